This design comes from an exercise in tuning for small area and a short achievable clock period on the open sky130 flow, not from production work.
At most, simulation tests tie the RTL to the original design; equivalence was not proved.
Runs are listed by start time; runs that overlapped did not see each other's results, and the first one shown may already differ from the original design.
Not every run is shown, and edits may drop behaviour that the tests do not exercise.
Function not checked in run 6: the RTL went through the layout flow alone.
No activity file was given, so power comes from the tool's default toggle rates.

<file path="design/flow/config.mk">
export PLATFORM = sky130hd
export DESIGN_NAME = afvip
export DESIGN_NICKNAME = afvip
export VERILOG_FILES = /design/flow/design.v
export SDC_FILE = /design/flow/constraint.sdc
export NUM_CORES = 8
export LEC_CHECK = 0
export CAP_MARGIN = 20
export CORE_MARGIN = 2
export CORE_UTILIZATION = 30
export PLACE_DENSITY = 0.4
export SLEW_MARGIN = 20
</file>
<file path="design/flow/constraint.sdc">
create_clock -name core_clock -period 13.0 [get_ports {clk}]
set_input_delay 2.6000 -clock core_clock [delete_from_list [all_inputs] [get_ports {clk}]]
set_output_delay 2.6000 -clock core_clock [all_outputs]
set_load 0.01 [all_outputs]
</file>
<file path="design/flow/design.v">
`timescale 1ns/1ps
module rw_field #(
  parameter TP        = 1              ,  
  parameter DWIDTH    = 32             ,  
  parameter RST_VALUE = {DWIDTH{1'd0}}    
)(
  input                   clk   ,  
  input                   rst_n ,  
  input                   en    ,  
  input      [DWIDTH-1:0] d     ,  
  output reg [DWIDTH-1:0] q        
);
always_ff @(posedge clk or negedge rst_n)
if (~rst_n) q <= RST_VALUE; else  
if (en)     q <= d        ;       
endmodule
`timescale 1ns/1ps
module rwa_field #(
  parameter TP        = 1              ,  
  parameter DWIDTH    = 32             ,  
  parameter RST_VALUE = {DWIDTH{1'd0}}    
)(
  input                   clk   ,  
  input                   rst_n ,  
  input                   en    ,  
  input      [DWIDTH-1:0] d     ,  
  output reg [DWIDTH-1:0] q        
);
always_ff @(posedge clk or negedge rst_n)
if (~rst_n)         q <= RST_VALUE; else  
if (en)             q <= d        ; else  
if (q != RST_VALUE) q <= RST_VALUE;       
endmodule
`timescale 1ns/1ps
module rws_field #(
  parameter TP        = 1              ,  
  parameter DWIDTH    = 32             ,  
  parameter RST_VALUE = {DWIDTH{1'd0}}    
)(
  input                   clk   ,  
  input                   rst_n ,  
  input                   a_en  ,  
  input                   b_en  ,  
  input      [DWIDTH-1:0] a_d   ,  
  input      [DWIDTH-1:0] b_d   ,  
  output reg [DWIDTH-1:0]   q      
);
always_ff @(posedge clk or negedge rst_n)
if (~rst_n) q <= RST_VALUE; else  
if (a_en)   q <= a_d      ; else  
if (b_en)   q <= b_d      ;       
endmodule
`timescale 1ns/1ps
module afvip_hw_registers #(
  parameter TP             = 1                 ,  
  parameter APB_ADDR_WIDTH = 16                ,  
  parameter BASE_ADDR      = 16'h8000             
)(
  input                       clk                            ,  
  input                       rst_n                          ,  
  output [               2:0] cfg_instr_op_code              ,  
  output [               4:0] cfg_instr_reg_rs0              ,  
  output [               4:0] cfg_instr_reg_rs1              ,  
  output [               4:0] cfg_instr_reg_dst              ,  
  output [               7:0] cfg_instr_imm                  ,  
  output [               0:0] ev_intr_clr_err                ,  
  output [               0:0] ev_intr_clr_finish             ,  
  output [               0:0] ev_ctrl_start                  ,  
  output [              31:0] work_reg00                     ,  
  input  [              31:0] ip_wdata_work_reg00            ,  
  input  [               0:0] ip_we_work_reg00              ,  
  output [              31:0] work_reg01                     ,  
  input  [              31:0] ip_wdata_work_reg01            ,  
  input  [               0:0] ip_we_work_reg01              ,  
  output [              31:0] work_reg02                     ,  
  input  [              31:0] ip_wdata_work_reg02            ,  
  input  [               0:0] ip_we_work_reg02              ,  
  output [              31:0] work_reg03                     ,  
  input  [              31:0] ip_wdata_work_reg03            ,  
  input  [               0:0] ip_we_work_reg03              ,  
  output [              31:0] work_reg04                     ,  
  input  [              31:0] ip_wdata_work_reg04            ,  
  input  [               0:0] ip_we_work_reg04              ,  
  output [              31:0] work_reg05                     ,  
  input  [              31:0] ip_wdata_work_reg05            ,  
  input  [               0:0] ip_we_work_reg05              ,  
  output [              31:0] work_reg06                     ,  
  input  [              31:0] ip_wdata_work_reg06            ,  
  input  [               0:0] ip_we_work_reg06              ,  
  output [              31:0] work_reg07                     ,  
  input  [              31:0] ip_wdata_work_reg07            ,  
  input  [               0:0] ip_we_work_reg07              ,  
  output [              31:0] work_reg08                     ,  
  input  [              31:0] ip_wdata_work_reg08            ,  
  input  [               0:0] ip_we_work_reg08              ,  
  output [              31:0] work_reg09                     ,  
  input  [              31:0] ip_wdata_work_reg09            ,  
  input  [               0:0] ip_we_work_reg09              ,  
  output [              31:0] work_reg0A                     ,  
  input  [              31:0] ip_wdata_work_reg0A            ,  
  input  [               0:0] ip_we_work_reg0A              ,  
  output [              31:0] work_reg0B                     ,  
  input  [              31:0] ip_wdata_work_reg0B            ,  
  input  [               0:0] ip_we_work_reg0B              ,  
  output [              31:0] work_reg0C                     ,  
  input  [              31:0] ip_wdata_work_reg0C            ,  
  input  [               0:0] ip_we_work_reg0C              ,  
  output [              31:0] work_reg0D                     ,  
  input  [              31:0] ip_wdata_work_reg0D            ,  
  input  [               0:0] ip_we_work_reg0D              ,  
  output [              31:0] work_reg0E                     ,  
  input  [              31:0] ip_wdata_work_reg0E            ,  
  input  [               0:0] ip_we_work_reg0E              ,  
  output [              31:0] work_reg0F                     ,  
  input  [              31:0] ip_wdata_work_reg0F            ,  
  input  [               0:0] ip_we_work_reg0F              ,  
  output [              31:0] work_reg10                     ,  
  input  [              31:0] ip_wdata_work_reg10            ,  
  input  [               0:0] ip_we_work_reg10              ,  
  output [              31:0] work_reg11                     ,  
  input  [              31:0] ip_wdata_work_reg11            ,  
  input  [               0:0] ip_we_work_reg11              ,  
  output [              31:0] work_reg12                     ,  
  input  [              31:0] ip_wdata_work_reg12            ,  
  input  [               0:0] ip_we_work_reg12              ,  
  output [              31:0] work_reg13                     ,  
  input  [              31:0] ip_wdata_work_reg13            ,  
  input  [               0:0] ip_we_work_reg13              ,  
  output [              31:0] work_reg14                     ,  
  input  [              31:0] ip_wdata_work_reg14            ,  
  input  [               0:0] ip_we_work_reg14              ,  
  output [              31:0] work_reg15                     ,  
  input  [              31:0] ip_wdata_work_reg15            ,  
  input  [               0:0] ip_we_work_reg15              ,  
  output [              31:0] work_reg16                     ,  
  input  [              31:0] ip_wdata_work_reg16            ,  
  input  [               0:0] ip_we_work_reg16              ,  
  output [              31:0] work_reg17                     ,  
  input  [              31:0] ip_wdata_work_reg17            ,  
  input  [               0:0] ip_we_work_reg17              ,  
  output [              31:0] work_reg18                     ,  
  input  [              31:0] ip_wdata_work_reg18            ,  
  input  [               0:0] ip_we_work_reg18              ,  
  output [              31:0] work_reg19                     ,  
  input  [              31:0] ip_wdata_work_reg19            ,  
  input  [               0:0] ip_we_work_reg19              ,  
  output [              31:0] work_reg1A                     ,  
  input  [              31:0] ip_wdata_work_reg1A            ,  
  input  [               0:0] ip_we_work_reg1A              ,  
  output [              31:0] work_reg1B                     ,  
  input  [              31:0] ip_wdata_work_reg1B            ,  
  input  [               0:0] ip_we_work_reg1B              ,  
  output [              31:0] work_reg1C                     ,  
  input  [              31:0] ip_wdata_work_reg1C            ,  
  input  [               0:0] ip_we_work_reg1C              ,  
  output [              31:0] work_reg1D                     ,  
  input  [              31:0] ip_wdata_work_reg1D            ,  
  input  [               0:0] ip_we_work_reg1D              ,  
  output [              31:0] work_reg1E                     ,  
  input  [              31:0] ip_wdata_work_reg1E            ,  
  input  [               0:0] ip_we_work_reg1E              ,  
  output [              31:0] work_reg1F                     ,  
  input  [              31:0] ip_wdata_work_reg1F            ,  
  input  [               0:0] ip_we_work_reg1F              ,  
  input  [               0:0] sts_intr_error_cfg             ,  
  input  [               0:0] sts_intr_finish_op             ,  
  input                       psel                           ,  
  input                       penable                        ,  
  input  [APB_ADDR_WIDTH-1:0] paddr                          ,  
  input                       pwrite                         ,  
  input                [31:0] pwdata                         ,  
  output                      pready                         ,  
  output reg           [31:0] prdata                         ,  
  output reg                  pslverr                           
);
localparam APB_ADDR_CFG_INSTR                           = BASE_ADDR + 16'h80  ;
localparam APB_ADDR_STS_INTR                            = BASE_ADDR + 16'h84  ;
localparam APB_ADDR_EV_INTR_CLR                         = BASE_ADDR + 16'h88  ;
localparam APB_ADDR_EV_CTRL                             = BASE_ADDR + 16'h8c  ;
localparam APB_ADDR_WORK_REG00                          = BASE_ADDR + 16'h0   ;
localparam APB_ADDR_WORK_REG01                          = BASE_ADDR + 16'h4   ;
localparam APB_ADDR_WORK_REG02                          = BASE_ADDR + 16'h8   ;
localparam APB_ADDR_WORK_REG03                          = BASE_ADDR + 16'hc   ;
localparam APB_ADDR_WORK_REG04                          = BASE_ADDR + 16'h10  ;
localparam APB_ADDR_WORK_REG05                          = BASE_ADDR + 16'h14  ;
localparam APB_ADDR_WORK_REG06                          = BASE_ADDR + 16'h18  ;
localparam APB_ADDR_WORK_REG07                          = BASE_ADDR + 16'h1c  ;
localparam APB_ADDR_WORK_REG08                          = BASE_ADDR + 16'h20  ;
localparam APB_ADDR_WORK_REG09                          = BASE_ADDR + 16'h24  ;
localparam APB_ADDR_WORK_REG0A                          = BASE_ADDR + 16'h28  ;
localparam APB_ADDR_WORK_REG0B                          = BASE_ADDR + 16'h2c  ;
localparam APB_ADDR_WORK_REG0C                          = BASE_ADDR + 16'h30  ;
localparam APB_ADDR_WORK_REG0D                          = BASE_ADDR + 16'h34  ;
localparam APB_ADDR_WORK_REG0E                          = BASE_ADDR + 16'h38  ;
localparam APB_ADDR_WORK_REG0F                          = BASE_ADDR + 16'h3c  ;
localparam APB_ADDR_WORK_REG10                          = BASE_ADDR + 16'h40  ;
localparam APB_ADDR_WORK_REG11                          = BASE_ADDR + 16'h44  ;
localparam APB_ADDR_WORK_REG12                          = BASE_ADDR + 16'h48  ;
localparam APB_ADDR_WORK_REG13                          = BASE_ADDR + 16'h4c  ;
localparam APB_ADDR_WORK_REG14                          = BASE_ADDR + 16'h50  ;
localparam APB_ADDR_WORK_REG15                          = BASE_ADDR + 16'h54  ;
localparam APB_ADDR_WORK_REG16                          = BASE_ADDR + 16'h58  ;
localparam APB_ADDR_WORK_REG17                          = BASE_ADDR + 16'h5c  ;
localparam APB_ADDR_WORK_REG18                          = BASE_ADDR + 16'h60  ;
localparam APB_ADDR_WORK_REG19                          = BASE_ADDR + 16'h64  ;
localparam APB_ADDR_WORK_REG1A                          = BASE_ADDR + 16'h68  ;
localparam APB_ADDR_WORK_REG1B                          = BASE_ADDR + 16'h6c  ;
localparam APB_ADDR_WORK_REG1C                          = BASE_ADDR + 16'h70  ;
localparam APB_ADDR_WORK_REG1D                          = BASE_ADDR + 16'h74  ;
localparam APB_ADDR_WORK_REG1E                          = BASE_ADDR + 16'h78  ;
localparam APB_ADDR_WORK_REG1F                          = BASE_ADDR + 16'h7c  ;
localparam RST_VAL_CFG_INSTR_OP_CODE                    = 3'h0    ;
localparam RST_VAL_CFG_INSTR_REG_RS0                    = 5'h0    ;
localparam RST_VAL_CFG_INSTR_REG_RS1                    = 5'h0    ;
localparam RST_VAL_CFG_INSTR_REG_DST                    = 5'h0    ;
localparam RST_VAL_CFG_INSTR_IMM                        = 8'h0    ;
localparam RST_VAL_EV_INTR_CLR_ERR                      = 1'h0    ;
localparam RST_VAL_EV_INTR_CLR_FINISH                   = 1'h0    ;
localparam RST_VAL_EV_CTRL_START                        = 1'h0    ;
localparam RST_VAL_WORK_REG00                           = 32'h0   ;
localparam RST_VAL_WORK_REG01                           = 32'h0   ;
localparam RST_VAL_WORK_REG02                           = 32'h0   ;
localparam RST_VAL_WORK_REG03                           = 32'h0   ;
localparam RST_VAL_WORK_REG04                           = 32'h0   ;
localparam RST_VAL_WORK_REG05                           = 32'h0   ;
localparam RST_VAL_WORK_REG06                           = 32'h0   ;
localparam RST_VAL_WORK_REG07                           = 32'h0   ;
localparam RST_VAL_WORK_REG08                           = 32'h0   ;
localparam RST_VAL_WORK_REG09                           = 32'h0   ;
localparam RST_VAL_WORK_REG0A                           = 32'h0   ;
localparam RST_VAL_WORK_REG0B                           = 32'h0   ;
localparam RST_VAL_WORK_REG0C                           = 32'h0   ;
localparam RST_VAL_WORK_REG0D                           = 32'h0   ;
localparam RST_VAL_WORK_REG0E                           = 32'h0   ;
localparam RST_VAL_WORK_REG0F                           = 32'h0   ;
localparam RST_VAL_WORK_REG10                           = 32'h0   ;
localparam RST_VAL_WORK_REG11                           = 32'h0   ;
localparam RST_VAL_WORK_REG12                           = 32'h0   ;
localparam RST_VAL_WORK_REG13                           = 32'h0   ;
localparam RST_VAL_WORK_REG14                           = 32'h0   ;
localparam RST_VAL_WORK_REG15                           = 32'h0   ;
localparam RST_VAL_WORK_REG16                           = 32'h0   ;
localparam RST_VAL_WORK_REG17                           = 32'h0   ;
localparam RST_VAL_WORK_REG18                           = 32'h0   ;
localparam RST_VAL_WORK_REG19                           = 32'h0   ;
localparam RST_VAL_WORK_REG1A                           = 32'h0   ;
localparam RST_VAL_WORK_REG1B                           = 32'h0   ;
localparam RST_VAL_WORK_REG1C                           = 32'h0   ;
localparam RST_VAL_WORK_REG1D                           = 32'h0   ;
localparam RST_VAL_WORK_REG1E                           = 32'h0   ;
localparam RST_VAL_WORK_REG1F                           = 32'h0   ;
wire         write_access                           ;  
wire [31:0]  read_data                              ;  
wire         set_error                              ;  
wire         try_write_access                       ;  
wire         try_read_access                        ;  
wire         try_misaligned_access                  ;  
wire         read_addr_decoded                      ;  
wire         write_addr_decoded                     ;  
wire         am_cfg_instr                           ;  
wire         am_sts_intr                            ;  
wire         am_ev_intr_clr                         ;  
wire         am_ev_ctrl                             ;  
wire         am_work_reg00                          ;  
wire         am_work_reg01                          ;  
wire         am_work_reg02                          ;  
wire         am_work_reg03                          ;  
wire         am_work_reg04                          ;  
wire         am_work_reg05                          ;  
wire         am_work_reg06                          ;  
wire         am_work_reg07                          ;  
wire         am_work_reg08                          ;  
wire         am_work_reg09                          ;  
wire         am_work_reg0A                          ;  
wire         am_work_reg0B                          ;  
wire         am_work_reg0C                          ;  
wire         am_work_reg0D                          ;  
wire         am_work_reg0E                          ;  
wire         am_work_reg0F                          ;  
wire         am_work_reg10                          ;  
wire         am_work_reg11                          ;  
wire         am_work_reg12                          ;  
wire         am_work_reg13                          ;  
wire         am_work_reg14                          ;  
wire         am_work_reg15                          ;  
wire         am_work_reg16                          ;  
wire         am_work_reg17                          ;  
wire         am_work_reg18                          ;  
wire         am_work_reg19                          ;  
wire         am_work_reg1A                          ;  
wire         am_work_reg1B                          ;  
wire         am_work_reg1C                          ;  
wire         am_work_reg1D                          ;  
wire         am_work_reg1E                          ;  
wire         am_work_reg1F                          ;  
wire         we_cfg_instr                           ;  
wire         we_ev_intr_clr                         ;  
wire         we_ev_ctrl                             ;  
wire         we_work_reg00                          ;  
wire         we_work_reg01                          ;  
wire         we_work_reg02                          ;  
wire         we_work_reg03                          ;  
wire         we_work_reg04                          ;  
wire         we_work_reg05                          ;  
wire         we_work_reg06                          ;  
wire         we_work_reg07                          ;  
wire         we_work_reg08                          ;  
wire         we_work_reg09                          ;  
wire         we_work_reg0A                          ;  
wire         we_work_reg0B                          ;  
wire         we_work_reg0C                          ;  
wire         we_work_reg0D                          ;  
wire         we_work_reg0E                          ;  
wire         we_work_reg0F                          ;  
wire         we_work_reg10                          ;  
wire         we_work_reg11                          ;  
wire         we_work_reg12                          ;  
wire         we_work_reg13                          ;  
wire         we_work_reg14                          ;  
wire         we_work_reg15                          ;  
wire         we_work_reg16                          ;  
wire         we_work_reg17                          ;  
wire         we_work_reg18                          ;  
wire         we_work_reg19                          ;  
wire         we_work_reg1A                          ;  
wire         we_work_reg1B                          ;  
wire         we_work_reg1C                          ;  
wire         we_work_reg1D                          ;  
wire         we_work_reg1E                          ;  
wire         we_work_reg1F                          ;  
wire  [ 2:0] wdata_cfg_instr_op_code                ;  
wire  [ 4:0] wdata_cfg_instr_reg_rs0                ;  
wire  [ 4:0] wdata_cfg_instr_reg_rs1                ;  
wire  [ 4:0] wdata_cfg_instr_reg_dst                ;  
wire  [ 7:0] wdata_cfg_instr_imm                    ;  
wire  [ 0:0] wdata_ev_intr_clr_err                  ;  
wire  [ 0:0] wdata_ev_intr_clr_finish               ;  
wire  [ 0:0] wdata_ev_ctrl_start                    ;  
wire  [31:0] wdata_work_reg00                       ;  
wire  [31:0] wdata_work_reg01                       ;  
wire  [31:0] wdata_work_reg02                       ;  
wire  [31:0] wdata_work_reg03                       ;  
wire  [31:0] wdata_work_reg04                       ;  
wire  [31:0] wdata_work_reg05                       ;  
wire  [31:0] wdata_work_reg06                       ;  
wire  [31:0] wdata_work_reg07                       ;  
wire  [31:0] wdata_work_reg08                       ;  
wire  [31:0] wdata_work_reg09                       ;  
wire  [31:0] wdata_work_reg0A                       ;  
wire  [31:0] wdata_work_reg0B                       ;  
wire  [31:0] wdata_work_reg0C                       ;  
wire  [31:0] wdata_work_reg0D                       ;  
wire  [31:0] wdata_work_reg0E                       ;  
wire  [31:0] wdata_work_reg0F                       ;  
wire  [31:0] wdata_work_reg10                       ;  
wire  [31:0] wdata_work_reg11                       ;  
wire  [31:0] wdata_work_reg12                       ;  
wire  [31:0] wdata_work_reg13                       ;  
wire  [31:0] wdata_work_reg14                       ;  
wire  [31:0] wdata_work_reg15                       ;  
wire  [31:0] wdata_work_reg16                       ;  
wire  [31:0] wdata_work_reg17                       ;  
wire  [31:0] wdata_work_reg18                       ;  
wire  [31:0] wdata_work_reg19                       ;  
wire  [31:0] wdata_work_reg1A                       ;  
wire  [31:0] wdata_work_reg1B                       ;  
wire  [31:0] wdata_work_reg1C                       ;  
wire  [31:0] wdata_work_reg1D                       ;  
wire  [31:0] wdata_work_reg1E                       ;  
wire  [31:0] wdata_work_reg1F                       ;  
assign pready                     = 1'b1 ;
assign write_access               = psel & penable & pwrite ;
assign read_addr_decoded  = (1'd0|am_cfg_instr|am_sts_intr|am_ev_intr_clr|am_ev_ctrl|am_work_reg00|am_work_reg01|am_work_reg02|am_work_reg03|am_work_reg04|am_work_reg05|am_work_reg06|am_work_reg07|am_work_reg08|am_work_reg09|am_work_reg0A|am_work_reg0B|am_work_reg0C|am_work_reg0D|am_work_reg0E|am_work_reg0F|am_work_reg10|am_work_reg11|am_work_reg12|am_work_reg13|am_work_reg14|am_work_reg15|am_work_reg16|am_work_reg17|am_work_reg18|am_work_reg19|am_work_reg1A|am_work_reg1B|am_work_reg1C|am_work_reg1D|am_work_reg1E|am_work_reg1F);
assign write_addr_decoded = (1'd0|am_cfg_instr|am_ev_intr_clr|am_ev_ctrl|am_work_reg00|am_work_reg01|am_work_reg02|am_work_reg03|am_work_reg04|am_work_reg05|am_work_reg06|am_work_reg07|am_work_reg08|am_work_reg09|am_work_reg0A|am_work_reg0B|am_work_reg0C|am_work_reg0D|am_work_reg0E|am_work_reg0F|am_work_reg10|am_work_reg11|am_work_reg12|am_work_reg13|am_work_reg14|am_work_reg15|am_work_reg16|am_work_reg17|am_work_reg18|am_work_reg19|am_work_reg1A|am_work_reg1B|am_work_reg1C|am_work_reg1D|am_work_reg1E|am_work_reg1F);
assign am_cfg_instr               = (paddr == APB_ADDR_CFG_INSTR           );  
assign am_sts_intr                = (paddr == APB_ADDR_STS_INTR            );  
assign am_ev_intr_clr             = (paddr == APB_ADDR_EV_INTR_CLR         );  
assign am_ev_ctrl                 = (paddr == APB_ADDR_EV_CTRL             );  
assign am_work_reg00              = (paddr == APB_ADDR_WORK_REG00          );  
assign am_work_reg01              = (paddr == APB_ADDR_WORK_REG01          );  
assign am_work_reg02              = (paddr == APB_ADDR_WORK_REG02          );  
assign am_work_reg03              = (paddr == APB_ADDR_WORK_REG03          );  
assign am_work_reg04              = (paddr == APB_ADDR_WORK_REG04          );  
assign am_work_reg05              = (paddr == APB_ADDR_WORK_REG05          );  
assign am_work_reg06              = (paddr == APB_ADDR_WORK_REG06          );  
assign am_work_reg07              = (paddr == APB_ADDR_WORK_REG07          );  
assign am_work_reg08              = (paddr == APB_ADDR_WORK_REG08          );  
assign am_work_reg09              = (paddr == APB_ADDR_WORK_REG09          );  
assign am_work_reg0A              = (paddr == APB_ADDR_WORK_REG0A          );  
assign am_work_reg0B              = (paddr == APB_ADDR_WORK_REG0B          );  
assign am_work_reg0C              = (paddr == APB_ADDR_WORK_REG0C          );  
assign am_work_reg0D              = (paddr == APB_ADDR_WORK_REG0D          );  
assign am_work_reg0E              = (paddr == APB_ADDR_WORK_REG0E          );  
assign am_work_reg0F              = (paddr == APB_ADDR_WORK_REG0F          );  
assign am_work_reg10              = (paddr == APB_ADDR_WORK_REG10          );  
assign am_work_reg11              = (paddr == APB_ADDR_WORK_REG11          );  
assign am_work_reg12              = (paddr == APB_ADDR_WORK_REG12          );  
assign am_work_reg13              = (paddr == APB_ADDR_WORK_REG13          );  
assign am_work_reg14              = (paddr == APB_ADDR_WORK_REG14          );  
assign am_work_reg15              = (paddr == APB_ADDR_WORK_REG15          );  
assign am_work_reg16              = (paddr == APB_ADDR_WORK_REG16          );  
assign am_work_reg17              = (paddr == APB_ADDR_WORK_REG17          );  
assign am_work_reg18              = (paddr == APB_ADDR_WORK_REG18          );  
assign am_work_reg19              = (paddr == APB_ADDR_WORK_REG19          );  
assign am_work_reg1A              = (paddr == APB_ADDR_WORK_REG1A          );  
assign am_work_reg1B              = (paddr == APB_ADDR_WORK_REG1B          );  
assign am_work_reg1C              = (paddr == APB_ADDR_WORK_REG1C          );  
assign am_work_reg1D              = (paddr == APB_ADDR_WORK_REG1D          );  
assign am_work_reg1E              = (paddr == APB_ADDR_WORK_REG1E          );  
assign am_work_reg1F              = (paddr == APB_ADDR_WORK_REG1F          );  
assign we_cfg_instr               = write_access & am_cfg_instr              ;  
assign we_ev_intr_clr             = write_access & am_ev_intr_clr            ;  
assign we_ev_ctrl                 = write_access & am_ev_ctrl                ;  
assign we_work_reg00              = write_access & am_work_reg00             ;  
assign we_work_reg01              = write_access & am_work_reg01             ;  
assign we_work_reg02              = write_access & am_work_reg02             ;  
assign we_work_reg03              = write_access & am_work_reg03             ;  
assign we_work_reg04              = write_access & am_work_reg04             ;  
assign we_work_reg05              = write_access & am_work_reg05             ;  
assign we_work_reg06              = write_access & am_work_reg06             ;  
assign we_work_reg07              = write_access & am_work_reg07             ;  
assign we_work_reg08              = write_access & am_work_reg08             ;  
assign we_work_reg09              = write_access & am_work_reg09             ;  
assign we_work_reg0A              = write_access & am_work_reg0A             ;  
assign we_work_reg0B              = write_access & am_work_reg0B             ;  
assign we_work_reg0C              = write_access & am_work_reg0C             ;  
assign we_work_reg0D              = write_access & am_work_reg0D             ;  
assign we_work_reg0E              = write_access & am_work_reg0E             ;  
assign we_work_reg0F              = write_access & am_work_reg0F             ;  
assign we_work_reg10              = write_access & am_work_reg10             ;  
assign we_work_reg11              = write_access & am_work_reg11             ;  
assign we_work_reg12              = write_access & am_work_reg12             ;  
assign we_work_reg13              = write_access & am_work_reg13             ;  
assign we_work_reg14              = write_access & am_work_reg14             ;  
assign we_work_reg15              = write_access & am_work_reg15             ;  
assign we_work_reg16              = write_access & am_work_reg16             ;  
assign we_work_reg17              = write_access & am_work_reg17             ;  
assign we_work_reg18              = write_access & am_work_reg18             ;  
assign we_work_reg19              = write_access & am_work_reg19             ;  
assign we_work_reg1A              = write_access & am_work_reg1A             ;  
assign we_work_reg1B              = write_access & am_work_reg1B             ;  
assign we_work_reg1C              = write_access & am_work_reg1C             ;  
assign we_work_reg1D              = write_access & am_work_reg1D             ;  
assign we_work_reg1E              = write_access & am_work_reg1E             ;  
assign we_work_reg1F              = write_access & am_work_reg1F             ;  
assign wdata_cfg_instr_op_code    = pwdata[ 2: 0];  
assign wdata_cfg_instr_reg_rs0    = pwdata[ 7: 3];  
assign wdata_cfg_instr_reg_rs1    = pwdata[12: 8];  
assign wdata_cfg_instr_reg_dst    = pwdata[20:16];  
assign wdata_cfg_instr_imm        = pwdata[31:24];  
assign wdata_ev_intr_clr_err      = pwdata[ 0: 0];  
assign wdata_ev_intr_clr_finish   = pwdata[ 1: 1];  
assign wdata_ev_ctrl_start        = pwdata[ 0: 0];  
assign wdata_work_reg00           = pwdata[31: 0];  
assign wdata_work_reg01           = pwdata[31: 0];  
assign wdata_work_reg02           = pwdata[31: 0];  
assign wdata_work_reg03           = pwdata[31: 0];  
assign wdata_work_reg04           = pwdata[31: 0];  
assign wdata_work_reg05           = pwdata[31: 0];  
assign wdata_work_reg06           = pwdata[31: 0];  
assign wdata_work_reg07           = pwdata[31: 0];  
assign wdata_work_reg08           = pwdata[31: 0];  
assign wdata_work_reg09           = pwdata[31: 0];  
assign wdata_work_reg0A           = pwdata[31: 0];  
assign wdata_work_reg0B           = pwdata[31: 0];  
assign wdata_work_reg0C           = pwdata[31: 0];  
assign wdata_work_reg0D           = pwdata[31: 0];  
assign wdata_work_reg0E           = pwdata[31: 0];  
assign wdata_work_reg0F           = pwdata[31: 0];  
assign wdata_work_reg10           = pwdata[31: 0];  
assign wdata_work_reg11           = pwdata[31: 0];  
assign wdata_work_reg12           = pwdata[31: 0];  
assign wdata_work_reg13           = pwdata[31: 0];  
assign wdata_work_reg14           = pwdata[31: 0];  
assign wdata_work_reg15           = pwdata[31: 0];  
assign wdata_work_reg16           = pwdata[31: 0];  
assign wdata_work_reg17           = pwdata[31: 0];  
assign wdata_work_reg18           = pwdata[31: 0];  
assign wdata_work_reg19           = pwdata[31: 0];  
assign wdata_work_reg1A           = pwdata[31: 0];  
assign wdata_work_reg1B           = pwdata[31: 0];  
assign wdata_work_reg1C           = pwdata[31: 0];  
assign wdata_work_reg1D           = pwdata[31: 0];  
assign wdata_work_reg1E           = pwdata[31: 0];  
assign wdata_work_reg1F           = pwdata[31: 0];  
assign read_data = (32'd0
                 | ({32{am_cfg_instr              }} & {cfg_instr_imm, 3'b0, cfg_instr_reg_dst, 3'b0, cfg_instr_reg_rs1, cfg_instr_reg_rs0, cfg_instr_op_code})
                 | ({32{am_sts_intr               }} & {30'b0, sts_intr_finish_op, sts_intr_error_cfg})
                 | ({32{am_ev_intr_clr            }} & {30'b0, ev_intr_clr_finish, ev_intr_clr_err})
                 | ({32{am_ev_ctrl                }} & {31'b0, ev_ctrl_start})
                 | ({32{am_work_reg00             }} & {work_reg00})
                 | ({32{am_work_reg01             }} & {work_reg01})
                 | ({32{am_work_reg02             }} & {work_reg02})
                 | ({32{am_work_reg03             }} & {work_reg03})
                 | ({32{am_work_reg04             }} & {work_reg04})
                 | ({32{am_work_reg05             }} & {work_reg05})
                 | ({32{am_work_reg06             }} & {work_reg06})
                 | ({32{am_work_reg07             }} & {work_reg07})
                 | ({32{am_work_reg08             }} & {work_reg08})
                 | ({32{am_work_reg09             }} & {work_reg09})
                 | ({32{am_work_reg0A             }} & {work_reg0A})
                 | ({32{am_work_reg0B             }} & {work_reg0B})
                 | ({32{am_work_reg0C             }} & {work_reg0C})
                 | ({32{am_work_reg0D             }} & {work_reg0D})
                 | ({32{am_work_reg0E             }} & {work_reg0E})
                 | ({32{am_work_reg0F             }} & {work_reg0F})
                 | ({32{am_work_reg10             }} & {work_reg10})
                 | ({32{am_work_reg11             }} & {work_reg11})
                 | ({32{am_work_reg12             }} & {work_reg12})
                 | ({32{am_work_reg13             }} & {work_reg13})
                 | ({32{am_work_reg14             }} & {work_reg14})
                 | ({32{am_work_reg15             }} & {work_reg15})
                 | ({32{am_work_reg16             }} & {work_reg16})
                 | ({32{am_work_reg17             }} & {work_reg17})
                 | ({32{am_work_reg18             }} & {work_reg18})
                 | ({32{am_work_reg19             }} & {work_reg19})
                 | ({32{am_work_reg1A             }} & {work_reg1A})
                 | ({32{am_work_reg1B             }} & {work_reg1B})
                 | ({32{am_work_reg1C             }} & {work_reg1C})
                 | ({32{am_work_reg1D             }} & {work_reg1D})
                 | ({32{am_work_reg1E             }} & {work_reg1E})
                 | ({32{am_work_reg1F             }} & {work_reg1F})
);
always @(posedge clk or negedge rst_n)
if(~rst_n)                        prdata <= 32'd0    ; else  
if(psel & (!penable) & (!pwrite)) prdata <= read_data;       
assign try_write_access        = psel & (~penable) &   pwrite     ;
assign try_read_access         = psel & (~penable) & (~pwrite)    ;
assign try_misaligned_access   = psel & (~penable) & (|paddr[1:0]);
assign set_error = (try_write_access & (~write_addr_decoded))|
                   (try_read_access  & (~read_addr_decoded ))|
                    try_misaligned_access                    ;
always @(posedge clk or negedge rst_n)
if(~rst_n)    pslverr <= 1'd0; else  
if(set_error) pslverr <= 1'd1; else  
if(pslverr)   pslverr <= 1'd0;       
rw_field #(
  .TP         (TP                                          ),  
  .DWIDTH     (3                                           ),  
  .RST_VALUE  (RST_VAL_CFG_INSTR_OP_CODE                   )   
)rw_field_cfg_instr_op_code                     (
  .clk        (clk                                         ),  
  .rst_n      (rst_n                                       ),  
  .en         (we_cfg_instr                                ),  
  .d          (wdata_cfg_instr_op_code                     ),  
  .q          (cfg_instr_op_code                           )   
);
rw_field #(
  .TP         (TP                                          ),  
  .DWIDTH     (5                                           ),  
  .RST_VALUE  (RST_VAL_CFG_INSTR_REG_RS0                   )   
)rw_field_cfg_instr_reg_rs0                     (
  .clk        (clk                                         ),  
  .rst_n      (rst_n                                       ),  
  .en         (we_cfg_instr                                ),  
  .d          (wdata_cfg_instr_reg_rs0                     ),  
  .q          (cfg_instr_reg_rs0                           )   
);
rw_field #(
  .TP         (TP                                          ),  
  .DWIDTH     (5                                           ),  
  .RST_VALUE  (RST_VAL_CFG_INSTR_REG_RS1                   )   
)rw_field_cfg_instr_reg_rs1                     (
  .clk        (clk                                         ),  
  .rst_n      (rst_n                                       ),  
  .en         (we_cfg_instr                                ),  
  .d          (wdata_cfg_instr_reg_rs1                     ),  
  .q          (cfg_instr_reg_rs1                           )   
);
rw_field #(
  .TP         (TP                                          ),  
  .DWIDTH     (5                                           ),  
  .RST_VALUE  (RST_VAL_CFG_INSTR_REG_DST                   )   
)rw_field_cfg_instr_reg_dst                     (
  .clk        (clk                                         ),  
  .rst_n      (rst_n                                       ),  
  .en         (we_cfg_instr                                ),  
  .d          (wdata_cfg_instr_reg_dst                     ),  
  .q          (cfg_instr_reg_dst                           )   
);
rw_field #(
  .TP         (TP                                          ),  
  .DWIDTH     (8                                           ),  
  .RST_VALUE  (RST_VAL_CFG_INSTR_IMM                       )   
)rw_field_cfg_instr_imm                         (
  .clk        (clk                                         ),  
  .rst_n      (rst_n                                       ),  
  .en         (we_cfg_instr                                ),  
  .d          (wdata_cfg_instr_imm                         ),  
  .q          (cfg_instr_imm                               )   
);
rwa_field #(
  .TP         (TP                                          ),  
  .DWIDTH     (1                                           ),  
  .RST_VALUE  (RST_VAL_EV_INTR_CLR_ERR                     )   
)rwa_field_ev_intr_clr_err                       (
  .clk        (clk                                         ),  
  .rst_n      (rst_n                                       ),  
  .en         (we_ev_intr_clr                              ),  
  .d          (wdata_ev_intr_clr_err                       ),  
  .q          (ev_intr_clr_err                             )   
);
rwa_field #(
  .TP         (TP                                          ),  
  .DWIDTH     (1                                           ),  
  .RST_VALUE  (RST_VAL_EV_INTR_CLR_FINISH                  )   
)rwa_field_ev_intr_clr_finish                    (
  .clk        (clk                                         ),  
  .rst_n      (rst_n                                       ),  
  .en         (we_ev_intr_clr                              ),  
  .d          (wdata_ev_intr_clr_finish                    ),  
  .q          (ev_intr_clr_finish                          )   
);
rwa_field #(
  .TP         (TP                                          ),  
  .DWIDTH     (1                                           ),  
  .RST_VALUE  (RST_VAL_EV_CTRL_START                       )   
)rwa_field_ev_ctrl_start                         (
  .clk        (clk                                         ),  
  .rst_n      (rst_n                                       ),  
  .en         (we_ev_ctrl                                  ),  
  .d          (wdata_ev_ctrl_start                         ),  
  .q          (ev_ctrl_start                               )   
);
rws_field #(
  .TP         (TP                                             ),  
  .DWIDTH     (32                                             ),  
  .RST_VALUE  (RST_VAL_WORK_REG00                             )   
)rws_field_work_reg00                            (
  .clk        (clk                                            ),  
  .rst_n      (rst_n                                          ),  
  .a_en       (we_work_reg00                                  ),  
  .b_en       (ip_we_work_reg00                               ),  
  .a_d        (wdata_work_reg00                               ),  
  .b_d        (ip_wdata_work_reg00                            ),  
  .q          (work_reg00                                     )   
);
rws_field #(
  .TP         (TP                                             ),  
  .DWIDTH     (32                                             ),  
  .RST_VALUE  (RST_VAL_WORK_REG01                             )   
)rws_field_work_reg01                            (
  .clk        (clk                                            ),  
  .rst_n      (rst_n                                          ),  
  .a_en       (we_work_reg01                                  ),  
  .b_en       (ip_we_work_reg01                               ),  
  .a_d        (wdata_work_reg01                               ),  
  .b_d        (ip_wdata_work_reg01                            ),  
  .q          (work_reg01                                     )   
);
rws_field #(
  .TP         (TP                                             ),  
  .DWIDTH     (32                                             ),  
  .RST_VALUE  (RST_VAL_WORK_REG02                             )   
)rws_field_work_reg02                            (
  .clk        (clk                                            ),  
  .rst_n      (rst_n                                          ),  
  .a_en       (we_work_reg02                                  ),  
  .b_en       (ip_we_work_reg02                               ),  
  .a_d        (wdata_work_reg02                               ),  
  .b_d        (ip_wdata_work_reg02                            ),  
  .q          (work_reg02                                     )   
);
rws_field #(
  .TP         (TP                                             ),  
  .DWIDTH     (32                                             ),  
  .RST_VALUE  (RST_VAL_WORK_REG03                             )   
)rws_field_work_reg03                            (
  .clk        (clk                                            ),  
  .rst_n      (rst_n                                          ),  
  .a_en       (we_work_reg03                                  ),  
  .b_en       (ip_we_work_reg03                               ),  
  .a_d        (wdata_work_reg03                               ),  
  .b_d        (ip_wdata_work_reg03                            ),  
  .q          (work_reg03                                     )   
);
rws_field #(
  .TP         (TP                                             ),  
  .DWIDTH     (32                                             ),  
  .RST_VALUE  (RST_VAL_WORK_REG04                             )   
)rws_field_work_reg04                            (
  .clk        (clk                                            ),  
  .rst_n      (rst_n                                          ),  
  .a_en       (we_work_reg04                                  ),  
  .b_en       (ip_we_work_reg04                               ),  
  .a_d        (wdata_work_reg04                               ),  
  .b_d        (ip_wdata_work_reg04                            ),  
  .q          (work_reg04                                     )   
);
rws_field #(
  .TP         (TP                                             ),  
  .DWIDTH     (32                                             ),  
  .RST_VALUE  (RST_VAL_WORK_REG05                             )   
)rws_field_work_reg05                            (
  .clk        (clk                                            ),  
  .rst_n      (rst_n                                          ),  
  .a_en       (we_work_reg05                                  ),  
  .b_en       (ip_we_work_reg05                               ),  
  .a_d        (wdata_work_reg05                               ),  
  .b_d        (ip_wdata_work_reg05                            ),  
  .q          (work_reg05                                     )   
);
rws_field #(
  .TP         (TP                                             ),  
  .DWIDTH     (32                                             ),  
  .RST_VALUE  (RST_VAL_WORK_REG06                             )   
)rws_field_work_reg06                            (
  .clk        (clk                                            ),  
  .rst_n      (rst_n                                          ),  
  .a_en       (we_work_reg06                                  ),  
  .b_en       (ip_we_work_reg06                               ),  
  .a_d        (wdata_work_reg06                               ),  
  .b_d        (ip_wdata_work_reg06                            ),  
  .q          (work_reg06                                     )   
);
rws_field #(
  .TP         (TP                                             ),  
  .DWIDTH     (32                                             ),  
  .RST_VALUE  (RST_VAL_WORK_REG07                             )   
)rws_field_work_reg07                            (
  .clk        (clk                                            ),  
  .rst_n      (rst_n                                          ),  
  .a_en       (we_work_reg07                                  ),  
  .b_en       (ip_we_work_reg07                               ),  
  .a_d        (wdata_work_reg07                               ),  
  .b_d        (ip_wdata_work_reg07                            ),  
  .q          (work_reg07                                     )   
);
rws_field #(
  .TP         (TP                                             ),  
  .DWIDTH     (32                                             ),  
  .RST_VALUE  (RST_VAL_WORK_REG08                             )   
)rws_field_work_reg08                            (
  .clk        (clk                                            ),  
  .rst_n      (rst_n                                          ),  
  .a_en       (we_work_reg08                                  ),  
  .b_en       (ip_we_work_reg08                               ),  
  .a_d        (wdata_work_reg08                               ),  
  .b_d        (ip_wdata_work_reg08                            ),  
  .q          (work_reg08                                     )   
);
rws_field #(
  .TP         (TP                                             ),  
  .DWIDTH     (32                                             ),  
  .RST_VALUE  (RST_VAL_WORK_REG09                             )   
)rws_field_work_reg09                            (
  .clk        (clk                                            ),  
  .rst_n      (rst_n                                          ),  
  .a_en       (we_work_reg09                                  ),  
  .b_en       (ip_we_work_reg09                               ),  
  .a_d        (wdata_work_reg09                               ),  
  .b_d        (ip_wdata_work_reg09                            ),  
  .q          (work_reg09                                     )   
);
rws_field #(
  .TP         (TP                                             ),  
  .DWIDTH     (32                                             ),  
  .RST_VALUE  (RST_VAL_WORK_REG0A                             )   
)rws_field_work_reg0A                            (
  .clk        (clk                                            ),  
  .rst_n      (rst_n                                          ),  
  .a_en       (we_work_reg0A                                  ),  
  .b_en       (ip_we_work_reg0A                               ),  
  .a_d        (wdata_work_reg0A                               ),  
  .b_d        (ip_wdata_work_reg0A                            ),  
  .q          (work_reg0A                                     )   
);
rws_field #(
  .TP         (TP                                             ),  
  .DWIDTH     (32                                             ),  
  .RST_VALUE  (RST_VAL_WORK_REG0B                             )   
)rws_field_work_reg0B                            (
  .clk        (clk                                            ),  
  .rst_n      (rst_n                                          ),  
  .a_en       (we_work_reg0B                                  ),  
  .b_en       (ip_we_work_reg0B                               ),  
  .a_d        (wdata_work_reg0B                               ),  
  .b_d        (ip_wdata_work_reg0B                            ),  
  .q          (work_reg0B                                     )   
);
rws_field #(
  .TP         (TP                                             ),  
  .DWIDTH     (32                                             ),  
  .RST_VALUE  (RST_VAL_WORK_REG0C                             )   
)rws_field_work_reg0C                            (
  .clk        (clk                                            ),  
  .rst_n      (rst_n                                          ),  
  .a_en       (we_work_reg0C                                  ),  
  .b_en       (ip_we_work_reg0C                               ),  
  .a_d        (wdata_work_reg0C                               ),  
  .b_d        (ip_wdata_work_reg0C                            ),  
  .q          (work_reg0C                                     )   
);
rws_field #(
  .TP         (TP                                             ),  
  .DWIDTH     (32                                             ),  
  .RST_VALUE  (RST_VAL_WORK_REG0D                             )   
)rws_field_work_reg0D                            (
  .clk        (clk                                            ),  
  .rst_n      (rst_n                                          ),  
  .a_en       (we_work_reg0D                                  ),  
  .b_en       (ip_we_work_reg0D                               ),  
  .a_d        (wdata_work_reg0D                               ),  
  .b_d        (ip_wdata_work_reg0D                            ),  
  .q          (work_reg0D                                     )   
);
rws_field #(
  .TP         (TP                                             ),  
  .DWIDTH     (32                                             ),  
  .RST_VALUE  (RST_VAL_WORK_REG0E                             )   
)rws_field_work_reg0E                            (
  .clk        (clk                                            ),  
  .rst_n      (rst_n                                          ),  
  .a_en       (we_work_reg0E                                  ),  
  .b_en       (ip_we_work_reg0E                               ),  
  .a_d        (wdata_work_reg0E                               ),  
  .b_d        (ip_wdata_work_reg0E                            ),  
  .q          (work_reg0E                                     )   
);
rws_field #(
  .TP         (TP                                             ),  
  .DWIDTH     (32                                             ),  
  .RST_VALUE  (RST_VAL_WORK_REG0F                             )   
)rws_field_work_reg0F                            (
  .clk        (clk                                            ),  
  .rst_n      (rst_n                                          ),  
  .a_en       (we_work_reg0F                                  ),  
  .b_en       (ip_we_work_reg0F                               ),  
  .a_d        (wdata_work_reg0F                               ),  
  .b_d        (ip_wdata_work_reg0F                            ),  
  .q          (work_reg0F                                     )   
);
rws_field #(
  .TP         (TP                                             ),  
  .DWIDTH     (32                                             ),  
  .RST_VALUE  (RST_VAL_WORK_REG10                             )   
)rws_field_work_reg10                            (
  .clk        (clk                                            ),  
  .rst_n      (rst_n                                          ),  
  .a_en       (we_work_reg10                                  ),  
  .b_en       (ip_we_work_reg10                               ),  
  .a_d        (wdata_work_reg10                               ),  
  .b_d        (ip_wdata_work_reg10                            ),  
  .q          (work_reg10                                     )   
);
rws_field #(
  .TP         (TP                                             ),  
  .DWIDTH     (32                                             ),  
  .RST_VALUE  (RST_VAL_WORK_REG11                             )   
)rws_field_work_reg11                            (
  .clk        (clk                                            ),  
  .rst_n      (rst_n                                          ),  
  .a_en       (we_work_reg11                                  ),  
  .b_en       (ip_we_work_reg11                               ),  
  .a_d        (wdata_work_reg11                               ),  
  .b_d        (ip_wdata_work_reg11                            ),  
  .q          (work_reg11                                     )   
);
rws_field #(
  .TP         (TP                                             ),  
  .DWIDTH     (32                                             ),  
  .RST_VALUE  (RST_VAL_WORK_REG12                             )   
)rws_field_work_reg12                            (
  .clk        (clk                                            ),  
  .rst_n      (rst_n                                          ),  
  .a_en       (we_work_reg12                                  ),  
  .b_en       (ip_we_work_reg12                               ),  
  .a_d        (wdata_work_reg12                               ),  
  .b_d        (ip_wdata_work_reg12                            ),  
  .q          (work_reg12                                     )   
);
rws_field #(
  .TP         (TP                                             ),  
  .DWIDTH     (32                                             ),  
  .RST_VALUE  (RST_VAL_WORK_REG13                             )   
)rws_field_work_reg13                            (
  .clk        (clk                                            ),  
  .rst_n      (rst_n                                          ),  
  .a_en       (we_work_reg13                                  ),  
  .b_en       (ip_we_work_reg13                               ),  
  .a_d        (wdata_work_reg13                               ),  
  .b_d        (ip_wdata_work_reg13                            ),  
  .q          (work_reg13                                     )   
);
rws_field #(
  .TP         (TP                                             ),  
  .DWIDTH     (32                                             ),  
  .RST_VALUE  (RST_VAL_WORK_REG14                             )   
)rws_field_work_reg14                            (
  .clk        (clk                                            ),  
  .rst_n      (rst_n                                          ),  
  .a_en       (we_work_reg14                                  ),  
  .b_en       (ip_we_work_reg14                               ),  
  .a_d        (wdata_work_reg14                               ),  
  .b_d        (ip_wdata_work_reg14                            ),  
  .q          (work_reg14                                     )   
);
rws_field #(
  .TP         (TP                                             ),  
  .DWIDTH     (32                                             ),  
  .RST_VALUE  (RST_VAL_WORK_REG15                             )   
)rws_field_work_reg15                            (
  .clk        (clk                                            ),  
  .rst_n      (rst_n                                          ),  
  .a_en       (we_work_reg15                                  ),  
  .b_en       (ip_we_work_reg15                               ),  
  .a_d        (wdata_work_reg15                               ),  
  .b_d        (ip_wdata_work_reg15                            ),  
  .q          (work_reg15                                     )   
);
rws_field #(
  .TP         (TP                                             ),  
  .DWIDTH     (32                                             ),  
  .RST_VALUE  (RST_VAL_WORK_REG16                             )   
)rws_field_work_reg16                            (
  .clk        (clk                                            ),  
  .rst_n      (rst_n                                          ),  
  .a_en       (we_work_reg16                                  ),  
  .b_en       (ip_we_work_reg16                               ),  
  .a_d        (wdata_work_reg16                               ),  
  .b_d        (ip_wdata_work_reg16                            ),  
  .q          (work_reg16                                     )   
);
rws_field #(
  .TP         (TP                                             ),  
  .DWIDTH     (32                                             ),  
  .RST_VALUE  (RST_VAL_WORK_REG17                             )   
)rws_field_work_reg17                            (
  .clk        (clk                                            ),  
  .rst_n      (rst_n                                          ),  
  .a_en       (we_work_reg17                                  ),  
  .b_en       (ip_we_work_reg17                               ),  
  .a_d        (wdata_work_reg17                               ),  
  .b_d        (ip_wdata_work_reg17                            ),  
  .q          (work_reg17                                     )   
);
rws_field #(
  .TP         (TP                                             ),  
  .DWIDTH     (32                                             ),  
  .RST_VALUE  (RST_VAL_WORK_REG18                             )   
)rws_field_work_reg18                            (
  .clk        (clk                                            ),  
  .rst_n      (rst_n                                          ),  
  .a_en       (we_work_reg18                                  ),  
  .b_en       (ip_we_work_reg18                               ),  
  .a_d        (wdata_work_reg18                               ),  
  .b_d        (ip_wdata_work_reg18                            ),  
  .q          (work_reg18                                     )   
);
rws_field #(
  .TP         (TP                                             ),  
  .DWIDTH     (32                                             ),  
  .RST_VALUE  (RST_VAL_WORK_REG19                             )   
)rws_field_work_reg19                            (
  .clk        (clk                                            ),  
  .rst_n      (rst_n                                          ),  
  .a_en       (we_work_reg19                                  ),  
  .b_en       (ip_we_work_reg19                               ),  
  .a_d        (wdata_work_reg19                               ),  
  .b_d        (ip_wdata_work_reg19                            ),  
  .q          (work_reg19                                     )   
);
rws_field #(
  .TP         (TP                                             ),  
  .DWIDTH     (32                                             ),  
  .RST_VALUE  (RST_VAL_WORK_REG1A                             )   
)rws_field_work_reg1A                            (
  .clk        (clk                                            ),  
  .rst_n      (rst_n                                          ),  
  .a_en       (we_work_reg1A                                  ),  
  .b_en       (ip_we_work_reg1A                               ),  
  .a_d        (wdata_work_reg1A                               ),  
  .b_d        (ip_wdata_work_reg1A                            ),  
  .q          (work_reg1A                                     )   
);
rws_field #(
  .TP         (TP                                             ),  
  .DWIDTH     (32                                             ),  
  .RST_VALUE  (RST_VAL_WORK_REG1B                             )   
)rws_field_work_reg1B                            (
  .clk        (clk                                            ),  
  .rst_n      (rst_n                                          ),  
  .a_en       (we_work_reg1B                                  ),  
  .b_en       (ip_we_work_reg1B                               ),  
  .a_d        (wdata_work_reg1B                               ),  
  .b_d        (ip_wdata_work_reg1B                            ),  
  .q          (work_reg1B                                     )   
);
rws_field #(
  .TP         (TP                                             ),  
  .DWIDTH     (32                                             ),  
  .RST_VALUE  (RST_VAL_WORK_REG1C                             )   
)rws_field_work_reg1C                            (
  .clk        (clk                                            ),  
  .rst_n      (rst_n                                          ),  
  .a_en       (we_work_reg1C                                  ),  
  .b_en       (ip_we_work_reg1C                               ),  
  .a_d        (wdata_work_reg1C                               ),  
  .b_d        (ip_wdata_work_reg1C                            ),  
  .q          (work_reg1C                                     )   
);
rws_field #(
  .TP         (TP                                             ),  
  .DWIDTH     (32                                             ),  
  .RST_VALUE  (RST_VAL_WORK_REG1D                             )   
)rws_field_work_reg1D                            (
  .clk        (clk                                            ),  
  .rst_n      (rst_n                                          ),  
  .a_en       (we_work_reg1D                                  ),  
  .b_en       (ip_we_work_reg1D                               ),  
  .a_d        (wdata_work_reg1D                               ),  
  .b_d        (ip_wdata_work_reg1D                            ),  
  .q          (work_reg1D                                     )   
);
rws_field #(
  .TP         (TP                                             ),  
  .DWIDTH     (32                                             ),  
  .RST_VALUE  (RST_VAL_WORK_REG1E                             )   
)rws_field_work_reg1E                            (
  .clk        (clk                                            ),  
  .rst_n      (rst_n                                          ),  
  .a_en       (we_work_reg1E                                  ),  
  .b_en       (ip_we_work_reg1E                               ),  
  .a_d        (wdata_work_reg1E                               ),  
  .b_d        (ip_wdata_work_reg1E                            ),  
  .q          (work_reg1E                                     )   
);
rws_field #(
  .TP         (TP                                             ),  
  .DWIDTH     (32                                             ),  
  .RST_VALUE  (RST_VAL_WORK_REG1F                             )   
)rws_field_work_reg1F                            (
  .clk        (clk                                            ),  
  .rst_n      (rst_n                                          ),  
  .a_en       (we_work_reg1F                                  ),  
  .b_en       (ip_we_work_reg1F                               ),  
  .a_d        (wdata_work_reg1F                               ),  
  .b_d        (ip_wdata_work_reg1F                            ),  
  .q          (work_reg1F                                     )   
);
endmodule
`timescale 1ns/1ps
module afvip_au#(
  parameter TP = 1    
)(
  input             clk                            ,  
  input             rst_n                          ,  
  output            afvip_intr                     ,  
  input      [31:0] work_reg00                     ,  
  input      [31:0] work_reg01                     ,  
  input      [31:0] work_reg02                     ,  
  input      [31:0] work_reg03                     ,  
  input      [31:0] work_reg04                     ,  
  input      [31:0] work_reg05                     ,  
  input      [31:0] work_reg06                     ,  
  input      [31:0] work_reg07                     ,  
  input      [31:0] work_reg08                     ,  
  input      [31:0] work_reg09                     ,  
  input      [31:0] work_reg0A                     ,  
  input      [31:0] work_reg0B                     ,  
  input      [31:0] work_reg0C                     ,  
  input      [31:0] work_reg0D                     ,  
  input      [31:0] work_reg0E                     ,  
  input      [31:0] work_reg0F                     ,  
  input      [31:0] work_reg10                     ,  
  input      [31:0] work_reg11                     ,  
  input      [31:0] work_reg12                     ,  
  input      [31:0] work_reg13                     ,  
  input      [31:0] work_reg14                     ,  
  input      [31:0] work_reg15                     ,  
  input      [31:0] work_reg16                     ,  
  input      [31:0] work_reg17                     ,  
  input      [31:0] work_reg18                     ,  
  input      [31:0] work_reg19                     ,  
  input      [31:0] work_reg1A                     ,  
  input      [31:0] work_reg1B                     ,  
  input      [31:0] work_reg1C                     ,  
  input      [31:0] work_reg1D                     ,  
  input      [31:0] work_reg1E                     ,  
  input      [31:0] work_reg1F                     ,  
  output     [ 0:0] ip_we_work_reg00               ,  
  output     [ 0:0] ip_we_work_reg01               ,  
  output     [ 0:0] ip_we_work_reg02               ,  
  output     [ 0:0] ip_we_work_reg03               ,  
  output     [ 0:0] ip_we_work_reg04               ,  
  output     [ 0:0] ip_we_work_reg05               ,  
  output     [ 0:0] ip_we_work_reg06               ,  
  output     [ 0:0] ip_we_work_reg07               ,  
  output     [ 0:0] ip_we_work_reg08               ,  
  output     [ 0:0] ip_we_work_reg09               ,  
  output     [ 0:0] ip_we_work_reg0A               ,  
  output     [ 0:0] ip_we_work_reg0B               ,  
  output     [ 0:0] ip_we_work_reg0C               ,  
  output     [ 0:0] ip_we_work_reg0D               ,  
  output     [ 0:0] ip_we_work_reg0E               ,  
  output     [ 0:0] ip_we_work_reg0F               ,  
  output     [ 0:0] ip_we_work_reg10               ,  
  output     [ 0:0] ip_we_work_reg11               ,  
  output     [ 0:0] ip_we_work_reg12               ,  
  output     [ 0:0] ip_we_work_reg13               ,  
  output     [ 0:0] ip_we_work_reg14               ,  
  output     [ 0:0] ip_we_work_reg15               ,  
  output     [ 0:0] ip_we_work_reg16               ,  
  output     [ 0:0] ip_we_work_reg17               ,  
  output     [ 0:0] ip_we_work_reg18               ,  
  output     [ 0:0] ip_we_work_reg19               ,  
  output     [ 0:0] ip_we_work_reg1A               ,  
  output     [ 0:0] ip_we_work_reg1B               ,  
  output     [ 0:0] ip_we_work_reg1C               ,  
  output     [ 0:0] ip_we_work_reg1D               ,  
  output     [ 0:0] ip_we_work_reg1E               ,  
  output     [ 0:0] ip_we_work_reg1F               ,  
  output     [31:0] ip_wdata_work_reg00            ,  
  output     [31:0] ip_wdata_work_reg01            ,  
  output     [31:0] ip_wdata_work_reg02            ,  
  output     [31:0] ip_wdata_work_reg03            ,  
  output     [31:0] ip_wdata_work_reg04            ,  
  output     [31:0] ip_wdata_work_reg05            ,  
  output     [31:0] ip_wdata_work_reg06            ,  
  output     [31:0] ip_wdata_work_reg07            ,  
  output     [31:0] ip_wdata_work_reg08            ,  
  output     [31:0] ip_wdata_work_reg09            ,  
  output     [31:0] ip_wdata_work_reg0A            ,  
  output     [31:0] ip_wdata_work_reg0B            ,  
  output     [31:0] ip_wdata_work_reg0C            ,  
  output     [31:0] ip_wdata_work_reg0D            ,  
  output     [31:0] ip_wdata_work_reg0E            ,  
  output     [31:0] ip_wdata_work_reg0F            ,  
  output     [31:0] ip_wdata_work_reg10            ,  
  output     [31:0] ip_wdata_work_reg11            ,  
  output     [31:0] ip_wdata_work_reg12            ,  
  output     [31:0] ip_wdata_work_reg13            ,  
  output     [31:0] ip_wdata_work_reg14            ,  
  output     [31:0] ip_wdata_work_reg15            ,  
  output     [31:0] ip_wdata_work_reg16            ,  
  output     [31:0] ip_wdata_work_reg17            ,  
  output     [31:0] ip_wdata_work_reg18            ,  
  output     [31:0] ip_wdata_work_reg19            ,  
  output     [31:0] ip_wdata_work_reg1A            ,  
  output     [31:0] ip_wdata_work_reg1B            ,  
  output     [31:0] ip_wdata_work_reg1C            ,  
  output     [31:0] ip_wdata_work_reg1D            ,  
  output     [31:0] ip_wdata_work_reg1E            ,  
  output     [31:0] ip_wdata_work_reg1F            ,  
  input      [ 2:0] cfg_instr_op_code              ,  
  input      [ 4:0] cfg_instr_reg_rs0              ,  
  input      [ 4:0] cfg_instr_reg_rs1              ,  
  input      [ 4:0] cfg_instr_reg_dst              ,  
  input      [ 7:0] cfg_instr_imm                  ,  
  input      [ 0:0] ev_intr_clr_err                ,  
  input      [ 0:0] ev_intr_clr_finish             ,  
  input      [ 0:0] ev_ctrl_start                  ,  
  output reg [ 0:0] sts_intr_error_cfg             ,  
  output reg [ 0:0] sts_intr_finish_op                
);
wire        valid_instruction ;  
wire        instr_0           ;  
wire        instr_1           ;  
wire        instr_2           ;  
wire        instr_3           ;  
wire        instr_4           ;  
wire [31:0] lut [31:0]        ;  
wire [31:0] rs0_val           ;  
wire [31:0] rs1_val           ;  
reg         lut_we            ;  
reg   [4:0] lut_addr          ;  
reg  [31:0] lut_wdata         ;  
assign valid_instruction = (cfg_instr_op_code < 5);  
assign instr_0           = (cfg_instr_op_code == 3'd0)      ;  
assign instr_1           = (cfg_instr_op_code == 3'd1)      ;  
assign instr_2           = (cfg_instr_op_code == 3'd2)      ;  
assign instr_3           = (cfg_instr_op_code == 3'd3)      ;  
assign instr_4           = (cfg_instr_op_code == 3'd4)      ;  
assign lut[0]   = work_reg00;  
assign lut[1]   = work_reg01;  
assign lut[2]   = work_reg02;  
assign lut[3]   = work_reg03;  
assign lut[4]   = work_reg04;  
assign lut[5]   = work_reg05;  
assign lut[6]   = work_reg06;  
assign lut[7]   = work_reg07;  
assign lut[8]   = work_reg08;  
assign lut[9]   = work_reg09;  
assign lut[10]  = work_reg0A;  
assign lut[11]  = work_reg0B;  
assign lut[12]  = work_reg0C;  
assign lut[13]  = work_reg0D;  
assign lut[14]  = work_reg0E;  
assign lut[15]  = work_reg0F;  
assign lut[16]  = work_reg10;  
assign lut[17]  = work_reg11;  
assign lut[18]  = work_reg12;  
assign lut[19]  = work_reg13;  
assign lut[20]  = work_reg14;  
assign lut[21]  = work_reg15;  
assign lut[22]  = work_reg16;  
assign lut[23]  = work_reg17;  
assign lut[24]  = work_reg18;  
assign lut[25]  = work_reg19;  
assign lut[26]  = work_reg1A;  
assign lut[27]  = work_reg1B;  
assign lut[28]  = work_reg1C;  
assign lut[29]  = work_reg1D;  
assign lut[30]  = work_reg1E;  
assign lut[31]  = work_reg1F;  
assign rs0_val = lut[cfg_instr_reg_rs0]           ;  
assign rs1_val = lut[cfg_instr_reg_rs1]           ;  
always @(posedge clk or negedge rst_n)
if(~rst_n)                                            lut_we <= 1'd0; else  
if(ev_ctrl_start & valid_instruction) lut_we <= 1'd1; else  
if(lut_we)                                            lut_we <= 1'd0;       
always @(posedge clk or negedge rst_n)
if(~rst_n)                            lut_addr <= 5'd0                        ; else  
if(ev_ctrl_start & valid_instruction) lut_addr <= cfg_instr_reg_dst;       
always @(posedge clk or negedge rst_n)
if(~rst_n)                  lut_wdata <= 32'd0                            ; else  
if(ev_ctrl_start & instr_0) lut_wdata <= rs0_val + cfg_instr_imm          ; else  
if(ev_ctrl_start & instr_1) lut_wdata <= rs0_val * cfg_instr_imm          ; else  
if(ev_ctrl_start & instr_2) lut_wdata <= rs0_val + rs1_val                ; else  
if(ev_ctrl_start & instr_3) lut_wdata <= rs0_val * rs1_val                ; else  
if(ev_ctrl_start & instr_4) lut_wdata <= rs0_val * rs1_val + cfg_instr_imm;       
assign ip_wdata_work_reg00 = lut_wdata;
assign ip_wdata_work_reg01 = lut_wdata;
assign ip_wdata_work_reg02 = lut_wdata;
assign ip_wdata_work_reg03 = lut_wdata;
assign ip_wdata_work_reg04 = lut_wdata;
assign ip_wdata_work_reg05 = lut_wdata;
assign ip_wdata_work_reg06 = lut_wdata;
assign ip_wdata_work_reg07 = lut_wdata;
assign ip_wdata_work_reg08 = lut_wdata;
assign ip_wdata_work_reg09 = lut_wdata;
assign ip_wdata_work_reg0A = lut_wdata;
assign ip_wdata_work_reg0B = lut_wdata;
assign ip_wdata_work_reg0C = lut_wdata;
assign ip_wdata_work_reg0D = lut_wdata;
assign ip_wdata_work_reg0E = lut_wdata;
assign ip_wdata_work_reg0F = lut_wdata;
assign ip_wdata_work_reg10 = lut_wdata;
assign ip_wdata_work_reg11 = lut_wdata;
assign ip_wdata_work_reg12 = lut_wdata;
assign ip_wdata_work_reg13 = lut_wdata;
assign ip_wdata_work_reg14 = lut_wdata;
assign ip_wdata_work_reg15 = lut_wdata;
assign ip_wdata_work_reg16 = lut_wdata;
assign ip_wdata_work_reg17 = lut_wdata;
assign ip_wdata_work_reg18 = lut_wdata;
assign ip_wdata_work_reg19 = lut_wdata;
assign ip_wdata_work_reg1A = lut_wdata;
assign ip_wdata_work_reg1B = lut_wdata;
assign ip_wdata_work_reg1C = lut_wdata;
assign ip_wdata_work_reg1D = lut_wdata;
assign ip_wdata_work_reg1E = lut_wdata;
assign ip_wdata_work_reg1F = lut_wdata;
assign ip_we_work_reg00 = lut_we & (lut_addr == 5'h00);
assign ip_we_work_reg01 = lut_we & (lut_addr == 5'h01);
assign ip_we_work_reg02 = lut_we & (lut_addr == 5'h02);
assign ip_we_work_reg03 = lut_we & (lut_addr == 5'h03);
assign ip_we_work_reg04 = lut_we & (lut_addr == 5'h04);
assign ip_we_work_reg05 = lut_we & (lut_addr == 5'h05);
assign ip_we_work_reg06 = lut_we & (lut_addr == 5'h06);
assign ip_we_work_reg07 = lut_we & (lut_addr == 5'h07);
assign ip_we_work_reg08 = lut_we & (lut_addr == 5'h08);
assign ip_we_work_reg09 = lut_we & (lut_addr == 5'h09);
assign ip_we_work_reg0A = lut_we & (lut_addr == 5'h0A);
assign ip_we_work_reg0B = lut_we & (lut_addr == 5'h0B);
assign ip_we_work_reg0C = lut_we & (lut_addr == 5'h0C);
assign ip_we_work_reg0D = lut_we & (lut_addr == 5'h0D);
assign ip_we_work_reg0E = lut_we & (lut_addr == 5'h0E);
assign ip_we_work_reg0F = lut_we & (lut_addr == 5'h0F);
assign ip_we_work_reg10 = lut_we & (lut_addr == 5'h10);
assign ip_we_work_reg11 = lut_we & (lut_addr == 5'h11);
assign ip_we_work_reg12 = lut_we & (lut_addr == 5'h12);
assign ip_we_work_reg13 = lut_we & (lut_addr == 5'h13);
assign ip_we_work_reg14 = lut_we & (lut_addr == 5'h14);
assign ip_we_work_reg15 = lut_we & (lut_addr == 5'h15);
assign ip_we_work_reg16 = lut_we & (lut_addr == 5'h16);
assign ip_we_work_reg17 = lut_we & (lut_addr == 5'h17);
assign ip_we_work_reg18 = lut_we & (lut_addr == 5'h18);
assign ip_we_work_reg19 = lut_we & (lut_addr == 5'h19);
assign ip_we_work_reg1A = lut_we & (lut_addr == 5'h1A);
assign ip_we_work_reg1B = lut_we & (lut_addr == 5'h1B);
assign ip_we_work_reg1C = lut_we & (lut_addr == 5'h1C);
assign ip_we_work_reg1D = lut_we & (lut_addr == 5'h1D);
assign ip_we_work_reg1E = lut_we & (lut_addr == 5'h1E);
assign ip_we_work_reg1F = lut_we & (lut_addr == 5'h1F);
always @(posedge clk or negedge rst_n)
if(~rst_n)                               sts_intr_error_cfg <= 1'd0     ; else  
if(ev_ctrl_start & (~valid_instruction)) sts_intr_error_cfg <= 1'd1     ; else  
if(ev_intr_clr_err)                      sts_intr_error_cfg <= 1'd0     ;       
always @(posedge clk or negedge rst_n)
if(~rst_n)                               sts_intr_finish_op <= 1'd0     ; else  
if(ev_ctrl_start &   valid_instruction ) sts_intr_finish_op <= 1'd1     ; else  
if(ev_intr_clr_finish)                   sts_intr_finish_op <= 1'd0     ;       
assign afvip_intr = sts_intr_error_cfg | sts_intr_finish_op;
endmodule
`timescale 1ns/1ps
module afvip #(
    parameter TP = 0   
)(
    input            clk        ,  
    input            rst_n      ,  
    output           afvip_intr ,  
    input            psel       ,  
    input            penable    ,  
    input     [15:0] paddr      ,  
    input            pwrite     ,  
    input     [31:0] pwdata     ,  
    output           pready     ,  
    output    [31:0] prdata     ,  
    output           pslverr       
);
wire [31:0] work_reg00                     ;  
wire [31:0] ip_wdata_work_reg00            ;  
wire [ 0:0] ip_we_work_reg00              ;  
wire [31:0] work_reg01                     ;  
wire [31:0] ip_wdata_work_reg01            ;  
wire [ 0:0] ip_we_work_reg01              ;  
wire [31:0] work_reg02                     ;  
wire [31:0] ip_wdata_work_reg02            ;  
wire [ 0:0] ip_we_work_reg02              ;  
wire [31:0] work_reg03                     ;  
wire [31:0] ip_wdata_work_reg03            ;  
wire [ 0:0] ip_we_work_reg03              ;  
wire [31:0] work_reg04                     ;  
wire [31:0] ip_wdata_work_reg04            ;  
wire [ 0:0] ip_we_work_reg04              ;  
wire [31:0] work_reg05                     ;  
wire [31:0] ip_wdata_work_reg05            ;  
wire [ 0:0] ip_we_work_reg05              ;  
wire [31:0] work_reg06                     ;  
wire [31:0] ip_wdata_work_reg06            ;  
wire [ 0:0] ip_we_work_reg06              ;  
wire [31:0] work_reg07                     ;  
wire [31:0] ip_wdata_work_reg07            ;  
wire [ 0:0] ip_we_work_reg07              ;  
wire [31:0] work_reg08                     ;  
wire [31:0] ip_wdata_work_reg08            ;  
wire [ 0:0] ip_we_work_reg08              ;  
wire [31:0] work_reg09                     ;  
wire [31:0] ip_wdata_work_reg09            ;  
wire [ 0:0] ip_we_work_reg09              ;  
wire [31:0] work_reg0A                     ;  
wire [31:0] ip_wdata_work_reg0A            ;  
wire [ 0:0] ip_we_work_reg0A              ;  
wire [31:0] work_reg0B                     ;  
wire [31:0] ip_wdata_work_reg0B            ;  
wire [ 0:0] ip_we_work_reg0B              ;  
wire [31:0] work_reg0C                     ;  
wire [31:0] ip_wdata_work_reg0C            ;  
wire [ 0:0] ip_we_work_reg0C              ;  
wire [31:0] work_reg0D                     ;  
wire [31:0] ip_wdata_work_reg0D            ;  
wire [ 0:0] ip_we_work_reg0D              ;  
wire [31:0] work_reg0E                     ;  
wire [31:0] ip_wdata_work_reg0E            ;  
wire [ 0:0] ip_we_work_reg0E              ;  
wire [31:0] work_reg0F                     ;  
wire [31:0] ip_wdata_work_reg0F            ;  
wire [ 0:0] ip_we_work_reg0F              ;  
wire [31:0] work_reg10                     ;  
wire [31:0] ip_wdata_work_reg10            ;  
wire [ 0:0] ip_we_work_reg10              ;  
wire [31:0] work_reg11                     ;  
wire [31:0] ip_wdata_work_reg11            ;  
wire [ 0:0] ip_we_work_reg11              ;  
wire [31:0] work_reg12                     ;  
wire [31:0] ip_wdata_work_reg12            ;  
wire [ 0:0] ip_we_work_reg12              ;  
wire [31:0] work_reg13                     ;  
wire [31:0] ip_wdata_work_reg13            ;  
wire [ 0:0] ip_we_work_reg13              ;  
wire [31:0] work_reg14                     ;  
wire [31:0] ip_wdata_work_reg14            ;  
wire [ 0:0] ip_we_work_reg14              ;  
wire [31:0] work_reg15                     ;  
wire [31:0] ip_wdata_work_reg15            ;  
wire [ 0:0] ip_we_work_reg15              ;  
wire [31:0] work_reg16                     ;  
wire [31:0] ip_wdata_work_reg16            ;  
wire [ 0:0] ip_we_work_reg16              ;  
wire [31:0] work_reg17                     ;  
wire [31:0] ip_wdata_work_reg17            ;  
wire [ 0:0] ip_we_work_reg17              ;  
wire [31:0] work_reg18                     ;  
wire [31:0] ip_wdata_work_reg18            ;  
wire [ 0:0] ip_we_work_reg18              ;  
wire [31:0] work_reg19                     ;  
wire [31:0] ip_wdata_work_reg19            ;  
wire [ 0:0] ip_we_work_reg19              ;  
wire [31:0] work_reg1A                     ;  
wire [31:0] ip_wdata_work_reg1A            ;  
wire [ 0:0] ip_we_work_reg1A              ;  
wire [31:0] work_reg1B                     ;  
wire [31:0] ip_wdata_work_reg1B            ;  
wire [ 0:0] ip_we_work_reg1B              ;  
wire [31:0] work_reg1C                     ;  
wire [31:0] ip_wdata_work_reg1C            ;  
wire [ 0:0] ip_we_work_reg1C              ;  
wire [31:0] work_reg1D                     ;  
wire [31:0] ip_wdata_work_reg1D            ;  
wire [ 0:0] ip_we_work_reg1D              ;  
wire [31:0] work_reg1E                     ;  
wire [31:0] ip_wdata_work_reg1E            ;  
wire [ 0:0] ip_we_work_reg1E              ;  
wire [31:0] work_reg1F                     ;  
wire [31:0] ip_wdata_work_reg1F            ;  
wire [ 0:0] ip_we_work_reg1F              ;  
wire [ 2:0] cfg_instr_op_code              ;  
wire [ 4:0] cfg_instr_reg_rs0              ;  
wire [ 4:0] cfg_instr_reg_rs1              ;  
wire [ 4:0] cfg_instr_reg_dst              ;  
wire [ 7:0] cfg_instr_imm                  ;  
wire [ 0:0] ev_intr_clr_err                ;  
wire [ 0:0] ev_intr_clr_finish             ;  
wire [ 0:0] ev_ctrl_start                  ;  
wire [ 0:0] sts_intr_error_cfg             ;  
wire [ 0:0] sts_intr_finish_op             ;  
wire        lut_we                         ;  
wire  [4:0] lut_addr                       ;  
wire [31:0] lut_wdata                      ;  
afvip_hw_registers #(
  .TP                             (TP                   ),  
  .APB_ADDR_WIDTH                 (16                   ),  
  .BASE_ADDR                      (16'h0000             )   
)afvip_hw_registers_i(
  .clk                            (clk                  ),  
  .rst_n                          (rst_n                ),  
  .work_reg00                     (work_reg00           ),  
  .work_reg01                     (work_reg01           ),  
  .work_reg02                     (work_reg02           ),  
  .work_reg03                     (work_reg03           ),  
  .work_reg04                     (work_reg04           ),  
  .work_reg05                     (work_reg05           ),  
  .work_reg06                     (work_reg06           ),  
  .work_reg07                     (work_reg07           ),  
  .work_reg08                     (work_reg08           ),  
  .work_reg09                     (work_reg09           ),  
  .work_reg0A                     (work_reg0A           ),  
  .work_reg0B                     (work_reg0B           ),  
  .work_reg0C                     (work_reg0C           ),  
  .work_reg0D                     (work_reg0D           ),  
  .work_reg0E                     (work_reg0E           ),  
  .work_reg0F                     (work_reg0F           ),  
  .work_reg10                     (work_reg10           ),  
  .work_reg11                     (work_reg11           ),  
  .work_reg12                     (work_reg12           ),  
  .work_reg13                     (work_reg13           ),  
  .work_reg14                     (work_reg14           ),  
  .work_reg15                     (work_reg15           ),  
  .work_reg16                     (work_reg16           ),  
  .work_reg17                     (work_reg17           ),  
  .work_reg18                     (work_reg18           ),  
  .work_reg19                     (work_reg19           ),  
  .work_reg1A                     (work_reg1A           ),  
  .work_reg1B                     (work_reg1B           ),  
  .work_reg1C                     (work_reg1C           ),  
  .work_reg1D                     (work_reg1D           ),  
  .work_reg1E                     (work_reg1E           ),  
  .work_reg1F                     (work_reg1F           ),  
  .ip_we_work_reg00               (ip_we_work_reg00     ),  
  .ip_we_work_reg01               (ip_we_work_reg01     ),  
  .ip_we_work_reg02               (ip_we_work_reg02     ),  
  .ip_we_work_reg03               (ip_we_work_reg03     ),  
  .ip_we_work_reg04               (ip_we_work_reg04     ),  
  .ip_we_work_reg05               (ip_we_work_reg05     ),  
  .ip_we_work_reg06               (ip_we_work_reg06     ),  
  .ip_we_work_reg07               (ip_we_work_reg07     ),  
  .ip_we_work_reg08               (ip_we_work_reg08     ),  
  .ip_we_work_reg09               (ip_we_work_reg09     ),  
  .ip_we_work_reg0A               (ip_we_work_reg0A     ),  
  .ip_we_work_reg0B               (ip_we_work_reg0B     ),  
  .ip_we_work_reg0C               (ip_we_work_reg0C     ),  
  .ip_we_work_reg0D               (ip_we_work_reg0D     ),  
  .ip_we_work_reg0E               (ip_we_work_reg0E     ),  
  .ip_we_work_reg0F               (ip_we_work_reg0F     ),  
  .ip_we_work_reg10               (ip_we_work_reg10     ),  
  .ip_we_work_reg11               (ip_we_work_reg11     ),  
  .ip_we_work_reg12               (ip_we_work_reg12     ),  
  .ip_we_work_reg13               (ip_we_work_reg13     ),  
  .ip_we_work_reg14               (ip_we_work_reg14     ),  
  .ip_we_work_reg15               (ip_we_work_reg15     ),  
  .ip_we_work_reg16               (ip_we_work_reg16     ),  
  .ip_we_work_reg17               (ip_we_work_reg17     ),  
  .ip_we_work_reg18               (ip_we_work_reg18     ),  
  .ip_we_work_reg19               (ip_we_work_reg19     ),  
  .ip_we_work_reg1A               (ip_we_work_reg1A     ),  
  .ip_we_work_reg1B               (ip_we_work_reg1B     ),  
  .ip_we_work_reg1C               (ip_we_work_reg1C     ),  
  .ip_we_work_reg1D               (ip_we_work_reg1D     ),  
  .ip_we_work_reg1E               (ip_we_work_reg1E     ),  
  .ip_we_work_reg1F               (ip_we_work_reg1F     ),  
  .ip_wdata_work_reg00            (ip_wdata_work_reg00  ),  
  .ip_wdata_work_reg01            (ip_wdata_work_reg01  ),  
  .ip_wdata_work_reg02            (ip_wdata_work_reg02  ),  
  .ip_wdata_work_reg03            (ip_wdata_work_reg03  ),  
  .ip_wdata_work_reg04            (ip_wdata_work_reg04  ),  
  .ip_wdata_work_reg05            (ip_wdata_work_reg05  ),  
  .ip_wdata_work_reg06            (ip_wdata_work_reg06  ),  
  .ip_wdata_work_reg07            (ip_wdata_work_reg07  ),  
  .ip_wdata_work_reg08            (ip_wdata_work_reg08  ),  
  .ip_wdata_work_reg09            (ip_wdata_work_reg09  ),  
  .ip_wdata_work_reg0A            (ip_wdata_work_reg0A  ),  
  .ip_wdata_work_reg0B            (ip_wdata_work_reg0B  ),  
  .ip_wdata_work_reg0C            (ip_wdata_work_reg0C  ),  
  .ip_wdata_work_reg0D            (ip_wdata_work_reg0D  ),  
  .ip_wdata_work_reg0E            (ip_wdata_work_reg0E  ),  
  .ip_wdata_work_reg0F            (ip_wdata_work_reg0F  ),  
  .ip_wdata_work_reg10            (ip_wdata_work_reg10  ),  
  .ip_wdata_work_reg11            (ip_wdata_work_reg11  ),  
  .ip_wdata_work_reg12            (ip_wdata_work_reg12  ),  
  .ip_wdata_work_reg13            (ip_wdata_work_reg13  ),  
  .ip_wdata_work_reg14            (ip_wdata_work_reg14  ),  
  .ip_wdata_work_reg15            (ip_wdata_work_reg15  ),  
  .ip_wdata_work_reg16            (ip_wdata_work_reg16  ),  
  .ip_wdata_work_reg17            (ip_wdata_work_reg17  ),  
  .ip_wdata_work_reg18            (ip_wdata_work_reg18  ),  
  .ip_wdata_work_reg19            (ip_wdata_work_reg19  ),  
  .ip_wdata_work_reg1A            (ip_wdata_work_reg1A  ),  
  .ip_wdata_work_reg1B            (ip_wdata_work_reg1B  ),  
  .ip_wdata_work_reg1C            (ip_wdata_work_reg1C  ),  
  .ip_wdata_work_reg1D            (ip_wdata_work_reg1D  ),  
  .ip_wdata_work_reg1E            (ip_wdata_work_reg1E  ),  
  .ip_wdata_work_reg1F            (ip_wdata_work_reg1F  ),  
  .cfg_instr_op_code              (cfg_instr_op_code    ),  
  .cfg_instr_reg_rs0              (cfg_instr_reg_rs0    ),  
  .cfg_instr_reg_rs1              (cfg_instr_reg_rs1    ),  
  .cfg_instr_reg_dst              (cfg_instr_reg_dst    ),  
  .cfg_instr_imm                  (cfg_instr_imm        ),  
  .ev_intr_clr_err                (ev_intr_clr_err      ),  
  .ev_intr_clr_finish             (ev_intr_clr_finish   ),  
  .ev_ctrl_start                  (ev_ctrl_start        ),  
  .sts_intr_error_cfg             (sts_intr_error_cfg   ),  
  .sts_intr_finish_op             (sts_intr_finish_op   ),  
  .psel                           (psel                 ),  
  .penable                        (penable              ),  
  .paddr                          (paddr                ),  
  .pwrite                         (pwrite               ),  
  .pwdata                         (pwdata               ),  
  .pready                         (pready               ),  
  .prdata                         (prdata               ),  
  .pslverr                        (pslverr              )   
);
afvip_au #(
  .TP                             (TP                    )   
)afvip_au_i(
  .clk                            (clk                   ),  
  .rst_n                          (rst_n                 ),  
  .afvip_intr                     (afvip_intr            ),  
  .work_reg00                     (work_reg00            ),  
  .work_reg01                     (work_reg01            ),  
  .work_reg02                     (work_reg02            ),  
  .work_reg03                     (work_reg03            ),  
  .work_reg04                     (work_reg04            ),  
  .work_reg05                     (work_reg05            ),  
  .work_reg06                     (work_reg06            ),  
  .work_reg07                     (work_reg07            ),  
  .work_reg08                     (work_reg08            ),  
  .work_reg09                     (work_reg09            ),  
  .work_reg0A                     (work_reg0A            ),  
  .work_reg0B                     (work_reg0B            ),  
  .work_reg0C                     (work_reg0C            ),  
  .work_reg0D                     (work_reg0D            ),  
  .work_reg0E                     (work_reg0E            ),  
  .work_reg0F                     (work_reg0F            ),  
  .work_reg10                     (work_reg10            ),  
  .work_reg11                     (work_reg11            ),  
  .work_reg12                     (work_reg12            ),  
  .work_reg13                     (work_reg13            ),  
  .work_reg14                     (work_reg14            ),  
  .work_reg15                     (work_reg15            ),  
  .work_reg16                     (work_reg16            ),  
  .work_reg17                     (work_reg17            ),  
  .work_reg18                     (work_reg18            ),  
  .work_reg19                     (work_reg19            ),  
  .work_reg1A                     (work_reg1A            ),  
  .work_reg1B                     (work_reg1B            ),  
  .work_reg1C                     (work_reg1C            ),  
  .work_reg1D                     (work_reg1D            ),  
  .work_reg1E                     (work_reg1E            ),  
  .work_reg1F                     (work_reg1F            ),  
  .ip_we_work_reg00               (ip_we_work_reg00      ),  
  .ip_we_work_reg01               (ip_we_work_reg01      ),  
  .ip_we_work_reg02               (ip_we_work_reg02      ),  
  .ip_we_work_reg03               (ip_we_work_reg03      ),  
  .ip_we_work_reg04               (ip_we_work_reg04      ),  
  .ip_we_work_reg05               (ip_we_work_reg05      ),  
  .ip_we_work_reg06               (ip_we_work_reg06      ),  
  .ip_we_work_reg07               (ip_we_work_reg07      ),  
  .ip_we_work_reg08               (ip_we_work_reg08      ),  
  .ip_we_work_reg09               (ip_we_work_reg09      ),  
  .ip_we_work_reg0A               (ip_we_work_reg0A      ),  
  .ip_we_work_reg0B               (ip_we_work_reg0B      ),  
  .ip_we_work_reg0C               (ip_we_work_reg0C      ),  
  .ip_we_work_reg0D               (ip_we_work_reg0D      ),  
  .ip_we_work_reg0E               (ip_we_work_reg0E      ),  
  .ip_we_work_reg0F               (ip_we_work_reg0F      ),  
  .ip_we_work_reg10               (ip_we_work_reg10      ),  
  .ip_we_work_reg11               (ip_we_work_reg11      ),  
  .ip_we_work_reg12               (ip_we_work_reg12      ),  
  .ip_we_work_reg13               (ip_we_work_reg13      ),  
  .ip_we_work_reg14               (ip_we_work_reg14      ),  
  .ip_we_work_reg15               (ip_we_work_reg15      ),  
  .ip_we_work_reg16               (ip_we_work_reg16      ),  
  .ip_we_work_reg17               (ip_we_work_reg17      ),  
  .ip_we_work_reg18               (ip_we_work_reg18      ),  
  .ip_we_work_reg19               (ip_we_work_reg19      ),  
  .ip_we_work_reg1A               (ip_we_work_reg1A      ),  
  .ip_we_work_reg1B               (ip_we_work_reg1B      ),  
  .ip_we_work_reg1C               (ip_we_work_reg1C      ),  
  .ip_we_work_reg1D               (ip_we_work_reg1D      ),  
  .ip_we_work_reg1E               (ip_we_work_reg1E      ),  
  .ip_we_work_reg1F               (ip_we_work_reg1F      ),  
  .ip_wdata_work_reg00            (ip_wdata_work_reg00   ),  
  .ip_wdata_work_reg01            (ip_wdata_work_reg01   ),  
  .ip_wdata_work_reg02            (ip_wdata_work_reg02   ),  
  .ip_wdata_work_reg03            (ip_wdata_work_reg03   ),  
  .ip_wdata_work_reg04            (ip_wdata_work_reg04   ),  
  .ip_wdata_work_reg05            (ip_wdata_work_reg05   ),  
  .ip_wdata_work_reg06            (ip_wdata_work_reg06   ),  
  .ip_wdata_work_reg07            (ip_wdata_work_reg07   ),  
  .ip_wdata_work_reg08            (ip_wdata_work_reg08   ),  
  .ip_wdata_work_reg09            (ip_wdata_work_reg09   ),  
  .ip_wdata_work_reg0A            (ip_wdata_work_reg0A   ),  
  .ip_wdata_work_reg0B            (ip_wdata_work_reg0B   ),  
  .ip_wdata_work_reg0C            (ip_wdata_work_reg0C   ),  
  .ip_wdata_work_reg0D            (ip_wdata_work_reg0D   ),  
  .ip_wdata_work_reg0E            (ip_wdata_work_reg0E   ),  
  .ip_wdata_work_reg0F            (ip_wdata_work_reg0F   ),  
  .ip_wdata_work_reg10            (ip_wdata_work_reg10   ),  
  .ip_wdata_work_reg11            (ip_wdata_work_reg11   ),  
  .ip_wdata_work_reg12            (ip_wdata_work_reg12   ),  
  .ip_wdata_work_reg13            (ip_wdata_work_reg13   ),  
  .ip_wdata_work_reg14            (ip_wdata_work_reg14   ),  
  .ip_wdata_work_reg15            (ip_wdata_work_reg15   ),  
  .ip_wdata_work_reg16            (ip_wdata_work_reg16   ),  
  .ip_wdata_work_reg17            (ip_wdata_work_reg17   ),  
  .ip_wdata_work_reg18            (ip_wdata_work_reg18   ),  
  .ip_wdata_work_reg19            (ip_wdata_work_reg19   ),  
  .ip_wdata_work_reg1A            (ip_wdata_work_reg1A   ),  
  .ip_wdata_work_reg1B            (ip_wdata_work_reg1B   ),  
  .ip_wdata_work_reg1C            (ip_wdata_work_reg1C   ),  
  .ip_wdata_work_reg1D            (ip_wdata_work_reg1D   ),  
  .ip_wdata_work_reg1E            (ip_wdata_work_reg1E   ),  
  .ip_wdata_work_reg1F            (ip_wdata_work_reg1F   ),  
  .cfg_instr_op_code              (cfg_instr_op_code     ),  
  .cfg_instr_reg_rs0              (cfg_instr_reg_rs0     ),  
  .cfg_instr_reg_rs1              (cfg_instr_reg_rs1     ),  
  .cfg_instr_reg_dst              (cfg_instr_reg_dst     ),  
  .cfg_instr_imm                  (cfg_instr_imm         ),  
  .ev_intr_clr_err                (ev_intr_clr_err       ),  
  .ev_intr_clr_finish             (ev_intr_clr_finish    ),  
  .ev_ctrl_start                  (ev_ctrl_start         ),  
  .sts_intr_error_cfg             (sts_intr_error_cfg    ),  
  .sts_intr_finish_op             (sts_intr_finish_op    )   
);
endmodule 
</file>
<file path="design/flow/run.sh">
#!/bin/bash
# synth_recipe.tcl (not shown) runs the flow's synth.tcl, then flattens the netlist and writes it again
# the make line also repeats each setting of config.mk as NAME=value (left out here)
make -C /OpenROAD-flow-scripts/flow DESIGN_CONFIG=/design/flow/config.mk WORK_HOME=/design/flow/orfs CLKGATE_MAP_FILE= SYNTH_SCRIPT=/design/flow/synth_recipe.tcl finish
</file>
==> results.json, run 1 <==
{
  "grt_pass1_wl_um": 965000,
  "cts.htree.levels": 4,
  "postLayoutCoreUtil_pct": 34.4,
  "final.period_utilization_pct": 92.3,
  "post_cts_hold_buffer_count": 0,
  "final_period_minus_worst_setup_slack_ns": 12.00,
  "number_of_enable_flip_flop_cells_after_synthesis": 0,
  "cts_root_buf": "sky130_fd_sc_hd__clkbuf_16",
  "cts.sinks": 1126,
  "path_clk_slew_ns": 0.08,
  "floorplan.io_pins": 88,
  "timing_limited_maximum_frequency_mhz": 83.3,
  "power.leakage_nw": 46.7,
  "postCtsResizedCells": 0,
  "overall_die_width_um": 574,
  "worst_setup_path_start_kind": "flop",
  "ys_seq_elements": 1126,
  "met2_wirelength_um": 284000,
  "synth_cell_types": 103,
  "cts.path.max_buffers": 4,
  "slew_headroom_pct": 5.34,
  "p_int_w": 0.00651,
  "power.ir.vdd_worst_mv": 0.109,
  "max_incr_delay_on_cp_ns": 0.99,
  "dp.cells": 15300,
  "tritoncts": "done",
  "multi_input_area_sq_mm": 0.0641,
  "worst_skew_pair.late_latency_ns": 0.95,
  "power_density_mw_per_mm2": 84.0,
  "min-delay-path-class": "flop to flop",
  "via_count_of_the_first_global_routing_pass": 98000,
  "synth.avg_cell_area_sq_um": 8.55,
  "clockPowerShare_pct": 47.9,
  "num-nets-final": 11900,
  "synthesis.area_sq_mm": 0.0974,
  "setup.worst_path.end_class": "flop",
  "routed_via_count": 108000,
  "seq_power_share_pct": 38.1,
  "via_per_inst": 6.88,
  "postSynthCellCount": 11400,
  "cts.repair_timing.setup_buffer_count": 0,
  "totalWireLength_um": 738000,
  "critPathTopFamily": "simple AND/OR/NAND/NOR gates",
  "post_route_met1_wirelength_um": 286000,
  "wl_met3_um": 101000,
  "critical_path_buf_inv_count": 7,
  "total_power_w": 0.00934,
  "tritoncts.num_buffers": 156,
  "final_setup_viols": 0,
  "postSynth.asyncResetShare_pct": 100,
  "seq_area_frac_synth_pct": 28.9,
  "sequential_cell_area_in_the_final_layout_sq_mm": 0.0282,
  "switchingPower_w": 0.00283,
  "critical-path-slowest-cell": "sky130_fd_sc_hd__nor2_4",
  "port_buffer_count": 86,
  "synth_flop_cell": "sky130_fd_sc_hd__dfrtp_1",
  "routed.top_layer": "met5",
  "dieArea_sq_mm": 0.329,
  "rd_place_congestion": 1.04,
  "max_cap_violations": 0,
  "critical_path_required_ns": 13.80,
  "setup_tns_ns": 0,
  "instances_no_fill": 15700,
  "slew_violations": 0,
  "rsz_0062_raised_after_global_routing": "false",
  "placeableCoreArea_sq_mm": 0.323,
  "grt_antenna_before_repair": 89,
  "detail_route.first_pass.iterations": 14,
  "sw_frac_of_total_pct": 30.3,
  "final-hold-violation-count": 0,
  "post_route_cells_drive_above_1_share_pct": 10.3,
  "fillers": 33300,
  "grt-ovfl-total": 0,
  "pre_cts_slack_ns": 1.28,
  "dp.final_hpwl_um": 476000,
  "grt_start_max_net_pins": 149,
  "run_status": "no timing/DRC/antenna violations",
  "postLayoutSetupSlackWorst_ns": 0.997,
  "wire_per_inst_um": 47.1,
  "drcViolationCount": 0,
  "globalRouteTotalUtil_pct": 43.4,
  "row_count": 209,
  "worst-slew-pin-transition_ns": 1.42,
  "criticalPathCategory": "flop to flop",
  "synth_nets": 12200,
  "power_frac_comb_pct": 14.1,
  "worst-endpoint-arrival_ns": 12.80,
  "die_h_um": 574,
  "synthToLayoutAreaGrowth_pct": 14.2,
  "initial_standard_cell_utilization_of_the_core_pct": 30.1,
  "drt_first_iter_violations": 20600,
  "final_worst_clock_skew_ns": 0.0668,
  "synth-warning-count": 7,
  "ant_nets": 0,
  "critical_path.max_fanout": 22
}
-- routing by layer --
| metal | vias to the layer above | GRT usage (%) |
|---|---|---|
| met5 | - | 0.348 |
| met4 | 18 | 30.9 |
| met3 | 3324 | 18.0 |
| met2 | 10500 | 58.0 |
| met1 | 53900 | 55.6 |
| li1 | 39900 | - |
-- layout make-up --
class | count | area share, %
antenna | 128 | 0.288
clock buffer | 218 | 4.01
clock inverter | 48 | 0.437
inverter | 679 | 2.30
multi-input combinational | 8465 | 57.7
sequential | 1126 | 25.4
tap | 4325 | 4.87
timing repair buffer | 665 | 5.04
-- cells in the mapped netlist, types with 246 or more instances --
| master | n | share of area [%] |
|---|---|---|
| sky130_fd_sc_hd__a21oi_1 | 907 | 4.7 |
| sky130_fd_sc_hd__a22oi_1 | 658 | 5.1 |
| sky130_fd_sc_hd__and3_1 | 288 | 1.9 |
| sky130_fd_sc_hd__clkbuf_1 | 803 | 3.1 |
| sky130_fd_sc_hd__dfrtp_1 | 1126 | 29 |
| sky130_fd_sc_hd__fa_1 | 567 | 12 |
| sky130_fd_sc_hd__inv_1 | 664 | 2.6 |
| sky130_fd_sc_hd__mux2i_1 | 1071 | 11 |
| sky130_fd_sc_hd__nand2_1 | 943 | 3.6 |
| sky130_fd_sc_hd__nand3_1 | 432 | 2.2 |
| sky130_fd_sc_hd__nand4_1 | 246 | 1.6 |
| sky130_fd_sc_hd__nor2_1 | 1211 | 4.7 |
| sky130_fd_sc_hd__o21ai_0 | 382 | 2.0 |
-- kinds of logic after synthesis --
kind of cell               count (synthesis)  share of synthesized area, %
other                                      1                       0.00385
DFF                                     1126                          28.9
and+or+nand+nor                         3693                          17.8
AOI/OAI and AO/OA                       2687                          18.4
buffers and inverters                   1792                          7.18
adders and majority gates                777                          14.4
muxes                                   1111                          11.5
xor gates and xnor gates                 196                          1.81
-- per-stage QoR --
step | cell area (sq um) | hold WS [ns]
detailed placement | 106000 | 0.459
global placement | 106000 | 0.441
global route | 111000 | 0.503
CTS | 111000 | 0.476
floorplan | 97400 | 0.424
finish | 111000 | 0.471
-- placed cells by master, fill, tap and decap left out, types with 430 or more instances in the layout --
cell type / netlist / layout
sky130_fd_sc_hd__mux2i_1: 1071 / 1071
sky130_fd_sc_hd__nand2_1: 943 / 906
sky130_fd_sc_hd__dfrtp_1: 1126 / 1110
sky130_fd_sc_hd__fa_1: 567 / 567
sky130_fd_sc_hd__a22oi_1: 658 / 658
sky130_fd_sc_hd__nand3_1: 432 / 430
sky130_fd_sc_hd__nor2_1: 1211 / 1114
sky130_fd_sc_hd__a21oi_1: 907 / 904
sky130_fd_sc_hd__buf_4: 11 / 548
sky130_fd_sc_hd__inv_1: 664 / 664
-- power groups by stage --
stage               clock (W)  combinational [W]  sequential, W
floorplan                   0           0.000623        0.00360
global placement            0            0.00130        0.00362
detailed placement          0            0.00129        0.00362
CTS                   0.00444            0.00130        0.00355
global route          0.00458            0.00139        0.00355
finish                0.00447            0.00131        0.00355
-- path summary, 6_finish.rpt --
path                       start                                              end  slack (ns)  cells past startpoint
min in group asynchronous  rst_n  afvip_hw_registers_i.rws_field_work_reg13.q[18]        1.62                      1
max in group asynchronous  rst_n   afvip_hw_registers_i.rws_field_work_reg10.q[5]        9.22                      3
min reg2reg                 flop                    afvip_au_i.sts_intr_finish_op        0.47                      1
max reg2reg                 flop                         afvip_au_i.lut_wdata[29]         1.0                     35
min                         flop                    afvip_au_i.sts_intr_finish_op        0.47                      1
max                         flop                         afvip_au_i.lut_wdata[29]         1.0                     35
==> run 2, diff against run 1 <==
==> design/flow/design.v (replaced) <==
`timescale 1ns/1ps
module rw_field #(
  parameter TP        = 1              ,  
  parameter DWIDTH    = 32             ,  
  parameter RST_VALUE = {DWIDTH{1'd0}}    
)(
  input                   clk   ,  
  input                   rst_n ,  
  input                   en    ,  
  input      [DWIDTH-1:0] d     ,  
  output reg [DWIDTH-1:0] q        
);
always_ff @(posedge clk or negedge rst_n)
if (~rst_n) q <= RST_VALUE; else  
if (en)     q <= d        ;       
endmodule
`timescale 1ns/1ps
module rwa_field #(
  parameter TP        = 1              ,  
  parameter DWIDTH    = 32             ,  
  parameter RST_VALUE = {DWIDTH{1'd0}}    
)(
  input                   clk   ,  
  input                   rst_n ,  
  input                   en    ,  
  input      [DWIDTH-1:0] d     ,  
  output reg [DWIDTH-1:0] q        
);
always_ff @(posedge clk or negedge rst_n)
if (~rst_n)         q <= RST_VALUE; else  
if (en)             q <= d        ; else  
if (q != RST_VALUE) q <= RST_VALUE;       
endmodule
`timescale 1ns/1ps
module rws_field #(
  parameter TP        = 1              ,  
  parameter DWIDTH    = 32             ,  
  parameter RST_VALUE = {DWIDTH{1'd0}}    
)(
  input                   clk   ,  
  input                   rst_n ,  
  input                   a_en  ,  
  input                   b_en  ,  
  input      [DWIDTH-1:0] a_d   ,  
  input      [DWIDTH-1:0] b_d   ,  
  output reg [DWIDTH-1:0]   q      
);
always_ff @(posedge clk or negedge rst_n)
if (~rst_n) q <= RST_VALUE; else  
if (a_en)   q <= a_d      ; else  
if (b_en)   q <= b_d      ;       
endmodule
module afvip_au (
  input  [31:0] a,
  input  [31:0] m,
  input  [31:0] c,
  output [31:0] s,
  output [31:0] cy
);
  wire t0 = (a[0] & m[27]) ^ (a[1] & m[26]) ^ (a[2] & m[25]);
  wire t1 = ((a[0] & m[27]) & (a[1] & m[26])) | ((a[0] & m[27]) & (a[2] & m[25])) | ((a[1] & m[26]) & (a[2] & m[25]));
  wire t2 = (a[0] & m[28]) ^ (a[1] & m[27]) ^ (a[2] & m[26]);
  wire t3 = ((a[0] & m[28]) & (a[1] & m[27])) | ((a[0] & m[28]) & (a[2] & m[26])) | ((a[1] & m[27]) & (a[2] & m[26]));
  wire t4 = (a[3] & m[25]) ^ (a[4] & m[24]) ^ (a[5] & m[23]);
  wire t5 = ((a[3] & m[25]) & (a[4] & m[24])) | ((a[3] & m[25]) & (a[5] & m[23])) | ((a[4] & m[24]) & (a[5] & m[23]));
  wire t6 = (a[0] & m[29]) ^ (a[1] & m[28]) ^ (a[2] & m[27]);
  wire t7 = ((a[0] & m[29]) & (a[1] & m[28])) | ((a[0] & m[29]) & (a[2] & m[27])) | ((a[1] & m[28]) & (a[2] & m[27]));
  wire t8 = (a[3] & m[26]) ^ (a[4] & m[25]) ^ (a[5] & m[24]);
  wire t9 = ((a[3] & m[26]) & (a[4] & m[25])) | ((a[3] & m[26]) & (a[5] & m[24])) | ((a[4] & m[25]) & (a[5] & m[24]));
  wire t10 = (a[6] & m[23]) ^ (a[7] & m[22]) ^ (a[8] & m[21]);
  wire t11 = ((a[6] & m[23]) & (a[7] & m[22])) | ((a[6] & m[23]) & (a[8] & m[21])) | ((a[7] & m[22]) & (a[8] & m[21]));
  wire t12 = (a[0] & m[30]) ^ (a[1] & m[29]) ^ (a[2] & m[28]);
  wire t13 = ((a[0] & m[30]) & (a[1] & m[29])) | ((a[0] & m[30]) & (a[2] & m[28])) | ((a[1] & m[29]) & (a[2] & m[28]));
  wire t14 = (a[3] & m[27]) ^ (a[4] & m[26]) ^ (a[5] & m[25]);
  wire t15 = ((a[3] & m[27]) & (a[4] & m[26])) | ((a[3] & m[27]) & (a[5] & m[25])) | ((a[4] & m[26]) & (a[5] & m[25]));
  wire t16 = (a[6] & m[24]) ^ (a[7] & m[23]) ^ (a[8] & m[22]);
  wire t17 = ((a[6] & m[24]) & (a[7] & m[23])) | ((a[6] & m[24]) & (a[8] & m[22])) | ((a[7] & m[23]) & (a[8] & m[22]));
  wire t18 = (a[9] & m[21]) ^ (a[10] & m[20]) ^ (a[11] & m[19]);
  wire t19 = ((a[9] & m[21]) & (a[10] & m[20])) | ((a[9] & m[21]) & (a[11] & m[19])) | ((a[10] & m[20]) & (a[11] & m[19]));
  wire t20 = (a[0] & m[31]) ^ (a[1] & m[30]) ^ (a[2] & m[29]);
  wire t21 = (a[3] & m[28]) ^ (a[4] & m[27]) ^ (a[5] & m[26]);
  wire t22 = (a[6] & m[25]) ^ (a[7] & m[24]) ^ (a[8] & m[23]);
  wire t23 = (a[9] & m[22]) ^ (a[10] & m[21]) ^ (a[11] & m[20]);
  wire t24 = (a[12] & m[19]) ^ (a[13] & m[18]) ^ (a[14] & m[17]);
  wire t25 = (a[0] & m[18]) ^ (a[1] & m[17]) ^ (a[2] & m[16]);
  wire t26 = ((a[0] & m[18]) & (a[1] & m[17])) | ((a[0] & m[18]) & (a[2] & m[16])) | ((a[1] & m[17]) & (a[2] & m[16]));
  wire t27 = (a[0] & m[19]) ^ (a[1] & m[18]) ^ (a[2] & m[17]);
  wire t28 = ((a[0] & m[19]) & (a[1] & m[18])) | ((a[0] & m[19]) & (a[2] & m[17])) | ((a[1] & m[18]) & (a[2] & m[17]));
  wire t29 = (a[3] & m[16]) ^ (a[4] & m[15]) ^ (a[5] & m[14]);
  wire t30 = ((a[3] & m[16]) & (a[4] & m[15])) | ((a[3] & m[16]) & (a[5] & m[14])) | ((a[4] & m[15]) & (a[5] & m[14]));
  wire t31 = (a[0] & m[20]) ^ (a[1] & m[19]) ^ (a[2] & m[18]);
  wire t32 = ((a[0] & m[20]) & (a[1] & m[19])) | ((a[0] & m[20]) & (a[2] & m[18])) | ((a[1] & m[19]) & (a[2] & m[18]));
  wire t33 = (a[3] & m[17]) ^ (a[4] & m[16]) ^ (a[5] & m[15]);
  wire t34 = ((a[3] & m[17]) & (a[4] & m[16])) | ((a[3] & m[17]) & (a[5] & m[15])) | ((a[4] & m[16]) & (a[5] & m[15]));
  wire t35 = (a[6] & m[14]) ^ (a[7] & m[13]) ^ (a[8] & m[12]);
  wire t36 = ((a[6] & m[14]) & (a[7] & m[13])) | ((a[6] & m[14]) & (a[8] & m[12])) | ((a[7] & m[13]) & (a[8] & m[12]));
  wire t37 = (a[0] & m[21]) ^ (a[1] & m[20]) ^ (a[2] & m[19]);
  wire t38 = ((a[0] & m[21]) & (a[1] & m[20])) | ((a[0] & m[21]) & (a[2] & m[19])) | ((a[1] & m[20]) & (a[2] & m[19]));
  wire t39 = (a[3] & m[18]) ^ (a[4] & m[17]) ^ (a[5] & m[16]);
  wire t40 = ((a[3] & m[18]) & (a[4] & m[17])) | ((a[3] & m[18]) & (a[5] & m[16])) | ((a[4] & m[17]) & (a[5] & m[16]));
  wire t41 = (a[6] & m[15]) ^ (a[7] & m[14]) ^ (a[8] & m[13]);
  wire t42 = ((a[6] & m[15]) & (a[7] & m[14])) | ((a[6] & m[15]) & (a[8] & m[13])) | ((a[7] & m[14]) & (a[8] & m[13]));
  wire t43 = (a[9] & m[12]) ^ (a[10] & m[11]) ^ (a[11] & m[10]);
  wire t44 = ((a[9] & m[12]) & (a[10] & m[11])) | ((a[9] & m[12]) & (a[11] & m[10])) | ((a[10] & m[11]) & (a[11] & m[10]));
  wire t45 = (a[0] & m[22]) ^ (a[1] & m[21]) ^ (a[2] & m[20]);
  wire t46 = ((a[0] & m[22]) & (a[1] & m[21])) | ((a[0] & m[22]) & (a[2] & m[20])) | ((a[1] & m[21]) & (a[2] & m[20]));
  wire t47 = (a[3] & m[19]) ^ (a[4] & m[18]) ^ (a[5] & m[17]);
  wire t48 = ((a[3] & m[19]) & (a[4] & m[18])) | ((a[3] & m[19]) & (a[5] & m[17])) | ((a[4] & m[18]) & (a[5] & m[17]));
  wire t49 = (a[6] & m[16]) ^ (a[7] & m[15]) ^ (a[8] & m[14]);
  wire t50 = ((a[6] & m[16]) & (a[7] & m[15])) | ((a[6] & m[16]) & (a[8] & m[14])) | ((a[7] & m[15]) & (a[8] & m[14]));
  wire t51 = (a[9] & m[13]) ^ (a[10] & m[12]) ^ (a[11] & m[11]);
  wire t52 = ((a[9] & m[13]) & (a[10] & m[12])) | ((a[9] & m[13]) & (a[11] & m[11])) | ((a[10] & m[12]) & (a[11] & m[11]));
  wire t53 = (a[12] & m[10]) ^ (a[13] & m[9]) ^ (a[14] & m[8]);
  wire t54 = ((a[12] & m[10]) & (a[13] & m[9])) | ((a[12] & m[10]) & (a[14] & m[8])) | ((a[13] & m[9]) & (a[14] & m[8]));
  wire t55 = (a[0] & m[23]) ^ (a[1] & m[22]) ^ (a[2] & m[21]);
  wire t56 = ((a[0] & m[23]) & (a[1] & m[22])) | ((a[0] & m[23]) & (a[2] & m[21])) | ((a[1] & m[22]) & (a[2] & m[21]));
  wire t57 = (a[3] & m[20]) ^ (a[4] & m[19]) ^ (a[5] & m[18]);
  wire t58 = ((a[3] & m[20]) & (a[4] & m[19])) | ((a[3] & m[20]) & (a[5] & m[18])) | ((a[4] & m[19]) & (a[5] & m[18]));
  wire t59 = (a[6] & m[17]) ^ (a[7] & m[16]) ^ (a[8] & m[15]);
  wire t60 = ((a[6] & m[17]) & (a[7] & m[16])) | ((a[6] & m[17]) & (a[8] & m[15])) | ((a[7] & m[16]) & (a[8] & m[15]));
  wire t61 = (a[9] & m[14]) ^ (a[10] & m[13]) ^ (a[11] & m[12]);
  wire t62 = ((a[9] & m[14]) & (a[10] & m[13])) | ((a[9] & m[14]) & (a[11] & m[12])) | ((a[10] & m[13]) & (a[11] & m[12]));
  wire t63 = (a[12] & m[11]) ^ (a[13] & m[10]) ^ (a[14] & m[9]);
  wire t64 = ((a[12] & m[11]) & (a[13] & m[10])) | ((a[12] & m[11]) & (a[14] & m[9])) | ((a[13] & m[10]) & (a[14] & m[9]));
  wire t65 = (a[15] & m[8]) ^ (a[16] & m[7]) ^ (a[17] & m[6]);
  wire t66 = ((a[15] & m[8]) & (a[16] & m[7])) | ((a[15] & m[8]) & (a[17] & m[6])) | ((a[16] & m[7]) & (a[17] & m[6]));
  wire t67 = (a[0] & m[24]) ^ (a[1] & m[23]) ^ (a[2] & m[22]);
  wire t68 = ((a[0] & m[24]) & (a[1] & m[23])) | ((a[0] & m[24]) & (a[2] & m[22])) | ((a[1] & m[23]) & (a[2] & m[22]));
  wire t69 = (a[3] & m[21]) ^ (a[4] & m[20]) ^ (a[5] & m[19]);
  wire t70 = ((a[3] & m[21]) & (a[4] & m[20])) | ((a[3] & m[21]) & (a[5] & m[19])) | ((a[4] & m[20]) & (a[5] & m[19]));
  wire t71 = (a[6] & m[18]) ^ (a[7] & m[17]) ^ (a[8] & m[16]);
  wire t72 = ((a[6] & m[18]) & (a[7] & m[17])) | ((a[6] & m[18]) & (a[8] & m[16])) | ((a[7] & m[17]) & (a[8] & m[16]));
  wire t73 = (a[9] & m[15]) ^ (a[10] & m[14]) ^ (a[11] & m[13]);
  wire t74 = ((a[9] & m[15]) & (a[10] & m[14])) | ((a[9] & m[15]) & (a[11] & m[13])) | ((a[10] & m[14]) & (a[11] & m[13]));
  wire t75 = (a[12] & m[12]) ^ (a[13] & m[11]) ^ (a[14] & m[10]);
  wire t76 = ((a[12] & m[12]) & (a[13] & m[11])) | ((a[12] & m[12]) & (a[14] & m[10])) | ((a[13] & m[11]) & (a[14] & m[10]));
  wire t77 = (a[15] & m[9]) ^ (a[16] & m[8]) ^ (a[17] & m[7]);
  wire t78 = ((a[15] & m[9]) & (a[16] & m[8])) | ((a[15] & m[9]) & (a[17] & m[7])) | ((a[16] & m[8]) & (a[17] & m[7]));
  wire t79 = (a[18] & m[6]) ^ (a[19] & m[5]) ^ (a[20] & m[4]);
  wire t80 = ((a[18] & m[6]) & (a[19] & m[5])) | ((a[18] & m[6]) & (a[20] & m[4])) | ((a[19] & m[5]) & (a[20] & m[4]));
  wire t81 = (a[0] & m[25]) ^ (a[1] & m[24]) ^ (a[2] & m[23]);
  wire t82 = ((a[0] & m[25]) & (a[1] & m[24])) | ((a[0] & m[25]) & (a[2] & m[23])) | ((a[1] & m[24]) & (a[2] & m[23]));
  wire t83 = (a[3] & m[22]) ^ (a[4] & m[21]) ^ (a[5] & m[20]);
  wire t84 = ((a[3] & m[22]) & (a[4] & m[21])) | ((a[3] & m[22]) & (a[5] & m[20])) | ((a[4] & m[21]) & (a[5] & m[20]));
  wire t85 = (a[6] & m[19]) ^ (a[7] & m[18]) ^ (a[8] & m[17]);
  wire t86 = ((a[6] & m[19]) & (a[7] & m[18])) | ((a[6] & m[19]) & (a[8] & m[17])) | ((a[7] & m[18]) & (a[8] & m[17]));
  wire t87 = (a[9] & m[16]) ^ (a[10] & m[15]) ^ (a[11] & m[14]);
  wire t88 = ((a[9] & m[16]) & (a[10] & m[15])) | ((a[9] & m[16]) & (a[11] & m[14])) | ((a[10] & m[15]) & (a[11] & m[14]));
  wire t89 = (a[12] & m[13]) ^ (a[13] & m[12]) ^ (a[14] & m[11]);
  wire t90 = ((a[12] & m[13]) & (a[13] & m[12])) | ((a[12] & m[13]) & (a[14] & m[11])) | ((a[13] & m[12]) & (a[14] & m[11]));
  wire t91 = (a[15] & m[10]) ^ (a[16] & m[9]) ^ (a[17] & m[8]);
  wire t92 = ((a[15] & m[10]) & (a[16] & m[9])) | ((a[15] & m[10]) & (a[17] & m[8])) | ((a[16] & m[9]) & (a[17] & m[8]));
  wire t93 = (a[18] & m[7]) ^ (a[19] & m[6]) ^ (a[20] & m[5]);
  wire t94 = ((a[18] & m[7]) & (a[19] & m[6])) | ((a[18] & m[7]) & (a[20] & m[5])) | ((a[19] & m[6]) & (a[20] & m[5]));
  wire t95 = (a[21] & m[4]) ^ (a[22] & m[3]) ^ (a[23] & m[2]);
  wire t96 = ((a[21] & m[4]) & (a[22] & m[3])) | ((a[21] & m[4]) & (a[23] & m[2])) | ((a[22] & m[3]) & (a[23] & m[2]));
  wire t97 = (a[0] & m[26]) ^ (a[1] & m[25]) ^ (a[2] & m[24]);
  wire t98 = ((a[0] & m[26]) & (a[1] & m[25])) | ((a[0] & m[26]) & (a[2] & m[24])) | ((a[1] & m[25]) & (a[2] & m[24]));
  wire t99 = (a[3] & m[23]) ^ (a[4] & m[22]) ^ (a[5] & m[21]);
  wire t100 = ((a[3] & m[23]) & (a[4] & m[22])) | ((a[3] & m[23]) & (a[5] & m[21])) | ((a[4] & m[22]) & (a[5] & m[21]));
  wire t101 = (a[6] & m[20]) ^ (a[7] & m[19]) ^ (a[8] & m[18]);
  wire t102 = ((a[6] & m[20]) & (a[7] & m[19])) | ((a[6] & m[20]) & (a[8] & m[18])) | ((a[7] & m[19]) & (a[8] & m[18]));
  wire t103 = (a[9] & m[17]) ^ (a[10] & m[16]) ^ (a[11] & m[15]);
  wire t104 = ((a[9] & m[17]) & (a[10] & m[16])) | ((a[9] & m[17]) & (a[11] & m[15])) | ((a[10] & m[16]) & (a[11] & m[15]));
  wire t105 = (a[12] & m[14]) ^ (a[13] & m[13]) ^ (a[14] & m[12]);
  wire t106 = ((a[12] & m[14]) & (a[13] & m[13])) | ((a[12] & m[14]) & (a[14] & m[12])) | ((a[13] & m[13]) & (a[14] & m[12]));
  wire t107 = (a[15] & m[11]) ^ (a[16] & m[10]) ^ (a[17] & m[9]);
  wire t108 = ((a[15] & m[11]) & (a[16] & m[10])) | ((a[15] & m[11]) & (a[17] & m[9])) | ((a[16] & m[10]) & (a[17] & m[9]));
  wire t109 = (a[18] & m[8]) ^ (a[19] & m[7]) ^ (a[20] & m[6]);
  wire t110 = ((a[18] & m[8]) & (a[19] & m[7])) | ((a[18] & m[8]) & (a[20] & m[6])) | ((a[19] & m[7]) & (a[20] & m[6]));
  wire t111 = (a[21] & m[5]) ^ (a[22] & m[4]) ^ (a[23] & m[3]);
  wire t112 = ((a[21] & m[5]) & (a[22] & m[4])) | ((a[21] & m[5]) & (a[23] & m[3])) | ((a[22] & m[4]) & (a[23] & m[3]));
  wire t113 = (a[24] & m[2]) ^ (a[25] & m[1]) ^ (a[26] & m[0]);
  wire t114 = ((a[24] & m[2]) & (a[25] & m[1])) | ((a[24] & m[2]) & (a[26] & m[0])) | ((a[25] & m[1]) & (a[26] & m[0]));
  wire t115 = t0 ^ (a[3] & m[24]) ^ (a[4] & m[23]);
  wire t116 = (t0 & (a[3] & m[24])) | (t0 & (a[4] & m[23])) | ((a[3] & m[24]) & (a[4] & m[23]));
  wire t117 = (a[5] & m[22]) ^ (a[6] & m[21]) ^ (a[7] & m[20]);
  wire t118 = ((a[5] & m[22]) & (a[6] & m[21])) | ((a[5] & m[22]) & (a[7] & m[20])) | ((a[6] & m[21]) & (a[7] & m[20]));
  wire t119 = (a[8] & m[19]) ^ (a[9] & m[18]) ^ (a[10] & m[17]);
  wire t120 = ((a[8] & m[19]) & (a[9] & m[18])) | ((a[8] & m[19]) & (a[10] & m[17])) | ((a[9] & m[18]) & (a[10] & m[17]));
  wire t121 = (a[11] & m[16]) ^ (a[12] & m[15]) ^ (a[13] & m[14]);
  wire t122 = ((a[11] & m[16]) & (a[12] & m[15])) | ((a[11] & m[16]) & (a[13] & m[14])) | ((a[12] & m[15]) & (a[13] & m[14]));
  wire t123 = (a[14] & m[13]) ^ (a[15] & m[12]) ^ (a[16] & m[11]);
  wire t124 = ((a[14] & m[13]) & (a[15] & m[12])) | ((a[14] & m[13]) & (a[16] & m[11])) | ((a[15] & m[12]) & (a[16] & m[11]));
  wire t125 = (a[17] & m[10]) ^ (a[18] & m[9]) ^ (a[19] & m[8]);
  wire t126 = ((a[17] & m[10]) & (a[18] & m[9])) | ((a[17] & m[10]) & (a[19] & m[8])) | ((a[18] & m[9]) & (a[19] & m[8]));
  wire t127 = (a[20] & m[7]) ^ (a[21] & m[6]) ^ (a[22] & m[5]);
  wire t128 = ((a[20] & m[7]) & (a[21] & m[6])) | ((a[20] & m[7]) & (a[22] & m[5])) | ((a[21] & m[6]) & (a[22] & m[5]));
  wire t129 = (a[23] & m[4]) ^ (a[24] & m[3]) ^ (a[25] & m[2]);
  wire t130 = ((a[23] & m[4]) & (a[24] & m[3])) | ((a[23] & m[4]) & (a[25] & m[2])) | ((a[24] & m[3]) & (a[25] & m[2]));
  wire t131 = (a[26] & m[1]) ^ (a[27] & m[0]) ^ c[27];
  wire t132 = ((a[26] & m[1]) & (a[27] & m[0])) | ((a[26] & m[1]) & c[27]) | ((a[27] & m[0]) & c[27]);
  wire t133 = t1 ^ t2 ^ t4;
  wire t134 = (t1 & t2) | (t1 & t4) | (t2 & t4);
  wire t135 = (a[6] & m[22]) ^ (a[7] & m[21]) ^ (a[8] & m[20]);
  wire t136 = ((a[6] & m[22]) & (a[7] & m[21])) | ((a[6] & m[22]) & (a[8] & m[20])) | ((a[7] & m[21]) & (a[8] & m[20]));
  wire t137 = (a[9] & m[19]) ^ (a[10] & m[18]) ^ (a[11] & m[17]);
  wire t138 = ((a[9] & m[19]) & (a[10] & m[18])) | ((a[9] & m[19]) & (a[11] & m[17])) | ((a[10] & m[18]) & (a[11] & m[17]));
  wire t139 = (a[12] & m[16]) ^ (a[13] & m[15]) ^ (a[14] & m[14]);
  wire t140 = ((a[12] & m[16]) & (a[13] & m[15])) | ((a[12] & m[16]) & (a[14] & m[14])) | ((a[13] & m[15]) & (a[14] & m[14]));
  wire t141 = (a[15] & m[13]) ^ (a[16] & m[12]) ^ (a[17] & m[11]);
  wire t142 = ((a[15] & m[13]) & (a[16] & m[12])) | ((a[15] & m[13]) & (a[17] & m[11])) | ((a[16] & m[12]) & (a[17] & m[11]));
  wire t143 = (a[18] & m[10]) ^ (a[19] & m[9]) ^ (a[20] & m[8]);
  wire t144 = ((a[18] & m[10]) & (a[19] & m[9])) | ((a[18] & m[10]) & (a[20] & m[8])) | ((a[19] & m[9]) & (a[20] & m[8]));
  wire t145 = (a[21] & m[7]) ^ (a[22] & m[6]) ^ (a[23] & m[5]);
  wire t146 = ((a[21] & m[7]) & (a[22] & m[6])) | ((a[21] & m[7]) & (a[23] & m[5])) | ((a[22] & m[6]) & (a[23] & m[5]));
  wire t147 = (a[24] & m[4]) ^ (a[25] & m[3]) ^ (a[26] & m[2]);
  wire t148 = ((a[24] & m[4]) & (a[25] & m[3])) | ((a[24] & m[4]) & (a[26] & m[2])) | ((a[25] & m[3]) & (a[26] & m[2]));
  wire t149 = (a[27] & m[1]) ^ (a[28] & m[0]) ^ c[28];
  wire t150 = ((a[27] & m[1]) & (a[28] & m[0])) | ((a[27] & m[1]) & c[28]) | ((a[28] & m[0]) & c[28]);
  wire t151 = t3 ^ t5 ^ t6;
  wire t152 = (t3 & t5) | (t3 & t6) | (t5 & t6);
  wire t153 = t8 ^ t10 ^ (a[9] & m[20]);
  wire t154 = (t8 & t10) | (t8 & (a[9] & m[20])) | (t10 & (a[9] & m[20]));
  wire t155 = (a[10] & m[19]) ^ (a[11] & m[18]) ^ (a[12] & m[17]);
  wire t156 = ((a[10] & m[19]) & (a[11] & m[18])) | ((a[10] & m[19]) & (a[12] & m[17])) | ((a[11] & m[18]) & (a[12] & m[17]));
  wire t157 = (a[13] & m[16]) ^ (a[14] & m[15]) ^ (a[15] & m[14]);
  wire t158 = ((a[13] & m[16]) & (a[14] & m[15])) | ((a[13] & m[16]) & (a[15] & m[14])) | ((a[14] & m[15]) & (a[15] & m[14]));
  wire t159 = (a[16] & m[13]) ^ (a[17] & m[12]) ^ (a[18] & m[11]);
  wire t160 = ((a[16] & m[13]) & (a[17] & m[12])) | ((a[16] & m[13]) & (a[18] & m[11])) | ((a[17] & m[12]) & (a[18] & m[11]));
  wire t161 = (a[19] & m[10]) ^ (a[20] & m[9]) ^ (a[21] & m[8]);
  wire t162 = ((a[19] & m[10]) & (a[20] & m[9])) | ((a[19] & m[10]) & (a[21] & m[8])) | ((a[20] & m[9]) & (a[21] & m[8]));
  wire t163 = (a[22] & m[7]) ^ (a[23] & m[6]) ^ (a[24] & m[5]);
  wire t164 = ((a[22] & m[7]) & (a[23] & m[6])) | ((a[22] & m[7]) & (a[24] & m[5])) | ((a[23] & m[6]) & (a[24] & m[5]));
  wire t165 = (a[25] & m[4]) ^ (a[26] & m[3]) ^ (a[27] & m[2]);
  wire t166 = ((a[25] & m[4]) & (a[26] & m[3])) | ((a[25] & m[4]) & (a[27] & m[2])) | ((a[26] & m[3]) & (a[27] & m[2]));
  wire t167 = (a[28] & m[1]) ^ (a[29] & m[0]) ^ c[29];
  wire t168 = ((a[28] & m[1]) & (a[29] & m[0])) | ((a[28] & m[1]) & c[29]) | ((a[29] & m[0]) & c[29]);
  wire t169 = t7 ^ t9 ^ t11;
  wire t170 = (t7 & t9) | (t7 & t11) | (t9 & t11);
  wire t171 = t12 ^ t14 ^ t16;
  wire t172 = (t12 & t14) | (t12 & t16) | (t14 & t16);
  wire t173 = t18 ^ (a[12] & m[18]) ^ (a[13] & m[17]);
  wire t174 = (t18 & (a[12] & m[18])) | (t18 & (a[13] & m[17])) | ((a[12] & m[18]) & (a[13] & m[17]));
  wire t175 = (a[14] & m[16]) ^ (a[15] & m[15]) ^ (a[16] & m[14]);
  wire t176 = ((a[14] & m[16]) & (a[15] & m[15])) | ((a[14] & m[16]) & (a[16] & m[14])) | ((a[15] & m[15]) & (a[16] & m[14]));
  wire t177 = (a[17] & m[13]) ^ (a[18] & m[12]) ^ (a[19] & m[11]);
  wire t178 = ((a[17] & m[13]) & (a[18] & m[12])) | ((a[17] & m[13]) & (a[19] & m[11])) | ((a[18] & m[12]) & (a[19] & m[11]));
  wire t179 = (a[20] & m[10]) ^ (a[21] & m[9]) ^ (a[22] & m[8]);
  wire t180 = ((a[20] & m[10]) & (a[21] & m[9])) | ((a[20] & m[10]) & (a[22] & m[8])) | ((a[21] & m[9]) & (a[22] & m[8]));
  wire t181 = (a[23] & m[7]) ^ (a[24] & m[6]) ^ (a[25] & m[5]);
  wire t182 = ((a[23] & m[7]) & (a[24] & m[6])) | ((a[23] & m[7]) & (a[25] & m[5])) | ((a[24] & m[6]) & (a[25] & m[5]));
  wire t183 = (a[26] & m[4]) ^ (a[27] & m[3]) ^ (a[28] & m[2]);
  wire t184 = ((a[26] & m[4]) & (a[27] & m[3])) | ((a[26] & m[4]) & (a[28] & m[2])) | ((a[27] & m[3]) & (a[28] & m[2]));
  wire t185 = (a[29] & m[1]) ^ (a[30] & m[0]) ^ c[30];
  wire t186 = ((a[29] & m[1]) & (a[30] & m[0])) | ((a[29] & m[1]) & c[30]) | ((a[30] & m[0]) & c[30]);
  wire t187 = t13 ^ t15 ^ t17;
  wire t188 = t19 ^ t20 ^ t21;
  wire t189 = t22 ^ t23 ^ t24;
  wire t190 = (a[15] & m[16]) ^ (a[16] & m[15]) ^ (a[17] & m[14]);
  wire t191 = (a[18] & m[13]) ^ (a[19] & m[12]) ^ (a[20] & m[11]);
  wire t192 = (a[21] & m[10]) ^ (a[22] & m[9]) ^ (a[23] & m[8]);
  wire t193 = (a[24] & m[7]) ^ (a[25] & m[6]) ^ (a[26] & m[5]);
  wire t194 = (a[27] & m[4]) ^ (a[28] & m[3]) ^ (a[29] & m[2]);
  wire t195 = (a[30] & m[1]) ^ (a[31] & m[0]) ^ c[31];
  wire t196 = (a[0] & m[12]) ^ (a[1] & m[11]) ^ (a[2] & m[10]);
  wire t197 = ((a[0] & m[12]) & (a[1] & m[11])) | ((a[0] & m[12]) & (a[2] & m[10])) | ((a[1] & m[11]) & (a[2] & m[10]));
  wire t198 = (a[0] & m[13]) ^ (a[1] & m[12]) ^ (a[2] & m[11]);
  wire t199 = ((a[0] & m[13]) & (a[1] & m[12])) | ((a[0] & m[13]) & (a[2] & m[11])) | ((a[1] & m[12]) & (a[2] & m[11]));
  wire t200 = (a[3] & m[10]) ^ (a[4] & m[9]) ^ (a[5] & m[8]);
  wire t201 = ((a[3] & m[10]) & (a[4] & m[9])) | ((a[3] & m[10]) & (a[5] & m[8])) | ((a[4] & m[9]) & (a[5] & m[8]));
  wire t202 = (a[0] & m[14]) ^ (a[1] & m[13]) ^ (a[2] & m[12]);
  wire t203 = ((a[0] & m[14]) & (a[1] & m[13])) | ((a[0] & m[14]) & (a[2] & m[12])) | ((a[1] & m[13]) & (a[2] & m[12]));
  wire t204 = (a[3] & m[11]) ^ (a[4] & m[10]) ^ (a[5] & m[9]);
  wire t205 = ((a[3] & m[11]) & (a[4] & m[10])) | ((a[3] & m[11]) & (a[5] & m[9])) | ((a[4] & m[10]) & (a[5] & m[9]));
  wire t206 = (a[6] & m[8]) ^ (a[7] & m[7]) ^ (a[8] & m[6]);
  wire t207 = ((a[6] & m[8]) & (a[7] & m[7])) | ((a[6] & m[8]) & (a[8] & m[6])) | ((a[7] & m[7]) & (a[8] & m[6]));
  wire t208 = (a[0] & m[15]) ^ (a[1] & m[14]) ^ (a[2] & m[13]);
  wire t209 = ((a[0] & m[15]) & (a[1] & m[14])) | ((a[0] & m[15]) & (a[2] & m[13])) | ((a[1] & m[14]) & (a[2] & m[13]));
  wire t210 = (a[3] & m[12]) ^ (a[4] & m[11]) ^ (a[5] & m[10]);
  wire t211 = ((a[3] & m[12]) & (a[4] & m[11])) | ((a[3] & m[12]) & (a[5] & m[10])) | ((a[4] & m[11]) & (a[5] & m[10]));
  wire t212 = (a[6] & m[9]) ^ (a[7] & m[8]) ^ (a[8] & m[7]);
  wire t213 = ((a[6] & m[9]) & (a[7] & m[8])) | ((a[6] & m[9]) & (a[8] & m[7])) | ((a[7] & m[8]) & (a[8] & m[7]));
  wire t214 = (a[9] & m[6]) ^ (a[10] & m[5]) ^ (a[11] & m[4]);
  wire t215 = ((a[9] & m[6]) & (a[10] & m[5])) | ((a[9] & m[6]) & (a[11] & m[4])) | ((a[10] & m[5]) & (a[11] & m[4]));
  wire t216 = (a[0] & m[16]) ^ (a[1] & m[15]) ^ (a[2] & m[14]);
  wire t217 = ((a[0] & m[16]) & (a[1] & m[15])) | ((a[0] & m[16]) & (a[2] & m[14])) | ((a[1] & m[15]) & (a[2] & m[14]));
  wire t218 = (a[3] & m[13]) ^ (a[4] & m[12]) ^ (a[5] & m[11]);
  wire t219 = ((a[3] & m[13]) & (a[4] & m[12])) | ((a[3] & m[13]) & (a[5] & m[11])) | ((a[4] & m[12]) & (a[5] & m[11]));
  wire t220 = (a[6] & m[10]) ^ (a[7] & m[9]) ^ (a[8] & m[8]);
  wire t221 = ((a[6] & m[10]) & (a[7] & m[9])) | ((a[6] & m[10]) & (a[8] & m[8])) | ((a[7] & m[9]) & (a[8] & m[8]));
  wire t222 = (a[9] & m[7]) ^ (a[10] & m[6]) ^ (a[11] & m[5]);
  wire t223 = ((a[9] & m[7]) & (a[10] & m[6])) | ((a[9] & m[7]) & (a[11] & m[5])) | ((a[10] & m[6]) & (a[11] & m[5]));
  wire t224 = (a[12] & m[4]) ^ (a[13] & m[3]) ^ (a[14] & m[2]);
  wire t225 = ((a[12] & m[4]) & (a[13] & m[3])) | ((a[12] & m[4]) & (a[14] & m[2])) | ((a[13] & m[3]) & (a[14] & m[2]));
  wire t226 = (a[0] & m[17]) ^ (a[1] & m[16]) ^ (a[2] & m[15]);
  wire t227 = ((a[0] & m[17]) & (a[1] & m[16])) | ((a[0] & m[17]) & (a[2] & m[15])) | ((a[1] & m[16]) & (a[2] & m[15]));
  wire t228 = (a[3] & m[14]) ^ (a[4] & m[13]) ^ (a[5] & m[12]);
  wire t229 = ((a[3] & m[14]) & (a[4] & m[13])) | ((a[3] & m[14]) & (a[5] & m[12])) | ((a[4] & m[13]) & (a[5] & m[12]));
  wire t230 = (a[6] & m[11]) ^ (a[7] & m[10]) ^ (a[8] & m[9]);
  wire t231 = ((a[6] & m[11]) & (a[7] & m[10])) | ((a[6] & m[11]) & (a[8] & m[9])) | ((a[7] & m[10]) & (a[8] & m[9]));
  wire t232 = (a[9] & m[8]) ^ (a[10] & m[7]) ^ (a[11] & m[6]);
  wire t233 = ((a[9] & m[8]) & (a[10] & m[7])) | ((a[9] & m[8]) & (a[11] & m[6])) | ((a[10] & m[7]) & (a[11] & m[6]));
  wire t234 = (a[12] & m[5]) ^ (a[13] & m[4]) ^ (a[14] & m[3]);
  wire t235 = ((a[12] & m[5]) & (a[13] & m[4])) | ((a[12] & m[5]) & (a[14] & m[3])) | ((a[13] & m[4]) & (a[14] & m[3]));
  wire t236 = (a[15] & m[2]) ^ (a[16] & m[1]) ^ (a[17] & m[0]);
  wire t237 = ((a[15] & m[2]) & (a[16] & m[1])) | ((a[15] & m[2]) & (a[17] & m[0])) | ((a[16] & m[1]) & (a[17] & m[0]));
  wire t238 = t25 ^ (a[3] & m[15]) ^ (a[4] & m[14]);
  wire t239 = (t25 & (a[3] & m[15])) | (t25 & (a[4] & m[14])) | ((a[3] & m[15]) & (a[4] & m[14]));
  wire t240 = (a[5] & m[13]) ^ (a[6] & m[12]) ^ (a[7] & m[11]);
  wire t241 = ((a[5] & m[13]) & (a[6] & m[12])) | ((a[5] & m[13]) & (a[7] & m[11])) | ((a[6] & m[12]) & (a[7] & m[11]));
  wire t242 = (a[8] & m[10]) ^ (a[9] & m[9]) ^ (a[10] & m[8]);
  wire t243 = ((a[8] & m[10]) & (a[9] & m[9])) | ((a[8] & m[10]) & (a[10] & m[8])) | ((a[9] & m[9]) & (a[10] & m[8]));
  wire t244 = (a[11] & m[7]) ^ (a[12] & m[6]) ^ (a[13] & m[5]);
  wire t245 = ((a[11] & m[7]) & (a[12] & m[6])) | ((a[11] & m[7]) & (a[13] & m[5])) | ((a[12] & m[6]) & (a[13] & m[5]));
  wire t246 = (a[14] & m[4]) ^ (a[15] & m[3]) ^ (a[16] & m[2]);
  wire t247 = ((a[14] & m[4]) & (a[15] & m[3])) | ((a[14] & m[4]) & (a[16] & m[2])) | ((a[15] & m[3]) & (a[16] & m[2]));
  wire t248 = (a[17] & m[1]) ^ (a[18] & m[0]) ^ c[18];
  wire t249 = ((a[17] & m[1]) & (a[18] & m[0])) | ((a[17] & m[1]) & c[18]) | ((a[18] & m[0]) & c[18]);
  wire t250 = t26 ^ t27 ^ t29;
  wire t251 = (t26 & t27) | (t26 & t29) | (t27 & t29);
  wire t252 = (a[6] & m[13]) ^ (a[7] & m[12]) ^ (a[8] & m[11]);
  wire t253 = ((a[6] & m[13]) & (a[7] & m[12])) | ((a[6] & m[13]) & (a[8] & m[11])) | ((a[7] & m[12]) & (a[8] & m[11]));
  wire t254 = (a[9] & m[10]) ^ (a[10] & m[9]) ^ (a[11] & m[8]);
  wire t255 = ((a[9] & m[10]) & (a[10] & m[9])) | ((a[9] & m[10]) & (a[11] & m[8])) | ((a[10] & m[9]) & (a[11] & m[8]));
  wire t256 = (a[12] & m[7]) ^ (a[13] & m[6]) ^ (a[14] & m[5]);
  wire t257 = ((a[12] & m[7]) & (a[13] & m[6])) | ((a[12] & m[7]) & (a[14] & m[5])) | ((a[13] & m[6]) & (a[14] & m[5]));
  wire t258 = (a[15] & m[4]) ^ (a[16] & m[3]) ^ (a[17] & m[2]);
  wire t259 = ((a[15] & m[4]) & (a[16] & m[3])) | ((a[15] & m[4]) & (a[17] & m[2])) | ((a[16] & m[3]) & (a[17] & m[2]));
  wire t260 = (a[18] & m[1]) ^ (a[19] & m[0]) ^ c[19];
  wire t261 = ((a[18] & m[1]) & (a[19] & m[0])) | ((a[18] & m[1]) & c[19]) | ((a[19] & m[0]) & c[19]);
  wire t262 = t28 ^ t30 ^ t31;
  wire t263 = (t28 & t30) | (t28 & t31) | (t30 & t31);
  wire t264 = t33 ^ t35 ^ (a[9] & m[11]);
  wire t265 = (t33 & t35) | (t33 & (a[9] & m[11])) | (t35 & (a[9] & m[11]));
  wire t266 = (a[10] & m[10]) ^ (a[11] & m[9]) ^ (a[12] & m[8]);
  wire t267 = ((a[10] & m[10]) & (a[11] & m[9])) | ((a[10] & m[10]) & (a[12] & m[8])) | ((a[11] & m[9]) & (a[12] & m[8]));
  wire t268 = (a[13] & m[7]) ^ (a[14] & m[6]) ^ (a[15] & m[5]);
  wire t269 = ((a[13] & m[7]) & (a[14] & m[6])) | ((a[13] & m[7]) & (a[15] & m[5])) | ((a[14] & m[6]) & (a[15] & m[5]));
  wire t270 = (a[16] & m[4]) ^ (a[17] & m[3]) ^ (a[18] & m[2]);
  wire t271 = ((a[16] & m[4]) & (a[17] & m[3])) | ((a[16] & m[4]) & (a[18] & m[2])) | ((a[17] & m[3]) & (a[18] & m[2]));
  wire t272 = (a[19] & m[1]) ^ (a[20] & m[0]) ^ c[20];
  wire t273 = ((a[19] & m[1]) & (a[20] & m[0])) | ((a[19] & m[1]) & c[20]) | ((a[20] & m[0]) & c[20]);
  wire t274 = t32 ^ t34 ^ t36;
  wire t275 = (t32 & t34) | (t32 & t36) | (t34 & t36);
  wire t276 = t37 ^ t39 ^ t41;
  wire t277 = (t37 & t39) | (t37 & t41) | (t39 & t41);
  wire t278 = t43 ^ (a[12] & m[9]) ^ (a[13] & m[8]);
  wire t279 = (t43 & (a[12] & m[9])) | (t43 & (a[13] & m[8])) | ((a[12] & m[9]) & (a[13] & m[8]));
  wire t280 = (a[14] & m[7]) ^ (a[15] & m[6]) ^ (a[16] & m[5]);
  wire t281 = ((a[14] & m[7]) & (a[15] & m[6])) | ((a[14] & m[7]) & (a[16] & m[5])) | ((a[15] & m[6]) & (a[16] & m[5]));
  wire t282 = (a[17] & m[4]) ^ (a[18] & m[3]) ^ (a[19] & m[2]);
  wire t283 = ((a[17] & m[4]) & (a[18] & m[3])) | ((a[17] & m[4]) & (a[19] & m[2])) | ((a[18] & m[3]) & (a[19] & m[2]));
  wire t284 = (a[20] & m[1]) ^ (a[21] & m[0]) ^ c[21];
  wire t285 = ((a[20] & m[1]) & (a[21] & m[0])) | ((a[20] & m[1]) & c[21]) | ((a[21] & m[0]) & c[21]);
  wire t286 = t38 ^ t40 ^ t42;
  wire t287 = (t38 & t40) | (t38 & t42) | (t40 & t42);
  wire t288 = t44 ^ t45 ^ t47;
  wire t289 = (t44 & t45) | (t44 & t47) | (t45 & t47);
  wire t290 = t49 ^ t51 ^ t53;
  wire t291 = (t49 & t51) | (t49 & t53) | (t51 & t53);
  wire t292 = (a[15] & m[7]) ^ (a[16] & m[6]) ^ (a[17] & m[5]);
  wire t293 = ((a[15] & m[7]) & (a[16] & m[6])) | ((a[15] & m[7]) & (a[17] & m[5])) | ((a[16] & m[6]) & (a[17] & m[5]));
  wire t294 = (a[18] & m[4]) ^ (a[19] & m[3]) ^ (a[20] & m[2]);
  wire t295 = ((a[18] & m[4]) & (a[19] & m[3])) | ((a[18] & m[4]) & (a[20] & m[2])) | ((a[19] & m[3]) & (a[20] & m[2]));
  wire t296 = (a[21] & m[1]) ^ (a[22] & m[0]) ^ c[22];
  wire t297 = ((a[21] & m[1]) & (a[22] & m[0])) | ((a[21] & m[1]) & c[22]) | ((a[22] & m[0]) & c[22]);
  wire t298 = t46 ^ t48 ^ t50;
  wire t299 = (t46 & t48) | (t46 & t50) | (t48 & t50);
  wire t300 = t52 ^ t54 ^ t55;
  wire t301 = (t52 & t54) | (t52 & t55) | (t54 & t55);
  wire t302 = t57 ^ t59 ^ t61;
  wire t303 = (t57 & t59) | (t57 & t61) | (t59 & t61);
  wire t304 = t63 ^ t65 ^ (a[18] & m[5]);
  wire t305 = (t63 & t65) | (t63 & (a[18] & m[5])) | (t65 & (a[18] & m[5]));
  wire t306 = (a[19] & m[4]) ^ (a[20] & m[3]) ^ (a[21] & m[2]);
  wire t307 = ((a[19] & m[4]) & (a[20] & m[3])) | ((a[19] & m[4]) & (a[21] & m[2])) | ((a[20] & m[3]) & (a[21] & m[2]));
  wire t308 = (a[22] & m[1]) ^ (a[23] & m[0]) ^ c[23];
  wire t309 = ((a[22] & m[1]) & (a[23] & m[0])) | ((a[22] & m[1]) & c[23]) | ((a[23] & m[0]) & c[23]);
  wire t310 = t56 ^ t58 ^ t60;
  wire t311 = (t56 & t58) | (t56 & t60) | (t58 & t60);
  wire t312 = t62 ^ t64 ^ t66;
  wire t313 = (t62 & t64) | (t62 & t66) | (t64 & t66);
  wire t314 = t67 ^ t69 ^ t71;
  wire t315 = (t67 & t69) | (t67 & t71) | (t69 & t71);
  wire t316 = t73 ^ t75 ^ t77;
  wire t317 = (t73 & t75) | (t73 & t77) | (t75 & t77);
  wire t318 = t79 ^ (a[21] & m[3]) ^ (a[22] & m[2]);
  wire t319 = (t79 & (a[21] & m[3])) | (t79 & (a[22] & m[2])) | ((a[21] & m[3]) & (a[22] & m[2]));
  wire t320 = (a[23] & m[1]) ^ (a[24] & m[0]) ^ c[24];
  wire t321 = ((a[23] & m[1]) & (a[24] & m[0])) | ((a[23] & m[1]) & c[24]) | ((a[24] & m[0]) & c[24]);
  wire t322 = t68 ^ t70 ^ t72;
  wire t323 = (t68 & t70) | (t68 & t72) | (t70 & t72);
  wire t324 = t74 ^ t76 ^ t78;
  wire t325 = (t74 & t76) | (t74 & t78) | (t76 & t78);
  wire t326 = t80 ^ t81 ^ t83;
  wire t327 = (t80 & t81) | (t80 & t83) | (t81 & t83);
  wire t328 = t85 ^ t87 ^ t89;
  wire t329 = (t85 & t87) | (t85 & t89) | (t87 & t89);
  wire t330 = t91 ^ t93 ^ t95;
  wire t331 = (t91 & t93) | (t91 & t95) | (t93 & t95);
  wire t332 = (a[24] & m[1]) ^ (a[25] & m[0]) ^ c[25];
  wire t333 = ((a[24] & m[1]) & (a[25] & m[0])) | ((a[24] & m[1]) & c[25]) | ((a[25] & m[0]) & c[25]);
  wire t334 = t82 ^ t84 ^ t86;
  wire t335 = (t82 & t84) | (t82 & t86) | (t84 & t86);
  wire t336 = t88 ^ t90 ^ t92;
  wire t337 = (t88 & t90) | (t88 & t92) | (t90 & t92);
  wire t338 = t94 ^ t96 ^ t97;
  wire t339 = (t94 & t96) | (t94 & t97) | (t96 & t97);
  wire t340 = t99 ^ t101 ^ t103;
  wire t341 = (t99 & t101) | (t99 & t103) | (t101 & t103);
  wire t342 = t105 ^ t107 ^ t109;
  wire t343 = (t105 & t107) | (t105 & t109) | (t107 & t109);
  wire t344 = t111 ^ t113 ^ c[26];
  wire t345 = (t111 & t113) | (t111 & c[26]) | (t113 & c[26]);
  wire t346 = t98 ^ t100 ^ t102;
  wire t347 = (t98 & t100) | (t98 & t102) | (t100 & t102);
  wire t348 = t104 ^ t106 ^ t108;
  wire t349 = (t104 & t106) | (t104 & t108) | (t106 & t108);
  wire t350 = t110 ^ t112 ^ t114;
  wire t351 = (t110 & t112) | (t110 & t114) | (t112 & t114);
  wire t352 = t115 ^ t117 ^ t119;
  wire t353 = (t115 & t117) | (t115 & t119) | (t117 & t119);
  wire t354 = t121 ^ t123 ^ t125;
  wire t355 = (t121 & t123) | (t121 & t125) | (t123 & t125);
  wire t356 = t127 ^ t129 ^ t131;
  wire t357 = (t127 & t129) | (t127 & t131) | (t129 & t131);
  wire t358 = t116 ^ t118 ^ t120;
  wire t359 = (t116 & t118) | (t116 & t120) | (t118 & t120);
  wire t360 = t122 ^ t124 ^ t126;
  wire t361 = (t122 & t124) | (t122 & t126) | (t124 & t126);
  wire t362 = t128 ^ t130 ^ t132;
  wire t363 = (t128 & t130) | (t128 & t132) | (t130 & t132);
  wire t364 = t133 ^ t135 ^ t137;
  wire t365 = (t133 & t135) | (t133 & t137) | (t135 & t137);
  wire t366 = t139 ^ t141 ^ t143;
  wire t367 = (t139 & t141) | (t139 & t143) | (t141 & t143);
  wire t368 = t145 ^ t147 ^ t149;
  wire t369 = (t145 & t147) | (t145 & t149) | (t147 & t149);
  wire t370 = t134 ^ t136 ^ t138;
  wire t371 = (t134 & t136) | (t134 & t138) | (t136 & t138);
  wire t372 = t140 ^ t142 ^ t144;
  wire t373 = (t140 & t142) | (t140 & t144) | (t142 & t144);
  wire t374 = t146 ^ t148 ^ t150;
  wire t375 = (t146 & t148) | (t146 & t150) | (t148 & t150);
  wire t376 = t151 ^ t153 ^ t155;
  wire t377 = (t151 & t153) | (t151 & t155) | (t153 & t155);
  wire t378 = t157 ^ t159 ^ t161;
  wire t379 = (t157 & t159) | (t157 & t161) | (t159 & t161);
  wire t380 = t163 ^ t165 ^ t167;
  wire t381 = (t163 & t165) | (t163 & t167) | (t165 & t167);
  wire t382 = t152 ^ t154 ^ t156;
  wire t383 = (t152 & t154) | (t152 & t156) | (t154 & t156);
  wire t384 = t158 ^ t160 ^ t162;
  wire t385 = (t158 & t160) | (t158 & t162) | (t160 & t162);
  wire t386 = t164 ^ t166 ^ t168;
  wire t387 = (t164 & t166) | (t164 & t168) | (t166 & t168);
  wire t388 = t169 ^ t171 ^ t173;
  wire t389 = (t169 & t171) | (t169 & t173) | (t171 & t173);
  wire t390 = t175 ^ t177 ^ t179;
  wire t391 = (t175 & t177) | (t175 & t179) | (t177 & t179);
  wire t392 = t181 ^ t183 ^ t185;
  wire t393 = (t181 & t183) | (t181 & t185) | (t183 & t185);
  wire t394 = t170 ^ t172 ^ t174;
  wire t395 = t176 ^ t178 ^ t180;
  wire t396 = t182 ^ t184 ^ t186;
  wire t397 = t187 ^ t188 ^ t189;
  wire t398 = t190 ^ t191 ^ t192;
  wire t399 = t193 ^ t194 ^ t195;
  wire t400 = (a[0] & m[8]) ^ (a[1] & m[7]) ^ (a[2] & m[6]);
  wire t401 = ((a[0] & m[8]) & (a[1] & m[7])) | ((a[0] & m[8]) & (a[2] & m[6])) | ((a[1] & m[7]) & (a[2] & m[6]));
  wire t402 = (a[0] & m[9]) ^ (a[1] & m[8]) ^ (a[2] & m[7]);
  wire t403 = ((a[0] & m[9]) & (a[1] & m[8])) | ((a[0] & m[9]) & (a[2] & m[7])) | ((a[1] & m[8]) & (a[2] & m[7]));
  wire t404 = (a[3] & m[6]) ^ (a[4] & m[5]) ^ (a[5] & m[4]);
  wire t405 = ((a[3] & m[6]) & (a[4] & m[5])) | ((a[3] & m[6]) & (a[5] & m[4])) | ((a[4] & m[5]) & (a[5] & m[4]));
  wire t406 = (a[0] & m[10]) ^ (a[1] & m[9]) ^ (a[2] & m[8]);
  wire t407 = ((a[0] & m[10]) & (a[1] & m[9])) | ((a[0] & m[10]) & (a[2] & m[8])) | ((a[1] & m[9]) & (a[2] & m[8]));
  wire t408 = (a[3] & m[7]) ^ (a[4] & m[6]) ^ (a[5] & m[5]);
  wire t409 = ((a[3] & m[7]) & (a[4] & m[6])) | ((a[3] & m[7]) & (a[5] & m[5])) | ((a[4] & m[6]) & (a[5] & m[5]));
  wire t410 = (a[6] & m[4]) ^ (a[7] & m[3]) ^ (a[8] & m[2]);
  wire t411 = ((a[6] & m[4]) & (a[7] & m[3])) | ((a[6] & m[4]) & (a[8] & m[2])) | ((a[7] & m[3]) & (a[8] & m[2]));
  wire t412 = (a[0] & m[11]) ^ (a[1] & m[10]) ^ (a[2] & m[9]);
  wire t413 = ((a[0] & m[11]) & (a[1] & m[10])) | ((a[0] & m[11]) & (a[2] & m[9])) | ((a[1] & m[10]) & (a[2] & m[9]));
  wire t414 = (a[3] & m[8]) ^ (a[4] & m[7]) ^ (a[5] & m[6]);
  wire t415 = ((a[3] & m[8]) & (a[4] & m[7])) | ((a[3] & m[8]) & (a[5] & m[6])) | ((a[4] & m[7]) & (a[5] & m[6]));
  wire t416 = (a[6] & m[5]) ^ (a[7] & m[4]) ^ (a[8] & m[3]);
  wire t417 = ((a[6] & m[5]) & (a[7] & m[4])) | ((a[6] & m[5]) & (a[8] & m[3])) | ((a[7] & m[4]) & (a[8] & m[3]));
  wire t418 = (a[9] & m[2]) ^ (a[10] & m[1]) ^ (a[11] & m[0]);
  wire t419 = ((a[9] & m[2]) & (a[10] & m[1])) | ((a[9] & m[2]) & (a[11] & m[0])) | ((a[10] & m[1]) & (a[11] & m[0]));
  wire t420 = t196 ^ (a[3] & m[9]) ^ (a[4] & m[8]);
  wire t421 = (t196 & (a[3] & m[9])) | (t196 & (a[4] & m[8])) | ((a[3] & m[9]) & (a[4] & m[8]));
  wire t422 = (a[5] & m[7]) ^ (a[6] & m[6]) ^ (a[7] & m[5]);
  wire t423 = ((a[5] & m[7]) & (a[6] & m[6])) | ((a[5] & m[7]) & (a[7] & m[5])) | ((a[6] & m[6]) & (a[7] & m[5]));
  wire t424 = (a[8] & m[4]) ^ (a[9] & m[3]) ^ (a[10] & m[2]);
  wire t425 = ((a[8] & m[4]) & (a[9] & m[3])) | ((a[8] & m[4]) & (a[10] & m[2])) | ((a[9] & m[3]) & (a[10] & m[2]));
  wire t426 = (a[11] & m[1]) ^ (a[12] & m[0]) ^ c[12];
  wire t427 = ((a[11] & m[1]) & (a[12] & m[0])) | ((a[11] & m[1]) & c[12]) | ((a[12] & m[0]) & c[12]);
  wire t428 = t197 ^ t198 ^ t200;
  wire t429 = (t197 & t198) | (t197 & t200) | (t198 & t200);
  wire t430 = (a[6] & m[7]) ^ (a[7] & m[6]) ^ (a[8] & m[5]);
  wire t431 = ((a[6] & m[7]) & (a[7] & m[6])) | ((a[6] & m[7]) & (a[8] & m[5])) | ((a[7] & m[6]) & (a[8] & m[5]));
  wire t432 = (a[9] & m[4]) ^ (a[10] & m[3]) ^ (a[11] & m[2]);
  wire t433 = ((a[9] & m[4]) & (a[10] & m[3])) | ((a[9] & m[4]) & (a[11] & m[2])) | ((a[10] & m[3]) & (a[11] & m[2]));
  wire t434 = (a[12] & m[1]) ^ (a[13] & m[0]) ^ c[13];
  wire t435 = ((a[12] & m[1]) & (a[13] & m[0])) | ((a[12] & m[1]) & c[13]) | ((a[13] & m[0]) & c[13]);
  wire t436 = t199 ^ t201 ^ t202;
  wire t437 = (t199 & t201) | (t199 & t202) | (t201 & t202);
  wire t438 = t204 ^ t206 ^ (a[9] & m[5]);
  wire t439 = (t204 & t206) | (t204 & (a[9] & m[5])) | (t206 & (a[9] & m[5]));
  wire t440 = (a[10] & m[4]) ^ (a[11] & m[3]) ^ (a[12] & m[2]);
  wire t441 = ((a[10] & m[4]) & (a[11] & m[3])) | ((a[10] & m[4]) & (a[12] & m[2])) | ((a[11] & m[3]) & (a[12] & m[2]));
  wire t442 = (a[13] & m[1]) ^ (a[14] & m[0]) ^ c[14];
  wire t443 = ((a[13] & m[1]) & (a[14] & m[0])) | ((a[13] & m[1]) & c[14]) | ((a[14] & m[0]) & c[14]);
  wire t444 = t203 ^ t205 ^ t207;
  wire t445 = (t203 & t205) | (t203 & t207) | (t205 & t207);
  wire t446 = t208 ^ t210 ^ t212;
  wire t447 = (t208 & t210) | (t208 & t212) | (t210 & t212);
  wire t448 = t214 ^ (a[12] & m[3]) ^ (a[13] & m[2]);
  wire t449 = (t214 & (a[12] & m[3])) | (t214 & (a[13] & m[2])) | ((a[12] & m[3]) & (a[13] & m[2]));
  wire t450 = (a[14] & m[1]) ^ (a[15] & m[0]) ^ c[15];
  wire t451 = ((a[14] & m[1]) & (a[15] & m[0])) | ((a[14] & m[1]) & c[15]) | ((a[15] & m[0]) & c[15]);
  wire t452 = t209 ^ t211 ^ t213;
  wire t453 = (t209 & t211) | (t209 & t213) | (t211 & t213);
  wire t454 = t215 ^ t216 ^ t218;
  wire t455 = (t215 & t216) | (t215 & t218) | (t216 & t218);
  wire t456 = t220 ^ t222 ^ t224;
  wire t457 = (t220 & t222) | (t220 & t224) | (t222 & t224);
  wire t458 = (a[15] & m[1]) ^ (a[16] & m[0]) ^ c[16];
  wire t459 = ((a[15] & m[1]) & (a[16] & m[0])) | ((a[15] & m[1]) & c[16]) | ((a[16] & m[0]) & c[16]);
  wire t460 = t217 ^ t219 ^ t221;
  wire t461 = (t217 & t219) | (t217 & t221) | (t219 & t221);
  wire t462 = t223 ^ t225 ^ t226;
  wire t463 = (t223 & t225) | (t223 & t226) | (t225 & t226);
  wire t464 = t228 ^ t230 ^ t232;
  wire t465 = (t228 & t230) | (t228 & t232) | (t230 & t232);
  wire t466 = t234 ^ t236 ^ c[17];
  wire t467 = (t234 & t236) | (t234 & c[17]) | (t236 & c[17]);
  wire t468 = t227 ^ t229 ^ t231;
  wire t469 = (t227 & t229) | (t227 & t231) | (t229 & t231);
  wire t470 = t233 ^ t235 ^ t237;
  wire t471 = (t233 & t235) | (t233 & t237) | (t235 & t237);
  wire t472 = t238 ^ t240 ^ t242;
  wire t473 = (t238 & t240) | (t238 & t242) | (t240 & t242);
  wire t474 = t244 ^ t246 ^ t248;
  wire t475 = (t244 & t246) | (t244 & t248) | (t246 & t248);
  wire t476 = t239 ^ t241 ^ t243;
  wire t477 = (t239 & t241) | (t239 & t243) | (t241 & t243);
  wire t478 = t245 ^ t247 ^ t249;
  wire t479 = (t245 & t247) | (t245 & t249) | (t247 & t249);
  wire t480 = t250 ^ t252 ^ t254;
  wire t481 = (t250 & t252) | (t250 & t254) | (t252 & t254);
  wire t482 = t256 ^ t258 ^ t260;
  wire t483 = (t256 & t258) | (t256 & t260) | (t258 & t260);
  wire t484 = t251 ^ t253 ^ t255;
  wire t485 = (t251 & t253) | (t251 & t255) | (t253 & t255);
  wire t486 = t257 ^ t259 ^ t261;
  wire t487 = (t257 & t259) | (t257 & t261) | (t259 & t261);
  wire t488 = t262 ^ t264 ^ t266;
  wire t489 = (t262 & t264) | (t262 & t266) | (t264 & t266);
  wire t490 = t268 ^ t270 ^ t272;
  wire t491 = (t268 & t270) | (t268 & t272) | (t270 & t272);
  wire t492 = t263 ^ t265 ^ t267;
  wire t493 = (t263 & t265) | (t263 & t267) | (t265 & t267);
  wire t494 = t269 ^ t271 ^ t273;
  wire t495 = (t269 & t271) | (t269 & t273) | (t271 & t273);
  wire t496 = t274 ^ t276 ^ t278;
  wire t497 = (t274 & t276) | (t274 & t278) | (t276 & t278);
  wire t498 = t280 ^ t282 ^ t284;
  wire t499 = (t280 & t282) | (t280 & t284) | (t282 & t284);
  wire t500 = t275 ^ t277 ^ t279;
  wire t501 = (t275 & t277) | (t275 & t279) | (t277 & t279);
  wire t502 = t281 ^ t283 ^ t285;
  wire t503 = (t281 & t283) | (t281 & t285) | (t283 & t285);
  wire t504 = t286 ^ t288 ^ t290;
  wire t505 = (t286 & t288) | (t286 & t290) | (t288 & t290);
  wire t506 = t292 ^ t294 ^ t296;
  wire t507 = (t292 & t294) | (t292 & t296) | (t294 & t296);
  wire t508 = t287 ^ t289 ^ t291;
  wire t509 = (t287 & t289) | (t287 & t291) | (t289 & t291);
  wire t510 = t293 ^ t295 ^ t297;
  wire t511 = (t293 & t295) | (t293 & t297) | (t295 & t297);
  wire t512 = t298 ^ t300 ^ t302;
  wire t513 = (t298 & t300) | (t298 & t302) | (t300 & t302);
  wire t514 = t304 ^ t306 ^ t308;
  wire t515 = (t304 & t306) | (t304 & t308) | (t306 & t308);
  wire t516 = t299 ^ t301 ^ t303;
  wire t517 = (t299 & t301) | (t299 & t303) | (t301 & t303);
  wire t518 = t305 ^ t307 ^ t309;
  wire t519 = (t305 & t307) | (t305 & t309) | (t307 & t309);
  wire t520 = t310 ^ t312 ^ t314;
  wire t521 = (t310 & t312) | (t310 & t314) | (t312 & t314);
  wire t522 = t316 ^ t318 ^ t320;
  wire t523 = (t316 & t318) | (t316 & t320) | (t318 & t320);
  wire t524 = t311 ^ t313 ^ t315;
  wire t525 = (t311 & t313) | (t311 & t315) | (t313 & t315);
  wire t526 = t317 ^ t319 ^ t321;
  wire t527 = (t317 & t319) | (t317 & t321) | (t319 & t321);
  wire t528 = t322 ^ t324 ^ t326;
  wire t529 = (t322 & t324) | (t322 & t326) | (t324 & t326);
  wire t530 = t328 ^ t330 ^ t332;
  wire t531 = (t328 & t330) | (t328 & t332) | (t330 & t332);
  wire t532 = t323 ^ t325 ^ t327;
  wire t533 = (t323 & t325) | (t323 & t327) | (t325 & t327);
  wire t534 = t329 ^ t331 ^ t333;
  wire t535 = (t329 & t331) | (t329 & t333) | (t331 & t333);
  wire t536 = t334 ^ t336 ^ t338;
  wire t537 = (t334 & t336) | (t334 & t338) | (t336 & t338);
  wire t538 = t340 ^ t342 ^ t344;
  wire t539 = (t340 & t342) | (t340 & t344) | (t342 & t344);
  wire t540 = t335 ^ t337 ^ t339;
  wire t541 = (t335 & t337) | (t335 & t339) | (t337 & t339);
  wire t542 = t341 ^ t343 ^ t345;
  wire t543 = (t341 & t343) | (t341 & t345) | (t343 & t345);
  wire t544 = t346 ^ t348 ^ t350;
  wire t545 = (t346 & t348) | (t346 & t350) | (t348 & t350);
  wire t546 = t352 ^ t354 ^ t356;
  wire t547 = (t352 & t354) | (t352 & t356) | (t354 & t356);
  wire t548 = t347 ^ t349 ^ t351;
  wire t549 = (t347 & t349) | (t347 & t351) | (t349 & t351);
  wire t550 = t353 ^ t355 ^ t357;
  wire t551 = (t353 & t355) | (t353 & t357) | (t355 & t357);
  wire t552 = t358 ^ t360 ^ t362;
  wire t553 = (t358 & t360) | (t358 & t362) | (t360 & t362);
  wire t554 = t364 ^ t366 ^ t368;
  wire t555 = (t364 & t366) | (t364 & t368) | (t366 & t368);
  wire t556 = t359 ^ t361 ^ t363;
  wire t557 = (t359 & t361) | (t359 & t363) | (t361 & t363);
  wire t558 = t365 ^ t367 ^ t369;
  wire t559 = (t365 & t367) | (t365 & t369) | (t367 & t369);
  wire t560 = t370 ^ t372 ^ t374;
  wire t561 = (t370 & t372) | (t370 & t374) | (t372 & t374);
  wire t562 = t376 ^ t378 ^ t380;
  wire t563 = (t376 & t378) | (t376 & t380) | (t378 & t380);
  wire t564 = t371 ^ t373 ^ t375;
  wire t565 = (t371 & t373) | (t371 & t375) | (t373 & t375);
  wire t566 = t377 ^ t379 ^ t381;
  wire t567 = (t377 & t379) | (t377 & t381) | (t379 & t381);
  wire t568 = t382 ^ t384 ^ t386;
  wire t569 = (t382 & t384) | (t382 & t386) | (t384 & t386);
  wire t570 = t388 ^ t390 ^ t392;
  wire t571 = (t388 & t390) | (t388 & t392) | (t390 & t392);
  wire t572 = t383 ^ t385 ^ t387;
  wire t573 = t389 ^ t391 ^ t393;
  wire t574 = t394 ^ t395 ^ t396;
  wire t575 = t397 ^ t398 ^ t399;
  wire t576 = (a[0] & m[5]) ^ (a[1] & m[4]) ^ (a[2] & m[3]);
  wire t577 = ((a[0] & m[5]) & (a[1] & m[4])) | ((a[0] & m[5]) & (a[2] & m[3])) | ((a[1] & m[4]) & (a[2] & m[3]));
  wire t578 = (a[0] & m[6]) ^ (a[1] & m[5]) ^ (a[2] & m[4]);
  wire t579 = ((a[0] & m[6]) & (a[1] & m[5])) | ((a[0] & m[6]) & (a[2] & m[4])) | ((a[1] & m[5]) & (a[2] & m[4]));
  wire t580 = (a[3] & m[3]) ^ (a[4] & m[2]) ^ (a[5] & m[1]);
  wire t581 = ((a[3] & m[3]) & (a[4] & m[2])) | ((a[3] & m[3]) & (a[5] & m[1])) | ((a[4] & m[2]) & (a[5] & m[1]));
  wire t582 = (a[0] & m[7]) ^ (a[1] & m[6]) ^ (a[2] & m[5]);
  wire t583 = ((a[0] & m[7]) & (a[1] & m[6])) | ((a[0] & m[7]) & (a[2] & m[5])) | ((a[1] & m[6]) & (a[2] & m[5]));
  wire t584 = (a[3] & m[4]) ^ (a[4] & m[3]) ^ (a[5] & m[2]);
  wire t585 = ((a[3] & m[4]) & (a[4] & m[3])) | ((a[3] & m[4]) & (a[5] & m[2])) | ((a[4] & m[3]) & (a[5] & m[2]));
  wire t586 = (a[6] & m[1]) ^ (a[7] & m[0]) ^ c[7];
  wire t587 = ((a[6] & m[1]) & (a[7] & m[0])) | ((a[6] & m[1]) & c[7]) | ((a[7] & m[0]) & c[7]);
  wire t588 = t400 ^ (a[3] & m[5]) ^ (a[4] & m[4]);
  wire t589 = (t400 & (a[3] & m[5])) | (t400 & (a[4] & m[4])) | ((a[3] & m[5]) & (a[4] & m[4]));
  wire t590 = (a[5] & m[3]) ^ (a[6] & m[2]) ^ (a[7] & m[1]);
  wire t591 = ((a[5] & m[3]) & (a[6] & m[2])) | ((a[5] & m[3]) & (a[7] & m[1])) | ((a[6] & m[2]) & (a[7] & m[1]));
  wire t592 = (a[8] & m[0]) ^ c[8];
  wire t593 = (a[8] & m[0]) & c[8];
  wire t594 = t401 ^ t402 ^ t404;
  wire t595 = (t401 & t402) | (t401 & t404) | (t402 & t404);
  wire t596 = (a[6] & m[3]) ^ (a[7] & m[2]) ^ (a[8] & m[1]);
  wire t597 = ((a[6] & m[3]) & (a[7] & m[2])) | ((a[6] & m[3]) & (a[8] & m[1])) | ((a[7] & m[2]) & (a[8] & m[1]));
  wire t598 = (a[9] & m[0]) ^ c[9];
  wire t599 = (a[9] & m[0]) & c[9];
  wire t600 = t403 ^ t405 ^ t406;
  wire t601 = (t403 & t405) | (t403 & t406) | (t405 & t406);
  wire t602 = t408 ^ t410 ^ (a[9] & m[1]);
  wire t603 = (t408 & t410) | (t408 & (a[9] & m[1])) | (t410 & (a[9] & m[1]));
  wire t604 = (a[10] & m[0]) ^ c[10];
  wire t605 = (a[10] & m[0]) & c[10];
  wire t606 = t407 ^ t409 ^ t411;
  wire t607 = (t407 & t409) | (t407 & t411) | (t409 & t411);
  wire t608 = t412 ^ t414 ^ t416;
  wire t609 = (t412 & t414) | (t412 & t416) | (t414 & t416);
  wire t610 = t418 ^ c[11];
  wire t611 = t418 & c[11];
  wire t612 = t413 ^ t415 ^ t417;
  wire t613 = (t413 & t415) | (t413 & t417) | (t415 & t417);
  wire t614 = t419 ^ t420 ^ t422;
  wire t615 = (t419 & t420) | (t419 & t422) | (t420 & t422);
  wire t616 = t424 ^ t426;
  wire t617 = t424 & t426;
  wire t618 = t421 ^ t423 ^ t425;
  wire t619 = (t421 & t423) | (t421 & t425) | (t423 & t425);
  wire t620 = t427 ^ t428 ^ t430;
  wire t621 = (t427 & t428) | (t427 & t430) | (t428 & t430);
  wire t622 = t432 ^ t434;
  wire t623 = t432 & t434;
  wire t624 = t429 ^ t431 ^ t433;
  wire t625 = (t429 & t431) | (t429 & t433) | (t431 & t433);
  wire t626 = t435 ^ t436 ^ t438;
  wire t627 = (t435 & t436) | (t435 & t438) | (t436 & t438);
  wire t628 = t440 ^ t442;
  wire t629 = t440 & t442;
  wire t630 = t437 ^ t439 ^ t441;
  wire t631 = (t437 & t439) | (t437 & t441) | (t439 & t441);
  wire t632 = t443 ^ t444 ^ t446;
  wire t633 = (t443 & t444) | (t443 & t446) | (t444 & t446);
  wire t634 = t448 ^ t450;
  wire t635 = t448 & t450;
  wire t636 = t445 ^ t447 ^ t449;
  wire t637 = (t445 & t447) | (t445 & t449) | (t447 & t449);
  wire t638 = t451 ^ t452 ^ t454;
  wire t639 = (t451 & t452) | (t451 & t454) | (t452 & t454);
  wire t640 = t456 ^ t458;
  wire t641 = t456 & t458;
  wire t642 = t453 ^ t455 ^ t457;
  wire t643 = (t453 & t455) | (t453 & t457) | (t455 & t457);
  wire t644 = t459 ^ t460 ^ t462;
  wire t645 = (t459 & t460) | (t459 & t462) | (t460 & t462);
  wire t646 = t464 ^ t466;
  wire t647 = t464 & t466;
  wire t648 = t461 ^ t463 ^ t465;
  wire t649 = (t461 & t463) | (t461 & t465) | (t463 & t465);
  wire t650 = t467 ^ t468 ^ t470;
  wire t651 = (t467 & t468) | (t467 & t470) | (t468 & t470);
  wire t652 = t472 ^ t474;
  wire t653 = t472 & t474;
  wire t654 = t469 ^ t471 ^ t473;
  wire t655 = (t469 & t471) | (t469 & t473) | (t471 & t473);
  wire t656 = t475 ^ t476 ^ t478;
  wire t657 = (t475 & t476) | (t475 & t478) | (t476 & t478);
  wire t658 = t480 ^ t482;
  wire t659 = t480 & t482;
  wire t660 = t477 ^ t479 ^ t481;
  wire t661 = (t477 & t479) | (t477 & t481) | (t479 & t481);
  wire t662 = t483 ^ t484 ^ t486;
  wire t663 = (t483 & t484) | (t483 & t486) | (t484 & t486);
  wire t664 = t488 ^ t490;
  wire t665 = t488 & t490;
  wire t666 = t485 ^ t487 ^ t489;
  wire t667 = (t485 & t487) | (t485 & t489) | (t487 & t489);
  wire t668 = t491 ^ t492 ^ t494;
  wire t669 = (t491 & t492) | (t491 & t494) | (t492 & t494);
  wire t670 = t496 ^ t498;
  wire t671 = t496 & t498;
  wire t672 = t493 ^ t495 ^ t497;
  wire t673 = (t493 & t495) | (t493 & t497) | (t495 & t497);
  wire t674 = t499 ^ t500 ^ t502;
  wire t675 = (t499 & t500) | (t499 & t502) | (t500 & t502);
  wire t676 = t504 ^ t506;
  wire t677 = t504 & t506;
  wire t678 = t501 ^ t503 ^ t505;
  wire t679 = (t501 & t503) | (t501 & t505) | (t503 & t505);
  wire t680 = t507 ^ t508 ^ t510;
  wire t681 = (t507 & t508) | (t507 & t510) | (t508 & t510);
  wire t682 = t512 ^ t514;
  wire t683 = t512 & t514;
  wire t684 = t509 ^ t511 ^ t513;
  wire t685 = (t509 & t511) | (t509 & t513) | (t511 & t513);
  wire t686 = t515 ^ t516 ^ t518;
  wire t687 = (t515 & t516) | (t515 & t518) | (t516 & t518);
  wire t688 = t520 ^ t522;
  wire t689 = t520 & t522;
  wire t690 = t517 ^ t519 ^ t521;
  wire t691 = (t517 & t519) | (t517 & t521) | (t519 & t521);
  wire t692 = t523 ^ t524 ^ t526;
  wire t693 = (t523 & t524) | (t523 & t526) | (t524 & t526);
  wire t694 = t528 ^ t530;
  wire t695 = t528 & t530;
  wire t696 = t525 ^ t527 ^ t529;
  wire t697 = (t525 & t527) | (t525 & t529) | (t527 & t529);
  wire t698 = t531 ^ t532 ^ t534;
  wire t699 = (t531 & t532) | (t531 & t534) | (t532 & t534);
  wire t700 = t536 ^ t538;
  wire t701 = t536 & t538;
  wire t702 = t533 ^ t535 ^ t537;
  wire t703 = (t533 & t535) | (t533 & t537) | (t535 & t537);
  wire t704 = t539 ^ t540 ^ t542;
  wire t705 = (t539 & t540) | (t539 & t542) | (t540 & t542);
  wire t706 = t544 ^ t546;
  wire t707 = t544 & t546;
  wire t708 = t541 ^ t543 ^ t545;
  wire t709 = (t541 & t543) | (t541 & t545) | (t543 & t545);
  wire t710 = t547 ^ t548 ^ t550;
  wire t711 = (t547 & t548) | (t547 & t550) | (t548 & t550);
  wire t712 = t552 ^ t554;
  wire t713 = t552 & t554;
  wire t714 = t549 ^ t551 ^ t553;
  wire t715 = (t549 & t551) | (t549 & t553) | (t551 & t553);
  wire t716 = t555 ^ t556 ^ t558;
  wire t717 = (t555 & t556) | (t555 & t558) | (t556 & t558);
  wire t718 = t560 ^ t562;
  wire t719 = t560 & t562;
  wire t720 = t557 ^ t559 ^ t561;
  wire t721 = (t557 & t559) | (t557 & t561) | (t559 & t561);
  wire t722 = t563 ^ t564 ^ t566;
  wire t723 = (t563 & t564) | (t563 & t566) | (t564 & t566);
  wire t724 = t568 ^ t570;
  wire t725 = t568 & t570;
  wire t726 = t565 ^ t567 ^ t569;
  wire t727 = t571 ^ t572 ^ t573;
  wire t728 = t574 ^ t575;
  wire t729 = (a[0] & m[3]) ^ (a[1] & m[2]) ^ (a[2] & m[1]);
  wire t730 = ((a[0] & m[3]) & (a[1] & m[2])) | ((a[0] & m[3]) & (a[2] & m[1])) | ((a[1] & m[2]) & (a[2] & m[1]));
  wire t731 = (a[0] & m[4]) ^ (a[1] & m[3]) ^ (a[2] & m[2]);
  wire t732 = ((a[0] & m[4]) & (a[1] & m[3])) | ((a[0] & m[4]) & (a[2] & m[2])) | ((a[1] & m[3]) & (a[2] & m[2]));
  wire t733 = (a[3] & m[1]) ^ (a[4] & m[0]) ^ c[4];
  wire t734 = ((a[3] & m[1]) & (a[4] & m[0])) | ((a[3] & m[1]) & c[4]) | ((a[4] & m[0]) & c[4]);
  wire t735 = t576 ^ (a[3] & m[2]) ^ (a[4] & m[1]);
  wire t736 = (t576 & (a[3] & m[2])) | (t576 & (a[4] & m[1])) | ((a[3] & m[2]) & (a[4] & m[1]));
  wire t737 = (a[5] & m[0]) ^ c[5];
  wire t738 = (a[5] & m[0]) & c[5];
  wire t739 = t577 ^ t578 ^ t580;
  wire t740 = (t577 & t578) | (t577 & t580) | (t578 & t580);
  wire t741 = (a[6] & m[0]) ^ c[6];
  wire t742 = (a[6] & m[0]) & c[6];
  wire t743 = t579 ^ t581 ^ t582;
  wire t744 = (t579 & t581) | (t579 & t582) | (t581 & t582);
  wire t745 = t584 ^ t586;
  wire t746 = t584 & t586;
  wire t747 = t583 ^ t585 ^ t587;
  wire t748 = (t583 & t585) | (t583 & t587) | (t585 & t587);
  wire t749 = t588 ^ t590 ^ t592;
  wire t750 = (t588 & t590) | (t588 & t592) | (t590 & t592);
  wire t751 = t589 ^ t591 ^ t593;
  wire t752 = (t589 & t591) | (t589 & t593) | (t591 & t593);
  wire t753 = t594 ^ t596 ^ t598;
  wire t754 = (t594 & t596) | (t594 & t598) | (t596 & t598);
  wire t755 = t595 ^ t597 ^ t599;
  wire t756 = (t595 & t597) | (t595 & t599) | (t597 & t599);
  wire t757 = t600 ^ t602 ^ t604;
  wire t758 = (t600 & t602) | (t600 & t604) | (t602 & t604);
  wire t759 = t601 ^ t603 ^ t605;
  wire t760 = (t601 & t603) | (t601 & t605) | (t603 & t605);
  wire t761 = t606 ^ t608 ^ t610;
  wire t762 = (t606 & t608) | (t606 & t610) | (t608 & t610);
  wire t763 = t607 ^ t609 ^ t611;
  wire t764 = (t607 & t609) | (t607 & t611) | (t609 & t611);
  wire t765 = t612 ^ t614 ^ t616;
  wire t766 = (t612 & t614) | (t612 & t616) | (t614 & t616);
  wire t767 = t613 ^ t615 ^ t617;
  wire t768 = (t613 & t615) | (t613 & t617) | (t615 & t617);
  wire t769 = t618 ^ t620 ^ t622;
  wire t770 = (t618 & t620) | (t618 & t622) | (t620 & t622);
  wire t771 = t619 ^ t621 ^ t623;
  wire t772 = (t619 & t621) | (t619 & t623) | (t621 & t623);
  wire t773 = t624 ^ t626 ^ t628;
  wire t774 = (t624 & t626) | (t624 & t628) | (t626 & t628);
  wire t775 = t625 ^ t627 ^ t629;
  wire t776 = (t625 & t627) | (t625 & t629) | (t627 & t629);
  wire t777 = t630 ^ t632 ^ t634;
  wire t778 = (t630 & t632) | (t630 & t634) | (t632 & t634);
  wire t779 = t631 ^ t633 ^ t635;
  wire t780 = (t631 & t633) | (t631 & t635) | (t633 & t635);
  wire t781 = t636 ^ t638 ^ t640;
  wire t782 = (t636 & t638) | (t636 & t640) | (t638 & t640);
  wire t783 = t637 ^ t639 ^ t641;
  wire t784 = (t637 & t639) | (t637 & t641) | (t639 & t641);
  wire t785 = t642 ^ t644 ^ t646;
  wire t786 = (t642 & t644) | (t642 & t646) | (t644 & t646);
  wire t787 = t643 ^ t645 ^ t647;
  wire t788 = (t643 & t645) | (t643 & t647) | (t645 & t647);
  wire t789 = t648 ^ t650 ^ t652;
  wire t790 = (t648 & t650) | (t648 & t652) | (t650 & t652);
  wire t791 = t649 ^ t651 ^ t653;
  wire t792 = (t649 & t651) | (t649 & t653) | (t651 & t653);
  wire t793 = t654 ^ t656 ^ t658;
  wire t794 = (t654 & t656) | (t654 & t658) | (t656 & t658);
  wire t795 = t655 ^ t657 ^ t659;
  wire t796 = (t655 & t657) | (t655 & t659) | (t657 & t659);
  wire t797 = t660 ^ t662 ^ t664;
  wire t798 = (t660 & t662) | (t660 & t664) | (t662 & t664);
  wire t799 = t661 ^ t663 ^ t665;
  wire t800 = (t661 & t663) | (t661 & t665) | (t663 & t665);
  wire t801 = t666 ^ t668 ^ t670;
  wire t802 = (t666 & t668) | (t666 & t670) | (t668 & t670);
  wire t803 = t667 ^ t669 ^ t671;
  wire t804 = (t667 & t669) | (t667 & t671) | (t669 & t671);
  wire t805 = t672 ^ t674 ^ t676;
  wire t806 = (t672 & t674) | (t672 & t676) | (t674 & t676);
  wire t807 = t673 ^ t675 ^ t677;
  wire t808 = (t673 & t675) | (t673 & t677) | (t675 & t677);
  wire t809 = t678 ^ t680 ^ t682;
  wire t810 = (t678 & t680) | (t678 & t682) | (t680 & t682);
  wire t811 = t679 ^ t681 ^ t683;
  wire t812 = (t679 & t681) | (t679 & t683) | (t681 & t683);
  wire t813 = t684 ^ t686 ^ t688;
  wire t814 = (t684 & t686) | (t684 & t688) | (t686 & t688);
  wire t815 = t685 ^ t687 ^ t689;
  wire t816 = (t685 & t687) | (t685 & t689) | (t687 & t689);
  wire t817 = t690 ^ t692 ^ t694;
  wire t818 = (t690 & t692) | (t690 & t694) | (t692 & t694);
  wire t819 = t691 ^ t693 ^ t695;
  wire t820 = (t691 & t693) | (t691 & t695) | (t693 & t695);
  wire t821 = t696 ^ t698 ^ t700;
  wire t822 = (t696 & t698) | (t696 & t700) | (t698 & t700);
  wire t823 = t697 ^ t699 ^ t701;
  wire t824 = (t697 & t699) | (t697 & t701) | (t699 & t701);
  wire t825 = t702 ^ t704 ^ t706;
  wire t826 = (t702 & t704) | (t702 & t706) | (t704 & t706);
  wire t827 = t703 ^ t705 ^ t707;
  wire t828 = (t703 & t705) | (t703 & t707) | (t705 & t707);
  wire t829 = t708 ^ t710 ^ t712;
  wire t830 = (t708 & t710) | (t708 & t712) | (t710 & t712);
  wire t831 = t709 ^ t711 ^ t713;
  wire t832 = (t709 & t711) | (t709 & t713) | (t711 & t713);
  wire t833 = t714 ^ t716 ^ t718;
  wire t834 = (t714 & t716) | (t714 & t718) | (t716 & t718);
  wire t835 = t715 ^ t717 ^ t719;
  wire t836 = (t715 & t717) | (t715 & t719) | (t717 & t719);
  wire t837 = t720 ^ t722 ^ t724;
  wire t838 = (t720 & t722) | (t720 & t724) | (t722 & t724);
  wire t839 = t721 ^ t723 ^ t725;
  wire t840 = t726 ^ t727 ^ t728;
  wire t841 = (a[0] & m[2]) ^ (a[1] & m[1]) ^ (a[2] & m[0]);
  wire t842 = ((a[0] & m[2]) & (a[1] & m[1])) | ((a[0] & m[2]) & (a[2] & m[0])) | ((a[1] & m[1]) & (a[2] & m[0]));
  wire t843 = t729 ^ (a[3] & m[0]) ^ c[3];
  wire t844 = (t729 & (a[3] & m[0])) | (t729 & c[3]) | ((a[3] & m[0]) & c[3]);
  wire t845 = t730 ^ t731 ^ t733;
  wire t846 = (t730 & t731) | (t730 & t733) | (t731 & t733);
  wire t847 = t732 ^ t734 ^ t735;
  wire t848 = (t732 & t734) | (t732 & t735) | (t734 & t735);
  wire t849 = t736 ^ t738 ^ t739;
  wire t850 = (t736 & t738) | (t736 & t739) | (t738 & t739);
  wire t851 = t740 ^ t742 ^ t743;
  wire t852 = (t740 & t742) | (t740 & t743) | (t742 & t743);
  wire t853 = t744 ^ t746 ^ t747;
  wire t854 = (t744 & t746) | (t744 & t747) | (t746 & t747);
  wire t855 = t748 ^ t750 ^ t751;
  wire t856 = (t748 & t750) | (t748 & t751) | (t750 & t751);
  wire t857 = t752 ^ t754 ^ t755;
  wire t858 = (t752 & t754) | (t752 & t755) | (t754 & t755);
  wire t859 = t756 ^ t758 ^ t759;
  wire t860 = (t756 & t758) | (t756 & t759) | (t758 & t759);
  wire t861 = t760 ^ t762 ^ t763;
  wire t862 = (t760 & t762) | (t760 & t763) | (t762 & t763);
  wire t863 = t764 ^ t766 ^ t767;
  wire t864 = (t764 & t766) | (t764 & t767) | (t766 & t767);
  wire t865 = t768 ^ t770 ^ t771;
  wire t866 = (t768 & t770) | (t768 & t771) | (t770 & t771);
  wire t867 = t772 ^ t774 ^ t775;
  wire t868 = (t772 & t774) | (t772 & t775) | (t774 & t775);
  wire t869 = t776 ^ t778 ^ t779;
  wire t870 = (t776 & t778) | (t776 & t779) | (t778 & t779);
  wire t871 = t780 ^ t782 ^ t783;
  wire t872 = (t780 & t782) | (t780 & t783) | (t782 & t783);
  wire t873 = t784 ^ t786 ^ t787;
  wire t874 = (t784 & t786) | (t784 & t787) | (t786 & t787);
  wire t875 = t788 ^ t790 ^ t791;
  wire t876 = (t788 & t790) | (t788 & t791) | (t790 & t791);
  wire t877 = t792 ^ t794 ^ t795;
  wire t878 = (t792 & t794) | (t792 & t795) | (t794 & t795);
  wire t879 = t796 ^ t798 ^ t799;
  wire t880 = (t796 & t798) | (t796 & t799) | (t798 & t799);
  wire t881 = t800 ^ t802 ^ t803;
  wire t882 = (t800 & t802) | (t800 & t803) | (t802 & t803);
  wire t883 = t804 ^ t806 ^ t807;
  wire t884 = (t804 & t806) | (t804 & t807) | (t806 & t807);
  wire t885 = t808 ^ t810 ^ t811;
  wire t886 = (t808 & t810) | (t808 & t811) | (t810 & t811);
  wire t887 = t812 ^ t814 ^ t815;
  wire t888 = (t812 & t814) | (t812 & t815) | (t814 & t815);
  wire t889 = t816 ^ t818 ^ t819;
  wire t890 = (t816 & t818) | (t816 & t819) | (t818 & t819);
  wire t891 = t820 ^ t822 ^ t823;
  wire t892 = (t820 & t822) | (t820 & t823) | (t822 & t823);
  wire t893 = t824 ^ t826 ^ t827;
  wire t894 = (t824 & t826) | (t824 & t827) | (t826 & t827);
  wire t895 = t828 ^ t830 ^ t831;
  wire t896 = (t828 & t830) | (t828 & t831) | (t830 & t831);
  wire t897 = t832 ^ t834 ^ t835;
  wire t898 = (t832 & t834) | (t832 & t835) | (t834 & t835);
  wire t899 = t836 ^ t838 ^ t839;
  wire t900 = (a[0] & m[1]) ^ (a[1] & m[0]) ^ c[1];
  wire t901 = ((a[0] & m[1]) & (a[1] & m[0])) | ((a[0] & m[1]) & c[1]) | ((a[1] & m[0]) & c[1]);
  wire t902 = t841 ^ c[2];
  wire t903 = t841 & c[2];
  wire t904 = t842 ^ t843;
  wire t905 = t842 & t843;
  wire t906 = t844 ^ t845;
  wire t907 = t844 & t845;
  wire t908 = t846 ^ t847 ^ t737;
  wire t909 = (t846 & t847) | (t846 & t737) | (t847 & t737);
  wire t910 = t848 ^ t849 ^ t741;
  wire t911 = (t848 & t849) | (t848 & t741) | (t849 & t741);
  wire t912 = t850 ^ t851 ^ t745;
  wire t913 = (t850 & t851) | (t850 & t745) | (t851 & t745);
  wire t914 = t852 ^ t853 ^ t749;
  wire t915 = (t852 & t853) | (t852 & t749) | (t853 & t749);
  wire t916 = t854 ^ t855 ^ t753;
  wire t917 = (t854 & t855) | (t854 & t753) | (t855 & t753);
  wire t918 = t856 ^ t857 ^ t757;
  wire t919 = (t856 & t857) | (t856 & t757) | (t857 & t757);
  wire t920 = t858 ^ t859 ^ t761;
  wire t921 = (t858 & t859) | (t858 & t761) | (t859 & t761);
  wire t922 = t860 ^ t861 ^ t765;
  wire t923 = (t860 & t861) | (t860 & t765) | (t861 & t765);
  wire t924 = t862 ^ t863 ^ t769;
  wire t925 = (t862 & t863) | (t862 & t769) | (t863 & t769);
  wire t926 = t864 ^ t865 ^ t773;
  wire t927 = (t864 & t865) | (t864 & t773) | (t865 & t773);
  wire t928 = t866 ^ t867 ^ t777;
  wire t929 = (t866 & t867) | (t866 & t777) | (t867 & t777);
  wire t930 = t868 ^ t869 ^ t781;
  wire t931 = (t868 & t869) | (t868 & t781) | (t869 & t781);
  wire t932 = t870 ^ t871 ^ t785;
  wire t933 = (t870 & t871) | (t870 & t785) | (t871 & t785);
  wire t934 = t872 ^ t873 ^ t789;
  wire t935 = (t872 & t873) | (t872 & t789) | (t873 & t789);
  wire t936 = t874 ^ t875 ^ t793;
  wire t937 = (t874 & t875) | (t874 & t793) | (t875 & t793);
  wire t938 = t876 ^ t877 ^ t797;
  wire t939 = (t876 & t877) | (t876 & t797) | (t877 & t797);
  wire t940 = t878 ^ t879 ^ t801;
  wire t941 = (t878 & t879) | (t878 & t801) | (t879 & t801);
  wire t942 = t880 ^ t881 ^ t805;
  wire t943 = (t880 & t881) | (t880 & t805) | (t881 & t805);
  wire t944 = t882 ^ t883 ^ t809;
  wire t945 = (t882 & t883) | (t882 & t809) | (t883 & t809);
  wire t946 = t884 ^ t885 ^ t813;
  wire t947 = (t884 & t885) | (t884 & t813) | (t885 & t813);
  wire t948 = t886 ^ t887 ^ t817;
  wire t949 = (t886 & t887) | (t886 & t817) | (t887 & t817);
  wire t950 = t888 ^ t889 ^ t821;
  wire t951 = (t888 & t889) | (t888 & t821) | (t889 & t821);
  wire t952 = t890 ^ t891 ^ t825;
  wire t953 = (t890 & t891) | (t890 & t825) | (t891 & t825);
  wire t954 = t892 ^ t893 ^ t829;
  wire t955 = (t892 & t893) | (t892 & t829) | (t893 & t829);
  wire t956 = t894 ^ t895 ^ t833;
  wire t957 = (t894 & t895) | (t894 & t833) | (t895 & t833);
  wire t958 = t896 ^ t897 ^ t837;
  wire t959 = (t896 & t897) | (t896 & t837) | (t897 & t837);
  wire t960 = t898 ^ t899 ^ t840;
  assign s[0] = (a[0] & m[0]);
  assign cy[0] = c[0];
  assign s[1] = t900;
  assign cy[1] = 1'b0;
  assign s[2] = t901;
  assign cy[2] = t902;
  assign s[3] = t903;
  assign cy[3] = t904;
  assign s[4] = t905;
  assign cy[4] = t906;
  assign s[5] = t907;
  assign cy[5] = t908;
  assign s[6] = t909;
  assign cy[6] = t910;
  assign s[7] = t911;
  assign cy[7] = t912;
  assign s[8] = t913;
  assign cy[8] = t914;
  assign s[9] = t915;
  assign cy[9] = t916;
  assign s[10] = t917;
  assign cy[10] = t918;
  assign s[11] = t919;
  assign cy[11] = t920;
  assign s[12] = t921;
  assign cy[12] = t922;
  assign s[13] = t923;
  assign cy[13] = t924;
  assign s[14] = t925;
  assign cy[14] = t926;
  assign s[15] = t927;
  assign cy[15] = t928;
  assign s[16] = t929;
  assign cy[16] = t930;
  assign s[17] = t931;
  assign cy[17] = t932;
  assign s[18] = t933;
  assign cy[18] = t934;
  assign s[19] = t935;
  assign cy[19] = t936;
  assign s[20] = t937;
  assign cy[20] = t938;
  assign s[21] = t939;
  assign cy[21] = t940;
  assign s[22] = t941;
  assign cy[22] = t942;
  assign s[23] = t943;
  assign cy[23] = t944;
  assign s[24] = t945;
  assign cy[24] = t946;
  assign s[25] = t947;
  assign cy[25] = t948;
  assign s[26] = t949;
  assign cy[26] = t950;
  assign s[27] = t951;
  assign cy[27] = t952;
  assign s[28] = t953;
  assign cy[28] = t954;
  assign s[29] = t955;
  assign cy[29] = t956;
  assign s[30] = t957;
  assign cy[30] = t958;
  assign s[31] = t959;
  assign cy[31] = t960;
endmodule
`timescale 1ns/1ps
module afvip #(
    parameter TP = 0
)(
    input            clk        ,
    input            rst_n      ,
    output           afvip_intr ,
    input            psel       ,
    input            penable    ,
    input     [15:0] paddr      ,
    input            pwrite     ,
    input     [31:0] pwdata     ,
    output           pready     ,
    output    [31:0] prdata     ,
    output           pslverr
);
wire        a_low    = ~|paddr[15:8];
wire        a_work   = a_low & ~paddr[7] & ~|paddr[1:0];
wire        a_cfg    = a_low & (paddr[7:0] == 8'h80);
wire        a_sts    = a_low & (paddr[7:0] == 8'h84);
wire        a_clr    = a_low & (paddr[7:0] == 8'h88);
wire        a_ctl    = a_low & (paddr[7:0] == 8'h8C);
wire [4:0]  a_idx    = paddr[6:2];
wire        wr_acc   = psel & penable & pwrite;
wire        rd_setup = psel & ~penable & ~pwrite;
wire        we_work  = wr_acc & a_work;
wire        we_cfg   = wr_acc & a_cfg;
wire        we_clr   = wr_acc & a_clr;
wire        we_ctl   = wr_acc & a_ctl;
reg  [2:0]  op;
reg  [4:0]  rs0, rs1, dst;
reg  [7:0]  imm;
always @(posedge clk or negedge rst_n)
if (~rst_n) begin
  op <= 3'd0; rs0 <= 5'd0; rs1 <= 5'd0; dst <= 5'd0; imm <= 8'd0;
end else if (we_cfg) begin
  op <= pwdata[2:0]; rs0 <= pwdata[7:3]; rs1 <= pwdata[12:8]; dst <= pwdata[20:16]; imm <= pwdata[31:24];
end
reg         clr_err, clr_fin, start;
always @(posedge clk or negedge rst_n)
if (~rst_n) begin
  clr_err <= 1'b0; clr_fin <= 1'b0; start <= 1'b0;
end else begin
  clr_err <= we_clr & pwdata[0];
  clr_fin <= we_clr & pwdata[1];
  start   <= we_ctl & pwdata[0];
end
wire        op_ok = (op < 3'd5);
reg         err, fin;
always @(posedge clk or negedge rst_n)
if (~rst_n)                err <= 1'b0; else
if (start & ~op_ok)        err <= 1'b1; else
if (clr_err)               err <= 1'b0;
always @(posedge clk or negedge rst_n)
if (~rst_n)                fin <= 1'b0; else
if (start &  op_ok)        fin <= 1'b1; else
if (clr_fin)               fin <= 1'b0;
assign afvip_intr = err | fin;
reg         pend1;    
reg         pend2;    
wire [31:0] res;
wire        au_commit = (pend1 & ~we_work) | pend2;
always @(posedge clk or negedge rst_n)
if (~rst_n) begin
  pend1 <= 1'b0; pend2 <= 1'b0;
end else begin
  pend1 <= start & op_ok;
  pend2 <= pend1 & we_work & (a_idx != dst);
end
wire        wr_any = we_work | au_commit;
wire [4:0]  widx   = we_work ? a_idx  : dst;
wire [31:0] wbus   = we_work ? pwdata : res;
reg  [1023:0] wreg;
reg  [31:0]   vld;
wire [31:0]   wsel = {32{wr_any}} & (32'd1 << widx);
integer i;
always @(posedge clk)
  for (i = 0; i < 32; i = i + 1)
    if (wsel[i]) wreg[i*32 +: 32] <= wbus;
always @(posedge clk or negedge rst_n)
if (~rst_n) vld <= 32'd0;
else        vld <= vld | wsel;
reg         a_ok, b_ok;
wire [4:0]  rsel = rd_setup ? a_idx : (a_ok ? rs1 : rs0);
wire [31:0] rhot = vld & (32'd1 << rsel);
reg  [31:0] rval;
always @* begin
  rval = 32'd0;
  for (i = 0; i < 32; i = i + 1)
    rval = rval | (wreg[i*32 +: 32] & {32{rhot[i]}});
end
reg  [31:0] opa, opb;
wire        fill  = ~rd_setup;
wire        snp_a = wr_any & (widx == rs0);
wire        snp_b = wr_any & (widx == rs1);
always @(posedge clk) begin
  if (snp_a)                opa <= wbus; else
  if (fill & ~a_ok)         opa <= rval;
  if (snp_b)                opb <= wbus; else
  if (fill & a_ok & ~b_ok)  opb <= rval;
end
always @(posedge clk or negedge rst_n)
if (~rst_n) begin
  a_ok <= 1'b0; b_ok <= 1'b0;
end else if (we_cfg) begin
  a_ok <= 1'b0; b_ok <= 1'b0;
end else begin
  a_ok <= a_ok | fill | snp_a;
  b_ok <= b_ok | (fill & a_ok) | snp_b;
end
wire        m_b   = (op == 3'd3) | (op == 3'd4);
wire        m_imm = (op == 3'd1);
wire        c_b   = (op == 3'd2);
wire        c_imm = (op == 3'd0) | (op == 3'd4);
wire [31:0] mval  = ({32{m_b}} & opb) | {24'd0, {8{m_imm}} & imm} | {31'd0, ~m_b & ~m_imm};
wire [31:0] cval  = ({32{c_b}} & opb) | {24'd0, {8{c_imm}} & imm};
wire [31:0] cs_s, cs_c;
reg  [31:0] st_s, st_c;
afvip_au afvip_au_i (.a(opa), .m(mval), .c(cval), .s(cs_s), .cy(cs_c));
always @(posedge clk) begin
  st_s <= cs_s;
  st_c <= cs_c;
end
assign res = st_s + st_c;
wire [31:0] work_val = (pend2 & (a_idx == dst)) ? res : rval;
wire [31:0] rdata    = ({32{a_work}} & work_val)
                     | ({32{a_cfg }} & {imm, 3'd0, dst, 3'd0, rs1, rs0, op})
                     | ({32{a_sts }} & {30'd0, fin, err})
                     | ({32{a_clr }} & {30'd0, clr_fin, clr_err})
                     | ({32{a_ctl }} & {31'd0, start});
wire        dec_ok   = a_work | a_cfg | a_clr | a_ctl | (a_sts & ~pwrite);
reg  [31:0] prdata_r;
reg         pslverr_r;
always @(posedge clk) begin
  prdata_r  <= rdata;
  pslverr_r <= ~dec_ok;
end
assign prdata  = prdata_r;
assign pslverr = pslverr_r;
assign pready  = 1'b1;
endmodule
==> results.json, run 2 <==
{
  "tritoncts": "done",
  "initial_standard_cell_utilization_of_the_core_pct": 30.1,
  "grt_antenna_before_repair": 14,
  "ant_nets": 0,
  "sequential_cell_area_in_the_final_layout_sq_mm": 0.0363,
  "yosys.area_share.adder_pct": 15.0,
  "floorplan.io_pins": 88,
  "synthToLayoutAreaGrowth_pct": 15.9,
  "timing.reg2reg.setup_slack_ns": 5.30,
  "regToRegEndpoint": "st_c[31]",
  "yosysTopAreaCellShare_pct": 51.9,
  "via_count_of_the_first_global_routing_pass": 42500,
  "row_count": 168,
  "most-common-layout-cells": "1088 x sky130_fd_sc_hd__edfxtp_1, 514 x sky130_fd_sc_hd__inv_1, 436 x sky130_fd_sc_hd__fa_1",
  "postSynthCellCount": 4660,
  "cts.sinks": 1251,
  "multi_input_area_sq_mm": 0.0243,
  "die_h_um": 462,
  "worst-slew-pin-transition_ns": 1.20,
  "min_path_cells": 1,
  "post_cts_hold_buffer_count": 0,
  "routed_via_count": 41800,
  "synth_nets": 5209,
  "setup.worst_path.end_class": "flop",
  "synth_top_family_by_area": "adder cells",
  "drcViolationCount": 0,
  "detail_route.first_pass.iterations": 6,
  "num-nets-final": 5370,
  "setup_tns_ns": 0,
  "wire_per_inst_um": 34.9,
  "cts_root_buf": "sky130_fd_sc_hd__clkbuf_16",
  "synth_cell_types": 88,
  "synth_most_common_cell": "sky130_fd_sc_hd__edfxtp_1",
  "final.period_utilization_pct": 59.2,
  "port_buffer_count": 86,
  "critical_path.max_fanout": 134,
  "final_setup_viols": 0,
  "grt-ovfl-total": 0,
  "synth-simple-area-share_pct": 9.35,
  "post_route_cells_drive_above_1_share_pct": 11.9,
  "ff2ff_path_depth": 22,
  "post_synth_mux_area_share_pct": 1.73,
  "worst_setup_path_start_kind": "flop",
  "synthesis.area_sq_mm": 0.0630,
  "min-delay-path-class": "flop to flop",
  "run_status": "no timing/DRC/antenna violations",
  "critical_path_required_ns": 13.73,
  "netlist.top_cell.by_area": "sky130_fd_sc_hd__edfxtp_1",
  "dp.cells": 7480,
  "layout.cells.most_common": "sky130_fd_sc_hd__edfxtp_1",
  "via_per_inst": 5.41,
  "postSynth.asyncResetShare_pct": 5.36,
  "timing_limited_maximum_frequency_mhz": 130,
  "postCtsResizedCells": 0,
  "synth.avg_cell_area_sq_um": 13.5,
  "worst-endpoint-arrival_ns": 8.43,
  "totalWireLength_um": 270000,
  "synthTopCellsByArea": "sky130_fd_sc_hd__edfxtp_1 52%, sky130_fd_sc_hd__fa_1 14%, sky130_fd_sc_hd__a22oi_1 3.5%, sky130_fd_sc_hd__inv_1 3.1%, sky130_fd_sc_hd__dfxtp_1 3.1%",
  "final_period_minus_worst_setup_slack_ns": 7.70,
  "synth_flop_cell": "sky130_fd_sc_hd__edfxtp_1",
  "final-hold-violation-count": 0,
  "r2r_start": "op[1]",
  "max_cap_violations": 0,
  "synth_compound_gate_area_share_pct": 9.83,
  "ys_top_cells_by_count": "1088 x sky130_fd_sc_hd__edfxtp_1, 520 x sky130_fd_sc_hd__inv_1, 436 x sky130_fd_sc_hd__fa_1",
  "largest_register_ff_count": 1024,
  "grt_start_max_net_pins": 135,
  "tritoncts.num_buffers": 141,
  "timing.hold.worst.start": "vld[13]",
  "placeableCoreArea_sq_mm": 0.209,
  "biggest_register": "wreg",
  "drt_first_iter_violations": 4914,
  "seq_area_frac_synth_pct": 57.6,
  "synth-warning-count": 1,
  "dp.final_hpwl_um": 168000,
  "worst_hold_path.endpoint": "vld[13]",
  "slew_headroom_pct": 19.8,
  "rsz_0062_raised_after_global_routing": "false",
  "postLayoutCoreUtil_pct": 34.9,
  "ys_seq_elements": 1251,
  "grt_pass1_wl_um": 367000,
  "final_worst_clock_skew_ns": 0.0683,
  "post_synthesis_xor_xnor_area_fraction_pct": 1.43,
  "dieArea_sq_mm": 0.214,
  "globalRouteTotalUtil_pct": 25.2,
  "cts.htree.levels": 4,
  "path_clk_slew_ns": 0.08,
  "criticalPathCategory": "flop to flop",
  "number_of_enable_flip_flop_cells_after_synthesis": 1088,
  "fillers": 20500,
  "instances_no_fill": 7735,
  "cts.repair_timing.setup_buffer_count": 0,
  "rd_place_congestion": 0.862,
  "cts.path.max_buffers": 3,
  "slew_violations": 0,
  "overall_die_width_um": 462,
  "worst_skew_pair.late_latency_ns": 0.80
}
run 2: critical path, cell delays in order (launching register included):
cell,delay (ns)
sky130_fd_sc_hd__dfrtp_1,0.64
sky130_fd_sc_hd__nor3b_2,0.64
sky130_fd_sc_hd__nand2b_4,0.25
sky130_fd_sc_hd__buf_6,0.57
sky130_fd_sc_hd__buf_4,0.81
sky130_fd_sc_hd__and3_1,0.28
sky130_fd_sc_hd__fa_1,0.45
sky130_fd_sc_hd__fa_1,0.56
sky130_fd_sc_hd__inv_1,0.06
sky130_fd_sc_hd__fa_1,0.49
sky130_fd_sc_hd__fa_1,0.56
sky130_fd_sc_hd__inv_1,0.05
sky130_fd_sc_hd__ha_1,0.27
sky130_fd_sc_hd__inv_1,0.05
sky130_fd_sc_hd__fa_1,0.38
sky130_fd_sc_hd__fa_1,0.41
sky130_fd_sc_hd__xnor2_1,0.21
sky130_fd_sc_hd__xnor2_1,0.16
sky130_fd_sc_hd__xnor2_1,0.16
sky130_fd_sc_hd__xnor2_1,0.16
sky130_fd_sc_hd__xnor2_1,0.16
sky130_fd_sc_hd__xnor2_1,0.16
sky130_fd_sc_hd__xnor2_1,0.14
run 2: kinds of logic after synthesis:
family / count (synthesis)
DFF: 1251
and+or+nand+nor: 1106
AOI/OAI and AO/OA: 813
buffers and inverters: 788
adders and majority gates: 496
xor gates and xnor gates: 103
muxes: 102
other: 1
run 2: worst max path at each step:
| stage | startpoint | end | slack (ns) | cells after the start |
|---|---|---|---|---|
| 2_1_floorplan | op[0] | st_c[31] | 6.29 | 24 |
| 3_3_place_gp | op[1] | st_c[31] | 5.11 | 22 |
| 3_5_place_dp | op[1] | st_c[31] | 5.06 | 22 |
| 4_1_cts | op[1] | st_c[31] | 5.08 | 22 |
| 5_1_grt | op[1] | st_c[31] | 4.80 | 22 |
| 6_report | op[1] | st_c[31] | 5.30 | 22 |
run 2: cell type report:
cell class | count | area share, %
Inverter | 520 | 2.67
Sequential cell | 1251 | 49.7
Clock buffer | 178 | 5.05
Tap cell | 2805 | 4.81
Multi-Input combinational cell | 2621 | 33.2
Clock inverter | 71 | 1.26
Antenna cell | 3 | 0.0103
Timing Repair Buffer | 286 | 3.33
run 2: stage by stage:
step | worst slack (ns) | hold slack, ns | instance area, sq um
final | 5.30 | 0.462 | 73000
after global routing | 4.80 | 0.494 | 73000
after CTS | 5.08 | 0.463 | 72900
after detailed placement | 5.06 | 0.451 | 68300
after global placement | 5.11 | 0.449 | 68300
after floorplan | 6.29 | 0.428 | 63000
run 2: layer usage:
| layer | routed length, um | GRT usage, % |
|---|---|---|
| met1 | 113000 | 33.2 |
| met2 | 131000 | 42.3 |
| met3 | 17200 | 3.90 |
| met4 | 9610 | 8.14 |
| met5 | 7 | 0 |
Power of run 2 is not shown: the default activity estimate is doubtful for this run.
==> run 3: too many edits to list; what changed since run 2 <==
design/flow/design.v: 1226 -> 1003 lines; modules unchanged: 3
  afvip_au: edited, 1033 -> 801 lines, shown in part
  afvip: edited, 140 -> 149 lines
==> module afvip_au as of run 3, first 37 of 801 lines <==
module afvip_au (
  input  [31:0] a,
  input  [31:0] y,
  input  [7:0]  c,
  output [95:0] r
);
  wire [32:0] yx = {y, 1'b0};
  wire [15:0] one, two, neg;
  genvar g;
  for (g = 0; g < 16; g = g + 1) begin : g_booth
    assign one[g] = yx[2*g+1] ^ yx[2*g];
    assign two[g] = (yx[2*g+2] & ~yx[2*g+1] & ~yx[2*g]) | (~yx[2*g+2] & yx[2*g+1] & yx[2*g]);
    assign neg[g] = yx[2*g+2];
  end
  wire t0 = ((one[0] & a[0]) ^ neg[0]);
  wire t1 = (((one[0] & a[1]) | (two[0] & a[0])) ^ neg[0]);
  wire t2 = (((one[0] & a[2]) | (two[0] & a[1])) ^ neg[0]);
  wire t3 = (((one[0] & a[3]) | (two[0] & a[2])) ^ neg[0]);
  wire t4 = (((one[0] & a[4]) | (two[0] & a[3])) ^ neg[0]);
  wire t5 = (((one[0] & a[5]) | (two[0] & a[4])) ^ neg[0]);
  wire t6 = (((one[0] & a[6]) | (two[0] & a[5])) ^ neg[0]);
  wire t7 = (((one[0] & a[7]) | (two[0] & a[6])) ^ neg[0]);
  wire t8 = (((one[0] & a[8]) | (two[0] & a[7])) ^ neg[0]);
  wire t9 = (((one[0] & a[9]) | (two[0] & a[8])) ^ neg[0]);
  wire t10 = (((one[0] & a[10]) | (two[0] & a[9])) ^ neg[0]);
  wire t11 = (((one[0] & a[11]) | (two[0] & a[10])) ^ neg[0]);
  wire t12 = (((one[0] & a[12]) | (two[0] & a[11])) ^ neg[0]);
  wire t13 = (((one[0] & a[13]) | (two[0] & a[12])) ^ neg[0]);
  wire t14 = (((one[0] & a[14]) | (two[0] & a[13])) ^ neg[0]);
  wire t15 = (((one[0] & a[15]) | (two[0] & a[14])) ^ neg[0]);
  wire t16 = (((one[0] & a[16]) | (two[0] & a[15])) ^ neg[0]);
  wire t17 = (((one[0] & a[17]) | (two[0] & a[16])) ^ neg[0]);
  wire t18 = (((one[0] & a[18]) | (two[0] & a[17])) ^ neg[0]);
  wire t19 = (((one[0] & a[19]) | (two[0] & a[18])) ^ neg[0]);
  wire t20 = (((one[0] & a[20]) | (two[0] & a[19])) ^ neg[0]);
  wire t21 = (((one[0] & a[21]) | (two[0] & a[20])) ^ neg[0]);
  wire t22 = (((one[0] & a[22]) | (two[0] & a[21])) ^ neg[0]);
==> module afvip as of run 3 <==
module afvip #(
    parameter TP = 0
)(
    input            clk        ,
    input            rst_n      ,
    output           afvip_intr ,
    input            psel       ,
    input            penable    ,
    input     [15:0] paddr      ,
    input            pwrite     ,
    input     [31:0] pwdata     ,
    output           pready     ,
    output    [31:0] prdata     ,
    output           pslverr
);
integer i;
wire        a_low    = ~|paddr[15:8];
wire        a_work   = a_low & ~paddr[7] & ~|paddr[1:0];
wire        a_cfg    = a_low & (paddr[7:0] == 8'h80);
wire        a_sts    = a_low & (paddr[7:0] == 8'h84);
wire        a_clr    = a_low & (paddr[7:0] == 8'h88);
wire        a_ctl    = a_low & (paddr[7:0] == 8'h8C);
wire [4:0]  a_idx    = paddr[6:2];
wire        wr_acc   = psel & penable & pwrite;
wire        rd_setup = psel & ~penable & ~pwrite;
wire        we_work  = wr_acc & a_work;
wire        we_cfg   = wr_acc & a_cfg;
wire        we_clr   = wr_acc & a_clr;
wire        we_ctl   = wr_acc & a_ctl;
reg  [2:0]  op;
reg  [4:0]  rs0, rs1, dst;
reg  [7:0]  imm;
reg         mul, y_imm, c_b, c_imm, op_ok;
wire [2:0]  wop = pwdata[2:0];
always @(posedge clk or negedge rst_n)
if (~rst_n) begin
  op <= 3'd0; rs0 <= 5'd0; rs1 <= 5'd0; dst <= 5'd0; imm <= 8'd0;
  mul <= 1'b0; y_imm <= 1'b0; c_b <= 1'b0; c_imm <= 1'b0; op_ok <= 1'b1;
end else if (we_cfg) begin
  op <= wop; rs0 <= pwdata[7:3]; rs1 <= pwdata[12:8]; dst <= pwdata[20:16]; imm <= pwdata[31:24];
  mul   <= (wop == 3'd1) | (wop == 3'd3) | (wop == 3'd4);
  y_imm <= (wop == 3'd1);
  c_b   <= (wop == 3'd2);
  c_imm <= (wop == 3'd4);
  op_ok <= (wop < 3'd5);
end
reg         clr_err, clr_fin, start;
always @(posedge clk or negedge rst_n)
if (~rst_n) begin
  clr_err <= 1'b0; clr_fin <= 1'b0; start <= 1'b0;
end else begin
  clr_err <= we_clr & pwdata[0];
  clr_fin <= we_clr & pwdata[1];
  start   <= we_ctl & pwdata[0];
end
reg         err, fin;
always @(posedge clk or negedge rst_n)
if (~rst_n)                err <= 1'b0; else
if (start & ~op_ok)        err <= 1'b1; else
if (clr_err)               err <= 1'b0;
always @(posedge clk or negedge rst_n)
if (~rst_n)                fin <= 1'b0; else
if (start &  op_ok)        fin <= 1'b1; else
if (clr_fin)               fin <= 1'b0;
assign afvip_intr = err | fin;
reg         pend1;    
reg         pend2;    
wire [31:0] res;
wire        au_now = (pend1 | pend2) & ~we_work;
always @(posedge clk or negedge rst_n)
if (~rst_n) begin
  pend1 <= 1'b0; pend2 <= 1'b0;
end else begin
  pend1 <= start & op_ok;
  pend2 <= pend1 & we_work & (a_idx != dst);
end
wire [31:0] wbus  = we_work ? pwdata : res;
wire [31:0] a_hot = 32'd1 << a_idx;
wire [31:0] d_hot = 32'd1 << dst;
reg  [1023:0] wreg;
reg  [31:0]   vld;
wire [31:0]   wsel = ({32{we_work}} & a_hot) | ({32{au_now}} & d_hot);
always @(posedge clk)
  for (i = 0; i < 32; i = i + 1)
    if (wsel[i]) wreg[i*32 +: 32] <= wbus;
always @(posedge clk or negedge rst_n)
if (~rst_n) vld <= 32'd0;
else        vld <= vld | wsel;
reg         a_ok, b_ok;
wire [31:0] f_hot = vld & (32'd1 << (a_ok ? rs1 : rs0));
wire [31:0] r_hot = vld & a_hot & {32{a_work}} & ~({32{pend2}} & d_hot);
wire [31:0] rhot  = rd_setup ? r_hot : f_hot;
reg  [31:0] rval;
always @* begin
  rval = 32'd0;
  for (i = 0; i < 32; i = i + 1)
    rval = rval | (wreg[i*32 +: 32] & {32{rhot[i]}});
end
reg  [31:0] opa, opb;
wire        fill    = ~rd_setup;
wire        snp_a   = (we_work & (a_idx == rs0)) | (au_now & (dst == rs0));
wire        snp_b   = (we_work & (a_idx == rs1)) | (au_now & (dst == rs1));
wire        fill_a  = fill & ~a_ok;
wire        fill_b  = fill & a_ok & ~b_ok;
wire        ld_imm  = we_cfg & (wop == 3'd1);
wire        b_snp   = ~we_cfg & ~y_imm & snp_b;
wire        b_fill  = ~we_cfg & ~y_imm & ~snp_b & fill_b;
always @(posedge clk) begin
  if (snp_a)                opa <= wbus; else
  if (fill_a)               opa <= rval;
  if (ld_imm | b_snp | b_fill)
    opb <= ({32{ld_imm}} & {24'd0, pwdata[31:24]}) | ({32{b_snp}} & wbus) | ({32{b_fill}} & rval);
end
always @(posedge clk or negedge rst_n)
if (~rst_n) begin
  a_ok <= 1'b0; b_ok <= 1'b0;
end else if (we_cfg) begin
  a_ok <= 1'b0; b_ok <= ld_imm;
end else begin
  a_ok <= a_ok | fill | snp_a;
  b_ok <= b_ok | (fill & a_ok) | snp_b;
end
wire [95:0] cs;
reg  [95:0] st;
afvip_au afvip_au_i (.a(opa), .y(opb), .c(imm & {8{c_imm}}), .r(cs));
always @(posedge clk)
  st <= mul ? cs : {32'd0, (c_b ? opb : {24'd0, imm}), opa};
wire [31:0] r0 = st[31:0], r1 = st[63:32], r2 = st[95:64];
wire [31:0] cs_s = r0 ^ r1 ^ r2;
wire [31:0] cs_c = (r0 & r1) | (r0 & r2) | (r1 & r2);
assign res = cs_s + {cs_c[30:0], 1'b0};
wire        fwd      = a_work & pend2 & (a_idx == dst);
wire [31:0] rdata    = rval
                     | ({32{fwd   }} & res)
                     | ({32{a_cfg }} & {imm, 3'd0, dst, 3'd0, rs1, rs0, op})
                     | ({32{a_sts }} & {30'd0, fin, err})
                     | ({32{a_clr }} & {30'd0, clr_fin, clr_err})
                     | ({32{a_ctl }} & {31'd0, start});
wire        dec_ok   = a_work | a_cfg | a_clr | a_ctl | (a_sts & ~pwrite);
reg  [31:0] prdata_r;
reg         pslverr_r;
always @(posedge clk) begin
  prdata_r  <= rdata;
  pslverr_r <= ~dec_ok;
end
assign prdata  = prdata_r;
assign pslverr = pslverr_r;
assign pready  = 1'b1;
endmodule
removed: design/flow/run.sh
==> design/flow/flow/run.sh (new file) <==
#!/bin/bash
set -euo pipefail
export SETUP_SLACK_MARGIN=8.5
bash standard.sh finish > standard.log 2>&1
==> design/flow/standard.sh (new file) <==
#!/bin/bash
# synth_recipe.tcl (not shown) runs the flow's synth.tcl, then flattens the netlist and writes it again
# the make line also repeats each setting of config.mk as NAME=value (left out here)
make -C /OpenROAD-flow-scripts/flow DESIGN_CONFIG=/design/flow/config.mk WORK_HOME=/design/flow/orfs CLKGATE_MAP_FILE= SYNTH_SCRIPT=/design/flow/synth_recipe.tcl "${@:-finish}"
--- a/design/flow/config.mk
+++ b/design/flow/config.mk
@@ -7,6 +7,7 @@
 export LEC_CHECK = 0
+export ABC_AREA = 1
 export CAP_MARGIN = 20
 export CORE_MARGIN = 2
-export CORE_UTILIZATION = 30
-export PLACE_DENSITY = 0.4
+export CORE_UTILIZATION = 60
+export PLACE_DENSITY = 0.7
 export SLEW_MARGIN = 20
==> results.json, run 3 <==
{
  "detail_route.first_pass.iterations": 10,
  "cts.path.max_buffers": 3,
  "tritoncts.num_buffers": 134,
  "biggest_register": "wreg",
  "synth_flop_cell": "sky130_fd_sc_hd__edfxtp_1",
  "cts.htree.levels": 4,
  "dpl_cell_area_sq_mm": 0.0679,
  "slew_violations": 0,
  "routed.top_layer": "met5",
  "seq_area_frac_synth_pct": 56.8,
  "ys_seq_elements": 1283,
  "max_incr_delay_on_cp_ns": 0.71,
  "grt_start_max_net_pins": 102,
  "final-hold-violation-count": 0,
  "globalRouteTotalUtil_pct": 52.7,
  "drt_first_iter_violations": 12600,
  "sw_frac_of_total_pct": 24.2,
  "final_setup_viols": 0,
  "ant_nets": 0,
  "power_frac_comb_pct": 6.6,
  "met2_wirelength_um": 123000,
  "layout.cells.most_common": "sky130_fd_sc_hd__nand2_1",
  "timing.critical_path.cells": "clkinvlp_4, buf_4, o22ai_2, xor2_1, fa_1, fa_1, inv_1, fa_1, fa_1, fa_1, nand2_1, o21ai_0",
  "max_cap_violations": 0,
  "placeableCoreArea_sq_mm": 0.107,
  "dieArea_sq_mm": 0.111,
  "postSynthCellCount": 6459,
  "grt_antenna_before_repair": 24,
  "postLayoutCoreUtil_pct": 73.4,
  "worst-endpoint-arrival_ns": 5.20,
  "worst_setup_path_start_kind": "flop",
  "r2r_start": "opa[17]",
  "final_worst_clock_skew_ns": 0.0647,
  "synth_most_common_cell": "sky130_fd_sc_hd__nand2_1",
  "timing.critical_path.mode_cell": "sky130_fd_sc_hd__fa_1",
  "postSynth.asyncResetShare_pct": 5.61,
  "post-route-cell-area_sq_mm": 0.0788,
  "wl_met3_um": 58300,
  "critical-path-slowest-cell": "sky130_fd_sc_hd__edfxtp_1",
  "post_cts_hold_buffer_count": 0,
  "crit_path_from": "opa[17]",
  "seq_power_share_pct": 49.7,
  "most-common-layout-cells": "1380 x sky130_fd_sc_hd__nand2_1, 1103 x sky130_fd_sc_hd__nand3_1, 1088 x sky130_fd_sc_hd__edfxtp_1",
  "totalWireLength_um": 309000,
  "port_buffer_count": 86,
  "timing_limited_maximum_frequency_mhz": 217,
  "cts_root_buf": "sky130_fd_sc_hd__clkbuf_16",
  "die_h_um": 333,
  "post_route_met1_wirelength_um": 92200,
  "number_of_enable_flip_flop_cells_after_synthesis": 1088,
  "criticalPathCategory": "flop to flop",
  "setup_tns_ns": 0,
  "floorplan.io_pins": 88,
  "synthesis.area_sq_mm": 0.0651,
  "initial_standard_cell_utilization_of_the_core_pct": 60.6,
  "worst_skew_pair.late_latency_ns": 0.81,
  "routed_via_count": 58800,
  "run_status": "no timing/DRC/antenna violations",
  "drcViolationCount": 0,
  "critical_path_required_ns": 13.60,
  "critical_path.max_fanout": 8,
  "timing.hold.worst.start": "clr_err",
  "reg.largest.list": "wreg x1024, st x90",
  "min-delay-path-class": "flop to flop",
  "netlist.top_cell.by_area": "sky130_fd_sc_hd__edfxtp_1",
  "grt-ovfl-total": 0,
  "switchingPower_w": 0.00215,
  "tritoncts": "done",
  "final_period_minus_worst_setup_slack_ns": 4.61,
  "dp.final_hpwl_um": 159000,
  "power.leakage_nw": 31.9,
  "p_int_w": 0.00674,
  "yosysTopAreaCellShare_pct": 50.2,
  "via_per_inst": 7.12,
  "worst-slew-pin-transition_ns": 1.22,
  "power_density_mw_per_mm2": 113,
  "clockPowerShare_pct": 43.7,
  "row_count": 120,
  "num-nets-final": 7035,
  "via_count_of_the_first_global_routing_pass": 53300,
  "synthToLayoutAreaGrowth_pct": 21.0,
  "largest_register_ff_count": 1024,
  "ys_top_cells_by_count": "1489 x sky130_fd_sc_hd__nand2_1, 1132 x sky130_fd_sc_hd__nand3_1, 1088 x sky130_fd_sc_hd__edfxtp_1",
  "synth_cell_types": 55,
  "grt_pass1_wl_um": 404000,
  "rd_place_congestion": 1.03,
  "setup.worst_path.end_class": "flop",
  "power.ir.vdd_worst_mv": 0.151,
  "final.period_utilization_pct": 35.4,
  "slew_headroom_pct": 18.8,
  "synth_nets": 6768,
  "synth-warning-count": 1,
  "rsz_0062_raised_after_global_routing": "true",
  "wire_per_inst_um": 37.4,
  "synthTopCellsByArea": "sky130_fd_sc_hd__edfxtp_1 50%, sky130_fd_sc_hd__nand3_1 8.7%, sky130_fd_sc_hd__nand2_1 8.6%, sky130_fd_sc_hd__fa_1 6.1%, sky130_fd_sc_hd__dfxtp_1 3.8%",
  "overall_die_width_um": 333,
  "synth.avg_cell_area_sq_um": 10.1,
  "cts.sinks": 1283,
  "post_route_cells_drive_above_1_share_pct": 16.5,
  "path_clk_slew_ns": 0.06
}
[run 3: cell types whose count changed after synthesis, sizes merged, moves of 239 or more]
cell / before / now
nand2: 280 / 1515
a22oi: 293 / 5
o22ai: 16 / 262
nand3: 86 / 1134
fa: 436 / 197
nor2: 123 / 510
xor2: 27 / 274
[run 3: area by class of cell]
class / count / area [sq um]
fillers: 7359 / 28600
clock inverters: 75 / 782
diodes: 26 / 65.1
inverters: 386 / 1640
well taps: 1403 / 1760
repair buffers: 504 / 6550
clock buffers: 167 / 3620
multi-input cells: 4412 / 27400
repair inverters: 5 / 40.0
flip-flops and latches: 1283 / 37000
[run 3: cell families after synthesis]
family / after synthesis / share of synthesized area, %
flops: 1283 / 56.8
buf+inv: 772 / 5.09
other cells: 1 / 0.00576
xor+xnor: 299 / 4.02
simple gates: 3319 / 22.2
compound gates: 529 / 4.73
fa+ha+maj: 256 / 7.19
[run 3: final timing paths]
kind,depth (start not counted),endpoint,slack (ns)
max in group asynchronous,2,mul,10.10
max,12,st[59],8.39
max reg2reg,12,st[59],8.39
min in group asynchronous,1,vld[25],1.73
min reg2reg,1,err,0.46
min,1,err,0.46
[run 3: critical path: cells and delay by family, from the launching register on]
kind	cells	cell delay [ns]
xor+xnor	1	0.24
buf+inv	3	0.70
simple gates	1	0.09
compound gates	2	0.25
flops	1	0.71
fa+ha+maj	5	2.42
[run 3: what timing repair did]
item / 4_1_cts / 5_1_grt
cloned: 44 / 31
endpoints found under the hold margin: 0 / 0
resized for setup: 560 / 218
pin swaps: 83 / 126
buffers inserted: 121 / 70
setup endpoints to repair: 2281 / 546
[run 3: metal layers]
metal | track usage [%] | vias to the layer above
li1 | - | 22800
met4 | 41.9 | 24
met3 | 23.6 | 2080
met5 | 1.87 | -
met2 | 74.0 | 6745
met1 | 62.8 | 27200
[run 3: stage by stage]
stage	power, W	worst slack [ns]	std cells	hold WS, ns
6_report	0.00890	8.39	8261	0.462
2_1_floorplan	0.00469	8.02	6459	0.434
5_1_grt	0.00900	8.34	8240	0.472
4_1_cts	0.00875	8.48	8134	0.463
3_5_place_dp	0.00491	5.57	7727	0.458
3_3_place_gp	0.00491	5.20	7726	0.447
[run 3: power groups by stage]
stage                     registers [W]  logic, W  clock network [W]
after floorplan                 0.00452  0.000169                  0
final                           0.00442  0.000587            0.00389
after global routing            0.00442  0.000572            0.00400
after global placement          0.00451  0.000394                  0
after CTS                       0.00443  0.000483            0.00384
after detailed placement        0.00451  0.000396                  0
==> run 4, diff against run 3 <==
--- a/design/flow/design.v
+++ b/design/flow/design.v
@@ -56,3 +56,3 @@
   input  [7:0]  c,
-  output [95:0] r
+  output [127:0] r
 );
@@ -697,61 +697,2 @@
   wire t630 = t522 ^ t523 ^ t524;
-  wire t631 = t2 ^ t32 ^ neg[1];
-  wire t632 = (t2 & t32) | (t2 & neg[1]) | (t32 & neg[1]);
-  wire t633 = t3 ^ t33 ^ c[3];
-  wire t634 = (t3 & t33) | (t3 & c[3]) | (t33 & c[3]);
-  wire t635 = t525 ^ neg[2] ^ c[4];
-  wire t636 = (t525 & neg[2]) | (t525 & c[4]) | (neg[2] & c[4]);
-  wire t637 = t526 ^ t527 ^ c[5];
-  wire t638 = (t526 & t527) | (t526 & c[5]) | (t527 & c[5]);
-  wire t639 = t528 ^ t529 ^ t531;
-  wire t640 = (t528 & t529) | (t528 & t531) | (t529 & t531);
-  wire t641 = t530 ^ t532 ^ t533;
-  wire t642 = (t530 & t532) | (t530 & t533) | (t532 & t533);
-  wire t643 = t534 ^ t536 ^ t537;
-  wire t644 = (t534 & t536) | (t534 & t537) | (t536 & t537);
-  wire t645 = t538 ^ t540 ^ t541;
-  wire t646 = (t538 & t540) | (t538 & t541) | (t540 & t541);
-  wire t647 = t542 ^ t544 ^ t545;
-  wire t648 = (t542 & t544) | (t542 & t545) | (t544 & t545);
-  wire t649 = t546 ^ t548 ^ t549;
-  wire t650 = (t546 & t548) | (t546 & t549) | (t548 & t549);
-  wire t651 = t550 ^ t552 ^ t553;
-  wire t652 = (t550 & t552) | (t550 & t553) | (t552 & t553);
-  wire t653 = t554 ^ t556 ^ t557;
-  wire t654 = (t554 & t556) | (t554 & t557) | (t556 & t557);
-  wire t655 = t558 ^ t560 ^ t561;
-  wire t656 = (t558 & t560) | (t558 & t561) | (t560 & t561);
-  wire t657 = t562 ^ t564 ^ t565;
-  wire t658 = (t562 & t564) | (t562 & t565) | (t564 & t565);
-  wire t659 = t566 ^ t568 ^ t569;
-  wire t660 = (t566 & t568) | (t566 & t569) | (t568 & t569);
-  wire t661 = t570 ^ t572 ^ t573;
-  wire t662 = (t570 & t572) | (t570 & t573) | (t572 & t573);
-  wire t663 = t574 ^ t576 ^ t577;
-  wire t664 = (t574 & t576) | (t574 & t577) | (t576 & t577);
-  wire t665 = t578 ^ t580 ^ t581;
-  wire t666 = (t578 & t580) | (t578 & t581) | (t580 & t581);
-  wire t667 = t582 ^ t584 ^ t585;
-  wire t668 = (t582 & t584) | (t582 & t585) | (t584 & t585);
-  wire t669 = t586 ^ t588 ^ t589;
-  wire t670 = (t586 & t588) | (t586 & t589) | (t588 & t589);
-  wire t671 = t590 ^ t592 ^ t593;
-  wire t672 = (t590 & t592) | (t590 & t593) | (t592 & t593);
-  wire t673 = t594 ^ t596 ^ t597;
-  wire t674 = (t594 & t596) | (t594 & t597) | (t596 & t597);
-  wire t675 = t598 ^ t600 ^ t601;
-  wire t676 = (t598 & t600) | (t598 & t601) | (t600 & t601);
-  wire t677 = t602 ^ t604 ^ t605;
-  wire t678 = (t602 & t604) | (t602 & t605) | (t604 & t605);
-  wire t679 = t606 ^ t608 ^ t609;
-  wire t680 = (t606 & t608) | (t606 & t609) | (t608 & t609);
-  wire t681 = t610 ^ t612 ^ t613;
-  wire t682 = (t610 & t612) | (t610 & t613) | (t612 & t613);
-  wire t683 = t614 ^ t616 ^ t617;
-  wire t684 = (t614 & t616) | (t614 & t617) | (t616 & t617);
-  wire t685 = t618 ^ t620 ^ t621;
-  wire t686 = (t618 & t620) | (t618 & t621) | (t620 & t621);
-  wire t687 = t622 ^ t624 ^ t625;
-  wire t688 = (t622 & t624) | (t622 & t625) | (t624 & t625);
-  wire t689 = t626 ^ t628 ^ t629;
   assign r[0] = t0;
@@ -759,2 +700,3 @@
   assign r[64] = c[0];
+  assign r[96] = 1'b0;
   assign r[1] = t1;
@@ -762,92 +704,123 @@
   assign r[65] = 1'b0;
-  assign r[2] = t631;
-  assign r[34] = c[2];
-  assign r[66] = 1'b0;
-  assign r[3] = t632;
-  assign r[35] = t633;
-  assign r[67] = 1'b0;
-  assign r[4] = t634;
-  assign r[36] = t635;
-  assign r[68] = 1'b0;
-  assign r[5] = t636;
-  assign r[37] = t637;
-  assign r[69] = 1'b0;
-  assign r[6] = t638;
-  assign r[38] = t639;
-  assign r[70] = 1'b0;
-  assign r[7] = t640;
-  assign r[39] = t641;
-  assign r[71] = t535;
-  assign r[8] = t642;
-  assign r[40] = t643;
-  assign r[72] = t539;
-  assign r[9] = t644;
-  assign r[41] = t645;
-  assign r[73] = t543;
-  assign r[10] = t646;
-  assign r[42] = t647;
-  assign r[74] = t547;
-  assign r[11] = t648;
-  assign r[43] = t649;
-  assign r[75] = t551;
-  assign r[12] = t650;
-  assign r[44] = t651;
-  assign r[76] = t555;
-  assign r[13] = t652;
-  assign r[45] = t653;
-  assign r[77] = t559;
-  assign r[14] = t654;
-  assign r[46] = t655;
-  assign r[78] = t563;
-  assign r[15] = t656;
-  assign r[47] = t657;
-  assign r[79] = t567;
-  assign r[16] = t658;
-  assign r[48] = t659;
-  assign r[80] = t571;
-  assign r[17] = t660;
-  assign r[49] = t661;
-  assign r[81] = t575;
-  assign r[18] = t662;
-  assign r[50] = t663;
-  assign r[82] = t579;
-  assign r[19] = t664;
-  assign r[51] = t665;
-  assign r[83] = t583;
-  assign r[20] = t666;
-  assign r[52] = t667;
-  assign r[84] = t587;
-  assign r[21] = t668;
-  assign r[53] = t669;
-  assign r[85] = t591;
-  assign r[22] = t670;
-  assign r[54] = t671;
-  assign r[86] = t595;
-  assign r[23] = t672;
-  assign r[55] = t673;
-  assign r[87] = t599;
-  assign r[24] = t674;
-  assign r[56] = t675;
-  assign r[88] = t603;
-  assign r[25] = t676;
-  assign r[57] = t677;
-  assign r[89] = t607;
-  assign r[26] = t678;
-  assign r[58] = t679;
-  assign r[90] = t611;
-  assign r[27] = t680;
-  assign r[59] = t681;
-  assign r[91] = t615;
-  assign r[28] = t682;
-  assign r[60] = t683;
-  assign r[92] = t619;
-  assign r[29] = t684;
-  assign r[61] = t685;
-  assign r[93] = t623;
-  assign r[30] = t686;
-  assign r[62] = t687;
-  assign r[94] = t627;
-  assign r[31] = t688;
-  assign r[63] = t689;
-  assign r[95] = t630;
+  assign r[97] = 1'b0;
+  assign r[2] = t2;
+  assign r[34] = t32;
+  assign r[66] = neg[1];
+  assign r[98] = c[2];
+  assign r[3] = t3;
+  assign r[35] = t33;
+  assign r[67] = c[3];
+  assign r[99] = 1'b0;
+  assign r[4] = t525;
+  assign r[36] = neg[2];
+  assign r[68] = c[4];
+  assign r[100] = 1'b0;
+  assign r[5] = t526;
+  assign r[37] = t527;
+  assign r[69] = c[5];
+  assign r[101] = 1'b0;
+  assign r[6] = t528;
+  assign r[38] = t529;
+  assign r[70] = t531;
+  assign r[102] = 1'b0;
+  assign r[7] = t530;
+  assign r[39] = t532;
+  assign r[71] = t533;
+  assign r[103] = t535;
+  assign r[8] = t534;
+  assign r[40] = t536;
+  assign r[72] = t537;
+  assign r[104] = t539;
+  assign r[9] = t538;
+  assign r[41] = t540;
+  assign r[73] = t541;
+  assign r[105] = t543;
+  assign r[10] = t542;
+  assign r[42] = t544;
+  assign r[74] = t545;
+  assign r[106] = t547;
+  assign r[11] = t546;
+  assign r[43] = t548;
+  assign r[75] = t549;
+  assign r[107] = t551;
+  assign r[12] = t550;
+  assign r[44] = t552;
+  assign r[76] = t553;
+  assign r[108] = t555;
+  assign r[13] = t554;
+  assign r[45] = t556;
+  assign r[77] = t557;
+  assign r[109] = t559;
+  assign r[14] = t558;
+  assign r[46] = t560;
+  assign r[78] = t561;
+  assign r[110] = t563;
+  assign r[15] = t562;
+  assign r[47] = t564;
+  assign r[79] = t565;
+  assign r[111] = t567;
+  assign r[16] = t566;
+  assign r[48] = t568;
+  assign r[80] = t569;
+  assign r[112] = t571;
+  assign r[17] = t570;
+  assign r[49] = t572;
+  assign r[81] = t573;
+  assign r[113] = t575;
+  assign r[18] = t574;
+  assign r[50] = t576;
+  assign r[82] = t577;
+  assign r[114] = t579;
+  assign r[19] = t578;
+  assign r[51] = t580;
+  assign r[83] = t581;
+  assign r[115] = t583;
+  assign r[20] = t582;
+  assign r[52] = t584;
+  assign r[84] = t585;
+  assign r[116] = t587;
+  assign r[21] = t586;
+  assign r[53] = t588;
+  assign r[85] = t589;
+  assign r[117] = t591;
+  assign r[22] = t590;
+  assign r[54] = t592;
+  assign r[86] = t593;
+  assign r[118] = t595;
+  assign r[23] = t594;
+  assign r[55] = t596;
+  assign r[87] = t597;
+  assign r[119] = t599;
+  assign r[24] = t598;
+  assign r[56] = t600;
+  assign r[88] = t601;
+  assign r[120] = t603;
+  assign r[25] = t602;
+  assign r[57] = t604;
+  assign r[89] = t605;
+  assign r[121] = t607;
+  assign r[26] = t606;
+  assign r[58] = t608;
+  assign r[90] = t609;
+  assign r[122] = t611;
+  assign r[27] = t610;
+  assign r[59] = t612;
+  assign r[91] = t613;
+  assign r[123] = t615;
+  assign r[28] = t614;
+  assign r[60] = t616;
+  assign r[92] = t617;
+  assign r[124] = t619;
+  assign r[29] = t618;
+  assign r[61] = t620;
+  assign r[93] = t621;
+  assign r[125] = t623;
+  assign r[30] = t622;
+  assign r[62] = t624;
+  assign r[94] = t625;
+  assign r[126] = t627;
+  assign r[31] = t626;
+  assign r[63] = t628;
+  assign r[95] = t629;
+  assign r[127] = t630;
 endmodule
@@ -919,19 +892,24 @@
 assign afvip_intr = err | fin;
-reg         pend1;    
-reg         pend2;    
+reg         pend;     
 wire [31:0] res;
-wire        au_now = (pend1 | pend2) & ~we_work;
+reg         wb_v;
+reg  [4:0]  wb_idx;
+reg  [31:0] wb_dat;
 always @(posedge clk or negedge rst_n)
 if (~rst_n) begin
-  pend1 <= 1'b0; pend2 <= 1'b0;
+  pend <= 1'b0; wb_v <= 1'b0;
 end else begin
-  pend1 <= start & op_ok;
-  pend2 <= pend1 & we_work & (a_idx != dst);
+  pend <= start & op_ok;
+  wb_v <= we_work;
 end
-wire [31:0] wbus  = we_work ? pwdata : res;
-wire [31:0] a_hot = 32'd1 << a_idx;
+always @(posedge clk) begin
+  wb_idx <= a_idx;
+  wb_dat <= pwdata;
+end
+wire [31:0] wbus  = wb_v ? wb_dat : res;
 wire [31:0] d_hot = 32'd1 << dst;
+wire [31:0] w_hot = 32'd1 << wb_idx;
 reg  [1023:0] wreg;
 reg  [31:0]   vld;
-wire [31:0]   wsel = ({32{we_work}} & a_hot) | ({32{au_now}} & d_hot);
+wire [31:0]   wsel = ({32{wb_v}} & w_hot) | ({32{pend}} & d_hot);
 always @(posedge clk)
@@ -943,8 +921,11 @@
 reg         a_ok, b_ok;
-wire [31:0] f_hot = vld & (32'd1 << (a_ok ? rs1 : rs0));
-wire [31:0] r_hot = vld & a_hot & {32{a_work}} & ~({32{pend2}} & d_hot);
+wire [4:0]  f_idx = a_ok ? rs1 : rs0;
+wire [31:0] r_vld = vld & ~({32{wb_v}} & w_hot);           
+wire [31:0] f_hot = r_vld & (32'd1 << f_idx);
+wire [31:0] r_hot = r_vld & (32'd1 << a_idx) & {32{a_work}};
 wire [31:0] rhot  = rd_setup ? r_hot : f_hot;
+wire        r_fwd = wb_v & (rd_setup ? (a_work & (a_idx == wb_idx)) : (f_idx == wb_idx));
 reg  [31:0] rval;
 always @* begin
-  rval = 32'd0;
+  rval = {32{r_fwd}} & wb_dat;
   for (i = 0; i < 32; i = i + 1)
@@ -954,14 +935,11 @@
 wire        fill    = ~rd_setup;
-wire        snp_a   = (we_work & (a_idx == rs0)) | (au_now & (dst == rs0));
-wire        snp_b   = (we_work & (a_idx == rs1)) | (au_now & (dst == rs1));
+wire        au_a    = pend & (dst == rs0);
+wire        au_b    = pend & (dst == rs1);
 wire        fill_a  = fill & ~a_ok;
 wire        fill_b  = fill & a_ok & ~b_ok;
-wire        ld_imm  = we_cfg & (wop == 3'd1);
-wire        b_snp   = ~we_cfg & ~y_imm & snp_b;
-wire        b_fill  = ~we_cfg & ~y_imm & ~snp_b & fill_b;
 always @(posedge clk) begin
-  if (snp_a)                opa <= wbus; else
+  if (au_a)                 opa <= res; else
   if (fill_a)               opa <= rval;
-  if (ld_imm | b_snp | b_fill)
-    opb <= ({32{ld_imm}} & {24'd0, pwdata[31:24]}) | ({32{b_snp}} & wbus) | ({32{b_fill}} & rval);
+  if (au_b & ~y_imm)        opb <= res; else
+  if (fill_b)               opb <= y_imm ? {24'd0, imm} : rval;
 end
@@ -971,19 +949,19 @@
 end else if (we_cfg) begin
-  a_ok <= 1'b0; b_ok <= ld_imm;
+  a_ok <= 1'b0; b_ok <= 1'b0;
 end else begin
-  a_ok <= a_ok | fill | snp_a;
-  b_ok <= b_ok | (fill & a_ok) | snp_b;
+  a_ok <= (a_ok | fill | au_a) & ~(we_work & (a_idx == rs0));
+  b_ok <= (b_ok | (fill & a_ok) | au_b) & ~(we_work & (a_idx == rs1) & ~y_imm);
 end
-wire [95:0] cs;
-reg  [95:0] st;
+wire [127:0] cs;
+reg  [127:0] st;
 afvip_au afvip_au_i (.a(opa), .y(opb), .c(imm & {8{c_imm}}), .r(cs));
 always @(posedge clk)
-  st <= mul ? cs : {32'd0, (c_b ? opb : {24'd0, imm}), opa};
-wire [31:0] r0 = st[31:0], r1 = st[63:32], r2 = st[95:64];
-wire [31:0] cs_s = r0 ^ r1 ^ r2;
-wire [31:0] cs_c = (r0 & r1) | (r0 & r2) | (r1 & r2);
-assign res = cs_s + {cs_c[30:0], 1'b0};
-wire        fwd      = a_work & pend2 & (a_idx == dst);
+  st <= mul ? cs : {64'd0, (c_b ? opb : {24'd0, imm}), opa};
+wire [31:0] r0 = st[31:0], r1 = st[63:32], r2 = st[95:64], r3 = st[127:96];
+wire [31:0] s1 = r0 ^ r1 ^ r2;
+wire [31:0] c1 = {(r0[30:0] & r1[30:0]) | (r0[30:0] & r2[30:0]) | (r1[30:0] & r2[30:0]), 1'b0};
+wire [31:0] s2 = s1 ^ c1 ^ r3;
+wire [31:0] c2 = {(s1[30:0] & c1[30:0]) | (s1[30:0] & r3[30:0]) | (c1[30:0] & r3[30:0]), 1'b0};
+assign res = s2 + c2;
 wire [31:0] rdata    = rval
-                     | ({32{fwd   }} & res)
                      | ({32{a_cfg }} & {imm, 3'd0, dst, 3'd0, rs1, rs0, op})
--- a/design/flow/config.mk
+++ b/design/flow/config.mk
@@ -10,4 +10,4 @@
 export CORE_MARGIN = 2
-export CORE_UTILIZATION = 60
-export PLACE_DENSITY = 0.7
+export CORE_UTILIZATION = 55
+export PLACE_DENSITY = 0.65
 export SLEW_MARGIN = 20
==> results.json, run 4 <==
{
  "most-common-layout-cells": "1453 x sky130_fd_sc_hd__nand2_1, 1088 x sky130_fd_sc_hd__edfxtp_1, 892 x sky130_fd_sc_hd__nand3_1",
  "post_cts_hold_buffer_count": 0,
  "final-hold-violation-count": 0,
  "critical_path_required_ns": 13.52,
  "setup_tns_ns": 0,
  "synth_cell_types": 55,
  "tritoncts": "done",
  "drt_first_iter_violations": 8188,
  "grt-ovfl-total": 0,
  "die_h_um": 351,
  "seq_area_frac_synth_pct": 58.0,
  "synth-warning-count": 1,
  "via_count_of_the_first_global_routing_pass": 50900,
  "ys_seq_elements": 1351,
  "path_clk_slew_ns": 0.06,
  "cts_root_buf": "sky130_fd_sc_hd__clkbuf_16",
  "initial_standard_cell_utilization_of_the_core_pct": 55.3,
  "synthTopCellsByArea": "sky130_fd_sc_hd__edfxtp_1 49%, sky130_fd_sc_hd__nand2_1 8.8%, sky130_fd_sc_hd__nand3_1 7.0%, sky130_fd_sc_hd__fa_1 6.0%, sky130_fd_sc_hd__dfxtp_1 5.8%",
  "synth_compound_gate_area_share_pct": 4.85,
  "postSynth.asyncResetShare_pct": 5.33,
  "cts.htree.levels": 4,
  "via_per_inst": 6.35,
  "worst-slew-pin-transition_ns": 1.17,
  "number_of_enable_flip_flop_cells_after_synthesis": 1088,
  "final_period_minus_worst_setup_slack_ns": 4.56,
  "synth-simple-area-share_pct": 20.9,
  "setup.worst_path.end_class": "flop",
  "wire_per_inst_um": 33.2,
  "synth_nets": 6850,
  "post_synth_mux_area_share_pct": 0,
  "worst_setup_path_start_kind": "flop",
  "power.ir.vdd_worst_mv": 0.140,
  "cts.path.max_buffers": 3,
  "grt_start_max_net_pins": 72,
  "netlist.top_cell.by_area": "sky130_fd_sc_hd__edfxtp_1",
  "dieArea_sq_mm": 0.123,
  "run_status": "no timing/DRC/antenna violations",
  "post_synthesis_xor_xnor_area_fraction_pct": 3.75,
  "final.period_utilization_pct": 35.1,
  "synth_top_family_by_area": "simple AND/OR/NAND/NOR gates",
  "min-delay-path-class": "flop to flop",
  "worst_skew_pair.late_latency_ns": 0.82,
  "yosys.area_share.adder_pct": 7.13,
  "rd_place_congestion": 1.05,
  "fillers": 9510,
  "overall_die_width_um": 351,
  "placeableCoreArea_sq_mm": 0.119,
  "largest_register_ff_count": 1024,
  "row_count": 127,
  "grt_pass1_wl_um": 386000,
  "cts.sinks": 1351,
  "power.leakage_nw": 32.0,
  "power_density_mw_per_mm2": 116,
  "layout.cells.most_common": "sky130_fd_sc_hd__nand2_1",
  "drcViolationCount": 0,
  "multi_input_area_sq_mm": 0.0263,
  "reg.largest.list": "wreg x1024, st x121",
  "synth_most_common_cell": "sky130_fd_sc_hd__nand2_1",
  "num-nets-final": 7099,
  "postSynthCellCount": 6540,
  "sequential_cell_area_in_the_final_layout_sq_mm": 0.0383,
  "rsz_0062_raised_after_global_routing": "true",
  "tritoncts.num_buffers": 144,
  "routed_via_count": 54100,
  "post_route_cells_drive_above_1_share_pct": 14.4,
  "synthesis.area_sq_mm": 0.0661,
  "final_worst_clock_skew_ns": 0.0400,
  "synth_flop_cell": "sky130_fd_sc_hd__edfxtp_1",
  "critical_path.max_fanout": 32,
  "post-route-cell-area_sq_mm": 0.0780,
  "floorplan.io_pins": 88,
  "synth.avg_cell_area_sq_um": 10.1,
  "totalWireLength_um": 283000,
  "dp.final_hpwl_um": 180000,
  "port_buffer_count": 86,
  "slew_headroom_pct": 21.6,
  "final_setup_viols": 0,
  "max_cap_violations": 0,
  "criticalPathCategory": "flop to flop",
  "synthToLayoutAreaGrowth_pct": 18.0,
  "timing_limited_maximum_frequency_mhz": 219,
  "detail_route.first_pass.iterations": 9,
  "worst_hold_slack_ns": 0.465,
  "slew_violations": 0,
  "total_power_w": 0.00904,
  "grt_antenna_before_repair": 11,
  "dpl_cell_area_sq_mm": 0.0692,
  "ant_nets": 0,
  "biggest_register": "wreg",
  "globalRouteTotalUtil_pct": 45.5,
  "ys_top_cells_by_count": "1545 x sky130_fd_sc_hd__nand2_1, 1088 x sky130_fd_sc_hd__edfxtp_1, 921 x sky130_fd_sc_hd__nand3_1",
  "yosysTopAreaCellShare_pct": 49.5,
  "worst-endpoint-arrival_ns": 5.08
}
==> run 4: power breakdown <==
part           switching [W]  internal [W]  total [W]
clock network        0.00178       0.00230    0.00408
logic               0.000207      0.000101   0.000308
registers          0.0000237       0.00463    0.00466
==> run 4: repair_timing <==
action / in CTS / in global routing
setup buffers: 78 / 56
gates resized for setup: 462 / 211
pin swaps: 54 / 68
setup endpoints to repair: 375 / 486
gates cloned: 21 / 10
==> run 4: cell families (layout without fill, tap and decap cells) <==
logic type	Yosys count	in the layout
buf+inv	882	1248
xor+xnor	283	283
flops	1351	1351
fa+ha+maj	257	257
simple gates	3232	3234
other cells	1	4
compound gates	534	537
==> run 4: worst max-delay path, stage by stage, from the launching register on <==
cell and delay [ns]:
sky130_fd_sc_hd__dfxtp_1 0.32, sky130_fd_sc_hd__fa_1 0.57, sky130_fd_sc_hd__fa_1 0.45, sky130_fd_sc_hd__ha_1 0.44, sky130_fd_sc_hd__a21oi_1 0.39, sky130_fd_sc_hd__o21ai_0 0.20
sky130_fd_sc_hd__a21oi_2 0.35, sky130_fd_sc_hd__nand3_1 0.37, sky130_fd_sc_hd__nand2_1 0.25, sky130_fd_sc_hd__nand3_1 0.29, sky130_fd_sc_hd__nand2_1 0.18, sky130_fd_sc_hd__buf_6 0.40
==> run 4: area by class of cell <==
type | count | share of cell area, %
timing repair buffer | 411 | 5.68
clock inverter | 74 | 0.827
sequential | 1351 | 49.1
multi-input combinational | 4312 | 33.7
antenna | 3 | 0.00963
clock buffer | 194 | 5.10
timing repair inverter | 4 | 0.0369
inverter | 565 | 2.88
tap | 1612 | 2.59
==> run 4: metal layers <==
| metal | up-vias | share of wire, % | GRT usage [%] |
|---|---|---|---|
| met4 | 4 | 9.3 | 35.2 |
| met1 | 26100 | 34 | 54.6 |
| li1 | 22700 | - | - |
| met5 | - | 0.035 | 0.510 |
| met2 | 4305 | 44 | 68.2 |
| met3 | 1062 | 13 | 14.4 |
==> run 4: worst paths after layout <==
path	startpoint	end	slack (ns)	cells past startpoint
setup reg to reg	st[21]	wreg[214]	8.44	11
hold / removal	vld[7]	vld[7]	0.47	1
setup / recovery	st[21]	wreg[214]	8.44	11
min in group asynchronous	rst_n	vld[22]	1.80	1
hold reg to reg	vld[7]	vld[7]	0.47	1
max in group asynchronous	rst_n	wb_v	10.02	2
==> run 4: stage by stage <==
stage | util [%] | cells | worst slack (ns)
after floorplan | - | 6540 | 8.16
after global placement | 57.9 | 8090 | 5.67
after detailed placement | 57.9 | 8090 | 5.62
after CTS | 64.0 | 8457 | 8.41
after global routing | 65.2 | 8524 | 8.46
final | 65.2 | 8526 | 8.44
==> run 5, diff against run 4 <==
--- a/design/flow/design.v
+++ b/design/flow/design.v
@@ -338,489 +338,551 @@
   wire t271 = (((one[15] & a[1]) | (two[15] & a[0])) ^ neg[15]);
-  wire t272 = t24 ^ t54 ^ t82;
-  wire t273 = (t24 & t54) | (t24 & t82) | (t54 & t82);
-  wire t274 = t25 ^ t55 ^ t83;
-  wire t275 = (t25 & t55) | (t25 & t83) | (t55 & t83);
-  wire t276 = t26 ^ t56 ^ t84;
-  wire t277 = (t26 & t56) | (t26 & t84) | (t56 & t84);
-  wire t278 = t110 ^ t134 ^ t156;
-  wire t279 = (t110 & t134) | (t110 & t156) | (t134 & t156);
-  wire t280 = t27 ^ t57 ^ t85;
-  wire t281 = (t27 & t57) | (t27 & t85) | (t57 & t85);
-  wire t282 = t111 ^ t135 ^ t157;
-  wire t283 = (t111 & t135) | (t111 & t157) | (t135 & t157);
-  wire t284 = t28 ^ t58 ^ t86;
-  wire t285 = (t28 & t58) | (t28 & t86) | (t58 & t86);
-  wire t286 = t112 ^ t136 ^ t158;
-  wire t287 = (t112 & t136) | (t112 & t158) | (t136 & t158);
-  wire t288 = t178 ^ t196 ^ t212;
-  wire t289 = (t178 & t196) | (t178 & t212) | (t196 & t212);
-  wire t290 = t29 ^ t59 ^ t87;
-  wire t291 = (t29 & t59) | (t29 & t87) | (t59 & t87);
-  wire t292 = t113 ^ t137 ^ t159;
-  wire t293 = (t113 & t137) | (t113 & t159) | (t137 & t159);
-  wire t294 = t179 ^ t197 ^ t213;
-  wire t295 = (t179 & t197) | (t179 & t213) | (t197 & t213);
-  wire t296 = t30 ^ t60 ^ t88;
-  wire t297 = (t30 & t60) | (t30 & t88) | (t60 & t88);
-  wire t298 = t114 ^ t138 ^ t160;
-  wire t299 = (t114 & t138) | (t114 & t160) | (t138 & t160);
-  wire t300 = t180 ^ t198 ^ t214;
-  wire t301 = (t180 & t198) | (t180 & t214) | (t198 & t214);
-  wire t302 = t228 ^ t240 ^ t250;
-  wire t303 = (t228 & t240) | (t228 & t250) | (t240 & t250);
-  wire t304 = t31 ^ t61 ^ t89;
-  wire t305 = t115 ^ t139 ^ t161;
-  wire t306 = t181 ^ t199 ^ t215;
-  wire t307 = t229 ^ t241 ^ t251;
-  wire t308 = t16 ^ t46 ^ t74;
-  wire t309 = (t16 & t46) | (t16 & t74) | (t46 & t74);
-  wire t310 = t17 ^ t47 ^ t75;
-  wire t311 = (t17 & t47) | (t17 & t75) | (t47 & t75);
-  wire t312 = t18 ^ t48 ^ t76;
-  wire t313 = (t18 & t48) | (t18 & t76) | (t48 & t76);
-  wire t314 = t102 ^ t126 ^ t148;
-  wire t315 = (t102 & t126) | (t102 & t148) | (t126 & t148);
-  wire t316 = t19 ^ t49 ^ t77;
-  wire t317 = (t19 & t49) | (t19 & t77) | (t49 & t77);
-  wire t318 = t103 ^ t127 ^ t149;
-  wire t319 = (t103 & t127) | (t103 & t149) | (t127 & t149);
-  wire t320 = t20 ^ t50 ^ t78;
-  wire t321 = (t20 & t50) | (t20 & t78) | (t50 & t78);
-  wire t322 = t104 ^ t128 ^ t150;
-  wire t323 = (t104 & t128) | (t104 & t150) | (t128 & t150);
-  wire t324 = t170 ^ t188 ^ t204;
-  wire t325 = (t170 & t188) | (t170 & t204) | (t188 & t204);
-  wire t326 = t21 ^ t51 ^ t79;
-  wire t327 = (t21 & t51) | (t21 & t79) | (t51 & t79);
-  wire t328 = t105 ^ t129 ^ t151;
-  wire t329 = (t105 & t129) | (t105 & t151) | (t129 & t151);
-  wire t330 = t171 ^ t189 ^ t205;
-  wire t331 = (t171 & t189) | (t171 & t205) | (t189 & t205);
-  wire t332 = t22 ^ t52 ^ t80;
-  wire t333 = (t22 & t52) | (t22 & t80) | (t52 & t80);
-  wire t334 = t106 ^ t130 ^ t152;
-  wire t335 = (t106 & t130) | (t106 & t152) | (t130 & t152);
-  wire t336 = t172 ^ t190 ^ t206;
-  wire t337 = (t172 & t190) | (t172 & t206) | (t190 & t206);
-  wire t338 = t220 ^ t232 ^ t242;
-  wire t339 = (t220 & t232) | (t220 & t242) | (t232 & t242);
-  wire t340 = t23 ^ t53 ^ t81;
-  wire t341 = (t23 & t53) | (t23 & t81) | (t53 & t81);
-  wire t342 = t107 ^ t131 ^ t153;
-  wire t343 = (t107 & t131) | (t107 & t153) | (t131 & t153);
-  wire t344 = t173 ^ t191 ^ t207;
-  wire t345 = (t173 & t191) | (t173 & t207) | (t191 & t207);
-  wire t346 = t221 ^ t233 ^ t243;
-  wire t347 = (t221 & t233) | (t221 & t243) | (t233 & t243);
-  wire t348 = t272 ^ t108 ^ t132;
-  wire t349 = (t272 & t108) | (t272 & t132) | (t108 & t132);
-  wire t350 = t154 ^ t174 ^ t192;
-  wire t351 = (t154 & t174) | (t154 & t192) | (t174 & t192);
-  wire t352 = t208 ^ t222 ^ t234;
-  wire t353 = (t208 & t222) | (t208 & t234) | (t222 & t234);
-  wire t354 = t244 ^ t252 ^ neg[12];
-  wire t355 = (t244 & t252) | (t244 & neg[12]) | (t252 & neg[12]);
-  wire t356 = t273 ^ t274 ^ t109;
-  wire t357 = (t273 & t274) | (t273 & t109) | (t274 & t109);
-  wire t358 = t133 ^ t155 ^ t175;
-  wire t359 = (t133 & t155) | (t133 & t175) | (t155 & t175);
-  wire t360 = t193 ^ t209 ^ t223;
-  wire t361 = (t193 & t209) | (t193 & t223) | (t209 & t223);
-  wire t362 = t235 ^ t245 ^ t253;
-  wire t363 = (t235 & t245) | (t235 & t253) | (t245 & t253);
-  wire t364 = t275 ^ t276 ^ t278;
-  wire t365 = (t275 & t276) | (t275 & t278) | (t276 & t278);
-  wire t366 = t176 ^ t194 ^ t210;
-  wire t367 = (t176 & t194) | (t176 & t210) | (t194 & t210);
-  wire t368 = t224 ^ t236 ^ t246;
-  wire t369 = (t224 & t236) | (t224 & t246) | (t236 & t246);
-  wire t370 = t254 ^ t260 ^ neg[13];
-  wire t371 = (t254 & t260) | (t254 & neg[13]) | (t260 & neg[13]);
-  wire t372 = t277 ^ t279 ^ t280;
-  wire t373 = (t277 & t279) | (t277 & t280) | (t279 & t280);
-  wire t374 = t282 ^ t177 ^ t195;
-  wire t375 = (t282 & t177) | (t282 & t195) | (t177 & t195);
-  wire t376 = t211 ^ t225 ^ t237;
-  wire t377 = (t211 & t225) | (t211 & t237) | (t225 & t237);
-  wire t378 = t247 ^ t255 ^ t261;
-  wire t379 = (t247 & t255) | (t247 & t261) | (t255 & t261);
-  wire t380 = t281 ^ t283 ^ t284;
-  wire t381 = (t281 & t283) | (t281 & t284) | (t283 & t284);
-  wire t382 = t286 ^ t288 ^ t226;
-  wire t383 = (t286 & t288) | (t286 & t226) | (t288 & t226);
-  wire t384 = t238 ^ t248 ^ t256;
-  wire t385 = (t238 & t248) | (t238 & t256) | (t248 & t256);
-  wire t386 = t262 ^ t266 ^ neg[14];
-  wire t387 = (t262 & t266) | (t262 & neg[14]) | (t266 & neg[14]);
-  wire t388 = t285 ^ t287 ^ t289;
-  wire t389 = (t285 & t287) | (t285 & t289) | (t287 & t289);
-  wire t390 = t290 ^ t292 ^ t294;
-  wire t391 = (t290 & t292) | (t290 & t294) | (t292 & t294);
-  wire t392 = t227 ^ t239 ^ t249;
-  wire t393 = (t227 & t239) | (t227 & t249) | (t239 & t249);
-  wire t394 = t257 ^ t263 ^ t267;
-  wire t395 = (t257 & t263) | (t257 & t267) | (t263 & t267);
-  wire t396 = t291 ^ t293 ^ t295;
-  wire t397 = (t291 & t293) | (t291 & t295) | (t293 & t295);
-  wire t398 = t296 ^ t298 ^ t300;
-  wire t399 = (t296 & t298) | (t296 & t300) | (t298 & t300);
-  wire t400 = t302 ^ t258 ^ t264;
-  wire t401 = (t302 & t258) | (t302 & t264) | (t258 & t264);
-  wire t402 = t268 ^ t270 ^ neg[15];
-  wire t403 = (t268 & t270) | (t268 & neg[15]) | (t270 & neg[15]);
-  wire t404 = t297 ^ t299 ^ t301;
-  wire t405 = t303 ^ t304 ^ t305;
-  wire t406 = t306 ^ t307 ^ t259;
-  wire t407 = t265 ^ t269 ^ t271;
-  wire t408 = t10 ^ t40 ^ t68;
-  wire t409 = (t10 & t40) | (t10 & t68) | (t40 & t68);
-  wire t410 = t11 ^ t41 ^ t69;
-  wire t411 = (t11 & t41) | (t11 & t69) | (t41 & t69);
-  wire t412 = t12 ^ t42 ^ t70;
-  wire t413 = (t12 & t42) | (t12 & t70) | (t42 & t70);
-  wire t414 = t96 ^ t120 ^ t142;
-  wire t415 = (t96 & t120) | (t96 & t142) | (t120 & t142);
-  wire t416 = t13 ^ t43 ^ t71;
-  wire t417 = (t13 & t43) | (t13 & t71) | (t43 & t71);
-  wire t418 = t97 ^ t121 ^ t143;
-  wire t419 = (t97 & t121) | (t97 & t143) | (t121 & t143);
-  wire t420 = t14 ^ t44 ^ t72;
-  wire t421 = (t14 & t44) | (t14 & t72) | (t44 & t72);
-  wire t422 = t98 ^ t122 ^ t144;
-  wire t423 = (t98 & t122) | (t98 & t144) | (t122 & t144);
-  wire t424 = t164 ^ t182 ^ neg[7];
-  wire t425 = (t164 & t182) | (t164 & neg[7]) | (t182 & neg[7]);
-  wire t426 = t15 ^ t45 ^ t73;
-  wire t427 = (t15 & t45) | (t15 & t73) | (t45 & t73);
-  wire t428 = t99 ^ t123 ^ t145;
-  wire t429 = (t99 & t123) | (t99 & t145) | (t123 & t145);
-  wire t430 = t165 ^ t183;
-  wire t431 = t165 & t183;
-  wire t432 = t308 ^ t100 ^ t124;
-  wire t433 = (t308 & t100) | (t308 & t124) | (t100 & t124);
-  wire t434 = t146 ^ t166 ^ t184;
-  wire t435 = (t146 & t166) | (t146 & t184) | (t166 & t184);
-  wire t436 = t200 ^ neg[8];
-  wire t437 = t200 & neg[8];
-  wire t438 = t309 ^ t310 ^ t101;
-  wire t439 = (t309 & t310) | (t309 & t101) | (t310 & t101);
-  wire t440 = t125 ^ t147 ^ t167;
-  wire t441 = (t125 & t147) | (t125 & t167) | (t147 & t167);
-  wire t442 = t185 ^ t201;
-  wire t443 = t185 & t201;
-  wire t444 = t311 ^ t312 ^ t314;
-  wire t445 = (t311 & t312) | (t311 & t314) | (t312 & t314);
-  wire t446 = t168 ^ t186 ^ t202;
-  wire t447 = (t168 & t186) | (t168 & t202) | (t186 & t202);
-  wire t448 = t216 ^ neg[9];
-  wire t449 = t216 & neg[9];
-  wire t450 = t313 ^ t315 ^ t316;
-  wire t451 = (t313 & t315) | (t313 & t316) | (t315 & t316);
-  wire t452 = t318 ^ t169 ^ t187;
-  wire t453 = (t318 & t169) | (t318 & t187) | (t169 & t187);
-  wire t454 = t203 ^ t217;
-  wire t455 = t203 & t217;
-  wire t456 = t317 ^ t319 ^ t320;
-  wire t457 = (t317 & t319) | (t317 & t320) | (t319 & t320);
-  wire t458 = t322 ^ t324 ^ t218;
-  wire t459 = (t322 & t324) | (t322 & t218) | (t324 & t218);
-  wire t460 = t230 ^ neg[10];
-  wire t461 = t230 & neg[10];
-  wire t462 = t321 ^ t323 ^ t325;
-  wire t463 = (t321 & t323) | (t321 & t325) | (t323 & t325);
-  wire t464 = t326 ^ t328 ^ t330;
-  wire t465 = (t326 & t328) | (t326 & t330) | (t328 & t330);
-  wire t466 = t219 ^ t231;
-  wire t467 = t219 & t231;
-  wire t468 = t327 ^ t329 ^ t331;
-  wire t469 = (t327 & t329) | (t327 & t331) | (t329 & t331);
-  wire t470 = t332 ^ t334 ^ t336;
-  wire t471 = (t332 & t334) | (t332 & t336) | (t334 & t336);
-  wire t472 = t338 ^ neg[11];
-  wire t473 = t338 & neg[11];
-  wire t474 = t333 ^ t335 ^ t337;
-  wire t475 = (t333 & t335) | (t333 & t337) | (t335 & t337);
-  wire t476 = t339 ^ t340 ^ t342;
-  wire t477 = (t339 & t340) | (t339 & t342) | (t340 & t342);
-  wire t478 = t344 ^ t346;
-  wire t479 = t344 & t346;
-  wire t480 = t341 ^ t343 ^ t345;
-  wire t481 = (t341 & t343) | (t341 & t345) | (t343 & t345);
-  wire t482 = t347 ^ t348 ^ t350;
-  wire t483 = (t347 & t348) | (t347 & t350) | (t348 & t350);
-  wire t484 = t352 ^ t354;
-  wire t485 = t352 & t354;
-  wire t486 = t349 ^ t351 ^ t353;
-  wire t487 = (t349 & t351) | (t349 & t353) | (t351 & t353);
-  wire t488 = t355 ^ t356 ^ t358;
-  wire t489 = (t355 & t356) | (t355 & t358) | (t356 & t358);
-  wire t490 = t360 ^ t362;
-  wire t491 = t360 & t362;
-  wire t492 = t357 ^ t359 ^ t361;
-  wire t493 = (t357 & t359) | (t357 & t361) | (t359 & t361);
-  wire t494 = t363 ^ t364 ^ t366;
-  wire t495 = (t363 & t364) | (t363 & t366) | (t364 & t366);
-  wire t496 = t368 ^ t370;
-  wire t497 = t368 & t370;
-  wire t498 = t365 ^ t367 ^ t369;
-  wire t499 = (t365 & t367) | (t365 & t369) | (t367 & t369);
-  wire t500 = t371 ^ t372 ^ t374;
-  wire t501 = (t371 & t372) | (t371 & t374) | (t372 & t374);
-  wire t502 = t376 ^ t378;
-  wire t503 = t376 & t378;
-  wire t504 = t373 ^ t375 ^ t377;
-  wire t505 = (t373 & t375) | (t373 & t377) | (t375 & t377);
-  wire t506 = t379 ^ t380 ^ t382;
-  wire t507 = (t379 & t380) | (t379 & t382) | (t380 & t382);
-  wire t508 = t384 ^ t386;
-  wire t509 = t384 & t386;
-  wire t510 = t381 ^ t383 ^ t385;
-  wire t511 = (t381 & t383) | (t381 & t385) | (t383 & t385);
-  wire t512 = t387 ^ t388 ^ t390;
-  wire t513 = (t387 & t388) | (t387 & t390) | (t388 & t390);
-  wire t514 = t392 ^ t394;
-  wire t515 = t392 & t394;
-  wire t516 = t389 ^ t391 ^ t393;
-  wire t517 = (t389 & t391) | (t389 & t393) | (t391 & t393);
-  wire t518 = t395 ^ t396 ^ t398;
-  wire t519 = (t395 & t396) | (t395 & t398) | (t396 & t398);
-  wire t520 = t400 ^ t402;
-  wire t521 = t400 & t402;
-  wire t522 = t397 ^ t399 ^ t401;
-  wire t523 = t403 ^ t404 ^ t405;
-  wire t524 = t406 ^ t407;
-  wire t525 = t4 ^ t34 ^ t62;
-  wire t526 = (t4 & t34) | (t4 & t62) | (t34 & t62);
-  wire t527 = t5 ^ t35 ^ t63;
-  wire t528 = (t5 & t35) | (t5 & t63) | (t35 & t63);
-  wire t529 = t6 ^ t36 ^ t64;
-  wire t530 = (t6 & t36) | (t6 & t64) | (t36 & t64);
-  wire t531 = t90 ^ neg[3] ^ c[6];
-  wire t532 = (t90 & neg[3]) | (t90 & c[6]) | (neg[3] & c[6]);
-  wire t533 = t7 ^ t37 ^ t65;
-  wire t534 = (t7 & t37) | (t7 & t65) | (t37 & t65);
-  wire t535 = t91 ^ c[7];
-  wire t536 = t91 & c[7];
-  wire t537 = t8 ^ t38 ^ t66;
-  wire t538 = (t8 & t38) | (t8 & t66) | (t38 & t66);
-  wire t539 = t92 ^ t116 ^ neg[4];
-  wire t540 = (t92 & t116) | (t92 & neg[4]) | (t116 & neg[4]);
-  wire t541 = t9 ^ t39 ^ t67;
-  wire t542 = (t9 & t39) | (t9 & t67) | (t39 & t67);
-  wire t543 = t93 ^ t117;
-  wire t544 = t93 & t117;
-  wire t545 = t408 ^ t94 ^ t118;
-  wire t546 = (t408 & t94) | (t408 & t118) | (t94 & t118);
-  wire t547 = t140 ^ neg[5];
-  wire t548 = t140 & neg[5];
-  wire t549 = t409 ^ t410 ^ t95;
-  wire t550 = (t409 & t410) | (t409 & t95) | (t410 & t95);
-  wire t551 = t119 ^ t141;
-  wire t552 = t119 & t141;
-  wire t553 = t411 ^ t412 ^ t414;
-  wire t554 = (t411 & t412) | (t411 & t414) | (t412 & t414);
-  wire t555 = t162 ^ neg[6];
-  wire t556 = t162 & neg[6];
-  wire t557 = t413 ^ t415 ^ t416;
-  wire t558 = (t413 & t415) | (t413 & t416) | (t415 & t416);
-  wire t559 = t418 ^ t163;
-  wire t560 = t418 & t163;
-  wire t561 = t417 ^ t419 ^ t420;
-  wire t562 = (t417 & t419) | (t417 & t420) | (t419 & t420);
-  wire t563 = t422 ^ t424;
-  wire t564 = t422 & t424;
-  wire t565 = t421 ^ t423 ^ t425;
-  wire t566 = (t421 & t423) | (t421 & t425) | (t423 & t425);
-  wire t567 = t426 ^ t428 ^ t430;
-  wire t568 = (t426 & t428) | (t426 & t430) | (t428 & t430);
-  wire t569 = t427 ^ t429 ^ t431;
-  wire t570 = (t427 & t429) | (t427 & t431) | (t429 & t431);
-  wire t571 = t432 ^ t434 ^ t436;
-  wire t572 = (t432 & t434) | (t432 & t436) | (t434 & t436);
-  wire t573 = t433 ^ t435 ^ t437;
-  wire t574 = (t433 & t435) | (t433 & t437) | (t435 & t437);
-  wire t575 = t438 ^ t440 ^ t442;
-  wire t576 = (t438 & t440) | (t438 & t442) | (t440 & t442);
-  wire t577 = t439 ^ t441 ^ t443;
-  wire t578 = (t439 & t441) | (t439 & t443) | (t441 & t443);
-  wire t579 = t444 ^ t446 ^ t448;
-  wire t580 = (t444 & t446) | (t444 & t448) | (t446 & t448);
-  wire t581 = t445 ^ t447 ^ t449;
-  wire t582 = (t445 & t447) | (t445 & t449) | (t447 & t449);
-  wire t583 = t450 ^ t452 ^ t454;
-  wire t584 = (t450 & t452) | (t450 & t454) | (t452 & t454);
-  wire t585 = t451 ^ t453 ^ t455;
-  wire t586 = (t451 & t453) | (t451 & t455) | (t453 & t455);
-  wire t587 = t456 ^ t458 ^ t460;
-  wire t588 = (t456 & t458) | (t456 & t460) | (t458 & t460);
-  wire t589 = t457 ^ t459 ^ t461;
-  wire t590 = (t457 & t459) | (t457 & t461) | (t459 & t461);
-  wire t591 = t462 ^ t464 ^ t466;
-  wire t592 = (t462 & t464) | (t462 & t466) | (t464 & t466);
-  wire t593 = t463 ^ t465 ^ t467;
-  wire t594 = (t463 & t465) | (t463 & t467) | (t465 & t467);
-  wire t595 = t468 ^ t470 ^ t472;
-  wire t596 = (t468 & t470) | (t468 & t472) | (t470 & t472);
-  wire t597 = t469 ^ t471 ^ t473;
-  wire t598 = (t469 & t471) | (t469 & t473) | (t471 & t473);
-  wire t599 = t474 ^ t476 ^ t478;
-  wire t600 = (t474 & t476) | (t474 & t478) | (t476 & t478);
-  wire t601 = t475 ^ t477 ^ t479;
-  wire t602 = (t475 & t477) | (t475 & t479) | (t477 & t479);
-  wire t603 = t480 ^ t482 ^ t484;
-  wire t604 = (t480 & t482) | (t480 & t484) | (t482 & t484);
-  wire t605 = t481 ^ t483 ^ t485;
-  wire t606 = (t481 & t483) | (t481 & t485) | (t483 & t485);
-  wire t607 = t486 ^ t488 ^ t490;
-  wire t608 = (t486 & t488) | (t486 & t490) | (t488 & t490);
-  wire t609 = t487 ^ t489 ^ t491;
-  wire t610 = (t487 & t489) | (t487 & t491) | (t489 & t491);
-  wire t611 = t492 ^ t494 ^ t496;
-  wire t612 = (t492 & t494) | (t492 & t496) | (t494 & t496);
-  wire t613 = t493 ^ t495 ^ t497;
-  wire t614 = (t493 & t495) | (t493 & t497) | (t495 & t497);
-  wire t615 = t498 ^ t500 ^ t502;
-  wire t616 = (t498 & t500) | (t498 & t502) | (t500 & t502);
-  wire t617 = t499 ^ t501 ^ t503;
-  wire t618 = (t499 & t501) | (t499 & t503) | (t501 & t503);
-  wire t619 = t504 ^ t506 ^ t508;
-  wire t620 = (t504 & t506) | (t504 & t508) | (t506 & t508);
-  wire t621 = t505 ^ t507 ^ t509;
-  wire t622 = (t505 & t507) | (t505 & t509) | (t507 & t509);
-  wire t623 = t510 ^ t512 ^ t514;
-  wire t624 = (t510 & t512) | (t510 & t514) | (t512 & t514);
-  wire t625 = t511 ^ t513 ^ t515;
-  wire t626 = (t511 & t513) | (t511 & t515) | (t513 & t515);
-  wire t627 = t516 ^ t518 ^ t520;
-  wire t628 = (t516 & t518) | (t516 & t520) | (t518 & t520);
-  wire t629 = t517 ^ t519 ^ t521;
-  wire t630 = t522 ^ t523 ^ t524;
-  assign r[0] = t0;
-  assign r[32] = neg[0];
-  assign r[64] = c[0];
+  wire t272 = t0 ^ neg[0] ^ c[0];
+  wire t273 = (t0 & neg[0]) | (t0 & c[0]) | (neg[0] & c[0]);
+  wire t274 = t2 ^ t32 ^ neg[1];
+  wire t275 = (t2 & t32) | (t2 & neg[1]) | (t32 & neg[1]);
+  wire t276 = t3 ^ t33 ^ c[3];
+  wire t277 = (t3 & t33) | (t3 & c[3]) | (t33 & c[3]);
+  wire t278 = t4 ^ t34 ^ t62;
+  wire t279 = (t4 & t34) | (t4 & t62) | (t34 & t62);
+  wire t280 = t5 ^ t35 ^ t63;
+  wire t281 = (t5 & t35) | (t5 & t63) | (t35 & t63);
+  wire t282 = t6 ^ t36 ^ t64;
+  wire t283 = (t6 & t36) | (t6 & t64) | (t36 & t64);
+  wire t284 = t90 ^ neg[3] ^ c[6];
+  wire t285 = (t90 & neg[3]) | (t90 & c[6]) | (neg[3] & c[6]);
+  wire t286 = t7 ^ t37 ^ t65;
+  wire t287 = (t7 & t37) | (t7 & t65) | (t37 & t65);
+  wire t288 = t8 ^ t38 ^ t66;
+  wire t289 = (t8 & t38) | (t8 & t66) | (t38 & t66);
+  wire t290 = t92 ^ t116 ^ neg[4];
+  wire t291 = (t92 & t116) | (t92 & neg[4]) | (t116 & neg[4]);
+  wire t292 = t9 ^ t39 ^ t67;
+  wire t293 = (t9 & t39) | (t9 & t67) | (t39 & t67);
+  wire t294 = t10 ^ t40 ^ t68;
+  wire t295 = (t10 & t40) | (t10 & t68) | (t40 & t68);
+  wire t296 = t94 ^ t118 ^ t140;
+  wire t297 = (t94 & t118) | (t94 & t140) | (t118 & t140);
+  wire t298 = t11 ^ t41 ^ t69;
+  wire t299 = (t11 & t41) | (t11 & t69) | (t41 & t69);
+  wire t300 = t95 ^ t119 ^ t141;
+  wire t301 = (t95 & t119) | (t95 & t141) | (t119 & t141);
+  wire t302 = t12 ^ t42 ^ t70;
+  wire t303 = (t12 & t42) | (t12 & t70) | (t42 & t70);
+  wire t304 = t96 ^ t120 ^ t142;
+  wire t305 = (t96 & t120) | (t96 & t142) | (t120 & t142);
+  wire t306 = t13 ^ t43 ^ t71;
+  wire t307 = (t13 & t43) | (t13 & t71) | (t43 & t71);
+  wire t308 = t97 ^ t121 ^ t143;
+  wire t309 = (t97 & t121) | (t97 & t143) | (t121 & t143);
+  wire t310 = t14 ^ t44 ^ t72;
+  wire t311 = (t14 & t44) | (t14 & t72) | (t44 & t72);
+  wire t312 = t98 ^ t122 ^ t144;
+  wire t313 = (t98 & t122) | (t98 & t144) | (t122 & t144);
+  wire t314 = t164 ^ t182 ^ neg[7];
+  wire t315 = (t164 & t182) | (t164 & neg[7]) | (t182 & neg[7]);
+  wire t316 = t15 ^ t45 ^ t73;
+  wire t317 = (t15 & t45) | (t15 & t73) | (t45 & t73);
+  wire t318 = t99 ^ t123 ^ t145;
+  wire t319 = (t99 & t123) | (t99 & t145) | (t123 & t145);
+  wire t320 = t16 ^ t46 ^ t74;
+  wire t321 = (t16 & t46) | (t16 & t74) | (t46 & t74);
+  wire t322 = t100 ^ t124 ^ t146;
+  wire t323 = (t100 & t124) | (t100 & t146) | (t124 & t146);
+  wire t324 = t166 ^ t184 ^ t200;
+  wire t325 = (t166 & t184) | (t166 & t200) | (t184 & t200);
+  wire t326 = t17 ^ t47 ^ t75;
+  wire t327 = (t17 & t47) | (t17 & t75) | (t47 & t75);
+  wire t328 = t101 ^ t125 ^ t147;
+  wire t329 = (t101 & t125) | (t101 & t147) | (t125 & t147);
+  wire t330 = t167 ^ t185 ^ t201;
+  wire t331 = (t167 & t185) | (t167 & t201) | (t185 & t201);
+  wire t332 = t18 ^ t48 ^ t76;
+  wire t333 = (t18 & t48) | (t18 & t76) | (t48 & t76);
+  wire t334 = t102 ^ t126 ^ t148;
+  wire t335 = (t102 & t126) | (t102 & t148) | (t126 & t148);
+  wire t336 = t168 ^ t186 ^ t202;
+  wire t337 = (t168 & t186) | (t168 & t202) | (t186 & t202);
+  wire t338 = t19 ^ t49 ^ t77;
+  wire t339 = (t19 & t49) | (t19 & t77) | (t49 & t77);
+  wire t340 = t103 ^ t127 ^ t149;
+  wire t341 = (t103 & t127) | (t103 & t149) | (t127 & t149);
+  wire t342 = t169 ^ t187 ^ t203;
+  wire t343 = (t169 & t187) | (t169 & t203) | (t187 & t203);
+  wire t344 = t20 ^ t50 ^ t78;
+  wire t345 = (t20 & t50) | (t20 & t78) | (t50 & t78);
+  wire t346 = t104 ^ t128 ^ t150;
+  wire t347 = (t104 & t128) | (t104 & t150) | (t128 & t150);
+  wire t348 = t170 ^ t188 ^ t204;
+  wire t349 = (t170 & t188) | (t170 & t204) | (t188 & t204);
+  wire t350 = t218 ^ t230 ^ neg[10];
+  wire t351 = (t218 & t230) | (t218 & neg[10]) | (t230 & neg[10]);
+  wire t352 = t21 ^ t51 ^ t79;
+  wire t353 = (t21 & t51) | (t21 & t79) | (t51 & t79);
+  wire t354 = t105 ^ t129 ^ t151;
+  wire t355 = (t105 & t129) | (t105 & t151) | (t129 & t151);
+  wire t356 = t171 ^ t189 ^ t205;
+  wire t357 = (t171 & t189) | (t171 & t205) | (t189 & t205);
+  wire t358 = t22 ^ t52 ^ t80;
+  wire t359 = (t22 & t52) | (t22 & t80) | (t52 & t80);
+  wire t360 = t106 ^ t130 ^ t152;
+  wire t361 = (t106 & t130) | (t106 & t152) | (t130 & t152);
+  wire t362 = t172 ^ t190 ^ t206;
+  wire t363 = (t172 & t190) | (t172 & t206) | (t190 & t206);
+  wire t364 = t220 ^ t232 ^ t242;
+  wire t365 = (t220 & t232) | (t220 & t242) | (t232 & t242);
+  wire t366 = t23 ^ t53 ^ t81;
+  wire t367 = (t23 & t53) | (t23 & t81) | (t53 & t81);
+  wire t368 = t107 ^ t131 ^ t153;
+  wire t369 = (t107 & t131) | (t107 & t153) | (t131 & t153);
+  wire t370 = t173 ^ t191 ^ t207;
+  wire t371 = (t173 & t191) | (t173 & t207) | (t191 & t207);
+  wire t372 = t221 ^ t233 ^ t243;
+  wire t373 = (t221 & t233) | (t221 & t243) | (t233 & t243);
+  wire t374 = t24 ^ t54 ^ t82;
+  wire t375 = (t24 & t54) | (t24 & t82) | (t54 & t82);
+  wire t376 = t108 ^ t132 ^ t154;
+  wire t377 = (t108 & t132) | (t108 & t154) | (t132 & t154);
+  wire t378 = t174 ^ t192 ^ t208;
+  wire t379 = (t174 & t192) | (t174 & t208) | (t192 & t208);
+  wire t380 = t222 ^ t234 ^ t244;
+  wire t381 = (t222 & t234) | (t222 & t244) | (t234 & t244);
+  wire t382 = t25 ^ t55 ^ t83;
+  wire t383 = (t25 & t55) | (t25 & t83) | (t55 & t83);
+  wire t384 = t109 ^ t133 ^ t155;
+  wire t385 = (t109 & t133) | (t109 & t155) | (t133 & t155);
+  wire t386 = t175 ^ t193 ^ t209;
+  wire t387 = (t175 & t193) | (t175 & t209) | (t193 & t209);
+  wire t388 = t223 ^ t235 ^ t245;
+  wire t389 = (t223 & t235) | (t223 & t245) | (t235 & t245);
+  wire t390 = t26 ^ t56 ^ t84;
+  wire t391 = (t26 & t56) | (t26 & t84) | (t56 & t84);
+  wire t392 = t110 ^ t134 ^ t156;
+  wire t393 = (t110 & t134) | (t110 & t156) | (t134 & t156);
+  wire t394 = t176 ^ t194 ^ t210;
+  wire t395 = (t176 & t194) | (t176 & t210) | (t194 & t210);
+  wire t396 = t224 ^ t236 ^ t246;
+  wire t397 = (t224 & t236) | (t224 & t246) | (t236 & t246);
+  wire t398 = t254 ^ t260 ^ neg[13];
+  wire t399 = (t254 & t260) | (t254 & neg[13]) | (t260 & neg[13]);
+  wire t400 = t27 ^ t57 ^ t85;
+  wire t401 = (t27 & t57) | (t27 & t85) | (t57 & t85);
+  wire t402 = t111 ^ t135 ^ t157;
+  wire t403 = (t111 & t135) | (t111 & t157) | (t135 & t157);
+  wire t404 = t177 ^ t195 ^ t211;
+  wire t405 = (t177 & t195) | (t177 & t211) | (t195 & t211);
+  wire t406 = t225 ^ t237 ^ t247;
+  wire t407 = (t225 & t237) | (t225 & t247) | (t237 & t247);
+  wire t408 = t28 ^ t58 ^ t86;
+  wire t409 = (t28 & t58) | (t28 & t86) | (t58 & t86);
+  wire t410 = t112 ^ t136 ^ t158;
+  wire t411 = (t112 & t136) | (t112 & t158) | (t136 & t158);
+  wire t412 = t178 ^ t196 ^ t212;
+  wire t413 = (t178 & t196) | (t178 & t212) | (t196 & t212);
+  wire t414 = t226 ^ t238 ^ t248;
+  wire t415 = (t226 & t238) | (t226 & t248) | (t238 & t248);
+  wire t416 = t256 ^ t262 ^ t266;
+  wire t417 = (t256 & t262) | (t256 & t266) | (t262 & t266);
+  wire t418 = t29 ^ t59 ^ t87;
+  wire t419 = (t29 & t59) | (t29 & t87) | (t59 & t87);
+  wire t420 = t113 ^ t137 ^ t159;
+  wire t421 = (t113 & t137) | (t113 & t159) | (t137 & t159);
+  wire t422 = t179 ^ t197 ^ t213;
+  wire t423 = (t179 & t197) | (t179 & t213) | (t197 & t213);
+  wire t424 = t227 ^ t239 ^ t249;
+  wire t425 = (t227 & t239) | (t227 & t249) | (t239 & t249);
+  wire t426 = t257 ^ t263 ^ t267;
+  wire t427 = (t257 & t263) | (t257 & t267) | (t263 & t267);
+  wire t428 = t30 ^ t60 ^ t88;
+  wire t429 = (t30 & t60) | (t30 & t88) | (t60 & t88);
+  wire t430 = t114 ^ t138 ^ t160;
+  wire t431 = (t114 & t138) | (t114 & t160) | (t138 & t160);
+  wire t432 = t180 ^ t198 ^ t214;
+  wire t433 = (t180 & t198) | (t180 & t214) | (t198 & t214);
+  wire t434 = t228 ^ t240 ^ t250;
+  wire t435 = (t228 & t240) | (t228 & t250) | (t240 & t250);
+  wire t436 = t258 ^ t264 ^ t268;
+  wire t437 = (t258 & t264) | (t258 & t268) | (t264 & t268);
+  wire t438 = t31 ^ t61 ^ t89;
+  wire t439 = t115 ^ t139 ^ t161;
+  wire t440 = t181 ^ t199 ^ t215;
+  wire t441 = t229 ^ t241 ^ t251;
+  wire t442 = t259 ^ t265 ^ t269;
+  wire t443 = t273 ^ t1 ^ c[1];
+  wire t444 = (t273 & t1) | (t273 & c[1]) | (t1 & c[1]);
+  wire t445 = t277 ^ t278 ^ neg[2];
+  wire t446 = (t277 & t278) | (t277 & neg[2]) | (t278 & neg[2]);
+  wire t447 = t279 ^ t280 ^ c[5];
+  wire t448 = (t279 & t280) | (t279 & c[5]) | (t280 & c[5]);
+  wire t449 = t281 ^ t282 ^ t284;
+  wire t450 = (t281 & t282) | (t281 & t284) | (t282 & t284);
+  wire t451 = t283 ^ t285 ^ t286;
+  wire t452 = (t283 & t285) | (t283 & t286) | (t285 & t286);
+  wire t453 = t287 ^ t288 ^ t290;
+  wire t454 = (t287 & t288) | (t287 & t290) | (t288 & t290);
+  wire t455 = t289 ^ t291 ^ t292;
+  wire t456 = (t289 & t291) | (t289 & t292) | (t291 & t292);
+  wire t457 = t293 ^ t294 ^ t296;
+  wire t458 = (t293 & t294) | (t293 & t296) | (t294 & t296);
+  wire t459 = t295 ^ t297 ^ t298;
+  wire t460 = (t295 & t297) | (t295 & t298) | (t297 & t298);
+  wire t461 = t299 ^ t301 ^ t302;
+  wire t462 = (t299 & t301) | (t299 & t302) | (t301 & t302);
+  wire t463 = t304 ^ t162 ^ neg[6];
+  wire t464 = (t304 & t162) | (t304 & neg[6]) | (t162 & neg[6]);
+  wire t465 = t303 ^ t305 ^ t306;
+  wire t466 = (t303 & t305) | (t303 & t306) | (t305 & t306);
+  wire t467 = t307 ^ t309 ^ t310;
+  wire t468 = (t307 & t309) | (t307 & t310) | (t309 & t310);
+  wire t469 = t311 ^ t313 ^ t315;
+  wire t470 = (t311 & t313) | (t311 & t315) | (t313 & t315);
+  wire t471 = t316 ^ t318 ^ t165;
+  wire t472 = (t316 & t318) | (t316 & t165) | (t318 & t165);
+  wire t473 = t317 ^ t319 ^ t320;
+  wire t474 = (t317 & t319) | (t317 & t320) | (t319 & t320);
+  wire t475 = t322 ^ t324 ^ neg[8];
+  wire t476 = (t322 & t324) | (t322 & neg[8]) | (t324 & neg[8]);
+  wire t477 = t321 ^ t323 ^ t325;
+  wire t478 = (t321 & t323) | (t321 & t325) | (t323 & t325);
+  wire t479 = t326 ^ t328 ^ t330;
+  wire t480 = (t326 & t328) | (t326 & t330) | (t328 & t330);
+  wire t481 = t327 ^ t329 ^ t331;
+  wire t482 = (t327 & t329) | (t327 & t331) | (t329 & t331);
+  wire t483 = t332 ^ t334 ^ t336;
+  wire t484 = (t332 & t334) | (t332 & t336) | (t334 & t336);
+  wire t485 = t333 ^ t335 ^ t337;
+  wire t486 = (t333 & t335) | (t333 & t337) | (t335 & t337);
+  wire t487 = t338 ^ t340 ^ t342;
+  wire t488 = (t338 & t340) | (t338 & t342) | (t340 & t342);
+  wire t489 = t339 ^ t341 ^ t343;
+  wire t490 = (t339 & t341) | (t339 & t343) | (t341 & t343);
+  wire t491 = t344 ^ t346 ^ t348;
+  wire t492 = (t344 & t346) | (t344 & t348) | (t346 & t348);
+  wire t493 = t345 ^ t347 ^ t349;
+  wire t494 = (t345 & t347) | (t345 & t349) | (t347 & t349);
+  wire t495 = t351 ^ t352 ^ t354;
+  wire t496 = (t351 & t352) | (t351 & t354) | (t352 & t354);
+  wire t497 = t356 ^ t219 ^ t231;
+  wire t498 = (t356 & t219) | (t356 & t231) | (t219 & t231);
+  wire t499 = t353 ^ t355 ^ t357;
+  wire t500 = (t353 & t355) | (t353 & t357) | (t355 & t357);
+  wire t501 = t358 ^ t360 ^ t362;
+  wire t502 = (t358 & t360) | (t358 & t362) | (t360 & t362);
+  wire t503 = t359 ^ t361 ^ t363;
+  wire t504 = (t359 & t361) | (t359 & t363) | (t361 & t363);
+  wire t505 = t365 ^ t366 ^ t368;
+  wire t506 = (t365 & t366) | (t365 & t368) | (t366 & t368);
+  wire t507 = t367 ^ t369 ^ t371;
+  wire t508 = (t367 & t369) | (t367 & t371) | (t369 & t371);
+  wire t509 = t373 ^ t374 ^ t376;
+  wire t510 = (t373 & t374) | (t373 & t376) | (t374 & t376);
+  wire t511 = t378 ^ t380 ^ t252;
+  wire t512 = (t378 & t380) | (t378 & t252) | (t380 & t252);
+  wire t513 = t375 ^ t377 ^ t379;
+  wire t514 = (t375 & t377) | (t375 & t379) | (t377 & t379);
+  wire t515 = t381 ^ t382 ^ t384;
+  wire t516 = (t381 & t382) | (t381 & t384) | (t382 & t384);
+  wire t517 = t386 ^ t388 ^ t253;
+  wire t518 = (t386 & t388) | (t386 & t253) | (t388 & t253);
+  wire t519 = t383 ^ t385 ^ t387;
+  wire t520 = (t383 & t385) | (t383 & t387) | (t385 & t387);
+  wire t521 = t389 ^ t390 ^ t392;
+  wire t522 = (t389 & t390) | (t389 & t392) | (t390 & t392);
+  wire t523 = t394 ^ t396 ^ t398;
+  wire t524 = (t394 & t396) | (t394 & t398) | (t396 & t398);
+  wire t525 = t391 ^ t393 ^ t395;
+  wire t526 = (t391 & t393) | (t391 & t395) | (t393 & t395);
+  wire t527 = t397 ^ t399 ^ t400;
+  wire t528 = (t397 & t399) | (t397 & t400) | (t399 & t400);
+  wire t529 = t402 ^ t404 ^ t406;
+  wire t530 = (t402 & t404) | (t402 & t406) | (t404 & t406);
+  wire t531 = t401 ^ t403 ^ t405;
+  wire t532 = (t401 & t403) | (t401 & t405) | (t403 & t405);
+  wire t533 = t407 ^ t408 ^ t410;
+  wire t534 = (t407 & t408) | (t407 & t410) | (t408 & t410);
+  wire t535 = t412 ^ t414 ^ t416;
+  wire t536 = (t412 & t414) | (t412 & t416) | (t414 & t416);
+  wire t537 = t409 ^ t411 ^ t413;
+  wire t538 = (t409 & t411) | (t409 & t413) | (t411 & t413);
+  wire t539 = t415 ^ t417 ^ t418;
+  wire t540 = (t415 & t417) | (t415 & t418) | (t417 & t418);
+  wire t541 = t420 ^ t422 ^ t424;
+  wire t542 = (t420 & t422) | (t420 & t424) | (t422 & t424);
+  wire t543 = t419 ^ t421 ^ t423;
+  wire t544 = (t419 & t421) | (t419 & t423) | (t421 & t423);
+  wire t545 = t425 ^ t427 ^ t428;
+  wire t546 = (t425 & t427) | (t425 & t428) | (t427 & t428);
+  wire t547 = t430 ^ t432 ^ t434;
+  wire t548 = (t430 & t432) | (t430 & t434) | (t432 & t434);
+  wire t549 = t436 ^ t270 ^ neg[15];
+  wire t550 = (t436 & t270) | (t436 & neg[15]) | (t270 & neg[15]);
+  wire t551 = t429 ^ t431 ^ t433;
+  wire t552 = t435 ^ t437 ^ t438;
+  wire t553 = t439 ^ t440 ^ t441;
+  wire t554 = t444 ^ t274 ^ c[2];
+  wire t555 = (t444 & t274) | (t444 & c[2]) | (t274 & c[2]);
+  wire t556 = t450 ^ t451 ^ t91;
+  wire t557 = (t450 & t451) | (t450 & t91) | (t451 & t91);
+  wire t558 = t454 ^ t455 ^ t93;
+  wire t559 = (t454 & t455) | (t454 & t93) | (t455 & t93);
+  wire t560 = t456 ^ t457 ^ neg[5];
+  wire t561 = (t456 & t457) | (t456 & neg[5]) | (t457 & neg[5]);
+  wire t562 = t458 ^ t459 ^ t300;
+  wire t563 = (t458 & t459) | (t458 & t300) | (t459 & t300);
+  wire t564 = t460 ^ t461 ^ t463;
+  wire t565 = (t460 & t461) | (t460 & t463) | (t461 & t463);
+  wire t566 = t462 ^ t464 ^ t465;
+  wire t567 = (t462 & t464) | (t462 & t465) | (t464 & t465);
+  wire t568 = t466 ^ t467 ^ t312;
+  wire t569 = (t466 & t467) | (t466 & t312) | (t467 & t312);
+  wire t570 = t468 ^ t469 ^ t471;
+  wire t571 = (t468 & t469) | (t468 & t471) | (t469 & t471);
+  wire t572 = t470 ^ t472 ^ t473;
+  wire t573 = (t470 & t472) | (t470 & t473) | (t472 & t473);
+  wire t574 = t474 ^ t476 ^ t477;
+  wire t575 = (t474 & t476) | (t474 & t477) | (t476 & t477);
+  wire t576 = t478 ^ t480 ^ t481;
+  wire t577 = (t478 & t480) | (t478 & t481) | (t480 & t481);
+  wire t578 = t483 ^ t216 ^ neg[9];
+  wire t579 = (t483 & t216) | (t483 & neg[9]) | (t216 & neg[9]);
+  wire t580 = t482 ^ t484 ^ t485;
+  wire t581 = (t482 & t484) | (t482 & t485) | (t484 & t485);
+  wire t582 = t486 ^ t488 ^ t489;
+  wire t583 = (t486 & t488) | (t486 & t489) | (t488 & t489);
+  wire t584 = t490 ^ t492 ^ t493;
+  wire t585 = (t490 & t492) | (t490 & t493) | (t492 & t493);
+  wire t586 = t494 ^ t496 ^ t498;
+  wire t587 = (t494 & t496) | (t494 & t498) | (t496 & t498);
+  wire t588 = t499 ^ t501 ^ t364;
+  wire t589 = (t499 & t501) | (t499 & t364) | (t501 & t364);
+  wire t590 = t500 ^ t502 ^ t503;
+  wire t591 = (t500 & t502) | (t500 & t503) | (t502 & t503);
+  wire t592 = t505 ^ t370 ^ t372;
+  wire t593 = (t505 & t370) | (t505 & t372) | (t370 & t372);
+  wire t594 = t504 ^ t506 ^ t507;
+  wire t595 = (t504 & t506) | (t504 & t507) | (t506 & t507);
+  wire t596 = t509 ^ t511 ^ neg[12];
+  wire t597 = (t509 & t511) | (t509 & neg[12]) | (t511 & neg[12]);
+  wire t598 = t508 ^ t510 ^ t512;
+  wire t599 = (t508 & t510) | (t508 & t512) | (t510 & t512);
+  wire t600 = t513 ^ t515 ^ t517;
+  wire t601 = (t513 & t515) | (t513 & t517) | (t515 & t517);
+  wire t602 = t514 ^ t516 ^ t518;
+  wire t603 = (t514 & t516) | (t514 & t518) | (t516 & t518);
+  wire t604 = t519 ^ t521 ^ t523;
+  wire t605 = (t519 & t521) | (t519 & t523) | (t521 & t523);
+  wire t606 = t520 ^ t522 ^ t524;
+  wire t607 = (t520 & t522) | (t520 & t524) | (t522 & t524);
+  wire t608 = t525 ^ t527 ^ t529;
+  wire t609 = (t525 & t527) | (t525 & t529) | (t527 & t529);
+  wire t610 = t526 ^ t528 ^ t530;
+  wire t611 = (t526 & t528) | (t526 & t530) | (t528 & t530);
+  wire t612 = t531 ^ t533 ^ t535;
+  wire t613 = (t531 & t533) | (t531 & t535) | (t533 & t535);
+  wire t614 = t532 ^ t534 ^ t536;
+  wire t615 = (t532 & t534) | (t532 & t536) | (t534 & t536);
+  wire t616 = t537 ^ t539 ^ t541;
+  wire t617 = (t537 & t539) | (t537 & t541) | (t539 & t541);
+  wire t618 = t538 ^ t540 ^ t542;
+  wire t619 = (t538 & t540) | (t538 & t542) | (t540 & t542);
+  wire t620 = t543 ^ t545 ^ t547;
+  wire t621 = (t543 & t545) | (t543 & t547) | (t545 & t547);
+  wire t622 = t544 ^ t546 ^ t548;
+  wire t623 = t550 ^ t551 ^ t552;
+  wire t624 = t553 ^ t442 ^ t271;
+  wire t625 = t555 ^ t275 ^ t276;
+  wire t626 = (t555 & t275) | (t555 & t276) | (t275 & t276);
+  wire t627 = t445 ^ c[4];
+  wire t628 = t445 & c[4];
+  wire t629 = t446 ^ t447;
+  wire t630 = t446 & t447;
+  wire t631 = t448 ^ t449;
+  wire t632 = t448 & t449;
+  wire t633 = t556 ^ c[7];
+  wire t634 = t556 & c[7];
+  wire t635 = t557 ^ t452 ^ t453;
+  wire t636 = (t557 & t452) | (t557 & t453) | (t452 & t453);
+  wire t637 = t558 ^ t117;
+  wire t638 = t558 & t117;
+  wire t639 = t559 ^ t560;
+  wire t640 = t559 & t560;
+  wire t641 = t561 ^ t562;
+  wire t642 = t561 & t562;
+  wire t643 = t563 ^ t564;
+  wire t644 = t563 & t564;
+  wire t645 = t565 ^ t566 ^ t308;
+  wire t646 = (t565 & t566) | (t565 & t308) | (t566 & t308);
+  wire t647 = t567 ^ t568 ^ t314;
+  wire t648 = (t567 & t568) | (t567 & t314) | (t568 & t314);
+  wire t649 = t569 ^ t570 ^ t183;
+  wire t650 = (t569 & t570) | (t569 & t183) | (t570 & t183);
+  wire t651 = t571 ^ t572 ^ t475;
+  wire t652 = (t571 & t572) | (t571 & t475) | (t572 & t475);
+  wire t653 = t573 ^ t574 ^ t479;
+  wire t654 = (t573 & t574) | (t573 & t479) | (t574 & t479);
+  wire t655 = t575 ^ t576 ^ t578;
+  wire t656 = (t575 & t576) | (t575 & t578) | (t576 & t578);
+  wire t657 = t577 ^ t579 ^ t580;
+  wire t658 = (t577 & t579) | (t577 & t580) | (t579 & t580);
+  wire t659 = t487 ^ t217;
+  wire t660 = t487 & t217;
+  wire t661 = t581 ^ t582 ^ t491;
+  wire t662 = (t581 & t582) | (t581 & t491) | (t582 & t491);
+  wire t663 = t583 ^ t584 ^ t495;
+  wire t664 = (t583 & t584) | (t583 & t495) | (t584 & t495);
+  wire t665 = t585 ^ t586 ^ t588;
+  wire t666 = (t585 & t586) | (t585 & t588) | (t586 & t588);
+  wire t667 = t587 ^ t589 ^ t590;
+  wire t668 = (t587 & t589) | (t587 & t590) | (t589 & t590);
+  wire t669 = t591 ^ t593 ^ t594;
+  wire t670 = (t591 & t593) | (t591 & t594) | (t593 & t594);
+  wire t671 = t595 ^ t597 ^ t598;
+  wire t672 = (t595 & t597) | (t595 & t598) | (t597 & t598);
+  wire t673 = t599 ^ t601 ^ t602;
+  wire t674 = (t599 & t601) | (t599 & t602) | (t601 & t602);
+  wire t675 = t603 ^ t605 ^ t606;
+  wire t676 = (t603 & t605) | (t603 & t606) | (t605 & t606);
+  wire t677 = t608 ^ t255 ^ t261;
+  wire t678 = (t608 & t255) | (t608 & t261) | (t255 & t261);
+  wire t679 = t607 ^ t609 ^ t610;
+  wire t680 = (t607 & t609) | (t607 & t610) | (t609 & t610);
+  wire t681 = t612 ^ neg[14];
+  wire t682 = t612 & neg[14];
+  wire t683 = t611 ^ t613 ^ t614;
+  wire t684 = (t611 & t613) | (t611 & t614) | (t613 & t614);
+  wire t685 = t616 ^ t426;
+  wire t686 = t616 & t426;
+  wire t687 = t615 ^ t617 ^ t618;
+  wire t688 = (t615 & t617) | (t615 & t618) | (t617 & t618);
+  wire t689 = t620 ^ t549;
+  wire t690 = t620 & t549;
+  wire t691 = t619 ^ t621 ^ t622;
+  wire t692 = t623 ^ t624;
+  assign r[0] = t272;
+  assign r[32] = 1'b0;
+  assign r[64] = 1'b0;
   assign r[96] = 1'b0;
-  assign r[1] = t1;
-  assign r[33] = c[1];
+  assign r[1] = t443;
+  assign r[33] = 1'b0;
   assign r[65] = 1'b0;
   assign r[97] = 1'b0;
-  assign r[2] = t2;
-  assign r[34] = t32;
-  assign r[66] = neg[1];
-  assign r[98] = c[2];
-  assign r[3] = t3;
-  assign r[35] = t33;
-  assign r[67] = c[3];
+  assign r[2] = t554;
+  assign r[34] = 1'b0;
+  assign r[66] = 1'b0;
+  assign r[98] = 1'b0;
+  assign r[3] = t625;
+  assign r[35] = 1'b0;
+  assign r[67] = 1'b0;
   assign r[99] = 1'b0;
-  assign r[4] = t525;
-  assign r[36] = neg[2];
-  assign r[68] = c[4];
+  assign r[4] = t626;
+  assign r[36] = t627;
+  assign r[68] = 1'b0;
   assign r[100] = 1'b0;
-  assign r[5] = t526;
-  assign r[37] = t527;
-  assign r[69] = c[5];
+  assign r[5] = t628;
+  assign r[37] = t629;
+  assign r[69] = 1'b0;
   assign r[101] = 1'b0;
-  assign r[6] = t528;
-  assign r[38] = t529;
-  assign r[70] = t531;
+  assign r[6] = t630;
+  assign r[38] = t631;
+  assign r[70] = 1'b0;
   assign r[102] = 1'b0;
-  assign r[7] = t530;
-  assign r[39] = t532;
-  assign r[71] = t533;
-  assign r[103] = t535;
-  assign r[8] = t534;
-  assign r[40] = t536;
-  assign r[72] = t537;
-  assign r[104] = t539;
-  assign r[9] = t538;
-  assign r[41] = t540;
-  assign r[73] = t541;
-  assign r[105] = t543;
-  assign r[10] = t542;
-  assign r[42] = t544;
-  assign r[74] = t545;
-  assign r[106] = t547;
-  assign r[11] = t546;
-  assign r[43] = t548;
-  assign r[75] = t549;
-  assign r[107] = t551;
-  assign r[12] = t550;
-  assign r[44] = t552;
-  assign r[76] = t553;
-  assign r[108] = t555;
-  assign r[13] = t554;
-  assign r[45] = t556;
-  assign r[77] = t557;
-  assign r[109] = t559;
-  assign r[14] = t558;
-  assign r[46] = t560;
-  assign r[78] = t561;
-  assign r[110] = t563;
-  assign r[15] = t562;
-  assign r[47] = t564;
-  assign r[79] = t565;
-  assign r[111] = t567;
-  assign r[16] = t566;
-  assign r[48] = t568;
-  assign r[80] = t569;
-  assign r[112] = t571;
-  assign r[17] = t570;
-  assign r[49] = t572;
-  assign r[81] = t573;
-  assign r[113] = t575;
-  assign r[18] = t574;
-  assign r[50] = t576;
-  assign r[82] = t577;
-  assign r[114] = t579;
-  assign r[19] = t578;
-  assign r[51] = t580;
-  assign r[83] = t581;
-  assign r[115] = t583;
-  assign r[20] = t582;
-  assign r[52] = t584;
-  assign r[84] = t585;
-  assign r[116] = t587;
-  assign r[21] = t586;
-  assign r[53] = t588;
-  assign r[85] = t589;
-  assign r[117] = t591;
-  assign r[22] = t590;
-  assign r[54] = t592;
-  assign r[86] = t593;
-  assign r[118] = t595;
-  assign r[23] = t594;
-  assign r[55] = t596;
-  assign r[87] = t597;
-  assign r[119] = t599;
-  assign r[24] = t598;
-  assign r[56] = t600;
-  assign r[88] = t601;
-  assign r[120] = t603;
-  assign r[25] = t602;
-  assign r[57] = t604;
-  assign r[89] = t605;
-  assign r[121] = t607;
-  assign r[26] = t606;
-  assign r[58] = t608;
-  assign r[90] = t609;
-  assign r[122] = t611;
-  assign r[27] = t610;
-  assign r[59] = t612;
-  assign r[91] = t613;
-  assign r[123] = t615;
-  assign r[28] = t614;
-  assign r[60] = t616;
-  assign r[92] = t617;
-  assign r[124] = t619;
-  assign r[29] = t618;
-  assign r[61] = t620;
-  assign r[93] = t621;
-  assign r[125] = t623;
-  assign r[30] = t622;
-  assign r[62] = t624;
-  assign r[94] = t625;
-  assign r[126] = t627;
-  assign r[31] = t626;
-  assign r[63] = t628;
-  assign r[95] = t629;
-  assign r[127] = t630;
+  assign r[7] = t632;
+  assign r[39] = t633;
+  assign r[71] = 1'b0;
+  assign r[103] = 1'b0;
+  assign r[8] = t634;
+  assign r[40] = t635;
+  assign r[72] = 1'b0;
+  assign r[104] = 1'b0;
+  assign r[9] = t636;
+  assign r[41] = t637;
+  assign r[73] = 1'b0;
+  assign r[105] = 1'b0;
+  assign r[10] = t638;
+  assign r[42] = t639;
+  assign r[74] = 1'b0;
+  assign r[106] = 1'b0;
+  assign r[11] = t640;
+  assign r[43] = t641;
+  assign r[75] = 1'b0;
+  assign r[107] = 1'b0;
+  assign r[12] = t642;
+  assign r[44] = t643;
+  assign r[76] = 1'b0;
+  assign r[108] = 1'b0;
+  assign r[13] = t644;
+  assign r[45] = t645;
+  assign r[77] = t163;
+  assign r[109] = 1'b0;
+  assign r[14] = t646;
+  assign r[46] = t647;
+  assign r[78] = 1'b0;
+  assign r[110] = 1'b0;
+  assign r[15] = t648;
+  assign r[47] = t649;
+  assign r[79] = 1'b0;
+  assign r[111] = 1'b0;
+  assign r[16] = t650;
+  assign r[48] = t651;
+  assign r[80] = 1'b0;
+  assign r[112] = 1'b0;
+  assign r[17] = t652;
+  assign r[49] = t653;
+  assign r[81] = 1'b0;
+  assign r[113] = 1'b0;
+  assign r[18] = t654;
+  assign r[50] = t655;
+  assign r[82] = 1'b0;
+  assign r[114] = 1'b0;
+  assign r[19] = t656;
+  assign r[51] = t657;
+  assign r[83] = t659;
+  assign r[115] = 1'b0;
+  assign r[20] = t658;
+  assign r[52] = t660;
+  assign r[84] = t661;
+  assign r[116] = t350;
+  assign r[21] = t662;
+  assign r[53] = t663;
+  assign r[85] = t497;
+  assign r[117] = 1'b0;
+  assign r[22] = t664;
+  assign r[54] = t665;
+  assign r[86] = neg[11];
+  assign r[118] = 1'b0;
+  assign r[23] = t666;
+  assign r[55] = t667;
+  assign r[87] = t592;
+  assign r[119] = 1'b0;
+  assign r[24] = t668;
+  assign r[56] = t669;
+  assign r[88] = t596;
+  assign r[120] = 1'b0;
+  assign r[25] = t670;
+  assign r[57] = t671;
+  assign r[89] = t600;
+  assign r[121] = 1'b0;
+  assign r[26] = t672;
+  assign r[58] = t673;
+  assign r[90] = t604;
+  assign r[122] = 1'b0;
+  assign r[27] = t674;
+  assign r[59] = t675;
+  assign r[91] = t677;
+  assign r[123] = 1'b0;
+  assign r[28] = t676;
+  assign r[60] = t678;
+  assign r[92] = t679;
+  assign r[124] = t681;
+  assign r[29] = t680;
+  assign r[61] = t682;
+  assign r[93] = t683;
+  assign r[125] = t685;
+  assign r[30] = t684;
+  assign r[62] = t686;
+  assign r[94] = t687;
+  assign r[126] = t689;
+  assign r[31] = t688;
+  assign r[63] = t690;
+  assign r[95] = t691;
+  assign r[127] = t692;
 endmodule
==> design/flow/flow/run.sh (replaced) <==
#!/bin/bash
# Standard layout (standard.sh: standard synthesis, floorplan, placement, CTS, routing), with
#  - clock tree sink clusters of up to 25 flip-flops and no dummy loads (a smaller clock tree).
set -euo pipefail
export SETUP_SLACK_MARGIN=8.5
export CTS_ARGS="-sink_clustering_enable -repair_clock_nets -dont_use_dummy_load -sink_clustering_size 25 -sink_clustering_max_diameter 80"
bash standard.sh finish > standard.log 2>&1
==> results.json, run 5 <==
{
  "timing.critical_path.cells": "buf_8, nor2_4, nand3_4, buf_6, nor2_4, buf_6, buf_6, nand4_1, nand2_8, buf_16, buf_12, buf_6, nand3_2, nand2_1, nor2_1, nand2_1, nor2_2, nand3_2, nand2_1, nand2_1",
  "number_of_enable_flip_flop_cells_after_synthesis": 1088,
  "ys_seq_elements": 1313,
  "seq_area_frac_synth_pct": 57.0,
  "critPathTopFamily": "simple AND/OR/NAND/NOR gates",
  "final.period_utilization_pct": 35.4,
  "synth-warning-count": 1,
  "detail_route.first_pass.iterations": 7,
  "synth_nets": 6800,
  "rd_place_congestion": 1.01,
  "port_buffer_count": 86,
  "synthesis.area_sq_mm": 0.0658,
  "netlist.top_cell.by_area": "sky130_fd_sc_hd__edfxtp_1",
  "post_synth_mux_area_share_pct": 0,
  "biggest_register": "wreg",
  "setup_tns_ns": 0,
  "power_density_mw_per_mm2": 94.8,
  "synth.avg_cell_area_sq_um": 10.2,
  "grt_start_max_net_pins": 75,
  "via_per_inst": 6.56,
  "cts.sinks": 1313,
  "tritoncts.num_buffers": 71,
  "final_worst_clock_skew_ns": 0.141,
  "cts.htree.levels": 3,
  "overall_die_width_um": 350,
  "final_period_minus_worst_setup_slack_ns": 4.60,
  "run_status": "no timing/DRC/antenna violations",
  "critical_path_required_ns": 13.54,
  "routed_via_count": 54300,
  "globalRouteTotalUtil_pct": 45.6,
  "dpl_cell_area_sq_mm": 0.0687,
  "synthToLayoutAreaGrowth_pct": 15.0,
  "grt_pass1_wl_um": 388000,
  "worst_setup_path_start_kind": "input port",
  "tritoncts": "done",
  "critical-path-slowest-cell": "sky130_fd_sc_hd__nor2_4",
  "synth-simple-area-share_pct": 21.0,
  "postSynth.asyncResetShare_pct": 5.48,
  "totalWireLength_um": 284000,
  "synth_top_family_by_area": "simple AND/OR/NAND/NOR gates",
  "synth_compound_gate_area_share_pct": 4.94,
  "postSynthCellCount": 6462,
  "synth_most_common_cell": "sky130_fd_sc_hd__nand2_1",
  "post_cts_hold_buffer_count": 0,
  "floorplan.io_pins": 88,
  "worst-endpoint-arrival_ns": 5.14,
  "critical_path_buf_inv_count": 7,
  "worst-slew-pin-transition_ns": 1.19,
  "final_setup_viols": 0,
  "wire_per_inst_um": 34.2,
  "post_route_cells_drive_above_1_share_pct": 14.7,
  "final-hold-violation-count": 0,
  "dp.final_hpwl_um": 177000,
  "cts.path.max_buffers": 3,
  "synth_flop_cell": "sky130_fd_sc_hd__edfxtp_1",
  "ys_top_cells_by_count": "1436 x sky130_fd_sc_hd__nand2_1, 1088 x sky130_fd_sc_hd__edfxtp_1, 952 x sky130_fd_sc_hd__nand3_1",
  "die_h_um": 350,
  "row_count": 126,
  "slew_violations": 0,
  "yosys.area_share.adder_pct": 7.70,
  "placeableCoreArea_sq_mm": 0.118,
  "rsz_0062_raised_after_global_routing": "true",
  "synthTopCellsByArea": "sky130_fd_sc_hd__edfxtp_1 50%, sky130_fd_sc_hd__nand2_1 8.2%, sky130_fd_sc_hd__nand3_1 7.2%, sky130_fd_sc_hd__fa_1 6.1%, sky130_fd_sc_hd__dfxtp_1 4.7%",
  "via_count_of_the_first_global_routing_pass": 50800,
  "synth_cell_types": 57,
  "power.leakage_nw": 30.3,
  "timing_limited_maximum_frequency_mhz": 217,
  "num-nets-final": 7017,
  "reg.largest.list": "wreg x1024, st x83",
  "cts_root_buf": "sky130_fd_sc_hd__clkbuf_16",
  "max_incr_delay_on_cp_ns": 0.24,
  "critical_path.max_fanout": 7,
  "timing.reg2reg.setup_slack_ns": 8.52,
  "power.ir.vdd_worst_mv": 0.108,
  "yosysTopAreaCellShare_pct": 49.7,
  "grt-ovfl-total": 0,
  "worst_hold_slack_ns": 0.462,
  "path_clk_slew_ns": 0.08,
  "layout.cells.most_common": "sky130_fd_sc_hd__nand2_1",
  "criticalPathCategory": "input port to flop",
  "max_cap_violations": 0,
  "setup.worst_path.end_class": "flop",
  "most-common-layout-cells": "1338 x sky130_fd_sc_hd__nand2_1, 1088 x sky130_fd_sc_hd__edfxtp_1, 900 x sky130_fd_sc_hd__nand3_1",
  "drcViolationCount": 0,
  "slew_headroom_pct": 20.9,
  "min-delay-path-class": "flop to flop",
  "largest_register_ff_count": 1024,
  "initial_standard_cell_utilization_of_the_core_pct": 55.6,
  "dieArea_sq_mm": 0.122,
  "post-route-cell-area_sq_mm": 0.0757,
  "grt_antenna_before_repair": 12,
  "worst_skew_pair.late_latency_ns": 0.76,
  "ant_nets": 0,
  "drt_first_iter_violations": 9018,
  "post_synthesis_xor_xnor_area_fraction_pct": 3.91
}
-- run 5: cells by family after synthesis --
family,after synthesis
compound gates,542
xor+xnor,294
fa+ha+maj,285
buf+inv,842
flops,1313
other cells,1
simple gates,3185
-- run 5: metal layers --
| layer | wire length (um) | part of all wire (%) | vias to the layer above | GRT usage [%] |
|---|---|---|---|---|
| li1 | - | - | 22300 | - |
| met1 | 92300 | 33 | 26100 | 54.9 |
| met3 | 39000 | 14 | 1165 | 12.8 |
| met4 | 27800 | 9.8 | 8 | 35.1 |
| met2 | 124000 | 44 | 4745 | 69.7 |
| met5 | 53 | 0.019 | - | 0 |
-- run 5: metrics by stage --
stage / utilization [%] / total power (W) / std cells / setup slack, ns
2_1_floorplan: - / 0.00471 / 6462 / 8.58
6_report: 63.9 / 0.00718 / 8283 / 8.40
4_1_cts: 62.6 / 0.00712 / 8216 / 8.47
3_3_place_gp: 58.1 / 0.00485 / 7993 / 5.68
3_5_place_dp: 58.1 / 0.00485 / 7993 / 5.75
5_1_grt: 63.9 / 0.00729 / 8277 / 8.40
-- run 5: report_power, final --
part / switching (W) / leakage (nW) / internal (W)
Sequential: 0.0000219 / 12.0 / 0.00451
Combinational: 0.000206 / 17.4 / 0.000105
Clock: 0.00136 / 0.875 / 0.000976
-- run 5: final timing paths --
path / depth (start not counted) / start / to
max in group asynchronous: 2 / rst_n / mul
min in group asynchronous: 1 / rst_n / vld[27]
worst min-delay path: 1 / vld[17] / vld[17]
worst max register to register: 11 / st[19] / wreg[508]
worst max-delay path: 20 / paddr[1] / opa[29]
worst min register to register: 1 / vld[17] / vld[17]
-- run 5: timing repair --
action                     in CTS  in global routing
pin swaps                      66                124
buffers inserted              122                 50
gates cloned                   30                 10
gates resized for setup       499                251
setup endpoints to repair     349                165
-- run 5: worst reg2reg max path: stages (launching register included) --
cell and delay, ns:
sky130_fd_sc_hd__dfxtp_1 0.33, sky130_fd_sc_hd__fa_1 0.47, sky130_fd_sc_hd__fa_1 0.43, sky130_fd_sc_hd__ha_1 0.45
sky130_fd_sc_hd__a21oi_1 0.51, sky130_fd_sc_hd__o21ai_0 0.36, sky130_fd_sc_hd__a211oi_2 0.42, sky130_fd_sc_hd__o211ai_1 0.36
sky130_fd_sc_hd__or2_2 0.42, sky130_fd_sc_hd__nand3_1 0.09, sky130_fd_sc_hd__nand2_1 0.07, sky130_fd_sc_hd__buf_4 0.26
-- run 5: cell type report --
class	count	area (sq um)
Fill cell	9476	42700
Sequential cell	1313	37500
Multi-Input combinational cell	4314	27000
Timing Repair Buffer	453	5220
Inverter	522	2140
Tap cell	1600	2000
Clock buffer	71	1780
Timing Repair inverter	4	41.3
Antenna cell	6	15.0
==> run 6, diff against run 5 <==
--- a/design/flow/design.v
+++ b/design/flow/design.v
@@ -52,2 +52,15 @@
 endmodule
+`timescale 1ns/1ps
+module afvip_rmux (
+  input      [1023:0] d   ,
+  input      [31:0]   sel ,
+  output reg [31:0]   q
+);
+integer i;
+always @* begin
+  q = 32'd0;
+  for (i = 0; i < 32; i = i + 1)
+    q = q | (d[i*32 +: 32] & {32{sel[i]}});
+end
+endmodule
 module afvip_au (
@@ -913,3 +926,2 @@
 wire        wr_acc   = psel & penable & pwrite;
-wire        rd_setup = psel & ~penable & ~pwrite;
 wire        we_work  = wr_acc & a_work;
@@ -987,12 +999,9 @@
 wire [31:0] r_hot = r_vld & (32'd1 << a_idx) & {32{a_work}};
-wire [31:0] rhot  = rd_setup ? r_hot : f_hot;
-wire        r_fwd = wb_v & (rd_setup ? (a_work & (a_idx == wb_idx)) : (f_idx == wb_idx));
-reg  [31:0] rval;
-always @* begin
-  rval = {32{r_fwd}} & wb_dat;
-  for (i = 0; i < 32; i = i + 1)
-    rval = rval | (wreg[i*32 +: 32] & {32{rhot[i]}});
-end
+wire [31:0] rhot  = pwrite ? f_hot : r_hot;
+wire        r_fwd = wb_v & (pwrite ? (f_idx == wb_idx) : (a_work & (a_idx == wb_idx)));
+wire [31:0] rmux;
+afvip_rmux afvip_rmux_i (.d(wreg), .sel(rhot), .q(rmux));
+wire [31:0] rval  = rmux | ({32{r_fwd}} & wb_dat);
 reg  [31:0] opa, opb;
-wire        fill    = ~rd_setup;
+wire        fill    = pwrite;
 wire        au_a    = pend & (dst == rs0);
==> design/flow/flow/run.sh (replaced) <==
#!/bin/bash
# Layout flow: the standard layout (standard.sh) with these changes:
#  - synthesis uses flow/synth.tcl: the standard synthesis script, except that the work register read
#    mux (module afvip_rmux, which holds no registers) is mapped on its own onto a few AND-OR cells;
#    registers, their names and cells are those of the standard synthesis;
#  - repair_timing aims for a setup slack margin of SETUP_SLACK_MARGIN ns against the design's clock;
#  - clock tree sink clusters of up to 25 flip-flops and no dummy loads;
#  - ports are buffered with buf_4 cells.
# Each tool's output goes to a log here (synth.log, standard.log) and to ORFS's logs under orfs/logs.
set -euo pipefail
export SETUP_SLACK_MARGIN=8.5
export CTS_ARGS="-sink_clustering_enable -repair_clock_nets -dont_use_dummy_load -sink_clustering_size 25 -sink_clustering_max_diameter 80"
export BUFFER_PORTS_ARGS="-buffer_cell sky130_fd_sc_hd__buf_4"
make_line=$(grep '^make ' standard.sh)
synth_line=$(printf '%s\n' "$make_line" | sed -e "s|SYNTH_SCRIPT=[^ ]*|SYNTH_SCRIPT=$PWD/flow/synth.tcl|" -e 's|"${@:-finish}"|synth|')
bash -c "$synth_line" > synth.log 2>&1
bash standard.sh finish > standard.log 2>&1
==> design/flow/flow/synth.tcl (new file) <==
# Synthesis for flow/run.sh: the standard synthesis (synth_recipe.tcl, ORFS synth.tcl), except
# that the work register read mux (module afvip_rmux, no registers) is kept as its own module until
# the end and ABC maps it with an area-only mapping onto a few AND-OR cells; the top module is
# mapped exactly as in the standard flow. The design is flattened and renamed as synth_recipe.tcl does.
proc synth {args} { yosys synth -nofsm -noshare {*}$args }
set ::env(SYNTH_KEEP_MODULES) afvip_rmux
proc abc {args} {
  yosys abc {*}$args afvip
  set lib [lindex $args [expr {[lsearch -exact $args -liberty] + 1}]]
  set fh [open $lib r]; set text [read $fh]; close $fh
  set keep {sky130_fd_sc_hd__a22oi_1 sky130_fd_sc_hd__nand4_1 sky130_fd_sc_hd__nand2_1
            sky130_fd_sc_hd__nor2_1 sky130_fd_sc_hd__inv_1}
  set rargs {}
  set skip 0
  foreach a $args {
    if {$skip} { set skip 0; continue }
    if {$a eq "-script" || $a eq "-constr"} { set skip 1; continue }
    lappend rargs $a
  }
  foreach {- c} [regexp -all -inline {cell\s*\(\s*"?([A-Za-z0-9_]+)"?\s*\)} $text] {
    if {[lsearch -exact $keep $c] < 0} { lappend rargs -dont_use $c }
  }
  set scr $::env(OBJECTS_DIR)/abc_rmux.script
  set fh [open $scr w]; puts $fh "strash\ndch\nmap -a"; close $fh
  yosys abc -script $scr {*}$rargs afvip_rmux
}
source $::env(SCRIPTS_DIR)/synth.tcl
# left out here: clear keep_hierarchy, flatten, clean up, hide names made inside functions, write 1_2_yosys.v
==> results.json, run 6 <==
{
  "placeableCoreArea_sq_mm": 0.110,
  "final-hold-violation-count": 0,
  "port_buffer_count": 86,
  "final_period_minus_worst_setup_slack_ns": 4.84,
  "criticalPathCategory": "input port to flop",
  "slew_violations": 0,
  "synth_most_common_cell": "sky130_fd_sc_hd__edfxtp_1",
  "rd_place_congestion": 1.01,
  "seq_area_frac_synth_pct": 61.7,
  "dieArea_sq_mm": 0.113,
  "globalRouteTotalUtil_pct": 36.3,
  "timing.hold.worst.start": "clr_err",
  "largest_register_ff_count": 1024,
  "ant_nets": 0,
  "dp.final_hpwl_um": 129000,
  "multi_input_area_sq_mm": 0.0223,
  "path_clk_slew_ns": 0.09,
  "ys_top_cells_by_count": "1088 x sky130_fd_sc_hd__edfxtp_1, 621 x sky130_fd_sc_hd__nand2_1, 516 x sky130_fd_sc_hd__a22oi_1",
  "post_route_cells_drive_above_1_share_pct": 14.0,
  "overall_die_width_um": 337,
  "netlist.top_cell.by_area": "sky130_fd_sc_hd__edfxtp_1",
  "critical-path-slowest-cell": "sky130_fd_sc_hd__nand4_1",
  "cts.htree.levels": 3,
  "grt-ovfl-total": 0,
  "synthToLayoutAreaGrowth_pct": 13.2,
  "min-delay-path-class": "flop to flop",
  "synth-warning-count": 2,
  "dpl_cell_area_sq_mm": 0.0645,
  "regToRegEndpoint": "st[50]",
  "yosysTopAreaCellShare_pct": 53.7,
  "max_incr_delay_on_cp_ns": 0.28,
  "post-route-cell-area_sq_mm": 0.0689,
  "worst-endpoint-arrival_ns": 5.32,
  "initial_standard_cell_utilization_of_the_core_pct": 55.2,
  "drt_first_iter_violations": 7334,
  "grt_start_max_net_pins": 83,
  "run_status": "no timing/DRC/antenna violations",
  "post_cts_hold_buffer_count": 0,
  "timing.critical_path.cells": "buf_4, nor2_2, nand4_1, inv_2, nand3_4, nor2_4, inv_6, o21ai_4, nand3_2, a21oi_4, buf_12, buf_12, a22oi_1, nand4_1, nor2_1, nand2_1, inv_1, o21ai_2, nand2_1, o21ai_0",
  "slew_headroom_pct": 19.8,
  "cts.path.max_buffers": 3,
  "critical_path_required_ns": 13.48,
  "via_per_inst": 6.66,
  "ff2ff_path_depth": 13,
  "worst_setup_path_start_kind": "input port",
  "die_h_um": 337,
  "floorplan.io_pins": 88,
  "postSynth.asyncResetShare_pct": 5.48,
  "cts_root_buf": "sky130_fd_sc_hd__clkbuf_16",
  "routed_via_count": 44200,
  "postLayoutSetupSlackWorst_ns": 8.16,
  "sequential_cell_area_in_the_final_layout_sq_mm": 0.0375,
  "postSynthCellCount": 4937,
  "reg.largest.list": "wreg x1024, st x83",
  "synth_flop_cell": "sky130_fd_sc_hd__edfxtp_1",
  "crit_path_from": "paddr[9]",
  "timing.reg2reg.setup_slack_ns": 8.56,
  "cts.sinks": 1313,
  "fillers": 8541,
  "final.period_utilization_pct": 37.2,
  "drcViolationCount": 0,
  "tritoncts": "done",
  "num-nets-final": 5477,
  "synth_nets": 5275,
  "pre_cts_slack_ns": 6.63,
  "rsz_0062_raised_after_global_routing": "true",
  "timing_limited_maximum_frequency_mhz": 207,
  "detail_route.first_pass.iterations": 8,
  "row_count": 122,
  "synthTopCellsByArea": "sky130_fd_sc_hd__edfxtp_1 54%, sky130_fd_sc_hd__fa_1 6.4%, sky130_fd_sc_hd__a22oi_1 6.4%, sky130_fd_sc_hd__dfxtp_1 5.0%, sky130_fd_sc_hd__xor2_1 4.0%",
  "grt_pass1_wl_um": 293000,
  "critical_path.max_fanout": 12,
  "totalWireLength_um": 213000,
  "worst_hold_path.endpoint": "err",
  "worst-slew-pin-transition_ns": 1.20,
  "instances_no_fill": 6633,
  "dp.cells": 6455,
  "synthesis.area_sq_mm": 0.0609,
  "synth_cell_types": 58,
  "via_count_of_the_first_global_routing_pass": 41600,
  "r2r_start": "opb[15]",
  "biggest_register": "wreg",
  "worst_skew_pair.late_latency_ns": 0.70,
  "final_worst_clock_skew_ns": 0.132,
  "synth.avg_cell_area_sq_um": 12.3,
  "setup_tns_ns": 0,
  "number_of_enable_flip_flop_cells_after_synthesis": 1088,
  "most-common-layout-cells": "1088 x sky130_fd_sc_hd__edfxtp_1, 597 x sky130_fd_sc_hd__nand2_1, 510 x sky130_fd_sc_hd__a22oi_1",
  "layout.cells.most_common": "sky130_fd_sc_hd__edfxtp_1",
  "wire_per_inst_um": 32.1,
  "setup.worst_path.end_class": "flop",
  "final_setup_viols": 0,
  "ys_seq_elements": 1313,
  "min_path_cells": 1,
  "max_cap_violations": 0,
  "grt_antenna_before_repair": 17,
  "tritoncts.num_buffers": 66
}
-- run 6: changes by cell type after synthesis, sizes merged, moves of 8 or more --
cell and delta:
a22oi +510, o21ai +120, inv -43, clkbuf -27, buf -115, a211oi +8
o211ai -8, nand3 -833, a21boi -9, nor2 -404, nand2 -859, a21oi +23
o21bai +9, nand4 +66
-- run 6: repair_timing --
item                       CTS  global route
cloned                      18            20
setup endpoints to repair  226           206
pin swaps                   44            34
setup buffers               37            28
resized for setup          244            67
-- run 6: layer usage --
layer,routed length [um],GRT usage (%),vias up
li1,-,-,18400
met2,93700,54.0,3249
met4,11600,16.1,8
met1,79300,51.1,22000
met3,28200,8.70,545
met5,53,0,-
-- run 6: critical path: cells and delay by family --
| kind | cells | cell delay (ns) |
|---|---|---|
| and+or+nand+nor | 9 | 1.25 |
| AOI/OAI and AO/OA | 5 | 0.70 |
| buffers and inverters | 6 | 0.74 |
-- run 6: worst max-delay path by stage --
stage	end	slack [ns]	depth (start not counted)
after floorplan	opb[0]	8.13	18
after global placement	opa[11]	6.64	14
after detailed placement	opa[19]	6.63	13
after CTS	opb[12]	8.33	19
after global routing	opa[15]	8.11	19
final	opa[11]	8.16	20
-- run 6: cell type report --
type                            count  share of cell area, %
Antenna cell                        8                 0.0291
Clock buffer                       66                   2.40
Inverter                          481                   2.73
Multi-Input combinational cell   2968                   32.4
Sequential cell                  1313                   54.5
Tap cell                         1488                   2.70
Timing Repair Buffer              307                   5.25
Timing Repair inverter              2                 0.0218
-- run 6: stage by stage --
step / hold WS [ns] / utilization (%)
global placement: 0.445 / 58.5
global route: 0.492 / 62.5
finish: 0.472 / 62.5
CTS: 0.470 / 61.5
floorplan: 0.434 / -
detailed placement: 0.455 / 58.5
-- run 6: logic make-up (layout without fill, tap and decap cells) --
logic type,Yosys count,count (layout),synth area share [%]
XOR/XNOR,304,304,4.37
multiplexers,1,1,0.0164
flip-flops,1313,1313,61.7
adder cells (fa/ha/maj),285,285,8.26
AND/OR/NAND/NOR,1166,1169,8.37
AO/OA/AOI/OAI,1208,1208,13.1
other,1,9,0.00616
buffers and inverters,659,856,4.16
-- run 6: Yosys stat by module, one instance, submodules excluded --
module      cell area [sq um]  flip-flops and latches  copies in the design  cells inside
afvip_rmux               5000                       0                     1           736
afvip                   55900                    1313                     1          4201
Power of run 6 is not shown: the default activity estimate is doubtful for this run.
==> run 7, diff against run 6 <==
--- a/design/flow/design.v
+++ b/design/flow/design.v
@@ -998,5 +998,5 @@
 wire [31:0] f_hot = r_vld & (32'd1 << f_idx);
-wire [31:0] r_hot = r_vld & (32'd1 << a_idx) & {32{a_work}};
+wire [31:0] r_hot = r_vld & (32'd1 << a_idx);
 wire [31:0] rhot  = pwrite ? f_hot : r_hot;
-wire        r_fwd = wb_v & (pwrite ? (f_idx == wb_idx) : (a_work & (a_idx == wb_idx)));
+wire        r_fwd = wb_v & (pwrite ? (f_idx == wb_idx) : (a_idx == wb_idx));
 wire [31:0] rmux;
@@ -1036,3 +1036,3 @@
 assign res = s2 + c2;
-wire [31:0] rdata    = rval
+wire [31:0] rdata    = ({32{a_work}} & rval)
                      | ({32{a_cfg }} & {imm, 3'd0, dst, 3'd0, rs1, rs0, op})
==> results.json, run 7 <==
{
  "run_status": "finished with violations",
  "failed_layout_checks": "antenna rules",
  "yosysTopAreaCellShare_pct": 54.0,
  "overall_die_width_um": 336,
  "postSynthCellCount": 4913,
  "reg.largest.list": "wreg x1024, st x83",
  "initial_standard_cell_utilization_of_the_core_pct": 55.5,
  "drcViolationCount": 0,
  "grt_antenna_before_repair": 8,
  "min-delay-path-class": "flop to flop",
  "dieArea_sq_mm": 0.113,
  "grt-ovfl-total": 0,
  "critical_path_buf_inv_count": 8,
  "synth_cell_types": 56,
  "drt_first_iter_violations": 7113,
  "cts.sinks": 1313,
  "floorplan.io_pins": 88,
  "cts_root_buf": "sky130_fd_sc_hd__clkbuf_16",
  "sequential_cell_area_in_the_final_layout_sq_mm": 0.0375,
  "most-common-layout-cells": "1088 x sky130_fd_sc_hd__edfxtp_1, 605 x sky130_fd_sc_hd__nand2_1, 455 x sky130_fd_sc_hd__a22oi_1",
  "tritoncts.num_buffers": 68,
  "ys_top_cells_by_count": "1088 x sky130_fd_sc_hd__edfxtp_1, 674 x sky130_fd_sc_hd__nand2_1, 512 x sky130_fd_sc_hd__a22oi_1",
  "criticalPathCategory": "input port to flop",
  "tritoncts": "done",
  "final_worst_clock_skew_ns": 0.0803,
  "postSynth.asyncResetShare_pct": 5.48,
  "critical_path_required_ns": 13.39,
  "num-nets-final": 5520,
  "largest_register_ff_count": 1024,
  "die_h_um": 336,
  "cts.htree.levels": 3,
  "synth_nets": 5251,
  "post_route_cells_drive_above_1_share_pct": 15.8,
  "fillers": 8207,
  "via_per_inst": 6.63,
  "slew_headroom_pct": 25.1,
  "rd_place_congestion": 0.945,
  "placeableCoreArea_sq_mm": 0.109,
  "seq_area_frac_synth_pct": 62.1,
  "dp.final_hpwl_um": 128000,
  "worst_setup_path_start_kind": "input port",
  "final_period_minus_worst_setup_slack_ns": 4.76,
  "critical-path-slowest-cell": "sky130_fd_sc_hd__nand4_1",
  "biggest_register": "wreg",
  "via_count_of_the_first_global_routing_pass": 41300,
  "synth_flop_cell": "sky130_fd_sc_hd__edfxtp_1",
  "max_incr_delay_on_cp_ns": 0.33,
  "grt_pass1_wl_um": 294000,
  "worst-slew-pin-transition_ns": 1.12,
  "netlist.top_cell.by_area": "sky130_fd_sc_hd__edfxtp_1",
  "max_cap_violations": 0,
  "synth-warning-count": 2,
  "synthToLayoutAreaGrowth_pct": 14.4,
  "rsz_0062_raised_after_global_routing": "true",
  "timing.critical_path.cells": "buf_12, inv_8, nor2_4, inv_4, buf_4, o221ai_4, inv_6, nand2_4, nor4_4, buf_6, buf_12, a22oi_2, nand4_1, nor2_1, nand2_2, inv_2, nand2_2, nand2_1, o21ai_1",
  "totalWireLength_um": 207000,
  "final-hold-violation-count": 0,
  "synthTopCellsByArea": "sky130_fd_sc_hd__edfxtp_1 54%, sky130_fd_sc_hd__fa_1 6.5%, sky130_fd_sc_hd__a22oi_1 6.4%, sky130_fd_sc_hd__dfxtp_1 5.1%, sky130_fd_sc_hd__nand2_1 4.2%",
  "port_buffer_count": 86,
  "multi_input_area_sq_mm": 0.0223,
  "synth_most_common_cell": "sky130_fd_sc_hd__edfxtp_1",
  "final_setup_viols": 0,
  "critical_path.max_fanout": 9,
  "number_of_enable_flip_flop_cells_after_synthesis": 1088,
  "layout.cells.most_common": "sky130_fd_sc_hd__edfxtp_1",
  "cts.path.max_buffers": 3,
  "globalRouteTotalUtil_pct": 36.4,
  "synthesis.area_sq_mm": 0.0605,
  "path_clk_slew_ns": 0.08,
  "postLayoutCoreUtil_pct": 63.5,
  "grt_start_max_net_pins": 77,
  "setup_tns_ns": 0,
  "wire_per_inst_um": 31.4,
  "timing_limited_maximum_frequency_mhz": 210,
  "setup.worst_path.end_class": "flop",
  "detail_route.first_pass.iterations": 8,
  "routed_via_count": 43800,
  "final.period_utilization_pct": 36.6,
  "synth.avg_cell_area_sq_um": 12.3,
  "slew_violations": 0,
  "ant_nets": 1,
  "ys_seq_elements": 1313,
  "worst-endpoint-arrival_ns": 5.15,
  "row_count": 121,
  "critPathTopFamily": "simple AND/OR/NAND/NOR gates",
  "worst_skew_pair.late_latency_ns": 0.68
}
==> run 7: worst paths after layout <==
check / cells after the start / slack [ns] / startpoint / end
worst max-delay path: 19 / 8.24 / pwrite / opa[1]
worst min-delay path: 1 / 0.46 / clr_err / err
worst max register to register: 17 / 8.59 / opb[1] / st[45]
worst min register to register: 1 / 0.46 / clr_err / err
max in group asynchronous: 2 / 10.00 / rst_n / mul
min in group asynchronous: 1 / 1.76 / rst_n / imm[5]
==> run 7: stage by stage <==
stage / cell area, sq um / hold WS [ns] / setup WS [ns] / std cells
after floorplan: 60800 / 0.434 / 7.71 / 4913
after global placement: 63800 / 0.455 / 6.74 / 6355
after detailed placement: 63900 / 0.453 / 6.68 / 6357
after CTS: 68200 / 0.462 / 8.32 / 6554
after global routing: 69200 / 0.489 / 8.19 / 6594
final: 69200 / 0.458 / 8.24 / 6600
==> run 7: logic make-up after synthesis <==
| logic type | share of synthesized area (%) |
|---|---|
| and+or+nand+nor | 8.84 |
| other | 0.00620 |
| adders and majority gates | 8.32 |
| AOI/OAI and AO/OA | 12.1 |
| DFF | 62.1 |
| muxes | 0.0166 |
| xor gates and xnor gates | 4.43 |
| buffers and inverters | 4.25 |
==> run 7: per-layer routing <==
metal  track usage [%]  vias to the layer above  part of all wire [%]
met5                 0                        -                 0.028
met4              12.6                       10                   4.2
met3              10.3                      508                    14
met2              52.4                     3158                    43
met1              53.0                    21800                    39
li1                  -                    18300                     -
==> run 7: layout make-up <==
class                           count  share of cell area [%]
Antenna cell                        6                  0.0217
Clock buffer                       68                    2.46
Inverter                          500                    2.85
Multi-Input combinational cell   2946                    32.3
Sequential cell                  1313                    54.3
Tap cell                         1414                    2.56
Timing Repair Buffer              351                    5.55
Timing Repair inverter              2                  0.0217
==> run 7: timing repair <==
| action | in CTS | in global routing |
|---|---|---|
| resized for setup | 296 | 106 |
| gates cloned | 22 | 8 |
| hold buffers | 0 | 0 |
| setup buffers | 107 | 30 |
| pin swaps | 117 | 60 |
| setup endpoints to repair | 223 | 236 |
==> run 7: modules after synthesis (local to each module, per instance) <==
module	times used	flops+latches	cell area (sq um)	cells
afvip	1	1313	55500	4177
afvip_rmux	1	0	5000	736
Power of run 7 is not shown: the default activity estimate is doubtful for this run.
==> run 8, diff against run 7 <==
--- a/design/flow/design.v
+++ b/design/flow/design.v
@@ -53,2 +53,12 @@
 `timescale 1ns/1ps
+module afvip_rsel (
+  input  [4:0]  idx   ,
+  input         fill  ,
+  input  [31:0] f_hot ,
+  input  [31:0] vld   ,
+  output [31:0] hot
+);
+assign hot = fill ? f_hot : (vld & (32'd1 << idx));
+endmodule
+`timescale 1ns/1ps
 module afvip_rmux (
@@ -998,4 +1008,4 @@
 wire [31:0] f_hot = r_vld & (32'd1 << f_idx);
-wire [31:0] r_hot = r_vld & (32'd1 << a_idx);
-wire [31:0] rhot  = pwrite ? f_hot : r_hot;
+wire [31:0] rhot;
+afvip_rsel afvip_rsel_i (.idx(a_idx), .fill(pwrite), .f_hot(f_hot), .vld(r_vld), .hot(rhot));
 wire        r_fwd = wb_v & (pwrite ? (f_idx == wb_idx) : (a_idx == wb_idx));
--- a/design/flow/flow/run.sh
+++ b/design/flow/flow/run.sh
@@ -3,4 +3,5 @@
 #  - synthesis uses flow/synth.tcl: the standard synthesis script, except that the work register read
-#    mux (module afvip_rmux, which holds no registers) is mapped on its own onto a few AND-OR cells;
-#    registers, their names and cells are those of the standard synthesis;
+#    mux and its select lines (modules afvip_rmux and afvip_rsel, which hold no registers) are mapped
+#    on their own (see flow/synth.tcl); registers, their names and cells are those of the standard
+#    synthesis;
 #  - repair_timing aims for a setup slack margin of SETUP_SLACK_MARGIN ns against the design's clock;
--- a/design/flow/flow/synth.tcl
+++ b/design/flow/flow/synth.tcl
@@ -1,9 +1,11 @@
 # Synthesis for flow/run.sh: the standard synthesis (synth_recipe.tcl, ORFS synth.tcl), except
-# that the work register read mux (module afvip_rmux, no registers) is kept as its own module until
-# the end and ABC maps it with an area-only mapping onto a few AND-OR cells; the top module is
-# mapped exactly as in the standard flow. The design is flattened and renamed as synth_recipe.tcl does.
+# that the work register read mux (module afvip_rmux) and its select lines (module afvip_rsel) are
+# kept as modules of their own until the end: ABC maps afvip_rsel as it maps the top module, and
+# afvip_rmux with an area-only mapping onto a few AND-OR cells. Neither module holds registers.
+# The design is flattened and renamed as synth_recipe.tcl does.
 proc synth {args} { yosys synth -nofsm -noshare {*}$args }
-set ::env(SYNTH_KEEP_MODULES) afvip_rmux
+set ::env(SYNTH_KEEP_MODULES) {afvip_rmux afvip_rsel}
 proc abc {args} {
   yosys abc {*}$args afvip
+  yosys abc {*}$args afvip_rsel
   set lib [lindex $args [expr {[lsearch -exact $args -liberty] + 1}]]
==> results.json, run 8 <==
{
  "run_status": "no timing/DRC/antenna violations",
  "drt_first_iter_violations": 6366,
  "initial_standard_cell_utilization_of_the_core_pct": 55.5,
  "timing.reg2reg.setup_slack_ns": 8.48,
  "synth-warning-count": 2,
  "setup.worst_path.end_class": "flop",
  "routed_via_count": 43800,
  "critical_path.max_fanout": 14,
  "layout.cells.most_common": "sky130_fd_sc_hd__edfxtp_1",
  "rd_place_congestion": 0.988,
  "ant_nets": 0,
  "timing.critical_path.cells": "buf_4, nand2_1, and2_1, clkinvlp_4, o22ai_1, xor2_1, fa_1, fa_1, inv_1, fa_1, fa_1, nand2_1, o21ai_0",
  "critPathTopFamily": "adder cells",
  "synthesis.area_sq_mm": 0.0614,
  "cts.sinks": 1313,
  "path_clk_slew_ns": 0.10,
  "synth.avg_cell_area_sq_um": 12.0,
  "max_incr_delay_on_cp_ns": 0.56,
  "wire_per_inst_um": 30.2,
  "critical_path_required_ns": 13.47,
  "dp.final_hpwl_um": 129000,
  "final-hold-violation-count": 0,
  "worst-slew-pin-transition_ns": 1.14,
  "tritoncts.num_buffers": 68,
  "drcViolationCount": 0,
  "die_h_um": 338,
  "cts.path.max_buffers": 3,
  "biggest_register": "wreg",
  "post_cts_hold_buffer_count": 0,
  "cts_root_buf": "sky130_fd_sc_hd__clkbuf_16",
  "totalWireLength_um": 203000,
  "synth_most_common_cell": "sky130_fd_sc_hd__edfxtp_1",
  "criticalPathCategory": "flop to flop",
  "min-delay-path-class": "flop to flop",
  "worst_setup_path_start_kind": "flop",
  "via_per_inst": 6.51,
  "reg.largest.list": "wreg x1024, st x83",
  "port_buffer_count": 86,
  "timing_limited_maximum_frequency_mhz": 221,
  "setup_tns_ns": 0,
  "cts.htree.levels": 3,
  "num-nets-final": 5585,
  "final_setup_viols": 0,
  "largest_register_ff_count": 1024,
  "synthToLayoutAreaGrowth_pct": 9.74,
  "post_route_cells_drive_above_1_share_pct": 10.3,
  "netlist.top_cell.by_area": "sky130_fd_sc_hd__edfxtp_1",
  "final.period_utilization_pct": 34.8,
  "postSynth.asyncResetShare_pct": 5.48,
  "rsz_0062_raised_after_global_routing": "true",
  "row_count": 122,
  "ys_top_cells_by_count": "1088 x sky130_fd_sc_hd__edfxtp_1, 773 x sky130_fd_sc_hd__nand2_1, 513 x sky130_fd_sc_hd__a22oi_1",
  "worst-endpoint-arrival_ns": 4.98,
  "synth_flop_cell": "sky130_fd_sc_hd__edfxtp_1",
  "detail_route.first_pass.iterations": 6,
  "via_count_of_the_first_global_routing_pass": 42300,
  "critical_path_buf_inv_count": 3,
  "tritoncts": "done",
  "max_cap_violations": 0,
  "overall_die_width_um": 338,
  "grt_start_max_net_pins": 73,
  "placeableCoreArea_sq_mm": 0.111,
  "yosysTopAreaCellShare_pct": 53.2,
  "floorplan.io_pins": 88,
  "timing.critical_path.mode_cell": "sky130_fd_sc_hd__fa_1",
  "synth_cell_types": 53,
  "most-common-layout-cells": "1088 x sky130_fd_sc_hd__edfxtp_1, 750 x sky130_fd_sc_hd__nand2_1, 507 x sky130_fd_sc_hd__a22oi_1",
  "slew_headroom_pct": 23.4,
  "dieArea_sq_mm": 0.114,
  "grt_pass1_wl_um": 292000,
  "globalRouteTotalUtil_pct": 35.1,
  "postSynthCellCount": 5116,
  "critical-path-slowest-cell": "sky130_fd_sc_hd__edfxtp_1",
  "final_period_minus_worst_setup_slack_ns": 4.52,
  "grt_antenna_before_repair": 9,
  "number_of_enable_flip_flop_cells_after_synthesis": 1088,
  "synth_nets": 5454,
  "slew_violations": 0,
  "final_worst_clock_skew_ns": 0.0848,
  "seq_area_frac_synth_pct": 61.1,
  "grt-ovfl-total": 0,
  "ys_seq_elements": 1313,
  "worst_skew_pair.late_latency_ns": 0.68,
  "synthTopCellsByArea": "sky130_fd_sc_hd__edfxtp_1 53%, sky130_fd_sc_hd__fa_1 6.4%, sky130_fd_sc_hd__a22oi_1 6.3%, sky130_fd_sc_hd__dfxtp_1 5.0%, sky130_fd_sc_hd__nand2_1 4.7%"
}
==> run 8: routing by layer <==
layer | wire, um | GRT usage (%)
met1 | 79100 | 49.4
met2 | 89600 | 52.8
met3 | 24600 | 7.58
met4 | 10100 | 15.2
met5 | 32 | 0
==> run 8: cell type report <==
type	instances	area [sq um]
inverter	512	1990
clock buffer	68	1700
multi-input combinational	3119	22400
sequential	1313	37500
fill	8766	43200
timing repair buffer	232	1940
timing repair inverter	1	7.51
tap	1488	1860
antenna	3	7.51
==> run 8: cell families after synthesis <==
family / synth area share [%]
AOI/OAI and AO/OA: 12.0
xor gates and xnor gates: 4.33
adders and majority gates: 8.19
buffers and inverters: 4.37
DFF: 61.1
muxes: 0.0163
other: 0.00610
and+or+nand+nor: 9.98
==> run 8: what timing repair did <==
action	CTS	global route
buffers inserted	17	8
setup endpoints to repair	193	170
resized for setup	79	84
pin swaps	11	10
cloned	3	3
==> run 8: path summary, 6_finish.rpt <==
check                      endpoint  cells after the start     from
max                          st[60]                     13  opb[15]
min                         vld[27]                      1  vld[27]
max reg2reg                  st[60]                     13  opb[15]
min reg2reg                 vld[27]                      1  vld[27]
max in group asynchronous    vld[6]                      1    rst_n
min in group asynchronous     c_imm                      1    rst_n
==> run 8: per-stage QoR <==
stage | hold WS [ns] | utilization (%) | worst slack [ns] | instances | cell area, sq um
2_1_floorplan | 0.434 | - | 8.50 | 5116 | 61500
3_3_place_gp | 0.453 | 58.6 | 7.05 | 6632 | 64800
3_5_place_dp | 0.453 | 58.6 | 7.04 | 6633 | 64800
4_1_cts | 0.467 | 60.5 | 8.50 | 6721 | 67000
5_1_grt | 0.487 | 60.9 | 8.47 | 6734 | 67400
6_report | 0.473 | 60.9 | 8.48 | 6736 | 67400
==> run 8: modules after synthesis, one instance, submodules excluded <==
module	times used	flops+latches
afvip	1	1313
afvip_rmux	1	0
afvip_rsel	1	0
Power of run 8 is not shown: the default activity estimate is doubtful for this run.
==> run 9, diff against run 8 <==
--- a/design/flow/design.v
+++ b/design/flow/design.v
@@ -361,423 +361,219 @@
   wire t271 = (((one[15] & a[1]) | (two[15] & a[0])) ^ neg[15]);
-  wire t272 = t0 ^ neg[0] ^ c[0];
-  wire t273 = (t0 & neg[0]) | (t0 & c[0]) | (neg[0] & c[0]);
-  wire t274 = t2 ^ t32 ^ neg[1];
-  wire t275 = (t2 & t32) | (t2 & neg[1]) | (t32 & neg[1]);
-  wire t276 = t3 ^ t33 ^ c[3];
-  wire t277 = (t3 & t33) | (t3 & c[3]) | (t33 & c[3]);
-  wire t278 = t4 ^ t34 ^ t62;
-  wire t279 = (t4 & t34) | (t4 & t62) | (t34 & t62);
-  wire t280 = t5 ^ t35 ^ t63;
-  wire t281 = (t5 & t35) | (t5 & t63) | (t35 & t63);
-  wire t282 = t6 ^ t36 ^ t64;
-  wire t283 = (t6 & t36) | (t6 & t64) | (t36 & t64);
-  wire t284 = t90 ^ neg[3] ^ c[6];
-  wire t285 = (t90 & neg[3]) | (t90 & c[6]) | (neg[3] & c[6]);
-  wire t286 = t7 ^ t37 ^ t65;
-  wire t287 = (t7 & t37) | (t7 & t65) | (t37 & t65);
-  wire t288 = t8 ^ t38 ^ t66;
-  wire t289 = (t8 & t38) | (t8 & t66) | (t38 & t66);
-  wire t290 = t92 ^ t116 ^ neg[4];
-  wire t291 = (t92 & t116) | (t92 & neg[4]) | (t116 & neg[4]);
-  wire t292 = t9 ^ t39 ^ t67;
-  wire t293 = (t9 & t39) | (t9 & t67) | (t39 & t67);
-  wire t294 = t10 ^ t40 ^ t68;
-  wire t295 = (t10 & t40) | (t10 & t68) | (t40 & t68);
-  wire t296 = t94 ^ t118 ^ t140;
-  wire t297 = (t94 & t118) | (t94 & t140) | (t118 & t140);
-  wire t298 = t11 ^ t41 ^ t69;
-  wire t299 = (t11 & t41) | (t11 & t69) | (t41 & t69);
-  wire t300 = t95 ^ t119 ^ t141;
-  wire t301 = (t95 & t119) | (t95 & t141) | (t119 & t141);
-  wire t302 = t12 ^ t42 ^ t70;
-  wire t303 = (t12 & t42) | (t12 & t70) | (t42 & t70);
-  wire t304 = t96 ^ t120 ^ t142;
-  wire t305 = (t96 & t120) | (t96 & t142) | (t120 & t142);
-  wire t306 = t13 ^ t43 ^ t71;
-  wire t307 = (t13 & t43) | (t13 & t71) | (t43 & t71);
-  wire t308 = t97 ^ t121 ^ t143;
-  wire t309 = (t97 & t121) | (t97 & t143) | (t121 & t143);
-  wire t310 = t14 ^ t44 ^ t72;
-  wire t311 = (t14 & t44) | (t14 & t72) | (t44 & t72);
-  wire t312 = t98 ^ t122 ^ t144;
-  wire t313 = (t98 & t122) | (t98 & t144) | (t122 & t144);
-  wire t314 = t164 ^ t182 ^ neg[7];
-  wire t315 = (t164 & t182) | (t164 & neg[7]) | (t182 & neg[7]);
-  wire t316 = t15 ^ t45 ^ t73;
-  wire t317 = (t15 & t45) | (t15 & t73) | (t45 & t73);
-  wire t318 = t99 ^ t123 ^ t145;
-  wire t319 = (t99 & t123) | (t99 & t145) | (t123 & t145);
-  wire t320 = t16 ^ t46 ^ t74;
-  wire t321 = (t16 & t46) | (t16 & t74) | (t46 & t74);
-  wire t322 = t100 ^ t124 ^ t146;
-  wire t323 = (t100 & t124) | (t100 & t146) | (t124 & t146);
-  wire t324 = t166 ^ t184 ^ t200;
-  wire t325 = (t166 & t184) | (t166 & t200) | (t184 & t200);
-  wire t326 = t17 ^ t47 ^ t75;
-  wire t327 = (t17 & t47) | (t17 & t75) | (t47 & t75);
-  wire t328 = t101 ^ t125 ^ t147;
-  wire t329 = (t101 & t125) | (t101 & t147) | (t125 & t147);
-  wire t330 = t167 ^ t185 ^ t201;
-  wire t331 = (t167 & t185) | (t167 & t201) | (t185 & t201);
-  wire t332 = t18 ^ t48 ^ t76;
-  wire t333 = (t18 & t48) | (t18 & t76) | (t48 & t76);
-  wire t334 = t102 ^ t126 ^ t148;
-  wire t335 = (t102 & t126) | (t102 & t148) | (t126 & t148);
-  wire t336 = t168 ^ t186 ^ t202;
-  wire t337 = (t168 & t186) | (t168 & t202) | (t186 & t202);
-  wire t338 = t19 ^ t49 ^ t77;
-  wire t339 = (t19 & t49) | (t19 & t77) | (t49 & t77);
-  wire t340 = t103 ^ t127 ^ t149;
-  wire t341 = (t103 & t127) | (t103 & t149) | (t127 & t149);
-  wire t342 = t169 ^ t187 ^ t203;
-  wire t343 = (t169 & t187) | (t169 & t203) | (t187 & t203);
-  wire t344 = t20 ^ t50 ^ t78;
-  wire t345 = (t20 & t50) | (t20 & t78) | (t50 & t78);
-  wire t346 = t104 ^ t128 ^ t150;
-  wire t347 = (t104 & t128) | (t104 & t150) | (t128 & t150);
-  wire t348 = t170 ^ t188 ^ t204;
-  wire t349 = (t170 & t188) | (t170 & t204) | (t188 & t204);
-  wire t350 = t218 ^ t230 ^ neg[10];
-  wire t351 = (t218 & t230) | (t218 & neg[10]) | (t230 & neg[10]);
-  wire t352 = t21 ^ t51 ^ t79;
-  wire t353 = (t21 & t51) | (t21 & t79) | (t51 & t79);
-  wire t354 = t105 ^ t129 ^ t151;
-  wire t355 = (t105 & t129) | (t105 & t151) | (t129 & t151);
-  wire t356 = t171 ^ t189 ^ t205;
-  wire t357 = (t171 & t189) | (t171 & t205) | (t189 & t205);
-  wire t358 = t22 ^ t52 ^ t80;
-  wire t359 = (t22 & t52) | (t22 & t80) | (t52 & t80);
-  wire t360 = t106 ^ t130 ^ t152;
-  wire t361 = (t106 & t130) | (t106 & t152) | (t130 & t152);
-  wire t362 = t172 ^ t190 ^ t206;
-  wire t363 = (t172 & t190) | (t172 & t206) | (t190 & t206);
-  wire t364 = t220 ^ t232 ^ t242;
-  wire t365 = (t220 & t232) | (t220 & t242) | (t232 & t242);
-  wire t366 = t23 ^ t53 ^ t81;
-  wire t367 = (t23 & t53) | (t23 & t81) | (t53 & t81);
-  wire t368 = t107 ^ t131 ^ t153;
-  wire t369 = (t107 & t131) | (t107 & t153) | (t131 & t153);
-  wire t370 = t173 ^ t191 ^ t207;
-  wire t371 = (t173 & t191) | (t173 & t207) | (t191 & t207);
-  wire t372 = t221 ^ t233 ^ t243;
-  wire t373 = (t221 & t233) | (t221 & t243) | (t233 & t243);
-  wire t374 = t24 ^ t54 ^ t82;
-  wire t375 = (t24 & t54) | (t24 & t82) | (t54 & t82);
-  wire t376 = t108 ^ t132 ^ t154;
-  wire t377 = (t108 & t132) | (t108 & t154) | (t132 & t154);
-  wire t378 = t174 ^ t192 ^ t208;
-  wire t379 = (t174 & t192) | (t174 & t208) | (t192 & t208);
-  wire t380 = t222 ^ t234 ^ t244;
-  wire t381 = (t222 & t234) | (t222 & t244) | (t234 & t244);
-  wire t382 = t25 ^ t55 ^ t83;
-  wire t383 = (t25 & t55) | (t25 & t83) | (t55 & t83);
-  wire t384 = t109 ^ t133 ^ t155;
-  wire t385 = (t109 & t133) | (t109 & t155) | (t133 & t155);
-  wire t386 = t175 ^ t193 ^ t209;
-  wire t387 = (t175 & t193) | (t175 & t209) | (t193 & t209);
-  wire t388 = t223 ^ t235 ^ t245;
-  wire t389 = (t223 & t235) | (t223 & t245) | (t235 & t245);
-  wire t390 = t26 ^ t56 ^ t84;
-  wire t391 = (t26 & t56) | (t26 & t84) | (t56 & t84);
-  wire t392 = t110 ^ t134 ^ t156;
-  wire t393 = (t110 & t134) | (t110 & t156) | (t134 & t156);
-  wire t394 = t176 ^ t194 ^ t210;
-  wire t395 = (t176 & t194) | (t176 & t210) | (t194 & t210);
-  wire t396 = t224 ^ t236 ^ t246;
-  wire t397 = (t224 & t236) | (t224 & t246) | (t236 & t246);
-  wire t398 = t254 ^ t260 ^ neg[13];
-  wire t399 = (t254 & t260) | (t254 & neg[13]) | (t260 & neg[13]);
-  wire t400 = t27 ^ t57 ^ t85;
-  wire t401 = (t27 & t57) | (t27 & t85) | (t57 & t85);
-  wire t402 = t111 ^ t135 ^ t157;
-  wire t403 = (t111 & t135) | (t111 & t157) | (t135 & t157);
-  wire t404 = t177 ^ t195 ^ t211;
-  wire t405 = (t177 & t195) | (t177 & t211) | (t195 & t211);
-  wire t406 = t225 ^ t237 ^ t247;
-  wire t407 = (t225 & t237) | (t225 & t247) | (t237 & t247);
-  wire t408 = t28 ^ t58 ^ t86;
-  wire t409 = (t28 & t58) | (t28 & t86) | (t58 & t86);
-  wire t410 = t112 ^ t136 ^ t158;
-  wire t411 = (t112 & t136) | (t112 & t158) | (t136 & t158);
-  wire t412 = t178 ^ t196 ^ t212;
-  wire t413 = (t178 & t196) | (t178 & t212) | (t196 & t212);
-  wire t414 = t226 ^ t238 ^ t248;
-  wire t415 = (t226 & t238) | (t226 & t248) | (t238 & t248);
-  wire t416 = t256 ^ t262 ^ t266;
-  wire t417 = (t256 & t262) | (t256 & t266) | (t262 & t266);
-  wire t418 = t29 ^ t59 ^ t87;
-  wire t419 = (t29 & t59) | (t29 & t87) | (t59 & t87);
-  wire t420 = t113 ^ t137 ^ t159;
-  wire t421 = (t113 & t137) | (t113 & t159) | (t137 & t159);
-  wire t422 = t179 ^ t197 ^ t213;
-  wire t423 = (t179 & t197) | (t179 & t213) | (t197 & t213);
-  wire t424 = t227 ^ t239 ^ t249;
-  wire t425 = (t227 & t239) | (t227 & t249) | (t239 & t249);
-  wire t426 = t257 ^ t263 ^ t267;
-  wire t427 = (t257 & t263) | (t257 & t267) | (t263 & t267);
-  wire t428 = t30 ^ t60 ^ t88;
-  wire t429 = (t30 & t60) | (t30 & t88) | (t60 & t88);
-  wire t430 = t114 ^ t138 ^ t160;
-  wire t431 = (t114 & t138) | (t114 & t160) | (t138 & t160);
-  wire t432 = t180 ^ t198 ^ t214;
-  wire t433 = (t180 & t198) | (t180 & t214) | (t198 & t214);
-  wire t434 = t228 ^ t240 ^ t250;
-  wire t435 = (t228 & t240) | (t228 & t250) | (t240 & t250);
-  wire t436 = t258 ^ t264 ^ t268;
-  wire t437 = (t258 & t264) | (t258 & t268) | (t264 & t268);
-  wire t438 = t31 ^ t61 ^ t89;
-  wire t439 = t115 ^ t139 ^ t161;
-  wire t440 = t181 ^ t199 ^ t215;
-  wire t441 = t229 ^ t241 ^ t251;
-  wire t442 = t259 ^ t265 ^ t269;
-  wire t443 = t273 ^ t1 ^ c[1];
-  wire t444 = (t273 & t1) | (t273 & c[1]) | (t1 & c[1]);
-  wire t445 = t277 ^ t278 ^ neg[2];
-  wire t446 = (t277 & t278) | (t277 & neg[2]) | (t278 & neg[2]);
-  wire t447 = t279 ^ t280 ^ c[5];
-  wire t448 = (t279 & t280) | (t279 & c[5]) | (t280 & c[5]);
-  wire t449 = t281 ^ t282 ^ t284;
-  wire t450 = (t281 & t282) | (t281 & t284) | (t282 & t284);
-  wire t451 = t283 ^ t285 ^ t286;
-  wire t452 = (t283 & t285) | (t283 & t286) | (t285 & t286);
-  wire t453 = t287 ^ t288 ^ t290;
-  wire t454 = (t287 & t288) | (t287 & t290) | (t288 & t290);
-  wire t455 = t289 ^ t291 ^ t292;
-  wire t456 = (t289 & t291) | (t289 & t292) | (t291 & t292);
-  wire t457 = t293 ^ t294 ^ t296;
-  wire t458 = (t293 & t294) | (t293 & t296) | (t294 & t296);
-  wire t459 = t295 ^ t297 ^ t298;
-  wire t460 = (t295 & t297) | (t295 & t298) | (t297 & t298);
-  wire t461 = t299 ^ t301 ^ t302;
-  wire t462 = (t299 & t301) | (t299 & t302) | (t301 & t302);
-  wire t463 = t304 ^ t162 ^ neg[6];
-  wire t464 = (t304 & t162) | (t304 & neg[6]) | (t162 & neg[6]);
-  wire t465 = t303 ^ t305 ^ t306;
-  wire t466 = (t303 & t305) | (t303 & t306) | (t305 & t306);
-  wire t467 = t307 ^ t309 ^ t310;
-  wire t468 = (t307 & t309) | (t307 & t310) | (t309 & t310);
-  wire t469 = t311 ^ t313 ^ t315;
-  wire t470 = (t311 & t313) | (t311 & t315) | (t313 & t315);
-  wire t471 = t316 ^ t318 ^ t165;
-  wire t472 = (t316 & t318) | (t316 & t165) | (t318 & t165);
-  wire t473 = t317 ^ t319 ^ t320;
-  wire t474 = (t317 & t319) | (t317 & t320) | (t319 & t320);
-  wire t475 = t322 ^ t324 ^ neg[8];
-  wire t476 = (t322 & t324) | (t322 & neg[8]) | (t324 & neg[8]);
-  wire t477 = t321 ^ t323 ^ t325;
-  wire t478 = (t321 & t323) | (t321 & t325) | (t323 & t325);
-  wire t479 = t326 ^ t328 ^ t330;
-  wire t480 = (t326 & t328) | (t326 & t330) | (t328 & t330);
-  wire t481 = t327 ^ t329 ^ t331;
-  wire t482 = (t327 & t329) | (t327 & t331) | (t329 & t331);
-  wire t483 = t332 ^ t334 ^ t336;
-  wire t484 = (t332 & t334) | (t332 & t336) | (t334 & t336);
-  wire t485 = t333 ^ t335 ^ t337;
-  wire t486 = (t333 & t335) | (t333 & t337) | (t335 & t337);
-  wire t487 = t338 ^ t340 ^ t342;
-  wire t488 = (t338 & t340) | (t338 & t342) | (t340 & t342);
-  wire t489 = t339 ^ t341 ^ t343;
-  wire t490 = (t339 & t341) | (t339 & t343) | (t341 & t343);
-  wire t491 = t344 ^ t346 ^ t348;
-  wire t492 = (t344 & t346) | (t344 & t348) | (t346 & t348);
-  wire t493 = t345 ^ t347 ^ t349;
-  wire t494 = (t345 & t347) | (t345 & t349) | (t347 & t349);
-  wire t495 = t351 ^ t352 ^ t354;
-  wire t496 = (t351 & t352) | (t351 & t354) | (t352 & t354);
-  wire t497 = t356 ^ t219 ^ t231;
-  wire t498 = (t356 & t219) | (t356 & t231) | (t219 & t231);
-  wire t499 = t353 ^ t355 ^ t357;
-  wire t500 = (t353 & t355) | (t353 & t357) | (t355 & t357);
-  wire t501 = t358 ^ t360 ^ t362;
-  wire t502 = (t358 & t360) | (t358 & t362) | (t360 & t362);
-  wire t503 = t359 ^ t361 ^ t363;
-  wire t504 = (t359 & t361) | (t359 & t363) | (t361 & t363);
-  wire t505 = t365 ^ t366 ^ t368;
-  wire t506 = (t365 & t366) | (t365 & t368) | (t366 & t368);
-  wire t507 = t367 ^ t369 ^ t371;
-  wire t508 = (t367 & t369) | (t367 & t371) | (t369 & t371);
-  wire t509 = t373 ^ t374 ^ t376;
-  wire t510 = (t373 & t374) | (t373 & t376) | (t374 & t376);
-  wire t511 = t378 ^ t380 ^ t252;
-  wire t512 = (t378 & t380) | (t378 & t252) | (t380 & t252);
-  wire t513 = t375 ^ t377 ^ t379;
-  wire t514 = (t375 & t377) | (t375 & t379) | (t377 & t379);
-  wire t515 = t381 ^ t382 ^ t384;
-  wire t516 = (t381 & t382) | (t381 & t384) | (t382 & t384);
-  wire t517 = t386 ^ t388 ^ t253;
-  wire t518 = (t386 & t388) | (t386 & t253) | (t388 & t253);
-  wire t519 = t383 ^ t385 ^ t387;
-  wire t520 = (t383 & t385) | (t383 & t387) | (t385 & t387);
-  wire t521 = t389 ^ t390 ^ t392;
-  wire t522 = (t389 & t390) | (t389 & t392) | (t390 & t392);
-  wire t523 = t394 ^ t396 ^ t398;
-  wire t524 = (t394 & t396) | (t394 & t398) | (t396 & t398);
-  wire t525 = t391 ^ t393 ^ t395;
-  wire t526 = (t391 & t393) | (t391 & t395) | (t393 & t395);
-  wire t527 = t397 ^ t399 ^ t400;
-  wire t528 = (t397 & t399) | (t397 & t400) | (t399 & t400);
-  wire t529 = t402 ^ t404 ^ t406;
-  wire t530 = (t402 & t404) | (t402 & t406) | (t404 & t406);
-  wire t531 = t401 ^ t403 ^ t405;
-  wire t532 = (t401 & t403) | (t401 & t405) | (t403 & t405);
-  wire t533 = t407 ^ t408 ^ t410;
-  wire t534 = (t407 & t408) | (t407 & t410) | (t408 & t410);
-  wire t535 = t412 ^ t414 ^ t416;
-  wire t536 = (t412 & t414) | (t412 & t416) | (t414 & t416);
-  wire t537 = t409 ^ t411 ^ t413;
-  wire t538 = (t409 & t411) | (t409 & t413) | (t411 & t413);
-  wire t539 = t415 ^ t417 ^ t418;
-  wire t540 = (t415 & t417) | (t415 & t418) | (t417 & t418);
-  wire t541 = t420 ^ t422 ^ t424;
-  wire t542 = (t420 & t422) | (t420 & t424) | (t422 & t424);
-  wire t543 = t419 ^ t421 ^ t423;
-  wire t544 = (t419 & t421) | (t419 & t423) | (t421 & t423);
-  wire t545 = t425 ^ t427 ^ t428;
-  wire t546 = (t425 & t427) | (t425 & t428) | (t427 & t428);
-  wire t547 = t430 ^ t432 ^ t434;
-  wire t548 = (t430 & t432) | (t430 & t434) | (t432 & t434);
-  wire t549 = t436 ^ t270 ^ neg[15];
-  wire t550 = (t436 & t270) | (t436 & neg[15]) | (t270 & neg[15]);
-  wire t551 = t429 ^ t431 ^ t433;
-  wire t552 = t435 ^ t437 ^ t438;
-  wire t553 = t439 ^ t440 ^ t441;
-  wire t554 = t444 ^ t274 ^ c[2];
-  wire t555 = (t444 & t274) | (t444 & c[2]) | (t274 & c[2]);
-  wire t556 = t450 ^ t451 ^ t91;
-  wire t557 = (t450 & t451) | (t450 & t91) | (t451 & t91);
-  wire t558 = t454 ^ t455 ^ t93;
-  wire t559 = (t454 & t455) | (t454 & t93) | (t455 & t93);
-  wire t560 = t456 ^ t457 ^ neg[5];
-  wire t561 = (t456 & t457) | (t456 & neg[5]) | (t457 & neg[5]);
-  wire t562 = t458 ^ t459 ^ t300;
-  wire t563 = (t458 & t459) | (t458 & t300) | (t459 & t300);
-  wire t564 = t460 ^ t461 ^ t463;
-  wire t565 = (t460 & t461) | (t460 & t463) | (t461 & t463);
-  wire t566 = t462 ^ t464 ^ t465;
-  wire t567 = (t462 & t464) | (t462 & t465) | (t464 & t465);
-  wire t568 = t466 ^ t467 ^ t312;
-  wire t569 = (t466 & t467) | (t466 & t312) | (t467 & t312);
-  wire t570 = t468 ^ t469 ^ t471;
-  wire t571 = (t468 & t469) | (t468 & t471) | (t469 & t471);
-  wire t572 = t470 ^ t472 ^ t473;
-  wire t573 = (t470 & t472) | (t470 & t473) | (t472 & t473);
-  wire t574 = t474 ^ t476 ^ t477;
-  wire t575 = (t474 & t476) | (t474 & t477) | (t476 & t477);
-  wire t576 = t478 ^ t480 ^ t481;
-  wire t577 = (t478 & t480) | (t478 & t481) | (t480 & t481);
-  wire t578 = t483 ^ t216 ^ neg[9];
-  wire t579 = (t483 & t216) | (t483 & neg[9]) | (t216 & neg[9]);
-  wire t580 = t482 ^ t484 ^ t485;
-  wire t581 = (t482 & t484) | (t482 & t485) | (t484 & t485);
-  wire t582 = t486 ^ t488 ^ t489;
-  wire t583 = (t486 & t488) | (t486 & t489) | (t488 & t489);
-  wire t584 = t490 ^ t492 ^ t493;
-  wire t585 = (t490 & t492) | (t490 & t493) | (t492 & t493);
-  wire t586 = t494 ^ t496 ^ t498;
-  wire t587 = (t494 & t496) | (t494 & t498) | (t496 & t498);
-  wire t588 = t499 ^ t501 ^ t364;
-  wire t589 = (t499 & t501) | (t499 & t364) | (t501 & t364);
-  wire t590 = t500 ^ t502 ^ t503;
-  wire t591 = (t500 & t502) | (t500 & t503) | (t502 & t503);
-  wire t592 = t505 ^ t370 ^ t372;
-  wire t593 = (t505 & t370) | (t505 & t372) | (t370 & t372);
-  wire t594 = t504 ^ t506 ^ t507;
-  wire t595 = (t504 & t506) | (t504 & t507) | (t506 & t507);
-  wire t596 = t509 ^ t511 ^ neg[12];
-  wire t597 = (t509 & t511) | (t509 & neg[12]) | (t511 & neg[12]);
-  wire t598 = t508 ^ t510 ^ t512;
-  wire t599 = (t508 & t510) | (t508 & t512) | (t510 & t512);
-  wire t600 = t513 ^ t515 ^ t517;
-  wire t601 = (t513 & t515) | (t513 & t517) | (t515 & t517);
-  wire t602 = t514 ^ t516 ^ t518;
-  wire t603 = (t514 & t516) | (t514 & t518) | (t516 & t518);
-  wire t604 = t519 ^ t521 ^ t523;
-  wire t605 = (t519 & t521) | (t519 & t523) | (t521 & t523);
-  wire t606 = t520 ^ t522 ^ t524;
-  wire t607 = (t520 & t522) | (t520 & t524) | (t522 & t524);
-  wire t608 = t525 ^ t527 ^ t529;
-  wire t609 = (t525 & t527) | (t525 & t529) | (t527 & t529);
-  wire t610 = t526 ^ t528 ^ t530;
-  wire t611 = (t526 & t528) | (t526 & t530) | (t528 & t530);
-  wire t612 = t531 ^ t533 ^ t535;
-  wire t613 = (t531 & t533) | (t531 & t535) | (t533 & t535);
-  wire t614 = t532 ^ t534 ^ t536;
-  wire t615 = (t532 & t534) | (t532 & t536) | (t534 & t536);
-  wire t616 = t537 ^ t539 ^ t541;
-  wire t617 = (t537 & t539) | (t537 & t541) | (t539 & t541);
-  wire t618 = t538 ^ t540 ^ t542;
-  wire t619 = (t538 & t540) | (t538 & t542) | (t540 & t542);
-  wire t620 = t543 ^ t545 ^ t547;
-  wire t621 = (t543 & t545) | (t543 & t547) | (t545 & t547);
-  wire t622 = t544 ^ t546 ^ t548;
-  wire t623 = t550 ^ t551 ^ t552;
-  wire t624 = t553 ^ t442 ^ t271;
-  wire t625 = t555 ^ t275 ^ t276;
-  wire t626 = (t555 & t275) | (t555 & t276) | (t275 & t276);
-  wire t627 = t445 ^ c[4];
-  wire t628 = t445 & c[4];
-  wire t629 = t446 ^ t447;
-  wire t630 = t446 & t447;
-  wire t631 = t448 ^ t449;
-  wire t632 = t448 & t449;
-  wire t633 = t556 ^ c[7];
-  wire t634 = t556 & c[7];
-  wire t635 = t557 ^ t452 ^ t453;
-  wire t636 = (t557 & t452) | (t557 & t453) | (t452 & t453);
-  wire t637 = t558 ^ t117;
-  wire t638 = t558 & t117;
-  wire t639 = t559 ^ t560;
-  wire t640 = t559 & t560;
-  wire t641 = t561 ^ t562;
-  wire t642 = t561 & t562;
-  wire t643 = t563 ^ t564;
-  wire t644 = t563 & t564;
-  wire t645 = t565 ^ t566 ^ t308;
-  wire t646 = (t565 & t566) | (t565 & t308) | (t566 & t308);
-  wire t647 = t567 ^ t568 ^ t314;
-  wire t648 = (t567 & t568) | (t567 & t314) | (t568 & t314);
-  wire t649 = t569 ^ t570 ^ t183;
-  wire t650 = (t569 & t570) | (t569 & t183) | (t570 & t183);
-  wire t651 = t571 ^ t572 ^ t475;
-  wire t652 = (t571 & t572) | (t571 & t475) | (t572 & t475);
-  wire t653 = t573 ^ t574 ^ t479;
-  wire t654 = (t573 & t574) | (t573 & t479) | (t574 & t479);
-  wire t655 = t575 ^ t576 ^ t578;
-  wire t656 = (t575 & t576) | (t575 & t578) | (t576 & t578);
-  wire t657 = t577 ^ t579 ^ t580;
-  wire t658 = (t577 & t579) | (t577 & t580) | (t579 & t580);
-  wire t659 = t487 ^ t217;
-  wire t660 = t487 & t217;
-  wire t661 = t581 ^ t582 ^ t491;
-  wire t662 = (t581 & t582) | (t581 & t491) | (t582 & t491);
-  wire t663 = t583 ^ t584 ^ t495;
-  wire t664 = (t583 & t584) | (t583 & t495) | (t584 & t495);
-  wire t665 = t585 ^ t586 ^ t588;
-  wire t666 = (t585 & t586) | (t585 & t588) | (t586 & t588);
-  wire t667 = t587 ^ t589 ^ t590;
-  wire t668 = (t587 & t589) | (t587 & t590) | (t589 & t590);
-  wire t669 = t591 ^ t593 ^ t594;
-  wire t670 = (t591 & t593) | (t591 & t594) | (t593 & t594);
-  wire t671 = t595 ^ t597 ^ t598;
-  wire t672 = (t595 & t597) | (t595 & t598) | (t597 & t598);
-  wire t673 = t599 ^ t601 ^ t602;
-  wire t674 = (t599 & t601) | (t599 & t602) | (t601 & t602);
-  wire t675 = t603 ^ t605 ^ t606;
-  wire t676 = (t603 & t605) | (t603 & t606) | (t605 & t606);
-  wire t677 = t608 ^ t255 ^ t261;
-  wire t678 = (t608 & t255) | (t608 & t261) | (t255 & t261);
-  wire t679 = t607 ^ t609 ^ t610;
-  wire t680 = (t607 & t609) | (t607 & t610) | (t609 & t610);
-  wire t681 = t612 ^ neg[14];
-  wire t682 = t612 & neg[14];
-  wire t683 = t611 ^ t613 ^ t614;
-  wire t684 = (t611 & t613) | (t611 & t614) | (t613 & t614);
-  wire t685 = t616 ^ t426;
-  wire t686 = t616 & t426;
-  wire t687 = t615 ^ t617 ^ t618;
-  wire t688 = (t615 & t617) | (t615 & t618) | (t617 & t618);
-  wire t689 = t620 ^ t549;
-  wire t690 = t620 & t549;
-  wire t691 = t619 ^ t621 ^ t622;
-  wire t692 = t623 ^ t624;
+  wire t272, t273; assign {t273, t272} = t0 + neg[0] + c[0];
+  wire t274, t275; assign {t275, t274} = t2 + t32 + neg[1];
+  wire t276, t277; assign {t277, t276} = t3 + t33 + c[3];
+  wire t278, t279; assign {t279, t278} = t4 + t34 + t62;
+  wire t280, t281; assign {t281, t280} = t5 + t35 + t63;
+  wire t282, t283; assign {t283, t282} = t6 + t36 + t64;
+  wire t284, t285; assign {t285, t284} = t90 + neg[3] + c[6];
+  wire t286, t287; assign {t287, t286} = t7 + t37 + t65;
+  wire t288, t289; assign {t289, t288} = t8 + t38 + t66;
+  wire t290, t291; assign {t291, t290} = t92 + t116 + neg[4];
+  wire t292, t293; assign {t293, t292} = t9 + t39 + t67;
+  wire t294, t295; assign {t295, t294} = t10 + t40 + t68;
+  wire t296, t297; assign {t297, t296} = t94 + t118 + t140;
+  wire t298, t299; assign {t299, t298} = t11 + t41 + t69;
+  wire t300, t301; assign {t301, t300} = t95 + t119 + t141;
+  wire t302, t303; assign {t303, t302} = t12 + t42 + t70;
+  wire t304, t305; assign {t305, t304} = t96 + t120 + t142;
+  wire t306, t307; assign {t307, t306} = t13 + t43 + t71;
+  wire t308, t309; assign {t309, t308} = t97 + t121 + t143;
+  wire t310, t311; assign {t311, t310} = t14 + t44 + t72;
+  wire t312, t313; assign {t313, t312} = t98 + t122 + t144;
+  wire t314, t315; assign {t315, t314} = t164 + t182 + neg[7];
+  wire t316, t317; assign {t317, t316} = t15 + t45 + t73;
+  wire t318, t319; assign {t319, t318} = t99 + t123 + t145;
+  wire t320, t321; assign {t321, t320} = t16 + t46 + t74;
+  wire t322, t323; assign {t323, t322} = t100 + t124 + t146;
+  wire t324, t325; assign {t325, t324} = t166 + t184 + t200;
+  wire t326, t327; assign {t327, t326} = t17 + t47 + t75;
+  wire t328, t329; assign {t329, t328} = t101 + t125 + t147;
+  wire t330, t331; assign {t331, t330} = t167 + t185 + t201;
+  wire t332, t333; assign {t333, t332} = t18 + t48 + t76;
+  wire t334, t335; assign {t335, t334} = t102 + t126 + t148;
+  wire t336, t337; assign {t337, t336} = t168 + t186 + t202;
+  wire t338, t339; assign {t339, t338} = t19 + t49 + t77;
+  wire t340, t341; assign {t341, t340} = t103 + t127 + t149;
+  wire t342, t343; assign {t343, t342} = t169 + t187 + t203;
+  wire t344, t345; assign {t345, t344} = t20 + t50 + t78;
+  wire t346, t347; assign {t347, t346} = t104 + t128 + t150;
+  wire t348, t349; assign {t349, t348} = t170 + t188 + t204;
+  wire t350, t351; assign {t351, t350} = t218 + t230 + neg[10];
+  wire t352, t353; assign {t353, t352} = t21 + t51 + t79;
+  wire t354, t355; assign {t355, t354} = t105 + t129 + t151;
+  wire t356, t357; assign {t357, t356} = t171 + t189 + t205;
+  wire t358, t359; assign {t359, t358} = t22 + t52 + t80;
+  wire t360, t361; assign {t361, t360} = t106 + t130 + t152;
+  wire t362, t363; assign {t363, t362} = t172 + t190 + t206;
+  wire t364, t365; assign {t365, t364} = t220 + t232 + t242;
+  wire t366, t367; assign {t367, t366} = t23 + t53 + t81;
+  wire t368, t369; assign {t369, t368} = t107 + t131 + t153;
+  wire t370, t371; assign {t371, t370} = t173 + t191 + t207;
+  wire t372, t373; assign {t373, t372} = t221 + t233 + t243;
+  wire t374, t375; assign {t375, t374} = t24 + t54 + t82;
+  wire t376, t377; assign {t377, t376} = t108 + t132 + t154;
+  wire t378, t379; assign {t379, t378} = t174 + t192 + t208;
+  wire t380, t381; assign {t381, t380} = t222 + t234 + t244;
+  wire t382, t383; assign {t383, t382} = t25 + t55 + t83;
+  wire t384, t385; assign {t385, t384} = t109 + t133 + t155;
+  wire t386, t387; assign {t387, t386} = t175 + t193 + t209;
+  wire t388, t389; assign {t389, t388} = t223 + t235 + t245;
+  wire t390, t391; assign {t391, t390} = t26 + t56 + t84;
+  wire t392, t393; assign {t393, t392} = t110 + t134 + t156;
+  wire t394, t395; assign {t395, t394} = t176 + t194 + t210;
+  wire t396, t397; assign {t397, t396} = t224 + t236 + t246;
+  wire t398, t399; assign {t399, t398} = t254 + t260 + neg[13];
+  wire t400, t401; assign {t401, t400} = t27 + t57 + t85;
+  wire t402, t403; assign {t403, t402} = t111 + t135 + t157;
+  wire t404, t405; assign {t405, t404} = t177 + t195 + t211;
+  wire t406, t407; assign {t407, t406} = t225 + t237 + t247;
+  wire t408, t409; assign {t409, t408} = t28 + t58 + t86;
+  wire t410, t411; assign {t411, t410} = t112 + t136 + t158;
+  wire t412, t413; assign {t413, t412} = t178 + t196 + t212;
+  wire t414, t415; assign {t415, t414} = t226 + t238 + t248;
+  wire t416, t417; assign {t417, t416} = t256 + t262 + t266;
+  wire t418, t419; assign {t419, t418} = t29 + t59 + t87;
+  wire t420, t421; assign {t421, t420} = t113 + t137 + t159;
+  wire t422, t423; assign {t423, t422} = t179 + t197 + t213;
+  wire t424, t425; assign {t425, t424} = t227 + t239 + t249;
+  wire t426, t427; assign {t427, t426} = t257 + t263 + t267;
+  wire t428, t429; assign {t429, t428} = t30 + t60 + t88;
+  wire t430, t431; assign {t431, t430} = t114 + t138 + t160;
+  wire t432, t433; assign {t433, t432} = t180 + t198 + t214;
+  wire t434, t435; assign {t435, t434} = t228 + t240 + t250;
+  wire t436, t437; assign {t437, t436} = t258 + t264 + t268;
+  wire t438, t439; assign {t439, t438} = t31 + t61 + t89;
+  wire t440, t441; assign {t441, t440} = t115 + t139 + t161;
+  wire t442, t443; assign {t443, t442} = t181 + t199 + t215;
+  wire t444, t445; assign {t445, t444} = t229 + t241 + t251;
+  wire t446, t447; assign {t447, t446} = t259 + t265 + t269;
+  wire t448, t449; assign {t449, t448} = t273 + t1 + c[1];
+  wire t450, t451; assign {t451, t450} = t277 + t278 + neg[2];
+  wire t452, t453; assign {t453, t452} = t279 + t280 + c[5];
+  wire t454, t455; assign {t455, t454} = t281 + t282 + t284;
+  wire t456, t457; assign {t457, t456} = t283 + t285 + t286;
+  wire t458, t459; assign {t459, t458} = t287 + t288 + t290;
+  wire t460, t461; assign {t461, t460} = t289 + t291 + t292;
+  wire t462, t463; assign {t463, t462} = t293 + t294 + t296;
+  wire t464, t465; assign {t465, t464} = t295 + t297 + t298;
+  wire t466, t467; assign {t467, t466} = t299 + t301 + t302;
+  wire t468, t469; assign {t469, t468} = t304 + t162 + neg[6];
+  wire t470, t471; assign {t471, t470} = t303 + t305 + t306;
+  wire t472, t473; assign {t473, t472} = t307 + t309 + t310;
+  wire t474, t475; assign {t475, t474} = t311 + t313 + t315;
+  wire t476, t477; assign {t477, t476} = t316 + t318 + t165;
+  wire t478, t479; assign {t479, t478} = t317 + t319 + t320;
+  wire t480, t481; assign {t481, t480} = t322 + t324 + neg[8];
+  wire t482, t483; assign {t483, t482} = t321 + t323 + t325;
+  wire t484, t485; assign {t485, t484} = t326 + t328 + t330;
+  wire t486, t487; assign {t487, t486} = t327 + t329 + t331;
+  wire t488, t489; assign {t489, t488} = t332 + t334 + t336;
+  wire t490, t491; assign {t491, t490} = t333 + t335 + t337;
+  wire t492, t493; assign {t493, t492} = t338 + t340 + t342;
+  wire t494, t495; assign {t495, t494} = t339 + t341 + t343;
+  wire t496, t497; assign {t497, t496} = t344 + t346 + t348;
+  wire t498, t499; assign {t499, t498} = t345 + t347 + t349;
+  wire t500, t501; assign {t501, t500} = t351 + t352 + t354;
+  wire t502, t503; assign {t503, t502} = t356 + t219 + t231;
+  wire t504, t505; assign {t505, t504} = t353 + t355 + t357;
+  wire t506, t507; assign {t507, t506} = t358 + t360 + t362;
+  wire t508, t509; assign {t509, t508} = t359 + t361 + t363;
+  wire t510, t511; assign {t511, t510} = t365 + t366 + t368;
+  wire t512, t513; assign {t513, t512} = t367 + t369 + t371;
+  wire t514, t515; assign {t515, t514} = t373 + t374 + t376;
+  wire t516, t517; assign {t517, t516} = t378 + t380 + t252;
+  wire t518, t519; assign {t519, t518} = t375 + t377 + t379;
+  wire t520, t521; assign {t521, t520} = t381 + t382 + t384;
+  wire t522, t523; assign {t523, t522} = t386 + t388 + t253;
+  wire t524, t525; assign {t525, t524} = t383 + t385 + t387;
+  wire t526, t527; assign {t527, t526} = t389 + t390 + t392;
+  wire t528, t529; assign {t529, t528} = t394 + t396 + t398;
+  wire t530, t531; assign {t531, t530} = t391 + t393 + t395;
+  wire t532, t533; assign {t533, t532} = t397 + t399 + t400;
+  wire t534, t535; assign {t535, t534} = t402 + t404 + t406;
+  wire t536, t537; assign {t537, t536} = t401 + t403 + t405;
+  wire t538, t539; assign {t539, t538} = t407 + t408 + t410;
+  wire t540, t541; assign {t541, t540} = t412 + t414 + t416;
+  wire t542, t543; assign {t543, t542} = t409 + t411 + t413;
+  wire t544, t545; assign {t545, t544} = t415 + t417 + t418;
+  wire t546, t547; assign {t547, t546} = t420 + t422 + t424;
+  wire t548, t549; assign {t549, t548} = t419 + t421 + t423;
+  wire t550, t551; assign {t551, t550} = t425 + t427 + t428;
+  wire t552, t553; assign {t553, t552} = t430 + t432 + t434;
+  wire t554, t555; assign {t555, t554} = t436 + t270 + neg[15];
+  wire t556, t557; assign {t557, t556} = t429 + t431 + t433;
+  wire t558, t559; assign {t559, t558} = t435 + t437 + t438;
+  wire t560, t561; assign {t561, t560} = t440 + t442 + t444;
+  wire t562, t563; assign {t563, t562} = t449 + t274 + c[2];
+  wire t564, t565; assign {t565, t564} = t455 + t456 + t91;
+  wire t566, t567; assign {t567, t566} = t459 + t460 + t93;
+  wire t568, t569; assign {t569, t568} = t461 + t462 + neg[5];
+  wire t570, t571; assign {t571, t570} = t463 + t464 + t300;
+  wire t572, t573; assign {t573, t572} = t465 + t466 + t468;
+  wire t574, t575; assign {t575, t574} = t467 + t469 + t470;
+  wire t576, t577; assign {t577, t576} = t471 + t472 + t312;
+  wire t578, t579; assign {t579, t578} = t473 + t474 + t476;
+  wire t580, t581; assign {t581, t580} = t475 + t477 + t478;
+  wire t582, t583; assign {t583, t582} = t479 + t481 + t482;
+  wire t584, t585; assign {t585, t584} = t483 + t485 + t486;
+  wire t586, t587; assign {t587, t586} = t488 + t216 + neg[9];
+  wire t588, t589; assign {t589, t588} = t487 + t489 + t490;
+  wire t590, t591; assign {t591, t590} = t491 + t493 + t494;
+  wire t592, t593; assign {t593, t592} = t495 + t497 + t498;
+  wire t594, t595; assign {t595, t594} = t499 + t501 + t503;
+  wire t596, t597; assign {t597, t596} = t504 + t506 + t364;
+  wire t598, t599; assign {t599, t598} = t505 + t507 + t508;
+  wire t600, t601; assign {t601, t600} = t510 + t370 + t372;
+  wire t602, t603; assign {t603, t602} = t509 + t511 + t512;
+  wire t604, t605; assign {t605, t604} = t514 + t516 + neg[12];
+  wire t606, t607; assign {t607, t606} = t513 + t515 + t517;
+  wire t608, t609; assign {t609, t608} = t518 + t520 + t522;
+  wire t610, t611; assign {t611, t610} = t519 + t521 + t523;
+  wire t612, t613; assign {t613, t612} = t524 + t526 + t528;
+  wire t614, t615; assign {t615, t614} = t525 + t527 + t529;
+  wire t616, t617; assign {t617, t616} = t530 + t532 + t534;
+  wire t618, t619; assign {t619, t618} = t531 + t533 + t535;
+  wire t620, t621; assign {t621, t620} = t536 + t538 + t540;
+  wire t622, t623; assign {t623, t622} = t537 + t539 + t541;
+  wire t624, t625; assign {t625, t624} = t542 + t544 + t546;
+  wire t626, t627; assign {t627, t626} = t543 + t545 + t547;
+  wire t628, t629; assign {t629, t628} = t548 + t550 + t552;
+  wire t630, t631; assign {t631, t630} = t549 + t551 + t553;
+  wire t632, t633; assign {t633, t632} = t555 + t556 + t558;
+  wire t634, t635; assign {t635, t634} = t560 + t446 + t271;
+  wire t636, t637; assign {t637, t636} = t563 + t275 + t276;
+  wire t638, t639; assign {t639, t638} = t450 + c[4];
+  wire t640, t641; assign {t641, t640} = t451 + t452;
+  wire t642, t643; assign {t643, t642} = t453 + t454;
+  wire t644, t645; assign {t645, t644} = t564 + c[7];
+  wire t646, t647; assign {t647, t646} = t565 + t457 + t458;
+  wire t648, t649; assign {t649, t648} = t566 + t117;
+  wire t650, t651; assign {t651, t650} = t567 + t568;
+  wire t652, t653; assign {t653, t652} = t569 + t570;
+  wire t654, t655; assign {t655, t654} = t571 + t572;
+  wire t656, t657; assign {t657, t656} = t573 + t574 + t308;
+  wire t658, t659; assign {t659, t658} = t575 + t576 + t314;
+  wire t660, t661; assign {t661, t660} = t577 + t578 + t183;
+  wire t662, t663; assign {t663, t662} = t579 + t580 + t480;
+  wire t664, t665; assign {t665, t664} = t581 + t582 + t484;
+  wire t666, t667; assign {t667, t666} = t583 + t584 + t586;
+  wire t668, t669; assign {t669, t668} = t585 + t587 + t588;
+  wire t670, t671; assign {t671, t670} = t492 + t217;
+  wire t672, t673; assign {t673, t672} = t589 + t590 + t496;
+  wire t674, t675; assign {t675, t674} = t591 + t592 + t500;
+  wire t676, t677; assign {t677, t676} = t593 + t594 + t596;
+  wire t678, t679; assign {t679, t678} = t595 + t597 + t598;
+  wire t680, t681; assign {t681, t680} = t599 + t601 + t602;
+  wire t682, t683; assign {t683, t682} = t603 + t605 + t606;
+  wire t684, t685; assign {t685, t684} = t607 + t609 + t610;
+  wire t686, t687; assign {t687, t686} = t611 + t613 + t614;
+  wire t688, t689; assign {t689, t688} = t616 + t255 + t261;
+  wire t690, t691; assign {t691, t690} = t615 + t617 + t618;
+  wire t692, t693; assign {t693, t692} = t620 + neg[14];
+  wire t694, t695; assign {t695, t694} = t619 + t621 + t622;
+  wire t696, t697; assign {t697, t696} = t624 + t426;
+  wire t698, t699; assign {t699, t698} = t623 + t625 + t626;
+  wire t700, t701; assign {t701, t700} = t628 + t554;
+  wire t702, t703; assign {t703, t702} = t627 + t629 + t630;
+  wire t704, t705; assign {t705, t704} = t632 + t634;
   assign r[0] = t272;
@@ -786,3 +582,3 @@
   assign r[96] = 1'b0;
-  assign r[1] = t443;
+  assign r[1] = t448;
   assign r[33] = 1'b0;
@@ -790,3 +586,3 @@
   assign r[97] = 1'b0;
-  assign r[2] = t554;
+  assign r[2] = t562;
   assign r[34] = 1'b0;
@@ -794,3 +590,3 @@
   assign r[98] = 1'b0;
-  assign r[3] = t625;
+  assign r[3] = t636;
   assign r[35] = 1'b0;
@@ -798,114 +594,114 @@
   assign r[99] = 1'b0;
-  assign r[4] = t626;
-  assign r[36] = t627;
+  assign r[4] = t637;
+  assign r[36] = t638;
   assign r[68] = 1'b0;
   assign r[100] = 1'b0;
-  assign r[5] = t628;
-  assign r[37] = t629;
+  assign r[5] = t639;
+  assign r[37] = t640;
   assign r[69] = 1'b0;
   assign r[101] = 1'b0;
-  assign r[6] = t630;
-  assign r[38] = t631;
+  assign r[6] = t641;
+  assign r[38] = t642;
   assign r[70] = 1'b0;
   assign r[102] = 1'b0;
-  assign r[7] = t632;
-  assign r[39] = t633;
+  assign r[7] = t643;
+  assign r[39] = t644;
   assign r[71] = 1'b0;
   assign r[103] = 1'b0;
-  assign r[8] = t634;
-  assign r[40] = t635;
+  assign r[8] = t645;
+  assign r[40] = t646;
   assign r[72] = 1'b0;
   assign r[104] = 1'b0;
-  assign r[9] = t636;
-  assign r[41] = t637;
+  assign r[9] = t647;
+  assign r[41] = t648;
   assign r[73] = 1'b0;
   assign r[105] = 1'b0;
-  assign r[10] = t638;
-  assign r[42] = t639;
+  assign r[10] = t649;
+  assign r[42] = t650;
   assign r[74] = 1'b0;
   assign r[106] = 1'b0;
-  assign r[11] = t640;
-  assign r[43] = t641;
+  assign r[11] = t651;
+  assign r[43] = t652;
   assign r[75] = 1'b0;
   assign r[107] = 1'b0;
-  assign r[12] = t642;
-  assign r[44] = t643;
+  assign r[12] = t653;
+  assign r[44] = t654;
   assign r[76] = 1'b0;
   assign r[108] = 1'b0;
-  assign r[13] = t644;
-  assign r[45] = t645;
+  assign r[13] = t655;
+  assign r[45] = t656;
   assign r[77] = t163;
   assign r[109] = 1'b0;
-  assign r[14] = t646;
-  assign r[46] = t647;
+  assign r[14] = t657;
+  assign r[46] = t658;
   assign r[78] = 1'b0;
   assign r[110] = 1'b0;
-  assign r[15] = t648;
-  assign r[47] = t649;
+  assign r[15] = t659;
+  assign r[47] = t660;
   assign r[79] = 1'b0;
   assign r[111] = 1'b0;
-  assign r[16] = t650;
-  assign r[48] = t651;
+  assign r[16] = t661;
+  assign r[48] = t662;
   assign r[80] = 1'b0;
   assign r[112] = 1'b0;
-  assign r[17] = t652;
-  assign r[49] = t653;
+  assign r[17] = t663;
+  assign r[49] = t664;
   assign r[81] = 1'b0;
   assign r[113] = 1'b0;
-  assign r[18] = t654;
-  assign r[50] = t655;
+  assign r[18] = t665;
+  assign r[50] = t666;
   assign r[82] = 1'b0;
   assign r[114] = 1'b0;
-  assign r[19] = t656;
-  assign r[51] = t657;
-  assign r[83] = t659;
+  assign r[19] = t667;
+  assign r[51] = t668;
+  assign r[83] = t670;
   assign r[115] = 1'b0;
-  assign r[20] = t658;
-  assign r[52] = t660;
-  assign r[84] = t661;
+  assign r[20] = t669;
+  assign r[52] = t671;
+  assign r[84] = t672;
   assign r[116] = t350;
-  assign r[21] = t662;
-  assign r[53] = t663;
-  assign r[85] = t497;
+  assign r[21] = t673;
+  assign r[53] = t674;
+  assign r[85] = t502;
   assign r[117] = 1'b0;
-  assign r[22] = t664;
-  assign r[54] = t665;
+  assign r[22] = t675;
+  assign r[54] = t676;
   assign r[86] = neg[11];
   assign r[118] = 1'b0;
-  assign r[23] = t666;
-  assign r[55] = t667;
-  assign r[87] = t592;
+  assign r[23] = t677;
+  assign r[55] = t678;
+  assign r[87] = t600;
   assign r[119] = 1'b0;
-  assign r[24] = t668;
-  assign r[56] = t669;
-  assign r[88] = t596;
+  assign r[24] = t679;
+  assign r[56] = t680;
+  assign r[88] = t604;
   assign r[120] = 1'b0;
-  assign r[25] = t670;
-  assign r[57] = t671;
-  assign r[89] = t600;
+  assign r[25] = t681;
+  assign r[57] = t682;
+  assign r[89] = t608;
   assign r[121] = 1'b0;
-  assign r[26] = t672;
-  assign r[58] = t673;
-  assign r[90] = t604;
+  assign r[26] = t683;
+  assign r[58] = t684;
+  assign r[90] = t612;
   assign r[122] = 1'b0;
-  assign r[27] = t674;
-  assign r[59] = t675;
-  assign r[91] = t677;
+  assign r[27] = t685;
+  assign r[59] = t686;
+  assign r[91] = t688;
   assign r[123] = 1'b0;
-  assign r[28] = t676;
-  assign r[60] = t678;
-  assign r[92] = t679;
-  assign r[124] = t681;
-  assign r[29] = t680;
-  assign r[61] = t682;
-  assign r[93] = t683;
-  assign r[125] = t685;
-  assign r[30] = t684;
-  assign r[62] = t686;
-  assign r[94] = t687;
-  assign r[126] = t689;
-  assign r[31] = t688;
-  assign r[63] = t690;
-  assign r[95] = t691;
-  assign r[127] = t692;
+  assign r[28] = t687;
+  assign r[60] = t689;
+  assign r[92] = t690;
+  assign r[124] = t692;
+  assign r[29] = t691;
+  assign r[61] = t693;
+  assign r[93] = t694;
+  assign r[125] = t696;
+  assign r[30] = t695;
+  assign r[62] = t697;
+  assign r[94] = t698;
+  assign r[126] = t700;
+  assign r[31] = t699;
+  assign r[63] = t701;
+  assign r[95] = t702;
+  assign r[127] = t704;
 endmodule
--- a/design/flow/flow/run.sh
+++ b/design/flow/flow/run.sh
@@ -11,3 +11,3 @@
 set -euo pipefail
-export SETUP_SLACK_MARGIN=8.5
+export SETUP_SLACK_MARGIN=8.7
 export CTS_ARGS="-sink_clustering_enable -repair_clock_nets -dont_use_dummy_load -sink_clustering_size 25 -sink_clustering_max_diameter 80"
==> results.json, run 9 <==
{
  "synth-warning-count": 2,
  "dpl_cell_area_sq_mm": 0.0639,
  "final_period_minus_worst_setup_slack_ns": 4.35,
  "synthTopCellsByArea": "sky130_fd_sc_hd__edfxtp_1 54%, sky130_fd_sc_hd__fa_1 6.6%, sky130_fd_sc_hd__a22oi_1 6.4%, sky130_fd_sc_hd__dfxtp_1 5.1%, sky130_fd_sc_hd__nand2_1 3.9%",
  "synth_top_family_by_area": "compound AO/OA/AOI/OAI gates",
  "postLayoutSetupSlackWorst_ns": 8.65,
  "final_worst_clock_skew_ns": 0.0896,
  "cts.htree.levels": 3,
  "initial_standard_cell_utilization_of_the_core_pct": 55.5,
  "final-hold-violation-count": 0,
  "seq_area_frac_synth_pct": 61.9,
  "tritoncts.num_buffers": 69,
  "synth_nets": 5228,
  "ant_nets": 0,
  "row_count": 121,
  "dp.final_hpwl_um": 129000,
  "max_cap_violations": 0,
  "layout.cells.most_common": "sky130_fd_sc_hd__edfxtp_1",
  "cts_root_buf": "sky130_fd_sc_hd__clkbuf_16",
  "post-route-cell-area_sq_mm": 0.0678,
  "post_synthesis_xor_xnor_area_fraction_pct": 4.20,
  "die_h_um": 336,
  "met2_wirelength_um": 94600,
  "postSynth.asyncResetShare_pct": 5.48,
  "floorplan.io_pins": 88,
  "detail_route.first_pass.iterations": 8,
  "setup_tns_ns": 0,
  "rd_place_congestion": 0.984,
  "dieArea_sq_mm": 0.113,
  "r2r_start": "opb[13]",
  "final_setup_viols": 0,
  "biggest_register": "wreg",
  "worst_skew_pair.late_latency_ns": 0.69,
  "yosys.area_share.adder_pct": 8.36,
  "port_buffer_count": 86,
  "synthToLayoutAreaGrowth_pct": 11.9,
  "wire_per_inst_um": 33.9,
  "grt_pass1_wl_um": 306000,
  "critical_path_required_ns": 13.39,
  "timing.critical_path.cells": "buf_16, nor2_4, buf_4, inv_6, nor2_1, nand2_4, nand2_8, buf_12, a22oi_1, nand4_1, nor2_1, nand2_1, a21oi_2, mux2i_1",
  "timing_limited_maximum_frequency_mhz": 230,
  "post_synth_mux_area_share_pct": 0.165,
  "synthesis.area_sq_mm": 0.0606,
  "netlist.top_cell.by_area": "sky130_fd_sc_hd__edfxtp_1",
  "slew_violations": 0,
  "most-common-layout-cells": "1088 x sky130_fd_sc_hd__edfxtp_1, 543 x sky130_fd_sc_hd__nand2_1, 490 x sky130_fd_sc_hd__a22oi_1",
  "cts.path.max_buffers": 3,
  "instances_no_fill": 6538,
  "post_route_met1_wirelength_um": 84100,
  "criticalPathCategory": "input port to flop",
  "rsz_0062_raised_after_global_routing": "true",
  "regToRegEndpoint": "st[54]",
  "grt-ovfl-total": 0,
  "drt_first_iter_violations": 7640,
  "timing.reg2reg.setup_slack_ns": 8.73,
  "via_per_inst": 6.82,
  "synth.avg_cell_area_sq_um": 12.4,
  "worst_hold_path.endpoint": "err",
  "cts.sinks": 1313,
  "synth_compound_gate_area_share_pct": 12.5,
  "post_route_cells_drive_above_1_share_pct": 13.1,
  "slew_headroom_pct": 24.0,
  "ff2ff_path_depth": 11,
  "timing.critical_path.mode_cell": "sky130_fd_sc_hd__nor2_1",
  "setup.worst_path.end_class": "flop",
  "largest_register_ff_count": 1024,
  "run_status": "no timing/DRC/antenna violations",
  "reg.largest.list": "wreg x1024, st x83",
  "max_incr_delay_on_cp_ns": 0.27,
  "critical_path.max_fanout": 10,
  "grt_start_max_net_pins": 73,
  "tritoncts": "done",
  "synth_flop_cell": "sky130_fd_sc_hd__edfxtp_1",
  "synth-simple-area-share_pct": 9.12,
  "overall_die_width_um": 336,
  "via_count_of_the_first_global_routing_pass": 41900,
  "postSynthCellCount": 4890,
  "final.period_utilization_pct": 33.4,
  "worst_setup_path_start_kind": "input port",
  "ys_top_cells_by_count": "1088 x sky130_fd_sc_hd__edfxtp_1, 627 x sky130_fd_sc_hd__nand2_1, 516 x sky130_fd_sc_hd__a22oi_1",
  "routed_via_count": 44600,
  "globalRouteTotalUtil_pct": 38.7,
  "path_clk_slew_ns": 0.10,
  "num-nets-final": 5395,
  "pre_cts_slack_ns": 7.36,
  "timing.hold.worst.start": "clr_err",
  "totalWireLength_um": 221000,
  "synth_most_common_cell": "sky130_fd_sc_hd__edfxtp_1",
  "grt_antenna_before_repair": 8,
  "min_path_cells": 1,
  "ys_seq_elements": 1313,
  "critical-path-slowest-cell": "sky130_fd_sc_hd__a21oi_2",
  "dp.cells": 6378,
  "worst-slew-pin-transition_ns": 1.14,
  "yosysTopAreaCellShare_pct": 53.9,
  "routed.top_layer": "met5",
  "number_of_enable_flip_flop_cells_after_synthesis": 1088,
  "worst-endpoint-arrival_ns": 4.74,
  "min-delay-path-class": "flop to flop",
  "wl_met3_um": 33100,
  "synth_cell_types": 52,
  "drcViolationCount": 0,
  "placeableCoreArea_sq_mm": 0.109
}
run 9: cell types whose count changed after synthesis, moves of 6 or more:
| cell | delta |
|---|---|
| sky130_fd_sc_hd__mux2i_1 | +9 |
| sky130_fd_sc_hd__inv_1 | -123 |
| sky130_fd_sc_hd__nand4_1 | -7 |
| sky130_fd_sc_hd__nand2_1 | -146 |
| sky130_fd_sc_hd__a21oi_1 | +25 |
| sky130_fd_sc_hd__xor2_1 | -13 |
| sky130_fd_sc_hd__a21o_1 | +6 |
| sky130_fd_sc_hd__buf_1 | -8 |
| sky130_fd_sc_hd__clkbuf_1 | +18 |
| sky130_fd_sc_hd__o22ai_1 | +22 |
| sky130_fd_sc_hd__o21bai_2 | -10 |
run 9: repair_timing:
| item | 4_1_cts | 5_1_grt |
|---|---|---|
| gates resized for setup | 182 | 151 |
| setup endpoints to repair | 457 | 414 |
| buffers inserted | 17 | 43 |
| pin swaps | 13 | 40 |
| gates cloned | 14 | 10 |
| hold buffers | 0 | 0 |
run 9: per-stage QoR:
stage | utilization [%] | hold WS [ns]
after detailed placement | 58.5 | 0.452
after CTS | 61.1 | 0.465
after global routing | 62.1 | 0.467
after global placement | 58.5 | 0.450
after floorplan | - | 0.434
final | 62.1 | 0.462
run 9: kinds of logic after synthesis:
family / after synthesis
AOI/OAI and AO/OA: 1156
xor gates and xnor gates: 291
adders and majority gates: 285
buffers and inverters: 571
DFF: 1313
muxes: 10
other: 1
and+or+nand+nor: 1263
run 9: worst max path at each step:
| stage | start | slack, ns | cells past startpoint | endpoint |
|---|---|---|---|---|
| global placement | pwrite | 7.42 | 12 | opa[6] |
| finish | pwrite | 8.65 | 14 | opa[5] |
| floorplan | paddr[3] | 8.71 | 13 | opa[17] |
| CTS | paddr[6] | 8.60 | 14 | opa[0] |
| detailed placement | pwrite | 7.36 | 12 | opa[28] |
| global route | paddr[5] | 8.62 | 13 | opa[28] |
run 9: final cells by class:
class / instances / area [sq um]
Antenna cell: 7 / 17.5
Clock buffer: 69 / 1730
Fill cell: 8521 / 41300
Inverter: 385 / 1570
Multi-Input combinational cell: 3024 / 22700
Sequential cell: 1313 / 37500
Tap cell: 1476 / 1850
Timing Repair Buffer: 261 / 2450
Timing Repair inverter: 3 / 23.8
run 9: worst max-delay path: cells and delay by family:
kind / cells / cell delay (ns)
muxes: 1 / 0.13
and+or+nand+nor: 7 / 0.99
AOI/OAI and AO/OA: 2 / 0.43
buffers and inverters: 4 / 0.55
run 9: per-layer routing:
metal / vias up / global-route usage, %
met4: 4 / 14.1
met1: 22300 / 55.8
met3: 517 / 11.6
met5: - / 0
li1: 18300 / -
met2: 3484 / 55.6
run 9: modules after synthesis, one instance, submodules excluded:
module / area, sq um / times used / cells / flops+latches
afvip_rmux: 5000 / 1 / 736 / 0
afvip: 54900 / 1 / 3990 / 1313
afvip_rsel: 696 / 1 / 164 / 0
Power of run 9 is not shown: the default activity estimate is doubtful for this run.
==> run 10, diff against run 9 <==
--- a/design/flow/config.mk
+++ b/design/flow/config.mk
@@ -10,4 +10,4 @@
 export CORE_MARGIN = 2
-export CORE_UTILIZATION = 55
-export PLACE_DENSITY = 0.65
+export CORE_UTILIZATION = 62
+export PLACE_DENSITY = 0.72
 export SLEW_MARGIN = 20
==> results.json, run 10 <==
{
  "worst_hold_slack_ns": 0.466,
  "ys_top_cells_by_count": "1088 x sky130_fd_sc_hd__edfxtp_1, 627 x sky130_fd_sc_hd__nand2_1, 516 x sky130_fd_sc_hd__a22oi_1",
  "cts.sinks": 1313,
  "globalRouteTotalUtil_pct": 39.7,
  "detail_route.first_pass.iterations": 6,
  "critical_path_required_ns": 13.41,
  "slew_headroom_pct": 23.2,
  "synthToLayoutAreaGrowth_pct": 11.3,
  "synthTopCellsByArea": "sky130_fd_sc_hd__edfxtp_1 54%, sky130_fd_sc_hd__fa_1 6.6%, sky130_fd_sc_hd__a22oi_1 6.4%, sky130_fd_sc_hd__dfxtp_1 5.1%, sky130_fd_sc_hd__nand2_1 3.9%",
  "dieArea_sq_mm": 0.100,
  "timing.reg2reg.setup_slack_ns": 8.75,
  "wire_per_inst_um": 32.4,
  "grt_antenna_before_repair": 3,
  "synth_flop_cell": "sky130_fd_sc_hd__edfxtp_1",
  "ys_seq_elements": 1313,
  "final_period_minus_worst_setup_slack_ns": 4.31,
  "cts_root_buf": "sky130_fd_sc_hd__clkbuf_16",
  "final-hold-violation-count": 0,
  "setup.worst_path.end_class": "flop",
  "synth_top_family_by_area": "compound AO/OA/AOI/OAI gates",
  "r2r_start": "opa[11]",
  "critical_path.max_fanout": 20,
  "postSynth.asyncResetShare_pct": 5.48,
  "worst_setup_path_start_kind": "input port",
  "die_h_um": 317,
  "dp.final_hpwl_um": 124000,
  "seq_area_frac_synth_pct": 61.9,
  "worst-endpoint-arrival_ns": 4.71,
  "via_count_of_the_first_global_routing_pass": 41100,
  "synth_cell_types": 52,
  "ff2ff_path_depth": 10,
  "max_cap_violations": 0,
  "initial_standard_cell_utilization_of_the_core_pct": 62.6,
  "layout.cells.most_common": "sky130_fd_sc_hd__edfxtp_1",
  "totalWireLength_um": 205000,
  "regToRegEndpoint": "st[91]",
  "min-delay-path-class": "flop to flop",
  "min_path_cells": 1,
  "critical_path.endpoint": "opb[20]",
  "final.period_utilization_pct": 33.1,
  "cts.path.max_buffers": 3,
  "biggest_register": "wreg",
  "netlist.top_cell.by_area": "sky130_fd_sc_hd__edfxtp_1",
  "drt_first_iter_violations": 8111,
  "synth-simple-area-share_pct": 9.12,
  "synthesis.area_sq_mm": 0.0606,
  "worst_skew_pair.late_latency_ns": 0.67,
  "drcViolationCount": 0,
  "post_synthesis_xor_xnor_area_fraction_pct": 4.20,
  "rd_place_congestion": 1.01,
  "yosys.area_share.adder_pct": 8.36,
  "setup_tns_ns": 0,
  "row_count": 114,
  "post_synth_mux_area_share_pct": 0.165,
  "rsz_0062_raised_after_global_routing": "true",
  "worst-slew-pin-transition_ns": 1.15,
  "reg.largest.list": "wreg x1024, st x83",
  "num-nets-final": 5400,
  "postSynthCellCount": 4890,
  "ant_nets": 0,
  "largest_register_ff_count": 1024,
  "grt-ovfl-total": 0,
  "synth-warning-count": 2,
  "grt_pass1_wl_um": 284000,
  "tritoncts": "done",
  "slew_violations": 0,
  "most-common-layout-cells": "1088 x sky130_fd_sc_hd__edfxtp_1, 566 x sky130_fd_sc_hd__nand2_1, 500 x sky130_fd_sc_hd__a22oi_1",
  "floorplan.io_pins": 88,
  "synth_most_common_cell": "sky130_fd_sc_hd__edfxtp_1",
  "run_status": "no timing/DRC/antenna violations",
  "yosysTopAreaCellShare_pct": 53.9,
  "synth_compound_gate_area_share_pct": 12.5,
  "fillers": 6759,
  "port_buffer_count": 86,
  "overall_die_width_um": 317,
  "grt_start_max_net_pins": 73,
  "via_per_inst": 7.03,
  "cts.htree.levels": 3,
  "path_clk_slew_ns": 0.10,
  "criticalPathCategory": "input port to flop",
  "routed_via_count": 44600,
  "final_worst_clock_skew_ns": 0.0736,
  "final_setup_viols": 0,
  "post_route_cells_drive_above_1_share_pct": 12.5,
  "synth.avg_cell_area_sq_um": 12.4,
  "timing_limited_maximum_frequency_mhz": 232,
  "crit_path_from": "pwrite",
  "synth_nets": 5228,
  "placeableCoreArea_sq_mm": 0.0969,
  "tritoncts.num_buffers": 67,
  "number_of_enable_flip_flop_cells_after_synthesis": 1088
}
==> run 10: cell types whose count changed in the layout (fill, tap and decap cells not counted), moves of 7 or more <==
cell                      previous run  this run
sky130_fd_sc_hd__buf_4             202       209
sky130_fd_sc_hd__nor2_4             16        24
sky130_fd_sc_hd__a22oi_1           490       500
sky130_fd_sc_hd__nor2_2             23        16
sky130_fd_sc_hd__nand2_4            28        15
sky130_fd_sc_hd__nand2_1           543       566
sky130_fd_sc_hd__nand2_2            51        39
sky130_fd_sc_hd__a22oi_2            26        16
==> run 10: cells by family (layout without fill, tap and decap cells) <==
logic type | Yosys count | count (layout)
flip-flops | 1313 | 1313
AND/OR/NAND/NOR | 1263 | 1277
AO/OA/AOI/OAI | 1156 | 1156
buffers and inverters | 571 | 727
XOR/XNOR | 291 | 291
adder cells (fa/ha/maj) | 285 | 285
multiplexers | 10 | 10
other | 1 | 3
==> run 10: layout make-up <==
class / instances / area, sq um / share of cell area (%)
sequential: 1313 / 37500 / 55.6
multi-input combinational: 3020 / 22400 / 33.2
timing repair buffer: 270 / 2590 / 3.84
clock buffer: 67 / 1680 / 2.49
tap: 1276 / 1600 / 2.37
inverter: 385 / 1590 / 2.36
timing repair inverter: 5 / 37.5 / 0.0556
antenna: 2 / 5.00 / 0.00742
==> run 10: worst min-delay path by stage <==
stage,startpoint,end
floorplan,clr_err,err
global placement,vld[3],vld[3]
detailed placement,vld[31],vld[31]
CTS,vld[31],vld[31]
global route,vld[7],vld[7]
finish,vld[31],vld[31]
==> run 10: timing repair <==
action                     4_1_cts  5_1_grt
pin swaps                       20       38
setup endpoints to repair      358      369
resized for setup              142      163
hold buffers                     0        0
setup buffers                   30       36
gates cloned                    14       13
==> run 10: metrics by stage <==
step                      instances  setup WS (ns)  area [sq um]  utilization [%]
after floorplan                4890           8.71         60900                -
after global placement         6174           7.47         63600             65.7
after detailed placement       6176           7.47         63600             65.7
after CTS                      6287           8.63         66300             68.4
after global routing           6336           8.65         67500             69.6
final                          6338           8.69         67500             69.7
==> run 10: worst max-delay path, stage by stage <==
cell                      delay [ns]
sky130_fd_sc_hd__buf_16         0.15
sky130_fd_sc_hd__nand2_1        0.47
sky130_fd_sc_hd__nand2_8        0.29
sky130_fd_sc_hd__a22oi_1        0.23
sky130_fd_sc_hd__nand4_1        0.18
sky130_fd_sc_hd__nor2_2         0.31
sky130_fd_sc_hd__nand2_1        0.09
sky130_fd_sc_hd__a21oi_1        0.24
sky130_fd_sc_hd__o21ai_0        0.12
==> run 10: per-layer routing <==
metal / part of all wire [%] / routed length [um] / track usage, %
met1: 37 / 75000 / 57.3
met2: 42 / 86500 / 56.7
met3: 16 / 31900 / 10.6
met4: 5.8 / 11900 / 18.8
met5: 0.038 / 78 / 0.331
==> run 10: modules after synthesis, one instance, submodules excluded <==
module | cell area, sq um | flip-flops and latches
afvip | 54900 | 1313
afvip_rsel | 696 | 0
afvip_rmux | 5000 | 0
Power of run 10 is not shown: the default activity estimate is doubtful for this run.
==> run 11, diff against run 10 <==
--- a/design/flow/design.v
+++ b/design/flow/design.v
@@ -739,4 +739,2 @@
 reg  [7:0]  imm;
-reg         mul, y_imm, c_b, c_imm, op_ok;
-wire [2:0]  wop = pwdata[2:0];
 always @(posedge clk or negedge rst_n)
@@ -744,11 +742,10 @@
   op <= 3'd0; rs0 <= 5'd0; rs1 <= 5'd0; dst <= 5'd0; imm <= 8'd0;
-  mul <= 1'b0; y_imm <= 1'b0; c_b <= 1'b0; c_imm <= 1'b0; op_ok <= 1'b1;
 end else if (we_cfg) begin
-  op <= wop; rs0 <= pwdata[7:3]; rs1 <= pwdata[12:8]; dst <= pwdata[20:16]; imm <= pwdata[31:24];
-  mul   <= (wop == 3'd1) | (wop == 3'd3) | (wop == 3'd4);
-  y_imm <= (wop == 3'd1);
-  c_b   <= (wop == 3'd2);
-  c_imm <= (wop == 3'd4);
-  op_ok <= (wop < 3'd5);
+  op <= pwdata[2:0]; rs0 <= pwdata[7:3]; rs1 <= pwdata[12:8]; dst <= pwdata[20:16]; imm <= pwdata[31:24];
 end
+wire        mul   = (op == 3'd1) | (op == 3'd3) | (op == 3'd4);
+wire        y_imm = (op == 3'd1);
+wire        c_b   = (op == 3'd2);
+wire        c_imm = (op == 3'd4);
+wire        op_ok = (op < 3'd5);
 reg         clr_err, clr_fin, start;
@@ -776,3 +773,3 @@
 reg  [4:0]  wb_idx;
-reg  [31:0] wb_dat;
+reg  [31:0] xd;       
 always @(posedge clk or negedge rst_n)
@@ -784,7 +781,5 @@
 end
-always @(posedge clk) begin
+always @(posedge clk)
   wb_idx <= a_idx;
-  wb_dat <= pwdata;
-end
-wire [31:0] wbus  = wb_v ? wb_dat : res;
+wire [31:0] wbus  = wb_v ? xd : res;
 wire [31:0] d_hot = 32'd1 << dst;
@@ -809,3 +804,3 @@
 afvip_rmux afvip_rmux_i (.d(wreg), .sel(rhot), .q(rmux));
-wire [31:0] rval  = rmux | ({32{r_fwd}} & wb_dat);
+wire [31:0] rval  = rmux | ({32{r_fwd}} & xd);
 reg  [31:0] opa, opb;
@@ -842,15 +837,16 @@
 assign res = s2 + c2;
-wire [31:0] rdata    = ({32{a_work}} & rval)
-                     | ({32{a_cfg }} & {imm, 3'd0, dst, 3'd0, rs1, rs0, op})
-                     | ({32{a_sts }} & {30'd0, fin, err})
-                     | ({32{a_clr }} & {30'd0, clr_fin, clr_err})
-                     | ({32{a_ctl }} & {31'd0, start});
+wire        rd       = ~pwrite;
+wire [31:0] xd_d     = ({32{rd & a_work}} & rval)
+                     | ({32{rd & a_cfg }} & {imm, 3'd0, dst, 3'd0, rs1, rs0, op})
+                     | ({32{rd & a_sts }} & {30'd0, fin, err})
+                     | ({32{rd & a_clr }} & {30'd0, clr_fin, clr_err})
+                     | ({32{rd & a_ctl }} & {31'd0, start})
+                     | ({32{pwrite    }} & pwdata);
 wire        dec_ok   = a_work | a_cfg | a_clr | a_ctl | (a_sts & ~pwrite);
-reg  [31:0] prdata_r;
 reg         pslverr_r;
 always @(posedge clk) begin
-  prdata_r  <= rdata;
+  xd        <= xd_d;
   pslverr_r <= ~dec_ok;
 end
-assign prdata  = prdata_r;
+assign prdata  = xd;
 assign pslverr = pslverr_r;
==> results.json, run 11 <==
{
  "run_status": "no timing/DRC/antenna violations",
  "path_clk_slew_ns": 0.08,
  "synth_nets": 5259,
  "instances_no_fill": 6400,
  "grt_start_max_net_pins": 68,
  "critical_path_required_ns": 13.41,
  "tritoncts.num_buffers": 61,
  "synthesis.area_sq_mm": 0.0602,
  "initial_standard_cell_utilization_of_the_core_pct": 62.4,
  "criticalPathCategory": "input port to flop",
  "final_period_minus_worst_setup_slack_ns": 4.56,
  "number_of_enable_flip_flop_cells_after_synthesis": 1088,
  "min_path_cells": 1,
  "overall_die_width_um": 316,
  "layout.cells.most_common": "sky130_fd_sc_hd__edfxtp_1",
  "rsz_0062_raised_after_global_routing": "true",
  "cts_root_buf": "sky130_fd_sc_hd__clkbuf_16",
  "dp.final_hpwl_um": 125000,
  "globalRouteTotalUtil_pct": 41.1,
  "setup.worst_path.end_class": "flop",
  "die_h_um": 316,
  "synth_cell_types": 53,
  "num-nets-final": 5456,
  "ff2ff_path_depth": 9,
  "floorplan.io_pins": 88,
  "post_cts_hold_buffer_count": 0,
  "dieArea_sq_mm": 0.0996,
  "worst-slew-pin-transition_ns": 1.16,
  "via_count_of_the_first_global_routing_pass": 41900,
  "final_setup_viols": 0,
  "drcViolationCount": 0,
  "most-common-layout-cells": "1088 x sky130_fd_sc_hd__edfxtp_1, 590 x sky130_fd_sc_hd__nand2_1, 469 x sky130_fd_sc_hd__a22oi_1",
  "grt-ovfl-total": 0,
  "grt_pass1_wl_um": 292000,
  "postSynthCellCount": 4921,
  "biggest_register": "wreg",
  "seq_area_frac_synth_pct": 61.1,
  "drt_first_iter_violations": 8367,
  "synth_flop_cell": "sky130_fd_sc_hd__edfxtp_1",
  "reg.largest.list": "wreg x1024, st x83",
  "final.period_utilization_pct": 35.1,
  "ys_top_cells_by_count": "1088 x sky130_fd_sc_hd__edfxtp_1, 655 x sky130_fd_sc_hd__nand2_1, 515 x sky130_fd_sc_hd__a22oi_1",
  "yosysTopAreaCellShare_pct": 54.3,
  "row_count": 114,
  "max_cap_violations": 0,
  "cts.path.max_buffers": 3,
  "placeableCoreArea_sq_mm": 0.0964,
  "synth.avg_cell_area_sq_um": 12.2,
  "synth-warning-count": 2,
  "synth_most_common_cell": "sky130_fd_sc_hd__edfxtp_1",
  "timing_limited_maximum_frequency_mhz": 219,
  "slew_violations": 0,
  "postSynth.asyncResetShare_pct": 5.25,
  "critical_path.max_fanout": 16,
  "worst-endpoint-arrival_ns": 4.97,
  "post_route_cells_drive_above_1_share_pct": 14.5,
  "final_worst_clock_skew_ns": 0.0983,
  "ant_nets": 0,
  "netlist.top_cell.by_area": "sky130_fd_sc_hd__edfxtp_1",
  "via_per_inst": 7.03,
  "worst_skew_pair.late_latency_ns": 0.72,
  "ys_seq_elements": 1276,
  "synthTopCellsByArea": "sky130_fd_sc_hd__edfxtp_1 54%, sky130_fd_sc_hd__fa_1 6.7%, sky130_fd_sc_hd__a22oi_1 6.4%, sky130_fd_sc_hd__nand2_1 4.1%, sky130_fd_sc_hd__dfxtp_1 4.0%",
  "slew_headroom_pct": 22.3,
  "routed_via_count": 45000,
  "tritoncts": "done",
  "worst_setup_path_start_kind": "input port",
  "rd_place_congestion": 1.00,
  "largest_register_ff_count": 1024,
  "totalWireLength_um": 211000,
  "synthToLayoutAreaGrowth_pct": 12.2,
  "cts.sinks": 1276,
  "detail_route.first_pass.iterations": 9,
  "min-delay-path-class": "flop to flop",
  "dp.cells": 6221,
  "worst_hold_slack_ns": 0.474,
  "final-hold-violation-count": 0,
  "wire_per_inst_um": 33.0,
  "setup_tns_ns": 0,
  "port_buffer_count": 86,
  "grt_antenna_before_repair": 11,
  "cts.htree.levels": 2
}
-- run 11: cell types whose count changed in the layout (fill, tap and decap cells not counted), sizes merged, moves of 11 or more --
cell / delta
buf: +18
clkbuf: -11
inv: +34
o221ai: +23
nand2: +47
dfxtp: -32
o22ai: -23
-- run 11: logic make-up (layout without fill, tap and decap cells) --
family          count (synthesis)  count (layout)  share of synthesized area [%]
compound gates               1149            1149                           12.7
xor+xnor                      298             298                           4.33
fa+ha+maj                     285             285                           8.42
buf+inv                       597             771                           3.88
flops                        1276            1276                           61.1
mux                             2               2                         0.0333
other cells                     1               9                        0.00623
simple gates                 1313            1334                           9.56
-- run 11: per-stage QoR --
step                setup slack [ns]  instance area [sq um]  util, %
finish                          8.44                  67600     70.1
floorplan                       8.69                  60700        -
CTS                             8.70                  66300     68.8
detailed placement              6.83                  63400     65.8
global placement                6.94                  63400     65.8
global route                    8.55                  67500     70.0
-- run 11: path summary, 6_finish.rpt --
check                         start      end  slack, ns
min                         vld[18]  vld[18]       0.47
max reg2reg                 opa[12]   st[48]       8.72
max                        paddr[2]  opb[31]       8.44
max in group asynchronous     rst_n     wb_v      10.19
min in group asynchronous     rst_n   vld[7]       2.07
min reg2reg                 vld[18]  vld[18]       0.47
-- run 11: timing repair --
item / 4_1_cts / 5_1_grt
setup buffers: 43 / 36
pin swaps: 36 / 66
setup endpoints to repair: 192 / 130
resized for setup: 193 / 169
cloned: 15 / 16
-- run 11: per-module statistics from Yosys, one instance, submodules excluded --
| module | flip-flops and latches | cell area, sq um | copies in the design | cells |
|---|---|---|---|---|
| afvip_rsel | 0 | 696 | 1 | 164 |
| afvip | 1276 | 54500 | 1 | 4021 |
| afvip_rmux | 0 | 5000 | 1 | 736 |
-- run 11: routing by layer --
layer | global-route usage (%) | routed length [um] | up-vias
li1 | - | - | 18500
met3 | 10.9 | 32500 | 728
met5 | 0 | 31 | -
met1 | 57.7 | 75900 | 21900
met2 | 59.7 | 90000 | 3893
met4 | 20.8 | 13100 | 6
-- run 11: critical path: stages --
cell,delay [ns]
sky130_fd_sc_hd__buf_8,0.18
sky130_fd_sc_hd__inv_2,0.09
sky130_fd_sc_hd__nand3_1,0.15
sky130_fd_sc_hd__nor2_1,0.15
sky130_fd_sc_hd__nand2_4,0.22
sky130_fd_sc_hd__nand2_8,0.17
sky130_fd_sc_hd__a22oi_1,0.34
sky130_fd_sc_hd__nand4_1,0.28
sky130_fd_sc_hd__nor2_4,0.27
sky130_fd_sc_hd__nand2_1,0.16
sky130_fd_sc_hd__o21bai_4,0.21
sky130_fd_sc_hd__nand2_1,0.06
sky130_fd_sc_hd__nand2_1,0.06
-- run 11: cell type report --
| type | instances | area, sq um |
|---|---|---|
| Multi-Input combinational cell | 3069 | 23300 |
| Inverter | 420 | 1730 |
| Clock buffer | 61 | 1530 |
| Antenna cell | 8 | 20.0 |
| Fill cell | 6739 | 28900 |
| Sequential cell | 1276 | 36800 |
| Timing Repair inverter | 6 | 46.3 |
| Timing Repair Buffer | 284 | 2550 |
| Tap cell | 1276 | 1600 |
Power of run 11 is not shown: the default activity estimate is doubtful for this run.
==> run 12, diff against run 11 <==
--- a/design/flow/config.mk
+++ b/design/flow/config.mk
@@ -10,4 +10,4 @@
 export CORE_MARGIN = 2
-export CORE_UTILIZATION = 62
-export PLACE_DENSITY = 0.72
+export CORE_UTILIZATION = 58
+export PLACE_DENSITY = 0.68
 export SLEW_MARGIN = 20
==> results.json, run 12 <==
{
  "number_of_enable_flip_flop_cells_after_synthesis": 1088,
  "rd_place_congestion": 1.01,
  "globalRouteTotalUtil_pct": 38.7,
  "rsz_0062_raised_after_global_routing": "true",
  "timing_limited_maximum_frequency_mhz": 229,
  "cts_root_buf": "sky130_fd_sc_hd__clkbuf_16",
  "synthToLayoutAreaGrowth_pct": 12.2,
  "wire_per_inst_um": 32.4,
  "grt_antenna_before_repair": 9,
  "min-delay-path-class": "flop to flop",
  "yosysTopAreaCellShare_pct": 54.3,
  "synth_flop_cell": "sky130_fd_sc_hd__edfxtp_1",
  "placeableCoreArea_sq_mm": 0.103,
  "worst_skew_pair.late_latency_ns": 0.67,
  "worst-slew-pin-transition_ns": 1.17,
  "final-hold-violation-count": 0,
  "synth_cell_types": 53,
  "final_setup_viols": 0,
  "seq_area_frac_synth_pct": 61.1,
  "totalWireLength_um": 210000,
  "synth_most_common_cell": "sky130_fd_sc_hd__edfxtp_1",
  "worst_hold_slack_ns": 0.472,
  "layout.cells.most_common": "sky130_fd_sc_hd__edfxtp_1",
  "worst-endpoint-arrival_ns": 4.69,
  "largest_register_ff_count": 1024,
  "synthTopCellsByArea": "sky130_fd_sc_hd__edfxtp_1 54%, sky130_fd_sc_hd__fa_1 6.7%, sky130_fd_sc_hd__a22oi_1 6.4%, sky130_fd_sc_hd__nand2_1 4.1%, sky130_fd_sc_hd__dfxtp_1 4.0%",
  "postSynthCellCount": 4921,
  "final_worst_clock_skew_ns": 0.0988,
  "cts.sinks": 1276,
  "sequential_cell_area_in_the_final_layout_sq_mm": 0.0368,
  "synth-warning-count": 2,
  "netlist.top_cell.by_area": "sky130_fd_sc_hd__edfxtp_1",
  "ys_top_cells_by_count": "1088 x sky130_fd_sc_hd__edfxtp_1, 655 x sky130_fd_sc_hd__nand2_1, 515 x sky130_fd_sc_hd__a22oi_1",
  "die_h_um": 326,
  "grt-ovfl-total": 0,
  "synth.avg_cell_area_sq_um": 12.2,
  "row_count": 118,
  "post_route_cells_drive_above_1_share_pct": 14.1,
  "synth_nets": 5259,
  "initial_standard_cell_utilization_of_the_core_pct": 58.3,
  "reg.largest.list": "wreg x1024, st x83",
  "routed_via_count": 44500,
  "final_period_minus_worst_setup_slack_ns": 4.36,
  "via_count_of_the_first_global_routing_pass": 42200,
  "cts.htree.levels": 3,
  "dieArea_sq_mm": 0.106,
  "fillers": 7747,
  "setup_tns_ns": 0,
  "biggest_register": "wreg",
  "floorplan.io_pins": 88,
  "grt_start_max_net_pins": 68,
  "setup.worst_path.end_class": "flop",
  "ant_nets": 0,
  "multi_input_area_sq_mm": 0.0233,
  "tritoncts.num_buffers": 67,
  "cts.path.max_buffers": 3,
  "max_cap_violations": 0,
  "dp.final_hpwl_um": 125000,
  "critical_path_required_ns": 13.33,
  "most-common-layout-cells": "1088 x sky130_fd_sc_hd__edfxtp_1, 597 x sky130_fd_sc_hd__nand2_1, 461 x sky130_fd_sc_hd__a22oi_1",
  "postSynth.asyncResetShare_pct": 5.25,
  "slew_violations": 0,
  "slew_headroom_pct": 21.4,
  "ys_seq_elements": 1276,
  "via_per_inst": 6.86,
  "num-nets-final": 5437,
  "criticalPathCategory": "input port to flop",
  "worst_setup_path_start_kind": "input port",
  "final.period_utilization_pct": 33.5,
  "critical_path.max_fanout": 29,
  "tritoncts": "done",
  "overall_die_width_um": 326,
  "grt_pass1_wl_um": 295000,
  "drt_first_iter_violations": 7291,
  "port_buffer_count": 86,
  "run_status": "no timing/DRC/antenna violations",
  "path_clk_slew_ns": 0.08,
  "synthesis.area_sq_mm": 0.0602,
  "drcViolationCount": 0,
  "detail_route.first_pass.iterations": 7
}
## run 12: cell counts after synthesis
No cell type changed its count.
## run 12: cell type report
| cell class | instances | share of cell area, % |
|---|---|---|
| Antenna cell | 2 | 0.00741 |
| Multi-Input combinational cell | 3066 | 34.4 |
| Tap cell | 1380 | 2.56 |
| Inverter | 420 | 2.50 |
| Timing Repair Buffer | 266 | 3.59 |
| Sequential cell | 1276 | 54.4 |
| Clock buffer | 67 | 2.48 |
| Timing Repair inverter | 2 | 0.0222 |
## run 12: metal layers
layer  vias up  track usage, %  part of all wire (%)
met5         -           0.266                 0.030
met4         6            17.6                   5.2
met3       634            10.9                    15
met2      3507            55.9                    43
met1     21900            54.8                    37
li1      18400               -                     -
## run 12: logic make-up after synthesis
group	count (synthesis)	synth area share [%]
AND/OR/NAND/NOR	1313	9.56
flip-flops	1276	61.1
AO/OA/AOI/OAI	1149	12.7
buffers and inverters	597	3.88
XOR/XNOR	298	4.33
adder cells (fa/ha/maj)	285	8.42
multiplexers	2	0.0333
other	1	0.00623
## run 12: stage by stage
step                      util (%)  area, sq um  worst slack, ns  instances
after floorplan                  -        60700             8.69       4921
after global placement        61.6        63600             6.92       6325
after detailed placement      61.6        63600             6.87       6326
after CTS                     64.3        66300             8.66       6435
after global routing          65.5        67600             8.62       6477
final                         65.5        67600             8.64       6479
## run 12: final timing paths
path                          from      end  slack (ns)  cells past startpoint
max                         pwrite  opb[29]        8.64                      9
min                        vld[21]  vld[21]        0.47                      1
max reg2reg                 opb[3]   st[54]        8.69                     15
min reg2reg                vld[21]  vld[21]        0.47                      1
max in group asynchronous    rst_n     wb_v       10.17                      1
min in group asynchronous    rst_n  vld[10]        2.09                      1
## run 12: critical path, stage by stage
cell and delay [ns]:
sky130_fd_sc_hd__bufbuf_16 0.32, sky130_fd_sc_hd__nand2_1 0.40, sky130_fd_sc_hd__nand2_4 0.28, sky130_fd_sc_hd__a22oi_1 0.23
sky130_fd_sc_hd__nand4_1 0.17, sky130_fd_sc_hd__nor2_2 0.31, sky130_fd_sc_hd__nand2_1 0.12, sky130_fd_sc_hd__a21oi_2 0.17
sky130_fd_sc_hd__o21ai_1 0.08
## run 12: timing repair
item / in CTS / in global routing
setup endpoints to repair: 198 / 173
setup buffers: 29 / 32
pin swaps: 20 / 57
cloned: 13 / 9
resized for setup: 168 / 186
hold buffers: 0 / 0
## run 12: per-module statistics from Yosys, one instance, submodules excluded
module	flops+latches	cells	cell area, sq um	copies in the design
afvip_rmux	0	736	5000	1
afvip_rsel	0	164	696	1
afvip	1276	4021	54500	1
Power of run 12 is not shown: the default activity estimate is doubtful for this run.
==> run 13, diff against run 12 <==
--- a/design/flow/design.v
+++ b/design/flow/design.v
@@ -739,2 +739,4 @@
 reg  [7:0]  imm;
+reg         mul, y_imm, c_b, c_imm, op_ok;
+wire [2:0]  wop = pwdata[2:0];
 always @(posedge clk or negedge rst_n)
@@ -742,10 +744,11 @@
   op <= 3'd0; rs0 <= 5'd0; rs1 <= 5'd0; dst <= 5'd0; imm <= 8'd0;
+  mul <= 1'b0; y_imm <= 1'b0; c_b <= 1'b0; c_imm <= 1'b0; op_ok <= 1'b1;
 end else if (we_cfg) begin
-  op <= pwdata[2:0]; rs0 <= pwdata[7:3]; rs1 <= pwdata[12:8]; dst <= pwdata[20:16]; imm <= pwdata[31:24];
+  op <= wop; rs0 <= pwdata[7:3]; rs1 <= pwdata[12:8]; dst <= pwdata[20:16]; imm <= pwdata[31:24];
+  mul   <= (wop == 3'd1) | (wop == 3'd3) | (wop == 3'd4);
+  y_imm <= (wop == 3'd1);
+  c_b   <= (wop == 3'd2);
+  c_imm <= (wop == 3'd4);
+  op_ok <= (wop < 3'd5);
 end
-wire        mul   = (op == 3'd1) | (op == 3'd3) | (op == 3'd4);
-wire        y_imm = (op == 3'd1);
-wire        c_b   = (op == 3'd2);
-wire        c_imm = (op == 3'd4);
-wire        op_ok = (op < 3'd5);
 reg         clr_err, clr_fin, start;
@@ -773,3 +776,3 @@
 reg  [4:0]  wb_idx;
-reg  [31:0] xd;       
+reg  [31:0] wb_dat;
 always @(posedge clk or negedge rst_n)
@@ -781,5 +784,7 @@
 end
-always @(posedge clk)
+always @(posedge clk) begin
   wb_idx <= a_idx;
-wire [31:0] wbus  = wb_v ? xd : res;
+  wb_dat <= pwdata;
+end
+wire [31:0] wbus  = wb_v ? wb_dat : res;
 wire [31:0] d_hot = 32'd1 << dst;
@@ -804,3 +809,3 @@
 afvip_rmux afvip_rmux_i (.d(wreg), .sel(rhot), .q(rmux));
-wire [31:0] rval  = rmux | ({32{r_fwd}} & xd);
+wire [31:0] rval  = rmux | ({32{r_fwd}} & wb_dat);
 reg  [31:0] opa, opb;
@@ -811,2 +816,4 @@
 wire        fill_b  = fill & a_ok & ~b_ok;
+wire        b_alt_ld = y_imm ? fill_b : au_b;
+wire [31:0] b_alt    = y_imm ? {24'd0, imm} : res;
 always @(posedge clk) begin
@@ -814,4 +821,3 @@
   if (fill_a)               opa <= rval;
-  if (au_b & ~y_imm)        opb <= res; else
-  if (fill_b)               opb <= y_imm ? {24'd0, imm} : rval;
+  if (b_alt_ld | fill_b)    opb <= b_alt_ld ? b_alt : rval;
 end
@@ -837,16 +843,15 @@
 assign res = s2 + c2;
-wire        rd       = ~pwrite;
-wire [31:0] xd_d     = ({32{rd & a_work}} & rval)
-                     | ({32{rd & a_cfg }} & {imm, 3'd0, dst, 3'd0, rs1, rs0, op})
-                     | ({32{rd & a_sts }} & {30'd0, fin, err})
-                     | ({32{rd & a_clr }} & {30'd0, clr_fin, clr_err})
-                     | ({32{rd & a_ctl }} & {31'd0, start})
-                     | ({32{pwrite    }} & pwdata);
+wire [31:0] rdata    = ({32{a_work}} & rval)
+                     | ({32{a_cfg }} & {imm, 3'd0, dst, 3'd0, rs1, rs0, op})
+                     | ({32{a_sts }} & {30'd0, fin, err})
+                     | ({32{a_clr }} & {30'd0, clr_fin, clr_err})
+                     | ({32{a_ctl }} & {31'd0, start});
 wire        dec_ok   = a_work | a_cfg | a_clr | a_ctl | (a_sts & ~pwrite);
+reg  [31:0] prdata_r;
 reg         pslverr_r;
 always @(posedge clk) begin
-  xd        <= xd_d;
+  prdata_r  <= rdata;
   pslverr_r <= ~dec_ok;
 end
-assign prdata  = xd;
+assign prdata  = prdata_r;
 assign pslverr = pslverr_r;
--- a/design/flow/flow/synth.tcl
+++ b/design/flow/flow/synth.tcl
@@ -2,3 +2,3 @@
 # that the work register read mux (module afvip_rmux) and its select lines (module afvip_rsel) are
-# kept as modules of their own until the end: ABC maps afvip_rsel as it maps the top module, and
+# kept as modules of their own until the end: ABC maps afvip_rsel with ORFS's speed script, and
 # afvip_rmux with an area-only mapping onto a few AND-OR cells. Neither module holds registers.
@@ -9,3 +9,5 @@
   yosys abc {*}$args afvip
-  yosys abc {*}$args afvip_rsel
+  set sargs $args
+  lset sargs [expr {[lsearch -exact $sargs -script] + 1}] $::env(SCRIPTS_DIR)/abc_speed.script
+  yosys abc {*}$sargs afvip_rsel
   set lib [lindex $args [expr {[lsearch -exact $args -liberty] + 1}]]
--- a/design/flow/config.mk
+++ b/design/flow/config.mk
@@ -10,4 +10,4 @@
 export CORE_MARGIN = 2
-export CORE_UTILIZATION = 58
-export PLACE_DENSITY = 0.68
+export CORE_UTILIZATION = 62
+export PLACE_DENSITY = 0.72
 export SLEW_MARGIN = 20
==> results.json, run 13 <==
{
  "post-route-cell-area_sq_mm": 0.0676,
  "dieArea_sq_mm": 0.101,
  "yosysTopAreaCellShare_pct": 53.7,
  "worst_setup_path_start_kind": "input port",
  "postLayoutSetupSlackWorst_ns": 8.68,
  "dp.cells": 6172,
  "ff2ff_path_depth": 14,
  "synthToLayoutAreaGrowth_pct": 11.1,
  "postSynthCellCount": 4883,
  "post_route_cells_drive_above_1_share_pct": 13.0,
  "min-delay-path-class": "flop to flop",
  "port_buffer_count": 86,
  "path_clk_slew_ns": 0.09,
  "crit_path_from": "paddr[6]",
  "instances_no_fill": 6322,
  "drt_first_iter_violations": 8395,
  "biggest_register": "wreg",
  "seq_area_frac_synth_pct": 61.7,
  "synth-warning-count": 2,
  "number_of_enable_flip_flop_cells_after_synthesis": 1088,
  "criticalPathCategory": "input port to flop",
  "synthesis.area_sq_mm": 0.0609,
  "ys_top_cells_by_count": "1088 x sky130_fd_sc_hd__edfxtp_1, 596 x sky130_fd_sc_hd__nand2_1, 513 x sky130_fd_sc_hd__a22oi_1",
  "grt_pass1_wl_um": 289000,
  "globalRouteTotalUtil_pct": 40.4,
  "most-common-layout-cells": "1088 x sky130_fd_sc_hd__edfxtp_1, 555 x sky130_fd_sc_hd__nand2_1, 487 x sky130_fd_sc_hd__a22oi_1",
  "grt-ovfl-total": 0,
  "dp.final_hpwl_um": 124000,
  "postSynth.asyncResetShare_pct": 5.48,
  "detail_route.first_pass.iterations": 9,
  "cts_root_buf": "sky130_fd_sc_hd__clkbuf_16",
  "tritoncts.num_buffers": 67,
  "netlist.top_cell.by_area": "sky130_fd_sc_hd__edfxtp_1",
  "via_count_of_the_first_global_routing_pass": 41400,
  "timing_limited_maximum_frequency_mhz": 232,
  "layout.cells.most_common": "sky130_fd_sc_hd__edfxtp_1",
  "ant_nets": 0,
  "timing.reg2reg.setup_slack_ns": 8.69,
  "synth_most_common_cell": "sky130_fd_sc_hd__edfxtp_1",
  "tritoncts": "done",
  "synth_cell_types": 65,
  "pre_cts_slack_ns": 7.33,
  "worst-endpoint-arrival_ns": 4.73,
  "final_period_minus_worst_setup_slack_ns": 4.32,
  "final-hold-violation-count": 0,
  "cts.sinks": 1313,
  "overall_die_width_um": 317,
  "ys_seq_elements": 1313,
  "row_count": 114,
  "run_status": "no timing/DRC/antenna violations",
  "slew_violations": 0,
  "synthTopCellsByArea": "sky130_fd_sc_hd__edfxtp_1 54%, sky130_fd_sc_hd__fa_1 6.6%, sky130_fd_sc_hd__a22oi_1 6.3%, sky130_fd_sc_hd__dfxtp_1 5.0%, sky130_fd_sc_hd__xor2_1 3.8%",
  "synth_nets": 5221,
  "r2r_start": "opb[5]",
  "setup.worst_path.end_class": "flop",
  "setup_tns_ns": 0,
  "drcViolationCount": 0,
  "rsz_0062_raised_after_global_routing": "true",
  "max_cap_violations": 0,
  "final_worst_clock_skew_ns": 0.0917,
  "critical_path.endpoint": "opa[5]",
  "initial_standard_cell_utilization_of_the_core_pct": 62.8,
  "reg.largest.list": "wreg x1024, st x83",
  "cts.htree.levels": 3,
  "slew_headroom_pct": 21.7,
  "final.period_utilization_pct": 33.2,
  "worst_skew_pair.late_latency_ns": 0.70,
  "via_per_inst": 7.02,
  "rd_place_congestion": 0.994,
  "dpl_cell_area_sq_mm": 0.0638,
  "worst-slew-pin-transition_ns": 1.17,
  "grt_start_max_net_pins": 78,
  "regToRegEndpoint": "st[54]",
  "die_h_um": 317,
  "critical_path_required_ns": 13.41,
  "routed_via_count": 44400,
  "synth_flop_cell": "sky130_fd_sc_hd__edfxtp_1",
  "wire_per_inst_um": 32.6,
  "critical_path.max_fanout": 32,
  "num-nets-final": 5384,
  "floorplan.io_pins": 88,
  "cts.path.max_buffers": 3,
  "synth.avg_cell_area_sq_um": 12.5,
  "grt_antenna_before_repair": 13,
  "largest_register_ff_count": 1024,
  "post_cts_hold_buffer_count": 0,
  "placeableCoreArea_sq_mm": 0.0970,
  "totalWireLength_um": 206000,
  "final_setup_viols": 0
}
[run 13: cell type report]
type / instances / area, sq um
diodes: 2 / 5.00
clock buffers: 67 / 1680
fillers: 6824 / 29400
inverters: 405 / 1600
multi-input cells: 2997 / 22700
flip-flops and latches: 1313 / 37500
well taps: 1276 / 1600
repair buffers: 261 / 2510
repair inverters: 1 / 7.51
[run 13: critical path, stage by stage]
cell,delay [ns]
sky130_fd_sc_hd__buf_12,0.15
sky130_fd_sc_hd__nor3b_2,0.21
sky130_fd_sc_hd__a32o_2,0.30
sky130_fd_sc_hd__buf_12,0.17
sky130_fd_sc_hd__a22oi_1,0.22
sky130_fd_sc_hd__nand4_1,0.20
sky130_fd_sc_hd__nor2_2,0.25
sky130_fd_sc_hd__nand2_1,0.21
sky130_fd_sc_hd__o21bai_4,0.24
sky130_fd_sc_hd__nand2_1,0.07
sky130_fd_sc_hd__nand2_1,0.05
[run 13: kinds of logic after synthesis]
logic type      count (synthesis)  synth area share [%]
flops                        1313                  61.7
simple gates                 1237                  9.21
compound gates               1167                  12.8
buf+inv                       589                  3.78
xor+xnor                      291                  4.19
fa+ha+maj                     285                  8.33
other cells                     1               0.00616
[run 13: worst min path at each step]
stage                       start  endpoint  slack (ns)  cells after the start
after floorplan           clr_err       err        0.43                      1
after global placement    vld[17]   vld[17]        0.45                      1
after detailed placement   vld[0]    vld[0]        0.45                      1
after CTS                 clr_err       err        0.47                      1
after global routing       vld[3]    vld[3]        0.49                      1
final                     clr_err       err        0.47                      1
[run 13: metal layers]
metal	GRT usage (%)	up-vias	routed length [um]
met5	0.284	-	149
met4	13.3	12	7810
met3	13.6	556	34500
met2	56.0	3772	85800
met1	60.1	21700	77500
li1	-	18300	-
[run 13: timing repair]
| action | CTS | global route |
|---|---|---|
| buffers inserted | 12 | 44 |
| resized for setup | 164 | 165 |
| gates cloned | 13 | 9 |
| pin swaps | 6 | 41 |
| endpoints found under the setup margin | 392 | 338 |
[run 13: metrics by stage]
stage | hold WS, ns | utilization (%)
after floorplan | 0.434 | -
after global placement | 0.450 | 65.8
after detailed placement | 0.453 | 65.8
after CTS | 0.471 | 68.5
after global routing | 0.490 | 69.7
final | 0.470 | 69.7
[run 13: Yosys stat by module, one instance, submodules excluded]
module	flops+latches	cells inside
afvip	1313	4074
afvip_rsel	0	73
afvip_rmux	0	736
Power of run 13 is not shown: the default activity estimate is doubtful for this run.
==> run 14, diff against run 13 <==
--- a/design/flow/design.v
+++ b/design/flow/design.v
@@ -816,4 +816,2 @@
 wire        fill_b  = fill & a_ok & ~b_ok;
-wire        b_alt_ld = y_imm ? fill_b : au_b;
-wire [31:0] b_alt    = y_imm ? {24'd0, imm} : res;
 always @(posedge clk) begin
@@ -821,3 +819,4 @@
   if (fill_a)               opa <= rval;
-  if (b_alt_ld | fill_b)    opb <= b_alt_ld ? b_alt : rval;
+  if (au_b & ~y_imm)        opb <= res; else
+  if (fill_b)               opb <= y_imm ? {24'd0, imm} : rval;
 end
--- a/design/flow/flow/synth.tcl
+++ b/design/flow/flow/synth.tcl
@@ -2,3 +2,3 @@
 # that the work register read mux (module afvip_rmux) and its select lines (module afvip_rsel) are
-# kept as modules of their own until the end: ABC maps afvip_rsel with ORFS's speed script, and
+# kept as modules of their own until the end: ABC maps afvip_rsel as it maps the top module, and
 # afvip_rmux with an area-only mapping onto a few AND-OR cells. Neither module holds registers.
@@ -9,5 +9,3 @@
   yosys abc {*}$args afvip
-  set sargs $args
-  lset sargs [expr {[lsearch -exact $sargs -script] + 1}] $::env(SCRIPTS_DIR)/abc_speed.script
-  yosys abc {*}$sargs afvip_rsel
+  yosys abc {*}$args afvip_rsel
   set lib [lindex $args [expr {[lsearch -exact $args -liberty] + 1}]]
--- a/design/flow/config.mk
+++ b/design/flow/config.mk
@@ -10,4 +10,4 @@
 export CORE_MARGIN = 2
-export CORE_UTILIZATION = 62
-export PLACE_DENSITY = 0.72
+export CORE_UTILIZATION = 66
+export PLACE_DENSITY = 0.76
 export SLEW_MARGIN = 20
==> results.json, run 14 <==
{
  "initial_standard_cell_utilization_of_the_core_pct": 66.3,
  "post_synthesis_xor_xnor_area_fraction_pct": 4.20,
  "ant_nets": 0,
  "min-delay-path-class": "flop to flop",
  "max_cap_violations": 0,
  "placeableCoreArea_sq_mm": 0.0914,
  "globalRouteTotalUtil_pct": 45.0,
  "worst_skew_pair.late_latency_ns": 0.68,
  "postSynth.asyncResetShare_pct": 5.48,
  "run_status": "no timing/DRC/antenna violations",
  "worst-slew-pin-transition_ns": 1.21,
  "synth_top_family_by_area": "compound AO/OA/AOI/OAI gates",
  "via_per_inst": 7.31,
  "die_h_um": 307,
  "cts.sinks": 1313,
  "wire_per_inst_um": 34.9,
  "path_clk_slew_ns": 0.10,
  "dieArea_sq_mm": 0.0943,
  "synthTopCellsByArea": "sky130_fd_sc_hd__edfxtp_1 54%, sky130_fd_sc_hd__fa_1 6.6%, sky130_fd_sc_hd__a22oi_1 6.4%, sky130_fd_sc_hd__dfxtp_1 5.1%, sky130_fd_sc_hd__nand2_1 3.9%",
  "synth_flop_cell": "sky130_fd_sc_hd__edfxtp_1",
  "post_cts_hold_buffer_count": 0,
  "path_depth": 13,
  "synth-warning-count": 2,
  "final_setup_viols": 0,
  "number_of_enable_flip_flop_cells_after_synthesis": 1088,
  "synth.avg_cell_area_sq_um": 12.4,
  "synthesis.area_sq_mm": 0.0606,
  "timing.critical_path.cells": "buf_8, clkinvlp_4, buf_4, nor2_2, nand2_4, nand2_8, buf_4, a22oi_1, nand4_1, nor2_2, nand2_2, a21oi_2, o21ai_0",
  "setup_tns_ns": 0,
  "netlist.top_cell.by_area": "sky130_fd_sc_hd__edfxtp_1",
  "synth_cell_types": 52,
  "final.period_utilization_pct": 33.7,
  "rsz_0062_raised_after_global_routing": "true",
  "floorplan.io_pins": 88,
  "setup.worst_path.end_class": "flop",
  "tritoncts.num_buffers": 67,
  "critical_path.max_fanout": 18,
  "drcViolationCount": 0,
  "worst-endpoint-arrival_ns": 4.75,
  "final_worst_clock_skew_ns": 0.0685,
  "post_route_cells_drive_above_1_share_pct": 13.8,
  "cts.path.max_buffers": 3,
  "layout.cells.most_common": "sky130_fd_sc_hd__edfxtp_1",
  "rd_place_congestion": 1.04,
  "cts_root_buf": "sky130_fd_sc_hd__clkbuf_16",
  "postLayoutCoreUtil_pct": 74.2,
  "post_synth_mux_area_share_pct": 0.165,
  "criticalPathCategory": "input port to flop",
  "critical-path-slowest-cell": "sky130_fd_sc_hd__nand2_4",
  "synthToLayoutAreaGrowth_pct": 11.8,
  "fillers": 5881,
  "worst_setup_path_start_kind": "input port",
  "dp.final_hpwl_um": 127000,
  "postSynthCellCount": 4890,
  "via_count_of_the_first_global_routing_pass": 42800,
  "ys_seq_elements": 1313,
  "final_period_minus_worst_setup_slack_ns": 4.38,
  "totalWireLength_um": 219000,
  "yosysTopAreaCellShare_pct": 53.9,
  "most-common-layout-cells": "1088 x sky130_fd_sc_hd__edfxtp_1, 540 x sky130_fd_sc_hd__nand2_1, 476 x sky130_fd_sc_hd__a22oi_1",
  "drt_first_iter_violations": 8811,
  "seq_area_frac_synth_pct": 61.9,
  "final-hold-violation-count": 0,
  "synth_compound_gate_area_share_pct": 12.5,
  "synth_most_common_cell": "sky130_fd_sc_hd__edfxtp_1",
  "ff2ff_path_depth": 16,
  "reg.largest.list": "wreg x1024, st x83",
  "ys_top_cells_by_count": "1088 x sky130_fd_sc_hd__edfxtp_1, 627 x sky130_fd_sc_hd__nand2_1, 516 x sky130_fd_sc_hd__a22oi_1",
  "critical_path_buf_inv_count": 4,
  "synth_nets": 5228,
  "num-nets-final": 5415,
  "overall_die_width_um": 307,
  "largest_register_ff_count": 1024,
  "grt_antenna_before_repair": 16,
  "routed_via_count": 45800,
  "slew_headroom_pct": 19.3,
  "synth-simple-area-share_pct": 9.12,
  "critPathTopFamily": "simple AND/OR/NAND/NOR gates",
  "max_incr_delay_on_cp_ns": 0.23,
  "detail_route.first_pass.iterations": 8,
  "grt_pass1_wl_um": 299000,
  "biggest_register": "wreg",
  "cts.htree.levels": 3,
  "port_buffer_count": 86,
  "grt-ovfl-total": 0,
  "slew_violations": 0,
  "yosys.area_share.adder_pct": 8.36,
  "critical_path_required_ns": 13.37,
  "min_path_cells": 1,
  "tritoncts": "done",
  "timing_limited_maximum_frequency_mhz": 228,
  "grt_start_max_net_pins": 97,
  "row_count": 111
}
[run 14: Yosys stat by module, one instance, submodules excluded]
module      flip-flops and latches  cell area [sq um]  cells  times used
afvip                         1313              54900   3990           1
afvip_rmux                       0               5000    736           1
afvip_rsel                       0                696    164           1
[run 14: per-layer routing]
metal	up-vias	track usage [%]	share of wire, %
li1	18300	-	-
met1	22100	62.0	34
met2	4541	63.9	42
met3	846	17.3	18
met4	12	20.3	6.0
met5	-	0	0.039
[run 14: worst paths after layout]
check / from / to / slack, ns
worst max-delay path: paddr[5] / opa[24] / 8.62
worst min-delay path: clr_fin / fin / 0.47
worst max register to register: wb_v / opa[24] / 8.73
worst min register to register: clr_fin / fin / 0.47
max in group asynchronous: rst_n / vld[16] / 10.02
min in group asynchronous: rst_n / imm[7] / 1.84
[run 14: kinds of logic (layout without fill, tap and decap cells)]
kind of cell	Yosys count	in the layout
adder cells (fa/ha/maj)	285	285
multiplexers	10	10
XOR/XNOR	291	291
AND/OR/NAND/NOR	1263	1281
other	1	10
AO/OA/AOI/OAI	1156	1157
buffers and inverters	571	737
flip-flops	1313	1313
[run 14: final cells by class]
cell class,count,area (sq um),area share (%)
diodes,9,22.5,0.0332
clock buffers,67,1680,2.47
inverters,385,1560,2.30
multi-input cells,3025,22800,33.6
flip-flops and latches,1313,37500,55.4
well taps,1186,1480,2.19
repair buffers,281,2680,3.96
repair inverters,4,31.3,0.0462
[run 14: worst register-to-register path: stages, from the launching register on]
cell	delay, ns
sky130_fd_sc_hd__dfrtp_2	0.39
sky130_fd_sc_hd__buf_12	0.31
sky130_fd_sc_hd__clkinv_4	0.37
sky130_fd_sc_hd__nor2_1	0.33
sky130_fd_sc_hd__inv_2	0.21
sky130_fd_sc_hd__buf_4	0.29
sky130_fd_sc_hd__nor2_1	0.23
sky130_fd_sc_hd__nor4_1	0.09
sky130_fd_sc_hd__nand2_2	0.36
sky130_fd_sc_hd__nand2_8	0.22
sky130_fd_sc_hd__buf_4	0.21
sky130_fd_sc_hd__a22oi_1	0.21
sky130_fd_sc_hd__nand4_1	0.15
sky130_fd_sc_hd__nor2_2	0.15
sky130_fd_sc_hd__nand2_2	0.18
sky130_fd_sc_hd__a21oi_2	0.18
sky130_fd_sc_hd__o21ai_0	0.10
[run 14: timing repair]
| action | 4_1_cts | 5_1_grt |
|---|---|---|
| gates resized for setup | 192 | 174 |
| setup endpoints to repair | 529 | 514 |
| pin swaps | 18 | 42 |
| gates cloned | 12 | 16 |
| setup buffers | 26 | 57 |
[run 14: metrics by stage]
stage	cell area, sq um	hold slack [ns]	worst slack [ns]	std cells
2_1_floorplan	60900	0.434	8.71	4890
3_3_place_gp	63500	0.446	7.37	6081
3_5_place_dp	63500	0.452	7.31	6081
4_1_cts	66300	0.469	8.66	6186
5_1_grt	67700	0.477	8.62	6263
6_report	67800	0.469	8.62	6270
Power of run 14 is not shown: the default activity estimate is doubtful for this run.
==> run 15, diff against run 14 <==
--- a/design/flow/flow/run.sh
+++ b/design/flow/flow/run.sh
@@ -11,3 +11,3 @@
 set -euo pipefail
-export SETUP_SLACK_MARGIN=8.7
+export SETUP_SLACK_MARGIN=8.8
 export CTS_ARGS="-sink_clustering_enable -repair_clock_nets -dont_use_dummy_load -sink_clustering_size 25 -sink_clustering_max_diameter 80"
--- a/design/flow/config.mk
+++ b/design/flow/config.mk
@@ -10,4 +10,4 @@
 export CORE_MARGIN = 2
-export CORE_UTILIZATION = 66
-export PLACE_DENSITY = 0.76
+export CORE_UTILIZATION = 62
+export PLACE_DENSITY = 0.72
 export SLEW_MARGIN = 20
==> results.json, run 15 <==
{
  "dieArea_sq_mm": 0.100,
  "synth_flop_cell": "sky130_fd_sc_hd__edfxtp_1",
  "globalRouteTotalUtil_pct": 41.2,
  "instances_no_fill": 6401,
  "slew_violations": 0,
  "ys_top_cells_by_count": "1088 x sky130_fd_sc_hd__edfxtp_1, 627 x sky130_fd_sc_hd__nand2_1, 516 x sky130_fd_sc_hd__a22oi_1",
  "floorplan.io_pins": 88,
  "ant_nets": 0,
  "grt_start_max_net_pins": 65,
  "critical_path.endpoint": "c_b",
  "postSynth.asyncResetShare_pct": 5.48,
  "detail_route.first_pass.iterations": 8,
  "met3_usage_pct": 10.5,
  "final-hold-violation-count": 0,
  "timing.hold.worst.start": "clr_fin",
  "dp.final_hpwl_um": 124000,
  "largest_register_ff_count": 1024,
  "synthesis.area_sq_mm": 0.0606,
  "rd_place_congestion": 1.02,
  "multi_input_area_sq_mm": 0.0231,
  "rsz_0062_raised_after_global_routing": "true",
  "post_route_cells_drive_above_1_share_pct": 15.1,
  "timing.critical_path.cells": "buf_16, nand3_1, nand3b_1, o41ai_1",
  "overall_die_width_um": 317,
  "slew_headroom_pct": 13.7,
  "synth.avg_cell_area_sq_um": 12.4,
  "critical_path_required_ns": 13.54,
  "biggest_register": "wreg",
  "cts.sinks": 1313,
  "drcViolationCount": 0,
  "grt-ovfl-total": 0,
  "timing.reg2reg.setup_slack_ns": 8.82,
  "max_incr_delay_on_cp_ns": 0.88,
  "initial_standard_cell_utilization_of_the_core_pct": 62.6,
  "path_clk_slew_ns": 0.09,
  "dp.cells": 6182,
  "number_of_enable_flip_flop_cells_after_synthesis": 1088,
  "globalRouteMet1Util_pct": 57.4,
  "worst_hold_slack_ns": 0.469,
  "routed_via_count": 45400,
  "yosysTopAreaCellShare_pct": 53.9,
  "tritoncts": "done",
  "worst-slew-pin-transition_ns": 1.29,
  "most-common-layout-cells": "1088 x sky130_fd_sc_hd__edfxtp_1, 540 x sky130_fd_sc_hd__nand2_1, 481 x sky130_fd_sc_hd__a22oi_1",
  "num-nets-final": 5463,
  "via_count_of_the_first_global_routing_pass": 42800,
  "synthTopCellsByArea": "sky130_fd_sc_hd__edfxtp_1 54%, sky130_fd_sc_hd__fa_1 6.6%, sky130_fd_sc_hd__a22oi_1 6.4%, sky130_fd_sc_hd__dfxtp_1 5.1%, sky130_fd_sc_hd__nand2_1 3.9%",
  "worst-endpoint-arrival_ns": 4.78,
  "cts.path.max_buffers": 3,
  "final_worst_clock_skew_ns": 0.0836,
  "criticalPathCategory": "input port to flop",
  "critical_path.max_fanout": 15,
  "r2r_start": "opb[17]",
  "grt_antenna_before_repair": 6,
  "max_cap_violations": 0,
  "netlist.top_cell.by_area": "sky130_fd_sc_hd__edfxtp_1",
  "regToRegEndpoint": "st[91]",
  "worst_skew_pair.late_latency_ns": 0.70,
  "final_setup_viols": 0,
  "post_cts_hold_buffer_count": 0,
  "fillers": 6630,
  "cts_root_buf": "sky130_fd_sc_hd__clkbuf_16",
  "gr-max-usage-layer": "met2",
  "setup_tns_ns": 0,
  "synth-warning-count": 2,
  "cts.htree.levels": 3,
  "crit_path_from": "pwrite",
  "ys_seq_elements": 1313,
  "wire_per_inst_um": 33.5,
  "port_buffer_count": 86,
  "final.period_utilization_pct": 32.6,
  "timing_limited_maximum_frequency_mhz": 236,
  "synth_most_common_cell": "sky130_fd_sc_hd__edfxtp_1",
  "reg.largest.list": "wreg x1024, st x83",
  "critical-path-slowest-cell": "sky130_fd_sc_hd__nand3b_1",
  "worst_setup_path_start_kind": "input port",
  "ff2ff_path_depth": 13,
  "setup.worst_path.end_class": "flop",
  "postSynthCellCount": 4890,
  "synthToLayoutAreaGrowth_pct": 13.3,
  "via_per_inst": 7.10,
  "seq_area_frac_synth_pct": 61.9,
  "placeableCoreArea_sq_mm": 0.0969,
  "row_count": 114,
  "drt_first_iter_violations": 7524,
  "tritoncts.num_buffers": 67,
  "postLayoutCoreUtil_pct": 70.9,
  "totalWireLength_um": 214000,
  "die_h_um": 317,
  "synth_nets": 5228,
  "min-delay-path-class": "flop to flop",
  "global_route.usage.met2_pct": 60.7,
  "sequential_cell_area_in_the_final_layout_sq_mm": 0.0375,
  "final_period_minus_worst_setup_slack_ns": 4.24,
  "run_status": "no timing/DRC/antenna violations",
  "layout.cells.most_common": "sky130_fd_sc_hd__edfxtp_1",
  "grt_pass1_wl_um": 294000,
  "synth_cell_types": 52
}
[run 15: how the worst min path moves through the flow]
stage	endpoint	slack [ns]	depth (start not counted)
finish	fin	0.47	1
global placement	vld[6]	0.45	1
global route	vld[0]	0.48	1
detailed placement	vld[23]	0.45	1
floorplan	err	0.43	1
CTS	fin	0.47	1
[run 15: repair_timing]
action,in CTS,in global routing
pin swaps,39,58
gates cloned,19,22
gates resized for setup,222,183
buffers inserted,47,60
endpoints found under the setup margin,358,305
[run 15: cell type report]
cell class                 instances  share of cell area, %
clock buffer                      67                   2.44
antenna                            2                0.00729
tap                             1276                   2.32
sequential                      1313                   54.7
timing repair buffer             320                   4.55
multi-input combinational       3032                   33.6
inverter                         385                   2.34
timing repair inverter             6                 0.0674
[run 15: per-module statistics from Yosys (local to each module, per instance)]
| module | flip-flops and latches | area, sq um | cells inside | times used |
|---|---|---|---|---|
| afvip_rsel | 0 | 696 | 164 | 1 |
| afvip_rmux | 0 | 5000 | 736 | 1 |
| afvip | 1313 | 54900 | 3990 | 1 |
[run 15: metrics by stage]
stage          area (sq um)  setup slack (ns)
2_1_floorplan         61100              8.71
3_3_place_gp          63800              7.25
3_5_place_dp          63800              7.15
4_1_cts               67000              8.77
5_1_grt               68700              8.71
6_report              68700              8.76
[run 15: cells by family after synthesis]
| family | share of synthesized area (%) |
|---|---|
| xor+xnor | 4.20 |
| buf+inv | 3.69 |
| other cells | 0.00619 |
| mux | 0.165 |
| simple gates | 9.12 |
| compound gates | 12.5 |
| fa+ha+maj | 8.36 |
| flops | 61.9 |
[run 15: worst max-delay path: cells and delay by family]
| kind | cells | cell delay, ns |
|---|---|---|
| and+or+nand+nor | 2 | 1.57 |
| AOI/OAI and AO/OA | 1 | 0.46 |
| buffers and inverters | 1 | 0.11 |
[run 15: routing by layer]
layer	routed length (um)	vias up
met2	92200	3893
li1	-	18400
met3	32000	815
met4	14800	6
met1	75400	22300
met5	75	-
Power of run 15 is not shown: the default activity estimate is doubtful for this run.
==> run 16, diff against run 15 <==
--- a/design/flow/flow/run.sh
+++ b/design/flow/flow/run.sh
@@ -11,3 +11,3 @@
 set -euo pipefail
-export SETUP_SLACK_MARGIN=8.8
+export SETUP_SLACK_MARGIN=8.7
 export CTS_ARGS="-sink_clustering_enable -repair_clock_nets -dont_use_dummy_load -sink_clustering_size 25 -sink_clustering_max_diameter 80"
--- a/design/flow/config.mk
+++ b/design/flow/config.mk
@@ -10,4 +10,4 @@
 export CORE_MARGIN = 2
-export CORE_UTILIZATION = 62
-export PLACE_DENSITY = 0.72
+export CORE_UTILIZATION = 58
+export PLACE_DENSITY = 0.68
 export SLEW_MARGIN = 20
==> results.json, run 16 <==
{
  "run_status": "no timing/DRC/antenna violations",
  "routed_via_count": 44500,
  "criticalPathCategory": "input port to flop",
  "post_route_cells_drive_above_1_share_pct": 13.5,
  "biggest_register": "wreg",
  "max_cap_violations": 0,
  "slew_violations": 0,
  "timing.critical_path.cells": "buf_12, clkinvlp_4, buf_6, nor2_2, nand2_1, nand2_4, buf_12, clkbuf_16, a22oi_1, nand4_1, nor2_4, nand2_1, a21oi_2, o21ai_0",
  "largest_register_ff_count": 1024,
  "dp.final_hpwl_um": 134000,
  "final_period_minus_worst_setup_slack_ns": 4.32,
  "tritoncts.num_buffers": 68,
  "timing_limited_maximum_frequency_mhz": 231,
  "rsz_0062_raised_after_global_routing": "true",
  "drcViolationCount": 0,
  "globalRouteTotalUtil_pct": 39.2,
  "post_cts_hold_buffer_count": 0,
  "worst-slew-pin-transition_ns": 1.05,
  "via_per_inst": 6.89,
  "critical_path_buf_inv_count": 5,
  "row_count": 118,
  "setup.worst_path.end_class": "flop",
  "synthesis.area_sq_mm": 0.0606,
  "max_incr_delay_on_cp_ns": 0.29,
  "yosysTopAreaCellShare_pct": 53.9,
  "grt-ovfl-total": 0,
  "reg.largest.list": "wreg x1024, st x83",
  "number_of_enable_flip_flop_cells_after_synthesis": 1088,
  "cts.path.max_buffers": 3,
  "placeableCoreArea_sq_mm": 0.104,
  "critical-path-slowest-cell": "sky130_fd_sc_hd__nor2_4",
  "die_h_um": 327,
  "grt_start_max_net_pins": 73,
  "synth_cell_types": 52,
  "slew_headroom_pct": 29.7,
  "final_worst_clock_skew_ns": 0.102,
  "ys_top_cells_by_count": "1088 x sky130_fd_sc_hd__edfxtp_1, 627 x sky130_fd_sc_hd__nand2_1, 516 x sky130_fd_sc_hd__a22oi_1",
  "overall_die_width_um": 327,
  "layout.cells.most_common": "sky130_fd_sc_hd__edfxtp_1",
  "worst_skew_pair.late_latency_ns": 0.70,
  "worst_hold_slack_ns": 0.464,
  "wire_per_inst_um": 33.4,
  "synth_nets": 5228,
  "initial_standard_cell_utilization_of_the_core_pct": 58.5,
  "final-hold-violation-count": 0,
  "min-delay-path-class": "flop to flop",
  "synth_flop_cell": "sky130_fd_sc_hd__edfxtp_1",
  "port_buffer_count": 86,
  "final_setup_viols": 0,
  "synth-warning-count": 2,
  "grt_pass1_wl_um": 299000,
  "final.period_utilization_pct": 33.3,
  "synthTopCellsByArea": "sky130_fd_sc_hd__edfxtp_1 54%, sky130_fd_sc_hd__fa_1 6.6%, sky130_fd_sc_hd__a22oi_1 6.4%, sky130_fd_sc_hd__dfxtp_1 5.1%, sky130_fd_sc_hd__nand2_1 3.9%",
  "synthToLayoutAreaGrowth_pct": 12.0,
  "worst_setup_path_start_kind": "input port",
  "postSynthCellCount": 4890,
  "detail_route.first_pass.iterations": 6,
  "netlist.top_cell.by_area": "sky130_fd_sc_hd__edfxtp_1",
  "seq_area_frac_synth_pct": 61.9,
  "dieArea_sq_mm": 0.107,
  "setup_tns_ns": 0,
  "tritoncts": "done",
  "totalWireLength_um": 216000,
  "via_count_of_the_first_global_routing_pass": 42200,
  "ys_seq_elements": 1313,
  "worst-endpoint-arrival_ns": 4.68,
  "path_clk_slew_ns": 0.08,
  "critical_path.max_fanout": 18,
  "cts.htree.levels": 3,
  "postSynth.asyncResetShare_pct": 5.48,
  "most-common-layout-cells": "1088 x sky130_fd_sc_hd__edfxtp_1, 555 x sky130_fd_sc_hd__nand2_1, 493 x sky130_fd_sc_hd__a22oi_1",
  "critPathTopFamily": "simple AND/OR/NAND/NOR gates",
  "cts_root_buf": "sky130_fd_sc_hd__clkbuf_16",
  "num-nets-final": 5411,
  "drt_first_iter_violations": 6616,
  "synth_most_common_cell": "sky130_fd_sc_hd__edfxtp_1",
  "rd_place_congestion": 0.993,
  "critical_path_required_ns": 13.35,
  "cts.sinks": 1313,
  "floorplan.io_pins": 88,
  "ant_nets": 0,
  "grt_antenna_before_repair": 13,
  "synth.avg_cell_area_sq_um": 12.4
}
run 16: Yosys stat by module, one instance, submodules excluded:
module	flops+latches	times used	cells inside	area, sq um
afvip_rmux	0	1	736	5000
afvip	1313	1	3990	54900
afvip_rsel	0	1	164	696
run 16: cells by family after synthesis:
logic type | synth area share (%)
compound gates | 12.5
xor+xnor | 4.20
fa+ha+maj | 8.36
buf+inv | 3.69
flops | 61.9
mux | 0.165
other cells | 0.00619
simple gates | 9.12
run 16: layer usage:
layer | GRT usage (%) | part of all wire, %
met1 | 52.7 | 36
met2 | 60.2 | 45
met3 | 8.69 | 13
met4 | 21.0 | 6.7
met5 | 0 | 0.035
run 16: area by class of cell:
cell class / count / area [sq um]
Fill cell: 7787 / 35700
Antenna cell: 5 / 12.5
Sequential cell: 1313 / 37500
Multi-Input combinational cell: 3016 / 22500
Timing Repair inverter: 4 / 31.3
Timing Repair Buffer: 285 / 2800
Tap cell: 1380 / 1730
Clock buffer: 68 / 1700
Inverter: 385 / 1570
run 16: per-stage QoR:
stage	utilization (%)	std cells	cell area (sq um)	setup WS, ns
2_1_floorplan	-	4890	60900	8.71
3_3_place_gp	61.5	6285	63800	7.12
3_5_place_dp	61.6	6288	63800	7.11
4_1_cts	64.2	6395	66500	8.67
5_1_grt	65.5	6453	67900	8.63
6_report	65.5	6456	67900	8.68
run 16: path summary, 6_finish.rpt:
kind | slack [ns] | from | endpoint | cells after the start
worst min-delay path | 0.46 | vld[7] | vld[7] | 1
worst min register to register | 0.46 | vld[7] | vld[7] | 1
worst max register to register | 8.71 | st[4] | wreg[979] | 14
max in group asynchronous | 10.25 | rst_n | vld[4] | 1
min in group asynchronous | 2.06 | rst_n | imm[5] | 1
worst max-delay path | 8.68 | paddr[5] | opa[22] | 14
run 16: repair_timing:
item,4_1_cts,5_1_grt
pin swaps,16,59
setup buffers,30,43
setup endpoints to repair,289,318
resized for setup,155,210
cloned,9,12
Power of run 16 is not shown: the default activity estimate is doubtful for this run.
==> run 17, diff against run 16 <==
--- a/design/flow/flow/run.sh
+++ b/design/flow/flow/run.sh
@@ -8,3 +8,3 @@
 #  - clock tree sink clusters of up to 25 flip-flops and no dummy loads;
-#  - ports are buffered with buf_4 cells.
+#  - ports are buffered with buf_2 cells.
 # Each tool's output goes to a log here (synth.log, standard.log) and to ORFS's logs under orfs/logs.
@@ -13,3 +13,3 @@
 export CTS_ARGS="-sink_clustering_enable -repair_clock_nets -dont_use_dummy_load -sink_clustering_size 25 -sink_clustering_max_diameter 80"
-export BUFFER_PORTS_ARGS="-buffer_cell sky130_fd_sc_hd__buf_4"
+export BUFFER_PORTS_ARGS="-buffer_cell sky130_fd_sc_hd__buf_2"
 make_line=$(grep '^make ' standard.sh)
--- a/design/flow/config.mk
+++ b/design/flow/config.mk
@@ -10,4 +10,4 @@
 export CORE_MARGIN = 2
-export CORE_UTILIZATION = 58
-export PLACE_DENSITY = 0.68
+export CORE_UTILIZATION = 62
+export PLACE_DENSITY = 0.72
 export SLEW_MARGIN = 20
==> results.json, run 17 <==
{
  "critical_path.endpoint": "opb[27]",
  "worst_skew_pair.late_latency_ns": 0.67,
  "synthToLayoutAreaGrowth_pct": 11.6,
  "regToRegEndpoint": "st[59]",
  "worst-endpoint-arrival_ns": 4.74,
  "criticalPathCategory": "input port to flop",
  "max_incr_delay_on_cp_ns": 0.26,
  "tritoncts": "done",
  "timing_limited_maximum_frequency_mhz": 230,
  "synth-warning-count": 2,
  "most-common-layout-cells": "1088 x sky130_fd_sc_hd__edfxtp_1, 558 x sky130_fd_sc_hd__nand2_1, 504 x sky130_fd_sc_hd__a22oi_1",
  "postSynth.asyncResetShare_pct": 5.48,
  "reg.largest.list": "wreg x1024, st x83",
  "final_setup_viols": 0,
  "totalWireLength_um": 213000,
  "final_worst_clock_skew_ns": 0.0430,
  "cts.path.max_buffers": 3,
  "dp.final_hpwl_um": 125000,
  "ys_seq_elements": 1313,
  "floorplan.io_pins": 88,
  "tritoncts.num_buffers": 67,
  "synth_flop_cell": "sky130_fd_sc_hd__edfxtp_1",
  "slew_headroom_pct": 23.2,
  "netlist.top_cell.by_area": "sky130_fd_sc_hd__edfxtp_1",
  "final.period_utilization_pct": 33.4,
  "yosys.area_share.adder_pct": 8.36,
  "row_count": 114,
  "port_buffer_count": 86,
  "cts.htree.levels": 3,
  "run_status": "no timing/DRC/antenna violations",
  "via_per_inst": 7.08,
  "synthTopCellsByArea": "sky130_fd_sc_hd__edfxtp_1 54%, sky130_fd_sc_hd__fa_1 6.6%, sky130_fd_sc_hd__a22oi_1 6.4%, sky130_fd_sc_hd__dfxtp_1 5.1%, sky130_fd_sc_hd__nand2_1 3.9%",
  "rsz_0062_raised_after_global_routing": "true",
  "critical-path-slowest-cell": "sky130_fd_sc_hd__a22oi_1",
  "postSynthCellCount": 4890,
  "path_clk_slew_ns": 0.09,
  "seq_area_frac_synth_pct": 61.9,
  "biggest_register": "wreg",
  "synth_top_family_by_area": "compound AO/OA/AOI/OAI gates",
  "routed_via_count": 45000,
  "grt_pass1_wl_um": 293000,
  "timing.critical_path.cells": "clkbuf_4, inv_2, nor2_4, nand2_1, o21ai_4, buf_8, a22oi_1, nand4_1, nor2_2, nand2_1, a21oi_1, o21ai_0",
  "synth.avg_cell_area_sq_um": 12.4,
  "grt_start_max_net_pins": 97,
  "worst-slew-pin-transition_ns": 1.15,
  "yosysTopAreaCellShare_pct": 53.9,
  "drcViolationCount": 0,
  "critical_path.max_fanout": 32,
  "via_count_of_the_first_global_routing_pass": 41900,
  "detail_route.first_pass.iterations": 10,
  "num-nets-final": 5416,
  "setup.worst_path.end_class": "flop",
  "placeableCoreArea_sq_mm": 0.0969,
  "ff2ff_path_depth": 10,
  "max_cap_violations": 0,
  "ant_nets": 0,
  "drt_first_iter_violations": 8050,
  "post_route_cells_drive_above_1_share_pct": 13.1,
  "layout.cells.most_common": "sky130_fd_sc_hd__edfxtp_1",
  "worst_setup_path_start_kind": "input port",
  "r2r_start": "opa[11]",
  "synthesis.area_sq_mm": 0.0606,
  "ys_top_cells_by_count": "1088 x sky130_fd_sc_hd__edfxtp_1, 627 x sky130_fd_sc_hd__nand2_1, 516 x sky130_fd_sc_hd__a22oi_1",
  "fillers": 6782,
  "synth_most_common_cell": "sky130_fd_sc_hd__edfxtp_1",
  "final-hold-violation-count": 0,
  "setup_tns_ns": 0,
  "synth_compound_gate_area_share_pct": 12.5,
  "synth_cell_types": 52,
  "grt_antenna_before_repair": 5,
  "slew_violations": 0,
  "largest_register_ff_count": 1024,
  "post_synthesis_xor_xnor_area_fraction_pct": 4.20,
  "timing.reg2reg.setup_slack_ns": 8.67,
  "timing.critical_path.mode_cell": "sky130_fd_sc_hd__nand2_1",
  "crit_path_from": "paddr[6]",
  "synth_nets": 5228,
  "min-delay-path-class": "flop to flop",
  "grt-ovfl-total": 0,
  "post_synth_mux_area_share_pct": 0.165,
  "critical_path_required_ns": 13.40,
  "cts_root_buf": "sky130_fd_sc_hd__clkbuf_16",
  "final_period_minus_worst_setup_slack_ns": 4.34,
  "synth-simple-area-share_pct": 9.12,
  "cts.sinks": 1313,
  "globalRouteTotalUtil_pct": 41.3,
  "overall_die_width_um": 317,
  "dieArea_sq_mm": 0.100,
  "rd_place_congestion": 0.996,
  "wire_per_inst_um": 33.6,
  "die_h_um": 317,
  "number_of_enable_flip_flop_cells_after_synthesis": 1088,
  "initial_standard_cell_utilization_of_the_core_pct": 62.6
}
## run 17: cell counts after synthesis
No cell type changed its count.
## run 17: layer usage
layer / wire, um / track usage (%)
met1: 77200 / 58.1
met2: 89100 / 58.2
met3: 35400 / 14.2
met4: 11600 / 18.9
met5: 125 / 0
## run 17: area by class of cell
| class | instances | area (sq um) | area share (%) |
|---|---|---|---|
| inverters | 385 | 1590 | 2.35 |
| flip-flops and latches | 1313 | 37500 | 55.5 |
| clock buffers | 67 | 1680 | 2.48 |
| multi-input cells | 3027 | 22600 | 33.4 |
| repair inverters | 5 | 37.5 | 0.0555 |
| well taps | 1276 | 1600 | 2.36 |
| diodes | 5 | 12.5 | 0.0185 |
| repair buffers | 279 | 2590 | 3.83 |
## run 17: worst max-delay path: cells and delay by family
family | cells | cell delay, ns
buffers and inverters | 3 | 0.54
AOI/OAI and AO/OA | 4 | 0.69
and+or+nand+nor | 5 | 0.82
## run 17: repair_timing
action                                  in CTS  in global routing
pin swaps                                   23                 46
endpoints found under the setup margin     500                394
resized for setup                          199                155
cloned                                      15                 20
buffers inserted                            32                 40
hold buffers                                 0                  0
## run 17: logic make-up (layout without fill, tap and decap cells)
logic type | after synthesis | count (layout)
buffers and inverters | 571 | 736
muxes | 10 | 10
xor gates and xnor gates | 291 | 291
DFF | 1313 | 1313
adders and majority gates | 285 | 285
AOI/OAI and AO/OA | 1156 | 1156
and+or+nand+nor | 1263 | 1284
other | 1 | 6
## run 17: worst min path at each step
stage	cells past startpoint	from	slack, ns	endpoint
finish	1	vld[24]	0.47	vld[24]
global route	1	vld[15]	0.49	vld[15]
CTS	1	vld[16]	0.47	vld[16]
detailed placement	1	vld[6]	0.45	vld[6]
global placement	1	vld[23]	0.45	vld[23]
floorplan	1	clr_err	0.43	err
## run 17: stage by stage
step	worst slack, ns	hold WS [ns]	std cells	area [sq um]	util [%]
2_1_floorplan	8.71	0.434	4890	60900	-
3_3_place_gp	7.14	0.451	6176	63400	65.4
3_5_place_dp	7.11	0.452	6177	63400	65.5
4_1_cts	8.65	0.472	6291	66300	68.5
5_1_grt	8.62	0.488	6352	67600	69.8
6_report	8.66	0.469	6357	67600	69.8
## run 17: Yosys stat by module, one instance, submodules excluded
module	flip-flops and latches	copies in the design
afvip_rsel	0	1
afvip	1313	1
afvip_rmux	0	1
Power of run 17 is not shown: the default activity estimate is doubtful for this run.
==> run 18, diff against run 17 <==
--- a/design/flow/design.v
+++ b/design/flow/design.v
@@ -739,4 +739,2 @@
 reg  [7:0]  imm;
-reg         mul, y_imm, c_b, c_imm, op_ok;
-wire [2:0]  wop = pwdata[2:0];
 always @(posedge clk or negedge rst_n)
@@ -744,11 +742,10 @@
   op <= 3'd0; rs0 <= 5'd0; rs1 <= 5'd0; dst <= 5'd0; imm <= 8'd0;
-  mul <= 1'b0; y_imm <= 1'b0; c_b <= 1'b0; c_imm <= 1'b0; op_ok <= 1'b1;
 end else if (we_cfg) begin
-  op <= wop; rs0 <= pwdata[7:3]; rs1 <= pwdata[12:8]; dst <= pwdata[20:16]; imm <= pwdata[31:24];
-  mul   <= (wop == 3'd1) | (wop == 3'd3) | (wop == 3'd4);
-  y_imm <= (wop == 3'd1);
-  c_b   <= (wop == 3'd2);
-  c_imm <= (wop == 3'd4);
-  op_ok <= (wop < 3'd5);
+  op <= pwdata[2:0]; rs0 <= pwdata[7:3]; rs1 <= pwdata[12:8]; dst <= pwdata[20:16]; imm <= pwdata[31:24];
 end
+wire        mul   = (op == 3'd1) | (op == 3'd3) | (op == 3'd4);
+wire        y_imm = (op == 3'd1);
+wire        c_b   = (op == 3'd2);
+wire        c_imm = (op == 3'd4);
+wire        op_ok = (op < 3'd5);
 reg         clr_err, clr_fin, start;
--- a/design/flow/flow/run.sh
+++ b/design/flow/flow/run.sh
@@ -8,3 +8,3 @@
 #  - clock tree sink clusters of up to 25 flip-flops and no dummy loads;
-#  - ports are buffered with buf_2 cells.
+#  - ports are buffered with buf_4 cells.
 # Each tool's output goes to a log here (synth.log, standard.log) and to ORFS's logs under orfs/logs.
@@ -13,3 +13,3 @@
 export CTS_ARGS="-sink_clustering_enable -repair_clock_nets -dont_use_dummy_load -sink_clustering_size 25 -sink_clustering_max_diameter 80"
-export BUFFER_PORTS_ARGS="-buffer_cell sky130_fd_sc_hd__buf_2"
+export BUFFER_PORTS_ARGS="-buffer_cell sky130_fd_sc_hd__buf_4"
 make_line=$(grep '^make ' standard.sh)
==> results.json, run 18 <==
{
  "synth_top_family_by_area": "compound AO/OA/AOI/OAI gates",
  "synth_compound_gate_area_share_pct": 12.7,
  "critical-path-slowest-cell": "sky130_fd_sc_hd__nand4_1",
  "synth-simple-area-share_pct": 9.75,
  "yosysTopAreaCellShare_pct": 53.4,
  "dp.cells": 6288,
  "overall_die_width_um": 318,
  "final.period_utilization_pct": 33.9,
  "max_incr_delay_on_cp_ns": 0.37,
  "post_synthesis_xor_xnor_area_fraction_pct": 4.22,
  "tritoncts.num_buffers": 67,
  "detail_route.first_pass.iterations": 14,
  "timing.reg2reg.setup_slack_ns": 8.80,
  "tritoncts": "done",
  "initial_standard_cell_utilization_of_the_core_pct": 62.4,
  "setup_tns_ns": 0,
  "largest_register_ff_count": 1024,
  "slew_headroom_pct": 22.4,
  "critical_path_required_ns": 13.38,
  "synthTopCellsByArea": "sky130_fd_sc_hd__edfxtp_1 53%, sky130_fd_sc_hd__fa_1 6.5%, sky130_fd_sc_hd__a22oi_1 6.3%, sky130_fd_sc_hd__dfxtp_1 5.0%, sky130_fd_sc_hd__nand2_1 4.3%",
  "rd_place_congestion": 1.01,
  "most-common-layout-cells": "1088 x sky130_fd_sc_hd__edfxtp_1, 645 x sky130_fd_sc_hd__nand2_1, 473 x sky130_fd_sc_hd__a22oi_1",
  "worst_skew_pair.late_latency_ns": 0.70,
  "ys_top_cells_by_count": "1088 x sky130_fd_sc_hd__edfxtp_1, 706 x sky130_fd_sc_hd__nand2_1, 512 x sky130_fd_sc_hd__a22oi_1",
  "slew_violations": 0,
  "reg.largest.list": "wreg x1024, st x83",
  "die_h_um": 318,
  "synthesis.area_sq_mm": 0.0612,
  "dp.final_hpwl_um": 126000,
  "max_cap_violations": 0,
  "critical_path_buf_inv_count": 5,
  "floorplan.io_pins": 88,
  "setup.worst_path.end_class": "flop",
  "postSynthCellCount": 4986,
  "post_route_cells_drive_above_1_share_pct": 14.3,
  "instances_no_fill": 6479,
  "final_period_minus_worst_setup_slack_ns": 4.41,
  "synth_most_common_cell": "sky130_fd_sc_hd__edfxtp_1",
  "dieArea_sq_mm": 0.101,
  "final_setup_viols": 0,
  "post_cts_hold_buffer_count": 0,
  "criticalPathCategory": "input port to flop",
  "totalWireLength_um": 208000,
  "cts.path.max_buffers": 3,
  "final_worst_clock_skew_ns": 0.0981,
  "critical_path.max_fanout": 7,
  "biggest_register": "wreg",
  "timing.critical_path.cells": "buf_16, clkinvlp_4, buf_6, nand3_4, o21ai_4, buf_12, buf_12, a22oi_2, nand4_1, nor2_2, nand2_1, o21bai_4, nand2_1, o21ai_2",
  "synth_nets": 5324,
  "placeableCoreArea_sq_mm": 0.0981,
  "timing_limited_maximum_frequency_mhz": 227,
  "final-hold-violation-count": 0,
  "wire_per_inst_um": 32.2,
  "synth-warning-count": 2,
  "port_buffer_count": 86,
  "yosys.area_share.adder_pct": 8.28,
  "cts.sinks": 1308,
  "worst_setup_path_start_kind": "input port",
  "worst-endpoint-arrival_ns": 4.79,
  "number_of_enable_flip_flop_cells_after_synthesis": 1088,
  "synth_cell_types": 47,
  "via_count_of_the_first_global_routing_pass": 42900,
  "min-delay-path-class": "flop to flop",
  "run_status": "no timing/DRC/antenna violations",
  "drt_first_iter_violations": 6811,
  "seq_area_frac_synth_pct": 61.1,
  "row_count": 115,
  "via_per_inst": 6.87,
  "grt_antenna_before_repair": 4,
  "path_clk_slew_ns": 0.08,
  "routed_via_count": 44500,
  "synth_flop_cell": "sky130_fd_sc_hd__edfxtp_1",
  "globalRouteTotalUtil_pct": 40.5,
  "grt_start_max_net_pins": 91,
  "grt_pass1_wl_um": 295000,
  "worst-slew-pin-transition_ns": 1.16,
  "layout.cells.most_common": "sky130_fd_sc_hd__edfxtp_1",
  "synthToLayoutAreaGrowth_pct": 12.1,
  "netlist.top_cell.by_area": "sky130_fd_sc_hd__edfxtp_1",
  "grt-ovfl-total": 0,
  "ys_seq_elements": 1308,
  "ant_nets": 0,
  "synth.avg_cell_area_sq_um": 12.3,
  "num-nets-final": 5530,
  "post_synth_mux_area_share_pct": 0.0368,
  "cts_root_buf": "sky130_fd_sc_hd__clkbuf_16",
  "fillers": 6770,
  "postSynth.asyncResetShare_pct": 5.12,
  "cts.htree.levels": 3,
  "drcViolationCount": 0,
  "critPathTopFamily": "simple AND/OR/NAND/NOR gates",
  "rsz_0062_raised_after_global_routing": "true"
}
run 18: layer usage:
layer  GRT usage [%]  up-vias  wire length (um)
met5               0        -                 0
met4            23.9        0             14500
met3            12.1      747             28200
met2            61.7     3380             93700
met1            51.8    21900             72000
li1                -    18500                 -
run 18: final timing paths:
kind                               start  cells after the start      end
worst max register to register   opb[13]                     11   st[91]
min in group asynchronous          rst_n                      1   imm[0]
max in group asynchronous          rst_n                      1   rs1[4]
worst min register to register    vld[6]                      1   vld[6]
worst min-delay path              vld[6]                      1   vld[6]
worst max-delay path            paddr[5]                     14  opb[29]
run 18: kinds of logic (layout without fill, tap and decap cells):
| kind of cell | Yosys count | after routing |
|---|---|---|
| DFF | 1308 | 1308 |
| and+or+nand+nor | 1367 | 1384 |
| AOI/OAI and AO/OA | 1127 | 1128 |
| buffers and inverters | 602 | 788 |
| other | 1 | 3 |
| muxes | 1 | 1 |
| xor gates and xnor gates | 295 | 295 |
| adders and majority gates | 285 | 285 |
run 18: modules after synthesis, one instance, submodules excluded:
module | cell area, sq um | cells inside | copies in the design | flops+latches
afvip | 55500 | 4086 | 1 | 1308
afvip_rsel | 696 | 164 | 1 | 0
afvip_rmux | 5000 | 736 | 1 | 0
run 18: area by class of cell:
cell class / instances / area [sq um] / share of cell area (%)
tap: 1287 / 1610 / 2.35
antenna: 2 / 5.00 / 0.00729
multi-input combinational: 3094 / 23400 / 34.1
sequential: 1308 / 37400 / 54.5
clock buffer: 67 / 1680 / 2.44
inverter: 420 / 1700 / 2.48
timing repair inverter: 5 / 36.3 / 0.0529
timing repair buffer: 296 / 2780 / 4.05
run 18: repair_timing:
item / CTS / global route
setup endpoints to repair: 221 / 167
pin swaps: 30 / 44
resized for setup: 171 / 145
cloned: 16 / 11
setup buffers: 42 / 51
run 18: through the flow:
stage	util [%]	setup slack, ns	hold WS, ns	instance area, sq um
floorplan	-	8.70	0.436	61600
global placement	65.6	7.13	0.451	64400
detailed placement	65.6	7.11	0.454	64400
CTS	68.6	8.66	0.468	67300
global route	69.9	8.62	0.480	68600
finish	69.9	8.59	0.464	68600
Power of run 18 is not shown: the default activity estimate is doubtful for this run.

==> static timing again, ports no longer ideal <==
Ports are ideal in the flow. The routed layouts listed here were re-timed in OpenROAD. Step 1, drivers: a clkbuf_16 drives clk and a buf_2 each remaining input, both assumed. Step 2 adds t to the input delays and takes it off the output delays; t is the mean of the earliest and latest rising clock arrival at the registers after step 1. Input paths then give back, and output paths get back, about the clock's delay inside the block. Slacks: ideal / step 1 / step 2; pairs: ideal / step 1.
run | t, ns | slack for setup (ns) | clock arrival spread, ns | worst register clock-pin slew, ns
run 1 | 1.018 | 0.997 / 0.997 / 0.997 | 0.079 / 0.079 | 0.08 / 0.08
run 2 | 0.855 | 5.299 / 5.299 / 5.282 | 0.068 / 0.069 | 0.08 / 0.08
run 3 | 0.859 | 8.395 / 8.395 / 7.603 | 0.065 / 0.065 | 0.07 / 0.07
run 4 | 0.877 | 8.437 / 8.410 / 7.542 | 0.043 / 0.043 | 0.07 / 0.07
run 5 | 0.771 | 8.397 / 8.304 / 7.533 | 0.141 / 0.141 | 0.11 / 0.11
run 6 | 0.715 | 8.164 / 8.076 / 7.361 | 0.132 / 0.131 | 0.11 / 0.11
run 7 | 0.718 | 8.241 / 8.258 / 7.540 | 0.081 / 0.080 | 0.10 / 0.10
run 8 | 0.723 | 8.482 / 8.448 / 7.725 | 0.092 / 0.092 | 0.10 / 0.10
run 9 | 0.730 | 8.654 / 8.537 / 7.807 | 0.089 / 0.090 | 0.10 / 0.10
run 10 | 0.718 | 8.692 / 8.586 / 7.868 | 0.076 / 0.077 | 0.10 / 0.10
run 11 | 0.750 | 8.437 / 8.460 / 7.710 | 0.099 / 0.099 | 0.11 / 0.11
run 12 | 0.705 | 8.639 / 8.554 / 7.850 | 0.103 / 0.103 | 0.11 / 0.11
run 13 | 0.727 | 8.680 / 8.542 / 7.815 | 0.092 / 0.092 | 0.10 / 0.10
run 14 | 0.721 | 8.619 / 8.545 / 7.824 | 0.068 / 0.069 | 0.11 / 0.11
run 15 | 0.733 | 8.763 / 8.627 / 7.894 | 0.083 / 0.084 | 0.10 / 0.10
run 16 | 0.730 | 8.677 / 8.544 / 7.814 | 0.103 / 0.103 | 0.10 / 0.10
run 17 | 0.726 | 8.659 / 8.538 / 7.812 | 0.047 / 0.047 | 0.10 / 0.10
run 18 | 0.732 | 8.594 / 8.537 / 7.805 | 0.102 / 0.102 | 0.10 / 0.10
The setup slack of run 4, which loses most, moves by -0.027 ns with the drivers and by -0.895 ns with both steps.
